Context: an optimization exercise on an open-source flow, tuned for small area and a short achievable clock period. The choices shown serve that exercise and are no tape-out recipe.
Where RTL was checked, it was by simulation tests only, not by an equivalence proof against the original.
Order is by start time. A run may have started before the one above it ended, and the first run may already hold edits.
The series may have gaps, and a smaller design here may also do less where the tests do not look.
For run 3, only the layout was checked, not whether the RTL still works.

--- flow/design.v ---
module full_adder_31 (
    input a,
    input b,
    input ci,
    output reg s,
    output reg co
  );
  reg i;
  reg j;
  reg k;
  always @* begin
    s = a ^ b ^ ci;
    i = a & b;
    j = a & ci;
    k = b & ci;
    co = i | j | k;
  end
endmodule
module thirtytwobit_rca_28 (
    input [31:0] a,
    input [31:0] b,
    input ci,
    output reg [31:0] s,
    output reg co
  );
  wire [(6'h20+0)-1:0] M_fa_s;
  wire [(6'h20+0)-1:0] M_fa_co;
  reg [(6'h20+0)-1:0] M_fa_a;
  reg [(6'h20+0)-1:0] M_fa_b;
  reg [(6'h20+0)-1:0] M_fa_ci;
  genvar GEN_fa0;
  generate
  for (GEN_fa0=0;GEN_fa0<6'h20;GEN_fa0=GEN_fa0+1) begin: fa_gen_0
    full_adder_31 fa (
      .a(M_fa_a[GEN_fa0*(1)+(1)-1-:(1)]),
      .b(M_fa_b[GEN_fa0*(1)+(1)-1-:(1)]),
      .ci(M_fa_ci[GEN_fa0*(1)+(1)-1-:(1)]),
      .s(M_fa_s[GEN_fa0*(1)+(1)-1-:(1)]),
      .co(M_fa_co[GEN_fa0*(1)+(1)-1-:(1)])
    );
  end
  endgenerate
  always @* begin
    M_fa_a = a;
    M_fa_b = b;
    M_fa_ci[0+0-:1] = ci;
    M_fa_ci[1+30-:31] = M_fa_co[0+30-:31];
    s = M_fa_s;
    co = M_fa_co[31+0-:1];
  end
endmodule
module mux_2_25 (
    input s0,
    input g0,
    input g1,
    output reg out
  );
  always @* begin
    case (s0)
      1'h0: begin
        out = g0;
      end
      1'h1: begin
        out = g1;
      end
      default: begin
        out = 1'h0;
      end
    endcase
  end
endmodule
module mux_4_26 (
    input s0,
    input s1,
    input [3:0] in,
    output reg out
  );
  always @* begin
    case ({s1, s0})
      2'h0: begin
        out = in[0+0-:1];
      end
      2'h1: begin
        out = in[1+0-:1];
      end
      2'h2: begin
        out = in[2+0-:1];
      end
      2'h3: begin
        out = in[3+0-:1];
      end
      default: begin
        out = 1'h0;
      end
    endcase
  end
endmodule
module adder_20 (
    input [31:0] a,
    input [31:0] b,
    input [5:0] alufn_signal,
    output reg [31:0] out,
    output reg z,
    output reg v,
    output reg n
  );
  wire [32-1:0] M_ttba_s;
  wire [1-1:0] M_ttba_co;
  reg [32-1:0] M_ttba_a;
  reg [32-1:0] M_ttba_b;
  reg [1-1:0] M_ttba_ci;
  thirtytwobit_rca_28 ttba (
    .a(M_ttba_a),
    .b(M_ttba_b),
    .ci(M_ttba_ci),
    .s(M_ttba_s),
    .co(M_ttba_co)
  );
  always @* begin
    M_ttba_a = a;
    M_ttba_b = b ^ {6'h20{alufn_signal[0+0-:1]}};
    M_ttba_ci = alufn_signal[0+0-:1];
    out = M_ttba_s;
    v = (a[31+0-:1] & ((b[31+0-:1] ^ alufn_signal[0+0-:1])) & ~M_ttba_s[31+0-:1]) | (~a[31+0-:1] & ~(b[31+0-:1] ^ alufn_signal[0+0-:1]) & M_ttba_s[31+0-:1]);
    z = ((~((|M_ttba_s))) == 1'h1) ? 1'h1 : 1'h0;
    n = (M_ttba_s[31+0-:1] == 1'h1) ? 1'h1 : 1'h0;
  end
endmodule
module boolean_21 (
    input [31:0] a,
    input [31:0] b,
    input [5:0] alufn_signal,
    output reg [31:0] bool
  );
  wire [(6'h20+0)-1:0] M_mux_4_32_out;
  reg [(6'h20+0)-1:0] M_mux_4_32_s0;
  reg [(6'h20+0)-1:0] M_mux_4_32_s1;
  reg [(6'h20+0)*4-1:0] M_mux_4_32_in;
  genvar GEN_mux_4_320;
  generate
  for (GEN_mux_4_320=0;GEN_mux_4_320<6'h20;GEN_mux_4_320=GEN_mux_4_320+1) begin: mux_4_32_gen_0
    mux_4_26 mux_4_32 (
      .s0(M_mux_4_32_s0[GEN_mux_4_320*(1)+(1)-1-:(1)]),
      .s1(M_mux_4_32_s1[GEN_mux_4_320*(1)+(1)-1-:(1)]),
      .in(M_mux_4_32_in[GEN_mux_4_320*(3'h4)+(3'h4)-1-:(3'h4)]),
      .out(M_mux_4_32_out[GEN_mux_4_320*(1)+(1)-1-:(1)])
    );
  end
  endgenerate
  always @* begin
    bool = 1'h0;
    M_mux_4_32_in = {6'h20{{alufn_signal[0+3-:4]}}};
    M_mux_4_32_s0 = a;
    M_mux_4_32_s1 = b;
    bool = M_mux_4_32_out;
  end
endmodule
module compare_23 (
    input z,
    input v,
    input n,
    input [5:0] alufn_signal,
    output reg cmp
  );
  wire [1-1:0] M_mux_4_out;
  reg [1-1:0] M_mux_4_s0;
  reg [1-1:0] M_mux_4_s1;
  reg [4-1:0] M_mux_4_in;
  mux_4_26 mux_4 (
    .s0(M_mux_4_s0),
    .s1(M_mux_4_s1),
    .in(M_mux_4_in),
    .out(M_mux_4_out)
  );
  always @* begin
    cmp = 1'h0;
    M_mux_4_s0 = alufn_signal[1+0-:1];
    M_mux_4_s1 = alufn_signal[2+0-:1];
    M_mux_4_in[0+0-:1] = 1'h0;
    M_mux_4_in[1+0-:1] = z;
    M_mux_4_in[2+0-:1] = n ^ v;
    M_mux_4_in[3+0-:1] = z | (n ^ v);
    cmp = M_mux_4_out;
  end
endmodule
module x_bit_shifter_29 (
    input [31:0] a,
    input [4:0] b,
    input [5:0] alufn_signal,
    output reg [31:0] out
  );
  wire [(6'h20+0)-1:0] M_mux_2_16_out;
  reg [(6'h20+0)-1:0] M_mux_2_16_s0;
  reg [(6'h20+0)-1:0] M_mux_2_16_g0;
  reg [(6'h20+0)-1:0] M_mux_2_16_g1;
  genvar GEN_mux_2_160;
  generate
  for (GEN_mux_2_160=0;GEN_mux_2_160<6'h20;GEN_mux_2_160=GEN_mux_2_160+1) begin: mux_2_16_gen_0
    mux_2_25 mux_2_16 (
      .s0(M_mux_2_16_s0[GEN_mux_2_160*(1)+(1)-1-:(1)]),
      .g0(M_mux_2_16_g0[GEN_mux_2_160*(1)+(1)-1-:(1)]),
      .g1(M_mux_2_16_g1[GEN_mux_2_160*(1)+(1)-1-:(1)]),
      .out(M_mux_2_16_out[GEN_mux_2_160*(1)+(1)-1-:(1)])
    );
  end
  endgenerate
  wire [(6'h20+0)-1:0] M_mux_2_8_out;
  reg [(6'h20+0)-1:0] M_mux_2_8_s0;
  reg [(6'h20+0)-1:0] M_mux_2_8_g0;
  reg [(6'h20+0)-1:0] M_mux_2_8_g1;
  genvar GEN_mux_2_80;
  generate
  for (GEN_mux_2_80=0;GEN_mux_2_80<6'h20;GEN_mux_2_80=GEN_mux_2_80+1) begin: mux_2_8_gen_0
    mux_2_25 mux_2_8 (
      .s0(M_mux_2_8_s0[GEN_mux_2_80*(1)+(1)-1-:(1)]),
      .g0(M_mux_2_8_g0[GEN_mux_2_80*(1)+(1)-1-:(1)]),
      .g1(M_mux_2_8_g1[GEN_mux_2_80*(1)+(1)-1-:(1)]),
      .out(M_mux_2_8_out[GEN_mux_2_80*(1)+(1)-1-:(1)])
    );
  end
  endgenerate
  wire [(6'h20+0)-1:0] M_mux_2_4_out;
  reg [(6'h20+0)-1:0] M_mux_2_4_s0;
  reg [(6'h20+0)-1:0] M_mux_2_4_g0;
  reg [(6'h20+0)-1:0] M_mux_2_4_g1;
  genvar GEN_mux_2_40;
  generate
  for (GEN_mux_2_40=0;GEN_mux_2_40<6'h20;GEN_mux_2_40=GEN_mux_2_40+1) begin: mux_2_4_gen_0
    mux_2_25 mux_2_4 (
      .s0(M_mux_2_4_s0[GEN_mux_2_40*(1)+(1)-1-:(1)]),
      .g0(M_mux_2_4_g0[GEN_mux_2_40*(1)+(1)-1-:(1)]),
      .g1(M_mux_2_4_g1[GEN_mux_2_40*(1)+(1)-1-:(1)]),
      .out(M_mux_2_4_out[GEN_mux_2_40*(1)+(1)-1-:(1)])
    );
  end
  endgenerate
  wire [(6'h20+0)-1:0] M_mux_2_2_out;
  reg [(6'h20+0)-1:0] M_mux_2_2_s0;
  reg [(6'h20+0)-1:0] M_mux_2_2_g0;
  reg [(6'h20+0)-1:0] M_mux_2_2_g1;
  genvar GEN_mux_2_20;
  generate
  for (GEN_mux_2_20=0;GEN_mux_2_20<6'h20;GEN_mux_2_20=GEN_mux_2_20+1) begin: mux_2_2_gen_0
    mux_2_25 mux_2_2 (
      .s0(M_mux_2_2_s0[GEN_mux_2_20*(1)+(1)-1-:(1)]),
      .g0(M_mux_2_2_g0[GEN_mux_2_20*(1)+(1)-1-:(1)]),
      .g1(M_mux_2_2_g1[GEN_mux_2_20*(1)+(1)-1-:(1)]),
      .out(M_mux_2_2_out[GEN_mux_2_20*(1)+(1)-1-:(1)])
    );
  end
  endgenerate
  wire [(6'h20+0)-1:0] M_mux_2_1_out;
  reg [(6'h20+0)-1:0] M_mux_2_1_s0;
  reg [(6'h20+0)-1:0] M_mux_2_1_g0;
  reg [(6'h20+0)-1:0] M_mux_2_1_g1;
  genvar GEN_mux_2_10;
  generate
  for (GEN_mux_2_10=0;GEN_mux_2_10<6'h20;GEN_mux_2_10=GEN_mux_2_10+1) begin: mux_2_1_gen_0
    mux_2_25 mux_2_1 (
      .s0(M_mux_2_1_s0[GEN_mux_2_10*(1)+(1)-1-:(1)]),
      .g0(M_mux_2_1_g0[GEN_mux_2_10*(1)+(1)-1-:(1)]),
      .g1(M_mux_2_1_g1[GEN_mux_2_10*(1)+(1)-1-:(1)]),
      .out(M_mux_2_1_out[GEN_mux_2_10*(1)+(1)-1-:(1)])
    );
  end
  endgenerate
  always @* begin
    M_mux_2_16_s0 = {6'h20{b[4+0-:1]}};
    M_mux_2_8_s0 = {6'h20{b[3+0-:1]}};
    M_mux_2_4_s0 = {6'h20{b[2+0-:1]}};
    M_mux_2_2_s0 = {6'h20{b[1+0-:1]}};
    M_mux_2_1_s0 = {6'h20{b[0+0-:1]}};
    M_mux_2_16_g0 = a;
    M_mux_2_8_g0 = M_mux_2_16_out;
    M_mux_2_4_g0 = M_mux_2_8_out;
    M_mux_2_2_g0 = M_mux_2_4_out;
    M_mux_2_1_g0 = M_mux_2_2_out;
    case ({alufn_signal[1+0-:1], alufn_signal[0+0-:1]})
      2'h0: begin
        M_mux_2_16_g1 = {a[0+15-:16], 16'h0000};
        M_mux_2_8_g1 = {M_mux_2_16_out[0+23-:24], 8'h00};
        M_mux_2_4_g1 = {M_mux_2_8_out[0+27-:28], 4'h0};
        M_mux_2_2_g1 = {M_mux_2_4_out[0+29-:30], 2'h0};
        M_mux_2_1_g1 = {M_mux_2_2_out[0+30-:31], 1'h0};
      end
      2'h1: begin
        M_mux_2_16_g1 = {16'h0000, a[16+15-:16]};
        M_mux_2_8_g1 = {8'h00, M_mux_2_16_out[8+23-:24]};
        M_mux_2_4_g1 = {4'h0, M_mux_2_8_out[4+27-:28]};
        M_mux_2_2_g1 = {2'h0, M_mux_2_4_out[2+29-:30]};
        M_mux_2_1_g1 = {1'h0, M_mux_2_2_out[1+30-:31]};
      end
      2'h3: begin
        M_mux_2_16_g1 = {{5'h10{a[31+0-:1]}}, a[16+15-:16]};
        M_mux_2_8_g1 = {{4'h8{a[31+0-:1]}}, M_mux_2_16_out[8+23-:24]};
        M_mux_2_4_g1 = {{3'h4{a[31+0-:1]}}, M_mux_2_8_out[4+27-:28]};
        M_mux_2_2_g1 = {{2'h2{a[31+0-:1]}}, M_mux_2_4_out[2+29-:30]};
        M_mux_2_1_g1 = {a[31+0-:1], M_mux_2_2_out[1+30-:31]};
      end
      default: begin
        M_mux_2_16_g1 = 32'h00000000;
        M_mux_2_8_g1 = 32'h00000000;
        M_mux_2_4_g1 = 32'h00000000;
        M_mux_2_2_g1 = 32'h00000000;
        M_mux_2_1_g1 = 32'h00000000;
      end
    endcase
    out = (alufn_signal[0+1-:2] == 4'ha) ? 32'h00000000 : M_mux_2_1_out;
  end
endmodule
module shifter_22 (
    input [31:0] a,
    input [4:0] b,
    input [5:0] alufn_signal,
    output reg [31:0] shift
  );
  wire [32-1:0] M_shifter_out;
  reg [32-1:0] M_shifter_a;
  reg [5-1:0] M_shifter_b;
  reg [6-1:0] M_shifter_alufn_signal;
  x_bit_shifter_29 shifter (
    .a(M_shifter_a),
    .b(M_shifter_b),
    .alufn_signal(M_shifter_alufn_signal),
    .out(M_shifter_out)
  );
  always @* begin
    shift = 1'h0;
    M_shifter_a = a;
    M_shifter_alufn_signal = alufn_signal;
    M_shifter_b = b;
    shift = M_shifter_out;
  end
endmodule
module rca_adderarray_30 (
    input [31:0] a,
    input [31:0] b,
    output reg [31:0] out
  );
  wire [(5'h1f+0)*32-1:0] M_adderarray_s;
  wire [(5'h1f+0)-1:0] M_adderarray_co;
  wire [(5'h1f+0)*32-1:0] M_adderarray_a;
  wire [(5'h1f+0)*32-1:0] M_adderarray_b;
  wire [(5'h1f+0)-1:0] M_adderarray_ci;
  genvar GEN_adderarray0;
  generate
  for (GEN_adderarray0=0;GEN_adderarray0<5'h1f;GEN_adderarray0=GEN_adderarray0+1) begin: adderarray_gen_0
    thirtytwobit_rca_28 adderarray (
      .a(M_adderarray_a[GEN_adderarray0*(6'h20)+(6'h20)-1-:(6'h20)]),
      .b(M_adderarray_b[GEN_adderarray0*(6'h20)+(6'h20)-1-:(6'h20)]),
      .ci(M_adderarray_ci[GEN_adderarray0*(1)+(1)-1-:(1)]),
      .s(M_adderarray_s[GEN_adderarray0*(6'h20)+(6'h20)-1-:(6'h20)]),
      .co(M_adderarray_co[GEN_adderarray0*(1)+(1)-1-:(1)])
    );
  end
  endgenerate
  genvar GEN_pp0;
  generate
  for (GEN_pp0=0;GEN_pp0<5'h1f;GEN_pp0=GEN_pp0+1) begin: pp_gen_0
    assign M_adderarray_a[GEN_pp0*32+31-:32] = (a << (GEN_pp0 + 1)) & {6'h20{b[GEN_pp0+1]}};
    assign M_adderarray_ci[GEN_pp0+0-:1] = 1'h0;
    if (GEN_pp0 == 0) begin: first
      assign M_adderarray_b[0+31-:32] = a & {6'h20{b[0+0-:1]}};
    end else begin: chain
      assign M_adderarray_b[GEN_pp0*32+31-:32] = M_adderarray_s[(GEN_pp0-1)*32+31-:32];
    end
  end
  endgenerate
  always @* begin
    out = M_adderarray_s[960+31-:32];
  end
endmodule
module multiplier_24 (
    input [31:0] a,
    input [31:0] b,
    output reg [31:0] mul
  );
  wire [32-1:0] M_adderarray_out;
  reg [32-1:0] M_adderarray_a;
  reg [32-1:0] M_adderarray_b;
  rca_adderarray_30 adderarray (
    .a(M_adderarray_a),
    .b(M_adderarray_b),
    .out(M_adderarray_out)
  );
  always @* begin
    mul = 1'h0;
    M_adderarray_a = a;
    M_adderarray_b = b;
    mul = M_adderarray_out;
  end
endmodule
module alu_15 (
    input [31:0] a,
    input [31:0] b,
    input [5:0] alufn_signal,
    output reg [31:0] out,
    output reg [2:0] zvn
  );
  wire [32-1:0] M_adder_out;
  wire [1-1:0] M_adder_z;
  wire [1-1:0] M_adder_v;
  wire [1-1:0] M_adder_n;
  reg [32-1:0] M_adder_a;
  reg [32-1:0] M_adder_b;
  reg [6-1:0] M_adder_alufn_signal;
  adder_20 adder (
    .a(M_adder_a),
    .b(M_adder_b),
    .alufn_signal(M_adder_alufn_signal),
    .out(M_adder_out),
    .z(M_adder_z),
    .v(M_adder_v),
    .n(M_adder_n)
  );
  wire [32-1:0] M_boolean_bool;
  reg [32-1:0] M_boolean_a;
  reg [32-1:0] M_boolean_b;
  reg [6-1:0] M_boolean_alufn_signal;
  boolean_21 boolean (
    .a(M_boolean_a),
    .b(M_boolean_b),
    .alufn_signal(M_boolean_alufn_signal),
    .bool(M_boolean_bool)
  );
  wire [32-1:0] M_shifter_shift;
  reg [32-1:0] M_shifter_a;
  reg [5-1:0] M_shifter_b;
  reg [6-1:0] M_shifter_alufn_signal;
  shifter_22 shifter (
    .a(M_shifter_a),
    .b(M_shifter_b),
    .alufn_signal(M_shifter_alufn_signal),
    .shift(M_shifter_shift)
  );
  wire [1-1:0] M_compare_cmp;
  reg [1-1:0] M_compare_z;
  reg [1-1:0] M_compare_v;
  reg [1-1:0] M_compare_n;
  reg [6-1:0] M_compare_alufn_signal;
  compare_23 compare (
    .z(M_compare_z),
    .v(M_compare_v),
    .n(M_compare_n),
    .alufn_signal(M_compare_alufn_signal),
    .cmp(M_compare_cmp)
  );
  wire [32-1:0] M_multiplier_mul;
  reg [32-1:0] M_multiplier_a;
  reg [32-1:0] M_multiplier_b;
  multiplier_24 multiplier (
    .a(M_multiplier_a),
    .b(M_multiplier_b),
    .mul(M_multiplier_mul)
  );
  wire [(6'h20+0)-1:0] M_mux_a_out;
  reg [(6'h20+0)-1:0] M_mux_a_s0;
  reg [(6'h20+0)-1:0] M_mux_a_g0;
  reg [(6'h20+0)-1:0] M_mux_a_g1;
  genvar GEN_mux_a0;
  generate
  for (GEN_mux_a0=0;GEN_mux_a0<6'h20;GEN_mux_a0=GEN_mux_a0+1) begin: mux_a_gen_0
    mux_2_25 mux_a (
      .s0(M_mux_a_s0[GEN_mux_a0*(1)+(1)-1-:(1)]),
      .g0(M_mux_a_g0[GEN_mux_a0*(1)+(1)-1-:(1)]),
      .g1(M_mux_a_g1[GEN_mux_a0*(1)+(1)-1-:(1)]),
      .out(M_mux_a_out[GEN_mux_a0*(1)+(1)-1-:(1)])
    );
  end
  endgenerate
  wire [(6'h20+0)-1:0] M_mux_b_out;
  reg [(6'h20+0)-1:0] M_mux_b_s0;
  reg [(6'h20+0)-1:0] M_mux_b_s1;
  reg [(6'h20+0)*4-1:0] M_mux_b_in;
  genvar GEN_mux_b0;
  generate
  for (GEN_mux_b0=0;GEN_mux_b0<6'h20;GEN_mux_b0=GEN_mux_b0+1) begin: mux_b_gen_0
    mux_4_26 mux_b (
      .s0(M_mux_b_s0[GEN_mux_b0*(1)+(1)-1-:(1)]),
      .s1(M_mux_b_s1[GEN_mux_b0*(1)+(1)-1-:(1)]),
      .in(M_mux_b_in[GEN_mux_b0*(3'h4)+(3'h4)-1-:(3'h4)]),
      .out(M_mux_b_out[GEN_mux_b0*(1)+(1)-1-:(1)])
    );
  end
  endgenerate
  integer i;
  always @* begin
    M_mux_b_in = 128'h00000000000000000000000000000000;
    M_adder_a = a;
    M_adder_b = b;
    M_adder_alufn_signal = alufn_signal;
    zvn[0+0-:1] = M_adder_z;
    zvn[1+0-:1] = M_adder_v;
    zvn[2+0-:1] = M_adder_n;
    out = M_adder_out;
    M_compare_z = M_adder_z;
    M_compare_v = M_adder_v;
    M_compare_n = M_adder_n;
    M_compare_alufn_signal = alufn_signal;
    M_boolean_a = a;
    M_boolean_b = b;
    M_boolean_alufn_signal = alufn_signal;
    M_shifter_a = a;
    M_shifter_b = b[0+4-:5];
    M_shifter_alufn_signal = alufn_signal;
    M_multiplier_a = a;
    M_multiplier_b = b;
    M_mux_a_g0 = M_adder_out;
    M_mux_a_g1 = M_multiplier_mul;
    M_mux_a_s0 = {6'h20{alufn_signal[1+0-:1]}};
    for (i = 1'h0; i < 6'h20; i = i + 1) begin
      M_mux_b_in[(i)*4+0+0-:1] = M_mux_a_out[(i)*1+0-:1];
      M_mux_b_in[(i)*4+1+0-:1] = M_boolean_bool[(i)*1+0-:1];
      M_mux_b_in[(i)*4+2+0-:1] = M_shifter_shift[(i)*1+0-:1];
      M_mux_b_in[(i)*4+3+0-:1] = (i == 1'h0) ? M_compare_cmp : 1'h0;
    end
    M_mux_b_s0 = {6'h20{alufn_signal[4+0-:1]}};
    M_mux_b_s1 = {6'h20{alufn_signal[5+0-:1]}};
    out = M_mux_b_out;
  end
endmodule
module control_unit_14 (
    input clk,
    input irq,
    input z,
    input rst,
    input [5:0] opcode,
    input slowclk,
    input ia31,
    output reg [2:0] pcsel,
    output reg wasel,
    output reg asel,
    output reg ra2sel,
    output reg bsel,
    output reg [5:0] alufn,
    output reg [1:0] wdsel,
    output reg werf,
    output reg wr
  );
  localparam CU_ROM = 1088'h7001018d80c2c06067001015980bcc0586700101dd80eac0736700101098082c04067001008d8042c020670010059803cc0186700100dd806ac0336700100098002c000608d5046882344e00248d1380081802040a700138009c004e002700138009c004e002700138009c004e002700138009c004e002700138009c004e002700138009c004e002;
  reg M_irq_sampler_d, M_irq_sampler_q;
  always @* begin
    M_irq_sampler_d = M_irq_sampler_q;
    if (~M_irq_sampler_q) begin
      M_irq_sampler_d = irq;
    end
    pcsel = CU_ROM[(opcode)*17+14+2-:3];
    wasel = CU_ROM[(opcode)*17+13+0-:1];
    asel = CU_ROM[(opcode)*17+12+0-:1];
    ra2sel = CU_ROM[(opcode)*17+11+0-:1];
    bsel = CU_ROM[(opcode)*17+10+0-:1];
    alufn = CU_ROM[(opcode)*17+4+5-:6];
    wdsel = CU_ROM[(opcode)*17+2+1-:2];
    werf = CU_ROM[(opcode)*17+1+0-:1];
    wr = CU_ROM[(opcode)*17+0+0-:1];
    case (opcode)
      6'h1d: begin
        case (z)
          1'h0: begin
            pcsel = 3'h0;
          end
          1'h1: begin
            pcsel = 3'h1;
          end
        endcase
      end
      6'h1e: begin
        case (z)
          1'h0: begin
            pcsel = 3'h1;
          end
          1'h1: begin
            pcsel = 3'h0;
          end
        endcase
      end
    endcase
    if (M_irq_sampler_q & slowclk & ~ia31) begin
      pcsel = 3'h4;
      wasel = 1'h1;
      werf = 1'h1;
      wdsel = 2'h0;
      wr = 1'h0;
      M_irq_sampler_d = 1'h0;
    end
    if (rst) begin
      wr = 1'h0;
    end
  end
  always @(posedge clk) begin
    if (rst == 1'b1) begin
      M_irq_sampler_q <= 1'h0;
    end else begin
      M_irq_sampler_q <= M_irq_sampler_d;
    end
  end
endmodule
module pc_unit_17 (
    input clk,
    input rst,
    input slowclk,
    input [15:0] id,
    input [2:0] pcsel,
    input [31:0] reg_data_1,
    output reg [31:0] pc_4,
    output reg [31:0] pc_4_sxtc,
    output reg [31:0] pcsel_out,
    output reg [31:0] ia
  );
  reg [31:0] M_pc_d, M_pc_q;
  reg [31:0] pcsel_out_sig;
  reg [31:0] pc_4_sxtc_32_sig;
  reg [31:0] pc_4_sxtc_sig;
  reg [31:0] pc_4_sig;
  always @* begin
    M_pc_d = M_pc_q;
    pc_4_sig = 1'h0;
    pc_4_sxtc_sig = 1'h0;
    pcsel_out_sig = 1'h0;
    pc_4_sig = {M_pc_q[31+0-:1], M_pc_q[0+30-:31] + 3'h4};
    pc_4_sxtc_32_sig = M_pc_q + 3'h4 + 3'h4 * {{5'h10{id[15+0-:1]}}, id};
    pc_4_sxtc_sig = {M_pc_q[31+0-:1], pc_4_sxtc_32_sig[0+30-:31]};
    case (pcsel)
      3'h0: begin
        pcsel_out_sig = {pc_4_sig[2+29-:30], 2'h0};
      end
      3'h1: begin
        pcsel_out_sig = {pc_4_sxtc_sig[2+29-:30], 2'h0};
      end
      3'h2: begin
        pcsel_out_sig = (M_pc_q[31+0-:1] == 1'h0) ? {1'h0, reg_data_1[2+28-:29], 2'h0} : {reg_data_1[2+29-:30], 2'h0};
      end
      3'h3: begin
        pcsel_out_sig = 32'h80000004;
      end
      3'h4: begin
        pcsel_out_sig = 32'h80000008;
      end
      3'h5: begin
        pcsel_out_sig = 32'h80000008;
      end
      3'h6: begin
        pcsel_out_sig = 32'h80000008;
      end
      3'h7: begin
        pcsel_out_sig = 32'h80000008;
      end
      default: begin
        pcsel_out_sig = M_pc_q;
      end
    endcase
    if (slowclk) begin
      M_pc_d = pcsel_out_sig;
    end
    case (rst)
      1'h1: begin
        M_pc_d = 32'h80000000;
      end
    endcase
    ia = M_pc_q;
    pc_4 = {pc_4_sig[2+29-:30], 2'h0};
    pc_4_sxtc = pc_4_sxtc_sig;
    pcsel_out = pcsel_out_sig;
  end
  always @(posedge clk) begin
    M_pc_q <= M_pc_d;
  end
endmodule
module regfile_memory_27 (
    input clk,
    input rst,
    input [4:0] read_address_1,
    input [4:0] read_address_2,
    output reg [31:0] reg_data_1,
    output reg [31:0] reg_data_2,
    input [4:0] write_address,
    input [31:0] write_data,
    input write_enable
  );
  reg [1023:0] M_registers_d, M_registers_q;
  always @* begin
    M_registers_d = M_registers_q;
    reg_data_1 = 1'h0;
    reg_data_2 = 1'h0;
    case (read_address_1)
      5'h00: begin
        reg_data_1 = M_registers_q[0+31-:32];
      end
      5'h01: begin
        reg_data_1 = M_registers_q[32+31-:32];
      end
      5'h02: begin
        reg_data_1 = M_registers_q[64+31-:32];
      end
      5'h03: begin
        reg_data_1 = M_registers_q[96+31-:32];
      end
      5'h04: begin
        reg_data_1 = M_registers_q[128+31-:32];
      end
      5'h05: begin
        reg_data_1 = M_registers_q[160+31-:32];
      end
      5'h06: begin
        reg_data_1 = M_registers_q[192+31-:32];
      end
      5'h07: begin
        reg_data_1 = M_registers_q[224+31-:32];
      end
      5'h08: begin
        reg_data_1 = M_registers_q[256+31-:32];
      end
      5'h09: begin
        reg_data_1 = M_registers_q[288+31-:32];
      end
      5'h0a: begin
        reg_data_1 = M_registers_q[320+31-:32];
      end
      5'h0b: begin
        reg_data_1 = M_registers_q[352+31-:32];
      end
      5'h0c: begin
        reg_data_1 = M_registers_q[384+31-:32];
      end
      5'h0d: begin
        reg_data_1 = M_registers_q[416+31-:32];
      end
      5'h0e: begin
        reg_data_1 = M_registers_q[448+31-:32];
      end
      5'h0f: begin
        reg_data_1 = M_registers_q[480+31-:32];
      end
      5'h10: begin
        reg_data_1 = M_registers_q[512+31-:32];
      end
      5'h11: begin
        reg_data_1 = M_registers_q[544+31-:32];
      end
      5'h12: begin
        reg_data_1 = M_registers_q[576+31-:32];
      end
      5'h13: begin
        reg_data_1 = M_registers_q[608+31-:32];
      end
      5'h14: begin
        reg_data_1 = M_registers_q[640+31-:32];
      end
      5'h15: begin
        reg_data_1 = M_registers_q[672+31-:32];
      end
      5'h16: begin
        reg_data_1 = M_registers_q[704+31-:32];
      end
      5'h17: begin
        reg_data_1 = M_registers_q[736+31-:32];
      end
      5'h18: begin
        reg_data_1 = M_registers_q[768+31-:32];
      end
      5'h19: begin
        reg_data_1 = M_registers_q[800+31-:32];
      end
      5'h1a: begin
        reg_data_1 = M_registers_q[832+31-:32];
      end
      5'h1b: begin
        reg_data_1 = M_registers_q[864+31-:32];
      end
      5'h1c: begin
        reg_data_1 = M_registers_q[896+31-:32];
      end
      5'h1d: begin
        reg_data_1 = M_registers_q[928+31-:32];
      end
      5'h1e: begin
        reg_data_1 = M_registers_q[960+31-:32];
      end
      5'h1f: begin
        reg_data_1 = 32'h00000000;
      end
    endcase
    case (read_address_2)
      5'h00: begin
        reg_data_2 = M_registers_q[0+31-:32];
      end
      5'h01: begin
        reg_data_2 = M_registers_q[32+31-:32];
      end
      5'h02: begin
        reg_data_2 = M_registers_q[64+31-:32];
      end
      5'h03: begin
        reg_data_2 = M_registers_q[96+31-:32];
      end
      5'h04: begin
        reg_data_2 = M_registers_q[128+31-:32];
      end
      5'h05: begin
        reg_data_2 = M_registers_q[160+31-:32];
      end
      5'h06: begin
        reg_data_2 = M_registers_q[192+31-:32];
      end
      5'h07: begin
        reg_data_2 = M_registers_q[224+31-:32];
      end
      5'h08: begin
        reg_data_2 = M_registers_q[256+31-:32];
      end
      5'h09: begin
        reg_data_2 = M_registers_q[288+31-:32];
      end
      5'h0a: begin
        reg_data_2 = M_registers_q[320+31-:32];
      end
      5'h0b: begin
        reg_data_2 = M_registers_q[352+31-:32];
      end
      5'h0c: begin
        reg_data_2 = M_registers_q[384+31-:32];
      end
      5'h0d: begin
        reg_data_2 = M_registers_q[416+31-:32];
      end
      5'h0e: begin
        reg_data_2 = M_registers_q[448+31-:32];
      end
      5'h0f: begin
        reg_data_2 = M_registers_q[480+31-:32];
      end
      5'h10: begin
        reg_data_2 = M_registers_q[512+31-:32];
      end
      5'h11: begin
        reg_data_2 = M_registers_q[544+31-:32];
      end
      5'h12: begin
        reg_data_2 = M_registers_q[576+31-:32];
      end
      5'h13: begin
        reg_data_2 = M_registers_q[608+31-:32];
      end
      5'h14: begin
        reg_data_2 = M_registers_q[640+31-:32];
      end
      5'h15: begin
        reg_data_2 = M_registers_q[672+31-:32];
      end
      5'h16: begin
        reg_data_2 = M_registers_q[704+31-:32];
      end
      5'h17: begin
        reg_data_2 = M_registers_q[736+31-:32];
      end
      5'h18: begin
        reg_data_2 = M_registers_q[768+31-:32];
      end
      5'h19: begin
        reg_data_2 = M_registers_q[800+31-:32];
      end
      5'h1a: begin
        reg_data_2 = M_registers_q[832+31-:32];
      end
      5'h1b: begin
        reg_data_2 = M_registers_q[864+31-:32];
      end
      5'h1c: begin
        reg_data_2 = M_registers_q[896+31-:32];
      end
      5'h1d: begin
        reg_data_2 = M_registers_q[928+31-:32];
      end
      5'h1e: begin
        reg_data_2 = M_registers_q[960+31-:32];
      end
      5'h1f: begin
        reg_data_2 = 32'h00000000;
      end
    endcase
    case (write_enable)
      1'h0: begin
        M_registers_d = M_registers_q;
      end
      1'h1: begin
        case (write_address)
          5'h1f: begin
            M_registers_d[992+31-:32] = M_registers_q[992+31-:32];
          end
          default: begin
            M_registers_d[(5'h10 * write_address[4+0-:1] + 4'h8 * write_address[3+0-:1] + 3'h4 * write_address[2+0-:1] + 2'h2 * write_address[1+0-:1] + 1'h1 * write_address[0+0-:1])*32+31-:32] = write_data;
          end
        endcase
      end
    endcase
  end
  always @(posedge clk) begin
    if (rst == 1'b1) begin
      M_registers_q <= 1024'h0000000000000000000000000000000000000000000000000000000000000000000000000000000000000000000000000000000000000000000000000000000000000000000000000000000000000000000000000000000000000000000000000000000000000000000000000000000000000000000000000000000000000000;
    end else begin
      M_registers_q <= M_registers_d;
    end
  end
endmodule
module regfile_unit_16 (
    input clk,
    input rst,
    input [4:0] ra,
    input [4:0] rb,
    input [4:0] rc,
    input wasel,
    input ra2sel,
    input werf,
    input [31:0] wdsel_out,
    input slowclk,
    output reg z,
    output reg [31:0] reg_data_1,
    output reg [31:0] reg_data_2,
    output reg [31:0] mwd
  );
  wire [32-1:0] M_regfile_reg_data_1;
  wire [32-1:0] M_regfile_reg_data_2;
  reg [5-1:0] M_regfile_read_address_1;
  reg [5-1:0] M_regfile_read_address_2;
  reg [5-1:0] M_regfile_write_address;
  reg [32-1:0] M_regfile_write_data;
  reg [1-1:0] M_regfile_write_enable;
  regfile_memory_27 regfile (
    .clk(clk),
    .rst(rst),
    .read_address_1(M_regfile_read_address_1),
    .read_address_2(M_regfile_read_address_2),
    .write_address(M_regfile_write_address),
    .write_data(M_regfile_write_data),
    .write_enable(M_regfile_write_enable),
    .reg_data_1(M_regfile_reg_data_1),
    .reg_data_2(M_regfile_reg_data_2)
  );
  reg [4:0] ra2sel_out;
  reg [4:0] wasel_out;
  always @* begin
    ra2sel_out = 1'h0;
    wasel_out = 1'h0;
    z = 1'h0;
    mwd = 1'h0;
    M_regfile_write_enable = 1'h0;
    if (slowclk) begin
      M_regfile_write_enable = werf;
    end
    case (ra2sel)
      1'h0: begin
        ra2sel_out = rb;
      end
      1'h1: begin
        ra2sel_out = rc;
      end
      default: begin
        ra2sel_out = rb;
      end
    endcase
    case (wasel)
      1'h0: begin
        wasel_out = rc;
      end
      1'h1: begin
        wasel_out = 5'h1e;
      end
      default: begin
        wasel_out = rc;
      end
    endcase
    M_regfile_read_address_2 = ra2sel_out;
    M_regfile_read_address_1 = ra;
    M_regfile_write_address = wasel_out;
    M_regfile_write_data = wdsel_out;
    z = ~(|M_regfile_reg_data_1);
    reg_data_1 = M_regfile_reg_data_1;
    reg_data_2 = M_regfile_reg_data_2;
    mwd = M_regfile_reg_data_2;
  end
endmodule
module beta_cpu_7 (
    input clk,
    input slowclk,
    input rst,
    input irq,
    input [31:0] instruction,
    input [31:0] mem_data_input,
    output reg [31:0] ia,
    output reg [31:0] mem_data_address,
    output reg [31:0] mem_data_output,
    output reg wr
  );
  wire [3-1:0] M_control_system_pcsel;
  wire [1-1:0] M_control_system_wasel;
  wire [1-1:0] M_control_system_asel;
  wire [1-1:0] M_control_system_ra2sel;
  wire [1-1:0] M_control_system_bsel;
  wire [6-1:0] M_control_system_alufn;
  wire [2-1:0] M_control_system_wdsel;
  wire [1-1:0] M_control_system_werf;
  wire [1-1:0] M_control_system_wr;
  reg [1-1:0] M_control_system_irq;
  reg [1-1:0] M_control_system_z;
  reg [6-1:0] M_control_system_opcode;
  reg [1-1:0] M_control_system_slowclk;
  reg [1-1:0] M_control_system_ia31;
  control_unit_14 control_system (
    .clk(clk),
    .rst(rst),
    .irq(M_control_system_irq),
    .z(M_control_system_z),
    .opcode(M_control_system_opcode),
    .slowclk(M_control_system_slowclk),
    .ia31(M_control_system_ia31),
    .pcsel(M_control_system_pcsel),
    .wasel(M_control_system_wasel),
    .asel(M_control_system_asel),
    .ra2sel(M_control_system_ra2sel),
    .bsel(M_control_system_bsel),
    .alufn(M_control_system_alufn),
    .wdsel(M_control_system_wdsel),
    .werf(M_control_system_werf),
    .wr(M_control_system_wr)
  );
  wire [32-1:0] M_alu_system_out;
  wire [3-1:0] M_alu_system_zvn;
  reg [32-1:0] M_alu_system_a;
  reg [32-1:0] M_alu_system_b;
  reg [6-1:0] M_alu_system_alufn_signal;
  alu_15 alu_system (
    .a(M_alu_system_a),
    .b(M_alu_system_b),
    .alufn_signal(M_alu_system_alufn_signal),
    .out(M_alu_system_out),
    .zvn(M_alu_system_zvn)
  );
  wire [1-1:0] M_regfile_system_z;
  wire [32-1:0] M_regfile_system_reg_data_1;
  wire [32-1:0] M_regfile_system_reg_data_2;
  wire [32-1:0] M_regfile_system_mwd;
  reg [5-1:0] M_regfile_system_ra;
  reg [5-1:0] M_regfile_system_rb;
  reg [5-1:0] M_regfile_system_rc;
  reg [1-1:0] M_regfile_system_wasel;
  reg [1-1:0] M_regfile_system_ra2sel;
  reg [1-1:0] M_regfile_system_werf;
  reg [32-1:0] M_regfile_system_wdsel_out;
  reg [1-1:0] M_regfile_system_slowclk;
  regfile_unit_16 regfile_system (
    .clk(clk),
    .rst(rst),
    .ra(M_regfile_system_ra),
    .rb(M_regfile_system_rb),
    .rc(M_regfile_system_rc),
    .wasel(M_regfile_system_wasel),
    .ra2sel(M_regfile_system_ra2sel),
    .werf(M_regfile_system_werf),
    .wdsel_out(M_regfile_system_wdsel_out),
    .slowclk(M_regfile_system_slowclk),
    .z(M_regfile_system_z),
    .reg_data_1(M_regfile_system_reg_data_1),
    .reg_data_2(M_regfile_system_reg_data_2),
    .mwd(M_regfile_system_mwd)
  );
  wire [32-1:0] M_pc_system_pc_4;
  wire [32-1:0] M_pc_system_pc_4_sxtc;
  wire [32-1:0] M_pc_system_pcsel_out;
  wire [32-1:0] M_pc_system_ia;
  reg [1-1:0] M_pc_system_slowclk;
  reg [16-1:0] M_pc_system_id;
  reg [3-1:0] M_pc_system_pcsel;
  reg [32-1:0] M_pc_system_reg_data_1;
  pc_unit_17 pc_system (
    .clk(clk),
    .rst(rst),
    .slowclk(M_pc_system_slowclk),
    .id(M_pc_system_id),
    .pcsel(M_pc_system_pcsel),
    .reg_data_1(M_pc_system_reg_data_1),
    .pc_4(M_pc_system_pc_4),
    .pc_4_sxtc(M_pc_system_pc_4_sxtc),
    .pcsel_out(M_pc_system_pcsel_out),
    .ia(M_pc_system_ia)
  );
  reg [31:0] asel_out;
  reg [31:0] bsel_out;
  reg [31:0] wdsel_out;
  always @* begin
    ia = 1'h0;
    mem_data_address = 1'h0;
    mem_data_output = 1'h0;
    wr = 1'h0;
    M_control_system_irq = 1'h0;
    M_control_system_slowclk = 1'h0;
    M_control_system_ia31 = 1'h0;
    M_control_system_opcode = 1'h0;
    M_control_system_z = 1'h0;
    M_regfile_system_ra2sel = 1'h0;
    M_regfile_system_wasel = 1'h0;
    M_regfile_system_ra = 1'h0;
    M_regfile_system_rb = 1'h0;
    M_regfile_system_rc = 1'h0;
    M_regfile_system_werf = 1'h0;
    M_regfile_system_slowclk = 1'h0;
    M_pc_system_slowclk = 1'h0;
    M_pc_system_id = 1'h0;
    M_pc_system_reg_data_1 = 1'h0;
    M_pc_system_pcsel = 1'h0;
    M_alu_system_alufn_signal = M_control_system_alufn;
    case (M_control_system_asel)
      1'h0: begin
        asel_out = M_regfile_system_reg_data_1;
      end
      1'h1: begin
        asel_out = {1'h0, M_pc_system_pc_4_sxtc[0+30-:31]};
      end
      default: begin
        asel_out = M_regfile_system_reg_data_1;
      end
    endcase
    case (M_control_system_bsel)
      1'h0: begin
        bsel_out = M_regfile_system_reg_data_2;
      end
      1'h1: begin
        bsel_out = {{5'h10{instruction[15+0-:1]}}, instruction[0+15-:16]};
      end
      default: begin
        bsel_out = M_regfile_system_reg_data_2;
      end
    endcase
    case (M_control_system_wdsel)
      2'h0: begin
        wdsel_out = M_pc_system_pc_4;
      end
      2'h1: begin
        wdsel_out = M_alu_system_out;
      end
      2'h2: begin
        wdsel_out = mem_data_input;
      end
      default: begin
        wdsel_out = M_alu_system_out;
      end
    endcase
    M_alu_system_a = asel_out;
    M_alu_system_b = bsel_out;
    M_regfile_system_wdsel_out = wdsel_out;
    ia = M_pc_system_ia;
    mem_data_address = M_alu_system_out;
    mem_data_output = M_regfile_system_reg_data_2;
    wr = M_control_system_wr;
    M_control_system_irq = irq;
    M_control_system_slowclk = slowclk;
    M_control_system_ia31 = M_pc_system_ia[31+0-:1];
    M_control_system_opcode = instruction[26+5-:6];
    M_control_system_z = M_regfile_system_z;
    M_pc_system_slowclk = slowclk;
    M_pc_system_id = instruction[0+15-:16];
    M_pc_system_reg_data_1 = M_regfile_system_reg_data_1;
    M_pc_system_pcsel = M_control_system_pcsel;
    M_regfile_system_ra2sel = M_control_system_ra2sel;
    M_regfile_system_wasel = M_control_system_wasel;
    M_regfile_system_ra = instruction[16+4-:5];
    M_regfile_system_rb = instruction[11+4-:5];
    M_regfile_system_rc = instruction[21+4-:5];
    M_regfile_system_werf = M_control_system_werf;
    M_regfile_system_slowclk = slowclk;
  end
endmodule
--- flow/run.sh ---
#!/bin/bash
# synth_recipe.tcl (not shown) runs the flow's synth.tcl, then flattens the netlist and writes it again
# the make line also repeats each setting of config.mk as NAME=value (left out here)
make -C /OpenROAD-flow-scripts/flow DESIGN_CONFIG=/design/flow/config.mk WORK_HOME=/design/flow/orfs CLKGATE_MAP_FILE= SYNTH_SCRIPT=/design/flow/synth_recipe.tcl finish
--- flow/config.mk ---
export PLATFORM = sky130hd
export DESIGN_NAME = beta_cpu_7
export DESIGN_NICKNAME = beta_cpu_7
export VERILOG_FILES = /design/flow/design.v
export SDC_FILE = /design/flow/constraint.sdc
export NUM_CORES = 8
export LEC_CHECK = 0
export CAP_MARGIN = 20
export CORE_MARGIN = 2
export CORE_UTILIZATION = 40
export PLACE_DENSITY = 0.6
export SLEW_MARGIN = 20
--- flow/constraint.sdc ---
create_clock -name core_clock -period 66.0 [get_ports {clk}]
set_input_delay 13.2000 -clock core_clock [delete_from_list [all_inputs] [get_ports {clk}]]
set_output_delay 13.2000 -clock core_clock [all_outputs]
set_load 0.01 [all_outputs]
==> results of run 1 <==
## cell type report
class	instances	area [um2]
fillers	22600	124000
well taps	2975	3720
flip-flops and latches	1023	20500
diodes	51	128
repair buffers	682	5550
multi-input cells	9426	65000
clock inverters	41	489
clock buffers	141	2880
inverters	131	499
## stage by stage
| stage | utilization, % | hold slack [ns] | std cells | setup WS [ns] | area, um2 |
|---|---|---|---|---|---|
| 4_1_cts | 44.2 | 0.479 | 14400 | 1.76 | 98500 |
| 6_report | 44.3 | 0.480 | 14500 | 1.49 | 98700 |
| 2_1_floorplan | - | 0.452 | 11900 | 4.83 | 89800 |
| 3_3_place_gp | 42.7 | 0.462 | 14200 | 2.08 | 95200 |
| 3_5_place_dp | 42.7 | 0.469 | 14200 | 1.81 | 95200 |
| 5_1_grt | 44.3 | 0.493 | 14400 | 0.487 | 98700 |
## cell families after synthesis
logic type                 count (synthesis)
buffers and inverters                   1491
other                                      1
DFF                                     1023
and+or+nand+nor                         4104
AOI/OAI and AO/OA                       4105
adders and majority gates                590
xor gates and xnor gates                 248
muxes                                    377
## worst min-delay path by stage
stage / to / cells past startpoint / slack (ns)
after global routing: regfile_system.regfile.M_registers_q[433] / 2 / 0.49
after detailed placement: regfile_system.regfile.M_registers_q[879] / 2 / 0.47
after CTS: regfile_system.regfile.M_registers_q[879] / 2 / 0.48
after floorplan: regfile_system.regfile.M_registers_q[629] / 2 / 0.45
after global placement: regfile_system.regfile.M_registers_q[879] / 2 / 0.46
final: regfile_system.regfile.M_registers_q[879] / 2 / 0.48
## per-layer routing
layer  routed length [um]  vias up  track usage (%)  part of all wire [%]
met5                  725        -             1.32                  0.13
met1               194000    50900             55.6                    36
met4                54200       49             35.9                   9.9
met2               215000     9597             63.4                    39
li1                     -    43100                -                     -
met3                82400     2953             18.9                    15
## critical path: cells and delay by family
family                   cells  cell delay, ns
adder cells (fa/ha/maj)     61           27.34
buffers and inverters       10            2.96
AO/OA/AOI/OAI                7            2.63
XOR/XNOR                    11            2.49
AND/OR/NAND/NOR              6            1.90
multiplexers                 2            0.72
## sequential cells by signal, indices dropped and copies added (netlist names)
signal,cells
control_system.M_irq_sampler_q,1
regfile_system.regfile.M_registers_q,992
pc_system.M_pc_q,30
## layout by cell type (no fill, tap or decap), drive strengths merged, types with 38 or more instances in the layout
cell type      netlist  routed
o21ai             1504    1504
nand3             1350    1350
nor2              1168    1168
dfxtp             1023    1023
nand2              851     851
a22oi              594     594
a21oi              559     559
buf                320     526
fa                 467     467
mux2i              280     280
xnor2              192     192
a221oi             191     191
a211oi             183     183
nand4              175     175
nor3               167     167
clkdlybuf4s50        0     156
a22o               143     143
clkbuf            1040     141
o211ai             139     139
inv                127     136
ha                 122     122
a31oi               97      97
o22ai               81      81
a2111oi             70      70
nor2b               70      70
a311oi              62      62
o311ai              58      58
or2                 56      56
nand2b              55      55
and2                55      55
o221ai              54      54
diode                0      51
mux4                51      51
xor2                51      51
mux2                46      46
o31ai               45      45
nor4                44      44
a21o                42      42
and3                38      38
==> summary.md, run 1 <==
| Metric | Value |
|---|---|
| Status | `timing/DRC/antenna clean` |
| Clk slew on worst S/H paths | `0.07 ns` |
| Reg2reg path depth | `86` |
| Crit path from | `instruction[30]` |
| Period utilization | `between 90% and 100%` |
| Top area cells in the synthesized netlist | `dfxtp_1 23%, fa_1 10%, nand3_1 7.5%` |
| Layout cells sized above 1 | `under 10%` |
| DRT iter0 DRCs | `about 21,000` |
| Max Root-Sink Buffers | `3` |
| Critical Path Start Type | `input pin` |
| CP arrival | `51.31 ns` |
| XOR/XNOR share of the synthesized area | `between 2 and 3%` |
| Die ar. | `approximately 230,000 um2` |
| Largest area contributor in the netlist | `dfxtp_1` |
| Initial core utilization | `approximately two fifths` |
| Post-synth top cells | `1,348 x nand3_1, 1,167 x nor2_1, 1,133 x o21ai_0` |
| Slowest-stage cell, CP | `a311oi_4` |
| Die H | `478 um` |
| Setup_tns | `0 ns` |
| Syn-to-layout area delta | `9.98%` |
| Required time worst endpoint | `around 53 ns` |
| First-pass GRT wire length | `762 mm` |
| Post-synth EDFFs | `0` |
| Total gr overflow | `0` |
| Tot GR Track Use | `approximately 46%` |
| Inserted Clock Buffers | `103` |
| Gates resized, CTS repair | `0` |
| Post-synth ARST share | `0%` |
| Worst slew margin | `a little under an eighth` |
| Most numerous cell in the Yosys netlist | `nand3_1` |
| Mean Syn Cell Area | `~7.5 um2` |
| Clock Skew | `0.0804 ns` |
| Post-CTS setup buffers | `0` |
| Simple-Gate Fraction of Synth Area | `between 20% and 30%` |
| Clock root buffer | `clkbuf_16` |
| Io pins | `approximately 170` |
| Main combinational cell family by area after synthesis | `compound AO/OA/AOI/OAI gates` |
| FP Rows | `173` |
| Crit path to | `mem_data_address[31]` |
| Core area | `between 200,000 and 250,000 um2` |
| Adder-cell share of the synthesized area | `12.1%` |
| Port Buffers | `162` |
| Worst Hold Class | `reg2reg` |
| Maximum number of pins on one net before global-route repair | `just over 200` |
| CP max stage delay | `just under 1 ns` |
| Synth Register Bits | `1,023` |
| Main synth FF type | `dfxtp_1` |
| Fraction of synthesized area in multiplexers | `under 10%` |
| Vias in the first global route | `about 98,000` |
| Nets | `approximately 12,000` |
| Compound-Gate Fraction of Synth Area | `between 20% and 30%` |
| Post-synthesis cell count | `between 10,000 and 15,000` |
| Critical-path maximum fanout | `15` |
| Min Tclk post-route | `around 65 ns` |
| Final Hold Viols | `0` |
| Die X | `478 um` |
| Sequential cell area fraction in the yosys report | `a little under a quarter` |
| Worst Setup End Kind | `output port` |
| Max Slew Vio Count | `0` |
| Critical R2R Launch | `regfile_system.regfile.M_registers_q[480]` |
| RSZ-0062 raised after global routing | `no` |
| Hold_sp | `regfile_system.regfile.M_registers_q[879]` |
| Vias | `between 100k and 150k` |
| DRC | `0` |
| Fmax | `15.5 MHz` |
| Max cap viols | `0` |
| Post-Syn Area | `approximately 90,000 um2` |
| Vias/cell | `between 7 and 8` |
| CTS tree | `yes` |
| Placer Congestion | `between 1 and 1.5` |
| Setup violators final | `0` |
| Clock sinks | `1,023` |
| Post-DRT Antenna Nets | `0` |
| FF-to-FF setup slack | `around 34 ns` |
| Crit path kind | `in2out` |
| Crit Reg-Reg Endpoint | `regfile_system.regfile.M_registers_q[319]` |
| Clock Latency Late Sink | `0.82 ns` |
| Antenna violations before repair | `a little over 70` |
| Drt pass-1 iters | `15` |
| Post-synthesis cell type count | `between 100 and 150` |
| Worst-Margin Slew | `between 1 and 1.5 ns` |
| Most common cell on crit path | `fa_1` |
| H-tree Lvls | `3` |
| CTS Hold Bufs | `0` |
| Drt wl/cell | `37.8 um` |
| Syn. warnings | `17` |
| Post-synth top area share | `22.8%` |
| HPWL after DPL | `around 360 mm` |
| Post-Route WL | `547 mm` |
Power of run 1 is not shown: the default activity estimate is doubtful for this run.
==> inputs of run 2 (changes only) <==
==> flow/design.v (replaced) <==
module multiplier_24 (
    input [31:0] a,
    input [31:0] b,
    output [31:0] mul
  );
  wire s1 = (a[0] & b[2]) ^ (a[1] & b[1]);
  wire c2 = (a[0] & b[2]) & (a[1] & b[1]);
  wire s3 = (a[0] & b[3]) ^ (a[1] & b[2]) ^ (a[2] & b[1]);
  wire c4 = ((a[0] & b[3]) & (a[1] & b[2])) | ((a[0] & b[3]) & (a[2] & b[1])) | ((a[1] & b[2]) & (a[2] & b[1]));
  wire s5 = (a[3] & b[0]) ^ c2;
  wire c6 = (a[3] & b[0]) & c2;
  wire s7 = (a[0] & b[4]) ^ (a[1] & b[3]) ^ (a[2] & b[2]);
  wire c8 = ((a[0] & b[4]) & (a[1] & b[3])) | ((a[0] & b[4]) & (a[2] & b[2])) | ((a[1] & b[3]) & (a[2] & b[2]));
  wire s9 = (a[3] & b[1]) ^ (a[4] & b[0]) ^ c4;
  wire c10 = ((a[3] & b[1]) & (a[4] & b[0])) | ((a[3] & b[1]) & c4) | ((a[4] & b[0]) & c4);
  wire s11 = s7 ^ c6;
  wire c12 = s7 & c6;
  wire s13 = (a[0] & b[5]) ^ (a[1] & b[4]) ^ (a[2] & b[3]);
  wire c14 = ((a[0] & b[5]) & (a[1] & b[4])) | ((a[0] & b[5]) & (a[2] & b[3])) | ((a[1] & b[4]) & (a[2] & b[3]));
  wire s15 = (a[3] & b[2]) ^ (a[4] & b[1]) ^ (a[5] & b[0]);
  wire c16 = ((a[3] & b[2]) & (a[4] & b[1])) | ((a[3] & b[2]) & (a[5] & b[0])) | ((a[4] & b[1]) & (a[5] & b[0]));
  wire s17 = c8 ^ s13 ^ s15;
  wire c18 = (c8 & s13) | (c8 & s15) | (s13 & s15);
  wire s19 = c10 ^ s17;
  wire c20 = c10 & s17;
  wire s21 = (a[0] & b[6]) ^ (a[1] & b[5]) ^ (a[2] & b[4]);
  wire c22 = ((a[0] & b[6]) & (a[1] & b[5])) | ((a[0] & b[6]) & (a[2] & b[4])) | ((a[1] & b[5]) & (a[2] & b[4]));
  wire s23 = (a[3] & b[3]) ^ (a[4] & b[2]) ^ (a[5] & b[1]);
  wire c24 = ((a[3] & b[3]) & (a[4] & b[2])) | ((a[3] & b[3]) & (a[5] & b[1])) | ((a[4] & b[2]) & (a[5] & b[1]));
  wire s25 = (a[6] & b[0]) ^ c14 ^ c16;
  wire c26 = ((a[6] & b[0]) & c14) | ((a[6] & b[0]) & c16) | (c14 & c16);
  wire s27 = s21 ^ s23 ^ c18;
  wire c28 = (s21 & s23) | (s21 & c18) | (s23 & c18);
  wire s29 = s25 ^ c20;
  wire c30 = s25 & c20;
  wire s31 = (a[0] & b[7]) ^ (a[1] & b[6]) ^ (a[2] & b[5]);
  wire c32 = ((a[0] & b[7]) & (a[1] & b[6])) | ((a[0] & b[7]) & (a[2] & b[5])) | ((a[1] & b[6]) & (a[2] & b[5]));
  wire s33 = (a[3] & b[4]) ^ (a[4] & b[3]) ^ (a[5] & b[2]);
  wire c34 = ((a[3] & b[4]) & (a[4] & b[3])) | ((a[3] & b[4]) & (a[5] & b[2])) | ((a[4] & b[3]) & (a[5] & b[2]));
  wire s35 = (a[6] & b[1]) ^ (a[7] & b[0]) ^ c22;
  wire c36 = ((a[6] & b[1]) & (a[7] & b[0])) | ((a[6] & b[1]) & c22) | ((a[7] & b[0]) & c22);
  wire s37 = c24 ^ s31 ^ s33;
  wire c38 = (c24 & s31) | (c24 & s33) | (s31 & s33);
  wire s39 = c26 ^ s35 ^ s37;
  wire c40 = (c26 & s35) | (c26 & s37) | (s35 & s37);
  wire s41 = c28 ^ s39;
  wire c42 = c28 & s39;
  wire s43 = (a[0] & b[8]) ^ (a[1] & b[7]) ^ (a[2] & b[6]);
  wire c44 = ((a[0] & b[8]) & (a[1] & b[7])) | ((a[0] & b[8]) & (a[2] & b[6])) | ((a[1] & b[7]) & (a[2] & b[6]));
  wire s45 = (a[3] & b[5]) ^ (a[4] & b[4]) ^ (a[5] & b[3]);
  wire c46 = ((a[3] & b[5]) & (a[4] & b[4])) | ((a[3] & b[5]) & (a[5] & b[3])) | ((a[4] & b[4]) & (a[5] & b[3]));
  wire s47 = (a[6] & b[2]) ^ (a[7] & b[1]) ^ (a[8] & b[0]);
  wire c48 = ((a[6] & b[2]) & (a[7] & b[1])) | ((a[6] & b[2]) & (a[8] & b[0])) | ((a[7] & b[1]) & (a[8] & b[0]));
  wire s49 = c32 ^ c34 ^ s43;
  wire c50 = (c32 & c34) | (c32 & s43) | (c34 & s43);
  wire s51 = s45 ^ s47 ^ c36;
  wire c52 = (s45 & s47) | (s45 & c36) | (s47 & c36);
  wire s53 = c38 ^ s49 ^ s51;
  wire c54 = (c38 & s49) | (c38 & s51) | (s49 & s51);
  wire s55 = c40 ^ s53;
  wire c56 = c40 & s53;
  wire s57 = (a[0] & b[9]) ^ (a[1] & b[8]) ^ (a[2] & b[7]);
  wire c58 = ((a[0] & b[9]) & (a[1] & b[8])) | ((a[0] & b[9]) & (a[2] & b[7])) | ((a[1] & b[8]) & (a[2] & b[7]));
  wire s59 = (a[3] & b[6]) ^ (a[4] & b[5]) ^ (a[5] & b[4]);
  wire c60 = ((a[3] & b[6]) & (a[4] & b[5])) | ((a[3] & b[6]) & (a[5] & b[4])) | ((a[4] & b[5]) & (a[5] & b[4]));
  wire s61 = (a[6] & b[3]) ^ (a[7] & b[2]) ^ (a[8] & b[1]);
  wire c62 = ((a[6] & b[3]) & (a[7] & b[2])) | ((a[6] & b[3]) & (a[8] & b[1])) | ((a[7] & b[2]) & (a[8] & b[1]));
  wire s63 = (a[9] & b[0]) ^ c44 ^ c46;
  wire c64 = ((a[9] & b[0]) & c44) | ((a[9] & b[0]) & c46) | (c44 & c46);
  wire s65 = c48 ^ s57 ^ s59;
  wire c66 = (c48 & s57) | (c48 & s59) | (s57 & s59);
  wire s67 = s61 ^ c50 ^ s63;
  wire c68 = (s61 & c50) | (s61 & s63) | (c50 & s63);
  wire s69 = s65 ^ c52 ^ s67;
  wire c70 = (s65 & c52) | (s65 & s67) | (c52 & s67);
  wire s71 = c54 ^ s69;
  wire c72 = c54 & s69;
  wire s73 = (a[0] & b[10]) ^ (a[1] & b[9]) ^ (a[2] & b[8]);
  wire c74 = ((a[0] & b[10]) & (a[1] & b[9])) | ((a[0] & b[10]) & (a[2] & b[8])) | ((a[1] & b[9]) & (a[2] & b[8]));
  wire s75 = (a[3] & b[7]) ^ (a[4] & b[6]) ^ (a[5] & b[5]);
  wire c76 = ((a[3] & b[7]) & (a[4] & b[6])) | ((a[3] & b[7]) & (a[5] & b[5])) | ((a[4] & b[6]) & (a[5] & b[5]));
  wire s77 = (a[6] & b[4]) ^ (a[7] & b[3]) ^ (a[8] & b[2]);
  wire c78 = ((a[6] & b[4]) & (a[7] & b[3])) | ((a[6] & b[4]) & (a[8] & b[2])) | ((a[7] & b[3]) & (a[8] & b[2]));
  wire s79 = (a[9] & b[1]) ^ (a[10] & b[0]) ^ c58;
  wire c80 = ((a[9] & b[1]) & (a[10] & b[0])) | ((a[9] & b[1]) & c58) | ((a[10] & b[0]) & c58);
  wire s81 = c60 ^ c62 ^ s73;
  wire c82 = (c60 & c62) | (c60 & s73) | (c62 & s73);
  wire s83 = s75 ^ s77 ^ c64;
  wire c84 = (s75 & s77) | (s75 & c64) | (s77 & c64);
  wire s85 = c66 ^ s79 ^ s81;
  wire c86 = (c66 & s79) | (c66 & s81) | (s79 & s81);
  wire s87 = c68 ^ s83 ^ s85;
  wire c88 = (c68 & s83) | (c68 & s85) | (s83 & s85);
  wire s89 = c70 ^ s87;
  wire c90 = c70 & s87;
  wire s91 = (a[0] & b[11]) ^ (a[1] & b[10]) ^ (a[2] & b[9]);
  wire c92 = ((a[0] & b[11]) & (a[1] & b[10])) | ((a[0] & b[11]) & (a[2] & b[9])) | ((a[1] & b[10]) & (a[2] & b[9]));
  wire s93 = (a[3] & b[8]) ^ (a[4] & b[7]) ^ (a[5] & b[6]);
  wire c94 = ((a[3] & b[8]) & (a[4] & b[7])) | ((a[3] & b[8]) & (a[5] & b[6])) | ((a[4] & b[7]) & (a[5] & b[6]));
  wire s95 = (a[6] & b[5]) ^ (a[7] & b[4]) ^ (a[8] & b[3]);
  wire c96 = ((a[6] & b[5]) & (a[7] & b[4])) | ((a[6] & b[5]) & (a[8] & b[3])) | ((a[7] & b[4]) & (a[8] & b[3]));
  wire s97 = (a[9] & b[2]) ^ (a[10] & b[1]) ^ (a[11] & b[0]);
  wire c98 = ((a[9] & b[2]) & (a[10] & b[1])) | ((a[9] & b[2]) & (a[11] & b[0])) | ((a[10] & b[1]) & (a[11] & b[0]));
  wire s99 = c74 ^ c76 ^ c78;
  wire c100 = (c74 & c76) | (c74 & c78) | (c76 & c78);
  wire s101 = s91 ^ s93 ^ s95;
  wire c102 = (s91 & s93) | (s91 & s95) | (s93 & s95);
  wire s103 = s97 ^ c80 ^ c82;
  wire c104 = (s97 & c80) | (s97 & c82) | (c80 & c82);
  wire s105 = s99 ^ s101 ^ c84;
  wire c106 = (s99 & s101) | (s99 & c84) | (s101 & c84);
  wire s107 = c86 ^ s103 ^ s105;
  wire c108 = (c86 & s103) | (c86 & s105) | (s103 & s105);
  wire s109 = c88 ^ s107;
  wire c110 = c88 & s107;
  wire s111 = (a[0] & b[12]) ^ (a[1] & b[11]) ^ (a[2] & b[10]);
  wire c112 = ((a[0] & b[12]) & (a[1] & b[11])) | ((a[0] & b[12]) & (a[2] & b[10])) | ((a[1] & b[11]) & (a[2] & b[10]));
  wire s113 = (a[3] & b[9]) ^ (a[4] & b[8]) ^ (a[5] & b[7]);
  wire c114 = ((a[3] & b[9]) & (a[4] & b[8])) | ((a[3] & b[9]) & (a[5] & b[7])) | ((a[4] & b[8]) & (a[5] & b[7]));
  wire s115 = (a[6] & b[6]) ^ (a[7] & b[5]) ^ (a[8] & b[4]);
  wire c116 = ((a[6] & b[6]) & (a[7] & b[5])) | ((a[6] & b[6]) & (a[8] & b[4])) | ((a[7] & b[5]) & (a[8] & b[4]));
  wire s117 = (a[9] & b[3]) ^ (a[10] & b[2]) ^ (a[11] & b[1]);
  wire c118 = ((a[9] & b[3]) & (a[10] & b[2])) | ((a[9] & b[3]) & (a[11] & b[1])) | ((a[10] & b[2]) & (a[11] & b[1]));
  wire s119 = (a[12] & b[0]) ^ c92 ^ c94;
  wire c120 = ((a[12] & b[0]) & c92) | ((a[12] & b[0]) & c94) | (c92 & c94);
  wire s121 = c96 ^ c98 ^ s111;
  wire c122 = (c96 & c98) | (c96 & s111) | (c98 & s111);
  wire s123 = s113 ^ s115 ^ s117;
  wire c124 = (s113 & s115) | (s113 & s117) | (s115 & s117);
  wire s125 = c100 ^ c102 ^ s119;
  wire c126 = (c100 & c102) | (c100 & s119) | (c102 & s119);
  wire s127 = s121 ^ s123 ^ c104;
  wire c128 = (s121 & s123) | (s121 & c104) | (s123 & c104);
  wire s129 = s125 ^ c106 ^ s127;
  wire c130 = (s125 & c106) | (s125 & s127) | (c106 & s127);
  wire s131 = c108 ^ s129;
  wire c132 = c108 & s129;
  wire s133 = (a[0] & b[13]) ^ (a[1] & b[12]) ^ (a[2] & b[11]);
  wire c134 = ((a[0] & b[13]) & (a[1] & b[12])) | ((a[0] & b[13]) & (a[2] & b[11])) | ((a[1] & b[12]) & (a[2] & b[11]));
  wire s135 = (a[3] & b[10]) ^ (a[4] & b[9]) ^ (a[5] & b[8]);
  wire c136 = ((a[3] & b[10]) & (a[4] & b[9])) | ((a[3] & b[10]) & (a[5] & b[8])) | ((a[4] & b[9]) & (a[5] & b[8]));
  wire s137 = (a[6] & b[7]) ^ (a[7] & b[6]) ^ (a[8] & b[5]);
  wire c138 = ((a[6] & b[7]) & (a[7] & b[6])) | ((a[6] & b[7]) & (a[8] & b[5])) | ((a[7] & b[6]) & (a[8] & b[5]));
  wire s139 = (a[9] & b[4]) ^ (a[10] & b[3]) ^ (a[11] & b[2]);
  wire c140 = ((a[9] & b[4]) & (a[10] & b[3])) | ((a[9] & b[4]) & (a[11] & b[2])) | ((a[10] & b[3]) & (a[11] & b[2]));
  wire s141 = (a[12] & b[1]) ^ (a[13] & b[0]) ^ c112;
  wire c142 = ((a[12] & b[1]) & (a[13] & b[0])) | ((a[12] & b[1]) & c112) | ((a[13] & b[0]) & c112);
  wire s143 = c114 ^ c116 ^ c118;
  wire c144 = (c114 & c116) | (c114 & c118) | (c116 & c118);
  wire s145 = s133 ^ s135 ^ s137;
  wire c146 = (s133 & s135) | (s133 & s137) | (s135 & s137);
  wire s147 = s139 ^ c120 ^ c122;
  wire c148 = (s139 & c120) | (s139 & c122) | (c120 & c122);
  wire s149 = c124 ^ s141 ^ s143;
  wire c150 = (c124 & s141) | (c124 & s143) | (s141 & s143);
  wire s151 = s145 ^ c126 ^ s147;
  wire c152 = (s145 & c126) | (s145 & s147) | (c126 & s147);
  wire s153 = s149 ^ c128 ^ s151;
  wire c154 = (s149 & c128) | (s149 & s151) | (c128 & s151);
  wire s155 = c130 ^ s153;
  wire c156 = c130 & s153;
  wire s157 = (a[0] & b[14]) ^ (a[1] & b[13]) ^ (a[2] & b[12]);
  wire c158 = ((a[0] & b[14]) & (a[1] & b[13])) | ((a[0] & b[14]) & (a[2] & b[12])) | ((a[1] & b[13]) & (a[2] & b[12]));
  wire s159 = (a[3] & b[11]) ^ (a[4] & b[10]) ^ (a[5] & b[9]);
  wire c160 = ((a[3] & b[11]) & (a[4] & b[10])) | ((a[3] & b[11]) & (a[5] & b[9])) | ((a[4] & b[10]) & (a[5] & b[9]));
  wire s161 = (a[6] & b[8]) ^ (a[7] & b[7]) ^ (a[8] & b[6]);
  wire c162 = ((a[6] & b[8]) & (a[7] & b[7])) | ((a[6] & b[8]) & (a[8] & b[6])) | ((a[7] & b[7]) & (a[8] & b[6]));
  wire s163 = (a[9] & b[5]) ^ (a[10] & b[4]) ^ (a[11] & b[3]);
  wire c164 = ((a[9] & b[5]) & (a[10] & b[4])) | ((a[9] & b[5]) & (a[11] & b[3])) | ((a[10] & b[4]) & (a[11] & b[3]));
  wire s165 = (a[12] & b[2]) ^ (a[13] & b[1]) ^ (a[14] & b[0]);
  wire c166 = ((a[12] & b[2]) & (a[13] & b[1])) | ((a[12] & b[2]) & (a[14] & b[0])) | ((a[13] & b[1]) & (a[14] & b[0]));
  wire s167 = c134 ^ c136 ^ c138;
  wire c168 = (c134 & c136) | (c134 & c138) | (c136 & c138);
  wire s169 = c140 ^ s157 ^ s159;
  wire c170 = (c140 & s157) | (c140 & s159) | (s157 & s159);
  wire s171 = s161 ^ s163 ^ s165;
  wire c172 = (s161 & s163) | (s161 & s165) | (s163 & s165);
  wire s173 = c142 ^ c144 ^ c146;
  wire c174 = (c142 & c144) | (c142 & c146) | (c144 & c146);
  wire s175 = s167 ^ s169 ^ s171;
  wire c176 = (s167 & s169) | (s167 & s171) | (s169 & s171);
  wire s177 = c148 ^ c150 ^ s173;
  wire c178 = (c148 & c150) | (c148 & s173) | (c150 & s173);
  wire s179 = s175 ^ c152 ^ s177;
  wire c180 = (s175 & c152) | (s175 & s177) | (c152 & s177);
  wire s181 = c154 ^ s179;
  wire c182 = c154 & s179;
  wire s183 = (a[0] & b[15]) ^ (a[1] & b[14]) ^ (a[2] & b[13]);
  wire c184 = ((a[0] & b[15]) & (a[1] & b[14])) | ((a[0] & b[15]) & (a[2] & b[13])) | ((a[1] & b[14]) & (a[2] & b[13]));
  wire s185 = (a[3] & b[12]) ^ (a[4] & b[11]) ^ (a[5] & b[10]);
  wire c186 = ((a[3] & b[12]) & (a[4] & b[11])) | ((a[3] & b[12]) & (a[5] & b[10])) | ((a[4] & b[11]) & (a[5] & b[10]));
  wire s187 = (a[6] & b[9]) ^ (a[7] & b[8]) ^ (a[8] & b[7]);
  wire c188 = ((a[6] & b[9]) & (a[7] & b[8])) | ((a[6] & b[9]) & (a[8] & b[7])) | ((a[7] & b[8]) & (a[8] & b[7]));
  wire s189 = (a[9] & b[6]) ^ (a[10] & b[5]) ^ (a[11] & b[4]);
  wire c190 = ((a[9] & b[6]) & (a[10] & b[5])) | ((a[9] & b[6]) & (a[11] & b[4])) | ((a[10] & b[5]) & (a[11] & b[4]));
  wire s191 = (a[12] & b[3]) ^ (a[13] & b[2]) ^ (a[14] & b[1]);
  wire c192 = ((a[12] & b[3]) & (a[13] & b[2])) | ((a[12] & b[3]) & (a[14] & b[1])) | ((a[13] & b[2]) & (a[14] & b[1]));
  wire s193 = (a[15] & b[0]) ^ c158 ^ c160;
  wire c194 = ((a[15] & b[0]) & c158) | ((a[15] & b[0]) & c160) | (c158 & c160);
  wire s195 = c162 ^ c164 ^ c166;
  wire c196 = (c162 & c164) | (c162 & c166) | (c164 & c166);
  wire s197 = s183 ^ s185 ^ s187;
  wire c198 = (s183 & s185) | (s183 & s187) | (s185 & s187);
  wire s199 = s189 ^ s191 ^ c168;
  wire c200 = (s189 & s191) | (s189 & c168) | (s191 & c168);
  wire s201 = c170 ^ c172 ^ s193;
  wire c202 = (c170 & c172) | (c170 & s193) | (c172 & s193);
  wire s203 = s195 ^ s197 ^ c174;
  wire c204 = (s195 & s197) | (s195 & c174) | (s197 & c174);
  wire s205 = s199 ^ c176 ^ s201;
  wire c206 = (s199 & c176) | (s199 & s201) | (c176 & s201);
  wire s207 = c178 ^ s203 ^ s205;
  wire c208 = (c178 & s203) | (c178 & s205) | (s203 & s205);
  wire s209 = c180 ^ s207;
  wire c210 = c180 & s207;
  wire s211 = (a[0] & b[16]) ^ (a[1] & b[15]) ^ (a[2] & b[14]);
  wire c212 = ((a[0] & b[16]) & (a[1] & b[15])) | ((a[0] & b[16]) & (a[2] & b[14])) | ((a[1] & b[15]) & (a[2] & b[14]));
  wire s213 = (a[3] & b[13]) ^ (a[4] & b[12]) ^ (a[5] & b[11]);
  wire c214 = ((a[3] & b[13]) & (a[4] & b[12])) | ((a[3] & b[13]) & (a[5] & b[11])) | ((a[4] & b[12]) & (a[5] & b[11]));
  wire s215 = (a[6] & b[10]) ^ (a[7] & b[9]) ^ (a[8] & b[8]);
  wire c216 = ((a[6] & b[10]) & (a[7] & b[9])) | ((a[6] & b[10]) & (a[8] & b[8])) | ((a[7] & b[9]) & (a[8] & b[8]));
  wire s217 = (a[9] & b[7]) ^ (a[10] & b[6]) ^ (a[11] & b[5]);
  wire c218 = ((a[9] & b[7]) & (a[10] & b[6])) | ((a[9] & b[7]) & (a[11] & b[5])) | ((a[10] & b[6]) & (a[11] & b[5]));
  wire s219 = (a[12] & b[4]) ^ (a[13] & b[3]) ^ (a[14] & b[2]);
  wire c220 = ((a[12] & b[4]) & (a[13] & b[3])) | ((a[12] & b[4]) & (a[14] & b[2])) | ((a[13] & b[3]) & (a[14] & b[2]));
  wire s221 = (a[15] & b[1]) ^ (a[16] & b[0]) ^ c184;
  wire c222 = ((a[15] & b[1]) & (a[16] & b[0])) | ((a[15] & b[1]) & c184) | ((a[16] & b[0]) & c184);
  wire s223 = c186 ^ c188 ^ c190;
  wire c224 = (c186 & c188) | (c186 & c190) | (c188 & c190);
  wire s225 = c192 ^ s211 ^ s213;
  wire c226 = (c192 & s211) | (c192 & s213) | (s211 & s213);
  wire s227 = s215 ^ s217 ^ s219;
  wire c228 = (s215 & s217) | (s215 & s219) | (s217 & s219);
  wire s229 = c194 ^ c196 ^ c198;
  wire c230 = (c194 & c196) | (c194 & c198) | (c196 & c198);
  wire s231 = s221 ^ s223 ^ s225;
  wire c232 = (s221 & s223) | (s221 & s225) | (s223 & s225);
  wire s233 = s227 ^ c200 ^ c202;
  wire c234 = (s227 & c200) | (s227 & c202) | (c200 & c202);
  wire s235 = s229 ^ s231 ^ c204;
  wire c236 = (s229 & s231) | (s229 & c204) | (s231 & c204);
  wire s237 = c206 ^ s233 ^ s235;
  wire c238 = (c206 & s233) | (c206 & s235) | (s233 & s235);
  wire s239 = c208 ^ s237;
  wire c240 = c208 & s237;
  wire s241 = (a[0] & b[17]) ^ (a[1] & b[16]) ^ (a[2] & b[15]);
  wire c242 = ((a[0] & b[17]) & (a[1] & b[16])) | ((a[0] & b[17]) & (a[2] & b[15])) | ((a[1] & b[16]) & (a[2] & b[15]));
  wire s243 = (a[3] & b[14]) ^ (a[4] & b[13]) ^ (a[5] & b[12]);
  wire c244 = ((a[3] & b[14]) & (a[4] & b[13])) | ((a[3] & b[14]) & (a[5] & b[12])) | ((a[4] & b[13]) & (a[5] & b[12]));
  wire s245 = (a[6] & b[11]) ^ (a[7] & b[10]) ^ (a[8] & b[9]);
  wire c246 = ((a[6] & b[11]) & (a[7] & b[10])) | ((a[6] & b[11]) & (a[8] & b[9])) | ((a[7] & b[10]) & (a[8] & b[9]));
  wire s247 = (a[9] & b[8]) ^ (a[10] & b[7]) ^ (a[11] & b[6]);
  wire c248 = ((a[9] & b[8]) & (a[10] & b[7])) | ((a[9] & b[8]) & (a[11] & b[6])) | ((a[10] & b[7]) & (a[11] & b[6]));
  wire s249 = (a[12] & b[5]) ^ (a[13] & b[4]) ^ (a[14] & b[3]);
  wire c250 = ((a[12] & b[5]) & (a[13] & b[4])) | ((a[12] & b[5]) & (a[14] & b[3])) | ((a[13] & b[4]) & (a[14] & b[3]));
  wire s251 = (a[15] & b[2]) ^ (a[16] & b[1]) ^ (a[17] & b[0]);
  wire c252 = ((a[15] & b[2]) & (a[16] & b[1])) | ((a[15] & b[2]) & (a[17] & b[0])) | ((a[16] & b[1]) & (a[17] & b[0]));
  wire s253 = c212 ^ c214 ^ c216;
  wire c254 = (c212 & c214) | (c212 & c216) | (c214 & c216);
  wire s255 = c218 ^ c220 ^ s241;
  wire c256 = (c218 & c220) | (c218 & s241) | (c220 & s241);
  wire s257 = s243 ^ s245 ^ s247;
  wire c258 = (s243 & s245) | (s243 & s247) | (s245 & s247);
  wire s259 = s249 ^ s251 ^ c222;
  wire c260 = (s249 & s251) | (s249 & c222) | (s251 & c222);
  wire s261 = c224 ^ c226 ^ c228;
  wire c262 = (c224 & c226) | (c224 & c228) | (c226 & c228);
  wire s263 = s253 ^ s255 ^ s257;
  wire c264 = (s253 & s255) | (s253 & s257) | (s255 & s257);
  wire s265 = c230 ^ s259 ^ c232;
  wire c266 = (c230 & s259) | (c230 & c232) | (s259 & c232);
  wire s267 = s261 ^ s263 ^ c234;
  wire c268 = (s261 & s263) | (s261 & c234) | (s263 & c234);
  wire s269 = s265 ^ c236 ^ s267;
  wire c270 = (s265 & c236) | (s265 & s267) | (c236 & s267);
  wire s271 = c238 ^ s269;
  wire c272 = c238 & s269;
  wire s273 = (a[0] & b[18]) ^ (a[1] & b[17]) ^ (a[2] & b[16]);
  wire c274 = ((a[0] & b[18]) & (a[1] & b[17])) | ((a[0] & b[18]) & (a[2] & b[16])) | ((a[1] & b[17]) & (a[2] & b[16]));
  wire s275 = (a[3] & b[15]) ^ (a[4] & b[14]) ^ (a[5] & b[13]);
  wire c276 = ((a[3] & b[15]) & (a[4] & b[14])) | ((a[3] & b[15]) & (a[5] & b[13])) | ((a[4] & b[14]) & (a[5] & b[13]));
  wire s277 = (a[6] & b[12]) ^ (a[7] & b[11]) ^ (a[8] & b[10]);
  wire c278 = ((a[6] & b[12]) & (a[7] & b[11])) | ((a[6] & b[12]) & (a[8] & b[10])) | ((a[7] & b[11]) & (a[8] & b[10]));
  wire s279 = (a[9] & b[9]) ^ (a[10] & b[8]) ^ (a[11] & b[7]);
  wire c280 = ((a[9] & b[9]) & (a[10] & b[8])) | ((a[9] & b[9]) & (a[11] & b[7])) | ((a[10] & b[8]) & (a[11] & b[7]));
  wire s281 = (a[12] & b[6]) ^ (a[13] & b[5]) ^ (a[14] & b[4]);
  wire c282 = ((a[12] & b[6]) & (a[13] & b[5])) | ((a[12] & b[6]) & (a[14] & b[4])) | ((a[13] & b[5]) & (a[14] & b[4]));
  wire s283 = (a[15] & b[3]) ^ (a[16] & b[2]) ^ (a[17] & b[1]);
  wire c284 = ((a[15] & b[3]) & (a[16] & b[2])) | ((a[15] & b[3]) & (a[17] & b[1])) | ((a[16] & b[2]) & (a[17] & b[1]));
  wire s285 = (a[18] & b[0]) ^ c242 ^ c244;
  wire c286 = ((a[18] & b[0]) & c242) | ((a[18] & b[0]) & c244) | (c242 & c244);
  wire s287 = c246 ^ c248 ^ c250;
  wire c288 = (c246 & c248) | (c246 & c250) | (c248 & c250);
  wire s289 = c252 ^ s273 ^ s275;
  wire c290 = (c252 & s273) | (c252 & s275) | (s273 & s275);
  wire s291 = s277 ^ s279 ^ s281;
  wire c292 = (s277 & s279) | (s277 & s281) | (s279 & s281);
  wire s293 = s283 ^ c254 ^ c256;
  wire c294 = (s283 & c254) | (s283 & c256) | (c254 & c256);
  wire s295 = c258 ^ s285 ^ s287;
  wire c296 = (c258 & s285) | (c258 & s287) | (s285 & s287);
  wire s297 = s289 ^ s291 ^ c260;
  wire c298 = (s289 & s291) | (s289 & c260) | (s291 & c260);
  wire s299 = c262 ^ c264 ^ s293;
  wire c300 = (c262 & c264) | (c262 & s293) | (c264 & s293);
  wire s301 = s295 ^ s297 ^ c266;
  wire c302 = (s295 & s297) | (s295 & c266) | (s297 & c266);
  wire s303 = s299 ^ c268 ^ s301;
  wire c304 = (s299 & c268) | (s299 & s301) | (c268 & s301);
  wire s305 = c270 ^ s303;
  wire c306 = c270 & s303;
  wire s307 = (a[0] & b[19]) ^ (a[1] & b[18]) ^ (a[2] & b[17]);
  wire c308 = ((a[0] & b[19]) & (a[1] & b[18])) | ((a[0] & b[19]) & (a[2] & b[17])) | ((a[1] & b[18]) & (a[2] & b[17]));
  wire s309 = (a[3] & b[16]) ^ (a[4] & b[15]) ^ (a[5] & b[14]);
  wire c310 = ((a[3] & b[16]) & (a[4] & b[15])) | ((a[3] & b[16]) & (a[5] & b[14])) | ((a[4] & b[15]) & (a[5] & b[14]));
  wire s311 = (a[6] & b[13]) ^ (a[7] & b[12]) ^ (a[8] & b[11]);
  wire c312 = ((a[6] & b[13]) & (a[7] & b[12])) | ((a[6] & b[13]) & (a[8] & b[11])) | ((a[7] & b[12]) & (a[8] & b[11]));
  wire s313 = (a[9] & b[10]) ^ (a[10] & b[9]) ^ (a[11] & b[8]);
  wire c314 = ((a[9] & b[10]) & (a[10] & b[9])) | ((a[9] & b[10]) & (a[11] & b[8])) | ((a[10] & b[9]) & (a[11] & b[8]));
  wire s315 = (a[12] & b[7]) ^ (a[13] & b[6]) ^ (a[14] & b[5]);
  wire c316 = ((a[12] & b[7]) & (a[13] & b[6])) | ((a[12] & b[7]) & (a[14] & b[5])) | ((a[13] & b[6]) & (a[14] & b[5]));
  wire s317 = (a[15] & b[4]) ^ (a[16] & b[3]) ^ (a[17] & b[2]);
  wire c318 = ((a[15] & b[4]) & (a[16] & b[3])) | ((a[15] & b[4]) & (a[17] & b[2])) | ((a[16] & b[3]) & (a[17] & b[2]));
  wire s319 = (a[18] & b[1]) ^ (a[19] & b[0]) ^ c274;
  wire c320 = ((a[18] & b[1]) & (a[19] & b[0])) | ((a[18] & b[1]) & c274) | ((a[19] & b[0]) & c274);
  wire s321 = c276 ^ c278 ^ c280;
  wire c322 = (c276 & c278) | (c276 & c280) | (c278 & c280);
  wire s323 = c282 ^ c284 ^ s307;
  wire c324 = (c282 & c284) | (c282 & s307) | (c284 & s307);
  wire s325 = s309 ^ s311 ^ s313;
  wire c326 = (s309 & s311) | (s309 & s313) | (s311 & s313);
  wire s327 = s315 ^ s317 ^ c286;
  wire c328 = (s315 & s317) | (s315 & c286) | (s317 & c286);
  wire s329 = c288 ^ c290 ^ c292;
  wire c330 = (c288 & c290) | (c288 & c292) | (c290 & c292);
  wire s331 = s319 ^ s321 ^ s323;
  wire c332 = (s319 & s321) | (s319 & s323) | (s321 & s323);
  wire s333 = s325 ^ c294 ^ c296;
  wire c334 = (s325 & c294) | (s325 & c296) | (c294 & c296);
  wire s335 = s327 ^ s329 ^ s331;
  wire c336 = (s327 & s329) | (s327 & s331) | (s329 & s331);
  wire s337 = c298 ^ c300 ^ s333;
  wire c338 = (c298 & c300) | (c298 & s333) | (c300 & s333);
  wire s339 = s335 ^ c302 ^ s337;
  wire c340 = (s335 & c302) | (s335 & s337) | (c302 & s337);
  wire s341 = c304 ^ s339;
  wire c342 = c304 & s339;
  wire s343 = (a[0] & b[20]) ^ (a[1] & b[19]) ^ (a[2] & b[18]);
  wire c344 = ((a[0] & b[20]) & (a[1] & b[19])) | ((a[0] & b[20]) & (a[2] & b[18])) | ((a[1] & b[19]) & (a[2] & b[18]));
  wire s345 = (a[3] & b[17]) ^ (a[4] & b[16]) ^ (a[5] & b[15]);
  wire c346 = ((a[3] & b[17]) & (a[4] & b[16])) | ((a[3] & b[17]) & (a[5] & b[15])) | ((a[4] & b[16]) & (a[5] & b[15]));
  wire s347 = (a[6] & b[14]) ^ (a[7] & b[13]) ^ (a[8] & b[12]);
  wire c348 = ((a[6] & b[14]) & (a[7] & b[13])) | ((a[6] & b[14]) & (a[8] & b[12])) | ((a[7] & b[13]) & (a[8] & b[12]));
  wire s349 = (a[9] & b[11]) ^ (a[10] & b[10]) ^ (a[11] & b[9]);
  wire c350 = ((a[9] & b[11]) & (a[10] & b[10])) | ((a[9] & b[11]) & (a[11] & b[9])) | ((a[10] & b[10]) & (a[11] & b[9]));
  wire s351 = (a[12] & b[8]) ^ (a[13] & b[7]) ^ (a[14] & b[6]);
  wire c352 = ((a[12] & b[8]) & (a[13] & b[7])) | ((a[12] & b[8]) & (a[14] & b[6])) | ((a[13] & b[7]) & (a[14] & b[6]));
  wire s353 = (a[15] & b[5]) ^ (a[16] & b[4]) ^ (a[17] & b[3]);
  wire c354 = ((a[15] & b[5]) & (a[16] & b[4])) | ((a[15] & b[5]) & (a[17] & b[3])) | ((a[16] & b[4]) & (a[17] & b[3]));
  wire s355 = (a[18] & b[2]) ^ (a[19] & b[1]) ^ (a[20] & b[0]);
  wire c356 = ((a[18] & b[2]) & (a[19] & b[1])) | ((a[18] & b[2]) & (a[20] & b[0])) | ((a[19] & b[1]) & (a[20] & b[0]));
  wire s357 = c308 ^ c310 ^ c312;
  wire c358 = (c308 & c310) | (c308 & c312) | (c310 & c312);
  wire s359 = c314 ^ c316 ^ c318;
  wire c360 = (c314 & c316) | (c314 & c318) | (c316 & c318);
  wire s361 = s343 ^ s345 ^ s347;
  wire c362 = (s343 & s345) | (s343 & s347) | (s345 & s347);
  wire s363 = s349 ^ s351 ^ s353;
  wire c364 = (s349 & s351) | (s349 & s353) | (s351 & s353);
  wire s365 = s355 ^ c320 ^ c322;
  wire c366 = (s355 & c320) | (s355 & c322) | (c320 & c322);
  wire s367 = c324 ^ c326 ^ s357;
  wire c368 = (c324 & c326) | (c324 & s357) | (c326 & s357);
  wire s369 = s359 ^ s361 ^ s363;
  wire c370 = (s359 & s361) | (s359 & s363) | (s361 & s363);
  wire s371 = c328 ^ c330 ^ s365;
  wire c372 = (c328 & c330) | (c328 & s365) | (c330 & s365);
  wire s373 = c332 ^ s367 ^ s369;
  wire c374 = (c332 & s367) | (c332 & s369) | (s367 & s369);
  wire s375 = c334 ^ s371 ^ c336;
  wire c376 = (c334 & s371) | (c334 & c336) | (s371 & c336);
  wire s377 = s373 ^ c338 ^ s375;
  wire c378 = (s373 & c338) | (s373 & s375) | (c338 & s375);
  wire s379 = c340 ^ s377;
  wire c380 = c340 & s377;
  wire s381 = (a[0] & b[21]) ^ (a[1] & b[20]) ^ (a[2] & b[19]);
  wire c382 = ((a[0] & b[21]) & (a[1] & b[20])) | ((a[0] & b[21]) & (a[2] & b[19])) | ((a[1] & b[20]) & (a[2] & b[19]));
  wire s383 = (a[3] & b[18]) ^ (a[4] & b[17]) ^ (a[5] & b[16]);
  wire c384 = ((a[3] & b[18]) & (a[4] & b[17])) | ((a[3] & b[18]) & (a[5] & b[16])) | ((a[4] & b[17]) & (a[5] & b[16]));
  wire s385 = (a[6] & b[15]) ^ (a[7] & b[14]) ^ (a[8] & b[13]);
  wire c386 = ((a[6] & b[15]) & (a[7] & b[14])) | ((a[6] & b[15]) & (a[8] & b[13])) | ((a[7] & b[14]) & (a[8] & b[13]));
  wire s387 = (a[9] & b[12]) ^ (a[10] & b[11]) ^ (a[11] & b[10]);
  wire c388 = ((a[9] & b[12]) & (a[10] & b[11])) | ((a[9] & b[12]) & (a[11] & b[10])) | ((a[10] & b[11]) & (a[11] & b[10]));
  wire s389 = (a[12] & b[9]) ^ (a[13] & b[8]) ^ (a[14] & b[7]);
  wire c390 = ((a[12] & b[9]) & (a[13] & b[8])) | ((a[12] & b[9]) & (a[14] & b[7])) | ((a[13] & b[8]) & (a[14] & b[7]));
  wire s391 = (a[15] & b[6]) ^ (a[16] & b[5]) ^ (a[17] & b[4]);
  wire c392 = ((a[15] & b[6]) & (a[16] & b[5])) | ((a[15] & b[6]) & (a[17] & b[4])) | ((a[16] & b[5]) & (a[17] & b[4]));
  wire s393 = (a[18] & b[3]) ^ (a[19] & b[2]) ^ (a[20] & b[1]);
  wire c394 = ((a[18] & b[3]) & (a[19] & b[2])) | ((a[18] & b[3]) & (a[20] & b[1])) | ((a[19] & b[2]) & (a[20] & b[1]));
  wire s395 = (a[21] & b[0]) ^ c344 ^ c346;
  wire c396 = ((a[21] & b[0]) & c344) | ((a[21] & b[0]) & c346) | (c344 & c346);
  wire s397 = c348 ^ c350 ^ c352;
  wire c398 = (c348 & c350) | (c348 & c352) | (c350 & c352);
  wire s399 = c354 ^ c356 ^ s381;
  wire c400 = (c354 & c356) | (c354 & s381) | (c356 & s381);
  wire s401 = s383 ^ s385 ^ s387;
  wire c402 = (s383 & s385) | (s383 & s387) | (s385 & s387);
  wire s403 = s389 ^ s391 ^ s393;
  wire c404 = (s389 & s391) | (s389 & s393) | (s391 & s393);
  wire s405 = c358 ^ c360 ^ c362;
  wire c406 = (c358 & c360) | (c358 & c362) | (c360 & c362);
  wire s407 = c364 ^ s395 ^ s397;
  wire c408 = (c364 & s395) | (c364 & s397) | (s395 & s397);
  wire s409 = s399 ^ s401 ^ s403;
  wire c410 = (s399 & s401) | (s399 & s403) | (s401 & s403);
  wire s411 = c366 ^ c368 ^ c370;
  wire c412 = (c366 & c368) | (c366 & c370) | (c368 & c370);
  wire s413 = s405 ^ s407 ^ s409;
  wire c414 = (s405 & s407) | (s405 & s409) | (s407 & s409);
  wire s415 = c372 ^ c374 ^ s411;
  wire c416 = (c372 & c374) | (c372 & s411) | (c374 & s411);
  wire s417 = s413 ^ c376 ^ s415;
  wire c418 = (s413 & c376) | (s413 & s415) | (c376 & s415);
  wire s419 = c378 ^ s417;
  wire c420 = c378 & s417;
  wire s421 = (a[0] & b[22]) ^ (a[1] & b[21]) ^ (a[2] & b[20]);
  wire c422 = ((a[0] & b[22]) & (a[1] & b[21])) | ((a[0] & b[22]) & (a[2] & b[20])) | ((a[1] & b[21]) & (a[2] & b[20]));
  wire s423 = (a[3] & b[19]) ^ (a[4] & b[18]) ^ (a[5] & b[17]);
  wire c424 = ((a[3] & b[19]) & (a[4] & b[18])) | ((a[3] & b[19]) & (a[5] & b[17])) | ((a[4] & b[18]) & (a[5] & b[17]));
  wire s425 = (a[6] & b[16]) ^ (a[7] & b[15]) ^ (a[8] & b[14]);
  wire c426 = ((a[6] & b[16]) & (a[7] & b[15])) | ((a[6] & b[16]) & (a[8] & b[14])) | ((a[7] & b[15]) & (a[8] & b[14]));
  wire s427 = (a[9] & b[13]) ^ (a[10] & b[12]) ^ (a[11] & b[11]);
  wire c428 = ((a[9] & b[13]) & (a[10] & b[12])) | ((a[9] & b[13]) & (a[11] & b[11])) | ((a[10] & b[12]) & (a[11] & b[11]));
  wire s429 = (a[12] & b[10]) ^ (a[13] & b[9]) ^ (a[14] & b[8]);
  wire c430 = ((a[12] & b[10]) & (a[13] & b[9])) | ((a[12] & b[10]) & (a[14] & b[8])) | ((a[13] & b[9]) & (a[14] & b[8]));
  wire s431 = (a[15] & b[7]) ^ (a[16] & b[6]) ^ (a[17] & b[5]);
  wire c432 = ((a[15] & b[7]) & (a[16] & b[6])) | ((a[15] & b[7]) & (a[17] & b[5])) | ((a[16] & b[6]) & (a[17] & b[5]));
  wire s433 = (a[18] & b[4]) ^ (a[19] & b[3]) ^ (a[20] & b[2]);
  wire c434 = ((a[18] & b[4]) & (a[19] & b[3])) | ((a[18] & b[4]) & (a[20] & b[2])) | ((a[19] & b[3]) & (a[20] & b[2]));
  wire s435 = (a[21] & b[1]) ^ (a[22] & b[0]) ^ c382;
  wire c436 = ((a[21] & b[1]) & (a[22] & b[0])) | ((a[21] & b[1]) & c382) | ((a[22] & b[0]) & c382);
  wire s437 = c384 ^ c386 ^ c388;
  wire c438 = (c384 & c386) | (c384 & c388) | (c386 & c388);
  wire s439 = c390 ^ c392 ^ c394;
  wire c440 = (c390 & c392) | (c390 & c394) | (c392 & c394);
  wire s441 = s421 ^ s423 ^ s425;
  wire c442 = (s421 & s423) | (s421 & s425) | (s423 & s425);
  wire s443 = s427 ^ s429 ^ s431;
  wire c444 = (s427 & s429) | (s427 & s431) | (s429 & s431);
  wire s445 = s433 ^ c396 ^ c398;
  wire c446 = (s433 & c396) | (s433 & c398) | (c396 & c398);
  wire s447 = c400 ^ c402 ^ c404;
  wire c448 = (c400 & c402) | (c400 & c404) | (c402 & c404);
  wire s449 = s435 ^ s437 ^ s439;
  wire c450 = (s435 & s437) | (s435 & s439) | (s437 & s439);
  wire s451 = s441 ^ s443 ^ c406;
  wire c452 = (s441 & s443) | (s441 & c406) | (s443 & c406);
  wire s453 = c408 ^ s445 ^ c410;
  wire c454 = (c408 & s445) | (c408 & c410) | (s445 & c410);
  wire s455 = s447 ^ s449 ^ c412;
  wire c456 = (s447 & s449) | (s447 & c412) | (s449 & c412);
  wire s457 = s451 ^ c414 ^ s453;
  wire c458 = (s451 & c414) | (s451 & s453) | (c414 & s453);
  wire s459 = c416 ^ s455 ^ s457;
  wire c460 = (c416 & s455) | (c416 & s457) | (s455 & s457);
  wire s461 = c418 ^ s459;
  wire c462 = c418 & s459;
  wire s463 = (a[0] & b[23]) ^ (a[1] & b[22]) ^ (a[2] & b[21]);
  wire c464 = ((a[0] & b[23]) & (a[1] & b[22])) | ((a[0] & b[23]) & (a[2] & b[21])) | ((a[1] & b[22]) & (a[2] & b[21]));
  wire s465 = (a[3] & b[20]) ^ (a[4] & b[19]) ^ (a[5] & b[18]);
  wire c466 = ((a[3] & b[20]) & (a[4] & b[19])) | ((a[3] & b[20]) & (a[5] & b[18])) | ((a[4] & b[19]) & (a[5] & b[18]));
  wire s467 = (a[6] & b[17]) ^ (a[7] & b[16]) ^ (a[8] & b[15]);
  wire c468 = ((a[6] & b[17]) & (a[7] & b[16])) | ((a[6] & b[17]) & (a[8] & b[15])) | ((a[7] & b[16]) & (a[8] & b[15]));
  wire s469 = (a[9] & b[14]) ^ (a[10] & b[13]) ^ (a[11] & b[12]);
  wire c470 = ((a[9] & b[14]) & (a[10] & b[13])) | ((a[9] & b[14]) & (a[11] & b[12])) | ((a[10] & b[13]) & (a[11] & b[12]));
  wire s471 = (a[12] & b[11]) ^ (a[13] & b[10]) ^ (a[14] & b[9]);
  wire c472 = ((a[12] & b[11]) & (a[13] & b[10])) | ((a[12] & b[11]) & (a[14] & b[9])) | ((a[13] & b[10]) & (a[14] & b[9]));
  wire s473 = (a[15] & b[8]) ^ (a[16] & b[7]) ^ (a[17] & b[6]);
  wire c474 = ((a[15] & b[8]) & (a[16] & b[7])) | ((a[15] & b[8]) & (a[17] & b[6])) | ((a[16] & b[7]) & (a[17] & b[6]));
  wire s475 = (a[18] & b[5]) ^ (a[19] & b[4]) ^ (a[20] & b[3]);
  wire c476 = ((a[18] & b[5]) & (a[19] & b[4])) | ((a[18] & b[5]) & (a[20] & b[3])) | ((a[19] & b[4]) & (a[20] & b[3]));
  wire s477 = (a[21] & b[2]) ^ (a[22] & b[1]) ^ (a[23] & b[0]);
  wire c478 = ((a[21] & b[2]) & (a[22] & b[1])) | ((a[21] & b[2]) & (a[23] & b[0])) | ((a[22] & b[1]) & (a[23] & b[0]));
  wire s479 = c422 ^ c424 ^ c426;
  wire c480 = (c422 & c424) | (c422 & c426) | (c424 & c426);
  wire s481 = c428 ^ c430 ^ c432;
  wire c482 = (c428 & c430) | (c428 & c432) | (c430 & c432);
  wire s483 = c434 ^ s463 ^ s465;
  wire c484 = (c434 & s463) | (c434 & s465) | (s463 & s465);
  wire s485 = s467 ^ s469 ^ s471;
  wire c486 = (s467 & s469) | (s467 & s471) | (s469 & s471);
  wire s487 = s473 ^ s475 ^ s477;
  wire c488 = (s473 & s475) | (s473 & s477) | (s475 & s477);
  wire s489 = c436 ^ c438 ^ c440;
  wire c490 = (c436 & c438) | (c436 & c440) | (c438 & c440);
  wire s491 = c442 ^ c444 ^ s479;
  wire c492 = (c442 & c444) | (c442 & s479) | (c444 & s479);
  wire s493 = s481 ^ s483 ^ s485;
  wire c494 = (s481 & s483) | (s481 & s485) | (s483 & s485);
  wire s495 = s487 ^ c446 ^ c448;
  wire c496 = (s487 & c446) | (s487 & c448) | (c446 & c448);
  wire s497 = c450 ^ s489 ^ s491;
  wire c498 = (c450 & s489) | (c450 & s491) | (s489 & s491);
  wire s499 = s493 ^ c452 ^ c454;
  wire c500 = (s493 & c452) | (s493 & c454) | (c452 & c454);
  wire s501 = s495 ^ s497 ^ c456;
  wire c502 = (s495 & s497) | (s495 & c456) | (s497 & c456);
  wire s503 = c458 ^ s499 ^ s501;
  wire c504 = (c458 & s499) | (c458 & s501) | (s499 & s501);
  wire s505 = c460 ^ s503;
  wire c506 = c460 & s503;
  wire s507 = (a[0] & b[24]) ^ (a[1] & b[23]) ^ (a[2] & b[22]);
  wire c508 = ((a[0] & b[24]) & (a[1] & b[23])) | ((a[0] & b[24]) & (a[2] & b[22])) | ((a[1] & b[23]) & (a[2] & b[22]));
  wire s509 = (a[3] & b[21]) ^ (a[4] & b[20]) ^ (a[5] & b[19]);
  wire c510 = ((a[3] & b[21]) & (a[4] & b[20])) | ((a[3] & b[21]) & (a[5] & b[19])) | ((a[4] & b[20]) & (a[5] & b[19]));
  wire s511 = (a[6] & b[18]) ^ (a[7] & b[17]) ^ (a[8] & b[16]);
  wire c512 = ((a[6] & b[18]) & (a[7] & b[17])) | ((a[6] & b[18]) & (a[8] & b[16])) | ((a[7] & b[17]) & (a[8] & b[16]));
  wire s513 = (a[9] & b[15]) ^ (a[10] & b[14]) ^ (a[11] & b[13]);
  wire c514 = ((a[9] & b[15]) & (a[10] & b[14])) | ((a[9] & b[15]) & (a[11] & b[13])) | ((a[10] & b[14]) & (a[11] & b[13]));
  wire s515 = (a[12] & b[12]) ^ (a[13] & b[11]) ^ (a[14] & b[10]);
  wire c516 = ((a[12] & b[12]) & (a[13] & b[11])) | ((a[12] & b[12]) & (a[14] & b[10])) | ((a[13] & b[11]) & (a[14] & b[10]));
  wire s517 = (a[15] & b[9]) ^ (a[16] & b[8]) ^ (a[17] & b[7]);
  wire c518 = ((a[15] & b[9]) & (a[16] & b[8])) | ((a[15] & b[9]) & (a[17] & b[7])) | ((a[16] & b[8]) & (a[17] & b[7]));
  wire s519 = (a[18] & b[6]) ^ (a[19] & b[5]) ^ (a[20] & b[4]);
  wire c520 = ((a[18] & b[6]) & (a[19] & b[5])) | ((a[18] & b[6]) & (a[20] & b[4])) | ((a[19] & b[5]) & (a[20] & b[4]));
  wire s521 = (a[21] & b[3]) ^ (a[22] & b[2]) ^ (a[23] & b[1]);
  wire c522 = ((a[21] & b[3]) & (a[22] & b[2])) | ((a[21] & b[3]) & (a[23] & b[1])) | ((a[22] & b[2]) & (a[23] & b[1]));
  wire s523 = (a[24] & b[0]) ^ c464 ^ c466;
  wire c524 = ((a[24] & b[0]) & c464) | ((a[24] & b[0]) & c466) | (c464 & c466);
  wire s525 = c468 ^ c470 ^ c472;
  wire c526 = (c468 & c470) | (c468 & c472) | (c470 & c472);
  wire s527 = c474 ^ c476 ^ c478;
  wire c528 = (c474 & c476) | (c474 & c478) | (c476 & c478);
  wire s529 = s507 ^ s509 ^ s511;
  wire c530 = (s507 & s509) | (s507 & s511) | (s509 & s511);
  wire s531 = s513 ^ s515 ^ s517;
  wire c532 = (s513 & s515) | (s513 & s517) | (s515 & s517);
  wire s533 = s519 ^ s521 ^ c480;
  wire c534 = (s519 & s521) | (s519 & c480) | (s521 & c480);
  wire s535 = c482 ^ c484 ^ c486;
  wire c536 = (c482 & c484) | (c482 & c486) | (c484 & c486);
  wire s537 = c488 ^ s523 ^ s525;
  wire c538 = (c488 & s523) | (c488 & s525) | (s523 & s525);
  wire s539 = s527 ^ s529 ^ s531;
  wire c540 = (s527 & s529) | (s527 & s531) | (s529 & s531);
  wire s541 = c490 ^ c492 ^ s533;
  wire c542 = (c490 & c492) | (c490 & s533) | (c492 & s533);
  wire s543 = c494 ^ s535 ^ s537;
  wire c544 = (c494 & s535) | (c494 & s537) | (s535 & s537);
  wire s545 = s539 ^ c496 ^ c498;
  wire c546 = (s539 & c496) | (s539 & c498) | (c496 & c498);
  wire s547 = s541 ^ s543 ^ c500;
  wire c548 = (s541 & s543) | (s541 & c500) | (s543 & c500);
  wire s549 = s545 ^ c502 ^ s547;
  wire c550 = (s545 & c502) | (s545 & s547) | (c502 & s547);
  wire s551 = c504 ^ s549;
  wire c552 = c504 & s549;
  wire s553 = (a[0] & b[25]) ^ (a[1] & b[24]) ^ (a[2] & b[23]);
  wire c554 = ((a[0] & b[25]) & (a[1] & b[24])) | ((a[0] & b[25]) & (a[2] & b[23])) | ((a[1] & b[24]) & (a[2] & b[23]));
  wire s555 = (a[3] & b[22]) ^ (a[4] & b[21]) ^ (a[5] & b[20]);
  wire c556 = ((a[3] & b[22]) & (a[4] & b[21])) | ((a[3] & b[22]) & (a[5] & b[20])) | ((a[4] & b[21]) & (a[5] & b[20]));
  wire s557 = (a[6] & b[19]) ^ (a[7] & b[18]) ^ (a[8] & b[17]);
  wire c558 = ((a[6] & b[19]) & (a[7] & b[18])) | ((a[6] & b[19]) & (a[8] & b[17])) | ((a[7] & b[18]) & (a[8] & b[17]));
  wire s559 = (a[9] & b[16]) ^ (a[10] & b[15]) ^ (a[11] & b[14]);
  wire c560 = ((a[9] & b[16]) & (a[10] & b[15])) | ((a[9] & b[16]) & (a[11] & b[14])) | ((a[10] & b[15]) & (a[11] & b[14]));
  wire s561 = (a[12] & b[13]) ^ (a[13] & b[12]) ^ (a[14] & b[11]);
  wire c562 = ((a[12] & b[13]) & (a[13] & b[12])) | ((a[12] & b[13]) & (a[14] & b[11])) | ((a[13] & b[12]) & (a[14] & b[11]));
  wire s563 = (a[15] & b[10]) ^ (a[16] & b[9]) ^ (a[17] & b[8]);
  wire c564 = ((a[15] & b[10]) & (a[16] & b[9])) | ((a[15] & b[10]) & (a[17] & b[8])) | ((a[16] & b[9]) & (a[17] & b[8]));
  wire s565 = (a[18] & b[7]) ^ (a[19] & b[6]) ^ (a[20] & b[5]);
  wire c566 = ((a[18] & b[7]) & (a[19] & b[6])) | ((a[18] & b[7]) & (a[20] & b[5])) | ((a[19] & b[6]) & (a[20] & b[5]));
  wire s567 = (a[21] & b[4]) ^ (a[22] & b[3]) ^ (a[23] & b[2]);
  wire c568 = ((a[21] & b[4]) & (a[22] & b[3])) | ((a[21] & b[4]) & (a[23] & b[2])) | ((a[22] & b[3]) & (a[23] & b[2]));
  wire s569 = (a[24] & b[1]) ^ (a[25] & b[0]) ^ c508;
  wire c570 = ((a[24] & b[1]) & (a[25] & b[0])) | ((a[24] & b[1]) & c508) | ((a[25] & b[0]) & c508);
  wire s571 = c510 ^ c512 ^ c514;
  wire c572 = (c510 & c512) | (c510 & c514) | (c512 & c514);
  wire s573 = c516 ^ c518 ^ c520;
  wire c574 = (c516 & c518) | (c516 & c520) | (c518 & c520);
  wire s575 = c522 ^ s553 ^ s555;
  wire c576 = (c522 & s553) | (c522 & s555) | (s553 & s555);
  wire s577 = s557 ^ s559 ^ s561;
  wire c578 = (s557 & s559) | (s557 & s561) | (s559 & s561);
  wire s579 = s563 ^ s565 ^ s567;
  wire c580 = (s563 & s565) | (s563 & s567) | (s565 & s567);
  wire s581 = c524 ^ c526 ^ c528;
  wire c582 = (c524 & c526) | (c524 & c528) | (c526 & c528);
  wire s583 = c530 ^ c532 ^ s569;
  wire c584 = (c530 & c532) | (c530 & s569) | (c532 & s569);
  wire s585 = s571 ^ s573 ^ s575;
  wire c586 = (s571 & s573) | (s571 & s575) | (s573 & s575);
  wire s587 = s577 ^ s579 ^ c534;
  wire c588 = (s577 & s579) | (s577 & c534) | (s579 & c534);
  wire s589 = c536 ^ c538 ^ s581;
  wire c590 = (c536 & c538) | (c536 & s581) | (c538 & s581);
  wire s591 = c540 ^ s583 ^ s585;
  wire c592 = (c540 & s583) | (c540 & s585) | (s583 & s585);
  wire s593 = c542 ^ s587 ^ c544;
  wire c594 = (c542 & s587) | (c542 & c544) | (s587 & c544);
  wire s595 = s589 ^ s591 ^ c546;
  wire c596 = (s589 & s591) | (s589 & c546) | (s591 & c546);
  wire s597 = s593 ^ c548 ^ s595;
  wire c598 = (s593 & c548) | (s593 & s595) | (c548 & s595);
  wire s599 = c550 ^ s597;
  wire c600 = c550 & s597;
  wire s601 = (a[0] & b[26]) ^ (a[1] & b[25]) ^ (a[2] & b[24]);
  wire c602 = ((a[0] & b[26]) & (a[1] & b[25])) | ((a[0] & b[26]) & (a[2] & b[24])) | ((a[1] & b[25]) & (a[2] & b[24]));
  wire s603 = (a[3] & b[23]) ^ (a[4] & b[22]) ^ (a[5] & b[21]);
  wire c604 = ((a[3] & b[23]) & (a[4] & b[22])) | ((a[3] & b[23]) & (a[5] & b[21])) | ((a[4] & b[22]) & (a[5] & b[21]));
  wire s605 = (a[6] & b[20]) ^ (a[7] & b[19]) ^ (a[8] & b[18]);
  wire c606 = ((a[6] & b[20]) & (a[7] & b[19])) | ((a[6] & b[20]) & (a[8] & b[18])) | ((a[7] & b[19]) & (a[8] & b[18]));
  wire s607 = (a[9] & b[17]) ^ (a[10] & b[16]) ^ (a[11] & b[15]);
  wire c608 = ((a[9] & b[17]) & (a[10] & b[16])) | ((a[9] & b[17]) & (a[11] & b[15])) | ((a[10] & b[16]) & (a[11] & b[15]));
  wire s609 = (a[12] & b[14]) ^ (a[13] & b[13]) ^ (a[14] & b[12]);
  wire c610 = ((a[12] & b[14]) & (a[13] & b[13])) | ((a[12] & b[14]) & (a[14] & b[12])) | ((a[13] & b[13]) & (a[14] & b[12]));
  wire s611 = (a[15] & b[11]) ^ (a[16] & b[10]) ^ (a[17] & b[9]);
  wire c612 = ((a[15] & b[11]) & (a[16] & b[10])) | ((a[15] & b[11]) & (a[17] & b[9])) | ((a[16] & b[10]) & (a[17] & b[9]));
  wire s613 = (a[18] & b[8]) ^ (a[19] & b[7]) ^ (a[20] & b[6]);
  wire c614 = ((a[18] & b[8]) & (a[19] & b[7])) | ((a[18] & b[8]) & (a[20] & b[6])) | ((a[19] & b[7]) & (a[20] & b[6]));
  wire s615 = (a[21] & b[5]) ^ (a[22] & b[4]) ^ (a[23] & b[3]);
  wire c616 = ((a[21] & b[5]) & (a[22] & b[4])) | ((a[21] & b[5]) & (a[23] & b[3])) | ((a[22] & b[4]) & (a[23] & b[3]));
  wire s617 = (a[24] & b[2]) ^ (a[25] & b[1]) ^ (a[26] & b[0]);
  wire c618 = ((a[24] & b[2]) & (a[25] & b[1])) | ((a[24] & b[2]) & (a[26] & b[0])) | ((a[25] & b[1]) & (a[26] & b[0]));
  wire s619 = c554 ^ c556 ^ c558;
  wire c620 = (c554 & c556) | (c554 & c558) | (c556 & c558);
  wire s621 = c560 ^ c562 ^ c564;
  wire c622 = (c560 & c562) | (c560 & c564) | (c562 & c564);
  wire s623 = c566 ^ c568 ^ s601;
  wire c624 = (c566 & c568) | (c566 & s601) | (c568 & s601);
  wire s625 = s603 ^ s605 ^ s607;
  wire c626 = (s603 & s605) | (s603 & s607) | (s605 & s607);
  wire s627 = s609 ^ s611 ^ s613;
  wire c628 = (s609 & s611) | (s609 & s613) | (s611 & s613);
  wire s629 = s615 ^ s617 ^ c570;
  wire c630 = (s615 & s617) | (s615 & c570) | (s617 & c570);
  wire s631 = c572 ^ c574 ^ c576;
  wire c632 = (c572 & c574) | (c572 & c576) | (c574 & c576);
  wire s633 = c578 ^ c580 ^ s619;
  wire c634 = (c578 & c580) | (c578 & s619) | (c580 & s619);
  wire s635 = s621 ^ s623 ^ s625;
  wire c636 = (s621 & s623) | (s621 & s625) | (s623 & s625);
  wire s637 = s627 ^ c582 ^ c584;
  wire c638 = (s627 & c582) | (s627 & c584) | (c582 & c584);
  wire s639 = s629 ^ c586 ^ s631;
  wire c640 = (s629 & c586) | (s629 & s631) | (c586 & s631);
  wire s641 = s633 ^ s635 ^ c588;
  wire c642 = (s633 & s635) | (s633 & c588) | (s635 & c588);
  wire s643 = c590 ^ s637 ^ c592;
  wire c644 = (c590 & s637) | (c590 & c592) | (s637 & c592);
  wire s645 = s639 ^ s641 ^ c594;
  wire c646 = (s639 & s641) | (s639 & c594) | (s641 & c594);
  wire s647 = s643 ^ c596 ^ s645;
  wire c648 = (s643 & c596) | (s643 & s645) | (c596 & s645);
  wire s649 = c598 ^ s647;
  wire c650 = c598 & s647;
  wire s651 = (a[0] & b[27]) ^ (a[1] & b[26]) ^ (a[2] & b[25]);
  wire c652 = ((a[0] & b[27]) & (a[1] & b[26])) | ((a[0] & b[27]) & (a[2] & b[25])) | ((a[1] & b[26]) & (a[2] & b[25]));
  wire s653 = (a[3] & b[24]) ^ (a[4] & b[23]) ^ (a[5] & b[22]);
  wire c654 = ((a[3] & b[24]) & (a[4] & b[23])) | ((a[3] & b[24]) & (a[5] & b[22])) | ((a[4] & b[23]) & (a[5] & b[22]));
  wire s655 = (a[6] & b[21]) ^ (a[7] & b[20]) ^ (a[8] & b[19]);
  wire c656 = ((a[6] & b[21]) & (a[7] & b[20])) | ((a[6] & b[21]) & (a[8] & b[19])) | ((a[7] & b[20]) & (a[8] & b[19]));
  wire s657 = (a[9] & b[18]) ^ (a[10] & b[17]) ^ (a[11] & b[16]);
  wire c658 = ((a[9] & b[18]) & (a[10] & b[17])) | ((a[9] & b[18]) & (a[11] & b[16])) | ((a[10] & b[17]) & (a[11] & b[16]));
  wire s659 = (a[12] & b[15]) ^ (a[13] & b[14]) ^ (a[14] & b[13]);
  wire c660 = ((a[12] & b[15]) & (a[13] & b[14])) | ((a[12] & b[15]) & (a[14] & b[13])) | ((a[13] & b[14]) & (a[14] & b[13]));
  wire s661 = (a[15] & b[12]) ^ (a[16] & b[11]) ^ (a[17] & b[10]);
  wire c662 = ((a[15] & b[12]) & (a[16] & b[11])) | ((a[15] & b[12]) & (a[17] & b[10])) | ((a[16] & b[11]) & (a[17] & b[10]));
  wire s663 = (a[18] & b[9]) ^ (a[19] & b[8]) ^ (a[20] & b[7]);
  wire c664 = ((a[18] & b[9]) & (a[19] & b[8])) | ((a[18] & b[9]) & (a[20] & b[7])) | ((a[19] & b[8]) & (a[20] & b[7]));
  wire s665 = (a[21] & b[6]) ^ (a[22] & b[5]) ^ (a[23] & b[4]);
  wire c666 = ((a[21] & b[6]) & (a[22] & b[5])) | ((a[21] & b[6]) & (a[23] & b[4])) | ((a[22] & b[5]) & (a[23] & b[4]));
  wire s667 = (a[24] & b[3]) ^ (a[25] & b[2]) ^ (a[26] & b[1]);
  wire c668 = ((a[24] & b[3]) & (a[25] & b[2])) | ((a[24] & b[3]) & (a[26] & b[1])) | ((a[25] & b[2]) & (a[26] & b[1]));
  wire s669 = (a[27] & b[0]) ^ c602 ^ c604;
  wire c670 = ((a[27] & b[0]) & c602) | ((a[27] & b[0]) & c604) | (c602 & c604);
  wire s671 = c606 ^ c608 ^ c610;
  wire c672 = (c606 & c608) | (c606 & c610) | (c608 & c610);
  wire s673 = c612 ^ c614 ^ c616;
  wire c674 = (c612 & c614) | (c612 & c616) | (c614 & c616);
  wire s675 = c618 ^ s651 ^ s653;
  wire c676 = (c618 & s651) | (c618 & s653) | (s651 & s653);
  wire s677 = s655 ^ s657 ^ s659;
  wire c678 = (s655 & s657) | (s655 & s659) | (s657 & s659);
  wire s679 = s661 ^ s663 ^ s665;
  wire c680 = (s661 & s663) | (s661 & s665) | (s663 & s665);
  wire s681 = s667 ^ c620 ^ c622;
  wire c682 = (s667 & c620) | (s667 & c622) | (c620 & c622);
  wire s683 = c624 ^ c626 ^ c628;
  wire c684 = (c624 & c626) | (c624 & c628) | (c626 & c628);
  wire s685 = s669 ^ s671 ^ s673;
  wire c686 = (s669 & s671) | (s669 & s673) | (s671 & s673);
  wire s687 = s675 ^ s677 ^ s679;
  wire c688 = (s675 & s677) | (s675 & s679) | (s677 & s679);
  wire s689 = c630 ^ c632 ^ c634;
  wire c690 = (c630 & c632) | (c630 & c634) | (c632 & c634);
  wire s691 = s681 ^ c636 ^ s683;
  wire c692 = (s681 & c636) | (s681 & s683) | (c636 & s683);
  wire s693 = s685 ^ s687 ^ c638;
  wire c694 = (s685 & s687) | (s685 & c638) | (s687 & c638);
  wire s695 = c640 ^ s689 ^ s691;
  wire c696 = (c640 & s689) | (c640 & s691) | (s689 & s691);
  wire s697 = c642 ^ s693 ^ c644;
  wire c698 = (c642 & s693) | (c642 & c644) | (s693 & c644);
  wire s699 = s695 ^ c646 ^ s697;
  wire c700 = (s695 & c646) | (s695 & s697) | (c646 & s697);
  wire s701 = c648 ^ s699;
  wire c702 = c648 & s699;
  wire s703 = (a[0] & b[28]) ^ (a[1] & b[27]) ^ (a[2] & b[26]);
  wire c704 = ((a[0] & b[28]) & (a[1] & b[27])) | ((a[0] & b[28]) & (a[2] & b[26])) | ((a[1] & b[27]) & (a[2] & b[26]));
  wire s705 = (a[3] & b[25]) ^ (a[4] & b[24]) ^ (a[5] & b[23]);
  wire c706 = ((a[3] & b[25]) & (a[4] & b[24])) | ((a[3] & b[25]) & (a[5] & b[23])) | ((a[4] & b[24]) & (a[5] & b[23]));
  wire s707 = (a[6] & b[22]) ^ (a[7] & b[21]) ^ (a[8] & b[20]);
  wire c708 = ((a[6] & b[22]) & (a[7] & b[21])) | ((a[6] & b[22]) & (a[8] & b[20])) | ((a[7] & b[21]) & (a[8] & b[20]));
  wire s709 = (a[9] & b[19]) ^ (a[10] & b[18]) ^ (a[11] & b[17]);
  wire c710 = ((a[9] & b[19]) & (a[10] & b[18])) | ((a[9] & b[19]) & (a[11] & b[17])) | ((a[10] & b[18]) & (a[11] & b[17]));
  wire s711 = (a[12] & b[16]) ^ (a[13] & b[15]) ^ (a[14] & b[14]);
  wire c712 = ((a[12] & b[16]) & (a[13] & b[15])) | ((a[12] & b[16]) & (a[14] & b[14])) | ((a[13] & b[15]) & (a[14] & b[14]));
  wire s713 = (a[15] & b[13]) ^ (a[16] & b[12]) ^ (a[17] & b[11]);
  wire c714 = ((a[15] & b[13]) & (a[16] & b[12])) | ((a[15] & b[13]) & (a[17] & b[11])) | ((a[16] & b[12]) & (a[17] & b[11]));
  wire s715 = (a[18] & b[10]) ^ (a[19] & b[9]) ^ (a[20] & b[8]);
  wire c716 = ((a[18] & b[10]) & (a[19] & b[9])) | ((a[18] & b[10]) & (a[20] & b[8])) | ((a[19] & b[9]) & (a[20] & b[8]));
  wire s717 = (a[21] & b[7]) ^ (a[22] & b[6]) ^ (a[23] & b[5]);
  wire c718 = ((a[21] & b[7]) & (a[22] & b[6])) | ((a[21] & b[7]) & (a[23] & b[5])) | ((a[22] & b[6]) & (a[23] & b[5]));
  wire s719 = (a[24] & b[4]) ^ (a[25] & b[3]) ^ (a[26] & b[2]);
  wire c720 = ((a[24] & b[4]) & (a[25] & b[3])) | ((a[24] & b[4]) & (a[26] & b[2])) | ((a[25] & b[3]) & (a[26] & b[2]));
  wire s721 = (a[27] & b[1]) ^ (a[28] & b[0]) ^ c652;
  wire c722 = ((a[27] & b[1]) & (a[28] & b[0])) | ((a[27] & b[1]) & c652) | ((a[28] & b[0]) & c652);
  wire s723 = c654 ^ c656 ^ c658;
  wire c724 = (c654 & c656) | (c654 & c658) | (c656 & c658);
  wire s725 = c660 ^ c662 ^ c664;
  wire c726 = (c660 & c662) | (c660 & c664) | (c662 & c664);
  wire s727 = c666 ^ c668 ^ s703;
  wire c728 = (c666 & c668) | (c666 & s703) | (c668 & s703);
  wire s729 = s705 ^ s707 ^ s709;
  wire c730 = (s705 & s707) | (s705 & s709) | (s707 & s709);
  wire s731 = s711 ^ s713 ^ s715;
  wire c732 = (s711 & s713) | (s711 & s715) | (s713 & s715);
  wire s733 = s717 ^ s719 ^ c670;
  wire c734 = (s717 & s719) | (s717 & c670) | (s719 & c670);
  wire s735 = c672 ^ c674 ^ c676;
  wire c736 = (c672 & c674) | (c672 & c676) | (c674 & c676);
  wire s737 = c678 ^ c680 ^ s721;
  wire c738 = (c678 & c680) | (c678 & s721) | (c680 & s721);
  wire s739 = s723 ^ s725 ^ s727;
  wire c740 = (s723 & s725) | (s723 & s727) | (s725 & s727);
  wire s741 = s729 ^ s731 ^ c682;
  wire c742 = (s729 & s731) | (s729 & c682) | (s731 & c682);
  wire s743 = c684 ^ c686 ^ s733;
  wire c744 = (c684 & c686) | (c684 & s733) | (c686 & s733);
  wire s745 = c688 ^ s735 ^ s737;
  wire c746 = (c688 & s735) | (c688 & s737) | (s735 & s737);
  wire s747 = s739 ^ c690 ^ s741;
  wire c748 = (s739 & c690) | (s739 & s741) | (c690 & s741);
  wire s749 = c692 ^ s743 ^ s745;
  wire c750 = (c692 & s743) | (c692 & s745) | (s743 & s745);
  wire s751 = c694 ^ s747 ^ c696;
  wire c752 = (c694 & s747) | (c694 & c696) | (s747 & c696);
  wire s753 = s749 ^ c698 ^ s751;
  wire c754 = (s749 & c698) | (s749 & s751) | (c698 & s751);
  wire s755 = c700 ^ s753;
  wire c756 = c700 & s753;
  wire s757 = (a[0] & b[29]) ^ (a[1] & b[28]) ^ (a[2] & b[27]);
  wire c758 = ((a[0] & b[29]) & (a[1] & b[28])) | ((a[0] & b[29]) & (a[2] & b[27])) | ((a[1] & b[28]) & (a[2] & b[27]));
  wire s759 = (a[3] & b[26]) ^ (a[4] & b[25]) ^ (a[5] & b[24]);
  wire c760 = ((a[3] & b[26]) & (a[4] & b[25])) | ((a[3] & b[26]) & (a[5] & b[24])) | ((a[4] & b[25]) & (a[5] & b[24]));
  wire s761 = (a[6] & b[23]) ^ (a[7] & b[22]) ^ (a[8] & b[21]);
  wire c762 = ((a[6] & b[23]) & (a[7] & b[22])) | ((a[6] & b[23]) & (a[8] & b[21])) | ((a[7] & b[22]) & (a[8] & b[21]));
  wire s763 = (a[9] & b[20]) ^ (a[10] & b[19]) ^ (a[11] & b[18]);
  wire c764 = ((a[9] & b[20]) & (a[10] & b[19])) | ((a[9] & b[20]) & (a[11] & b[18])) | ((a[10] & b[19]) & (a[11] & b[18]));
  wire s765 = (a[12] & b[17]) ^ (a[13] & b[16]) ^ (a[14] & b[15]);
  wire c766 = ((a[12] & b[17]) & (a[13] & b[16])) | ((a[12] & b[17]) & (a[14] & b[15])) | ((a[13] & b[16]) & (a[14] & b[15]));
  wire s767 = (a[15] & b[14]) ^ (a[16] & b[13]) ^ (a[17] & b[12]);
  wire c768 = ((a[15] & b[14]) & (a[16] & b[13])) | ((a[15] & b[14]) & (a[17] & b[12])) | ((a[16] & b[13]) & (a[17] & b[12]));
  wire s769 = (a[18] & b[11]) ^ (a[19] & b[10]) ^ (a[20] & b[9]);
  wire c770 = ((a[18] & b[11]) & (a[19] & b[10])) | ((a[18] & b[11]) & (a[20] & b[9])) | ((a[19] & b[10]) & (a[20] & b[9]));
  wire s771 = (a[21] & b[8]) ^ (a[22] & b[7]) ^ (a[23] & b[6]);
  wire c772 = ((a[21] & b[8]) & (a[22] & b[7])) | ((a[21] & b[8]) & (a[23] & b[6])) | ((a[22] & b[7]) & (a[23] & b[6]));
  wire s773 = (a[24] & b[5]) ^ (a[25] & b[4]) ^ (a[26] & b[3]);
  wire c774 = ((a[24] & b[5]) & (a[25] & b[4])) | ((a[24] & b[5]) & (a[26] & b[3])) | ((a[25] & b[4]) & (a[26] & b[3]));
  wire s775 = (a[27] & b[2]) ^ (a[28] & b[1]) ^ (a[29] & b[0]);
  wire c776 = ((a[27] & b[2]) & (a[28] & b[1])) | ((a[27] & b[2]) & (a[29] & b[0])) | ((a[28] & b[1]) & (a[29] & b[0]));
  wire s777 = c704 ^ c706 ^ c708;
  wire c778 = (c704 & c706) | (c704 & c708) | (c706 & c708);
  wire s779 = c710 ^ c712 ^ c714;
  wire c780 = (c710 & c712) | (c710 & c714) | (c712 & c714);
  wire s781 = c716 ^ c718 ^ c720;
  wire c782 = (c716 & c718) | (c716 & c720) | (c718 & c720);
  wire s783 = s757 ^ s759 ^ s761;
  wire c784 = (s757 & s759) | (s757 & s761) | (s759 & s761);
  wire s785 = s763 ^ s765 ^ s767;
  wire c786 = (s763 & s765) | (s763 & s767) | (s765 & s767);
  wire s787 = s769 ^ s771 ^ s773;
  wire c788 = (s769 & s771) | (s769 & s773) | (s771 & s773);
  wire s789 = s775 ^ c722 ^ c724;
  wire c790 = (s775 & c722) | (s775 & c724) | (c722 & c724);
  wire s791 = c726 ^ c728 ^ c730;
  wire c792 = (c726 & c728) | (c726 & c730) | (c728 & c730);
  wire s793 = c732 ^ s777 ^ s779;
  wire c794 = (c732 & s777) | (c732 & s779) | (s777 & s779);
  wire s795 = s781 ^ s783 ^ s785;
  wire c796 = (s781 & s783) | (s781 & s785) | (s783 & s785);
  wire s797 = s787 ^ c734 ^ c736;
  wire c798 = (s787 & c734) | (s787 & c736) | (c734 & c736);
  wire s799 = c738 ^ s789 ^ c740;
  wire c800 = (c738 & s789) | (c738 & c740) | (s789 & c740);
  wire s801 = s791 ^ s793 ^ s795;
  wire c802 = (s791 & s793) | (s791 & s795) | (s793 & s795);
  wire s803 = c742 ^ c744 ^ c746;
  wire c804 = (c742 & c744) | (c742 & c746) | (c744 & c746);
  wire s805 = s797 ^ s799 ^ s801;
  wire c806 = (s797 & s799) | (s797 & s801) | (s799 & s801);
  wire s807 = c748 ^ c750 ^ s803;
  wire c808 = (c748 & c750) | (c748 & s803) | (c750 & s803);
  wire s809 = s805 ^ c752 ^ s807;
  wire c810 = (s805 & c752) | (s805 & s807) | (c752 & s807);
  wire s811 = c754 ^ s809;
  wire c812 = c754 & s809;
  wire s813 = (a[0] & b[30]) ^ (a[1] & b[29]) ^ (a[2] & b[28]);
  wire c814 = ((a[0] & b[30]) & (a[1] & b[29])) | ((a[0] & b[30]) & (a[2] & b[28])) | ((a[1] & b[29]) & (a[2] & b[28]));
  wire s815 = (a[3] & b[27]) ^ (a[4] & b[26]) ^ (a[5] & b[25]);
  wire c816 = ((a[3] & b[27]) & (a[4] & b[26])) | ((a[3] & b[27]) & (a[5] & b[25])) | ((a[4] & b[26]) & (a[5] & b[25]));
  wire s817 = (a[6] & b[24]) ^ (a[7] & b[23]) ^ (a[8] & b[22]);
  wire c818 = ((a[6] & b[24]) & (a[7] & b[23])) | ((a[6] & b[24]) & (a[8] & b[22])) | ((a[7] & b[23]) & (a[8] & b[22]));
  wire s819 = (a[9] & b[21]) ^ (a[10] & b[20]) ^ (a[11] & b[19]);
  wire c820 = ((a[9] & b[21]) & (a[10] & b[20])) | ((a[9] & b[21]) & (a[11] & b[19])) | ((a[10] & b[20]) & (a[11] & b[19]));
  wire s821 = (a[12] & b[18]) ^ (a[13] & b[17]) ^ (a[14] & b[16]);
  wire c822 = ((a[12] & b[18]) & (a[13] & b[17])) | ((a[12] & b[18]) & (a[14] & b[16])) | ((a[13] & b[17]) & (a[14] & b[16]));
  wire s823 = (a[15] & b[15]) ^ (a[16] & b[14]) ^ (a[17] & b[13]);
  wire c824 = ((a[15] & b[15]) & (a[16] & b[14])) | ((a[15] & b[15]) & (a[17] & b[13])) | ((a[16] & b[14]) & (a[17] & b[13]));
  wire s825 = (a[18] & b[12]) ^ (a[19] & b[11]) ^ (a[20] & b[10]);
  wire c826 = ((a[18] & b[12]) & (a[19] & b[11])) | ((a[18] & b[12]) & (a[20] & b[10])) | ((a[19] & b[11]) & (a[20] & b[10]));
  wire s827 = (a[21] & b[9]) ^ (a[22] & b[8]) ^ (a[23] & b[7]);
  wire c828 = ((a[21] & b[9]) & (a[22] & b[8])) | ((a[21] & b[9]) & (a[23] & b[7])) | ((a[22] & b[8]) & (a[23] & b[7]));
  wire s829 = (a[24] & b[6]) ^ (a[25] & b[5]) ^ (a[26] & b[4]);
  wire c830 = ((a[24] & b[6]) & (a[25] & b[5])) | ((a[24] & b[6]) & (a[26] & b[4])) | ((a[25] & b[5]) & (a[26] & b[4]));
  wire s831 = (a[27] & b[3]) ^ (a[28] & b[2]) ^ (a[29] & b[1]);
  wire c832 = ((a[27] & b[3]) & (a[28] & b[2])) | ((a[27] & b[3]) & (a[29] & b[1])) | ((a[28] & b[2]) & (a[29] & b[1]));
  wire s833 = (a[30] & b[0]) ^ c758 ^ c760;
  wire c834 = ((a[30] & b[0]) & c758) | ((a[30] & b[0]) & c760) | (c758 & c760);
  wire s835 = c762 ^ c764 ^ c766;
  wire c836 = (c762 & c764) | (c762 & c766) | (c764 & c766);
  wire s837 = c768 ^ c770 ^ c772;
  wire c838 = (c768 & c770) | (c768 & c772) | (c770 & c772);
  wire s839 = c774 ^ c776 ^ s813;
  wire c840 = (c774 & c776) | (c774 & s813) | (c776 & s813);
  wire s841 = s815 ^ s817 ^ s819;
  wire c842 = (s815 & s817) | (s815 & s819) | (s817 & s819);
  wire s843 = s821 ^ s823 ^ s825;
  wire c844 = (s821 & s823) | (s821 & s825) | (s823 & s825);
  wire s845 = s827 ^ s829 ^ s831;
  wire c846 = (s827 & s829) | (s827 & s831) | (s829 & s831);
  wire s847 = c778 ^ c780 ^ c782;
  wire c848 = (c778 & c780) | (c778 & c782) | (c780 & c782);
  wire s849 = c784 ^ c786 ^ c788;
  wire c850 = (c784 & c786) | (c784 & c788) | (c786 & c788);
  wire s851 = s833 ^ s835 ^ s837;
  wire c852 = (s833 & s835) | (s833 & s837) | (s835 & s837);
  wire s853 = s839 ^ s841 ^ s843;
  wire c854 = (s839 & s841) | (s839 & s843) | (s841 & s843);
  wire s855 = s845 ^ c790 ^ c792;
  wire c856 = (s845 & c790) | (s845 & c792) | (c790 & c792);
  wire s857 = c794 ^ s847 ^ c796;
  wire c858 = (c794 & s847) | (c794 & c796) | (s847 & c796);
  wire s859 = s849 ^ s851 ^ s853;
  wire c860 = (s849 & s851) | (s849 & s853) | (s851 & s853);
  wire s861 = c798 ^ c800 ^ s855;
  wire c862 = (c798 & c800) | (c798 & s855) | (c800 & s855);
  wire s863 = c802 ^ s857 ^ s859;
  wire c864 = (c802 & s857) | (c802 & s859) | (s857 & s859);
  wire s865 = c804 ^ s861 ^ c806;
  wire c866 = (c804 & s861) | (c804 & c806) | (s861 & c806);
  wire s867 = s863 ^ c808 ^ s865;
  wire c868 = (s863 & c808) | (s863 & s865) | (c808 & s865);
  wire s869 = c810 ^ s867;
  wire c870 = c810 & s867;
  wire s871 = (a[0] & b[31]) ^ (a[1] & b[30]) ^ (a[2] & b[29]);
  wire s872 = (a[3] & b[28]) ^ (a[4] & b[27]) ^ (a[5] & b[26]);
  wire s873 = (a[6] & b[25]) ^ (a[7] & b[24]) ^ (a[8] & b[23]);
  wire s874 = (a[9] & b[22]) ^ (a[10] & b[21]) ^ (a[11] & b[20]);
  wire s875 = (a[12] & b[19]) ^ (a[13] & b[18]) ^ (a[14] & b[17]);
  wire s876 = (a[15] & b[16]) ^ (a[16] & b[15]) ^ (a[17] & b[14]);
  wire s877 = (a[18] & b[13]) ^ (a[19] & b[12]) ^ (a[20] & b[11]);
  wire s878 = (a[21] & b[10]) ^ (a[22] & b[9]) ^ (a[23] & b[8]);
  wire s879 = (a[24] & b[7]) ^ (a[25] & b[6]) ^ (a[26] & b[5]);
  wire s880 = (a[27] & b[4]) ^ (a[28] & b[3]) ^ (a[29] & b[2]);
  wire s881 = (a[30] & b[1]) ^ (a[31] & b[0]) ^ c814;
  wire s882 = c816 ^ c818 ^ c820;
  wire s883 = c822 ^ c824 ^ c826;
  wire s884 = c828 ^ c830 ^ c832;
  wire s885 = s871 ^ s872 ^ s873;
  wire s886 = s874 ^ s875 ^ s876;
  wire s887 = s877 ^ s878 ^ s879;
  wire s888 = s880 ^ c834 ^ c836;
  wire s889 = c838 ^ c840 ^ c842;
  wire s890 = c844 ^ c846 ^ s881;
  wire s891 = s882 ^ s883 ^ s884;
  wire s892 = s885 ^ s886 ^ s887;
  wire s893 = c848 ^ c850 ^ c852;
  wire s894 = s888 ^ c854 ^ s889;
  wire s895 = s890 ^ s891 ^ s892;
  wire s896 = c856 ^ c858 ^ s893;
  wire s897 = c860 ^ s894 ^ s895;
  wire s898 = c862 ^ s896 ^ c864;
  wire s899 = s897 ^ c866 ^ s898;
  wire s900 = c868 ^ s899;
  wire [31:0] r0 = {c870, c812, c756, c702, c650, c600, c552, c506, c462, c420, c380, c342, c306, c272, c240, c210, c182, c156, c132, c110, c90, c72, c56, c42, c30, s27, c12, s9, s3, (a[2] & b[0]), (a[0] & b[1]), (a[0] & b[0])};
  wire [31:0] r1 = {s900, s869, s811, s755, s701, s649, s599, s551, s505, s461, s419, s379, s341, s305, s271, s239, s209, s181, s155, s131, s109, s89, s71, s55, s41, s29, s19, s11, s5, s1, (a[1] & b[0]), 1'b0};
  assign mul = r0 + r1;
endmodule
module alu_15 (
    input [31:0] a,
    input [31:0] b,
    input [3:0] fn,
    output [31:0] out
  );
  wire sub = fn[0] | fn[2];
  wire [31:0] bx = b ^ {32{sub}};
  wire [32:0] s33 = {a, sub} + {bx, sub};
  wire [31:0] s = s33[32:1];
  wire z = ~|s;
  wire v = (a[31] & bx[31] & ~s[31]) | (~a[31] & ~bx[31] & s[31]);
  wire lt = s[31] ^ v;
  wire cmp = fn[1] ? (z | lt) : (fn[0] ? lt : z);
  wire [31:0] m;
  multiplier_24 mul (.a(a), .b(b), .mul(m));
  wire [31:0] bl = fn[1] ? (a ^ b) : (fn[0] ? (a | b) : (a & b));
  wire left = ~fn[1] & ~fn[0];
  wire fill = fn[1] & a[31];
  wire [31:0] x0;
  wire [31:0] y;
  genvar i;
  generate
    for (i = 0; i < 32; i = i + 1) begin : rev
      assign x0[i] = left ? a[31 - i] : a[i];
    end
  endgenerate
  wire [31:0] x1 = b[0] ? {fill, x0[31:1]} : x0;
  wire [31:0] x2 = b[1] ? {{2{fill}}, x1[31:2]} : x1;
  wire [31:0] x3 = b[2] ? {{4{fill}}, x2[31:4]} : x2;
  wire [31:0] x4 = b[3] ? {{8{fill}}, x3[31:8]} : x3;
  wire [31:0] x5 = b[4] ? {{16{fill}}, x4[31:16]} : x4;
  generate
    for (i = 0; i < 32; i = i + 1) begin : rev2
      assign y[i] = left ? x5[31 - i] : x5[i];
    end
  endgenerate
  wire sel_as  = ~fn[3] & ~fn[2] & ~fn[1];
  wire sel_mul = ~fn[3] & ~fn[2] & fn[1];
  wire sel_cmp = ~fn[3] & fn[2];
  wire sel_bl  = fn[3] & ~fn[2];
  wire sel_sh  = fn[3] & fn[2];
  assign out = (s & {32{sel_as}}) | (m & {32{sel_mul}}) | {31'b0, cmp & sel_cmp}
             | (bl & {32{sel_bl}}) | (y & {32{sel_sh}});
endmodule
module regfile_memory_27 (
    input clk,
    input rst,
    input [4:0] ra,
    input alt_sel,
    input [31:0] alt_a,
    input [4:0] rb,
    input we,
    input [4:0] wa,
    input [31:0] wd,
    output [31:0] rda,
    output [31:0] rdb
  );
  wire [31:0] wdata = wd & {32{~rst}};
  wire [31:0] and_a [0:31];
  wire [31:0] and_b [0:30];
  genvar i;
  generate
    for (i = 0; i < 31; i = i + 1) begin : r
      reg [31:0] x;
      wire en = rst | (we & (wa == i));
      always @(posedge clk) begin
        if (en) x <= wdata;
      end
      wire sa = (ra == i) & ~alt_sel;
      wire sb = (rb == i);
      assign and_a[i] = x & {32{sa}};
      assign and_b[i] = x & {32{sb}};
    end
  endgenerate
  assign and_a[31] = alt_a & {32{alt_sel}};
  reg [31:0] oa, ob;
  integer k;
  always @* begin
    oa = 32'h0;
    ob = 32'h0;
    for (k = 0; k < 32; k = k + 1) oa = oa | and_a[k];
    for (k = 0; k < 31; k = k + 1) ob = ob | and_b[k];
  end
  assign rda = oa;
  assign rdb = ob;
endmodule
module beta_cpu_7 (
    input clk,
    input slowclk,
    input rst,
    input irq,
    input [31:0] instruction,
    input [31:0] mem_data_input,
    output [31:0] ia,
    output [31:0] mem_data_address,
    output [31:0] mem_data_output,
    output wr
  );
  wire [5:0] op = instruction[31:26];
  wire [4:0] rc = instruction[25:21];
  wire [4:0] ra = instruction[20:16];
  wire [4:0] rb = instruction[15:11];
  wire [15:0] lit = instruction[15:0];
  reg [29:0] pc;    
  reg irq_q;
  assign ia = {pc, 2'b00};
  wire is_ld  = op == 6'h18;
  wire is_st  = op == 6'h19;
  wire is_jmp = op == 6'h1b;
  wire is_beq = op == 6'h1d;
  wire is_bne = op == 6'h1e;
  wire is_ldr = op == 6'h1f;
  wire is_alu = op[5] & ~(op[1] & op[0]);
  wire legal = is_alu | is_ld | is_st | is_jmp | is_beq | is_bne | is_ldr;
  wire irq_take = irq_q & slowclk & ~pc[29];
  wire xp = irq_take | ~legal;
  wire [28:0] pc_inc = pc[28:0] + 29'd1;
  wire [28:0] tgt = pc_inc + {{13{lit[15]}}, lit};
  wire [31:0] pc4 = {pc[29], pc_inc, 2'b00};
  wire [31:0] rda, rdb, wd;
  wire we = slowclk & (xp | ~is_st);
  wire [4:0] wa = xp ? 5'd30 : rc;
  regfile_memory_27 regfile (
    .clk(clk), .rst(rst),
    .ra(ra), .alt_sel(is_ldr), .alt_a({1'b0, pc_inc, 2'b00}),
    .rb(is_st ? rc : rb),
    .we(we), .wa(wa), .wd(wd),
    .rda(rda), .rdb(rdb)
  );
  wire [31:0] ab = is_ldr ? {{14{lit[15]}}, lit, 2'b00} : {{16{lit[15]}}, lit};
  wire [31:0] asum = rda + ab;
  assign mem_data_address = {asum[31] & ~is_ldr, asum[30:0]};
  assign mem_data_output = rdb;
  assign wr = is_st & ~rst & ~irq_take;
  wire [31:0] alu_out;
  alu_15 alu (.a(rda), .b(op[4] ? {{16{lit[15]}}, lit} : rdb), .fn(op[3:0]), .out(alu_out));
  wire sel_pc4 = xp | is_jmp | is_beq | is_bne;
  wire sel_mem = ~xp & (is_ld | is_ldr);
  wire sel_alu = ~xp & is_alu;
  assign wd = (pc4 & {32{sel_pc4}}) | (mem_data_input & {32{sel_mem}}) | (alu_out & {32{sel_alu}});
  wire z = ~|rda;
  wire taken = (is_beq & z) | (is_bne & ~z);
  reg [29:0] npc;
  always @* begin
    if (irq_take) npc = 30'h20000002;
    else if (~legal) npc = 30'h20000001;
    else if (is_jmp) npc = {rda[31] & pc[29], rda[30:2]};
    else if (taken) npc = {pc[29], tgt};
    else npc = {pc[29], pc_inc};
  end
  always @(posedge clk) begin
    if (rst) begin
      pc <= 30'h20000000;
      irq_q <= 1'b0;
    end else begin
      if (slowclk) pc <= npc;
      irq_q <= ~irq_take & (irq_q | irq);
    end
  end
endmodule
==> run 2 against run 1 <==
Compared with the run above:
- still clean
- setup slack improved by 29 ns
- clock-buffer cell count fell by 21
- sequential cell count did not move
- critical path depth fell by 68
- fmax rose by 81%
- hold slack improved by 0.040 ns
- area after synthesis fell by 19%
- sequential share of layout area rose by 16 points
- critical endpoint is now mem_data_address[30]
- largest cell class unchanged
==> summary.md, run 2 <==
| Metric | Value |
|---|---|
| Status | `timing/DRC/antenna clean (unchanged)` |
| Total gr overflow | `0 (unchanged)` |
| H-tree Lvls | `3 (unchanged)` |
| Required time worst endpoint | `52.80 ns (about the same)` |
| Clock root buffer | `clkbuf_16 (unchanged)` |
| Hold Path End | `pc[17] (was regfile_system.regfile.M_registers_q[879])` |
| CP arrival | `22.48 ns (was 51.31 ns)` |
| DRT iter0 DRCs | `14,900 (was 21,000)` |
| Most common cell on crit path | `buf_4 (was fa_1)` |
| Syn-to-layout area delta | `14.4% (was 9.98%)` |
| First-pass GRT wire length | `613 mm (was 762 mm)` |
| Die ar. | `185,000 um2 (was 228,000 um2)` |
| Placed Area | `78,800 um2 (was 95,200 um2)` |
| CTS Hold Bufs | `0 (unchanged)` |
| Main synth FF type | `edfxtp_1 (was dfxtp_1)` |
| Crit path kind | `in2out (unchanged)` |
| Fmax | `28.0 MHz (was 15.5 MHz)` |
| Worst Setup End Kind | `output port (unchanged)` |
| Clock Latency Late Sink | `0.84 ns (was 0.82 ns)` |
| Most numerous cell in the Yosys netlist | `edfxtp_1 (was nand3_1)` |
| Post-DRT Antenna Nets | `0 (unchanged)` |
| Post-synthesis cell count | `6,821 (was 11,900)` |
| Drt wl/cell | `49.3 um (was 37.8 um)` |
| Clock sinks | `1,023 (unchanged)` |
| Min Tclk post-route | `35.68 ns (was 64.51 ns)` |
| Io pins | `165 (unchanged)` |
| Max cap viols | `0 (unchanged)` |
| Critical-path maximum fanout | `25 (was 15)` |
| Largest register by flop count | `regfile.r.x (was regfile_system.regfile.M_registers_q)` |
| Vias | `72,000 (was 107,000)` |
| FILL cells | `16,800 (was 22,600)` |
| Core area | `181,000 um2 (was 223,000 um2)` |
| Post-synth EDFFs | `992 (was 0)` |
| Largest area contributor in the netlist | `edfxtp_1 (was dfxtp_1)` |
| Post-synth top area share | `41.1% (was 22.8%)` |
| Most frequent cells in the layout | `992 x edfxtp_1, 536 x inv_1, 501 x nand2_1 (was 1,339 x nand3_1, 1,130 x nor2_1, 1,124 x o21ai_0)` |
| Top flop regs | `regfile.r.x: 992 flops, pc: 30 flops, irq_q: 1 flops (was regfile_system.regfile.M_registers_q: 992 flops, pc_system.M_pc_q: 30 flops, control_system.M_irq_sampler_q: 1 flops)` |
| Worst Hold Class | `reg2reg (unchanged)` |
| RSZ-0062 raised after global routing | `no (unchanged)` |
| Top area cells in the synthesized netlist | `edfxtp_1 41%, fa_1 11%, a22oi_1 5.1% (was dfxtp_1 23%, fa_1 10%, nand3_1 7.5%)` |
| Final Hold Viols | `0 (unchanged)` |
| Sequential cell area fraction in the yosys report | `41.9% (was 22.8%)` |
| Drt pass-1 iters | `11 (was 15)` |
| Max reg flops | `992 (unchanged)` |
| Clk slew on worst S/H paths | `0.06 ns (was 0.07 ns)` |
| Post-CTS setup buffers | `0 (unchanged)` |
| Setup_tns | `0 ns (unchanged)` |
| Maximum number of pins on one net before global-route repair | `69 (was 207)` |
| Gates resized, CTS repair | `0 (unchanged)` |
| FF-to-FF setup slack | `54.35 ns (was 33.52 ns)` |
| Syn. warnings | `2 (was 17)` |
| Critical Path Start Type | `input pin (unchanged)` |
| Port Buffers | `162 (unchanged)` |
| Commonest non-fill, non-tap cell in the layout | `edfxtp_1 (was nand3_1)` |
| Clock Skew | `0.0970 ns (was 0.0804 ns)` |
| CP max stage delay | `1.17 ns (was 0.97 ns)` |
| Synth Register Bits | `1,023 (unchanged)` |
| Slowest-stage cell, CP | `clkdlybuf4s50_1 (was a311oi_4)` |
| Tot GR Track Use | `49.5% (was 45.8%)` |
| DRC | `0 (unchanged)` |
| Die X | `430 um (was 478 um)` |
| Period utilization | `54.1% (was 97.7%)` |
| Post-synth ARST share | `0% (unchanged)` |
| Placer Congestion | `1.07 (was 1.06)` |
| Max Root-Sink Buffers | `3 (unchanged)` |
| CTS tree | `yes (unchanged)` |
| Depth of the worst hold-timing path | `2 (unchanged)` |
| Post-Syn Area | `72,600 um2 (was 89,800 um2)` |
| Vias in the first global route | `66,600 (was 98,400)` |
| Hold_sp | `pc[17] (was regfile_system.regfile.M_registers_q[879])` |
| Inserted Clock Buffers | `110 (was 103)` |
| Post-route cell area | `83,000 um2 (was 98,700 um2)` |
| Max Slew Vio Count | `0 (unchanged)` |
| Layout cells sized above 1 | `12.8% (was 9.66%)` |
| Setup violators final | `0 (unchanged)` |
| Nets | `7,672 (was 12,000)` |
| FP Rows | `156 (was 173)` |
| Inst Count DP | `9,234 (was 14,200)` |
| Mean Syn Cell Area | `10.6 um2 (was 7.52 um2)` |
| Die H | `430 um (was 478 um)` |
| Vias/cell | `7.54 (was 7.37)` |
| Post-synth top cells | `992 x edfxtp_1, 536 x inv_1, 503 x nor2_1 (was 1,348 x nand3_1, 1,167 x nor2_1, 1,133 x o21ai_0)` |
| Reg2reg path depth | `31 (was 86)` |
| Crit Reg-Reg Endpoint | `regfile.r[14].x[26] (was regfile_system.regfile.M_registers_q[319])` |
| Non-Filler Instances | `9,541 (was 14,500)` |
| Post-Route WL | `470 mm (was 547 mm)` |
| Post-synthesis cell type count | `120 (was 114)` |
| HPWL after DPL | `314 mm (was 361 mm)` |
| Worst slew margin | `13.4% (was 11.6%)` |
| Antenna violations before repair | `82 (was 72)` |
| Utilization after layout | `46.0% (was 44.3%)` |
| Critical R2R Launch | `regfile.r[14].x[6] (was regfile_system.regfile.M_registers_q[480])` |
| Worst-Margin Slew | `1.30 ns (was 1.33 ns)` |
| Initial core utilization | `40.2% (was 40.3%)` |
-- run 2: worst max-delay path by stage --
stage / from / end / slack, ns / cells past startpoint
2_1_floorplan: instruction[27] / mem_data_address[30] / 34.09 / 29
3_3_place_gp: instruction[28] / mem_data_address[30] / 30.62 / 29
3_5_place_dp: instruction[28] / mem_data_address[30] / 30.70 / 29
4_1_cts: instruction[28] / mem_data_address[30] / 30.64 / 29
5_1_grt: instruction[28] / mem_data_address[30] / 30.11 / 29
6_report: instruction[28] / mem_data_address[30] / 30.32 / 29
-- run 2: logic make-up (layout without fill, tap and decap cells) --
logic type / Yosys count / in the layout / share of synthesized area, %
compound gates: 1951 / 1951 / 19.5
xor+xnor: 209 / 209 / 2.56
fa+ha+maj: 624 / 624 / 15.0
buf+inv: 1042 / 1291 / 5.95
flops: 1023 / 1023 / 41.9
mux: 220 / 220 / 3.24
other cells: 1 / 102 / 0.00517
simple gates: 1751 / 1751 / 11.8
-- run 2: worst max-delay path, delay by kind of cell --
family                     cells  cell delay (ns)
xor gates and xnor gates       1             0.14
and+or+nand+nor                7             1.91
buffers and inverters          7             3.53
AOI/OAI and AO/OA             13             3.26
adders and majority gates      1             0.30
-- run 2: routing by layer --
metal / up-vias / track usage, % / share of wire (%) / wire length, um
met3: 2790 / 24.4 / 15 / 72000
met1: 35200 / 56.2 / 33 / 155000
met4: 62 / 44.7 / 12 / 55300
li1: 26000 / - / - / -
met2: 7938 / 68.0 / 40 / 187000
met5: - / 1.61 / 0.18 / 852
-- run 2: area by class of cell --
cell class	instances	area (um2)	share of cell area [%]
diodes	100	250	0.301
clock buffers	120	2810	3.39
clock inverters	83	1080	1.31
inverters	557	2090	2.52
multi-input cells	4757	39000	47.0
flip-flops and latches	1023	30400	36.6
well taps	2370	2970	3.57
repair buffers	531	4370	5.26
-- run 2: per-stage QoR --
stage | hold slack (ns) | setup WS (ns)
4_1_cts | 0.521 | 30.64
2_1_floorplan | 0.476 | 34.09
3_3_place_gp | 0.487 | 30.62
6_report | 0.520 | 30.32
3_5_place_dp | 0.506 | 30.70
5_1_grt | 0.542 | 30.11
Power of run 2 is not shown: the default activity estimate is doubtful for this run.
==> inputs of run 3 (changes only) <==
==> flow/design.v (replaced) <==
module full_adder_31 (
    input a,
    input b,
    input ci,
    output s,
    output co
  );
  assign s = a ^ b ^ ci;
  assign co = (a & b) | (a & ci) | (b & ci);
endmodule
module half_adder (
    input a,
    input b,
    output s,
    output co
  );
  assign s = a ^ b;
  assign co = a & b;
endmodule
module c_aoi222 (input a0, input b0, input a1, input b1, input a2, input b2, output y);
  assign y = ~((a0 & b0) | (a1 & b1) | (a2 & b2));
endmodule
module c_nand4 (input a, input b, input c, input d, output y);
  assign y = ~(a & b & c & d);
endmodule
module c_nand3 (input a, input b, input c, output y);
  assign y = ~(a & b & c);
endmodule
module c_nand2 (input a, input b, output y);
  assign y = ~(a & b);
endmodule
module c_or3 (input a, input b, input c, output y);
  assign y = a | b | c;
endmodule
module c_or2 (input a, input b, output y);
  assign y = a | b;
endmodule
module c_xnor2 (input a, input b, output y);
  assign y = ~(a ^ b);
endmodule
module rf_bit #(parameter LEGS = 32) (input [31:0] s, input [31:0] d, output y);
  wire [10:0] t;
  genvar g;
  generate
    for (g = 0; g < 10; g = g + 1) begin : a
      c_aoi222 u (.a0(s[3*g]), .b0(d[3*g]), .a1(s[3*g+1]), .b1(d[3*g+1]), .a2(s[3*g+2]), .b2(d[3*g+2]), .y(t[g]));
    end
    if (LEGS == 32) begin : l32
      c_aoi222 u (.a0(s[30]), .b0(d[30]), .a1(s[31]), .b1(d[31]), .a2(1'b0), .b2(1'b0), .y(t[10]));
    end else begin : l31
      c_nand2 u (.a(s[30]), .b(d[30]), .y(t[10]));
    end
  endgenerate
  wire n0, n1, n2;
  c_nand4 u0 (.a(t[0]), .b(t[1]), .c(t[2]), .d(t[3]), .y(n0));
  c_nand4 u1 (.a(t[4]), .b(t[5]), .c(t[6]), .d(t[7]), .y(n1));
  c_nand3 u2 (.a(t[8]), .b(t[9]), .c(t[10]), .y(n2));
  c_or3 u3 (.a(n0), .b(n1), .c(n2), .y(y));
endmodule
module rf_port #(parameter LEGS = 32) (input [31:0] s, input [1023:0] q, output [31:0] y);
  genvar i, k;
  generate
    for (i = 0; i < 32; i = i + 1) begin : b
      wire [31:0] d;
      for (k = 0; k < 32; k = k + 1) begin : l
        assign d[k] = q[32*k+i];
      end
      rf_bit #(.LEGS(LEGS)) u (.s(s), .d(d), .y(y[i]));
    end
  endgenerate
endmodule
module mux_4_26 (
    input [5:0] op,
    input [4:0] rc,
    input [4:0] rb,
    input [991:0] q,
    output [31:0] rdb
  );
  wire [4:0] r = (op == 6'h19) ? rc : rb;
  wire [31:0] s;
  genvar k;
  generate
    for (k = 0; k < 31; k = k + 1) begin : dec
      assign s[k] = r == k;
    end
  endgenerate
  assign s[31] = 1'b0;
  rf_port #(.LEGS(31)) port (.s(s), .q({32'h0, q}), .y(rdb));
endmodule
module adder_20 (
    input [5:0] op,
    input [4:0] ra,
    input [15:0] lit,
    input [31:0] alt,
    input [991:0] q,
    output [31:0] rda,
    output [31:0] mda
  );
  wire is_ldr = op == 6'h1f;
  wire [31:0] s;
  genvar k;
  generate
    for (k = 0; k < 31; k = k + 1) begin : dec
      assign s[k] = (ra == k) & ~is_ldr;
    end
  endgenerate
  assign s[31] = is_ldr;
  rf_port #(.LEGS(32)) port (.s(s), .q({alt, q}), .y(rda));
  wire [31:0] ab = is_ldr ? {{14{lit[15]}}, lit, 2'b00} : {{16{lit[15]}}, lit};
  wire [31:0] sum = rda + ab;
  assign mda = {sum[31] & ~is_ldr, sum[30:0]};
endmodule
module multiplier_24 (
    input [31:0] a,
    input [31:0] b,
    output [31:0] mul
  );
  genvar i, k;
  generate
    for (i = 0; i < 32; i = i + 1) begin : row
      wire [31-i:0] n;
      for (k = 0; k < 32 - i; k = k + 1) begin : col
        c_nand2 u (.a(a[k]), .b(b[i]), .y(n[k]));
      end
    end
  endgenerate
  wire s1, c1;
  c_xnor2 hx1 (.a(row[0].n[2]), .b(row[1].n[1]), .y(s1));
  c_or2 ho1 (.a(row[0].n[2]), .b(row[1].n[1]), .y(c1));
  wire s2, c2;
  full_adder_31 fa2 (.a(row[0].n[3]), .b(row[1].n[2]), .ci(row[2].n[1]), .s(s2), .co(c2));
  wire s3, c3;
  c_xnor2 hx3 (.a(row[3].n[0]), .b(c1), .y(s3));
  c_or2 ho3 (.a(row[3].n[0]), .b(c1), .y(c3));
  wire s4, c4;
  full_adder_31 fa4 (.a(row[0].n[4]), .b(row[1].n[3]), .ci(row[2].n[2]), .s(s4), .co(c4));
  wire s5, c5;
  full_adder_31 fa5 (.a(row[3].n[1]), .b(row[4].n[0]), .ci(c2), .s(s5), .co(c5));
  wire s6, c6;
  c_xnor2 hx6 (.a(s4), .b(c3), .y(s6));
  c_or2 ho6 (.a(s4), .b(c3), .y(c6));
  wire s7, c7;
  full_adder_31 fa7 (.a(row[0].n[5]), .b(row[1].n[4]), .ci(row[2].n[3]), .s(s7), .co(c7));
  wire s8, c8;
  full_adder_31 fa8 (.a(row[3].n[2]), .b(row[4].n[1]), .ci(row[5].n[0]), .s(s8), .co(c8));
  wire s9, c9;
  full_adder_31 fa9 (.a(c4), .b(s7), .ci(s8), .s(s9), .co(c9));
  wire s10, c10;
  c_xnor2 hx10 (.a(c5), .b(s9), .y(s10));
  c_or2 ho10 (.a(c5), .b(s9), .y(c10));
  wire s11, c11;
  full_adder_31 fa11 (.a(row[0].n[6]), .b(row[1].n[5]), .ci(row[2].n[4]), .s(s11), .co(c11));
  wire s12, c12;
  full_adder_31 fa12 (.a(row[3].n[3]), .b(row[4].n[2]), .ci(row[5].n[1]), .s(s12), .co(c12));
  wire s13, c13;
  full_adder_31 fa13 (.a(row[6].n[0]), .b(c7), .ci(c8), .s(s13), .co(c13));
  wire s14, c14;
  full_adder_31 fa14 (.a(s11), .b(s12), .ci(c9), .s(s14), .co(c14));
  wire s15, c15;
  c_xnor2 hx15 (.a(s13), .b(c10), .y(s15));
  c_or2 ho15 (.a(s13), .b(c10), .y(c15));
  wire s16, c16;
  full_adder_31 fa16 (.a(row[0].n[7]), .b(row[1].n[6]), .ci(row[2].n[5]), .s(s16), .co(c16));
  wire s17, c17;
  full_adder_31 fa17 (.a(row[3].n[4]), .b(row[4].n[3]), .ci(row[5].n[2]), .s(s17), .co(c17));
  wire s18, c18;
  full_adder_31 fa18 (.a(row[6].n[1]), .b(row[7].n[0]), .ci(c11), .s(s18), .co(c18));
  wire s19, c19;
  full_adder_31 fa19 (.a(c12), .b(s16), .ci(s17), .s(s19), .co(c19));
  wire s20, c20;
  full_adder_31 fa20 (.a(c13), .b(s18), .ci(s19), .s(s20), .co(c20));
  wire s21, c21;
  c_xnor2 hx21 (.a(c14), .b(s20), .y(s21));
  c_or2 ho21 (.a(c14), .b(s20), .y(c21));
  wire s22, c22;
  full_adder_31 fa22 (.a(row[0].n[8]), .b(row[1].n[7]), .ci(row[2].n[6]), .s(s22), .co(c22));
  wire s23, c23;
  full_adder_31 fa23 (.a(row[3].n[5]), .b(row[4].n[4]), .ci(row[5].n[3]), .s(s23), .co(c23));
  wire s24, c24;
  full_adder_31 fa24 (.a(row[6].n[2]), .b(row[7].n[1]), .ci(row[8].n[0]), .s(s24), .co(c24));
  wire s25, c25;
  full_adder_31 fa25 (.a(c16), .b(c17), .ci(s22), .s(s25), .co(c25));
  wire s26, c26;
  full_adder_31 fa26 (.a(s23), .b(s24), .ci(c18), .s(s26), .co(c26));
  wire s27, c27;
  full_adder_31 fa27 (.a(c19), .b(s25), .ci(s26), .s(s27), .co(c27));
  wire s28, c28;
  c_xnor2 hx28 (.a(c20), .b(s27), .y(s28));
  c_or2 ho28 (.a(c20), .b(s27), .y(c28));
  wire s29, c29;
  full_adder_31 fa29 (.a(row[0].n[9]), .b(row[1].n[8]), .ci(row[2].n[7]), .s(s29), .co(c29));
  wire s30, c30;
  full_adder_31 fa30 (.a(row[3].n[6]), .b(row[4].n[5]), .ci(row[5].n[4]), .s(s30), .co(c30));
  wire s31, c31;
  full_adder_31 fa31 (.a(row[6].n[3]), .b(row[7].n[2]), .ci(row[8].n[1]), .s(s31), .co(c31));
  wire s32, c32;
  full_adder_31 fa32 (.a(row[9].n[0]), .b(c22), .ci(c23), .s(s32), .co(c32));
  wire s33, c33;
  full_adder_31 fa33 (.a(c24), .b(s29), .ci(s30), .s(s33), .co(c33));
  wire s34, c34;
  full_adder_31 fa34 (.a(s31), .b(c25), .ci(s32), .s(s34), .co(c34));
  wire s35, c35;
  full_adder_31 fa35 (.a(s33), .b(c26), .ci(s34), .s(s35), .co(c35));
  wire s36, c36;
  c_xnor2 hx36 (.a(c27), .b(s35), .y(s36));
  c_or2 ho36 (.a(c27), .b(s35), .y(c36));
  wire s37, c37;
  full_adder_31 fa37 (.a(row[0].n[10]), .b(row[1].n[9]), .ci(row[2].n[8]), .s(s37), .co(c37));
  wire s38, c38;
  full_adder_31 fa38 (.a(row[3].n[7]), .b(row[4].n[6]), .ci(row[5].n[5]), .s(s38), .co(c38));
  wire s39, c39;
  full_adder_31 fa39 (.a(row[6].n[4]), .b(row[7].n[3]), .ci(row[8].n[2]), .s(s39), .co(c39));
  wire s40, c40;
  full_adder_31 fa40 (.a(row[9].n[1]), .b(row[10].n[0]), .ci(c29), .s(s40), .co(c40));
  wire s41, c41;
  full_adder_31 fa41 (.a(c30), .b(c31), .ci(s37), .s(s41), .co(c41));
  wire s42, c42;
  full_adder_31 fa42 (.a(s38), .b(s39), .ci(c32), .s(s42), .co(c42));
  wire s43, c43;
  full_adder_31 fa43 (.a(c33), .b(s40), .ci(s41), .s(s43), .co(c43));
  wire s44, c44;
  full_adder_31 fa44 (.a(c34), .b(s42), .ci(s43), .s(s44), .co(c44));
  wire s45, c45;
  c_xnor2 hx45 (.a(c35), .b(s44), .y(s45));
  c_or2 ho45 (.a(c35), .b(s44), .y(c45));
  wire s46, c46;
  full_adder_31 fa46 (.a(row[0].n[11]), .b(row[1].n[10]), .ci(row[2].n[9]), .s(s46), .co(c46));
  wire s47, c47;
  full_adder_31 fa47 (.a(row[3].n[8]), .b(row[4].n[7]), .ci(row[5].n[6]), .s(s47), .co(c47));
  wire s48, c48;
  full_adder_31 fa48 (.a(row[6].n[5]), .b(row[7].n[4]), .ci(row[8].n[3]), .s(s48), .co(c48));
  wire s49, c49;
  full_adder_31 fa49 (.a(row[9].n[2]), .b(row[10].n[1]), .ci(row[11].n[0]), .s(s49), .co(c49));
  wire s50, c50;
  full_adder_31 fa50 (.a(c37), .b(c38), .ci(c39), .s(s50), .co(c50));
  wire s51, c51;
  full_adder_31 fa51 (.a(s46), .b(s47), .ci(s48), .s(s51), .co(c51));
  wire s52, c52;
  full_adder_31 fa52 (.a(s49), .b(c40), .ci(c41), .s(s52), .co(c52));
  wire s53, c53;
  full_adder_31 fa53 (.a(s50), .b(s51), .ci(c42), .s(s53), .co(c53));
  wire s54, c54;
  full_adder_31 fa54 (.a(c43), .b(s52), .ci(s53), .s(s54), .co(c54));
  wire s55, c55;
  c_xnor2 hx55 (.a(c44), .b(s54), .y(s55));
  c_or2 ho55 (.a(c44), .b(s54), .y(c55));
  wire s56, c56;
  full_adder_31 fa56 (.a(row[0].n[12]), .b(row[1].n[11]), .ci(row[2].n[10]), .s(s56), .co(c56));
  wire s57, c57;
  full_adder_31 fa57 (.a(row[3].n[9]), .b(row[4].n[8]), .ci(row[5].n[7]), .s(s57), .co(c57));
  wire s58, c58;
  full_adder_31 fa58 (.a(row[6].n[6]), .b(row[7].n[5]), .ci(row[8].n[4]), .s(s58), .co(c58));
  wire s59, c59;
  full_adder_31 fa59 (.a(row[9].n[3]), .b(row[10].n[2]), .ci(row[11].n[1]), .s(s59), .co(c59));
  wire s60, c60;
  full_adder_31 fa60 (.a(row[12].n[0]), .b(c46), .ci(c47), .s(s60), .co(c60));
  wire s61, c61;
  full_adder_31 fa61 (.a(c48), .b(c49), .ci(s56), .s(s61), .co(c61));
  wire s62, c62;
  full_adder_31 fa62 (.a(s57), .b(s58), .ci(s59), .s(s62), .co(c62));
  wire s63, c63;
  full_adder_31 fa63 (.a(c50), .b(c51), .ci(s60), .s(s63), .co(c63));
  wire s64, c64;
  full_adder_31 fa64 (.a(s61), .b(s62), .ci(c52), .s(s64), .co(c64));
  wire s65, c65;
  full_adder_31 fa65 (.a(s63), .b(c53), .ci(s64), .s(s65), .co(c65));
  wire s66, c66;
  c_xnor2 hx66 (.a(c54), .b(s65), .y(s66));
  c_or2 ho66 (.a(c54), .b(s65), .y(c66));
  wire s67, c67;
  full_adder_31 fa67 (.a(row[0].n[13]), .b(row[1].n[12]), .ci(row[2].n[11]), .s(s67), .co(c67));
  wire s68, c68;
  full_adder_31 fa68 (.a(row[3].n[10]), .b(row[4].n[9]), .ci(row[5].n[8]), .s(s68), .co(c68));
  wire s69, c69;
  full_adder_31 fa69 (.a(row[6].n[7]), .b(row[7].n[6]), .ci(row[8].n[5]), .s(s69), .co(c69));
  wire s70, c70;
  full_adder_31 fa70 (.a(row[9].n[4]), .b(row[10].n[3]), .ci(row[11].n[2]), .s(s70), .co(c70));
  wire s71, c71;
  full_adder_31 fa71 (.a(row[12].n[1]), .b(row[13].n[0]), .ci(c56), .s(s71), .co(c71));
  wire s72, c72;
  full_adder_31 fa72 (.a(c57), .b(c58), .ci(c59), .s(s72), .co(c72));
  wire s73, c73;
  full_adder_31 fa73 (.a(s67), .b(s68), .ci(s69), .s(s73), .co(c73));
  wire s74, c74;
  full_adder_31 fa74 (.a(s70), .b(c60), .ci(c61), .s(s74), .co(c74));
  wire s75, c75;
  full_adder_31 fa75 (.a(c62), .b(s71), .ci(s72), .s(s75), .co(c75));
  wire s76, c76;
  full_adder_31 fa76 (.a(s73), .b(c63), .ci(s74), .s(s76), .co(c76));
  wire s77, c77;
  full_adder_31 fa77 (.a(s75), .b(c64), .ci(s76), .s(s77), .co(c77));
  wire s78, c78;
  c_xnor2 hx78 (.a(c65), .b(s77), .y(s78));
  c_or2 ho78 (.a(c65), .b(s77), .y(c78));
  wire s79, c79;
  full_adder_31 fa79 (.a(row[0].n[14]), .b(row[1].n[13]), .ci(row[2].n[12]), .s(s79), .co(c79));
  wire s80, c80;
  full_adder_31 fa80 (.a(row[3].n[11]), .b(row[4].n[10]), .ci(row[5].n[9]), .s(s80), .co(c80));
  wire s81, c81;
  full_adder_31 fa81 (.a(row[6].n[8]), .b(row[7].n[7]), .ci(row[8].n[6]), .s(s81), .co(c81));
  wire s82, c82;
  full_adder_31 fa82 (.a(row[9].n[5]), .b(row[10].n[4]), .ci(row[11].n[3]), .s(s82), .co(c82));
  wire s83, c83;
  full_adder_31 fa83 (.a(row[12].n[2]), .b(row[13].n[1]), .ci(row[14].n[0]), .s(s83), .co(c83));
  wire s84, c84;
  full_adder_31 fa84 (.a(c67), .b(c68), .ci(c69), .s(s84), .co(c84));
  wire s85, c85;
  full_adder_31 fa85 (.a(c70), .b(s79), .ci(s80), .s(s85), .co(c85));
  wire s86, c86;
  full_adder_31 fa86 (.a(s81), .b(s82), .ci(s83), .s(s86), .co(c86));
  wire s87, c87;
  full_adder_31 fa87 (.a(c71), .b(c72), .ci(c73), .s(s87), .co(c87));
  wire s88, c88;
  full_adder_31 fa88 (.a(s84), .b(s85), .ci(s86), .s(s88), .co(c88));
  wire s89, c89;
  full_adder_31 fa89 (.a(c74), .b(c75), .ci(s87), .s(s89), .co(c89));
  wire s90, c90;
  full_adder_31 fa90 (.a(s88), .b(c76), .ci(s89), .s(s90), .co(c90));
  wire s91, c91;
  c_xnor2 hx91 (.a(c77), .b(s90), .y(s91));
  c_or2 ho91 (.a(c77), .b(s90), .y(c91));
  wire s92, c92;
  full_adder_31 fa92 (.a(row[0].n[15]), .b(row[1].n[14]), .ci(row[2].n[13]), .s(s92), .co(c92));
  wire s93, c93;
  full_adder_31 fa93 (.a(row[3].n[12]), .b(row[4].n[11]), .ci(row[5].n[10]), .s(s93), .co(c93));
  wire s94, c94;
  full_adder_31 fa94 (.a(row[6].n[9]), .b(row[7].n[8]), .ci(row[8].n[7]), .s(s94), .co(c94));
  wire s95, c95;
  full_adder_31 fa95 (.a(row[9].n[6]), .b(row[10].n[5]), .ci(row[11].n[4]), .s(s95), .co(c95));
  wire s96, c96;
  full_adder_31 fa96 (.a(row[12].n[3]), .b(row[13].n[2]), .ci(row[14].n[1]), .s(s96), .co(c96));
  wire s97, c97;
  full_adder_31 fa97 (.a(row[15].n[0]), .b(c79), .ci(c80), .s(s97), .co(c97));
  wire s98, c98;
  full_adder_31 fa98 (.a(c81), .b(c82), .ci(c83), .s(s98), .co(c98));
  wire s99, c99;
  full_adder_31 fa99 (.a(s92), .b(s93), .ci(s94), .s(s99), .co(c99));
  wire s100, c100;
  full_adder_31 fa100 (.a(s95), .b(s96), .ci(c84), .s(s100), .co(c100));
  wire s101, c101;
  full_adder_31 fa101 (.a(c85), .b(c86), .ci(s97), .s(s101), .co(c101));
  wire s102, c102;
  full_adder_31 fa102 (.a(s98), .b(s99), .ci(c87), .s(s102), .co(c102));
  wire s103, c103;
  full_adder_31 fa103 (.a(s100), .b(c88), .ci(s101), .s(s103), .co(c103));
  wire s104, c104;
  full_adder_31 fa104 (.a(c89), .b(s102), .ci(s103), .s(s104), .co(c104));
  wire s105, c105;
  c_xnor2 hx105 (.a(c90), .b(s104), .y(s105));
  c_or2 ho105 (.a(c90), .b(s104), .y(c105));
  wire s106, c106;
  full_adder_31 fa106 (.a(row[0].n[16]), .b(row[1].n[15]), .ci(row[2].n[14]), .s(s106), .co(c106));
  wire s107, c107;
  full_adder_31 fa107 (.a(row[3].n[13]), .b(row[4].n[12]), .ci(row[5].n[11]), .s(s107), .co(c107));
  wire s108, c108;
  full_adder_31 fa108 (.a(row[6].n[10]), .b(row[7].n[9]), .ci(row[8].n[8]), .s(s108), .co(c108));
  wire s109, c109;
  full_adder_31 fa109 (.a(row[9].n[7]), .b(row[10].n[6]), .ci(row[11].n[5]), .s(s109), .co(c109));
  wire s110, c110;
  full_adder_31 fa110 (.a(row[12].n[4]), .b(row[13].n[3]), .ci(row[14].n[2]), .s(s110), .co(c110));
  wire s111, c111;
  full_adder_31 fa111 (.a(row[15].n[1]), .b(row[16].n[0]), .ci(c92), .s(s111), .co(c111));
  wire s112, c112;
  full_adder_31 fa112 (.a(c93), .b(c94), .ci(c95), .s(s112), .co(c112));
  wire s113, c113;
  full_adder_31 fa113 (.a(c96), .b(s106), .ci(s107), .s(s113), .co(c113));
  wire s114, c114;
  full_adder_31 fa114 (.a(s108), .b(s109), .ci(s110), .s(s114), .co(c114));
  wire s115, c115;
  full_adder_31 fa115 (.a(c97), .b(c98), .ci(c99), .s(s115), .co(c115));
  wire s116, c116;
  full_adder_31 fa116 (.a(s111), .b(s112), .ci(s113), .s(s116), .co(c116));
  wire s117, c117;
  full_adder_31 fa117 (.a(s114), .b(c100), .ci(c101), .s(s117), .co(c117));
  wire s118, c118;
  full_adder_31 fa118 (.a(s115), .b(s116), .ci(c102), .s(s118), .co(c118));
  wire s119, c119;
  full_adder_31 fa119 (.a(c103), .b(s117), .ci(s118), .s(s119), .co(c119));
  wire s120, c120;
  c_xnor2 hx120 (.a(c104), .b(s119), .y(s120));
  c_or2 ho120 (.a(c104), .b(s119), .y(c120));
  wire s121, c121;
  full_adder_31 fa121 (.a(row[0].n[17]), .b(row[1].n[16]), .ci(row[2].n[15]), .s(s121), .co(c121));
  wire s122, c122;
  full_adder_31 fa122 (.a(row[3].n[14]), .b(row[4].n[13]), .ci(row[5].n[12]), .s(s122), .co(c122));
  wire s123, c123;
  full_adder_31 fa123 (.a(row[6].n[11]), .b(row[7].n[10]), .ci(row[8].n[9]), .s(s123), .co(c123));
  wire s124, c124;
  full_adder_31 fa124 (.a(row[9].n[8]), .b(row[10].n[7]), .ci(row[11].n[6]), .s(s124), .co(c124));
  wire s125, c125;
  full_adder_31 fa125 (.a(row[12].n[5]), .b(row[13].n[4]), .ci(row[14].n[3]), .s(s125), .co(c125));
  wire s126, c126;
  full_adder_31 fa126 (.a(row[15].n[2]), .b(row[16].n[1]), .ci(row[17].n[0]), .s(s126), .co(c126));
  wire s127, c127;
  full_adder_31 fa127 (.a(c106), .b(c107), .ci(c108), .s(s127), .co(c127));
  wire s128, c128;
  full_adder_31 fa128 (.a(c109), .b(c110), .ci(s121), .s(s128), .co(c128));
  wire s129, c129;
  full_adder_31 fa129 (.a(s122), .b(s123), .ci(s124), .s(s129), .co(c129));
  wire s130, c130;
  full_adder_31 fa130 (.a(s125), .b(s126), .ci(c111), .s(s130), .co(c130));
  wire s131, c131;
  full_adder_31 fa131 (.a(c112), .b(c113), .ci(c114), .s(s131), .co(c131));
  wire s132, c132;
  full_adder_31 fa132 (.a(s127), .b(s128), .ci(s129), .s(s132), .co(c132));
  wire s133, c133;
  full_adder_31 fa133 (.a(c115), .b(s130), .ci(c116), .s(s133), .co(c133));
  wire s134, c134;
  full_adder_31 fa134 (.a(s131), .b(s132), .ci(c117), .s(s134), .co(c134));
  wire s135, c135;
  full_adder_31 fa135 (.a(s133), .b(c118), .ci(s134), .s(s135), .co(c135));
  wire s136, c136;
  c_xnor2 hx136 (.a(c119), .b(s135), .y(s136));
  c_or2 ho136 (.a(c119), .b(s135), .y(c136));
  wire s137, c137;
  full_adder_31 fa137 (.a(row[0].n[18]), .b(row[1].n[17]), .ci(row[2].n[16]), .s(s137), .co(c137));
  wire s138, c138;
  full_adder_31 fa138 (.a(row[3].n[15]), .b(row[4].n[14]), .ci(row[5].n[13]), .s(s138), .co(c138));
  wire s139, c139;
  full_adder_31 fa139 (.a(row[6].n[12]), .b(row[7].n[11]), .ci(row[8].n[10]), .s(s139), .co(c139));
  wire s140, c140;
  full_adder_31 fa140 (.a(row[9].n[9]), .b(row[10].n[8]), .ci(row[11].n[7]), .s(s140), .co(c140));
  wire s141, c141;
  full_adder_31 fa141 (.a(row[12].n[6]), .b(row[13].n[5]), .ci(row[14].n[4]), .s(s141), .co(c141));
  wire s142, c142;
  full_adder_31 fa142 (.a(row[15].n[3]), .b(row[16].n[2]), .ci(row[17].n[1]), .s(s142), .co(c142));
  wire s143, c143;
  full_adder_31 fa143 (.a(row[18].n[0]), .b(c121), .ci(c122), .s(s143), .co(c143));
  wire s144, c144;
  full_adder_31 fa144 (.a(c123), .b(c124), .ci(c125), .s(s144), .co(c144));
  wire s145, c145;
  full_adder_31 fa145 (.a(c126), .b(s137), .ci(s138), .s(s145), .co(c145));
  wire s146, c146;
  full_adder_31 fa146 (.a(s139), .b(s140), .ci(s141), .s(s146), .co(c146));
  wire s147, c147;
  full_adder_31 fa147 (.a(s142), .b(c127), .ci(c128), .s(s147), .co(c147));
  wire s148, c148;
  full_adder_31 fa148 (.a(c129), .b(s143), .ci(s144), .s(s148), .co(c148));
  wire s149, c149;
  full_adder_31 fa149 (.a(s145), .b(s146), .ci(c130), .s(s149), .co(c149));
  wire s150, c150;
  full_adder_31 fa150 (.a(c131), .b(c132), .ci(s147), .s(s150), .co(c150));
  wire s151, c151;
  full_adder_31 fa151 (.a(s148), .b(s149), .ci(c133), .s(s151), .co(c151));
  wire s152, c152;
  full_adder_31 fa152 (.a(s150), .b(c134), .ci(s151), .s(s152), .co(c152));
  wire s153, c153;
  c_xnor2 hx153 (.a(c135), .b(s152), .y(s153));
  c_or2 ho153 (.a(c135), .b(s152), .y(c153));
  wire s154, c154;
  full_adder_31 fa154 (.a(row[0].n[19]), .b(row[1].n[18]), .ci(row[2].n[17]), .s(s154), .co(c154));
  wire s155, c155;
  full_adder_31 fa155 (.a(row[3].n[16]), .b(row[4].n[15]), .ci(row[5].n[14]), .s(s155), .co(c155));
  wire s156, c156;
  full_adder_31 fa156 (.a(row[6].n[13]), .b(row[7].n[12]), .ci(row[8].n[11]), .s(s156), .co(c156));
  wire s157, c157;
  full_adder_31 fa157 (.a(row[9].n[10]), .b(row[10].n[9]), .ci(row[11].n[8]), .s(s157), .co(c157));
  wire s158, c158;
  full_adder_31 fa158 (.a(row[12].n[7]), .b(row[13].n[6]), .ci(row[14].n[5]), .s(s158), .co(c158));
  wire s159, c159;
  full_adder_31 fa159 (.a(row[15].n[4]), .b(row[16].n[3]), .ci(row[17].n[2]), .s(s159), .co(c159));
  wire s160, c160;
  full_adder_31 fa160 (.a(row[18].n[1]), .b(row[19].n[0]), .ci(c137), .s(s160), .co(c160));
  wire s161, c161;
  full_adder_31 fa161 (.a(c138), .b(c139), .ci(c140), .s(s161), .co(c161));
  wire s162, c162;
  full_adder_31 fa162 (.a(c141), .b(c142), .ci(s154), .s(s162), .co(c162));
  wire s163, c163;
  full_adder_31 fa163 (.a(s155), .b(s156), .ci(s157), .s(s163), .co(c163));
  wire s164, c164;
  full_adder_31 fa164 (.a(s158), .b(s159), .ci(c143), .s(s164), .co(c164));
  wire s165, c165;
  full_adder_31 fa165 (.a(c144), .b(c145), .ci(c146), .s(s165), .co(c165));
  wire s166, c166;
  full_adder_31 fa166 (.a(s160), .b(s161), .ci(s162), .s(s166), .co(c166));
  wire s167, c167;
  full_adder_31 fa167 (.a(s163), .b(c147), .ci(c148), .s(s167), .co(c167));
  wire s168, c168;
  full_adder_31 fa168 (.a(s164), .b(s165), .ci(s166), .s(s168), .co(c168));
  wire s169, c169;
  full_adder_31 fa169 (.a(c149), .b(c150), .ci(s167), .s(s169), .co(c169));
  wire s170, c170;
  full_adder_31 fa170 (.a(s168), .b(c151), .ci(s169), .s(s170), .co(c170));
  wire s171, c171;
  c_xnor2 hx171 (.a(c152), .b(s170), .y(s171));
  c_or2 ho171 (.a(c152), .b(s170), .y(c171));
  wire s172, c172;
  full_adder_31 fa172 (.a(row[0].n[20]), .b(row[1].n[19]), .ci(row[2].n[18]), .s(s172), .co(c172));
  wire s173, c173;
  full_adder_31 fa173 (.a(row[3].n[17]), .b(row[4].n[16]), .ci(row[5].n[15]), .s(s173), .co(c173));
  wire s174, c174;
  full_adder_31 fa174 (.a(row[6].n[14]), .b(row[7].n[13]), .ci(row[8].n[12]), .s(s174), .co(c174));
  wire s175, c175;
  full_adder_31 fa175 (.a(row[9].n[11]), .b(row[10].n[10]), .ci(row[11].n[9]), .s(s175), .co(c175));
  wire s176, c176;
  full_adder_31 fa176 (.a(row[12].n[8]), .b(row[13].n[7]), .ci(row[14].n[6]), .s(s176), .co(c176));
  wire s177, c177;
  full_adder_31 fa177 (.a(row[15].n[5]), .b(row[16].n[4]), .ci(row[17].n[3]), .s(s177), .co(c177));
  wire s178, c178;
  full_adder_31 fa178 (.a(row[18].n[2]), .b(row[19].n[1]), .ci(row[20].n[0]), .s(s178), .co(c178));
  wire s179, c179;
  full_adder_31 fa179 (.a(c154), .b(c155), .ci(c156), .s(s179), .co(c179));
  wire s180, c180;
  full_adder_31 fa180 (.a(c157), .b(c158), .ci(c159), .s(s180), .co(c180));
  wire s181, c181;
  full_adder_31 fa181 (.a(s172), .b(s173), .ci(s174), .s(s181), .co(c181));
  wire s182, c182;
  full_adder_31 fa182 (.a(s175), .b(s176), .ci(s177), .s(s182), .co(c182));
  wire s183, c183;
  full_adder_31 fa183 (.a(s178), .b(c160), .ci(c161), .s(s183), .co(c183));
  wire s184, c184;
  full_adder_31 fa184 (.a(c162), .b(c163), .ci(s179), .s(s184), .co(c184));
  wire s185, c185;
  full_adder_31 fa185 (.a(s180), .b(s181), .ci(s182), .s(s185), .co(c185));
  wire s186, c186;
  full_adder_31 fa186 (.a(c164), .b(c165), .ci(s183), .s(s186), .co(c186));
  wire s187, c187;
  full_adder_31 fa187 (.a(c166), .b(s184), .ci(s185), .s(s187), .co(c187));
  wire s188, c188;
  full_adder_31 fa188 (.a(c167), .b(s186), .ci(c168), .s(s188), .co(c188));
  wire s189, c189;
  full_adder_31 fa189 (.a(s187), .b(c169), .ci(s188), .s(s189), .co(c189));
  wire s190, c190;
  c_xnor2 hx190 (.a(c170), .b(s189), .y(s190));
  c_or2 ho190 (.a(c170), .b(s189), .y(c190));
  wire s191, c191;
  full_adder_31 fa191 (.a(row[0].n[21]), .b(row[1].n[20]), .ci(row[2].n[19]), .s(s191), .co(c191));
  wire s192, c192;
  full_adder_31 fa192 (.a(row[3].n[18]), .b(row[4].n[17]), .ci(row[5].n[16]), .s(s192), .co(c192));
  wire s193, c193;
  full_adder_31 fa193 (.a(row[6].n[15]), .b(row[7].n[14]), .ci(row[8].n[13]), .s(s193), .co(c193));
  wire s194, c194;
  full_adder_31 fa194 (.a(row[9].n[12]), .b(row[10].n[11]), .ci(row[11].n[10]), .s(s194), .co(c194));
  wire s195, c195;
  full_adder_31 fa195 (.a(row[12].n[9]), .b(row[13].n[8]), .ci(row[14].n[7]), .s(s195), .co(c195));
  wire s196, c196;
  full_adder_31 fa196 (.a(row[15].n[6]), .b(row[16].n[5]), .ci(row[17].n[4]), .s(s196), .co(c196));
  wire s197, c197;
  full_adder_31 fa197 (.a(row[18].n[3]), .b(row[19].n[2]), .ci(row[20].n[1]), .s(s197), .co(c197));
  wire s198, c198;
  full_adder_31 fa198 (.a(row[21].n[0]), .b(c172), .ci(c173), .s(s198), .co(c198));
  wire s199, c199;
  full_adder_31 fa199 (.a(c174), .b(c175), .ci(c176), .s(s199), .co(c199));
  wire s200, c200;
  full_adder_31 fa200 (.a(c177), .b(c178), .ci(s191), .s(s200), .co(c200));
  wire s201, c201;
  full_adder_31 fa201 (.a(s192), .b(s193), .ci(s194), .s(s201), .co(c201));
  wire s202, c202;
  full_adder_31 fa202 (.a(s195), .b(s196), .ci(s197), .s(s202), .co(c202));
  wire s203, c203;
  full_adder_31 fa203 (.a(c179), .b(c180), .ci(c181), .s(s203), .co(c203));
  wire s204, c204;
  full_adder_31 fa204 (.a(c182), .b(s198), .ci(s199), .s(s204), .co(c204));
  wire s205, c205;
  full_adder_31 fa205 (.a(s200), .b(s201), .ci(s202), .s(s205), .co(c205));
  wire s206, c206;
  full_adder_31 fa206 (.a(c183), .b(c184), .ci(c185), .s(s206), .co(c206));
  wire s207, c207;
  full_adder_31 fa207 (.a(s203), .b(s204), .ci(s205), .s(s207), .co(c207));
  wire s208, c208;
  full_adder_31 fa208 (.a(c186), .b(c187), .ci(s206), .s(s208), .co(c208));
  wire s209, c209;
  full_adder_31 fa209 (.a(s207), .b(c188), .ci(s208), .s(s209), .co(c209));
  wire s210, c210;
  c_xnor2 hx210 (.a(c189), .b(s209), .y(s210));
  c_or2 ho210 (.a(c189), .b(s209), .y(c210));
  wire s211, c211;
  full_adder_31 fa211 (.a(row[0].n[22]), .b(row[1].n[21]), .ci(row[2].n[20]), .s(s211), .co(c211));
  wire s212, c212;
  full_adder_31 fa212 (.a(row[3].n[19]), .b(row[4].n[18]), .ci(row[5].n[17]), .s(s212), .co(c212));
  wire s213, c213;
  full_adder_31 fa213 (.a(row[6].n[16]), .b(row[7].n[15]), .ci(row[8].n[14]), .s(s213), .co(c213));
  wire s214, c214;
  full_adder_31 fa214 (.a(row[9].n[13]), .b(row[10].n[12]), .ci(row[11].n[11]), .s(s214), .co(c214));
  wire s215, c215;
  full_adder_31 fa215 (.a(row[12].n[10]), .b(row[13].n[9]), .ci(row[14].n[8]), .s(s215), .co(c215));
  wire s216, c216;
  full_adder_31 fa216 (.a(row[15].n[7]), .b(row[16].n[6]), .ci(row[17].n[5]), .s(s216), .co(c216));
  wire s217, c217;
  full_adder_31 fa217 (.a(row[18].n[4]), .b(row[19].n[3]), .ci(row[20].n[2]), .s(s217), .co(c217));
  wire s218, c218;
  full_adder_31 fa218 (.a(row[21].n[1]), .b(row[22].n[0]), .ci(c191), .s(s218), .co(c218));
  wire s219, c219;
  full_adder_31 fa219 (.a(c192), .b(c193), .ci(c194), .s(s219), .co(c219));
  wire s220, c220;
  full_adder_31 fa220 (.a(c195), .b(c196), .ci(c197), .s(s220), .co(c220));
  wire s221, c221;
  full_adder_31 fa221 (.a(s211), .b(s212), .ci(s213), .s(s221), .co(c221));
  wire s222, c222;
  full_adder_31 fa222 (.a(s214), .b(s215), .ci(s216), .s(s222), .co(c222));
  wire s223, c223;
  full_adder_31 fa223 (.a(s217), .b(c198), .ci(c199), .s(s223), .co(c223));
  wire s224, c224;
  full_adder_31 fa224 (.a(c200), .b(c201), .ci(c202), .s(s224), .co(c224));
  wire s225, c225;
  full_adder_31 fa225 (.a(s218), .b(s219), .ci(s220), .s(s225), .co(c225));
  wire s226, c226;
  full_adder_31 fa226 (.a(s221), .b(s222), .ci(c203), .s(s226), .co(c226));
  wire s227, c227;
  full_adder_31 fa227 (.a(c204), .b(s223), .ci(c205), .s(s227), .co(c227));
  wire s228, c228;
  full_adder_31 fa228 (.a(s224), .b(s225), .ci(c206), .s(s228), .co(c228));
  wire s229, c229;
  full_adder_31 fa229 (.a(s226), .b(c207), .ci(s227), .s(s229), .co(c229));
  wire s230, c230;
  full_adder_31 fa230 (.a(c208), .b(s228), .ci(s229), .s(s230), .co(c230));
  wire s231, c231;
  c_xnor2 hx231 (.a(c209), .b(s230), .y(s231));
  c_or2 ho231 (.a(c209), .b(s230), .y(c231));
  wire s232, c232;
  full_adder_31 fa232 (.a(row[0].n[23]), .b(row[1].n[22]), .ci(row[2].n[21]), .s(s232), .co(c232));
  wire s233, c233;
  full_adder_31 fa233 (.a(row[3].n[20]), .b(row[4].n[19]), .ci(row[5].n[18]), .s(s233), .co(c233));
  wire s234, c234;
  full_adder_31 fa234 (.a(row[6].n[17]), .b(row[7].n[16]), .ci(row[8].n[15]), .s(s234), .co(c234));
  wire s235, c235;
  full_adder_31 fa235 (.a(row[9].n[14]), .b(row[10].n[13]), .ci(row[11].n[12]), .s(s235), .co(c235));
  wire s236, c236;
  full_adder_31 fa236 (.a(row[12].n[11]), .b(row[13].n[10]), .ci(row[14].n[9]), .s(s236), .co(c236));
  wire s237, c237;
  full_adder_31 fa237 (.a(row[15].n[8]), .b(row[16].n[7]), .ci(row[17].n[6]), .s(s237), .co(c237));
  wire s238, c238;
  full_adder_31 fa238 (.a(row[18].n[5]), .b(row[19].n[4]), .ci(row[20].n[3]), .s(s238), .co(c238));
  wire s239, c239;
  full_adder_31 fa239 (.a(row[21].n[2]), .b(row[22].n[1]), .ci(row[23].n[0]), .s(s239), .co(c239));
  wire s240, c240;
  full_adder_31 fa240 (.a(c211), .b(c212), .ci(c213), .s(s240), .co(c240));
  wire s241, c241;
  full_adder_31 fa241 (.a(c214), .b(c215), .ci(c216), .s(s241), .co(c241));
  wire s242, c242;
  full_adder_31 fa242 (.a(c217), .b(s232), .ci(s233), .s(s242), .co(c242));
  wire s243, c243;
  full_adder_31 fa243 (.a(s234), .b(s235), .ci(s236), .s(s243), .co(c243));
  wire s244, c244;
  full_adder_31 fa244 (.a(s237), .b(s238), .ci(s239), .s(s244), .co(c244));
  wire s245, c245;
  full_adder_31 fa245 (.a(c218), .b(c219), .ci(c220), .s(s245), .co(c245));
  wire s246, c246;
  full_adder_31 fa246 (.a(c221), .b(c222), .ci(s240), .s(s246), .co(c246));
  wire s247, c247;
  full_adder_31 fa247 (.a(s241), .b(s242), .ci(s243), .s(s247), .co(c247));
  wire s248, c248;
  full_adder_31 fa248 (.a(s244), .b(c223), .ci(c224), .s(s248), .co(c248));
  wire s249, c249;
  full_adder_31 fa249 (.a(c225), .b(s245), .ci(s246), .s(s249), .co(c249));
  wire s250, c250;
  full_adder_31 fa250 (.a(s247), .b(c226), .ci(c227), .s(s250), .co(c250));
  wire s251, c251;
  full_adder_31 fa251 (.a(s248), .b(s249), .ci(c228), .s(s251), .co(c251));
  wire s252, c252;
  full_adder_31 fa252 (.a(c229), .b(s250), .ci(s251), .s(s252), .co(c252));
  wire s253, c253;
  c_xnor2 hx253 (.a(c230), .b(s252), .y(s253));
  c_or2 ho253 (.a(c230), .b(s252), .y(c253));
  wire s254, c254;
  full_adder_31 fa254 (.a(row[0].n[24]), .b(row[1].n[23]), .ci(row[2].n[22]), .s(s254), .co(c254));
  wire s255, c255;
  full_adder_31 fa255 (.a(row[3].n[21]), .b(row[4].n[20]), .ci(row[5].n[19]), .s(s255), .co(c255));
  wire s256, c256;
  full_adder_31 fa256 (.a(row[6].n[18]), .b(row[7].n[17]), .ci(row[8].n[16]), .s(s256), .co(c256));
  wire s257, c257;
  full_adder_31 fa257 (.a(row[9].n[15]), .b(row[10].n[14]), .ci(row[11].n[13]), .s(s257), .co(c257));
  wire s258, c258;
  full_adder_31 fa258 (.a(row[12].n[12]), .b(row[13].n[11]), .ci(row[14].n[10]), .s(s258), .co(c258));
  wire s259, c259;
  full_adder_31 fa259 (.a(row[15].n[9]), .b(row[16].n[8]), .ci(row[17].n[7]), .s(s259), .co(c259));
  wire s260, c260;
  full_adder_31 fa260 (.a(row[18].n[6]), .b(row[19].n[5]), .ci(row[20].n[4]), .s(s260), .co(c260));
  wire s261, c261;
  full_adder_31 fa261 (.a(row[21].n[3]), .b(row[22].n[2]), .ci(row[23].n[1]), .s(s261), .co(c261));
  wire s262, c262;
  full_adder_31 fa262 (.a(row[24].n[0]), .b(c232), .ci(c233), .s(s262), .co(c262));
  wire s263, c263;
  full_adder_31 fa263 (.a(c234), .b(c235), .ci(c236), .s(s263), .co(c263));
  wire s264, c264;
  full_adder_31 fa264 (.a(c237), .b(c238), .ci(c239), .s(s264), .co(c264));
  wire s265, c265;
  full_adder_31 fa265 (.a(s254), .b(s255), .ci(s256), .s(s265), .co(c265));
  wire s266, c266;
  full_adder_31 fa266 (.a(s257), .b(s258), .ci(s259), .s(s266), .co(c266));
  wire s267, c267;
  full_adder_31 fa267 (.a(s260), .b(s261), .ci(c240), .s(s267), .co(c267));
  wire s268, c268;
  full_adder_31 fa268 (.a(c241), .b(c242), .ci(c243), .s(s268), .co(c268));
  wire s269, c269;
  full_adder_31 fa269 (.a(c244), .b(s262), .ci(s263), .s(s269), .co(c269));
  wire s270, c270;
  full_adder_31 fa270 (.a(s264), .b(s265), .ci(s266), .s(s270), .co(c270));
  wire s271, c271;
  full_adder_31 fa271 (.a(c245), .b(c246), .ci(s267), .s(s271), .co(c271));
  wire s272, c272;
  full_adder_31 fa272 (.a(c247), .b(s268), .ci(s269), .s(s272), .co(c272));
  wire s273, c273;
  full_adder_31 fa273 (.a(s270), .b(c248), .ci(c249), .s(s273), .co(c273));
  wire s274, c274;
  full_adder_31 fa274 (.a(s271), .b(s272), .ci(c250), .s(s274), .co(c274));
  wire s275, c275;
  full_adder_31 fa275 (.a(s273), .b(c251), .ci(s274), .s(s275), .co(c275));
  wire s276, c276;
  c_xnor2 hx276 (.a(c252), .b(s275), .y(s276));
  c_or2 ho276 (.a(c252), .b(s275), .y(c276));
  wire s277, c277;
  full_adder_31 fa277 (.a(row[0].n[25]), .b(row[1].n[24]), .ci(row[2].n[23]), .s(s277), .co(c277));
  wire s278, c278;
  full_adder_31 fa278 (.a(row[3].n[22]), .b(row[4].n[21]), .ci(row[5].n[20]), .s(s278), .co(c278));
  wire s279, c279;
  full_adder_31 fa279 (.a(row[6].n[19]), .b(row[7].n[18]), .ci(row[8].n[17]), .s(s279), .co(c279));
  wire s280, c280;
  full_adder_31 fa280 (.a(row[9].n[16]), .b(row[10].n[15]), .ci(row[11].n[14]), .s(s280), .co(c280));
  wire s281, c281;
  full_adder_31 fa281 (.a(row[12].n[13]), .b(row[13].n[12]), .ci(row[14].n[11]), .s(s281), .co(c281));
  wire s282, c282;
  full_adder_31 fa282 (.a(row[15].n[10]), .b(row[16].n[9]), .ci(row[17].n[8]), .s(s282), .co(c282));
  wire s283, c283;
  full_adder_31 fa283 (.a(row[18].n[7]), .b(row[19].n[6]), .ci(row[20].n[5]), .s(s283), .co(c283));
  wire s284, c284;
  full_adder_31 fa284 (.a(row[21].n[4]), .b(row[22].n[3]), .ci(row[23].n[2]), .s(s284), .co(c284));
  wire s285, c285;
  full_adder_31 fa285 (.a(row[24].n[1]), .b(row[25].n[0]), .ci(c254), .s(s285), .co(c285));
  wire s286, c286;
  full_adder_31 fa286 (.a(c255), .b(c256), .ci(c257), .s(s286), .co(c286));
  wire s287, c287;
  full_adder_31 fa287 (.a(c258), .b(c259), .ci(c260), .s(s287), .co(c287));
  wire s288, c288;
  full_adder_31 fa288 (.a(c261), .b(s277), .ci(s278), .s(s288), .co(c288));
  wire s289, c289;
  full_adder_31 fa289 (.a(s279), .b(s280), .ci(s281), .s(s289), .co(c289));
  wire s290, c290;
  full_adder_31 fa290 (.a(s282), .b(s283), .ci(s284), .s(s290), .co(c290));
  wire s291, c291;
  full_adder_31 fa291 (.a(c262), .b(c263), .ci(c264), .s(s291), .co(c291));
  wire s292, c292;
  full_adder_31 fa292 (.a(c265), .b(c266), .ci(s285), .s(s292), .co(c292));
  wire s293, c293;
  full_adder_31 fa293 (.a(s286), .b(s287), .ci(s288), .s(s293), .co(c293));
  wire s294, c294;
  full_adder_31 fa294 (.a(s289), .b(s290), .ci(c267), .s(s294), .co(c294));
  wire s295, c295;
  full_adder_31 fa295 (.a(c268), .b(c269), .ci(s291), .s(s295), .co(c295));
  wire s296, c296;
  full_adder_31 fa296 (.a(c270), .b(s292), .ci(s293), .s(s296), .co(c296));
  wire s297, c297;
  full_adder_31 fa297 (.a(c271), .b(s294), .ci(c272), .s(s297), .co(c297));
  wire s298, c298;
  full_adder_31 fa298 (.a(s295), .b(s296), .ci(c273), .s(s298), .co(c298));
  wire s299, c299;
  full_adder_31 fa299 (.a(s297), .b(c274), .ci(s298), .s(s299), .co(c299));
  wire s300, c300;
  c_xnor2 hx300 (.a(c275), .b(s299), .y(s300));
  c_or2 ho300 (.a(c275), .b(s299), .y(c300));
  wire s301, c301;
  full_adder_31 fa301 (.a(row[0].n[26]), .b(row[1].n[25]), .ci(row[2].n[24]), .s(s301), .co(c301));
  wire s302, c302;
  full_adder_31 fa302 (.a(row[3].n[23]), .b(row[4].n[22]), .ci(row[5].n[21]), .s(s302), .co(c302));
  wire s303, c303;
  full_adder_31 fa303 (.a(row[6].n[20]), .b(row[7].n[19]), .ci(row[8].n[18]), .s(s303), .co(c303));
  wire s304, c304;
  full_adder_31 fa304 (.a(row[9].n[17]), .b(row[10].n[16]), .ci(row[11].n[15]), .s(s304), .co(c304));
  wire s305, c305;
  full_adder_31 fa305 (.a(row[12].n[14]), .b(row[13].n[13]), .ci(row[14].n[12]), .s(s305), .co(c305));
  wire s306, c306;
  full_adder_31 fa306 (.a(row[15].n[11]), .b(row[16].n[10]), .ci(row[17].n[9]), .s(s306), .co(c306));
  wire s307, c307;
  full_adder_31 fa307 (.a(row[18].n[8]), .b(row[19].n[7]), .ci(row[20].n[6]), .s(s307), .co(c307));
  wire s308, c308;
  full_adder_31 fa308 (.a(row[21].n[5]), .b(row[22].n[4]), .ci(row[23].n[3]), .s(s308), .co(c308));
  wire s309, c309;
  full_adder_31 fa309 (.a(row[24].n[2]), .b(row[25].n[1]), .ci(row[26].n[0]), .s(s309), .co(c309));
  wire s310, c310;
  full_adder_31 fa310 (.a(c277), .b(c278), .ci(c279), .s(s310), .co(c310));
  wire s311, c311;
  full_adder_31 fa311 (.a(c280), .b(c281), .ci(c282), .s(s311), .co(c311));
  wire s312, c312;
  full_adder_31 fa312 (.a(c283), .b(c284), .ci(s301), .s(s312), .co(c312));
  wire s313, c313;
  full_adder_31 fa313 (.a(s302), .b(s303), .ci(s304), .s(s313), .co(c313));
  wire s314, c314;
  full_adder_31 fa314 (.a(s305), .b(s306), .ci(s307), .s(s314), .co(c314));
  wire s315, c315;
  full_adder_31 fa315 (.a(s308), .b(s309), .ci(c285), .s(s315), .co(c315));
  wire s316, c316;
  full_adder_31 fa316 (.a(c286), .b(c287), .ci(c288), .s(s316), .co(c316));
  wire s317, c317;
  full_adder_31 fa317 (.a(c289), .b(c290), .ci(s310), .s(s317), .co(c317));
  wire s318, c318;
  full_adder_31 fa318 (.a(s311), .b(s312), .ci(s313), .s(s318), .co(c318));
  wire s319, c319;
  full_adder_31 fa319 (.a(s314), .b(c291), .ci(c292), .s(s319), .co(c319));
  wire s320, c320;
  full_adder_31 fa320 (.a(s315), .b(c293), .ci(s316), .s(s320), .co(c320));
  wire s321, c321;
  full_adder_31 fa321 (.a(s317), .b(s318), .ci(c294), .s(s321), .co(c321));
  wire s322, c322;
  full_adder_31 fa322 (.a(c295), .b(s319), .ci(c296), .s(s322), .co(c322));
  wire s323, c323;
  full_adder_31 fa323 (.a(s320), .b(s321), .ci(c297), .s(s323), .co(c323));
  wire s324, c324;
  full_adder_31 fa324 (.a(s322), .b(c298), .ci(s323), .s(s324), .co(c324));
  wire s325, c325;
  c_xnor2 hx325 (.a(c299), .b(s324), .y(s325));
  c_or2 ho325 (.a(c299), .b(s324), .y(c325));
  wire s326, c326;
  full_adder_31 fa326 (.a(row[0].n[27]), .b(row[1].n[26]), .ci(row[2].n[25]), .s(s326), .co(c326));
  wire s327, c327;
  full_adder_31 fa327 (.a(row[3].n[24]), .b(row[4].n[23]), .ci(row[5].n[22]), .s(s327), .co(c327));
  wire s328, c328;
  full_adder_31 fa328 (.a(row[6].n[21]), .b(row[7].n[20]), .ci(row[8].n[19]), .s(s328), .co(c328));
  wire s329, c329;
  full_adder_31 fa329 (.a(row[9].n[18]), .b(row[10].n[17]), .ci(row[11].n[16]), .s(s329), .co(c329));
  wire s330, c330;
  full_adder_31 fa330 (.a(row[12].n[15]), .b(row[13].n[14]), .ci(row[14].n[13]), .s(s330), .co(c330));
  wire s331, c331;
  full_adder_31 fa331 (.a(row[15].n[12]), .b(row[16].n[11]), .ci(row[17].n[10]), .s(s331), .co(c331));
  wire s332, c332;
  full_adder_31 fa332 (.a(row[18].n[9]), .b(row[19].n[8]), .ci(row[20].n[7]), .s(s332), .co(c332));
  wire s333, c333;
  full_adder_31 fa333 (.a(row[21].n[6]), .b(row[22].n[5]), .ci(row[23].n[4]), .s(s333), .co(c333));
  wire s334, c334;
  full_adder_31 fa334 (.a(row[24].n[3]), .b(row[25].n[2]), .ci(row[26].n[1]), .s(s334), .co(c334));
  wire s335, c335;
  full_adder_31 fa335 (.a(row[27].n[0]), .b(c301), .ci(c302), .s(s335), .co(c335));
  wire s336, c336;
  full_adder_31 fa336 (.a(c303), .b(c304), .ci(c305), .s(s336), .co(c336));
  wire s337, c337;
  full_adder_31 fa337 (.a(c306), .b(c307), .ci(c308), .s(s337), .co(c337));
  wire s338, c338;
  full_adder_31 fa338 (.a(c309), .b(s326), .ci(s327), .s(s338), .co(c338));
  wire s339, c339;
  full_adder_31 fa339 (.a(s328), .b(s329), .ci(s330), .s(s339), .co(c339));
  wire s340, c340;
  full_adder_31 fa340 (.a(s331), .b(s332), .ci(s333), .s(s340), .co(c340));
  wire s341, c341;
  full_adder_31 fa341 (.a(s334), .b(c310), .ci(c311), .s(s341), .co(c341));
  wire s342, c342;
  full_adder_31 fa342 (.a(c312), .b(c313), .ci(c314), .s(s342), .co(c342));
  wire s343, c343;
  full_adder_31 fa343 (.a(s335), .b(s336), .ci(s337), .s(s343), .co(c343));
  wire s344, c344;
  full_adder_31 fa344 (.a(s338), .b(s339), .ci(s340), .s(s344), .co(c344));
  wire s345, c345;
  full_adder_31 fa345 (.a(c315), .b(c316), .ci(c317), .s(s345), .co(c345));
  wire s346, c346;
  full_adder_31 fa346 (.a(s341), .b(c318), .ci(s342), .s(s346), .co(c346));
  wire s347, c347;
  full_adder_31 fa347 (.a(s343), .b(s344), .ci(c319), .s(s347), .co(c347));
  wire s348, c348;
  full_adder_31 fa348 (.a(c320), .b(s345), .ci(s346), .s(s348), .co(c348));
  wire s349, c349;
  full_adder_31 fa349 (.a(c321), .b(s347), .ci(c322), .s(s349), .co(c349));
  wire s350, c350;
  full_adder_31 fa350 (.a(s348), .b(c323), .ci(s349), .s(s350), .co(c350));
  wire s351, c351;
  c_xnor2 hx351 (.a(c324), .b(s350), .y(s351));
  c_or2 ho351 (.a(c324), .b(s350), .y(c351));
  wire s352, c352;
  full_adder_31 fa352 (.a(row[0].n[28]), .b(row[1].n[27]), .ci(row[2].n[26]), .s(s352), .co(c352));
  wire s353, c353;
  full_adder_31 fa353 (.a(row[3].n[25]), .b(row[4].n[24]), .ci(row[5].n[23]), .s(s353), .co(c353));
  wire s354, c354;
  full_adder_31 fa354 (.a(row[6].n[22]), .b(row[7].n[21]), .ci(row[8].n[20]), .s(s354), .co(c354));
  wire s355, c355;
  full_adder_31 fa355 (.a(row[9].n[19]), .b(row[10].n[18]), .ci(row[11].n[17]), .s(s355), .co(c355));
  wire s356, c356;
  full_adder_31 fa356 (.a(row[12].n[16]), .b(row[13].n[15]), .ci(row[14].n[14]), .s(s356), .co(c356));
  wire s357, c357;
  full_adder_31 fa357 (.a(row[15].n[13]), .b(row[16].n[12]), .ci(row[17].n[11]), .s(s357), .co(c357));
  wire s358, c358;
  full_adder_31 fa358 (.a(row[18].n[10]), .b(row[19].n[9]), .ci(row[20].n[8]), .s(s358), .co(c358));
  wire s359, c359;
  full_adder_31 fa359 (.a(row[21].n[7]), .b(row[22].n[6]), .ci(row[23].n[5]), .s(s359), .co(c359));
  wire s360, c360;
  full_adder_31 fa360 (.a(row[24].n[4]), .b(row[25].n[3]), .ci(row[26].n[2]), .s(s360), .co(c360));
  wire s361, c361;
  full_adder_31 fa361 (.a(row[27].n[1]), .b(row[28].n[0]), .ci(c326), .s(s361), .co(c361));
  wire s362, c362;
  full_adder_31 fa362 (.a(c327), .b(c328), .ci(c329), .s(s362), .co(c362));
  wire s363, c363;
  full_adder_31 fa363 (.a(c330), .b(c331), .ci(c332), .s(s363), .co(c363));
  wire s364, c364;
  full_adder_31 fa364 (.a(c333), .b(c334), .ci(s352), .s(s364), .co(c364));
  wire s365, c365;
  full_adder_31 fa365 (.a(s353), .b(s354), .ci(s355), .s(s365), .co(c365));
  wire s366, c366;
  full_adder_31 fa366 (.a(s356), .b(s357), .ci(s358), .s(s366), .co(c366));
  wire s367, c367;
  full_adder_31 fa367 (.a(s359), .b(s360), .ci(c335), .s(s367), .co(c367));
  wire s368, c368;
  full_adder_31 fa368 (.a(c336), .b(c337), .ci(c338), .s(s368), .co(c368));
  wire s369, c369;
  full_adder_31 fa369 (.a(c339), .b(c340), .ci(s361), .s(s369), .co(c369));
  wire s370, c370;
  full_adder_31 fa370 (.a(s362), .b(s363), .ci(s364), .s(s370), .co(c370));
  wire s371, c371;
  full_adder_31 fa371 (.a(s365), .b(s366), .ci(c341), .s(s371), .co(c371));
  wire s372, c372;
  full_adder_31 fa372 (.a(c342), .b(c343), .ci(s367), .s(s372), .co(c372));
  wire s373, c373;
  full_adder_31 fa373 (.a(c344), .b(s368), .ci(s369), .s(s373), .co(c373));
  wire s374, c374;
  full_adder_31 fa374 (.a(s370), .b(c345), .ci(s371), .s(s374), .co(c374));
  wire s375, c375;
  full_adder_31 fa375 (.a(c346), .b(s372), .ci(s373), .s(s375), .co(c375));
  wire s376, c376;
  full_adder_31 fa376 (.a(c347), .b(s374), .ci(c348), .s(s376), .co(c376));
  wire s377, c377;
  full_adder_31 fa377 (.a(s375), .b(c349), .ci(s376), .s(s377), .co(c377));
  wire s378, c378;
  c_xnor2 hx378 (.a(c350), .b(s377), .y(s378));
  c_or2 ho378 (.a(c350), .b(s377), .y(c378));
  wire s379, c379;
  full_adder_31 fa379 (.a(row[0].n[29]), .b(row[1].n[28]), .ci(row[2].n[27]), .s(s379), .co(c379));
  wire s380, c380;
  full_adder_31 fa380 (.a(row[3].n[26]), .b(row[4].n[25]), .ci(row[5].n[24]), .s(s380), .co(c380));
  wire s381, c381;
  full_adder_31 fa381 (.a(row[6].n[23]), .b(row[7].n[22]), .ci(row[8].n[21]), .s(s381), .co(c381));
  wire s382, c382;
  full_adder_31 fa382 (.a(row[9].n[20]), .b(row[10].n[19]), .ci(row[11].n[18]), .s(s382), .co(c382));
  wire s383, c383;
  full_adder_31 fa383 (.a(row[12].n[17]), .b(row[13].n[16]), .ci(row[14].n[15]), .s(s383), .co(c383));
  wire s384, c384;
  full_adder_31 fa384 (.a(row[15].n[14]), .b(row[16].n[13]), .ci(row[17].n[12]), .s(s384), .co(c384));
  wire s385, c385;
  full_adder_31 fa385 (.a(row[18].n[11]), .b(row[19].n[10]), .ci(row[20].n[9]), .s(s385), .co(c385));
  wire s386, c386;
  full_adder_31 fa386 (.a(row[21].n[8]), .b(row[22].n[7]), .ci(row[23].n[6]), .s(s386), .co(c386));
  wire s387, c387;
  full_adder_31 fa387 (.a(row[24].n[5]), .b(row[25].n[4]), .ci(row[26].n[3]), .s(s387), .co(c387));
  wire s388, c388;
  full_adder_31 fa388 (.a(row[27].n[2]), .b(row[28].n[1]), .ci(row[29].n[0]), .s(s388), .co(c388));
  wire s389, c389;
  full_adder_31 fa389 (.a(c352), .b(c353), .ci(c354), .s(s389), .co(c389));
  wire s390, c390;
  full_adder_31 fa390 (.a(c355), .b(c356), .ci(c357), .s(s390), .co(c390));
  wire s391, c391;
  full_adder_31 fa391 (.a(c358), .b(c359), .ci(c360), .s(s391), .co(c391));
  wire s392, c392;
  full_adder_31 fa392 (.a(s379), .b(s380), .ci(s381), .s(s392), .co(c392));
  wire s393, c393;
  full_adder_31 fa393 (.a(s382), .b(s383), .ci(s384), .s(s393), .co(c393));
  wire s394, c394;
  full_adder_31 fa394 (.a(s385), .b(s386), .ci(s387), .s(s394), .co(c394));
  wire s395, c395;
  full_adder_31 fa395 (.a(s388), .b(c361), .ci(c362), .s(s395), .co(c395));
  wire s396, c396;
  full_adder_31 fa396 (.a(c363), .b(c364), .ci(c365), .s(s396), .co(c396));
  wire s397, c397;
  full_adder_31 fa397 (.a(c366), .b(s389), .ci(s390), .s(s397), .co(c397));
  wire s398, c398;
  full_adder_31 fa398 (.a(s391), .b(s392), .ci(s393), .s(s398), .co(c398));
  wire s399, c399;
  full_adder_31 fa399 (.a(s394), .b(c367), .ci(c368), .s(s399), .co(c399));
  wire s400, c400;
  full_adder_31 fa400 (.a(c369), .b(s395), .ci(c370), .s(s400), .co(c400));
  wire s401, c401;
  full_adder_31 fa401 (.a(s396), .b(s397), .ci(s398), .s(s401), .co(c401));
  wire s402, c402;
  full_adder_31 fa402 (.a(c371), .b(c372), .ci(c373), .s(s402), .co(c402));
  wire s403, c403;
  full_adder_31 fa403 (.a(s399), .b(s400), .ci(s401), .s(s403), .co(c403));
  wire s404, c404;
  full_adder_31 fa404 (.a(c374), .b(c375), .ci(s402), .s(s404), .co(c404));
  wire s405, c405;
  full_adder_31 fa405 (.a(s403), .b(c376), .ci(s404), .s(s405), .co(c405));
  wire s406, c406;
  c_xnor2 hx406 (.a(c377), .b(s405), .y(s406));
  c_or2 ho406 (.a(c377), .b(s405), .y(c406));
  wire s407, c407;
  full_adder_31 fa407 (.a(row[0].n[30]), .b(row[1].n[29]), .ci(row[2].n[28]), .s(s407), .co(c407));
  wire s408, c408;
  full_adder_31 fa408 (.a(row[3].n[27]), .b(row[4].n[26]), .ci(row[5].n[25]), .s(s408), .co(c408));
  wire s409, c409;
  full_adder_31 fa409 (.a(row[6].n[24]), .b(row[7].n[23]), .ci(row[8].n[22]), .s(s409), .co(c409));
  wire s410, c410;
  full_adder_31 fa410 (.a(row[9].n[21]), .b(row[10].n[20]), .ci(row[11].n[19]), .s(s410), .co(c410));
  wire s411, c411;
  full_adder_31 fa411 (.a(row[12].n[18]), .b(row[13].n[17]), .ci(row[14].n[16]), .s(s411), .co(c411));
  wire s412, c412;
  full_adder_31 fa412 (.a(row[15].n[15]), .b(row[16].n[14]), .ci(row[17].n[13]), .s(s412), .co(c412));
  wire s413, c413;
  full_adder_31 fa413 (.a(row[18].n[12]), .b(row[19].n[11]), .ci(row[20].n[10]), .s(s413), .co(c413));
  wire s414, c414;
  full_adder_31 fa414 (.a(row[21].n[9]), .b(row[22].n[8]), .ci(row[23].n[7]), .s(s414), .co(c414));
  wire s415, c415;
  full_adder_31 fa415 (.a(row[24].n[6]), .b(row[25].n[5]), .ci(row[26].n[4]), .s(s415), .co(c415));
  wire s416, c416;
  full_adder_31 fa416 (.a(row[27].n[3]), .b(row[28].n[2]), .ci(row[29].n[1]), .s(s416), .co(c416));
  wire s417, c417;
  full_adder_31 fa417 (.a(row[30].n[0]), .b(c379), .ci(c380), .s(s417), .co(c417));
  wire s418, c418;
  full_adder_31 fa418 (.a(c381), .b(c382), .ci(c383), .s(s418), .co(c418));
  wire s419, c419;
  full_adder_31 fa419 (.a(c384), .b(c385), .ci(c386), .s(s419), .co(c419));
  wire s420, c420;
  full_adder_31 fa420 (.a(c387), .b(c388), .ci(s407), .s(s420), .co(c420));
  wire s421, c421;
  full_adder_31 fa421 (.a(s408), .b(s409), .ci(s410), .s(s421), .co(c421));
  wire s422, c422;
  full_adder_31 fa422 (.a(s411), .b(s412), .ci(s413), .s(s422), .co(c422));
  wire s423, c423;
  full_adder_31 fa423 (.a(s414), .b(s415), .ci(s416), .s(s423), .co(c423));
  wire s424, c424;
  full_adder_31 fa424 (.a(c389), .b(c390), .ci(c391), .s(s424), .co(c424));
  wire s425, c425;
  full_adder_31 fa425 (.a(c392), .b(c393), .ci(c394), .s(s425), .co(c425));
  wire s426, c426;
  full_adder_31 fa426 (.a(s417), .b(s418), .ci(s419), .s(s426), .co(c426));
  wire s427, c427;
  full_adder_31 fa427 (.a(s420), .b(s421), .ci(s422), .s(s427), .co(c427));
  wire s428, c428;
  full_adder_31 fa428 (.a(s423), .b(c395), .ci(c396), .s(s428), .co(c428));
  wire s429, c429;
  full_adder_31 fa429 (.a(c397), .b(s424), .ci(c398), .s(s429), .co(c429));
  wire s430, c430;
  full_adder_31 fa430 (.a(s425), .b(s426), .ci(s427), .s(s430), .co(c430));
  wire s431, c431;
  full_adder_31 fa431 (.a(c399), .b(c400), .ci(s428), .s(s431), .co(c431));
  wire s432, c432;
  full_adder_31 fa432 (.a(c401), .b(s429), .ci(s430), .s(s432), .co(c432));
  wire s433, c433;
  full_adder_31 fa433 (.a(c402), .b(s431), .ci(c403), .s(s433), .co(c433));
  wire s434, c434;
  full_adder_31 fa434 (.a(s432), .b(c404), .ci(s433), .s(s434), .co(c434));
  wire s435, c435;
  c_xnor2 hx435 (.a(c405), .b(s434), .y(s435));
  c_or2 ho435 (.a(c405), .b(s434), .y(c435));
  wire s436 = row[0].n[31] ^ row[1].n[30] ^ row[2].n[29];
  wire s437 = row[3].n[28] ^ row[4].n[27] ^ row[5].n[26];
  wire s438 = row[6].n[25] ^ row[7].n[24] ^ row[8].n[23];
  wire s439 = row[9].n[22] ^ row[10].n[21] ^ row[11].n[20];
  wire s440 = row[12].n[19] ^ row[13].n[18] ^ row[14].n[17];
  wire s441 = row[15].n[16] ^ row[16].n[15] ^ row[17].n[14];
  wire s442 = row[18].n[13] ^ row[19].n[12] ^ row[20].n[11];
  wire s443 = row[21].n[10] ^ row[22].n[9] ^ row[23].n[8];
  wire s444 = row[24].n[7] ^ row[25].n[6] ^ row[26].n[5];
  wire s445 = row[27].n[4] ^ row[28].n[3] ^ row[29].n[2];
  wire s446 = row[30].n[1] ^ row[31].n[0] ^ c407;
  wire s447 = c408 ^ c409 ^ c410;
  wire s448 = c411 ^ c412 ^ c413;
  wire s449 = c414 ^ c415 ^ c416;
  wire s450 = s436 ^ s437 ^ s438;
  wire s451 = s439 ^ s440 ^ s441;
  wire s452 = s442 ^ s443 ^ s444;
  wire s453 = s445 ^ c417 ^ c418;
  wire s454 = c419 ^ c420 ^ c421;
  wire s455 = c422 ^ c423 ^ s446;
  wire s456 = s447 ^ s448 ^ s449;
  wire s457 = s450 ^ s451 ^ s452;
  wire s458 = c424 ^ c425 ^ c426;
  wire s459 = s453 ^ c427 ^ s454;
  wire s460 = s455 ^ s456 ^ s457;
  wire s461 = c428 ^ c429 ^ s458;
  wire s462 = c430 ^ s459 ^ s460;
  wire s463 = c431 ^ s461 ^ c432;
  wire s464 = s462 ^ c433 ^ s463;
  wire s465 = ~(c434 ^ s464);
  wire [31:0] r0 = {c435, c406, c378, c351, c325, c300, c276, c253, c231, c210, c190, c171, c153, c136, c120, c105, c91, c78, c66, c55, c45, c36, c28, c21, c15, s14, c6, s5, s2, row[2].n[0], row[0].n[1], row[0].n[0]};
  wire [31:0] r1 = {s465, s435, s406, s378, s351, s325, s300, s276, s253, s231, s210, s190, s171, s153, s136, s120, s105, s91, s78, s66, s55, s45, s36, s28, s21, s15, s10, s6, s3, s1, row[1].n[0], 1'b1};
  wire [32:0] t = {r0, 1'b1} + {r1, 1'b1};
  assign mul = ~t[32:1];
endmodule
module alu_15 (
    input [5:0] op,
    input [15:0] lit,
    input [31:0] a,
    input [31:0] rdb,
    input [31:0] pc4,
    input [31:0] mem,
    input sel_pc4,
    input sel_mem,
    input sel_alu,
    output [31:0] wd
  );
  wire [3:0] fn = op[3:0];
  wire [31:0] b = op[4] ? {{16{lit[15]}}, lit} : rdb;
  wire [31:0] out;
  wire sub = fn[0] | fn[2];
  wire [31:0] bx = b ^ {32{sub}};
  wire [32:0] s33 = {a, sub} + {bx, sub};
  wire [31:0] s = s33[32:1];
  wire z = ~|s;
  wire v = (a[31] & bx[31] & ~s[31]) | (~a[31] & ~bx[31] & s[31]);
  wire lt = s[31] ^ v;
  wire cmp = fn[1] ? (z | lt) : (fn[0] ? lt : z);
  wire [31:0] m;
  multiplier_24 mul (.a(a), .b(b), .mul(m));
  wire [31:0] bl = fn[1] ? (a ^ b) : (fn[0] ? (a | b) : (a & b));
  wire left = ~fn[1] & ~fn[0];
  wire fill = fn[1] & a[31];
  wire [31:0] x0;
  wire [31:0] y;
  genvar i;
  generate
    for (i = 0; i < 32; i = i + 1) begin : rev
      assign x0[i] = left ? a[31 - i] : a[i];
    end
  endgenerate
  wire [31:0] x1 = b[0] ? {fill, x0[31:1]} : x0;
  wire [31:0] x2 = b[1] ? {{2{fill}}, x1[31:2]} : x1;
  wire [31:0] x3 = b[2] ? {{4{fill}}, x2[31:4]} : x2;
  wire [31:0] x4 = b[3] ? {{8{fill}}, x3[31:8]} : x3;
  wire [31:0] x5 = b[4] ? {{16{fill}}, x4[31:16]} : x4;
  generate
    for (i = 0; i < 32; i = i + 1) begin : rev2
      assign y[i] = left ? x5[31 - i] : x5[i];
    end
  endgenerate
  wire sel_as  = ~fn[3] & ~fn[2] & ~fn[1];
  wire sel_mul = ~fn[3] & ~fn[2] & fn[1];
  wire sel_cmp = ~fn[3] & fn[2];
  wire sel_bl  = fn[3] & ~fn[2];
  wire sel_sh  = fn[3] & fn[2];
  assign out = (s & {32{sel_as}}) | (m & {32{sel_mul}}) | {31'b0, cmp & sel_cmp}
             | (bl & {32{sel_bl}}) | (y & {32{sel_sh}});
  assign wd = (pc4 & {32{sel_pc4}}) | (mem & {32{sel_mem}}) | (out & {32{sel_alu}});
endmodule
module pc_unit_17 (
    input clk,
    input rst,
    input slowclk,
    input irq,
    input [31:0] instruction,
    input [31:0] rda,
    output [29:0] pc_q,
    output [31:0] pc4,
    output we,
    output [4:0] wa,
    output wr,
    output sel_pc4,
    output sel_mem,
    output sel_alu
  );
  wire [5:0] op = instruction[31:26];
  wire [4:0] rc = instruction[25:21];
  wire [15:0] lit = instruction[15:0];
  reg [29:0] pc;    
  reg irq_q;
  assign pc_q = pc;
  wire is_ld  = op == 6'h18;
  wire is_st  = op == 6'h19;
  wire is_jmp = op == 6'h1b;
  wire is_beq = op == 6'h1d;
  wire is_bne = op == 6'h1e;
  wire is_ldr = op == 6'h1f;
  wire is_alu = op[5] & ~(op[1] & op[0]);
  wire legal = is_alu | is_ld | is_st | is_jmp | is_beq | is_bne | is_ldr;
  wire irq_take = irq_q & slowclk & ~pc[29];
  wire xp = irq_take | ~legal;
  wire [28:0] pc_inc = pc[28:0] + 29'd1;
  wire [28:0] tgt = pc_inc + {{13{lit[15]}}, lit};
  assign pc4 = {pc[29], pc_inc, 2'b00};
  assign we = slowclk & (xp | ~is_st);
  assign wa = xp ? 5'd30 : rc;
  assign wr = is_st & ~rst & ~irq_take;
  assign sel_pc4 = xp | is_jmp | is_beq | is_bne;
  assign sel_mem = ~xp & (is_ld | is_ldr);
  assign sel_alu = ~xp & is_alu;
  wire z = ~|rda;
  wire taken = (is_beq & z) | (is_bne & ~z);
  reg [29:0] npc;
  always @* begin
    if (irq_take) npc = 30'h20000002;
    else if (~legal) npc = 30'h20000001;
    else if (is_jmp) npc = {rda[31] & pc[29], rda[30:2]};
    else if (taken) npc = {pc[29], tgt};
    else npc = {pc[29], pc_inc};
  end
  always @(posedge clk) begin
    if (rst) begin
      pc <= 30'h20000000;
      irq_q <= 1'b0;
    end else begin
      if (slowclk) pc <= npc;
      irq_q <= ~irq_take & (irq_q | irq);
    end
  end
endmodule
module regfile_memory_27 (
    input clk,
    input [31:0] wdata,
    input [30:0] en,
    input [30:0] hold,
    output [991:0] q
  );
  genvar i;
  generate
    for (i = 0; i < 31; i = i + 1) begin : r
      reg [31:0] x;
      always @(posedge clk) begin
        x <= (wdata & {32{en[i]}}) | (x & {32{hold[i]}});
      end
      assign q[32*i+31:32*i] = x;
    end
  endgenerate
endmodule
module regfile_unit_16 (
    input rst,
    input we,
    input [4:0] wa,
    input [31:0] wd,
    output [31:0] wdata,
    output [30:0] en,
    output [30:0] hold
  );
  assign wdata = wd & {32{~rst}};
  genvar i;
  generate
    for (i = 0; i < 31; i = i + 1) begin : w
      assign en[i] = rst | (we & (wa == i));
      assign hold[i] = ~en[i];
    end
  endgenerate
endmodule
module beta_cpu_7 (
    input clk,
    input slowclk,
    input rst,
    input irq,
    input [31:0] instruction,
    input [31:0] mem_data_input,
    output [31:0] ia,
    output [31:0] mem_data_address,
    output [31:0] mem_data_output,
    output wr
  );
  wire [29:0] pc;
  wire [31:0] pc4, rda, rdb, wd, wdata;
  wire [991:0] q;
  wire [30:0] en, hold;
  wire [4:0] wa;
  wire we, sel_pc4, sel_mem, sel_alu;
  pc_unit_17 ctl (
    .clk(clk), .rst(rst), .slowclk(slowclk), .irq(irq), .instruction(instruction), .rda(rda),
    .pc_q(pc), .pc4(pc4), .we(we), .wa(wa), .wr(wr),
    .sel_pc4(sel_pc4), .sel_mem(sel_mem), .sel_alu(sel_alu)
  );
  assign ia = {pc, 2'b00};
  regfile_unit_16 wctl (.rst(rst), .we(we), .wa(wa), .wd(wd), .wdata(wdata), .en(en), .hold(hold));
  regfile_memory_27 regs (.clk(clk), .wdata(wdata), .en(en), .hold(hold), .q(q));
  adder_20 porta (
    .op(instruction[31:26]), .ra(instruction[20:16]), .lit(instruction[15:0]),
    .alt({1'b0, pc4[30:0]}), .q(q), .rda(rda), .mda(mem_data_address)
  );
  mux_4_26 portb (.op(instruction[31:26]), .rc(instruction[25:21]), .rb(instruction[15:11]), .q(q), .rdb(rdb));
  assign mem_data_output = rdb;
  alu_15 alu (
    .op(instruction[31:26]), .lit(instruction[15:0]), .a(rda), .rdb(rdb),
    .pc4(pc4), .mem(mem_data_input), .sel_pc4(sel_pc4), .sel_mem(sel_mem), .sel_alu(sel_alu),
    .wd(wd)
  );
endmodule
--- a/flow/config.mk
+++ b/flow/config.mk
@@ -9,4 +9,5 @@
 export CORE_MARGIN = 2
-export CORE_UTILIZATION = 40
-export PLACE_DENSITY = 0.6
+export CORE_UTILIZATION = 55
+export PLACE_DENSITY = 0.7
 export SLEW_MARGIN = 20
+export SYNTH_HIERARCHICAL = 1
==> run 3 against run 2 <==
Compared with the run above:
- still clean on timing, DRC and antenna
- sequential share of layout area shrank 9.5 points
- clock-buffer cell count grew 7
- setup slack gained 2.1 ns
- fmax grew 6.2%
- hold slack lost 0.053 ns
- register-to-register slack gained 0.58 ns
- first-iteration DRC count grew 20%
- synthesized cell count shrank 0.57%
- critical path type unchanged
==> summary.md, run 3 <==
| Metric | Value |
|---|---|
| Status | `timing/DRC/antenna clean (unchanged)` |
| Die ar. | `126,000 um2 (was 185,000 um2)` |
| Max reg flops | `992 (unchanged)` |
| Clock sinks | `1,023 (unchanged)` |
| Max Slew Vio Count | `0 (unchanged)` |
| Clock Skew | `0.0720 ns (was 0.0970 ns)` |
| Clk slew on worst S/H paths | `0.06 ns (about the same)` |
| Post-DRT Antenna Nets | `0 (unchanged)` |
| Io pins | `165 (unchanged)` |
| Setup violators final | `0 (unchanged)` |
| HPWL after DPL | `206 mm (was 314 mm)` |
| Worst slew margin | `10.9% (was 13.4%)` |
| DRT iter0 DRCs | `17,900 (was 14,900)` |
| CTS tree | `yes (unchanged)` |
| Placed Area | `72,000 um2 (was 78,800 um2)` |
| Post-Syn Area | `68,000 um2 (was 72,600 um2)` |
| GRT met3 Usage | `23.0% (was 24.4%)` |
| CP arrival | `20.39 ns (was 22.48 ns)` |
| H-tree Lvls | `3 (unchanged)` |
| Nets | `7,567 (was 7,672)` |
| Drt wl/cell | `36.7 um (was 49.3 um)` |
| GR Layer Usage met1 | `62.9% (was 56.2%)` |
| Final Hold Viols | `0 (unchanged)` |
| Drt pass-1 iters | `22 (was 11)` |
| Vias/cell | `7.93 (was 7.54)` |
| Setup_tns | `0 ns (unchanged)` |
| Placer Congestion | `1.05 (was 1.07)` |
| Gates resized, CTS repair | `0 (unchanged)` |
| Clock root buffer | `clkbuf_16 (unchanged)` |
| Maximum number of pins on one net before global-route repair | `69 (unchanged)` |
| Critical Path Start Type | `input pin (unchanged)` |
| Port Buffers | `162 (unchanged)` |
| Fmax | `29.8 MHz (was 28.0 MHz)` |
| Crit path kind | `in2out (unchanged)` |
| Largest register by flop count | `regs.r.x (was regfile.r.x)` |
| Post-synthesis cell count | `6,782 (was 6,821)` |
| Core area | `123,000 um2 (was 181,000 um2)` |
| Die H | `356 um (was 430 um)` |
| Worst hold slack | `0.467 ns (was 0.520 ns)` |
| Die X | `356 um (was 430 um)` |
| Syn. warnings | `8 (was 2)` |
| Initial core utilization | `55.2% (was 40.2%)` |
| GR peak layer | `met1 (was met2)` |
| Met2 Usage GRT | `62.7% (was 68.0%)` |
| FILL cells | `10,300 (was 16,800)` |
| Worst-Margin Slew | `1.33 ns (was 1.30 ns)` |
| Required time worst endpoint | `52.80 ns (about the same)` |
| Period utilization | `50.9% (was 54.1%)` |
| Inst Count DP | `8,430 (was 9,234)` |
| Vias | `68,500 (was 72,000)` |
| Max cap viols | `0 (unchanged)` |
| Worst Setup End Kind | `output port (unchanged)` |
| Inserted Clock Buffers | `97 (was 110)` |
| Commonest non-fill, non-tap cell in the layout | `dfxtp_1 (was edfxtp_1)` |
| Layout cells sized above 1 | `11.1% (was 12.8%)` |
| RSZ-0062 raised after global routing | `no (unchanged)` |
| Min Tclk post-route | `33.59 ns (was 35.68 ns)` |
| Post-CTS setup buffers | `0 (unchanged)` |
| DRC | `0 (unchanged)` |
| Vias in the first global route | `64,400 (was 66,600)` |
| Worst Hold Class | `reg2reg (unchanged)` |
| First-pass GRT wire length | `449 mm (was 613 mm)` |
| Critical-path maximum fanout | `32 (was 25)` |
| Most frequent cells in the layout | `1,023 x dfxtp_1, 965 x a22o_1, 780 x nand2_1 (was 992 x edfxtp_1, 536 x inv_1, 501 x nand2_1)` |
| Max Root-Sink Buffers | `3 (unchanged)` |
| Total gr overflow | `0 (unchanged)` |
| Post-Route WL | `317 mm (was 470 mm)` |
| Mean Syn Cell Area | `10.0 um2 (was 10.6 um2)` |
| Post-route cell area | `75,600 um2 (was 83,000 um2)` |
| Antenna violations before repair | `30 (was 82)` |
| Tot GR Track Use | `48.1% (was 49.5%)` |
| Clock Latency Late Sink | `0.76 ns (was 0.84 ns)` |
| Syn-to-layout area delta | `11.1% (was 14.4%)` |
| Top flop regs | `regs.r.x: 992 flops, ctl.pc: 30 flops, ctl.irq_q: 1 flops (was regfile.r.x: 992 flops, pc: 30 flops, irq_q: 1 flops)` |
| CTS Hold Bufs | `0 (unchanged)` |
| Non-Filler Instances | `8,642 (was 9,541)` |
| FP Rows | `129 (was 156)` |
## run 3: cell count changes in the layout (fill, tap and decap cells not counted), moves of 78 or more
cell and delta:
nand2_1 +279, a22o_1 +848, a22oi_1 -480, buf_4 -103, a221oi_1 -78, dfxtp_1 +992
a222oi_1 +638, inv_1 -422, o21ai_0 -208, nor2_1 -330, edfxtp_1 -992
## run 3: worst paths after layout
kind | cells past startpoint | startpoint | slack, ns | to
hold / removal | 1 | ctl.irq_q | 0.47 | ctl.irq_q
setup reg to reg | 30 | regs.r[14].x[9] | 54.93 | regs.r[29].x[31]
hold reg to reg | 1 | ctl.irq_q | 0.47 | ctl.irq_q
setup / recovery | 22 | instruction[28] | 32.41 | mem_data_address[31]
## run 3: cell type report
type / count / area, um2 / area share (%)
tap: 1637 / 2050 / 2.71
antenna: 30 / 75.1 / 0.0993
timing repair buffer: 433 / 3760 / 4.97
multi-input combinational: 5216 / 45300 / 60.0
inverter: 122 / 460 / 0.609
sequential: 1023 / 20500 / 27.1
clock buffer: 127 / 2770 / 3.66
clock inverter: 54 / 673 / 0.891
## run 3: per-stage QoR
stage / setup WS (ns) / util (%)
6_report: 32.41 / 61.4
5_1_grt: 32.19 / 61.3
4_1_cts: 32.64 / 61.3
3_5_place_dp: 32.67 / 58.5
3_3_place_gp: 32.74 / 58.4
2_1_floorplan: 33.55 / -
## run 3: critical path: stages
cell             delay (ns)
clkdlybuf4s50_1        0.47
buf_4                  0.33
nand4_1                0.16
nor3b_2                0.20
buf_4                  0.38
nand3b_1               0.36
or2_2                  0.30
nor3_2                 0.06
buf_4                  0.32
a222oi_1               0.41
nand4_1                0.51
or3_2                  0.63
buf_4                  0.33
ha_1                   0.40
a211oi_1               0.36
o211ai_2               0.16
a41oi_2                0.35
nor3b_2                0.12
o211ai_1               0.23
nand2_1                0.08
o31ai_1                0.34
clkdlybuf4s50_1        0.60
## run 3: routing by layer
layer  routed length (um)  vias up
met2               119000     6819
met4                25500       30
li1                     -    27200
met1               114000    33000
met3                58100     1512
met5                  197        -
Power of run 3 is not shown: the default activity estimate is doubtful for this run.
==> run 4: too many edits to list; what changed since run 3 <==
flow/design.v: 1250 -> 2843 lines; modules unchanged: 11
  ks_addr: new, 512 lines, not shown
  ks_alu: new, 230 lines
  c_nor3: new, 3 lines
  c_nor2: new, 3 lines
  c_xor2: new, 3 lines
  c_inv: new, 3 lines
  c_oai21: new, 3 lines
  c_nor2b: new, 3 lines
  c_nand2b: new, 3 lines
  rf_bit: edited, 19 -> 26 lines
  c_aoi21: new, 3 lines
  c_mux2i: new, 3 lines
  c_nand3b: new, 3 lines
  c_o22ai: new, 3 lines
  dec31: new, 20 lines
  dec31d: new, 20 lines
  mux_4_26: edited, 18 -> 47 lines
  adder_20: edited, 23 -> 39 lines
  shifter: new, 178 lines, not shown
  multiplier_24: edited, 948 -> 1441 lines, shown in part
  alu_15: edited, 55 -> 63 lines
  pc_unit_17: edited, 61 -> 60 lines
  pc_ctl: new, 56 lines
  regfile_unit_16: edited, 18 -> 22 lines
  removed: rf_port
==> module ks_alu as of run 4 <==
module ks_alu (input [31:0] x_n, input [31:0] y_n, input cin_n,
               output [31:0] s, output [31:0] g, output [31:0] p);
  genvar i;
  wire c0n, s0n;
  generate
    for (i = 1; i < 32; i = i + 1) begin : pg
      c_nor2 ug (.a(x_n[i]), .b(y_n[i]), .y(g[i]));     
      c_xor2 ux (.a(x_n[i]), .b(y_n[i]), .y(p[i]));     
    end
  endgenerate
  c_nor2 ug0 (.a(x_n[0]), .b(y_n[0]), .y(g[0]));
  c_xor2 ux0 (.a(x_n[0]), .b(y_n[0]), .y(p[0]));
  full_adder_31 fa0 (.a(x_n[0]), .b(y_n[0]), .ci(cin_n), .s(s0n), .co(c0n));
  c_inv us0 (.a(s0n), .y(s[0]));
  wire iv1;
  c_inv u2 (.a(c0n), .y(iv1));
  wire g3;
  c_aoi21 u4 (.a1(p[1]), .a2(iv1), .b(g[1]), .y(g3));
  wire g5;
  c_aoi21 u6 (.a1(p[3]), .a2(g[2]), .b(g[3]), .y(g5));
  wire t7;
  c_nand2 u8 (.a(p[3]), .b(p[2]), .y(t7));
  wire g9;
  c_aoi21 u10 (.a1(p[5]), .a2(g[4]), .b(g[5]), .y(g9));
  wire t11;
  c_nand2 u12 (.a(p[5]), .b(p[4]), .y(t11));
  wire g13;
  c_aoi21 u14 (.a1(p[7]), .a2(g[6]), .b(g[7]), .y(g13));
  wire t15;
  c_nand2 u16 (.a(p[7]), .b(p[6]), .y(t15));
  wire g17;
  c_aoi21 u18 (.a1(p[9]), .a2(g[8]), .b(g[9]), .y(g17));
  wire t19;
  c_nand2 u20 (.a(p[9]), .b(p[8]), .y(t19));
  wire g21;
  c_aoi21 u22 (.a1(p[11]), .a2(g[10]), .b(g[11]), .y(g21));
  wire t23;
  c_nand2 u24 (.a(p[11]), .b(p[10]), .y(t23));
  wire g25;
  c_aoi21 u26 (.a1(p[13]), .a2(g[12]), .b(g[13]), .y(g25));
  wire t27;
  c_nand2 u28 (.a(p[13]), .b(p[12]), .y(t27));
  wire g29;
  c_aoi21 u30 (.a1(p[15]), .a2(g[14]), .b(g[15]), .y(g29));
  wire t31;
  c_nand2 u32 (.a(p[15]), .b(p[14]), .y(t31));
  wire g33;
  c_aoi21 u34 (.a1(p[17]), .a2(g[16]), .b(g[17]), .y(g33));
  wire t35;
  c_nand2 u36 (.a(p[17]), .b(p[16]), .y(t35));
  wire g37;
  c_aoi21 u38 (.a1(p[19]), .a2(g[18]), .b(g[19]), .y(g37));
  wire t39;
  c_nand2 u40 (.a(p[19]), .b(p[18]), .y(t39));
  wire g41;
  c_aoi21 u42 (.a1(p[21]), .a2(g[20]), .b(g[21]), .y(g41));
  wire t43;
  c_nand2 u44 (.a(p[21]), .b(p[20]), .y(t43));
  wire g45;
  c_aoi21 u46 (.a1(p[23]), .a2(g[22]), .b(g[23]), .y(g45));
  wire t47;
  c_nand2 u48 (.a(p[23]), .b(p[22]), .y(t47));
  wire g49;
  c_aoi21 u50 (.a1(p[25]), .a2(g[24]), .b(g[25]), .y(g49));
  wire t51;
  c_nand2 u52 (.a(p[25]), .b(p[24]), .y(t51));
  wire g53;
  c_aoi21 u54 (.a1(p[27]), .a2(g[26]), .b(g[27]), .y(g53));
  wire t55;
  c_nand2 u56 (.a(p[27]), .b(p[26]), .y(t55));
  wire g57;
  c_aoi21 u58 (.a1(p[29]), .a2(g[28]), .b(g[29]), .y(g57));
  wire t59;
  c_nand2 u60 (.a(p[29]), .b(p[28]), .y(t59));
  wire g61;
  c_aoi21 u62 (.a1(p[31]), .a2(g[30]), .b(g[31]), .y(g61));
  wire t63;
  c_nand2 u64 (.a(p[31]), .b(p[30]), .y(t63));
  wire g65;
  c_oai21 u66 (.a1(t7), .a2(g3), .b(g5), .y(g65));
  wire g67;
  c_oai21 u68 (.a1(t15), .a2(g9), .b(g13), .y(g67));
  wire t69;
  c_nor2 u70 (.a(t15), .b(t11), .y(t69));
  wire g71;
  c_oai21 u72 (.a1(t23), .a2(g17), .b(g21), .y(g71));
  wire t73;
  c_nor2 u74 (.a(t23), .b(t19), .y(t73));
  wire g75;
  c_oai21 u76 (.a1(t31), .a2(g25), .b(g29), .y(g75));
  wire t77;
  c_nor2 u78 (.a(t31), .b(t27), .y(t77));
  wire g79;
  c_oai21 u80 (.a1(t39), .a2(g33), .b(g37), .y(g79));
  wire t81;
  c_nor2 u82 (.a(t39), .b(t35), .y(t81));
  wire g83;
  c_oai21 u84 (.a1(t47), .a2(g41), .b(g45), .y(g83));
  wire t85;
  c_nor2 u86 (.a(t47), .b(t43), .y(t85));
  wire g87;
  c_oai21 u88 (.a1(t55), .a2(g49), .b(g53), .y(g87));
  wire t89;
  c_nor2 u90 (.a(t55), .b(t51), .y(t89));
  wire g91;
  c_oai21 u92 (.a1(t63), .a2(g57), .b(g61), .y(g91));
  wire t93;
  c_nor2 u94 (.a(t63), .b(t59), .y(t93));
  wire g95;
  c_aoi21 u96 (.a1(t69), .a2(g65), .b(g67), .y(g95));
  wire g97;
  c_aoi21 u98 (.a1(t77), .a2(g71), .b(g75), .y(g97));
  wire t99;
  c_nand2 u100 (.a(t77), .b(t73), .y(t99));
  wire g101;
  c_aoi21 u102 (.a1(t85), .a2(g79), .b(g83), .y(g101));
  wire t103;
  c_nand2 u104 (.a(t85), .b(t81), .y(t103));
  wire g105;
  c_aoi21 u106 (.a1(t93), .a2(g87), .b(g91), .y(g105));
  wire t107;
  c_nand2 u108 (.a(t93), .b(t89), .y(t107));
  wire g109;
  c_oai21 u110 (.a1(t99), .a2(g95), .b(g97), .y(g109));
  wire g111;
  c_oai21 u112 (.a1(t107), .a2(g101), .b(g105), .y(g111));
  wire t113;
  c_nor2 u114 (.a(t107), .b(t103), .y(t113));
  wire g115;
  c_aoi21 u116 (.a1(t113), .a2(g109), .b(g111), .y(g115));
  wire iv117;
  c_inv u118 (.a(g109), .y(iv117));
  wire g119;
  c_oai21 u120 (.a1(t103), .a2(iv117), .b(g101), .y(g119));
  wire iv121;
  c_inv u122 (.a(g95), .y(iv121));
  wire g123;
  c_aoi21 u124 (.a1(t73), .a2(iv121), .b(g71), .y(g123));
  wire g125;
  c_aoi21 u126 (.a1(t81), .a2(g109), .b(g79), .y(g125));
  wire g127;
  c_aoi21 u128 (.a1(t89), .a2(g119), .b(g87), .y(g127));
  wire iv129;
  c_inv u130 (.a(g65), .y(iv129));
  wire g131;
  c_oai21 u132 (.a1(t11), .a2(iv129), .b(g9), .y(g131));
  wire g133;
  c_oai21 u134 (.a1(t19), .a2(g95), .b(g17), .y(g133));
  wire g135;
  c_oai21 u136 (.a1(t27), .a2(g123), .b(g25), .y(g135));
  wire g137;
  c_oai21 u138 (.a1(t35), .a2(iv117), .b(g33), .y(g137));
  wire g139;
  c_oai21 u140 (.a1(t43), .a2(g125), .b(g41), .y(g139));
  wire iv141;
  c_inv u142 (.a(g119), .y(iv141));
  wire g143;
  c_oai21 u144 (.a1(t51), .a2(iv141), .b(g49), .y(g143));
  wire g145;
  c_oai21 u146 (.a1(t59), .a2(g127), .b(g57), .y(g145));
  wire iv147;
  c_inv u148 (.a(g3), .y(iv147));
  wire g149;
  c_aoi21 u150 (.a1(p[2]), .a2(iv147), .b(g[2]), .y(g149));
  wire g151;
  c_aoi21 u152 (.a1(p[4]), .a2(g65), .b(g[4]), .y(g151));
  wire g153;
  c_aoi21 u154 (.a1(p[6]), .a2(g131), .b(g[6]), .y(g153));
  wire g155;
  c_aoi21 u156 (.a1(p[8]), .a2(iv121), .b(g[8]), .y(g155));
  wire g157;
  c_aoi21 u158 (.a1(p[10]), .a2(g133), .b(g[10]), .y(g157));
  wire iv159;
  c_inv u160 (.a(g123), .y(iv159));
  wire g161;
  c_aoi21 u162 (.a1(p[12]), .a2(iv159), .b(g[12]), .y(g161));
  wire g163;
  c_aoi21 u164 (.a1(p[14]), .a2(g135), .b(g[14]), .y(g163));
  wire g165;
  c_aoi21 u166 (.a1(p[16]), .a2(g109), .b(g[16]), .y(g165));
  wire g167;
  c_aoi21 u168 (.a1(p[18]), .a2(g137), .b(g[18]), .y(g167));
  wire iv169;
  c_inv u170 (.a(g125), .y(iv169));
  wire g171;
  c_aoi21 u172 (.a1(p[20]), .a2(iv169), .b(g[20]), .y(g171));
  wire g173;
  c_aoi21 u174 (.a1(p[22]), .a2(g139), .b(g[22]), .y(g173));
  wire g175;
  c_aoi21 u176 (.a1(p[24]), .a2(g119), .b(g[24]), .y(g175));
  wire g177;
  c_aoi21 u178 (.a1(p[26]), .a2(g143), .b(g[26]), .y(g177));
  wire iv179;
  c_inv u180 (.a(g127), .y(iv179));
  wire g181;
  c_aoi21 u182 (.a1(p[28]), .a2(iv179), .b(g[28]), .y(g181));
  wire g183;
  c_aoi21 u184 (.a1(p[30]), .a2(g145), .b(g[30]), .y(g183));
  c_xnor2 u185 (.a(p[1]), .b(c0n), .y(s[1]));
  c_xnor2 u186 (.a(p[2]), .b(g3), .y(s[2]));
  c_xnor2 u187 (.a(p[3]), .b(g149), .y(s[3]));
  c_xor2 u188 (.a(p[4]), .b(g65), .y(s[4]));
  c_xnor2 u189 (.a(p[5]), .b(g151), .y(s[5]));
  c_xor2 u190 (.a(p[6]), .b(g131), .y(s[6]));
  c_xnor2 u191 (.a(p[7]), .b(g153), .y(s[7]));
  c_xnor2 u192 (.a(p[8]), .b(g95), .y(s[8]));
  c_xnor2 u193 (.a(p[9]), .b(g155), .y(s[9]));
  c_xor2 u194 (.a(p[10]), .b(g133), .y(s[10]));
  c_xnor2 u195 (.a(p[11]), .b(g157), .y(s[11]));
  c_xnor2 u196 (.a(p[12]), .b(g123), .y(s[12]));
  c_xnor2 u197 (.a(p[13]), .b(g161), .y(s[13]));
  c_xor2 u198 (.a(p[14]), .b(g135), .y(s[14]));
  c_xnor2 u199 (.a(p[15]), .b(g163), .y(s[15]));
  c_xor2 u200 (.a(p[16]), .b(g109), .y(s[16]));
  c_xnor2 u201 (.a(p[17]), .b(g165), .y(s[17]));
  c_xor2 u202 (.a(p[18]), .b(g137), .y(s[18]));
  c_xnor2 u203 (.a(p[19]), .b(g167), .y(s[19]));
  c_xnor2 u204 (.a(p[20]), .b(g125), .y(s[20]));
  c_xnor2 u205 (.a(p[21]), .b(g171), .y(s[21]));
  c_xor2 u206 (.a(p[22]), .b(g139), .y(s[22]));
  c_xnor2 u207 (.a(p[23]), .b(g173), .y(s[23]));
  c_xor2 u208 (.a(p[24]), .b(g119), .y(s[24]));
  c_xnor2 u209 (.a(p[25]), .b(g175), .y(s[25]));
  c_xor2 u210 (.a(p[26]), .b(g143), .y(s[26]));
  c_xnor2 u211 (.a(p[27]), .b(g177), .y(s[27]));
  c_xnor2 u212 (.a(p[28]), .b(g127), .y(s[28]));
  c_xnor2 u213 (.a(p[29]), .b(g181), .y(s[29]));
  c_xor2 u214 (.a(p[30]), .b(g145), .y(s[30]));
  c_xnor2 u215 (.a(p[31]), .b(g183), .y(s[31]));
endmodule
==> module c_nor3 as of run 4 <==
module c_nor3 (input a, input b, input c, output y);
  assign y = ~(a | b | c);
endmodule
==> module c_nor2 as of run 4 <==
module c_nor2 (input a, input b, output y);
  assign y = ~(a | b);
endmodule
==> module c_xor2 as of run 4 <==
module c_xor2 (input a, input b, output y);
  assign y = a ^ b;
endmodule
==> module c_inv as of run 4 <==
module c_inv (input a, output y);
  assign y = ~a;
endmodule
==> module c_oai21 as of run 4 <==
module c_oai21 (input a1, input a2, input b, output y);
  assign y = ~((a1 | a2) & b);
endmodule
==> module c_nor2b as of run 4 <==
module c_nor2b (input a, input b_n, output y);
  assign y = ~(a | ~b_n);
endmodule
==> module c_nand2b as of run 4 <==
module c_nand2b (input a_n, input b, output y);
  assign y = ~(~a_n & b);
endmodule
==> module rf_bit as of run 4 <==
module rf_bit #(parameter LEGS = 32, parameter INV = 0) (input [31:0] s, input [31:0] d, output y);
  wire [11:0] t;
  genvar g;
  generate
    for (g = 0; g < 10; g = g + 1) begin : a
      c_aoi222 u (.a0(s[3*g]), .b0(d[3*g]), .a1(s[3*g+1]), .b1(d[3*g+1]), .a2(s[3*g+2]), .b2(d[3*g+2]), .y(t[g]));
    end
  endgenerate
  c_nand2 u30 (.a(s[30]), .b(d[30]), .y(t[10]));
  wire n0, n1, n2;
  c_nand4 u0 (.a(t[0]), .b(t[1]), .c(t[2]), .d(t[3]), .y(n0));
  c_nand4 u1 (.a(t[4]), .b(t[5]), .c(t[6]), .d(t[7]), .y(n1));
  generate
    if (LEGS == 32) begin : l32
      c_nand2 u31 (.a(s[31]), .b(d[31]), .y(t[11]));
      c_nand4 u2 (.a(t[8]), .b(t[9]), .c(t[10]), .d(t[11]), .y(n2));
    end else begin : l31
      c_nand3 u2 (.a(t[8]), .b(t[9]), .c(t[10]), .y(n2));
    end
    if (INV) begin : i
      c_nor3 u3 (.a(n0), .b(n1), .c(n2), .y(y));
    end else begin : p
      c_or3 u3 (.a(n0), .b(n1), .c(n2), .y(y));
    end
  endgenerate
endmodule
==> module c_aoi21 as of run 4 <==
module c_aoi21 (input a1, input a2, input b, output y);
  assign y = ~((a1 & a2) | b);
endmodule
==> module c_mux2i as of run 4 <==
module c_mux2i (input s, input a0, input a1, output y);
  assign y = ~(s ? a1 : a0);
endmodule
==> module c_nand3b as of run 4 <==
module c_nand3b (input a_n, input b, input c, output y);
  assign y = ~(~a_n & b & c);
endmodule
==> module c_o22ai as of run 4 <==
module c_o22ai (input a1, input a2, input b1, input b2, output y);
  assign y = ~((a1 | a2) & (b1 | b2));
endmodule
==> module dec31 as of run 4 <==
module dec31 (input [4:0] r, input en, output [30:0] s);
  wire [4:0] rn;
  wire [3:0] lo_n;
  wire [7:0] hi_n;
  genvar i;
  generate
    for (i = 0; i < 5; i = i + 1) begin : v
      c_inv u (.a(r[i]), .y(rn[i]));
    end
    for (i = 0; i < 4; i = i + 1) begin : l
      c_nand2 u (.a(i & 1 ? r[0] : rn[0]), .b(i & 2 ? r[1] : rn[1]), .y(lo_n[i]));
    end
    for (i = 0; i < 8; i = i + 1) begin : h
      c_nand4 u (.a(i & 1 ? r[2] : rn[2]), .b(i & 2 ? r[3] : rn[3]), .c(i & 4 ? r[4] : rn[4]), .d(en), .y(hi_n[i]));
    end
    for (i = 0; i < 31; i = i + 1) begin : o
      c_nor2 u (.a(lo_n[i % 4]), .b(hi_n[i / 4]), .y(s[i]));
    end
  endgenerate
endmodule
==> module dec31d as of run 4 <==
module dec31d (input [4:0] r, input dis, output [30:0] s);
  wire [4:0] rn;
  wire [3:0] lo_n;
  wire [7:0] hi_n;
  genvar i;
  generate
    for (i = 0; i < 5; i = i + 1) begin : v
      c_inv u (.a(r[i]), .y(rn[i]));
    end
    for (i = 0; i < 4; i = i + 1) begin : l
      c_nand2 u (.a(i & 1 ? r[0] : rn[0]), .b(i & 2 ? r[1] : rn[1]), .y(lo_n[i]));
    end
    for (i = 0; i < 8; i = i + 1) begin : h
      c_nand3 u (.a(i & 1 ? r[2] : rn[2]), .b(i & 2 ? r[3] : rn[3]), .c(i & 4 ? r[4] : rn[4]), .y(hi_n[i]));
    end
    for (i = 0; i < 31; i = i + 1) begin : o
      c_nor3 u (.a(lo_n[i % 4]), .b(hi_n[i / 4]), .c(dis), .y(s[i]));
    end
  endgenerate
endmodule
==> module mux_4_26 as of run 4 <==
module mux_4_26 (
    input [5:0] op,
    input [4:0] rc,
    input [4:0] rb,
    input [991:0] q,
    output [31:0] rdb
  );
  wire m1, t1, m2, is_st, st_n;
  c_nand3b us1 (.a_n(op[5]), .b(op[4]), .c(op[3]), .y(m1));
  c_nor2 us2 (.a(op[2]), .b(op[1]), .y(t1));
  c_nand2 us3 (.a(t1), .b(op[0]), .y(m2));
  c_nor2 us4 (.a(m1), .b(m2), .y(is_st));
  c_or2 us5 (.a(m1), .b(m2), .y(st_n));
  wire [4:0] bn, cn;
  wire [3:0] lb_n, lc_n;
  wire [7:0] hb_n, hc_n;
  wire [31:0] s;
  genvar k, i;
  generate
    for (i = 0; i < 5; i = i + 1) begin : v
      c_inv ub (.a(rb[i]), .y(bn[i]));
      c_inv uc (.a(rc[i]), .y(cn[i]));
    end
    for (i = 0; i < 4; i = i + 1) begin : l
      c_nand3 ub (.a(i & 1 ? rb[0] : bn[0]), .b(i & 2 ? rb[1] : bn[1]), .c(st_n), .y(lb_n[i]));
      c_nand3 uc (.a(i & 1 ? rc[0] : cn[0]), .b(i & 2 ? rc[1] : cn[1]), .c(is_st), .y(lc_n[i]));
    end
    for (i = 0; i < 8; i = i + 1) begin : h
      c_nand3 ub (.a(i & 1 ? rb[2] : bn[2]), .b(i & 2 ? rb[3] : bn[3]), .c(i & 4 ? rb[4] : bn[4]), .y(hb_n[i]));
      c_nand3 uc (.a(i & 1 ? rc[2] : cn[2]), .b(i & 2 ? rc[3] : cn[3]), .c(i & 4 ? rc[4] : cn[4]), .y(hc_n[i]));
    end
    for (k = 0; k < 31; k = k + 1) begin : dec
      c_o22ai u (.a1(lb_n[k % 4]), .a2(hb_n[k / 4]), .b1(lc_n[k % 4]), .b2(hc_n[k / 4]), .y(s[k]));
    end
  endgenerate
  assign s[31] = 1'b0;
  generate
    for (i = 0; i < 32; i = i + 1) begin : b
      wire [31:0] d;
      for (k = 0; k < 31; k = k + 1) begin : l
        assign d[k] = q[32*k+i];
      end
      assign d[31] = 1'b0;
      rf_bit #(.LEGS(31), .INV(0)) u (.s(s), .d(d), .y(rdb[i]));
    end
  endgenerate
endmodule
==> module adder_20 as of run 4 <==
module adder_20 (
    input [5:0] op,
    input [4:0] ra,
    input [15:0] lit,
    input [31:0] alt,
    input [991:0] q,
    output [31:0] rda,
    output [31:0] mda
  );
  wire n1, n2, is_ldr;
  c_nand3 ul1 (.a(op[2]), .b(op[1]), .c(op[0]), .y(n1));
  c_nand3b ul2 (.a_n(op[5]), .b(op[4]), .c(op[3]), .y(n2));
  c_nor2 ul4 (.a(n1), .b(n2), .y(is_ldr));
  wire [31:0] s;
  dec31d dec (.r(ra), .dis(is_ldr), .s(s[30:0]));
  assign s[31] = is_ldr;
  genvar k, i;
  wire [31:0] rda_n;
  generate
    for (i = 0; i < 32; i = i + 1) begin : b
      wire [31:0] d;
      for (k = 0; k < 31; k = k + 1) begin : l
        assign d[k] = q[32*k+i];
      end
      assign d[31] = alt[i];
      if (i < 2 || i == 31) begin : n31
        rf_bit #(.LEGS(31), .INV(1)) u (.s(s), .d(d), .y(rda_n[i]));
      end else begin : n32
        rf_bit #(.LEGS(32), .INV(1)) u (.s(s), .d(d), .y(rda_n[i]));
      end
      c_inv ui (.a(rda_n[i]), .y(rda[i]));
    end
  endgenerate
  wire [31:0] ab = is_ldr ? {{14{lit[15]}}, lit, 2'b00} : {{16{lit[15]}}, lit};
  wire [31:0] sum;
  ks_addr add (.a_n(rda_n), .b(ab), .b_n(~ab), .s(sum));
  assign mda[30:0] = sum[30:0];
  c_nor2b m31 (.a(is_ldr), .b_n(sum[31]), .y(mda[31]));
endmodule
==> module multiplier_24, changes in run 4, first 49 of 2383 lines <==
@@ -1,12 +1,13 @@
 module multiplier_24 (
-    input [31:0] a,
-    input [31:0] b,
-    output [31:0] mul
+    input [31:0] a_n,
+    input [31:0] b_n,
+    output [31:0] r0,
+    output [31:0] r1
   );
-  genvar i, k;
+  genvar i, j;
   generate
-    for (i = 0; i < 32; i = i + 1) begin : row
-      wire [31-i:0] n;
-      for (k = 0; k < 32 - i; k = k + 1) begin : col
-        c_nand2 u (.a(a[k]), .b(b[i]), .y(n[k]));
+    for (j = 0; j < 32; j = j + 1) begin : row
+      wire [31-j:0] p;
+      for (i = 0; i < 32 - j; i = i + 1) begin : col
+        c_nor2 u (.a(a_n[i]), .b(b_n[j]), .y(p[i]));
       end
@@ -14,935 +15,1427 @@
   endgenerate
-  wire s1, c1;
-  c_xnor2 hx1 (.a(row[0].n[2]), .b(row[1].n[1]), .y(s1));
-  c_or2 ho1 (.a(row[0].n[2]), .b(row[1].n[1]), .y(c1));
-  wire s2, c2;
-  full_adder_31 fa2 (.a(row[0].n[3]), .b(row[1].n[2]), .ci(row[2].n[1]), .s(s2), .co(c2));
-  wire s3, c3;
-  c_xnor2 hx3 (.a(row[3].n[0]), .b(c1), .y(s3));
-  c_or2 ho3 (.a(row[3].n[0]), .b(c1), .y(c3));
-  wire s4, c4;
-  full_adder_31 fa4 (.a(row[0].n[4]), .b(row[1].n[3]), .ci(row[2].n[2]), .s(s4), .co(c4));
-  wire s5, c5;
-  full_adder_31 fa5 (.a(row[3].n[1]), .b(row[4].n[0]), .ci(c2), .s(s5), .co(c5));
-  wire s6, c6;
-  c_xnor2 hx6 (.a(s4), .b(c3), .y(s6));
-  c_or2 ho6 (.a(s4), .b(c3), .y(c6));
-  wire s7, c7;
-  full_adder_31 fa7 (.a(row[0].n[5]), .b(row[1].n[4]), .ci(row[2].n[3]), .s(s7), .co(c7));
-  wire s8, c8;
-  full_adder_31 fa8 (.a(row[3].n[2]), .b(row[4].n[1]), .ci(row[5].n[0]), .s(s8), .co(c8));
-  wire s9, c9;
-  full_adder_31 fa9 (.a(c4), .b(s7), .ci(s8), .s(s9), .co(c9));
-  wire s10, c10;
-  c_xnor2 hx10 (.a(c5), .b(s9), .y(s10));
-  c_or2 ho10 (.a(c5), .b(s9), .y(c10));
-  wire s11, c11;
==> module alu_15 as of run 4 <==
module alu_15 (
    input [5:0] op,
    input [15:0] lit,
    input [31:0] a,
    input [31:0] rdb,
    input [31:0] pc4,
    input [31:0] mem,
    input sel_pc4,
    input sel_mem,
    input sel_alu,
    output [31:0] wd
  );
  wire [3:0] fn = op[3:0];
  wire is_mul = ~fn[3] & ~fn[2] & fn[1];
  wire sub = ~fn[3] & (fn[0] | fn[2]);
  wire s_sum = sel_alu & ~fn[3] & ~fn[2];
  wire s_cmp = sel_alu & ~fn[3] & fn[2];
  wire s_bool = sel_alu & fn[3] & ~fn[2];
  wire s_sh = sel_alu & fn[3] & fn[2];
  wire s_ao = s_bool & ~fn[1];
  wire s_ox = s_bool & (fn[0] | fn[1]);
  wire [31:0] sx = {{16{lit[15]}}, lit};
  wire [31:0] b_n, bx, x_n, y_n, a_n2, r0, r1, s, g, p, sh_n;
  genvar i;
  generate
    for (i = 0; i < 32; i = i + 1) begin : bo
      c_mux2i ub (.s(op[4]), .a0(rdb[i]), .a1(sx[i]), .y(b_n[i]));
      c_xnor2 ux (.a(b_n[i]), .b(sub), .y(bx[i]));               
      c_inv ua (.a(a[i]), .y(a_n2[i]));
      c_mux2i um0 (.s(is_mul), .a0(a[i]), .a1(r0[i]), .y(x_n[i]));
      c_mux2i um1 (.s(is_mul), .a0(bx[i]), .a1(r1[i]), .y(y_n[i]));
    end
  endgenerate
  multiplier_24 mul (.a_n(a_n2), .b_n(b_n), .r0(r0), .r1(r1));
  ks_alu add (.x_n(x_n), .y_n(y_n), .cin_n(~sub), .s(s), .g(g), .p(p));
  wire z = ~|s;
  wire v = (a[31] & bx[31] & ~s[31]) | (~a[31] & ~bx[31] & s[31]);
  wire lt = s[31] ^ v;
  wire cmp = fn[1] ? (z | lt) : (fn[0] ? lt : z);
  wire cmp_s = cmp & s_cmp;
  wire [4:0] b5 = ~b_n[4:0];
  wire left = ~fn[1] & ~fn[0];
  wire [4:0] lsel = {s_sh, 4'b1111};
  wire [4:0] sl = {5{left}} & b5 & lsel;
  wire [4:0] sr = {5{~left}} & b5 & lsel;
  wire [4:0] sn = ~b5 & lsel;
  wire fill = fn[1] & a[31];
  shifter shf (.a(a), .sl(sl), .sl_n(~sl), .sr(sr), .sn(sn), .fill(fill), .fill_n(~fill), .y_n(sh_n));
  generate
    for (i = 0; i < 32; i = i + 1) begin : w
      wire t1, nb1, nb2, y4;
      c_aoi222 ut (.a0(pc4[i]), .b0(sel_pc4), .a1(mem[i]), .b1(sel_mem), .a2(s[i]), .b2(s_sum), .y(t1));
      c_nand2 ub1 (.a(g[i]), .b(s_ao), .y(nb1));
      c_nand2 ub2 (.a(p[i]), .b(s_ox), .y(nb2));
      c_nand4 uw (.a(t1), .b(nb1), .c(nb2), .d(sh_n[i]), .y(y4));
      if (i == 0) begin : c
        c_or2 uc (.a(y4), .b(cmp_s), .y(wd[i]));
      end else begin : n
        assign wd[i] = y4;
      end
    end
  endgenerate
endmodule
==> module pc_unit_17 as of run 4 <==
module pc_unit_17 (
    input clk,
    input rst,
    input slowclk,
    input irq,
    input [31:0] instruction,
    input [31:0] rda,
    output [29:0] pc_q,
    output [31:0] pc4,
    output we,
    output [4:0] wa,
    output wr,
    output sel_pc4,
    output sel_mem,
    output sel_alu
  );
  wire [15:0] lit = instruction[15:0];
  wire l_jmp, l_tgt, l_inc, l_ill_n, l_irq_n, hold, d29;
  wire [29:0] pc;
  assign pc_q = pc;
  pc_ctl ctl (
    .clk(clk), .rst(rst), .slowclk(slowclk), .irq(irq), .op(instruction[31:26]), .rc(instruction[25:21]),
    .rda(rda), .pc29(pc[29]),
    .l_jmp(l_jmp), .l_tgt(l_tgt), .l_inc(l_inc), .l_ill_n(l_ill_n), .l_irq_n(l_irq_n), .hold(hold), .d29(d29),
    .we(we), .wa(wa), .wr(wr), .sel_pc4(sel_pc4), .sel_mem(sel_mem), .sel_alu(sel_alu)
  );
  wire [28:0] inc, tgt;
  wire [29:0] ci, ct;
  assign ci[1] = pc[0];
  c_inv ui0 (.a(pc[0]), .y(inc[0]));
  half_adder ht0 (.a(inc[0]), .b(lit[0]), .s(tgt[0]), .co(ct[1]));
  genvar i;
  generate
    for (i = 1; i < 29; i = i + 1) begin : add
      half_adder hi (.a(pc[i]), .b(ci[i]), .s(inc[i]), .co(ci[i+1]));
      full_adder_31 ft (.a(inc[i]), .b(lit[i < 16 ? i : 15]), .ci(ct[i]), .s(tgt[i]), .co(ct[i+1]));
    end
  endgenerate
  assign pc4 = {pc[29], inc, 2'b00};
  generate
    for (i = 0; i < 29; i = i + 1) begin : r
      reg x;
      wire t, h, d;
      c_aoi222 ul (.a0(l_jmp), .b0(rda[i+2]), .a1(l_tgt), .b1(tgt[i]), .a2(l_inc), .b2(inc[i]), .y(t));
      c_nand2 uh (.a(hold), .b(x), .y(h));
      if (i == 0) begin : k0
        c_nand3 ud (.a(t), .b(h), .c(l_ill_n), .y(d));
      end else if (i == 1) begin : k1
        c_nand3 ud (.a(t), .b(h), .c(l_irq_n), .y(d));
      end else begin : k
        c_nand2 ud (.a(t), .b(h), .y(d));
      end
      always @(posedge clk) x <= d;
      assign pc[i] = x;
    end
  endgenerate
  reg x29;
  always @(posedge clk) x29 <= d29;
  assign pc[29] = x29;
endmodule
==> module pc_ctl as of run 4 <==
module pc_ctl (
    input clk,
    input rst,
    input slowclk,
    input irq,
    input [5:0] op,
    input [4:0] rc,
    input [31:0] rda,
    input pc29,
    output l_jmp,
    output l_tgt,
    output l_inc,
    output l_ill_n,
    output l_irq_n,
    output hold,
    output d29,
    output we,
    output [4:0] wa,
    output wr,
    output sel_pc4,
    output sel_mem,
    output sel_alu
  );
  reg irq_q;
  wire is_ld  = op == 6'h18;
  wire is_st  = op == 6'h19;
  wire is_jmp = op == 6'h1b;
  wire is_beq = op == 6'h1d;
  wire is_bne = op == 6'h1e;
  wire is_ldr = op == 6'h1f;
  wire is_alu = op[5] & ~(op[1] & op[0]);
  wire legal = is_alu | is_ld | is_st | is_jmp | is_beq | is_bne | is_ldr;
  wire irq_take = irq_q & slowclk & ~pc29;
  wire xp = irq_take | ~legal;
  wire z = ~|rda;
  wire taken = (is_beq & z) | (is_bne & ~z);
  wire step = slowclk & ~rst;
  wire go = step & ~xp;
  assign l_jmp = go & is_jmp;
  assign l_tgt = go & ~is_jmp & taken;
  assign l_inc = go & ~is_jmp & ~taken;
  assign l_ill_n = ~(step & ~irq_take & ~legal);
  assign l_irq_n = ~(step & irq_take);
  assign hold = ~slowclk & ~rst;
  assign d29 = rst | (step & xp) | (pc29 & (hold | (go & (~is_jmp | rda[31]))));
  assign we = slowclk & (xp | ~is_st);
  assign wa = xp ? 5'd30 : rc;
  assign wr = is_st & ~rst & ~irq_take;
  assign sel_pc4 = ~rst & (xp | is_jmp | is_beq | is_bne);
  assign sel_mem = ~rst & ~xp & (is_ld | is_ldr);
  assign sel_alu = ~rst & ~xp & is_alu;
  always @(posedge clk) begin
    if (rst) irq_q <= 1'b0;
    else irq_q <= ~irq_take & (irq_q | irq);
  end
endmodule
==> module regfile_unit_16 as of run 4 <==
module regfile_unit_16 (
    input rst,
    input we,
    input [4:0] wa,
    input [31:0] wd,
    output [31:0] wdata,
    output [30:0] en,
    output [30:0] hold
  );
  assign wdata = wd;
  wire [30:0] sel;
  wire rst_n;
  c_inv ur (.a(rst), .y(rst_n));
  dec31 dec (.r(wa), .en(we), .s(sel));
  genvar i;
  generate
    for (i = 0; i < 31; i = i + 1) begin : w
      c_or2 ue (.a(sel[i]), .b(rst), .y(en[i]));
      c_nor2 uh (.a(sel[i]), .b(rst), .y(hold[i]));
    end
  endgenerate
endmodule
removed: flow/run.sh
==> flow/flow/run.sh (new file) <==
#!/bin/bash
# Layout flow: the standard flow (standard.sh, unchanged synthesis) with two changes:
#  - every input and output port gets a sky130_fd_sc_hd__buf_2 as its port buffer
#    (BUFFER_PORTS_ARGS) instead of the default clkdlybuf4s50_1;
#  - the setup repair after clock tree synthesis aims at a setup slack of SETUP_MARGIN ns
#    (SETUP_SLACK_MARGIN for the cts step only), so that it sizes and buffers the paths from
#    the inputs to mem_data_address, which set the period this design achieves.
# The clock period and all constraints stay the design's. Each step's full output goes to a
# log file in the work folder.
set -euo pipefail
cd "$(dirname "$0")/.."
SETUP_MARGIN=35
export BUFFER_PORTS_ARGS="-buffer_cell sky130_fd_sc_hd__buf_2"
bash standard.sh synth > log_1_synth.txt 2>&1
bash standard.sh floorplan place > log_2_place.txt 2>&1
SETUP_SLACK_MARGIN=$SETUP_MARGIN bash standard.sh cts > log_3_cts.txt 2>&1
bash standard.sh > log_4_route_finish.txt 2>&1
==> flow/standard.sh (new file) <==
#!/bin/bash
# synth_recipe.tcl (not shown) runs the flow's synth.tcl, then flattens the netlist and writes it again
# the make line also repeats each setting of config.mk as NAME=value (left out here)
make -C /OpenROAD-flow-scripts/flow DESIGN_CONFIG=/design/flow/config.mk WORK_HOME=/design/flow/orfs CLKGATE_MAP_FILE= SYNTH_SCRIPT=/design/flow/synth_recipe.tcl "${@:-finish}"
--- a/flow/config.mk
+++ b/flow/config.mk
@@ -9,4 +9,7 @@
 export CORE_MARGIN = 2
-export CORE_UTILIZATION = 55
-export PLACE_DENSITY = 0.7
+export CORE_UTILIZATION = 65
+export CTS_BUF_LIST = sky130_fd_sc_hd__clkbuf_16
+export CTS_CLUSTER_DIAMETER = 80
+export CTS_CLUSTER_SIZE = 25
+export PLACE_DENSITY = 0.8
 export SLEW_MARGIN = 20
==> run 4 against run 3 <==
Compared with the run above:
- clock-buffer cell count is 78 lower
- clock skew is 0.0091 ns lower
- final area is 12% lower
- hold slack better by 0.0040 ns
- via count is 7.9% lower
- register-to-register slack worse by 4.1 ns
- sequential cell count stayed put
- first-iteration DRC count is 3.9% higher
- core utilization is 7.7 points higher
- final cell count is 16% lower
- area after synthesis is 7.6% lower
- non-clock buffer count is 37 lower
==> summary.md, run 4 <==
| Metric | Value |
|---|---|
| Status | `timing/DRC/antenna clean (unchanged)` |
| Vias/cell | `8.67 (was 7.93)` |
| Worst slew margin | `15.3% (was 10.9%)` |
| Inserted Clock Buffers | `48 (was 97)` |
| Critical Path Start Type | `input pin (unchanged)` |
| Total gr overflow | `0 (unchanged)` |
| Worst hold slack | `0.471 ns (was 0.467 ns)` |
| Clock Skew | `0.0629 ns (was 0.0720 ns)` |
| DRT iter0 DRCs | `18,600 (was 17,900)` |
| Die X | `315 um (was 356 um)` |
| CTS Hold Bufs | `0 (unchanged)` |
| Clock Latency Late Sink | `0.71 ns (was 0.76 ns)` |
| Setup violators final | `0 (unchanged)` |
| First-pass GRT wire length | `414 mm (was 449 mm)` |
| Tot GR Track Use | `57.1% (was 48.1%)` |
| CP arrival | `18.40 ns (was 20.39 ns)` |
| Post-Syn Area | `62,900 um2 (was 68,000 um2)` |
| RSZ-0062 raised after global routing | `no (unchanged)` |
| Post-Route WL | `294 mm (was 317 mm)` |
| Clk slew on worst S/H paths | `0.10 ns (was 0.06 ns)` |
| Worst Hold Class | `reg2reg (unchanged)` |
| Critical-path maximum fanout | `32 (unchanged)` |
| Max Slew Vio Count | `0 (unchanged)` |
| CTS tree | `yes (unchanged)` |
| Maximum number of pins on one net before global-route repair | `66 (was 69)` |
| Clock sinks | `1,023 (unchanged)` |
| Mean Syn Cell Area | `10.5 um2 (was 10.0 um2)` |
| Worst Setup End Kind | `output port (unchanged)` |
| Max Root-Sink Buffers | `3 (unchanged)` |
| Initial core utilization | `65.3% (was 55.2%)` |
| Vias | `63,100 (was 68,500)` |
| Most frequent cells in the layout | `1,023 x dfxtp_1, 946 x a22o_1, 861 x a222oi_1 (was 1,023 x dfxtp_1, 965 x a22o_1, 780 x nand2_1)` |
| Max reg flops | `992 (unchanged)` |
| Syn-to-layout area delta | `5.78% (was 11.1%)` |
| Core area | `96,300 um2 (was 123,000 um2)` |
| Drt pass-1 iters | `31 (was 22)` |
| Layout cells sized above 1 | `13.7% (was 11.1%)` |
| Clock root buffer | `clkbuf_16 (unchanged)` |
| FILL cells | `7,387 (was 10,300)` |
| Drt wl/cell | `40.4 um (was 36.7 um)` |
| HPWL after DPL | `192 mm (was 206 mm)` |
| Port Buffers | `162 (unchanged)` |
| FF-to-FF setup slack | `50.78 ns (was 54.93 ns)` |
| Largest register by flop count | `regs.r.x (unchanged)` |
| Antenna violations before repair | `23 (was 30)` |
| Max cap viols | `0 (unchanged)` |
| Die ar. | `99,200 um2 (was 126,000 um2)` |
| Top flop regs | `regs.r.x: 992 flops, ctl.r.x: 29 flops (was regs.r.x: 992 flops, ctl.pc: 30 flops, ctl.irq_q: 1 flops)` |
| Slack of the critical path | `34.40 ns (was 32.41 ns)` |
| FP Rows | `114 (was 129)` |
| H-tree Lvls | `2 (was 3)` |
| Post-synthesis cell count | `5,980 (was 6,782)` |
| Placer Congestion | `1.04 (was 1.05)` |
| Final Hold Viols | `0 (unchanged)` |
| Vias in the first global route | `59,100 (was 64,400)` |
| Required time worst endpoint | `52.80 ns (about the same)` |
| Nets | `6,538 (was 7,567)` |
| Post-DRT Antenna Nets | `0 (unchanged)` |
| Fmax | `31.6 MHz (was 29.8 MHz)` |
| Setup_tns | `0 ns (unchanged)` |
| Place WS | `33.57 ns (was 32.67 ns)` |
| Period utilization | `47.9% (was 50.9%)` |
| Commonest non-fill, non-tap cell in the layout | `dfxtp_1 (unchanged)` |
| Syn. warnings | `9 (was 8)` |
| DRC | `0 (unchanged)` |
| Io pins | `165 (unchanged)` |
| Worst-Margin Slew | `1.27 ns (was 1.33 ns)` |
| Crit path kind | `in2out (unchanged)` |
| Die H | `315 um (was 356 um)` |
| Min Tclk post-route | `31.60 ns (was 33.59 ns)` |
[run 4: worst max-delay path, stage by stage]
cell      delay (ns)
buf_2           0.32
nand3_2         0.23
nor2_4          0.18
buf_12          0.14
buf_12          0.24
nor3_4          0.04
buf_4           0.31
a222oi_1        0.88
nand4_1         0.56
nor3_2          0.50
xnor2_1         0.36
nand2_1         0.20
nor2_1          0.23
nand2_1         0.10
o21ai_1         0.15
a21oi_2         0.05
xnor2_1         0.16
nor2b_4         0.29
buf_2           0.18
[run 4: metrics by stage]
stage | std cells | area [um2] | util (%)
4_1_cts | 7251 | 66300 | 68.8
5_1_grt | 7263 | 66400 | 69.0
6_report | 7279 | 66500 | 69.1
3_5_place_dp | 7163 | 64300 | 66.8
2_1_floorplan | 5982 | 62900 | -
3_3_place_gp | 7162 | 64300 | 66.8
[run 4: cell type report]
cell class	count	area (um2)	share of cell area, %
multi-input cells	4395	39900	59.9
flip-flops and latches	1023	20500	30.8
repair buffers	396	2750	4.13
well taps	1276	1600	2.40
clock buffers	49	1230	1.84
inverters	113	424	0.638
clock inverters	7	115	0.173
diodes	20	50.0	0.0753
[run 4: final timing paths]
| check | from | endpoint | cells after the start |
|---|---|---|---|
| min reg2reg | ctl.r[4].x | ctl.r[4].x | 2 |
| max reg2reg | ctl.r[0].x | regs.r[8].x[0] | 48 |
| min | ctl.r[4].x | ctl.r[4].x | 2 |
| max | instruction[27] | mem_data_address[31] | 19 |
[run 4: layer usage]
| layer | part of all wire [%] | track usage (%) | vias up |
|---|---|---|---|
| met3 | 18 | 27.6 | 2131 |
| met5 | 0.094 | 2.08 | - |
| met2 | 39 | 78.5 | 6845 |
| met1 | 31 | 66.3 | 30100 |
| li1 | - | - | 24100 |
| met4 | 11 | 47.8 | 10 |
[run 4: what timing repair did]
action / CTS / global route
gates resized for setup: 58 / 0
setup endpoints to repair: 30 / 0
setup buffers: 30 / 0
Power of run 4 is not shown: the default activity estimate is doubtful for this run.
==> run 5: too many edits to list; what changed since run 4 <==
flow/design.v: 2843 -> 3880 lines; modules unchanged: 30
  ks_addr: edited, 512 -> 512 lines
  dec31p: new, 20 lines
  adder_20: edited, 39 -> 39 lines
  multiplier_24: edited, 1441 -> 2478 lines, shown in part
  alu_15: edited, 63 -> 63 lines
  removed: dec31d
==> module ks_addr as of run 5 <==
module ks_addr (input [31:0] a, input [31:0] b, output [31:0] s);
  genvar i;
  wire [31:0] gn, pn;
  generate
    for (i = 0; i < 32; i = i + 1) begin : pg
      c_nand2 ug (.a(a[i]), .b(b[i]), .y(gn[i]));     
      c_xnor2 ux (.a(a[i]), .b(b[i]), .y(pn[i]));     
    end
  endgenerate
  wire g1;
  c_oai21 u2 (.a1(pn[1]), .a2(gn[0]), .b(gn[1]), .y(g1));
  wire g3;
  c_oai21 u4 (.a1(pn[2]), .a2(gn[1]), .b(gn[2]), .y(g3));
  wire t5;
  c_nor2 u6 (.a(pn[2]), .b(pn[1]), .y(t5));
  wire g7;
  c_oai21 u8 (.a1(pn[3]), .a2(gn[2]), .b(gn[3]), .y(g7));
  wire t9;
  c_nor2 u10 (.a(pn[3]), .b(pn[2]), .y(t9));
  wire g11;
  c_oai21 u12 (.a1(pn[4]), .a2(gn[3]), .b(gn[4]), .y(g11));
  wire t13;
  c_nor2 u14 (.a(pn[4]), .b(pn[3]), .y(t13));
  wire g15;
  c_oai21 u16 (.a1(pn[5]), .a2(gn[4]), .b(gn[5]), .y(g15));
  wire t17;
  c_nor2 u18 (.a(pn[5]), .b(pn[4]), .y(t17));
  wire g19;
  c_oai21 u20 (.a1(pn[6]), .a2(gn[5]), .b(gn[6]), .y(g19));
  wire t21;
  c_nor2 u22 (.a(pn[6]), .b(pn[5]), .y(t21));
  wire g23;
  c_oai21 u24 (.a1(pn[7]), .a2(gn[6]), .b(gn[7]), .y(g23));
  wire t25;
  c_nor2 u26 (.a(pn[7]), .b(pn[6]), .y(t25));
  wire g27;
  c_oai21 u28 (.a1(pn[8]), .a2(gn[7]), .b(gn[8]), .y(g27));
  wire t29;
  c_nor2 u30 (.a(pn[8]), .b(pn[7]), .y(t29));
  wire g31;
  c_oai21 u32 (.a1(pn[9]), .a2(gn[8]), .b(gn[9]), .y(g31));
  wire t33;
  c_nor2 u34 (.a(pn[9]), .b(pn[8]), .y(t33));
  wire g35;
  c_oai21 u36 (.a1(pn[10]), .a2(gn[9]), .b(gn[10]), .y(g35));
  wire t37;
  c_nor2 u38 (.a(pn[10]), .b(pn[9]), .y(t37));
  wire g39;
  c_oai21 u40 (.a1(pn[11]), .a2(gn[10]), .b(gn[11]), .y(g39));
  wire t41;
  c_nor2 u42 (.a(pn[11]), .b(pn[10]), .y(t41));
  wire g43;
  c_oai21 u44 (.a1(pn[12]), .a2(gn[11]), .b(gn[12]), .y(g43));
  wire t45;
  c_nor2 u46 (.a(pn[12]), .b(pn[11]), .y(t45));
  wire g47;
  c_oai21 u48 (.a1(pn[13]), .a2(gn[12]), .b(gn[13]), .y(g47));
  wire t49;
  c_nor2 u50 (.a(pn[13]), .b(pn[12]), .y(t49));
  wire g51;
  c_oai21 u52 (.a1(pn[14]), .a2(gn[13]), .b(gn[14]), .y(g51));
  wire t53;
  c_nor2 u54 (.a(pn[14]), .b(pn[13]), .y(t53));
  wire g55;
  c_oai21 u56 (.a1(pn[15]), .a2(gn[14]), .b(gn[15]), .y(g55));
  wire t57;
  c_nor2 u58 (.a(pn[15]), .b(pn[14]), .y(t57));
  wire g59;
  c_oai21 u60 (.a1(pn[16]), .a2(gn[15]), .b(gn[16]), .y(g59));
  wire t61;
  c_nor2 u62 (.a(pn[16]), .b(pn[15]), .y(t61));
  wire g63;
  c_oai21 u64 (.a1(pn[17]), .a2(gn[16]), .b(gn[17]), .y(g63));
  wire t65;
  c_nor2 u66 (.a(pn[17]), .b(pn[16]), .y(t65));
  wire g67;
  c_oai21 u68 (.a1(pn[18]), .a2(gn[17]), .b(gn[18]), .y(g67));
  wire t69;
  c_nor2 u70 (.a(pn[18]), .b(pn[17]), .y(t69));
  wire g71;
  c_oai21 u72 (.a1(pn[19]), .a2(gn[18]), .b(gn[19]), .y(g71));
  wire t73;
  c_nor2 u74 (.a(pn[19]), .b(pn[18]), .y(t73));
  wire g75;
  c_oai21 u76 (.a1(pn[20]), .a2(gn[19]), .b(gn[20]), .y(g75));
  wire t77;
  c_nor2 u78 (.a(pn[20]), .b(pn[19]), .y(t77));
  wire g79;
  c_oai21 u80 (.a1(pn[21]), .a2(gn[20]), .b(gn[21]), .y(g79));
  wire t81;
  c_nor2 u82 (.a(pn[21]), .b(pn[20]), .y(t81));
  wire g83;
  c_oai21 u84 (.a1(pn[22]), .a2(gn[21]), .b(gn[22]), .y(g83));
  wire t85;
  c_nor2 u86 (.a(pn[22]), .b(pn[21]), .y(t85));
  wire g87;
  c_oai21 u88 (.a1(pn[23]), .a2(gn[22]), .b(gn[23]), .y(g87));
  wire t89;
  c_nor2 u90 (.a(pn[23]), .b(pn[22]), .y(t89));
  wire g91;
  c_oai21 u92 (.a1(pn[24]), .a2(gn[23]), .b(gn[24]), .y(g91));
  wire t93;
  c_nor2 u94 (.a(pn[24]), .b(pn[23]), .y(t93));
  wire g95;
  c_oai21 u96 (.a1(pn[25]), .a2(gn[24]), .b(gn[25]), .y(g95));
  wire t97;
  c_nor2 u98 (.a(pn[25]), .b(pn[24]), .y(t97));
  wire g99;
  c_oai21 u100 (.a1(pn[26]), .a2(gn[25]), .b(gn[26]), .y(g99));
  wire t101;
  c_nor2 u102 (.a(pn[26]), .b(pn[25]), .y(t101));
  wire g103;
  c_oai21 u104 (.a1(pn[27]), .a2(gn[26]), .b(gn[27]), .y(g103));
  wire t105;
  c_nor2 u106 (.a(pn[27]), .b(pn[26]), .y(t105));
  wire g107;
  c_oai21 u108 (.a1(pn[28]), .a2(gn[27]), .b(gn[28]), .y(g107));
  wire t109;
  c_nor2 u110 (.a(pn[28]), .b(pn[27]), .y(t109));
  wire g111;
  c_oai21 u112 (.a1(pn[29]), .a2(gn[28]), .b(gn[29]), .y(g111));
  wire t113;
  c_nor2 u114 (.a(pn[29]), .b(pn[28]), .y(t113));
  wire g115;
  c_oai21 u116 (.a1(pn[30]), .a2(gn[29]), .b(gn[30]), .y(g115));
  wire t117;
  c_nor2 u118 (.a(pn[30]), .b(pn[29]), .y(t117));
  wire g119;
  c_oai21 u120 (.a1(pn[31]), .a2(gn[30]), .b(gn[31]), .y(g119));
  wire t121;
  c_nor2 u122 (.a(pn[31]), .b(pn[30]), .y(t121));
  wire iv123;
  c_inv u124 (.a(gn[0]), .y(iv123));
  wire g125;
  c_aoi21 u126 (.a1(t5), .a2(iv123), .b(g3), .y(g125));
  wire g127;
  c_aoi21 u128 (.a1(t9), .a2(g1), .b(g7), .y(g127));
  wire g129;
  c_aoi21 u130 (.a1(t13), .a2(g3), .b(g11), .y(g129));
  wire t131;
  c_nand2 u132 (.a(t13), .b(t5), .y(t131));
  wire g133;
  c_aoi21 u134 (.a1(t17), .a2(g7), .b(g15), .y(g133));
  wire t135;
  c_nand2 u136 (.a(t17), .b(t9), .y(t135));
  wire g137;
  c_aoi21 u138 (.a1(t21), .a2(g11), .b(g19), .y(g137));
  wire t139;
  c_nand2 u140 (.a(t21), .b(t13), .y(t139));
  wire g141;
  c_aoi21 u142 (.a1(t25), .a2(g15), .b(g23), .y(g141));
  wire t143;
  c_nand2 u144 (.a(t25), .b(t17), .y(t143));
  wire g145;
  c_aoi21 u146 (.a1(t29), .a2(g19), .b(g27), .y(g145));
  wire t147;
  c_nand2 u148 (.a(t29), .b(t21), .y(t147));
  wire g149;
  c_aoi21 u150 (.a1(t33), .a2(g23), .b(g31), .y(g149));
  wire t151;
  c_nand2 u152 (.a(t33), .b(t25), .y(t151));
  wire g153;
  c_aoi21 u154 (.a1(t37), .a2(g27), .b(g35), .y(g153));
  wire t155;
  c_nand2 u156 (.a(t37), .b(t29), .y(t155));
  wire g157;
  c_aoi21 u158 (.a1(t41), .a2(g31), .b(g39), .y(g157));
  wire t159;
  c_nand2 u160 (.a(t41), .b(t33), .y(t159));
  wire g161;
  c_aoi21 u162 (.a1(t45), .a2(g35), .b(g43), .y(g161));
  wire t163;
  c_nand2 u164 (.a(t45), .b(t37), .y(t163));
  wire g165;
  c_aoi21 u166 (.a1(t49), .a2(g39), .b(g47), .y(g165));
  wire t167;
  c_nand2 u168 (.a(t49), .b(t41), .y(t167));
  wire g169;
  c_aoi21 u170 (.a1(t53), .a2(g43), .b(g51), .y(g169));
  wire t171;
  c_nand2 u172 (.a(t53), .b(t45), .y(t171));
  wire g173;
  c_aoi21 u174 (.a1(t57), .a2(g47), .b(g55), .y(g173));
  wire t175;
  c_nand2 u176 (.a(t57), .b(t49), .y(t175));
  wire g177;
  c_aoi21 u178 (.a1(t61), .a2(g51), .b(g59), .y(g177));
  wire t179;
  c_nand2 u180 (.a(t61), .b(t53), .y(t179));
  wire g181;
  c_aoi21 u182 (.a1(t65), .a2(g55), .b(g63), .y(g181));
  wire t183;
  c_nand2 u184 (.a(t65), .b(t57), .y(t183));
  wire g185;
  c_aoi21 u186 (.a1(t69), .a2(g59), .b(g67), .y(g185));
  wire t187;
  c_nand2 u188 (.a(t69), .b(t61), .y(t187));
  wire g189;
  c_aoi21 u190 (.a1(t73), .a2(g63), .b(g71), .y(g189));
  wire t191;
  c_nand2 u192 (.a(t73), .b(t65), .y(t191));
  wire g193;
  c_aoi21 u194 (.a1(t77), .a2(g67), .b(g75), .y(g193));
  wire t195;
  c_nand2 u196 (.a(t77), .b(t69), .y(t195));
  wire g197;
  c_aoi21 u198 (.a1(t81), .a2(g71), .b(g79), .y(g197));
  wire t199;
  c_nand2 u200 (.a(t81), .b(t73), .y(t199));
  wire g201;
  c_aoi21 u202 (.a1(t85), .a2(g75), .b(g83), .y(g201));
  wire t203;
  c_nand2 u204 (.a(t85), .b(t77), .y(t203));
  wire g205;
  c_aoi21 u206 (.a1(t89), .a2(g79), .b(g87), .y(g205));
  wire t207;
  c_nand2 u208 (.a(t89), .b(t81), .y(t207));
  wire g209;
  c_aoi21 u210 (.a1(t93), .a2(g83), .b(g91), .y(g209));
  wire t211;
  c_nand2 u212 (.a(t93), .b(t85), .y(t211));
  wire g213;
  c_aoi21 u214 (.a1(t97), .a2(g87), .b(g95), .y(g213));
  wire t215;
  c_nand2 u216 (.a(t97), .b(t89), .y(t215));
  wire g217;
  c_aoi21 u218 (.a1(t101), .a2(g91), .b(g99), .y(g217));
  wire t219;
  c_nand2 u220 (.a(t101), .b(t93), .y(t219));
  wire g221;
  c_aoi21 u222 (.a1(t105), .a2(g95), .b(g103), .y(g221));
  wire t223;
  c_nand2 u224 (.a(t105), .b(t97), .y(t223));
  wire g225;
  c_aoi21 u226 (.a1(t109), .a2(g99), .b(g107), .y(g225));
  wire t227;
  c_nand2 u228 (.a(t109), .b(t101), .y(t227));
  wire g229;
  c_aoi21 u230 (.a1(t113), .a2(g103), .b(g111), .y(g229));
  wire t231;
  c_nand2 u232 (.a(t113), .b(t105), .y(t231));
  wire g233;
  c_aoi21 u234 (.a1(t117), .a2(g107), .b(g115), .y(g233));
  wire t235;
  c_nand2 u236 (.a(t117), .b(t109), .y(t235));
  wire g237;
  c_aoi21 u238 (.a1(t121), .a2(g111), .b(g119), .y(g237));
  wire t239;
  c_nand2 u240 (.a(t121), .b(t113), .y(t239));
  wire g241;
  c_oai21 u242 (.a1(t131), .a2(gn[0]), .b(g129), .y(g241));
  wire iv243;
  c_inv u244 (.a(g1), .y(iv243));
  wire g245;
  c_oai21 u246 (.a1(t135), .a2(iv243), .b(g133), .y(g245));
  wire g247;
  c_oai21 u248 (.a1(t139), .a2(g125), .b(g137), .y(g247));
  wire g249;
  c_oai21 u250 (.a1(t143), .a2(g127), .b(g141), .y(g249));
  wire g251;
  c_oai21 u252 (.a1(t147), .a2(g129), .b(g145), .y(g251));
  wire t253;
  c_nor2 u254 (.a(t147), .b(t131), .y(t253));
  wire g255;
  c_oai21 u256 (.a1(t151), .a2(g133), .b(g149), .y(g255));
  wire t257;
  c_nor2 u258 (.a(t151), .b(t135), .y(t257));
  wire g259;
  c_oai21 u260 (.a1(t155), .a2(g137), .b(g153), .y(g259));
  wire t261;
  c_nor2 u262 (.a(t155), .b(t139), .y(t261));
  wire g263;
  c_oai21 u264 (.a1(t159), .a2(g141), .b(g157), .y(g263));
  wire t265;
  c_nor2 u266 (.a(t159), .b(t143), .y(t265));
  wire g267;
  c_oai21 u268 (.a1(t163), .a2(g145), .b(g161), .y(g267));
  wire t269;
  c_nor2 u270 (.a(t163), .b(t147), .y(t269));
  wire g271;
  c_oai21 u272 (.a1(t167), .a2(g149), .b(g165), .y(g271));
  wire t273;
  c_nor2 u274 (.a(t167), .b(t151), .y(t273));
  wire g275;
  c_oai21 u276 (.a1(t171), .a2(g153), .b(g169), .y(g275));
  wire t277;
  c_nor2 u278 (.a(t171), .b(t155), .y(t277));
  wire g279;
  c_oai21 u280 (.a1(t175), .a2(g157), .b(g173), .y(g279));
  wire t281;
  c_nor2 u282 (.a(t175), .b(t159), .y(t281));
  wire g283;
  c_oai21 u284 (.a1(t179), .a2(g161), .b(g177), .y(g283));
  wire t285;
  c_nor2 u286 (.a(t179), .b(t163), .y(t285));
  wire g287;
  c_oai21 u288 (.a1(t183), .a2(g165), .b(g181), .y(g287));
  wire t289;
  c_nor2 u290 (.a(t183), .b(t167), .y(t289));
  wire g291;
  c_oai21 u292 (.a1(t187), .a2(g169), .b(g185), .y(g291));
  wire t293;
  c_nor2 u294 (.a(t187), .b(t171), .y(t293));
  wire g295;
  c_oai21 u296 (.a1(t191), .a2(g173), .b(g189), .y(g295));
  wire t297;
  c_nor2 u298 (.a(t191), .b(t175), .y(t297));
  wire g299;
  c_oai21 u300 (.a1(t195), .a2(g177), .b(g193), .y(g299));
  wire t301;
  c_nor2 u302 (.a(t195), .b(t179), .y(t301));
  wire g303;
  c_oai21 u304 (.a1(t199), .a2(g181), .b(g197), .y(g303));
  wire t305;
  c_nor2 u306 (.a(t199), .b(t183), .y(t305));
  wire g307;
  c_oai21 u308 (.a1(t203), .a2(g185), .b(g201), .y(g307));
  wire t309;
  c_nor2 u310 (.a(t203), .b(t187), .y(t309));
  wire g311;
  c_oai21 u312 (.a1(t207), .a2(g189), .b(g205), .y(g311));
  wire t313;
  c_nor2 u314 (.a(t207), .b(t191), .y(t313));
  wire g315;
  c_oai21 u316 (.a1(t211), .a2(g193), .b(g209), .y(g315));
  wire t317;
  c_nor2 u318 (.a(t211), .b(t195), .y(t317));
  wire g319;
  c_oai21 u320 (.a1(t215), .a2(g197), .b(g213), .y(g319));
  wire t321;
  c_nor2 u322 (.a(t215), .b(t199), .y(t321));
  wire g323;
  c_oai21 u324 (.a1(t219), .a2(g201), .b(g217), .y(g323));
  wire t325;
  c_nor2 u326 (.a(t219), .b(t203), .y(t325));
  wire g327;
  c_oai21 u328 (.a1(t223), .a2(g205), .b(g221), .y(g327));
  wire t329;
  c_nor2 u330 (.a(t223), .b(t207), .y(t329));
  wire g331;
  c_oai21 u332 (.a1(t227), .a2(g209), .b(g225), .y(g331));
  wire t333;
  c_nor2 u334 (.a(t227), .b(t211), .y(t333));
  wire g335;
  c_oai21 u336 (.a1(t231), .a2(g213), .b(g229), .y(g335));
  wire t337;
  c_nor2 u338 (.a(t231), .b(t215), .y(t337));
  wire g339;
  c_oai21 u340 (.a1(t235), .a2(g217), .b(g233), .y(g339));
  wire t341;
  c_nor2 u342 (.a(t235), .b(t219), .y(t341));
  wire g343;
  c_oai21 u344 (.a1(t239), .a2(g221), .b(g237), .y(g343));
  wire t345;
  c_nor2 u346 (.a(t239), .b(t223), .y(t345));
  wire g347;
  c_aoi21 u348 (.a1(t253), .a2(iv123), .b(g251), .y(g347));
  wire g349;
  c_aoi21 u350 (.a1(t257), .a2(g1), .b(g255), .y(g349));
  wire iv351;
  c_inv u352 (.a(g125), .y(iv351));
  wire g353;
  c_aoi21 u354 (.a1(t261), .a2(iv351), .b(g259), .y(g353));
  wire iv355;
  c_inv u356 (.a(g127), .y(iv355));
  wire g357;
  c_aoi21 u358 (.a1(t265), .a2(iv355), .b(g263), .y(g357));
  wire g359;
  c_aoi21 u360 (.a1(t269), .a2(g241), .b(g267), .y(g359));
  wire g361;
  c_aoi21 u362 (.a1(t273), .a2(g245), .b(g271), .y(g361));
  wire g363;
  c_aoi21 u364 (.a1(t277), .a2(g247), .b(g275), .y(g363));
  wire g365;
  c_aoi21 u366 (.a1(t281), .a2(g249), .b(g279), .y(g365));
  wire g367;
  c_aoi21 u368 (.a1(t285), .a2(g251), .b(g283), .y(g367));
  wire t369;
  c_nand2 u370 (.a(t285), .b(t253), .y(t369));
  wire g371;
  c_aoi21 u372 (.a1(t289), .a2(g255), .b(g287), .y(g371));
  wire t373;
  c_nand2 u374 (.a(t289), .b(t257), .y(t373));
  wire g375;
  c_aoi21 u376 (.a1(t293), .a2(g259), .b(g291), .y(g375));
  wire t377;
  c_nand2 u378 (.a(t293), .b(t261), .y(t377));
  wire g379;
  c_aoi21 u380 (.a1(t297), .a2(g263), .b(g295), .y(g379));
  wire t381;
  c_nand2 u382 (.a(t297), .b(t265), .y(t381));
  wire g383;
  c_aoi21 u384 (.a1(t301), .a2(g267), .b(g299), .y(g383));
  wire t385;
  c_nand2 u386 (.a(t301), .b(t269), .y(t385));
  wire g387;
  c_aoi21 u388 (.a1(t305), .a2(g271), .b(g303), .y(g387));
  wire t389;
  c_nand2 u390 (.a(t305), .b(t273), .y(t389));
  wire g391;
  c_aoi21 u392 (.a1(t309), .a2(g275), .b(g307), .y(g391));
  wire t393;
  c_nand2 u394 (.a(t309), .b(t277), .y(t393));
  wire g395;
  c_aoi21 u396 (.a1(t313), .a2(g279), .b(g311), .y(g395));
  wire t397;
  c_nand2 u398 (.a(t313), .b(t281), .y(t397));
  wire g399;
  c_aoi21 u400 (.a1(t317), .a2(g283), .b(g315), .y(g399));
  wire t401;
  c_nand2 u402 (.a(t317), .b(t285), .y(t401));
  wire g403;
  c_aoi21 u404 (.a1(t321), .a2(g287), .b(g319), .y(g403));
  wire t405;
  c_nand2 u406 (.a(t321), .b(t289), .y(t405));
  wire g407;
  c_aoi21 u408 (.a1(t325), .a2(g291), .b(g323), .y(g407));
  wire t409;
  c_nand2 u410 (.a(t325), .b(t293), .y(t409));
  wire g411;
  c_aoi21 u412 (.a1(t329), .a2(g295), .b(g327), .y(g411));
  wire t413;
  c_nand2 u414 (.a(t329), .b(t297), .y(t413));
  wire g415;
  c_aoi21 u416 (.a1(t333), .a2(g299), .b(g331), .y(g415));
  wire t417;
  c_nand2 u418 (.a(t333), .b(t301), .y(t417));
  wire g419;
  c_aoi21 u420 (.a1(t337), .a2(g303), .b(g335), .y(g419));
  wire t421;
  c_nand2 u422 (.a(t337), .b(t305), .y(t421));
  wire g423;
  c_aoi21 u424 (.a1(t341), .a2(g307), .b(g339), .y(g423));
  wire t425;
  c_nand2 u426 (.a(t341), .b(t309), .y(t425));
  wire g427;
  c_aoi21 u428 (.a1(t345), .a2(g311), .b(g343), .y(g427));
  wire t429;
  c_nand2 u430 (.a(t345), .b(t313), .y(t429));
  wire g431;
  c_oai21 u432 (.a1(t369), .a2(gn[0]), .b(g367), .y(g431));
  wire g433;
  c_oai21 u434 (.a1(t373), .a2(iv243), .b(g371), .y(g433));
  wire g435;
  c_oai21 u436 (.a1(t377), .a2(g125), .b(g375), .y(g435));
  wire g437;
  c_oai21 u438 (.a1(t381), .a2(g127), .b(g379), .y(g437));
  wire iv439;
  c_inv u440 (.a(g241), .y(iv439));
  wire g441;
  c_oai21 u442 (.a1(t385), .a2(iv439), .b(g383), .y(g441));
  wire iv443;
  c_inv u444 (.a(g245), .y(iv443));
  wire g445;
  c_oai21 u446 (.a1(t389), .a2(iv443), .b(g387), .y(g445));
  wire iv447;
  c_inv u448 (.a(g247), .y(iv447));
  wire g449;
  c_oai21 u450 (.a1(t393), .a2(iv447), .b(g391), .y(g449));
  wire iv451;
  c_inv u452 (.a(g249), .y(iv451));
  wire g453;
  c_oai21 u454 (.a1(t397), .a2(iv451), .b(g395), .y(g453));
  wire g455;
  c_oai21 u456 (.a1(t401), .a2(g347), .b(g399), .y(g455));
  wire g457;
  c_oai21 u458 (.a1(t405), .a2(g349), .b(g403), .y(g457));
  wire g459;
  c_oai21 u460 (.a1(t409), .a2(g353), .b(g407), .y(g459));
  wire g461;
  c_oai21 u462 (.a1(t413), .a2(g357), .b(g411), .y(g461));
  wire g463;
  c_oai21 u464 (.a1(t417), .a2(g359), .b(g415), .y(g463));
  wire g465;
  c_oai21 u466 (.a1(t421), .a2(g361), .b(g419), .y(g465));
  wire g467;
  c_oai21 u468 (.a1(t425), .a2(g363), .b(g423), .y(g467));
  wire g469;
  c_oai21 u470 (.a1(t429), .a2(g365), .b(g427), .y(g469));
  c_inv u471 (.a(pn[0]), .y(s[0]));
  c_xor2 u472 (.a(pn[1]), .b(gn[0]), .y(s[1]));
  c_xnor2 u473 (.a(pn[2]), .b(g1), .y(s[2]));
  c_xor2 u474 (.a(pn[3]), .b(g125), .y(s[3]));
  c_xor2 u475 (.a(pn[4]), .b(g127), .y(s[4]));
  c_xnor2 u476 (.a(pn[5]), .b(g241), .y(s[5]));
  c_xnor2 u477 (.a(pn[6]), .b(g245), .y(s[6]));
  c_xnor2 u478 (.a(pn[7]), .b(g247), .y(s[7]));
  c_xnor2 u479 (.a(pn[8]), .b(g249), .y(s[8]));
  c_xor2 u480 (.a(pn[9]), .b(g347), .y(s[9]));
  c_xor2 u481 (.a(pn[10]), .b(g349), .y(s[10]));
  c_xor2 u482 (.a(pn[11]), .b(g353), .y(s[11]));
  c_xor2 u483 (.a(pn[12]), .b(g357), .y(s[12]));
  c_xor2 u484 (.a(pn[13]), .b(g359), .y(s[13]));
  c_xor2 u485 (.a(pn[14]), .b(g361), .y(s[14]));
  c_xor2 u486 (.a(pn[15]), .b(g363), .y(s[15]));
  c_xor2 u487 (.a(pn[16]), .b(g365), .y(s[16]));
  c_xnor2 u488 (.a(pn[17]), .b(g431), .y(s[17]));
  c_xnor2 u489 (.a(pn[18]), .b(g433), .y(s[18]));
  c_xnor2 u490 (.a(pn[19]), .b(g435), .y(s[19]));
  c_xnor2 u491 (.a(pn[20]), .b(g437), .y(s[20]));
  c_xnor2 u492 (.a(pn[21]), .b(g441), .y(s[21]));
  c_xnor2 u493 (.a(pn[22]), .b(g445), .y(s[22]));
  c_xnor2 u494 (.a(pn[23]), .b(g449), .y(s[23]));
  c_xnor2 u495 (.a(pn[24]), .b(g453), .y(s[24]));
  c_xnor2 u496 (.a(pn[25]), .b(g455), .y(s[25]));
  c_xnor2 u497 (.a(pn[26]), .b(g457), .y(s[26]));
  c_xnor2 u498 (.a(pn[27]), .b(g459), .y(s[27]));
  c_xnor2 u499 (.a(pn[28]), .b(g461), .y(s[28]));
  c_xnor2 u500 (.a(pn[29]), .b(g463), .y(s[29]));
  c_xnor2 u501 (.a(pn[30]), .b(g465), .y(s[30]));
  c_xnor2 u502 (.a(pn[31]), .b(g467), .y(s[31]));
endmodule
==> module dec31p as of run 5 <==
module dec31p (input [4:0] r, output [30:0] s);
  wire [4:0] rn;
  wire [3:0] lo_n;
  wire [7:0] hi_n;
  genvar i;
  generate
    for (i = 0; i < 5; i = i + 1) begin : v
      c_inv u (.a(r[i]), .y(rn[i]));
    end
    for (i = 0; i < 4; i = i + 1) begin : l
      c_nand2 u (.a(i & 1 ? r[0] : rn[0]), .b(i & 2 ? r[1] : rn[1]), .y(lo_n[i]));
    end
    for (i = 0; i < 8; i = i + 1) begin : h
      c_nand3 u (.a(i & 1 ? r[2] : rn[2]), .b(i & 2 ? r[3] : rn[3]), .c(i & 4 ? r[4] : rn[4]), .y(hi_n[i]));
    end
    for (i = 0; i < 31; i = i + 1) begin : o
      c_nor2 u (.a(lo_n[i % 4]), .b(hi_n[i / 4]), .y(s[i]));
    end
  endgenerate
endmodule
==> module adder_20 as of run 5 <==
module adder_20 (
    input [5:0] op,
    input [4:0] ra,
    input [15:0] lit,
    input [31:0] alt,
    input [991:0] q,
    output [31:0] rda,
    output [31:0] mda
  );
  wire n1, n2, is_ldr;
  c_nand3 ul1 (.a(op[2]), .b(op[1]), .c(op[0]), .y(n1));
  c_nand3b ul2 (.a_n(op[5]), .b(op[4]), .c(op[3]), .y(n2));
  c_nor2 ul4 (.a(n1), .b(n2), .y(is_ldr));
  wire [31:0] s;
  dec31p dec (.r(ra), .s(s[30:0]));
  assign s[31] = 1'b0;
  wire [31:0] rr_n, ra_v, rda_n;
  genvar k, i;
  generate
    for (i = 0; i < 32; i = i + 1) begin : b
      wire [31:0] d;
      for (k = 0; k < 31; k = k + 1) begin : l
        assign d[k] = q[32*k+i];
      end
      assign d[31] = 1'b0;
      wire alt_n;
      rf_bit #(.LEGS(31), .INV(1)) u (.s(s), .d(d), .y(rr_n[i]));
      c_inv ua (.a(alt[i]), .y(alt_n));
      c_mux2i um (.s(is_ldr), .a0(rr_n[i]), .a1(alt_n), .y(ra_v[i]));
      c_inv ui (.a(ra_v[i]), .y(rda_n[i]));
      c_inv uo (.a(rda_n[i]), .y(rda[i]));
    end
  endgenerate
  wire [31:0] ab = is_ldr ? {{14{lit[15]}}, lit, 2'b00} : {{16{lit[15]}}, lit};
  wire [31:0] sum;
  ks_addr add (.a(ra_v), .b(ab), .s(sum));
  assign mda[30:0] = sum[30:0];
  c_nor2b m31 (.a(is_ldr), .b_n(sum[31]), .y(mda[31]));
endmodule
==> module multiplier_24, changes in run 5, first 57 of 3908 lines <==
@@ -1,2 +1,3 @@
 module multiplier_24 (
+    input [31:0] a,
     input [31:0] a_n,
@@ -6,1436 +7,2472 @@
   );
-  genvar i, j;
+  wire [31:0] b;
+  genvar i;
   generate
-    for (j = 0; j < 32; j = j + 1) begin : row
-      wire [31-j:0] p;
-      for (i = 0; i < 32 - j; i = i + 1) begin : col
-        c_nor2 u (.a(a_n[i]), .b(b_n[j]), .y(p[i]));
-      end
+    for (i = 0; i < 32; i = i + 1) begin : bi
+      c_inv u (.a(b_n[i]), .y(b[i]));
     end
   endgenerate
-  wire s1;
-  wire c2;
-  half_adder u3 (.a(row[2].p[0]), .b(row[1].p[1]), .s(s1), .co(c2));
-  wire s4;
-  wire c5;
-  full_adder_31 u6 (.a(row[3].p[0]), .b(row[2].p[1]), .ci(row[1].p[2]), .s(s4), .co(c5));
-  wire s7;
-  wire c8;
-  half_adder u9 (.a(row[0].p[3]), .b(c2), .s(s7), .co(c8));
-  wire s10;
-  wire c11;
-  full_adder_31 u12 (.a(row[4].p[0]), .b(row[3].p[1]), .ci(row[2].p[2]), .s(s10), .co(c11));
-  wire s13;
-  wire c14;
-  full_adder_31 u15 (.a(row[1].p[3]), .b(row[0].p[4]), .ci(c5), .s(s13), .co(c14));
-  wire s16;
-  wire c17;
-  half_adder u18 (.a(s10), .b(c8), .s(s16), .co(c17));
-  wire s19;
-  wire c20;
-  full_adder_31 u21 (.a(row[5].p[0]), .b(row[4].p[1]), .ci(row[3].p[2]), .s(s19), .co(c20));
-  wire s22;
-  wire c23;
-  full_adder_31 u24 (.a(row[2].p[3]), .b(row[1].p[4]), .ci(row[0].p[5]), .s(s22), .co(c23));
-  wire s25;
-  wire c26;
-  full_adder_31 u27 (.a(c11), .b(s19), .ci(s22), .s(s25), .co(c26));
-  wire s28;
-  wire c29;
-  half_adder u30 (.a(c14), .b(s25), .s(s28), .co(c29));
-  wire s31;
-  wire c32;
-  full_adder_31 u33 (.a(row[6].p[0]), .b(row[5].p[1]), .ci(row[4].p[2]), .s(s31), .co(c32));
-  wire s34;
-  wire c35;
-  full_adder_31 u36 (.a(row[3].p[3]), .b(row[2].p[4]), .ci(row[1].p[5]), .s(s34), .co(c35));
-  wire s37;
-  wire c38;
==> module alu_15, changes in run 5 <==
@@ -33,3 +33,3 @@
   endgenerate
-  multiplier_24 mul (.a_n(a_n2), .b_n(b_n), .r0(r0), .r1(r1));
+  multiplier_24 mul (.a(a), .a_n(a_n2), .b_n(b_n), .r0(r0), .r1(r1));
   ks_alu add (.x_n(x_n), .y_n(y_n), .cin_n(~sub), .s(s), .g(g), .p(p));
==> flow/flow/run.sh (replaced) <==
#!/bin/bash
# Layout flow: the standard flow (standard.sh, unchanged synthesis) with two changes:
#  - every input and output port gets a sky130_fd_sc_hd__buf_2 as its port buffer
#    (BUFFER_PORTS_ARGS) instead of the default clkdlybuf4s50_1;
#  - the setup repairs after clock tree synthesis and after global routing aim at a setup
#    slack of CTS_MARGIN / GRT_MARGIN ns (SETUP_SLACK_MARGIN for those steps only), so that
#    they size and buffer the paths from the inputs to mem_data_address, which set the
#    period this design achieves.
# The clock period and all constraints stay the design's. Each step's full output goes to a
# log file in the work folder.
set -euo pipefail
cd "$(dirname "$0")/.."
CTS_MARGIN=35.5
GRT_MARGIN=35.3
export BUFFER_PORTS_ARGS="-buffer_cell sky130_fd_sc_hd__buf_2"
bash standard.sh synth > log_1_synth.txt 2>&1
bash standard.sh floorplan place > log_2_place.txt 2>&1
SETUP_SLACK_MARGIN=$CTS_MARGIN bash standard.sh cts > log_3_cts.txt 2>&1
SETUP_SLACK_MARGIN=$GRT_MARGIN bash standard.sh grt > log_4_grt.txt 2>&1
bash standard.sh > log_5_route_finish.txt 2>&1
==> run 5 against run 4 <==
Compared with the run above:
- setup slack better by 0.65 ns
- sequential share of layout area is 0.43 points higher
- wire length down 0.29%
- area after synthesis decreased by 1.8%
- hold slack worse by 0.013 ns
- final cell count rose by 2.5%
- die area decreased by 1.8%
- fmax grew 2.1%
- final area shrank 1.4%
- clock-buffer cell count is 3 higher
- synthesized cell count increased by 2.9%
- via count is 4.6% higher
- highest routed layer unchanged
==> summary.md, run 5 <==
| Metric | Value |
|---|---|
| Core area | `94,600 um2 (was 96,300 um2)` |
| Placer Congestion | `1.09 (was 1.04)` |
| DRT iter0 DRCs | `23,100 (was 18,600)` |
| Post-Route WL | `293 mm (was 294 mm)` |
| Clock sinks | `1,023 (unchanged)` |
| Largest register by flop count | `regs.r.x (unchanged)` |
| Vias in the first global route | `60,000 (was 59,100)` |
| Critical-path maximum fanout | `32 (unchanged)` |
| Clock Skew | `0.0633 ns (was 0.0629 ns)` |
| Clk slew on worst S/H paths | `0.07 ns (was 0.10 ns)` |
| Most frequent cells in the layout | `1,133 x a222oi_1, 1,023 x dfxtp_1, 946 x a22o_1 (was 1,023 x dfxtp_1, 946 x a22o_1, 861 x a222oi_1)` |
| Commonest non-fill, non-tap cell in the layout | `a222oi_1 (was dfxtp_1)` |
| Fmax | `32.3 MHz (was 31.6 MHz)` |
| Vias/cell | `8.85 (was 8.67)` |
| Mean Syn Cell Area | `10.0 um2 (was 10.5 um2)` |
| HPWL after DPL | `186 mm (was 192 mm)` |
| Nets | `6,503 (was 6,538)` |
| Worst Setup End Kind | `output port (unchanged)` |
| Max reg flops | `992 (unchanged)` |
| Setup_tns | `0 ns (unchanged)` |
| Met2 Wirelength | `114 mm (was 115 mm)` |
| Setup violators final | `0 (unchanged)` |
| Hold Path End | `ctl.r[5].x (was ctl.r[4].x)` |
| Clock root buffer | `clkbuf_16 (unchanged)` |
| Critical R2R Launch | `ctl.r[0].x (unchanged)` |
| Max cap viols | `0 (unchanged)` |
| Layout cells sized above 1 | `13.9% (was 13.7%)` |
| Die H | `312 um (was 315 um)` |
| FP Rows | `113 (was 114)` |
| CTS tree | `yes (unchanged)` |
| CTS Hold Bufs | `0 (unchanged)` |
| Reg2reg path depth | `52 (was 48)` |
| FF-to-FF setup slack | `52.11 ns (was 50.78 ns)` |
| Max Slew Vio Count | `0 (unchanged)` |
| Crit Reg-Reg Endpoint | `regs.r[2].x[0] (was regs.r[8].x[0])` |
| Die X | `312 um (was 315 um)` |
| Crit-path cells | `buf_2 > inv_1 > nand2_4 > nor2_2 > buf_6 > a222oi_1 > nand4_1 > nor3_4 > mux2i_2 > xnor2_1 > nor2_1 > nand2_1 > nor2_1 > nand2_1 > o21ai_2 > xnor2_1 > nor2b_4 > buf_2 (was buf_2 > nand3_2 > nor2_4 > buf_12 > buf_12 > nor3_4 > buf_4 > a222oi_1 > nand4_1 > nor3_2 > xnor2_1 > nand2_1 > nor2_1 > nand2_1 > o21ai_1 > a21oi_2 > xnor2_1 > nor2b_4 > buf_2)` |
| Vias | `66,000 (was 63,100)` |
| Max Root-Sink Buffers | `3 (unchanged)` |
| Worst-Margin Slew | `1.33 ns (was 1.27 ns)` |
| Inserted Clock Buffers | `51 (was 48)` |
| H-tree Lvls | `2 (unchanged)` |
| Period utilization | `46.9% (was 47.9%)` |
| CP arrival | `17.74 ns (was 18.40 ns)` |
| Tot GR Track Use | `56.9% (was 57.1%)` |
| Post-DRT Antenna Nets | `0 (unchanged)` |
| Antenna violations before repair | `42 (was 23)` |
| Top flop regs | `regs.r.x: 992 flops, ctl.r.x: 29 flops (unchanged)` |
| Initial core utilization | `65.3% (about the same)` |
| Critical Path Start Type | `input pin (unchanged)` |
| Top metal layer carrying routed signals | `met5 (unchanged)` |
| Syn-to-layout area delta | `6.23% (was 5.78%)` |
| Crit path kind | `in2out (unchanged)` |
| Post-Syn Area | `61,700 um2 (was 62,900 um2)` |
| Drt pass-1 iters | `22 (was 31)` |
| Kind of cell adding the most delay to the critical path | `simple AND/OR/NAND/NOR gates (unchanged)` |
| DRC | `0 (unchanged)` |
| Final Hold Viols | `0 (unchanged)` |
| M1 WL | `93.0 mm (was 91.3 mm)` |
| Hold_sp | `ctl.r[5].x (was ctl.r[4].x)` |
| CP Buf/Inv Count | `4 (was 5)` |
| Drt wl/cell | `39.3 um (was 40.4 um)` |
| Die ar. | `97,400 um2 (was 99,200 um2)` |
| Status | `timing/DRC/antenna clean (unchanged)` |
| Depth of the worst hold-timing path | `2 (unchanged)` |
| RSZ-0062 raised after global routing | `yes (was no)` |
| Worst slew margin | `11.2% (was 15.3%)` |
| Min Tclk post-route | `30.94 ns (was 31.60 ns)` |
| Maximum number of pins on one net before global-route repair | `57 (was 66)` |
| Met3 WL | `54.1 mm (was 53.8 mm)` |
| Port Buffers | `162 (unchanged)` |
| Slowest-stage cell, CP | `nor3_4 (was a222oi_1)` |
| Clock Latency Late Sink | `0.75 ns (was 0.71 ns)` |
| First-pass GRT wire length | `415 mm (was 414 mm)` |
| Worst Hold Class | `reg2reg (unchanged)` |
| Io pins | `165 (unchanged)` |
| Post-synthesis cell count | `6,154 (was 5,980)` |
| Required time worst endpoint | `52.80 ns (about the same)` |
| Syn. warnings | `9 (unchanged)` |
| CP max stage delay | `0.65 ns (was 0.88 ns)` |
| Total gr overflow | `0 (unchanged)` |
==> run 5: cell type report <==
type,instances,area (um2)
antenna,30,75.1
clock buffer,52,1300
clock inverter,14,210
fill,7324,29000
inverter,256,961
multi-input combinational,4430,38300
sequential,1023,20500
tap,1265,1580
timing repair buffer,390,2640
==> run 5: metal layers <==
metal / track usage [%] / vias to the layer above
li1: - / 25500
met1: 68.0 / 30800
met2: 78.5 / 7445
met3: 26.7 / 2204
met4: 43.7 / 28
met5: 4.06 / -
==> run 5: worst max-delay path by stage <==
| stage | slack [ns] | startpoint | cells past startpoint | end |
|---|---|---|---|---|
| 2_1_floorplan | 35.35 | instruction[31] | 12 | mem_data_address[31] |
| 3_3_place_gp | 35.06 | instruction[17] | 18 | mem_data_address[31] |
| 6_report | 35.06 | instruction[17] | 18 | mem_data_address[31] |
| 4_1_cts | 35.48 | instruction[16] | 18 | mem_data_address[31] |
| 3_5_place_dp | 35.02 | instruction[18] | 17 | mem_data_address[31] |
| 5_1_grt | 35.19 | instruction[16] | 17 | mem_data_address[28] |
==> run 5: per-stage QoR <==
step | hold WS [ns] | cell area [um2] | worst slack (ns) | util, % | instances
6_report | 0.458 | 65600 | 35.06 | 69.3 | 7460
5_1_grt | 0.484 | 65500 | 35.19 | 69.3 | 7437
4_1_cts | 0.462 | 65200 | 35.48 | 68.9 | 7425
3_5_place_dp | 0.452 | 63300 | 35.02 | 66.9 | 7356
3_3_place_gp | 0.442 | 63300 | 35.06 | 66.9 | 7354
2_1_floorplan | 0.436 | 61700 | 35.35 | - | 6157
==> run 5: worst register-to-register path, delay by kind of cell, from the launching register on <==
family	cells	cell delay, ns
AOI/OAI and AO/OA	5	1.20
xor gates and xnor gates	2	0.59
adders and majority gates	33	8.16
buffers and inverters	6	1.29
DFF	1	0.35
muxes	2	0.79
and+or+nand+nor	4	1.40
==> run 5: timing repair <==
action,CTS,global route
gates resized for setup,62,30
gates cloned,1,0
pin swaps,31,20
endpoints found under the setup margin,24,31
setup buffers,2,2
Power of run 5 is not shown: the default activity estimate is doubtful for this run.

## re-timing with driven ports
Ports are ideal in the flow. The routed layouts listed here were re-timed in OpenROAD. Step 1 (the two cells are an assumption about what drives the block):
set clk [get_ports {clk}]
set_driving_cell -lib_cell sky130_fd_sc_hd__clkbuf_16 $clk
set_driving_cell -lib_cell sky130_fd_sc_hd__buf_2 [delete_from_list [all_inputs] $clk]
Step 2 adds t to the input delays and takes it off the output delays; t is the mean of the earliest and latest rising clock arrival at the registers after step 1. Input paths then give back, and output paths get back, about the clock's delay inside the block. a / b / c = ideal / step 1 / step 2; a / b = the first two.
run | shift t [ns] | slack for setup (ns) | worst register clock-pin slew, ns | cell pins on the clock port's net
run 1 | 0.856 | 1.487 / 1.445 / 1.445 | 0.09 / 0.09 | 1
run 2 | 0.875 | 30.323 / 30.299 / 30.299 | 0.07 / 0.07 | 1
run 3 | 0.798 | 32.413 / 32.386 / 32.386 | 0.08 / 0.08 | 1
run 4 | 0.738 | 34.403 / 34.368 / 34.368 | 0.11 / 0.11 | 1
run 5 | 0.800 | 35.056 / 34.859 / 34.859 | 0.11 / 0.11 | 1
After both steps setup and hold are still met in every run listed. For run 5, which loses most, drivers alone change the setup slack by -0.197 ns; drivers and shift together by -0.197 ns.
